Source: an optimization exercise on an open RTL-to-GDS flow (aim: small area, a short achievable clock period and few clock cycles). Production flows keep margins and buffers that such runs may drop.
Function was checked by simulation only, so behaviour that the tests miss may differ from the original.
Runs are listed by start time; runs that overlapped did not see each other's results, and the first one shown may already differ from the original design.
The series may have gaps, and a smaller design here may also do less where the tests do not look.

--- flow/config.mk ---
export PLATFORM = sky130hd
export DESIGN_NAME = conv3x3_2D
export DESIGN_NICKNAME = conv3x3_2D
export VERILOG_FILES = /design/flow/design.v
export SDC_FILE = /design/flow/constraint.sdc
export NUM_CORES = 8
export LEC_CHECK = 0
export CAP_MARGIN = 20
export CORE_MARGIN = 2
export CORE_UTILIZATION = 40
export SLEW_MARGIN = 20
--- flow/constraint.sdc ---
create_clock -name core_clock -period 180.0 [get_ports {clk}]
set_input_delay 36.0000 -clock core_clock [delete_from_list [all_inputs] [get_ports {clk}]]
set_output_delay 36.0000 -clock core_clock [all_outputs]
set_load 0.01 [all_outputs]
--- flow/design.v ---
module addition_fp (Sum, InA, InB, valid_in, valid_out);
	input [31:0] InA, InB;
	input valid_in;
	output [31:0] Sum;
	output valid_out;
	reg [7:0] Exponent, Exponent_A, Exponent_B, Exponent_A_Out, Exponent_B_Out;
	reg  Sign_A, Sign_B, Sign, S, Temp;
	reg [23:0] Fraction_A,  Fraction_B, Fraction, Fraction_A_Out, Fraction_B_Out;
	reg [24:0] Result_Fraction, Fraction_Temp;
	reg [7:0] Ex_Difference;
always @ (*) begin
	begin
		Sign_A = InA[31];
		Sign_B = InB[31];
		Exponent_A = InA[30:23];
		Exponent_B = InB[30:23];
		Fraction_A = {1'b1, InA[22:0]};
		Fraction_B = {1'b1, InB[22:0]};
		Ex_Difference = 8'd0;
		if (Exponent_A == Exponent_B)
		begin
			Exponent_A_Out = Exponent_A + 8'd1;
			Exponent_B_Out = Exponent_B + 8'd1;
			Fraction_A_Out = Fraction_A;
			Fraction_B_Out = Fraction_B;
			S = 1'b1;
		end
		else if (Exponent_A > Exponent_B)
		begin
			Ex_Difference = Exponent_A - Exponent_B; 
			Exponent_A_Out = Exponent_A + 8'd1;
			Exponent_B_Out = Exponent_A + 8'd1;
			Fraction_A_Out = Fraction_A;
			Fraction_B_Out = Fraction_B >> Ex_Difference;
			S = 1'b1;
		end
		else
		begin
			Ex_Difference = Exponent_B - Exponent_A;
			Exponent_A_Out = Exponent_B + 8'd1;
			Exponent_B_Out = Exponent_B + 8'd1;
			Fraction_A_Out = Fraction_B;
			Fraction_B_Out = Fraction_A >> Ex_Difference;
			S = 1'b0;
		end
		if (Sign_A ^ Sign_B)
			Result_Fraction = Fraction_A_Out - Fraction_B_Out;
		else
			Result_Fraction = Fraction_A_Out + Fraction_B_Out;
		Temp = Sign_A ^ Sign_B;
		Sign = S ? (Sign_A ^ (Result_Fraction[24] & Temp)) : (Sign_B ^ (Result_Fraction[24] & Temp));
		Fraction_Temp = (Result_Fraction[24] & Temp) ? (~Result_Fraction + 25'd1) : Result_Fraction;
	end
end
	wire [23:0] Norm_Fraction [0:24];
	wire [7:0] Norm_Exponent [0:24];
	assign Norm_Fraction[0] = Fraction_Temp[24:1];
	assign Norm_Exponent[0] = Exponent_A_Out;
	genvar n;
	generate
		for (n = 0; n < 24; n = n + 1) begin: norm_stage
			assign Norm_Fraction[n+1] = Norm_Fraction[n][23] ? Norm_Fraction[n] : (Norm_Fraction[n] << 1'b1);
			assign Norm_Exponent[n+1] = Norm_Fraction[n][23] ? Norm_Exponent[n] : (Norm_Exponent[n] - 8'd1);
		end
	endgenerate
	always @ (*) begin
		Fraction = Norm_Fraction[24];
		Exponent = Norm_Exponent[24];
	end
	assign valid_out = valid_in;
	assign Sum = ((InA == 32'd0 && InB == 32'd0 || InA == 32'h80000000 && InB == 32'd0 ||InB == 32'h80000000 && InA == 32'd80000000 ||InB == 32'h80000000 && InA == 32'd0 ) ? 32'd0 :{Sign, Exponent, Fraction[22:0]});
endmodule
module multiple_fp (Out, InA, InB, valid_in, valid_out);
	input [31:0] InA, InB;
	input valid_in;
	output [31:0] Out;
	output valid_out;
	wire Sign;
	wire [7:0] Exponent_A, Exponent_B, Exponent, Exponent_Temp;
	wire [23:0] Fraction_A, Fraction_B;
	wire [47:0] Fraction_Temp;
	wire [22:0] Fraction;
	assign Sign = InA[31] ^ InB[31];
	assign Exponent_A = InA[30:23];
	assign Exponent_B = InB[30:23];
	assign Fraction_A = {1'b1, InA[22:0]};
	assign Fraction_B = {1'b1, InB[22:0]};
	assign Exponent_Temp = (Exponent_A - 8'd127) + (Exponent_B - 8'd127) + 8'd127;
	assign Fraction_Temp = Fraction_A * Fraction_B;
	Normalize N(Fraction, Exponent, Fraction_Temp, Exponent_Temp, valid_in, valid_out);
	assign Out = (InA == 32'd0 || InB == 32'd0) ? 32'd0 : {Sign, Exponent, Fraction};
endmodule
module Normalize(Fraction, Exponent, Fraction_Temp, Exponent_Temp, valid_in, valid_out);
	input valid_in;
	input [47:0] Fraction_Temp;
	input [7:0] Exponent_Temp;
	output reg [22:0] Fraction;
	output reg [7:0] Exponent;
	output valid_out;
	always @ (*)
	begin
		begin
			if (Fraction_Temp[47])
			begin
				Exponent = Exponent_Temp + 8'd1;
				Fraction = Fraction_Temp[46:24];
			end
			else
			begin
				Exponent = Exponent_Temp;
				Fraction = Fraction_Temp[45:23];
			end
		end
	end
	assign valid_out = valid_in;
endmodule
module fifo_padding_image 
	#(	parameter DATA_WIDTH = 32,
		parameter IMAGE_WIDTH = 4)
	(	clk,
		rst_n,
		i_valid,
		i_data,
		o_data,
		o_valid
	);
localparam IMAGE_OUT_WIDTH = IMAGE_WIDTH + 2;
input 								clk;
input 								rst_n;
input 								i_valid;
input 		[DATA_WIDTH-1:0]	i_data;
output reg 	[DATA_WIDTH-1:0] 	o_data;
output reg 							o_valid;
reg 		[DATA_WIDTH-1:0] 	ram_in 	[0:IMAGE_WIDTH*3-1];
integer col;
integer row;
integer i;
integer pixel_count;
integer mem_count;
always @(posedge clk or negedge rst_n) begin
	if (!rst_n) begin
		for (i=0; i<IMAGE_WIDTH*3; i=i+1) begin
			ram_in[i] = 'd0;
		end
		col = 0;
		row = 0;
		pixel_count = -1;
		mem_count = 0;
		o_data <= 'd0;
		o_valid <= 1'b0;
	end
	else begin
		if (i_valid) begin
			ram_in[mem_count] = i_data;
			mem_count = mem_count + 1;
		end
		if (mem_count == 1) begin
			if (pixel_count < 0) begin
				pixel_count = 0;
			end
		end
		if (pixel_count < IMAGE_OUT_WIDTH**2 && pixel_count >= 0) begin
			if (row < IMAGE_OUT_WIDTH+1) begin
				if (col < IMAGE_OUT_WIDTH) begin
					col = col + 1;
				end
				else begin
					col = 1;
					row = row + 1;
				end
			end
			if (col == 1 || col == IMAGE_OUT_WIDTH || row == 0 || row == IMAGE_OUT_WIDTH) begin	
				o_data <= 'd0;
			end
			else begin
				if (mem_count > 0) begin
					o_data <= ram_in[0];
					for (i=0; i<IMAGE_WIDTH*3-1; i=i+1) begin
						ram_in[i] = ram_in[i+1];
					end
					mem_count = mem_count - 1;
				end
			end
			pixel_count = pixel_count + 1;
			o_valid <= 1'b1;
		end
		else begin
			row = 0;
			col = 0;
			pixel_count = -1;
			o_valid <= 0;
		end
	end
end
endmodule
module lines_buffer_conv 
	#(	parameter DATA_WIDTH = 32,
		parameter IMAGE_WIDTH = 4)
	(	clk,
		rst_n,
		i_valid,
		i_data,
		o_data_0,
		o_data_1,
		o_data_2,
		o_data_3,
		o_data_4,
		o_data_5,
		o_data_6,
		o_data_7,
		o_data_8,
		o_valid
	);
input 							clk;
input 							rst_n;
input 							i_valid;
input 	[DATA_WIDTH-1:0] 	i_data;
output 	[DATA_WIDTH-1:0] 	o_data_0;
output 	[DATA_WIDTH-1:0] 	o_data_1;
output 	[DATA_WIDTH-1:0] 	o_data_2;
output 	[DATA_WIDTH-1:0] 	o_data_3;
output  	[DATA_WIDTH-1:0] 	o_data_4;
output  	[DATA_WIDTH-1:0] 	o_data_5;
output  	[DATA_WIDTH-1:0] 	o_data_6;
output  	[DATA_WIDTH-1:0] 	o_data_7;
output  	[DATA_WIDTH-1:0] 	o_data_8;
output reg						o_valid;
reg [DATA_WIDTH-1:0] register [0:2*IMAGE_WIDTH+2];
integer row;  
integer col;  
integer count;
always @(posedge clk or negedge rst_n) begin
	if (!rst_n) begin	
		for (count=0; count<2*IMAGE_WIDTH+3; count=count+1) begin
			register[count] = 32'd0;
		end
		row = 1;
		col = 0;
		o_valid <= 1'b0;
	end
	else begin
		if (i_valid) begin
			if (col < IMAGE_WIDTH) begin
				col = col + 1;
			end
			else begin
				if (row < IMAGE_WIDTH) begin
					row = row + 1;
					col = 1;
				end
				else begin
					row = 1;
					col = 1;
				end
			end
			for (count=2*IMAGE_WIDTH+2; count>0; count=count-1) begin
				register[count] = register[count-1];
			end
			register[0] = i_data;
			if (col >= 3 && row >=3) begin
				if (col <= IMAGE_WIDTH) begin
					o_valid <= 1;
				end
			end
			else begin
				o_valid <= 0;
			end
		end
		else o_valid <= 0;
	end
end
assign o_data_0 = register[IMAGE_WIDTH*2+2];
assign o_data_1 = register[IMAGE_WIDTH*2+1];
assign o_data_2 = register[IMAGE_WIDTH*2+0];
assign o_data_3 = register[IMAGE_WIDTH+2];
assign o_data_4 = register[IMAGE_WIDTH+1];
assign o_data_5 = register[IMAGE_WIDTH+0];
assign o_data_6 = register[2];
assign o_data_7 = register[1];
assign o_data_8 = register[0];
endmodule
module conv3x3_2D
	#(	parameter DATA_WIDTH = 32,
		parameter IMAGE_WIDTH = 5)
	(	clk,
		rst_n,
		i_valid,
		i_data,
		i_kernel,
		o_data,
		o_valid
	);
input 								clk;
input 								rst_n;
input 								i_valid;
input 	[DATA_WIDTH-1:0] 		i_data;
input 	[DATA_WIDTH*9-1:0] 	i_kernel;
output 	[DATA_WIDTH-1:0] 		o_data;
output 								o_valid;	
wire 		[DATA_WIDTH-1:0]		data_fifo_out;
wire 		[DATA_WIDTH-1:0] 		kernel 	[0:8];
wire 		[DATA_WIDTH-1:0] 		data 	[0:8];
wire 		[DATA_WIDTH-1:0] 		data_out_temp;
wire 		[DATA_WIDTH-1:0] 		mul [0:8];
wire 		[DATA_WIDTH-1:0] 		sum [0:6];
wire valid_fifo_out, load_data_done;
wire mul_done[0:8];
wire add1_done [0:3];
wire add2_done [0:1];
wire add3_done, add4_done;
wire add1_valid, add2_valid, add3_valid, add4_valid;
assign kernel[0] = i_kernel[DATA_WIDTH*1-1:DATA_WIDTH*0];
assign kernel[1] = i_kernel[DATA_WIDTH*2-1:DATA_WIDTH*1];
assign kernel[2] = i_kernel[DATA_WIDTH*3-1:DATA_WIDTH*2];
assign kernel[3] = i_kernel[DATA_WIDTH*4-1:DATA_WIDTH*3];
assign kernel[4] = i_kernel[DATA_WIDTH*5-1:DATA_WIDTH*4];
assign kernel[5] = i_kernel[DATA_WIDTH*6-1:DATA_WIDTH*5];
assign kernel[6] = i_kernel[DATA_WIDTH*7-1:DATA_WIDTH*6];
assign kernel[7] = i_kernel[DATA_WIDTH*8-1:DATA_WIDTH*7];
assign kernel[8] = i_kernel[DATA_WIDTH*9-1:DATA_WIDTH*8];
fifo_padding_image 
	#(	.DATA_WIDTH(DATA_WIDTH),
		.IMAGE_WIDTH(IMAGE_WIDTH))
	fifo_padding
	(	.clk(clk),
		.rst_n(rst_n),
		.i_valid(i_valid),
		.i_data(i_data),
		.o_data(data_fifo_out),
		.o_valid(valid_fifo_out)
	);
lines_buffer_conv 
		#(	.DATA_WIDTH(DATA_WIDTH),
			.IMAGE_WIDTH(IMAGE_WIDTH+2))
	LinesBuffer
		(	.clk(clk), 
			.rst_n(rst_n), 
			.i_valid(valid_fifo_out), 
			.i_data(data_fifo_out), 
			.o_data_0(data[0]),
			.o_data_1(data[1]),
			.o_data_2(data[2]),
			.o_data_3(data[3]),
			.o_data_4(data[4]),
			.o_data_5(data[5]),
			.o_data_6(data[6]),
			.o_data_7(data[7]),
			.o_data_8(data[8]),
			.o_valid(load_data_done)
		);
assign add1_valid = mul_done[0] & mul_done[1] & mul_done[2] & mul_done[3] & mul_done[4] & mul_done[5] & mul_done[6] & mul_done[7] & mul_done[8];
assign add2_valid = add1_done[0] & add1_done[1] & add1_done[2] & add1_done[3];
assign add3_valid = add2_done[0] & add2_done[1];
assign add4_valid = add3_done;
genvar i;
generate 
	for (i=0; i<9; i=i+1) begin: mul_generate
		multiple_fp muls (mul[i], kernel[i], data[i], load_data_done, mul_done[i]);
	end 
endgenerate
generate 
	for (i=0; i<4; i=i+1) begin: add1_generate
		addition_fp adds1 (sum[i], mul[7-i], mul[i], add1_valid, add1_done[i]);
	end
endgenerate
generate 
	for (i=0; i<2; i=i+1) begin: add2_generate
		addition_fp adds2 (sum[i+4], sum[3-i], sum[i], add2_valid, add2_done[i]);
	end
endgenerate
addition_fp adds3 (sum[6], sum[5], sum[4], add3_valid, add3_done);
addition_fp adds4 (data_out_temp, sum[6], mul[8], add4_valid, add4_done);
assign o_valid = add4_done;
assign o_data = data_out_temp;
endmodule 
--- flow/run.sh ---
#!/bin/bash
# synth_recipe.tcl (not shown) runs the flow's synth.tcl, then flattens the netlist and writes it again
# the make line also repeats each setting of config.mk as NAME=value (left out here)
make -C /OpenROAD-flow-scripts/flow DESIGN_CONFIG=/design/flow/config.mk WORK_HOME=/design/flow/orfs CLKGATE_MAP_FILE= SYNTH_SCRIPT=/design/flow/synth_recipe.tcl finish
==> results.cfg, run 1 <==
[outcome]
status = complete, no violations

[setup_path]
cp_slowest_cell = xor2_1
crit_path_start_kind = primary input
end_kind = primary output
critical_path.max_stage_delay_ns = 0.77
critPathMaxFanout = 50
critPathKind = in -> out
cp_data_required_time_ns = 144.00
crit_arrival_ns = 137.14
path_common_cell = ha_1

[floorplan]
num_rows = 346
core_area_um2 = 888000
die_w_um = 948
dieArea_um2 = 899000
initial_core_util_pct = 40.1
dieHeight_um = 948
io_pins = 356

[synthesis]
synth_top_family_by_area = adder cells
yosys_warnings = 7
synth-adder-area-share_pct = 32.1
synth_seq_area_share_pct = 8.78
synth_nets = 51200
syn_inst = 44400
synthXorXnorAreaFrac_pct = 5.62
avgSynthCellArea_um2 = 8.03
synth_flop_cell = dfrtp_1
synth_most_common_cell = inv_1
synth_edf_count = 0
yosys.area_share.simple_pct = 22.0
synth_mux_area_share_pct = 4.64
syn_area_um2 = 357000
synth_compound_area_share_pct = 17.2
yosysTopAreaCell = fa_1
ys_types = 229
netlist_top_cells_count = 5992 x inv_1, 5581 x nand2_1, 4362 x fa_1
synthArstFlopShare_pct = 100
yosysTopAreaCellShare_pct = 24.5
synth.area.top_cells = fa_1 24%, dfrtp_1 8.5%, ha_1 7.5%, inv_1 6.3%, nand2_1 5.9%
ys_ff_latch = 1250

[timing]
rsz0062_at_grt = no
slew_violations = 0
clock.fmax_ghz = 0.00578
final_hold_viol_count = 0
worstMarginPinSlew_ns = 1.29
period_share_pct = 96.2
min_period_ns = 173.14
finalSetupTns_ns = 0
whs_ns = 0.427
setup_violations = 0
clock-skew-final_ns = 0.157
maxSlewHeadroom_pct = 12.9

[global_routing]
grt_pass1_vias = 342000
grtUsageTotal_pct = 33.0
grt_max_degree = 157
grt-ovfl-total = 0
grt_pass1_wl_um = 2280000
antenna_found_initial = 158

[clock_network]
insertion_delay_ns = 1.06
hold_buffers = 0
cts.sinks = 1250
cts_made_buffers = 158
htree_levels = 4
postCtsSetupBuffers = 0
cts_root_buffer = clkbuf_16
ctsResizeCount = 0
cts_tree = yes
clock_path_buffers = 4
cts.clk_slew.worst_paths_ns = 0.06

[route]
routedWlPerCell_um = 27.5
vias = 338000
first_pass_iters = 12
drc = 0
viasPerCell = 6.08
drtIter0Drc = 35300
drt-total-wl_um = 1530000
antenna_left = 0

[place]
place_area_um2 = 372000
dp_hpwl_um = 1210000
port-buffer-count = 355
gp_routability_congestion = 1.02

[finish]
syn_to_final_growth_pct = 6.02
drive_above_1_share_pct = 8.30
post-route-cell-area_um2 = 378000
nets = 50400

[worst_hold_path]
hold_class = reg -> reg

[flow_run]
drv_cap = 0
## cell families (layout without fill, tap and decap cells)
| family | Yosys count | after routing |
|---|---|---|
| buffers and inverters | 8474 | 7749 |
| AOI/OAI and AO/OA | 8663 | 8663 |
| adders and majority gates | 6535 | 6535 |
| other | 0 | 129 |
| DFF | 1250 | 1250 |
| and+or+nand+nor | 15900 | 15900 |
| muxes | 1484 | 1484 |
| xor gates and xnor gates | 2128 | 2128 |
## path summary, 6_finish.rpt
path	to	from	cells after the start	slack, ns
min in group asynchronous	LinesBuffer.row[14]	rst_n	1	35.05
max in group asynchronous	LinesBuffer.register[15][3]	rst_n	6	141.09
hold / removal	fifo_padding.ram_in[3][19]	fifo_padding.ram_in[4][19]	2	0.43
setup / recovery	o_data[30]	i_kernel[72]	436	6.86
setup reg to reg	fifo_padding.mem_count[26]	fifo_padding.mem_count[0]	37	170.21
hold reg to reg	fifo_padding.ram_in[3][19]	fifo_padding.ram_in[4][19]	2	0.43
## routing by layer
layer	GRT usage, %	part of all wire, %	routed length [um]	vias to the layer above
li1	-	-	-	149000
met1	43.6	41	631000	171000
met2	52.6	45	684000	15600
met3	5.45	8.0	122000	3237
met4	16.2	6.0	91900	69
met5	0	0.031	471	-
## critical path, delay by kind of cell
kind	cells	cell delay, ns
adders and majority gates	83	26.56
buffers and inverters	36	5.66
AOI/OAI and AO/OA	111	24.09
xor gates and xnor gates	36	10.13
and+or+nand+nor	146	28.13
muxes	24	6.33
## state kept, by name (all words and copies together), names as in the netlist
signal	flops
LinesBuffer.register	544
fifo_padding.ram_in	480
LinesBuffer.col	32
LinesBuffer.row	32
fifo_padding.col	32
fifo_padding.mem_count	32
fifo_padding.o_data	32
fifo_padding.pixel_count	32
fifo_padding.row	32
LinesBuffer.o_valid	1
fifo_padding.o_valid	1
## through the flow
| step | std cells | util [%] | setup slack, ns |
|---|---|---|---|
| floorplan | 44400 | - | 21.95 |
| global placement | 55200 | 41.9 | 7.58 |
| detailed placement | 55200 | 41.9 | 7.51 |
| CTS | 55500 | 42.5 | 6.93 |
| global route | 55600 | 42.6 | 0.252 |
| finish | 55600 | 42.6 | 6.86 |
## placed cells by master (no fill, tap or decap), drive strengths merged, types with 161 or more instances in the layout
master,n
ha,2148
and3,395
or3,296
mux2i,686
nor2b,161
a222oi,358
xnor2,1369
nand4,497
o21a,244
buf,1072
mux2,752
clkdlybuf4s50,338
nand2b,226
o22ai,375
or2,190
a21o,301
inv,6016
nor3,969
nor2,3046
xor2,703
dfrtp,1217
o211ai,372
fa,4362
nand3,1092
o21bai,170
a21oi,1813
a211oi,433
o21ai,1783
nand2,5635
nor4,496
and2,2285
o31ai,273
a31oi,409
clkbuf,213
## layout make-up
| class | instances | area (um^2) |
|---|---|---|
| multi-input combinational | 34700 | 292000 |
| clock buffer | 213 | 4490 |
| tap | 11800 | 14800 |
| fill | 90200 | 510000 |
| clock inverter | 75 | 986 |
| inverter | 6051 | 22700 |
| timing repair buffer | 1410 | 11400 |
| antenna | 129 | 323 |
| sequential | 1250 | 31300 |
Testbench counts, summed over its fixed seeds: cycles 40,800.
Power of run 1 is not shown: default switching activity piles up to over one toggle a cycle in this logic, so the estimate is an artifact.
==> inputs of run 2 (changes only) <==
==> flow/design.v (replaced) <==
module addition_fp (Sum, InA, InB);
	input  [31:0] InA, InB;
	output [31:0] Sum;
	wire        sA = InA[31], sB = InB[31];
	wire [7:0]  eA = InA[30:23], eB = InB[30:23];
	wire [8:0]  dAB = {1'b0, eA} - {1'b0, eB};
	wire        agb = ~dAB[8];                       
	wire [7:0]  d   = agb ? dAB[7:0] : (8'd0 - dAB[7:0]);
	wire [23:0] high   = agb ? {1'b1, InA[22:0]} : {1'b1, InB[22:0]};
	wire [23:0] low = agb ? {1'b1, InB[22:0]} : {1'b1, InA[22:0]};
	wire [7:0]  E1 = (agb ? eA : eB) + 8'd1;
	wire [23:0] low_sh = (d > 8'd23) ? 24'd0 : (low >> d[4:0]);
	wire        sub = sA ^ sB;
	wire [24:0] R = sub ? ({1'b0, high} - {1'b0, low_sh}) : ({1'b0, high} + {1'b0, low_sh});
	wire        neg = R[24] & sub;
	wire        Sign = (agb ? sA : sB) ^ neg;
	wire [24:0] FT = neg ? (~R + 25'd1) : R;
	wire [23:0] F0 = FT[24:1];
	wire        z16 = ~|F0[23:8];
	wire [23:0] F1 = z16 ? {F0[7:0], 16'd0} : F0;
	wire        z8  = ~|F1[23:16];
	wire [23:0] F2 = z8 ? {F1[15:0], 8'd0} : F1;
	wire        z4  = ~|F2[23:20];
	wire [23:0] F3 = z4 ? {F2[19:0], 4'd0} : F2;
	wire        z2  = ~|F3[23:22];
	wire [23:0] F4 = z2 ? {F3[21:0], 2'd0} : F3;
	wire        z1  = ~F4[23];
	wire [23:0] F5 = z1 ? {F4[22:0], 1'b0} : F4;
	wire        fz  = ~|F0;
	wire [4:0]  n   = fz ? 5'd24 : {z16, z8, z4, z2, z1};
	wire [7:0]  E   = E1 - {3'd0, n};
	wire zero = (InA == 32'd0 && InB == 32'd0) || (InA == 32'h80000000 && InB == 32'd0) ||
	            (InB == 32'h80000000 && InA == 32'd80000000) || (InB == 32'h80000000 && InA == 32'd0);
	assign Sum = zero ? 32'd0 : {Sign, E, F5[22:0]};
endmodule
module multiple_fp (Out, InA, InB, pad);
	input  [31:0] InA, InB;
	input         pad;           
	output [31:0] Out;
	wire [24:0] p;               
	mul_mant mm (InA[22:0], InB[22:0], p);
	wire [7:0] e0 = InA[30:23] + InB[30:23] + 8'd129;
	wire [7:0] e1 = InA[30:23] + InB[30:23] + 8'd130;
	wire [7:0] Exponent = p[24] ? e1 : e0;
	wire [22:0] Fraction = p[24] ? p[23:1] : p[22:0];
	assign Out = (pad || InA == 32'd0 || InB == 32'd0) ? 32'd0 : {InA[31] ^ InB[31], Exponent, Fraction};
endmodule
module mul_mant (a, b, p);
	input  [22:0] a, b;
	output [24:0] p;
	wire s1, c2;
	ha_bit u_s1 ((a[0] & b[19]), (a[1] & b[18]), s1, c2);
	wire s3, c4;
	fa_bit u_s3 ((a[0] & b[20]), (a[1] & b[19]), (a[2] & b[18]), s3, c4);
	wire s5, c6;
	ha_bit u_s5 ((a[3] & b[17]), (a[4] & b[16]), s5, c6);
	wire s7, c8;
	fa_bit u_s7 ((a[0] & b[21]), (a[1] & b[20]), (a[2] & b[19]), s7, c8);
	wire s9, c10;
	fa_bit u_s9 ((a[3] & b[18]), (a[4] & b[17]), (a[5] & b[16]), s9, c10);
	wire s11, c12;
	ha_bit u_s11 ((a[6] & b[15]), (a[7] & b[14]), s11, c12);
	wire s13, c14;
	fa_bit u_s13 ((a[0] & b[22]), (a[1] & b[21]), (a[2] & b[20]), s13, c14);
	wire s15, c16;
	fa_bit u_s15 ((a[3] & b[19]), (a[4] & b[18]), (a[5] & b[17]), s15, c16);
	wire s17, c18;
	fa_bit u_s17 ((a[6] & b[16]), (a[7] & b[15]), (a[8] & b[14]), s17, c18);
	wire s19, c20;
	ha_bit u_s19 ((a[9] & b[13]), (a[10] & b[12]), s19, c20);
	wire s21, c22;
	fa_bit u_s21 (a[0], (a[1] & b[22]), (a[2] & b[21]), s21, c22);
	wire s23, c24;
	fa_bit u_s23 ((a[3] & b[20]), (a[4] & b[19]), (a[5] & b[18]), s23, c24);
	wire s25, c26;
	fa_bit u_s25 ((a[6] & b[17]), (a[7] & b[16]), (a[8] & b[15]), s25, c26);
	wire s27, c28;
	fa_bit u_s27 ((a[9] & b[14]), (a[10] & b[13]), (a[11] & b[12]), s27, c28);
	wire s29, c30;
	ha_bit u_s29 ((a[12] & b[11]), (a[13] & b[10]), s29, c30);
	wire s31, c32;
	fa_bit u_s31 (a[1], (a[2] & b[22]), (a[3] & b[21]), s31, c32);
	wire s33, c34;
	fa_bit u_s33 ((a[4] & b[20]), (a[5] & b[19]), (a[6] & b[18]), s33, c34);
	wire s35, c36;
	fa_bit u_s35 ((a[7] & b[17]), (a[8] & b[16]), (a[9] & b[15]), s35, c36);
	wire s37, c38;
	fa_bit u_s37 ((a[10] & b[14]), (a[11] & b[13]), (a[12] & b[12]), s37, c38);
	wire s39, c40;
	ha_bit u_s39 ((a[13] & b[11]), (a[14] & b[10]), s39, c40);
	wire s41, c42;
	fa_bit u_s41 (a[2], (a[3] & b[22]), (a[4] & b[21]), s41, c42);
	wire s43, c44;
	fa_bit u_s43 ((a[5] & b[20]), (a[6] & b[19]), (a[7] & b[18]), s43, c44);
	wire s45, c46;
	fa_bit u_s45 ((a[8] & b[17]), (a[9] & b[16]), (a[10] & b[15]), s45, c46);
	wire s47, c48;
	fa_bit u_s47 ((a[11] & b[14]), (a[12] & b[13]), (a[13] & b[12]), s47, c48);
	wire s49, c50;
	fa_bit u_s49 (a[3], (a[4] & b[22]), (a[5] & b[21]), s49, c50);
	wire s51, c52;
	fa_bit u_s51 ((a[6] & b[20]), (a[7] & b[19]), (a[8] & b[18]), s51, c52);
	wire s53, c54;
	fa_bit u_s53 ((a[9] & b[17]), (a[10] & b[16]), (a[11] & b[15]), s53, c54);
	wire s55, c56;
	fa_bit u_s55 (a[4], (a[5] & b[22]), (a[6] & b[21]), s55, c56);
	wire s57, c58;
	fa_bit u_s57 ((a[7] & b[20]), (a[8] & b[19]), (a[9] & b[18]), s57, c58);
	wire s59, c60;
	fa_bit u_s59 (a[5], (a[6] & b[22]), (a[7] & b[21]), s59, c60);
	wire s61, c62;
	ha_bit u_s61 ((a[0] & b[13]), (a[1] & b[12]), s61, c62);
	wire s63, c64;
	fa_bit u_s63 ((a[0] & b[14]), (a[1] & b[13]), (a[2] & b[12]), s63, c64);
	wire s65, c66;
	ha_bit u_s65 ((a[3] & b[11]), (a[4] & b[10]), s65, c66);
	wire s67, c68;
	fa_bit u_s67 ((a[0] & b[15]), (a[1] & b[14]), (a[2] & b[13]), s67, c68);
	wire s69, c70;
	fa_bit u_s69 ((a[3] & b[12]), (a[4] & b[11]), (a[5] & b[10]), s69, c70);
	wire s71, c72;
	ha_bit u_s71 ((a[6] & b[9]), (a[7] & b[8]), s71, c72);
	wire s73, c74;
	fa_bit u_s73 ((a[0] & b[16]), (a[1] & b[15]), (a[2] & b[14]), s73, c74);
	wire s75, c76;
	fa_bit u_s75 ((a[3] & b[13]), (a[4] & b[12]), (a[5] & b[11]), s75, c76);
	wire s77, c78;
	fa_bit u_s77 ((a[6] & b[10]), (a[7] & b[9]), (a[8] & b[8]), s77, c78);
	wire s79, c80;
	ha_bit u_s79 ((a[9] & b[7]), (a[10] & b[6]), s79, c80);
	wire s81, c82;
	fa_bit u_s81 ((a[0] & b[17]), (a[1] & b[16]), (a[2] & b[15]), s81, c82);
	wire s83, c84;
	fa_bit u_s83 ((a[3] & b[14]), (a[4] & b[13]), (a[5] & b[12]), s83, c84);
	wire s85, c86;
	fa_bit u_s85 ((a[6] & b[11]), (a[7] & b[10]), (a[8] & b[9]), s85, c86);
	wire s87, c88;
	fa_bit u_s87 ((a[9] & b[8]), (a[10] & b[7]), (a[11] & b[6]), s87, c88);
	wire s89, c90;
	ha_bit u_s89 ((a[12] & b[5]), (a[13] & b[4]), s89, c90);
	wire s91, c92;
	fa_bit u_s91 ((a[0] & b[18]), (a[1] & b[17]), (a[2] & b[16]), s91, c92);
	wire s93, c94;
	fa_bit u_s93 ((a[3] & b[15]), (a[4] & b[14]), (a[5] & b[13]), s93, c94);
	wire s95, c96;
	fa_bit u_s95 ((a[6] & b[12]), (a[7] & b[11]), (a[8] & b[10]), s95, c96);
	wire s97, c98;
	fa_bit u_s97 ((a[9] & b[9]), (a[10] & b[8]), (a[11] & b[7]), s97, c98);
	wire s99, c100;
	fa_bit u_s99 ((a[12] & b[6]), (a[13] & b[5]), (a[14] & b[4]), s99, c100);
	wire s101, c102;
	ha_bit u_s101 ((a[15] & b[3]), (a[16] & b[2]), s101, c102);
	wire s103, c104;
	fa_bit u_s103 (s1, (a[2] & b[17]), (a[3] & b[16]), s103, c104);
	wire s105, c106;
	fa_bit u_s105 ((a[4] & b[15]), (a[5] & b[14]), (a[6] & b[13]), s105, c106);
	wire s107, c108;
	fa_bit u_s107 ((a[7] & b[12]), (a[8] & b[11]), (a[9] & b[10]), s107, c108);
	wire s109, c110;
	fa_bit u_s109 ((a[10] & b[9]), (a[11] & b[8]), (a[12] & b[7]), s109, c110);
	wire s111, c112;
	fa_bit u_s111 ((a[13] & b[6]), (a[14] & b[5]), (a[15] & b[4]), s111, c112);
	wire s113, c114;
	fa_bit u_s113 ((a[16] & b[3]), (a[17] & b[2]), (a[18] & b[1]), s113, c114);
	wire s115, c116;
	fa_bit u_s115 (s3, s5, (a[5] & b[15]), s115, c116);
	wire s117, c118;
	fa_bit u_s117 ((a[6] & b[14]), (a[7] & b[13]), (a[8] & b[12]), s117, c118);
	wire s119, c120;
	fa_bit u_s119 ((a[9] & b[11]), (a[10] & b[10]), (a[11] & b[9]), s119, c120);
	wire s121, c122;
	fa_bit u_s121 ((a[12] & b[8]), (a[13] & b[7]), (a[14] & b[6]), s121, c122);
	wire s123, c124;
	fa_bit u_s123 ((a[15] & b[5]), (a[16] & b[4]), (a[17] & b[3]), s123, c124);
	wire s125, c126;
	fa_bit u_s125 ((a[18] & b[2]), (a[19] & b[1]), (a[20] & b[0]), s125, c126);
	wire s127, c128;
	fa_bit u_s127 (s7, s9, s11, s127, c128);
	wire s129, c130;
	fa_bit u_s129 ((a[8] & b[13]), (a[9] & b[12]), (a[10] & b[11]), s129, c130);
	wire s131, c132;
	fa_bit u_s131 ((a[11] & b[10]), (a[12] & b[9]), (a[13] & b[8]), s131, c132);
	wire s133, c134;
	fa_bit u_s133 ((a[14] & b[7]), (a[15] & b[6]), (a[16] & b[5]), s133, c134);
	wire s135, c136;
	fa_bit u_s135 ((a[17] & b[4]), (a[18] & b[3]), (a[19] & b[2]), s135, c136);
	wire s137, c138;
	fa_bit u_s137 ((a[20] & b[1]), (a[21] & b[0]), c4, s137, c138);
	wire s139, c140;
	fa_bit u_s139 (s13, s15, s17, s139, c140);
	wire s141, c142;
	fa_bit u_s141 (s19, (a[11] & b[11]), (a[12] & b[10]), s141, c142);
	wire s143, c144;
	fa_bit u_s143 ((a[13] & b[9]), (a[14] & b[8]), (a[15] & b[7]), s143, c144);
	wire s145, c146;
	fa_bit u_s145 ((a[16] & b[6]), (a[17] & b[5]), (a[18] & b[4]), s145, c146);
	wire s147, c148;
	fa_bit u_s147 ((a[19] & b[3]), (a[20] & b[2]), (a[21] & b[1]), s147, c148);
	wire s149, c150;
	fa_bit u_s149 ((a[22] & b[0]), c8, c10, s149, c150);
	wire s151, c152;
	fa_bit u_s151 (s21, s23, s25, s151, c152);
	wire s153, c154;
	fa_bit u_s153 (s27, s29, (a[14] & b[9]), s153, c154);
	wire s155, c156;
	fa_bit u_s155 ((a[15] & b[8]), (a[16] & b[7]), (a[17] & b[6]), s155, c156);
	wire s157, c158;
	fa_bit u_s157 ((a[18] & b[5]), (a[19] & b[4]), (a[20] & b[3]), s157, c158);
	wire s159, c160;
	fa_bit u_s159 ((a[21] & b[2]), (a[22] & b[1]), b[0], s159, c160);
	wire s161, c162;
	fa_bit u_s161 (c14, c16, c18, s161, c162);
	wire s163, c164;
	fa_bit u_s163 (s31, s33, s35, s163, c164);
	wire s165, c166;
	fa_bit u_s165 (s37, s39, (a[15] & b[9]), s165, c166);
	wire s167, c168;
	fa_bit u_s167 ((a[16] & b[8]), (a[17] & b[7]), (a[18] & b[6]), s167, c168);
	wire s169, c170;
	fa_bit u_s169 ((a[19] & b[5]), (a[20] & b[4]), (a[21] & b[3]), s169, c170);
	wire s171, c172;
	fa_bit u_s171 ((a[22] & b[2]), b[1], c22, s171, c172);
	wire s173, c174;
	fa_bit u_s173 (c24, c26, c28, s173, c174);
	wire s175, c176;
	fa_bit u_s175 (s41, s43, s45, s175, c176);
	wire s177, c178;
	fa_bit u_s177 (s47, (a[14] & b[11]), (a[15] & b[10]), s177, c178);
	wire s179, c180;
	fa_bit u_s179 ((a[16] & b[9]), (a[17] & b[8]), (a[18] & b[7]), s179, c180);
	wire s181, c182;
	fa_bit u_s181 ((a[19] & b[6]), (a[20] & b[5]), (a[21] & b[4]), s181, c182);
	wire s183, c184;
	fa_bit u_s183 ((a[22] & b[3]), b[2], c32, s183, c184);
	wire s185, c186;
	fa_bit u_s185 (c34, c36, c38, s185, c186);
	wire s187, c188;
	fa_bit u_s187 (s49, s51, s53, s187, c188);
	wire s189, c190;
	fa_bit u_s189 ((a[12] & b[14]), (a[13] & b[13]), (a[14] & b[12]), s189, c190);
	wire s191, c192;
	fa_bit u_s191 ((a[15] & b[11]), (a[16] & b[10]), (a[17] & b[9]), s191, c192);
	wire s193, c194;
	fa_bit u_s193 ((a[18] & b[8]), (a[19] & b[7]), (a[20] & b[6]), s193, c194);
	wire s195, c196;
	fa_bit u_s195 ((a[21] & b[5]), (a[22] & b[4]), b[3], s195, c196);
	wire s197, c198;
	fa_bit u_s197 (c42, c44, c46, s197, c198);
	wire s199, c200;
	fa_bit u_s199 (s55, s57, (a[10] & b[17]), s199, c200);
	wire s201, c202;
	fa_bit u_s201 ((a[11] & b[16]), (a[12] & b[15]), (a[13] & b[14]), s201, c202);
	wire s203, c204;
	fa_bit u_s203 ((a[14] & b[13]), (a[15] & b[12]), (a[16] & b[11]), s203, c204);
	wire s205, c206;
	fa_bit u_s205 ((a[17] & b[10]), (a[18] & b[9]), (a[19] & b[8]), s205, c206);
	wire s207, c208;
	fa_bit u_s207 ((a[20] & b[7]), (a[21] & b[6]), (a[22] & b[5]), s207, c208);
	wire s209, c210;
	fa_bit u_s209 (b[4], c50, c52, s209, c210);
	wire s211, c212;
	fa_bit u_s211 (s59, (a[8] & b[20]), (a[9] & b[19]), s211, c212);
	wire s213, c214;
	fa_bit u_s213 ((a[10] & b[18]), (a[11] & b[17]), (a[12] & b[16]), s213, c214);
	wire s215, c216;
	fa_bit u_s215 ((a[13] & b[15]), (a[14] & b[14]), (a[15] & b[13]), s215, c216);
	wire s217, c218;
	fa_bit u_s217 ((a[16] & b[12]), (a[17] & b[11]), (a[18] & b[10]), s217, c218);
	wire s219, c220;
	fa_bit u_s219 ((a[19] & b[9]), (a[20] & b[8]), (a[21] & b[7]), s219, c220);
	wire s221, c222;
	fa_bit u_s221 ((a[22] & b[6]), b[5], c56, s221, c222);
	wire s223, c224;
	fa_bit u_s223 (a[6], (a[7] & b[22]), (a[8] & b[21]), s223, c224);
	wire s225, c226;
	fa_bit u_s225 ((a[9] & b[20]), (a[10] & b[19]), (a[11] & b[18]), s225, c226);
	wire s227, c228;
	fa_bit u_s227 ((a[12] & b[17]), (a[13] & b[16]), (a[14] & b[15]), s227, c228);
	wire s229, c230;
	fa_bit u_s229 ((a[15] & b[14]), (a[16] & b[13]), (a[17] & b[12]), s229, c230);
	wire s231, c232;
	fa_bit u_s231 ((a[18] & b[11]), (a[19] & b[10]), (a[20] & b[9]), s231, c232);
	wire s233, c234;
	fa_bit u_s233 ((a[21] & b[8]), (a[22] & b[7]), b[6], s233, c234);
	wire s235, c236;
	fa_bit u_s235 (a[7], (a[8] & b[22]), (a[9] & b[21]), s235, c236);
	wire s237, c238;
	fa_bit u_s237 ((a[10] & b[20]), (a[11] & b[19]), (a[12] & b[18]), s237, c238);
	wire s239, c240;
	fa_bit u_s239 ((a[13] & b[17]), (a[14] & b[16]), (a[15] & b[15]), s239, c240);
	wire s241, c242;
	fa_bit u_s241 ((a[16] & b[14]), (a[17] & b[13]), (a[18] & b[12]), s241, c242);
	wire s243, c244;
	fa_bit u_s243 ((a[19] & b[11]), (a[20] & b[10]), (a[21] & b[9]), s243, c244);
	wire s245, c246;
	fa_bit u_s245 (a[8], (a[9] & b[22]), (a[10] & b[21]), s245, c246);
	wire s247, c248;
	fa_bit u_s247 ((a[11] & b[20]), (a[12] & b[19]), (a[13] & b[18]), s247, c248);
	wire s249, c250;
	fa_bit u_s249 ((a[14] & b[17]), (a[15] & b[16]), (a[16] & b[15]), s249, c250);
	wire s251, c252;
	fa_bit u_s251 ((a[17] & b[14]), (a[18] & b[13]), (a[19] & b[12]), s251, c252);
	wire s253, c254;
	fa_bit u_s253 (a[9], (a[10] & b[22]), (a[11] & b[21]), s253, c254);
	wire s255, c256;
	fa_bit u_s255 ((a[12] & b[20]), (a[13] & b[19]), (a[14] & b[18]), s255, c256);
	wire s257, c258;
	fa_bit u_s257 ((a[15] & b[17]), (a[16] & b[16]), (a[17] & b[15]), s257, c258);
	wire s259, c260;
	fa_bit u_s259 (a[10], (a[11] & b[22]), (a[12] & b[21]), s259, c260);
	wire s261, c262;
	fa_bit u_s261 ((a[13] & b[20]), (a[14] & b[19]), (a[15] & b[18]), s261, c262);
	wire s263, c264;
	fa_bit u_s263 (a[11], (a[12] & b[22]), (a[13] & b[21]), s263, c264);
	wire s265, c266;
	ha_bit u_s265 ((a[0] & b[9]), (a[1] & b[8]), s265, c266);
	wire s267, c268;
	fa_bit u_s267 ((a[0] & b[10]), (a[1] & b[9]), (a[2] & b[8]), s267, c268);
	wire s269, c270;
	ha_bit u_s269 ((a[3] & b[7]), (a[4] & b[6]), s269, c270);
	wire s271, c272;
	fa_bit u_s271 ((a[0] & b[11]), (a[1] & b[10]), (a[2] & b[9]), s271, c272);
	wire s273, c274;
	fa_bit u_s273 ((a[3] & b[8]), (a[4] & b[7]), (a[5] & b[6]), s273, c274);
	wire s275, c276;
	ha_bit u_s275 ((a[6] & b[5]), (a[7] & b[4]), s275, c276);
	wire s277, c278;
	fa_bit u_s277 ((a[0] & b[12]), (a[1] & b[11]), (a[2] & b[10]), s277, c278);
	wire s279, c280;
	fa_bit u_s279 ((a[3] & b[9]), (a[4] & b[8]), (a[5] & b[7]), s279, c280);
	wire s281, c282;
	fa_bit u_s281 ((a[6] & b[6]), (a[7] & b[5]), (a[8] & b[4]), s281, c282);
	wire s283, c284;
	ha_bit u_s283 ((a[9] & b[3]), (a[10] & b[2]), s283, c284);
	wire s285, c286;
	fa_bit u_s285 (s61, (a[2] & b[11]), (a[3] & b[10]), s285, c286);
	wire s287, c288;
	fa_bit u_s287 ((a[4] & b[9]), (a[5] & b[8]), (a[6] & b[7]), s287, c288);
	wire s289, c290;
	fa_bit u_s289 ((a[7] & b[6]), (a[8] & b[5]), (a[9] & b[4]), s289, c290);
	wire s291, c292;
	fa_bit u_s291 ((a[10] & b[3]), (a[11] & b[2]), (a[12] & b[1]), s291, c292);
	wire s293, c294;
	fa_bit u_s293 (s63, s65, (a[5] & b[9]), s293, c294);
	wire s295, c296;
	fa_bit u_s295 ((a[6] & b[8]), (a[7] & b[7]), (a[8] & b[6]), s295, c296);
	wire s297, c298;
	fa_bit u_s297 ((a[9] & b[5]), (a[10] & b[4]), (a[11] & b[3]), s297, c298);
	wire s299, c300;
	fa_bit u_s299 ((a[12] & b[2]), (a[13] & b[1]), (a[14] & b[0]), s299, c300);
	wire s301, c302;
	fa_bit u_s301 (s67, s69, s71, s301, c302);
	wire s303, c304;
	fa_bit u_s303 ((a[8] & b[7]), (a[9] & b[6]), (a[10] & b[5]), s303, c304);
	wire s305, c306;
	fa_bit u_s305 ((a[11] & b[4]), (a[12] & b[3]), (a[13] & b[2]), s305, c306);
	wire s307, c308;
	fa_bit u_s307 ((a[14] & b[1]), (a[15] & b[0]), c64, s307, c308);
	wire s309, c310;
	fa_bit u_s309 (s73, s75, s77, s309, c310);
	wire s311, c312;
	fa_bit u_s311 (s79, (a[11] & b[5]), (a[12] & b[4]), s311, c312);
	wire s313, c314;
	fa_bit u_s313 ((a[13] & b[3]), (a[14] & b[2]), (a[15] & b[1]), s313, c314);
	wire s315, c316;
	fa_bit u_s315 ((a[16] & b[0]), c68, c70, s315, c316);
	wire s317, c318;
	fa_bit u_s317 (s81, s83, s85, s317, c318);
	wire s319, c320;
	fa_bit u_s319 (s87, s89, (a[14] & b[3]), s319, c320);
	wire s321, c322;
	fa_bit u_s321 ((a[15] & b[2]), (a[16] & b[1]), (a[17] & b[0]), s321, c322);
	wire s323, c324;
	fa_bit u_s323 (c74, c76, c78, s323, c324);
	wire s325, c326;
	fa_bit u_s325 (s91, s93, s95, s325, c326);
	wire s327, c328;
	fa_bit u_s327 (s97, s99, s101, s327, c328);
	wire s329, c330;
	fa_bit u_s329 ((a[17] & b[1]), (a[18] & b[0]), c82, s329, c330);
	wire s331, c332;
	fa_bit u_s331 (c84, c86, c88, s331, c332);
	wire s333, c334;
	fa_bit u_s333 (s103, s105, s107, s333, c334);
	wire s335, c336;
	fa_bit u_s335 (s109, s111, s113, s335, c336);
	wire s337, c338;
	fa_bit u_s337 ((a[19] & b[0]), c92, c94, s337, c338);
	wire s339, c340;
	fa_bit u_s339 (c96, c98, c100, s339, c340);
	wire s341, c342;
	fa_bit u_s341 (s115, s117, s119, s341, c342);
	wire s343, c344;
	fa_bit u_s343 (s121, s123, s125, s343, c344);
	wire s345, c346;
	fa_bit u_s345 (c2, c104, c106, s345, c346);
	wire s347, c348;
	fa_bit u_s347 (c108, c110, c112, s347, c348);
	wire s349, c350;
	fa_bit u_s349 (s127, s129, s131, s349, c350);
	wire s351, c352;
	fa_bit u_s351 (s133, s135, s137, s351, c352);
	wire s353, c354;
	fa_bit u_s353 (c6, c116, c118, s353, c354);
	wire s355, c356;
	fa_bit u_s355 (c120, c122, c124, s355, c356);
	wire s357, c358;
	fa_bit u_s357 (s139, s141, s143, s357, c358);
	wire s359, c360;
	fa_bit u_s359 (s145, s147, s149, s359, c360);
	wire s361, c362;
	fa_bit u_s361 (c12, c128, c130, s361, c362);
	wire s363, c364;
	fa_bit u_s363 (c132, c134, c136, s363, c364);
	wire s365, c366;
	fa_bit u_s365 (s151, s153, s155, s365, c366);
	wire s367, c368;
	fa_bit u_s367 (s157, s159, s161, s367, c368);
	wire s369, c370;
	fa_bit u_s369 (c20, c140, c142, s369, c370);
	wire s371, c372;
	fa_bit u_s371 (c144, c146, c148, s371, c372);
	wire s373, c374;
	fa_bit u_s373 (s163, s165, s167, s373, c374);
	wire s375, c376;
	fa_bit u_s375 (s169, s171, s173, s375, c376);
	wire s377, c378;
	fa_bit u_s377 (c30, c152, c154, s377, c378);
	wire s379, c380;
	fa_bit u_s379 (c156, c158, c160, s379, c380);
	wire s381, c382;
	fa_bit u_s381 (s175, s177, s179, s381, c382);
	wire s383, c384;
	fa_bit u_s383 (s181, s183, s185, s383, c384);
	wire s385, c386;
	fa_bit u_s385 (c40, c164, c166, s385, c386);
	wire s387, c388;
	fa_bit u_s387 (c168, c170, c172, s387, c388);
	wire s389, c390;
	fa_bit u_s389 (s187, s189, s191, s389, c390);
	wire s391, c392;
	fa_bit u_s391 (s193, s195, s197, s391, c392);
	wire s393, c394;
	fa_bit u_s393 (c48, c176, c178, s393, c394);
	wire s395, c396;
	fa_bit u_s395 (c180, c182, c184, s395, c396);
	wire s397, c398;
	fa_bit u_s397 (s199, s201, s203, s397, c398);
	wire s399, c400;
	fa_bit u_s399 (s205, s207, s209, s399, c400);
	wire s401, c402;
	fa_bit u_s401 (c54, c188, c190, s401, c402);
	wire s403, c404;
	fa_bit u_s403 (c192, c194, c196, s403, c404);
	wire s405, c406;
	fa_bit u_s405 (s211, s213, s215, s405, c406);
	wire s407, c408;
	fa_bit u_s407 (s217, s219, s221, s407, c408);
	wire s409, c410;
	fa_bit u_s409 (c58, c200, c202, s409, c410);
	wire s411, c412;
	fa_bit u_s411 (c204, c206, c208, s411, c412);
	wire s413, c414;
	fa_bit u_s413 (s223, s225, s227, s413, c414);
	wire s415, c416;
	fa_bit u_s415 (s229, s231, s233, s415, c416);
	wire s417, c418;
	fa_bit u_s417 (c60, c212, c214, s417, c418);
	wire s419, c420;
	fa_bit u_s419 (c216, c218, c220, s419, c420);
	wire s421, c422;
	fa_bit u_s421 (s235, s237, s239, s421, c422);
	wire s423, c424;
	fa_bit u_s423 (s241, s243, (a[22] & b[8]), s423, c424);
	wire s425, c426;
	fa_bit u_s425 (b[7], c224, c226, s425, c426);
	wire s427, c428;
	fa_bit u_s427 (c228, c230, c232, s427, c428);
	wire s429, c430;
	fa_bit u_s429 (s245, s247, s249, s429, c430);
	wire s431, c432;
	fa_bit u_s431 (s251, (a[20] & b[11]), (a[21] & b[10]), s431, c432);
	wire s433, c434;
	fa_bit u_s433 ((a[22] & b[9]), b[8], c236, s433, c434);
	wire s435, c436;
	fa_bit u_s435 (c238, c240, c242, s435, c436);
	wire s437, c438;
	fa_bit u_s437 (s253, s255, s257, s437, c438);
	wire s439, c440;
	fa_bit u_s439 ((a[18] & b[14]), (a[19] & b[13]), (a[20] & b[12]), s439, c440);
	wire s441, c442;
	fa_bit u_s441 ((a[21] & b[11]), (a[22] & b[10]), b[9], s441, c442);
	wire s443, c444;
	fa_bit u_s443 (c246, c248, c250, s443, c444);
	wire s445, c446;
	fa_bit u_s445 (s259, s261, (a[16] & b[17]), s445, c446);
	wire s447, c448;
	fa_bit u_s447 ((a[17] & b[16]), (a[18] & b[15]), (a[19] & b[14]), s447, c448);
	wire s449, c450;
	fa_bit u_s449 ((a[20] & b[13]), (a[21] & b[12]), (a[22] & b[11]), s449, c450);
	wire s451, c452;
	fa_bit u_s451 (b[10], c254, c256, s451, c452);
	wire s453, c454;
	fa_bit u_s453 (s263, (a[14] & b[20]), (a[15] & b[19]), s453, c454);
	wire s455, c456;
	fa_bit u_s455 ((a[16] & b[18]), (a[17] & b[17]), (a[18] & b[16]), s455, c456);
	wire s457, c458;
	fa_bit u_s457 ((a[19] & b[15]), (a[20] & b[14]), (a[21] & b[13]), s457, c458);
	wire s459, c460;
	fa_bit u_s459 ((a[22] & b[12]), b[11], c260, s459, c460);
	wire s461, c462;
	fa_bit u_s461 (a[12], (a[13] & b[22]), (a[14] & b[21]), s461, c462);
	wire s463, c464;
	fa_bit u_s463 ((a[15] & b[20]), (a[16] & b[19]), (a[17] & b[18]), s463, c464);
	wire s465, c466;
	fa_bit u_s465 ((a[18] & b[17]), (a[19] & b[16]), (a[20] & b[15]), s465, c466);
	wire s467, c468;
	fa_bit u_s467 ((a[21] & b[14]), (a[22] & b[13]), b[12], s467, c468);
	wire s469, c470;
	fa_bit u_s469 (a[13], (a[14] & b[22]), (a[15] & b[21]), s469, c470);
	wire s471, c472;
	fa_bit u_s471 ((a[16] & b[20]), (a[17] & b[19]), (a[18] & b[18]), s471, c472);
	wire s473, c474;
	fa_bit u_s473 ((a[19] & b[17]), (a[20] & b[16]), (a[21] & b[15]), s473, c474);
	wire s475, c476;
	fa_bit u_s475 (a[14], (a[15] & b[22]), (a[16] & b[21]), s475, c476);
	wire s477, c478;
	fa_bit u_s477 ((a[17] & b[20]), (a[18] & b[19]), (a[19] & b[18]), s477, c478);
	wire s479, c480;
	fa_bit u_s479 (a[15], (a[16] & b[22]), (a[17] & b[21]), s479, c480);
	wire s481, c482;
	ha_bit u_s481 ((a[0] & b[6]), (a[1] & b[5]), s481, c482);
	wire s483, c484;
	fa_bit u_s483 ((a[0] & b[7]), (a[1] & b[6]), (a[2] & b[5]), s483, c484);
	wire s485, c486;
	ha_bit u_s485 ((a[3] & b[4]), (a[4] & b[3]), s485, c486);
	wire s487, c488;
	fa_bit u_s487 ((a[0] & b[8]), (a[1] & b[7]), (a[2] & b[6]), s487, c488);
	wire s489, c490;
	fa_bit u_s489 ((a[3] & b[5]), (a[4] & b[4]), (a[5] & b[3]), s489, c490);
	wire s491, c492;
	ha_bit u_s491 ((a[6] & b[2]), (a[7] & b[1]), s491, c492);
	wire s493, c494;
	fa_bit u_s493 (s265, (a[2] & b[7]), (a[3] & b[6]), s493, c494);
	wire s495, c496;
	fa_bit u_s495 ((a[4] & b[5]), (a[5] & b[4]), (a[6] & b[3]), s495, c496);
	wire s497, c498;
	fa_bit u_s497 ((a[7] & b[2]), (a[8] & b[1]), (a[9] & b[0]), s497, c498);
	wire s499, c500;
	fa_bit u_s499 (s267, s269, (a[5] & b[5]), s499, c500);
	wire s501, c502;
	fa_bit u_s501 ((a[6] & b[4]), (a[7] & b[3]), (a[8] & b[2]), s501, c502);
	wire s503, c504;
	fa_bit u_s503 ((a[9] & b[1]), (a[10] & b[0]), c266, s503, c504);
	wire s505, c506;
	fa_bit u_s505 (s271, s273, s275, s505, c506);
	wire s507, c508;
	fa_bit u_s507 ((a[8] & b[3]), (a[9] & b[2]), (a[10] & b[1]), s507, c508);
	wire s509, c510;
	fa_bit u_s509 ((a[11] & b[0]), c268, c270, s509, c510);
	wire s511, c512;
	fa_bit u_s511 (s277, s279, s281, s511, c512);
	wire s513, c514;
	fa_bit u_s513 (s283, (a[11] & b[1]), (a[12] & b[0]), s513, c514);
	wire s515, c516;
	fa_bit u_s515 (c272, c274, c276, s515, c516);
	wire s517, c518;
	fa_bit u_s517 (s285, s287, s289, s517, c518);
	wire s519, c520;
	fa_bit u_s519 (s291, (a[13] & b[0]), c278, s519, c520);
	wire s521, c522;
	fa_bit u_s521 (c280, c282, c284, s521, c522);
	wire s523, c524;
	fa_bit u_s523 (s293, s295, s297, s523, c524);
	wire s525, c526;
	fa_bit u_s525 (s299, c62, c286, s525, c526);
	wire s527, c528;
	fa_bit u_s527 (c288, c290, c292, s527, c528);
	wire s529, c530;
	fa_bit u_s529 (s301, s303, s305, s529, c530);
	wire s531, c532;
	fa_bit u_s531 (s307, c66, c294, s531, c532);
	wire s533, c534;
	fa_bit u_s533 (c296, c298, c300, s533, c534);
	wire s535, c536;
	fa_bit u_s535 (s309, s311, s313, s535, c536);
	wire s537, c538;
	fa_bit u_s537 (s315, c72, c302, s537, c538);
	wire s539, c540;
	fa_bit u_s539 (c304, c306, c308, s539, c540);
	wire s541, c542;
	fa_bit u_s541 (s317, s319, s321, s541, c542);
	wire s543, c544;
	fa_bit u_s543 (s323, c80, c310, s543, c544);
	wire s545, c546;
	fa_bit u_s545 (c312, c314, c316, s545, c546);
	wire s547, c548;
	fa_bit u_s547 (s325, s327, s329, s547, c548);
	wire s549, c550;
	fa_bit u_s549 (s331, c90, c318, s549, c550);
	wire s551, c552;
	fa_bit u_s551 (c320, c322, c324, s551, c552);
	wire s553, c554;
	fa_bit u_s553 (s333, s335, s337, s553, c554);
	wire s555, c556;
	fa_bit u_s555 (s339, c102, c326, s555, c556);
	wire s557, c558;
	fa_bit u_s557 (c328, c330, c332, s557, c558);
	wire s559, c560;
	fa_bit u_s559 (s341, s343, s345, s559, c560);
	wire s561, c562;
	fa_bit u_s561 (s347, c114, c334, s561, c562);
	wire s563, c564;
	fa_bit u_s563 (c336, c338, c340, s563, c564);
	wire s565, c566;
	fa_bit u_s565 (s349, s351, s353, s565, c566);
	wire s567, c568;
	fa_bit u_s567 (s355, c126, c342, s567, c568);
	wire s569, c570;
	fa_bit u_s569 (c344, c346, c348, s569, c570);
	wire s571, c572;
	fa_bit u_s571 (s357, s359, s361, s571, c572);
	wire s573, c574;
	fa_bit u_s573 (s363, c138, c350, s573, c574);
	wire s575, c576;
	fa_bit u_s575 (c352, c354, c356, s575, c576);
	wire s577, c578;
	fa_bit u_s577 (s365, s367, s369, s577, c578);
	wire s579, c580;
	fa_bit u_s579 (s371, c150, c358, s579, c580);
	wire s581, c582;
	fa_bit u_s581 (c360, c362, c364, s581, c582);
	wire s583, c584;
	fa_bit u_s583 (s373, s375, s377, s583, c584);
	wire s585, c586;
	fa_bit u_s585 (s379, c162, c366, s585, c586);
	wire s587, c588;
	fa_bit u_s587 (c368, c370, c372, s587, c588);
	wire s589, c590;
	fa_bit u_s589 (s381, s383, s385, s589, c590);
	wire s591, c592;
	fa_bit u_s591 (s387, c174, c374, s591, c592);
	wire s593, c594;
	fa_bit u_s593 (c376, c378, c380, s593, c594);
	wire s595, c596;
	fa_bit u_s595 (s389, s391, s393, s595, c596);
	wire s597, c598;
	fa_bit u_s597 (s395, c186, c382, s597, c598);
	wire s599, c600;
	fa_bit u_s599 (c384, c386, c388, s599, c600);
	wire s601, c602;
	fa_bit u_s601 (s397, s399, s401, s601, c602);
	wire s603, c604;
	fa_bit u_s603 (s403, c198, c390, s603, c604);
	wire s605, c606;
	fa_bit u_s605 (c392, c394, c396, s605, c606);
	wire s607, c608;
	fa_bit u_s607 (s405, s407, s409, s607, c608);
	wire s609, c610;
	fa_bit u_s609 (s411, c210, c398, s609, c610);
	wire s611, c612;
	fa_bit u_s611 (c400, c402, c404, s611, c612);
	wire s613, c614;
	fa_bit u_s613 (s413, s415, s417, s613, c614);
	wire s615, c616;
	fa_bit u_s615 (s419, c222, c406, s615, c616);
	wire s617, c618;
	fa_bit u_s617 (c408, c410, c412, s617, c618);
	wire s619, c620;
	fa_bit u_s619 (s421, s423, s425, s619, c620);
	wire s621, c622;
	fa_bit u_s621 (s427, c234, c414, s621, c622);
	wire s623, c624;
	fa_bit u_s623 (c416, c418, c420, s623, c624);
	wire s625, c626;
	fa_bit u_s625 (s429, s431, s433, s625, c626);
	wire s627, c628;
	fa_bit u_s627 (s435, c244, c422, s627, c628);
	wire s629, c630;
	fa_bit u_s629 (c424, c426, c428, s629, c630);
	wire s631, c632;
	fa_bit u_s631 (s437, s439, s441, s631, c632);
	wire s633, c634;
	fa_bit u_s633 (s443, c252, c430, s633, c634);
	wire s635, c636;
	fa_bit u_s635 (c432, c434, c436, s635, c636);
	wire s637, c638;
	fa_bit u_s637 (s445, s447, s449, s637, c638);
	wire s639, c640;
	fa_bit u_s639 (s451, c258, c438, s639, c640);
	wire s641, c642;
	fa_bit u_s641 (c440, c442, c444, s641, c642);
	wire s643, c644;
	fa_bit u_s643 (s453, s455, s457, s643, c644);
	wire s645, c646;
	fa_bit u_s645 (s459, c262, c446, s645, c646);
	wire s647, c648;
	fa_bit u_s647 (c448, c450, c452, s647, c648);
	wire s649, c650;
	fa_bit u_s649 (s461, s463, s465, s649, c650);
	wire s651, c652;
	fa_bit u_s651 (s467, c264, c454, s651, c652);
	wire s653, c654;
	fa_bit u_s653 (c456, c458, c460, s653, c654);
	wire s655, c656;
	fa_bit u_s655 (s469, s471, s473, s655, c656);
	wire s657, c658;
	fa_bit u_s657 ((a[22] & b[14]), b[13], c462, s657, c658);
	wire s659, c660;
	fa_bit u_s659 (c464, c466, c468, s659, c660);
	wire s661, c662;
	fa_bit u_s661 (s475, s477, (a[20] & b[17]), s661, c662);
	wire s663, c664;
	fa_bit u_s663 ((a[21] & b[16]), (a[22] & b[15]), b[14], s663, c664);
	wire s665, c666;
	fa_bit u_s665 (c470, c472, c474, s665, c666);
	wire s667, c668;
	fa_bit u_s667 (s479, (a[18] & b[20]), (a[19] & b[19]), s667, c668);
	wire s669, c670;
	fa_bit u_s669 ((a[20] & b[18]), (a[21] & b[17]), (a[22] & b[16]), s669, c670);
	wire s671, c672;
	fa_bit u_s671 (b[15], c476, c478, s671, c672);
	wire s673, c674;
	fa_bit u_s673 (a[16], (a[17] & b[22]), (a[18] & b[21]), s673, c674);
	wire s675, c676;
	fa_bit u_s675 ((a[19] & b[20]), (a[20] & b[19]), (a[21] & b[18]), s675, c676);
	wire s677, c678;
	fa_bit u_s677 ((a[22] & b[17]), b[16], c480, s677, c678);
	wire s679, c680;
	fa_bit u_s679 (a[17], (a[18] & b[22]), (a[19] & b[21]), s679, c680);
	wire s681, c682;
	fa_bit u_s681 ((a[20] & b[20]), (a[21] & b[19]), (a[22] & b[18]), s681, c682);
	wire s683, c684;
	fa_bit u_s683 (a[18], (a[19] & b[22]), (a[20] & b[21]), s683, c684);
	wire s685, c686;
	ha_bit u_s685 ((a[0] & b[4]), (a[1] & b[3]), s685, c686);
	wire s687, c688;
	fa_bit u_s687 ((a[0] & b[5]), (a[1] & b[4]), (a[2] & b[3]), s687, c688);
	wire s689, c690;
	ha_bit u_s689 ((a[3] & b[2]), (a[4] & b[1]), s689, c690);
	wire s691, c692;
	fa_bit u_s691 (s481, (a[2] & b[4]), (a[3] & b[3]), s691, c692);
	wire s693, c694;
	fa_bit u_s693 ((a[4] & b[2]), (a[5] & b[1]), (a[6] & b[0]), s693, c694);
	wire s695, c696;
	fa_bit u_s695 (s483, s485, (a[5] & b[2]), s695, c696);
	wire s697, c698;
	fa_bit u_s697 ((a[6] & b[1]), (a[7] & b[0]), c482, s697, c698);
	wire s699, c700;
	fa_bit u_s699 (s487, s489, s491, s699, c700);
	wire s701, c702;
	fa_bit u_s701 ((a[8] & b[0]), c484, c486, s701, c702);
	wire s703, c704;
	fa_bit u_s703 (s493, s495, s497, s703, c704);
	wire s705, c706;
	fa_bit u_s705 (c488, c490, c492, s705, c706);
	wire s707, c708;
	fa_bit u_s707 (s499, s501, s503, s707, c708);
	wire s709, c710;
	fa_bit u_s709 (c494, c496, c498, s709, c710);
	wire s711, c712;
	fa_bit u_s711 (s505, s507, s509, s711, c712);
	wire s713, c714;
	fa_bit u_s713 (c500, c502, c504, s713, c714);
	wire s715, c716;
	fa_bit u_s715 (s511, s513, s515, s715, c716);
	wire s717, c718;
	fa_bit u_s717 (c506, c508, c510, s717, c718);
	wire s719, c720;
	fa_bit u_s719 (s517, s519, s521, s719, c720);
	wire s721, c722;
	fa_bit u_s721 (c512, c514, c516, s721, c722);
	wire s723, c724;
	fa_bit u_s723 (s523, s525, s527, s723, c724);
	wire s725, c726;
	fa_bit u_s725 (c518, c520, c522, s725, c726);
	wire s727, c728;
	fa_bit u_s727 (s529, s531, s533, s727, c728);
	wire s729, c730;
	fa_bit u_s729 (c524, c526, c528, s729, c730);
	wire s731, c732;
	fa_bit u_s731 (s535, s537, s539, s731, c732);
	wire s733, c734;
	fa_bit u_s733 (c530, c532, c534, s733, c734);
	wire s735, c736;
	fa_bit u_s735 (s541, s543, s545, s735, c736);
	wire s737, c738;
	fa_bit u_s737 (c536, c538, c540, s737, c738);
	wire s739, c740;
	fa_bit u_s739 (s547, s549, s551, s739, c740);
	wire s741, c742;
	fa_bit u_s741 (c542, c544, c546, s741, c742);
	wire s743, c744;
	fa_bit u_s743 (s553, s555, s557, s743, c744);
	wire s745, c746;
	fa_bit u_s745 (c548, c550, c552, s745, c746);
	wire s747, c748;
	fa_bit u_s747 (s559, s561, s563, s747, c748);
	wire s749, c750;
	fa_bit u_s749 (c554, c556, c558, s749, c750);
	wire s751, c752;
	fa_bit u_s751 (s565, s567, s569, s751, c752);
	wire s753, c754;
	fa_bit u_s753 (c560, c562, c564, s753, c754);
	wire s755, c756;
	fa_bit u_s755 (s571, s573, s575, s755, c756);
	wire s757, c758;
	fa_bit u_s757 (c566, c568, c570, s757, c758);
	wire s759, c760;
	fa_bit u_s759 (s577, s579, s581, s759, c760);
	wire s761, c762;
	fa_bit u_s761 (c572, c574, c576, s761, c762);
	wire s763, c764;
	fa_bit u_s763 (s583, s585, s587, s763, c764);
	wire s765, c766;
	fa_bit u_s765 (c578, c580, c582, s765, c766);
	wire s767, c768;
	fa_bit u_s767 (s589, s591, s593, s767, c768);
	wire s769, c770;
	fa_bit u_s769 (c584, c586, c588, s769, c770);
	wire s771, c772;
	fa_bit u_s771 (s595, s597, s599, s771, c772);
	wire s773, c774;
	fa_bit u_s773 (c590, c592, c594, s773, c774);
	wire s775, c776;
	fa_bit u_s775 (s601, s603, s605, s775, c776);
	wire s777, c778;
	fa_bit u_s777 (c596, c598, c600, s777, c778);
	wire s779, c780;
	fa_bit u_s779 (s607, s609, s611, s779, c780);
	wire s781, c782;
	fa_bit u_s781 (c602, c604, c606, s781, c782);
	wire s783, c784;
	fa_bit u_s783 (s613, s615, s617, s783, c784);
	wire s785, c786;
	fa_bit u_s785 (c608, c610, c612, s785, c786);
	wire s787, c788;
	fa_bit u_s787 (s619, s621, s623, s787, c788);
	wire s789, c790;
	fa_bit u_s789 (c614, c616, c618, s789, c790);
	wire s791, c792;
	fa_bit u_s791 (s625, s627, s629, s791, c792);
	wire s793, c794;
	fa_bit u_s793 (c620, c622, c624, s793, c794);
	wire s795, c796;
	fa_bit u_s795 (s631, s633, s635, s795, c796);
	wire s797, c798;
	fa_bit u_s797 (c626, c628, c630, s797, c798);
	wire s799, c800;
	fa_bit u_s799 (s637, s639, s641, s799, c800);
	wire s801, c802;
	fa_bit u_s801 (c632, c634, c636, s801, c802);
	wire s803, c804;
	fa_bit u_s803 (s643, s645, s647, s803, c804);
	wire s805, c806;
	fa_bit u_s805 (c638, c640, c642, s805, c806);
	wire s807, c808;
	fa_bit u_s807 (s649, s651, s653, s807, c808);
	wire s809, c810;
	fa_bit u_s809 (c644, c646, c648, s809, c810);
	wire s811, c812;
	fa_bit u_s811 (s655, s657, s659, s811, c812);
	wire s813, c814;
	fa_bit u_s813 (c650, c652, c654, s813, c814);
	wire s815, c816;
	fa_bit u_s815 (s661, s663, s665, s815, c816);
	wire s817, c818;
	fa_bit u_s817 (c656, c658, c660, s817, c818);
	wire s819, c820;
	fa_bit u_s819 (s667, s669, s671, s819, c820);
	wire s821, c822;
	fa_bit u_s821 (c662, c664, c666, s821, c822);
	wire s823, c824;
	fa_bit u_s823 (s673, s675, s677, s823, c824);
	wire s825, c826;
	fa_bit u_s825 (c668, c670, c672, s825, c826);
	wire s827, c828;
	fa_bit u_s827 (s679, s681, b[17], s827, c828);
	wire s829, c830;
	fa_bit u_s829 (c674, c676, c678, s829, c830);
	wire s831, c832;
	fa_bit u_s831 (s683, (a[21] & b[20]), (a[22] & b[19]), s831, c832);
	wire s833, c834;
	fa_bit u_s833 (b[18], c680, c682, s833, c834);
	wire s835, c836;
	fa_bit u_s835 (a[19], (a[20] & b[22]), (a[21] & b[21]), s835, c836);
	wire s837, c838;
	fa_bit u_s837 ((a[22] & b[20]), b[19], c684, s837, c838);
	wire s839, c840;
	fa_bit u_s839 (a[20], (a[21] & b[22]), (a[22] & b[21]), s839, c840);
	wire s841, c842;
	ha_bit u_s841 ((a[0] & b[3]), (a[1] & b[2]), s841, c842);
	wire s843, c844;
	fa_bit u_s843 (s685, (a[2] & b[2]), (a[3] & b[1]), s843, c844);
	wire s845, c846;
	fa_bit u_s845 (s687, s689, (a[5] & b[0]), s845, c846);
	wire s847, c848;
	fa_bit u_s847 (s691, s693, c688, s847, c848);
	wire s849, c850;
	fa_bit u_s849 (s695, s697, c692, s849, c850);
	wire s851, c852;
	fa_bit u_s851 (s699, s701, c696, s851, c852);
	wire s853, c854;
	fa_bit u_s853 (s703, s705, c700, s853, c854);
	wire s855, c856;
	fa_bit u_s855 (s707, s709, c704, s855, c856);
	wire s857, c858;
	fa_bit u_s857 (s711, s713, c708, s857, c858);
	wire s859, c860;
	fa_bit u_s859 (s715, s717, c712, s859, c860);
	wire s861, c862;
	fa_bit u_s861 (s719, s721, c716, s861, c862);
	wire s863, c864;
	fa_bit u_s863 (s723, s725, c720, s863, c864);
	wire s865, c866;
	fa_bit u_s865 (s727, s729, c724, s865, c866);
	wire s867, c868;
	fa_bit u_s867 (s731, s733, c728, s867, c868);
	wire s869, c870;
	fa_bit u_s869 (s735, s737, c732, s869, c870);
	wire s871, c872;
	fa_bit u_s871 (s739, s741, c736, s871, c872);
	wire s873, c874;
	fa_bit u_s873 (s743, s745, c740, s873, c874);
	wire s875, c876;
	fa_bit u_s875 (s747, s749, c744, s875, c876);
	wire s877, c878;
	fa_bit u_s877 (s751, s753, c748, s877, c878);
	wire s879, c880;
	fa_bit u_s879 (s755, s757, c752, s879, c880);
	wire s881, c882;
	fa_bit u_s881 (s759, s761, c756, s881, c882);
	wire s883, c884;
	fa_bit u_s883 (s763, s765, c760, s883, c884);
	wire s885, c886;
	fa_bit u_s885 (s767, s769, c764, s885, c886);
	wire s887, c888;
	fa_bit u_s887 (s771, s773, c768, s887, c888);
	wire s889, c890;
	fa_bit u_s889 (s775, s777, c772, s889, c890);
	wire s891, c892;
	fa_bit u_s891 (s779, s781, c776, s891, c892);
	wire s893, c894;
	fa_bit u_s893 (s783, s785, c780, s893, c894);
	wire s895, c896;
	fa_bit u_s895 (s787, s789, c784, s895, c896);
	wire s897, c898;
	fa_bit u_s897 (s791, s793, c788, s897, c898);
	wire s899, c900;
	fa_bit u_s899 (s795, s797, c792, s899, c900);
	wire s901, c902;
	fa_bit u_s901 (s799, s801, c796, s901, c902);
	wire s903, c904;
	fa_bit u_s903 (s803, s805, c800, s903, c904);
	wire s905, c906;
	fa_bit u_s905 (s807, s809, c804, s905, c906);
	wire s907, c908;
	fa_bit u_s907 (s811, s813, c808, s907, c908);
	wire s909, c910;
	fa_bit u_s909 (s815, s817, c812, s909, c910);
	wire s911, c912;
	fa_bit u_s911 (s819, s821, c816, s911, c912);
	wire s913, c914;
	fa_bit u_s913 (s823, s825, c820, s913, c914);
	wire s915, c916;
	fa_bit u_s915 (s827, s829, c824, s915, c916);
	wire s917, c918;
	fa_bit u_s917 (s831, s833, c828, s917, c918);
	wire s919, c920;
	fa_bit u_s919 (s835, s837, c832, s919, c920);
	wire s921, c922;
	fa_bit u_s921 (s839, b[20], c836, s921, c922);
	wire s923, c924;
	fa_bit u_s923 (a[21], (a[22] & b[22]), b[21], s923, c924);
	wire s925, c926;
	ha_bit u_s925 ((a[0] & b[2]), (a[1] & b[1]), s925, c926);
	wire s927, c928;
	fa_bit u_s927 (s841, (a[2] & b[1]), (a[3] & b[0]), s927, c928);
	wire s929, c930;
	fa_bit u_s929 (s843, (a[4] & b[0]), c842, s929, c930);
	wire s931, c932;
	fa_bit u_s931 (s845, c686, c844, s931, c932);
	wire s933, c934;
	fa_bit u_s933 (s847, c690, c846, s933, c934);
	wire s935, c936;
	fa_bit u_s935 (s849, c694, c848, s935, c936);
	wire s937, c938;
	fa_bit u_s937 (s851, c698, c850, s937, c938);
	wire s939, c940;
	fa_bit u_s939 (s853, c702, c852, s939, c940);
	wire s941, c942;
	fa_bit u_s941 (s855, c706, c854, s941, c942);
	wire s943, c944;
	fa_bit u_s943 (s857, c710, c856, s943, c944);
	wire s945, c946;
	fa_bit u_s945 (s859, c714, c858, s945, c946);
	wire s947, c948;
	fa_bit u_s947 (s861, c718, c860, s947, c948);
	wire s949, c950;
	fa_bit u_s949 (s863, c722, c862, s949, c950);
	wire s951, c952;
	fa_bit u_s951 (s865, c726, c864, s951, c952);
	wire s953, c954;
	fa_bit u_s953 (s867, c730, c866, s953, c954);
	wire s955, c956;
	fa_bit u_s955 (s869, c734, c868, s955, c956);
	wire s957, c958;
	fa_bit u_s957 (s871, c738, c870, s957, c958);
	wire s959, c960;
	fa_bit u_s959 (s873, c742, c872, s959, c960);
	wire s961, c962;
	fa_bit u_s961 (s875, c746, c874, s961, c962);
	wire s963, c964;
	fa_bit u_s963 (s877, c750, c876, s963, c964);
	wire s965, c966;
	fa_bit u_s965 (s879, c754, c878, s965, c966);
	wire s967, c968;
	fa_bit u_s967 (s881, c758, c880, s967, c968);
	wire s969, c970;
	fa_bit u_s969 (s883, c762, c882, s969, c970);
	wire s971, c972;
	fa_bit u_s971 (s885, c766, c884, s971, c972);
	wire s973, c974;
	fa_bit u_s973 (s887, c770, c886, s973, c974);
	wire s975, c976;
	fa_bit u_s975 (s889, c774, c888, s975, c976);
	wire s977, c978;
	fa_bit u_s977 (s891, c778, c890, s977, c978);
	wire s979, c980;
	fa_bit u_s979 (s893, c782, c892, s979, c980);
	wire s981, c982;
	fa_bit u_s981 (s895, c786, c894, s981, c982);
	wire s983, c984;
	fa_bit u_s983 (s897, c790, c896, s983, c984);
	wire s985, c986;
	fa_bit u_s985 (s899, c794, c898, s985, c986);
	wire s987, c988;
	fa_bit u_s987 (s901, c798, c900, s987, c988);
	wire s989, c990;
	fa_bit u_s989 (s903, c802, c902, s989, c990);
	wire s991, c992;
	fa_bit u_s991 (s905, c806, c904, s991, c992);
	wire s993, c994;
	fa_bit u_s993 (s907, c810, c906, s993, c994);
	wire s995, c996;
	fa_bit u_s995 (s909, c814, c908, s995, c996);
	wire s997, c998;
	fa_bit u_s997 (s911, c818, c910, s997, c998);
	wire s999, c1000;
	fa_bit u_s999 (s913, c822, c912, s999, c1000);
	wire s1001, c1002;
	fa_bit u_s1001 (s915, c826, c914, s1001, c1002);
	wire s1003, c1004;
	fa_bit u_s1003 (s917, c830, c916, s1003, c1004);
	wire s1005, c1006;
	fa_bit u_s1005 (s919, c834, c918, s1005, c1006);
	wire s1007, c1008;
	fa_bit u_s1007 (s921, c838, c920, s1007, c1008);
	wire s1009, c1010;
	fa_bit u_s1009 (s923, c840, c922, s1009, c1010);
	wire s1011, c1012;
	fa_bit u_s1011 (a[22], b[22], c924, s1011, c1012);
	wire [47:0] ra = {1'b0, 1'b1, s1011, s1009, s1007, s1005, s1003, s1001, s999, s997, s995, s993, s991, s989, s987, s985, s983, s981, s979, s977, s975, s973, s971, s969, s967, s965, s963, s961, s959, s957, s955, s953, s951, s949, s947, s945, s943, s941, s939, s937, s935, s933, s931, s929, s927, s925, (a[0] & b[1]), (a[0] & b[0])};
	wire [47:0] rb = {1'b0, c1012, c1010, c1008, c1006, c1004, c1002, c1000, c998, c996, c994, c992, c990, c988, c986, c984, c982, c980, c978, c976, c974, c972, c970, c968, c966, c964, c962, c960, c958, c956, c954, c952, c950, c948, c946, c944, c942, c940, c938, c936, c934, c932, c930, c928, c926, (a[2] & b[0]), (a[1] & b[0]), 1'b0};
	wire [48:0] cy;
	wire [47:0] sum;
	assign cy[0] = 1'b0;
	genvar k;
	generate for (k = 0; k < 48; k = k + 1) begin: cpa
		assign sum[k] = ra[k] ^ rb[k] ^ cy[k];
		assign cy[k+1] = (ra[k] & rb[k]) | (ra[k] & cy[k]) | (rb[k] & cy[k]);
	end endgenerate
	assign p = sum[47:23];
endmodule
module fa_bit (x, y, z, s, c);
	input  x, y, z;
	output s, c;
	assign s = x ^ y ^ z;
	assign c = (x & y) | (x & z) | (y & z);
endmodule
module ha_bit (x, y, s, c);
	input  x, y;
	output s, c;
	assign s = x ^ y;
	assign c = x & y;
endmodule
module fifo_padding_image
	#(	parameter IMAGE_WIDTH = 5)
	(	input 				clk,
		input 				rst_n,
		input 				i_valid,
		output reg 			o_valid,
		output 		[3:0]	pad_s2,		 
		output 		[3:0]	pad_s1,		 
		output 		[3:0]	pad_s0		 
	);
localparam NPIX  = IMAGE_WIDTH * IMAGE_WIDTH;
localparam LAST  = NPIX + 7;				 
reg [5:0] cnt;								 
function [3:0] edges;
	input [5:0] c;
	input [5:0] off;
	integer k;
	begin
		edges = 4'd0;
		for (k = 0; k < NPIX; k = k + 1)
			if (c == k + off)
				edges = {(k % IMAGE_WIDTH) == IMAGE_WIDTH-1, (k % IMAGE_WIDTH) == 0,
				         (k / IMAGE_WIDTH) == IMAGE_WIDTH-1, (k / IMAGE_WIDTH) == 0};
	end
endfunction
assign pad_s2 = edges(cnt, 6'd5);
assign pad_s1 = edges(cnt, 6'd6);
assign pad_s0 = edges(cnt, 6'd7);
always @(posedge clk or negedge rst_n) begin
	if (!rst_n) begin
		cnt <= 6'd0;
		o_valid <= 1'b0;
	end
	else begin
		if (cnt == 6'd0)
			cnt <= i_valid ? 6'd1 : 6'd0;
		else if (cnt == LAST)
			cnt <= 6'd0;
		else
			cnt <= cnt + 6'd1;
		o_valid <= (cnt >= 6'd7) && (cnt < LAST);
	end
end
endmodule
module lines_buffer_conv
	#(	parameter DATA_WIDTH = 32,
		parameter DEPTH = 12)
	(	input 							clk,
		input 	[DATA_WIDTH-1:0] 		i_data,
		output 	[DATA_WIDTH*DEPTH-1:0] 	o_taps
	);
reg [DATA_WIDTH-1:0] register [0:DEPTH-1];
integer j;
always @(posedge clk) begin
	register[0] <= i_data;
	for (j = 1; j < DEPTH; j = j + 1)
		register[j] <= register[j-1];
end
genvar g;
generate
	for (g = 0; g < DEPTH; g = g + 1) begin: taps
		assign o_taps[DATA_WIDTH*g +: DATA_WIDTH] = register[g];
	end
endgenerate
endmodule
module conv3x3_2D
	#(	parameter DATA_WIDTH = 32,
		parameter IMAGE_WIDTH = 5)
	(	clk,
		rst_n,
		i_valid,
		i_data,
		i_kernel,
		o_data,
		o_valid
	);
input 								clk;
input 								rst_n;
input 								i_valid;
input 	[DATA_WIDTH-1:0] 		i_data;
input 	[DATA_WIDTH*9-1:0] 	i_kernel;
output 	[DATA_WIDTH-1:0] 		o_data;
output 								o_valid;
reg [DATA_WIDTH*9-1:0] kernel_r;
always @(posedge clk) kernel_r <= i_kernel;
wire [DATA_WIDTH-1:0] K [0:8];
genvar g;
generate
	for (g = 0; g < 9; g = g + 1) begin: kw
		assign K[g] = kernel_r[DATA_WIDTH*g +: DATA_WIDTH];
	end
endgenerate
localparam DEPTH = 2*IMAGE_WIDTH + 2;
wire [DATA_WIDTH*DEPTH-1:0] taps;
lines_buffer_conv #(.DATA_WIDTH(DATA_WIDTH), .DEPTH(DEPTH)) LinesBuffer (
	.clk(clk), .i_data(i_data), .o_taps(taps));
wire [DATA_WIDTH-1:0] P [0:DEPTH-1];
generate
	for (g = 0; g < DEPTH; g = g + 1) begin: px
		assign P[g] = taps[DATA_WIDTH*g +: DATA_WIDTH];
	end
endgenerate
wire [3:0] pad2, pad1, pad0;			 
fifo_padding_image #(.IMAGE_WIDTH(IMAGE_WIDTH)) fifo_padding (
	.clk(clk), .rst_n(rst_n), .i_valid(i_valid), .o_valid(o_valid),
	.pad_s2(pad2), .pad_s1(pad1), .pad_s0(pad0));
wire [DATA_WIDTH-1:0] m6, m1, m5, m2, s1, s2;
multiple_fp mul6 (m6, K[6], P[0], pad2[1] | pad2[2]);
multiple_fp mul1 (m1, K[1], P[9], pad2[0]);
multiple_fp mul5 (m5, K[5], P[3], pad2[3]);
multiple_fp mul2 (m2, K[2], P[8], pad2[0] | pad2[3]);
addition_fp add1 (s1, m6, m1);
addition_fp add2 (s2, m5, m2);
reg [DATA_WIDTH-1:0] s1_r, s2_r;
always @(posedge clk) begin
	s1_r <= s1;
	s2_r <= s2;
end
wire [DATA_WIDTH-1:0] m7, m0, m4, m3, s0, s3, s5;
multiple_fp mul7 (m7, K[7], P[0], pad1[1]);
multiple_fp mul0 (m0, K[0], P[11], pad1[0] | pad1[2]);
multiple_fp mul4 (m4, K[4], P[5], 1'b0);
multiple_fp mul3 (m3, K[3], P[6], pad1[2]);
addition_fp add0 (s0, m7, m0);
addition_fp add3 (s3, m4, m3);
addition_fp add5 (s5, s2_r, s1_r);
reg [DATA_WIDTH-1:0] s0_r, s3_r, s5_r;
always @(posedge clk) begin
	s0_r <= s0;
	s3_r <= s3;
	s5_r <= s5;
end
wire [DATA_WIDTH-1:0] m8, s4, s6, result;
multiple_fp mul8 (m8, K[8], P[0], pad0[1] | pad0[3]);
addition_fp add4 (s4, s3_r, s0_r);
addition_fp add6 (s6, s5_r, s4);
addition_fp add7 (result, s6, m8);
reg [DATA_WIDTH-1:0] result_r;
always @(posedge clk) result_r <= result;
assign o_data = result_r;
endmodule
--- a/flow/config.mk
+++ b/flow/config.mk
@@ -11 +11,2 @@
 export SLEW_MARGIN = 20
+export SYNTH_HIERARCHICAL = 1
==> run 2 against run 1 <==
Against the previous run:
- still clean
- wire length decreased by 46%
- non-clock buffer count decreased by 497
- core utilization increased by 0.23 points
- critical endpoint is now result_r[30]
==> results.cfg, run 2 <==
[floorplan]
initial_core_util_pct = 40.1
io_pins = 356
num_rows = 276
dieHeight_um = 757
die_w_um = 757
dieArea_um2 = 573000
core_area_um2 = 565000

[route]
drt-total-wl_um = 828000
routedWlPerCell_um = 27.0
antenna_left = 0
vias = 186000
drtIter0Drc = 18000
first_pass_iters = 9
drc = 0
viasPerCell = 6.08

[clock_network]
ctsResizeCount = 0
cts_tree = yes
postCtsSetupBuffers = 0
htree_levels = 3
insertion_delay_ns = 0.95
cts_root_buffer = clkbuf_16
cts.clk_slew.worst_paths_ns = 0.06
clock_path_buffers = 4
cts_made_buffers = 113
hold_buffers = 0
cts.sinks = 871

[setup_path]
crit_arrival_ns = 42.11
critPathMaxFanout = 43
cp_slowest_cell = a221oi_2
critical_path.max_stage_delay_ns = 0.82
critPathKind = reg -> reg
end_kind = flop
cp_data_required_time_ns = 180.77
crit_path_start_kind = flop
rr_worst_depth = 135

[global_routing]
grt_pass1_vias = 196000
antenna_found_initial = 45
grt-ovfl-total = 0
grtUsageTotal_pct = 28.7
grt_pass1_wl_um = 1260000
grt_max_degree = 62

[timing]
final_hold_viol_count = 0
clock-skew-final_ns = 0.0729
setup_violations = 0
worstMarginPinSlew_ns = 1.29
period_share_pct = 23.0
maxSlewHeadroom_pct = 12.6
slew_violations = 0
min_period_ns = 41.34
clock.fmax_ghz = 0.0242
finalSetupTns_ns = 0
rsz0062_at_grt = no
layout_setup_ws_ns = 138.66

[finish]
final_common_cell = and2_1
fillers = 55000
drive_above_1_share_pct = 7.35
final_cell_mix = 4830 x and2_1, 4587 x fa_1, 1487 x nand2_1
fin_util_pct = 42.8
syn_to_final_growth_pct = 6.62
largest_reg_flops = 384
nets = 28600

[flow_run]
drv_cap = 0

[place]
port-buffer-count = 355
dp_hpwl_um = 606000
gp_routability_congestion = 0.985
place_worst_setup_slack_ns = 139.43

[outcome]
status = complete, no violations

[synthesis]
avgSynthCellArea_um2 = 9.67
syn_inst = 23400
syn_area_um2 = 227000
yosys_warnings = 10
synth_nets = 29000

[worst_hold_path]
whs_path_depth = 0
hold_class = reg -> reg
## run 2: cell types whose count changed in the layout (fill, tap and decap cells not counted), moves of 1197 or more
| cell | change |
|---|---|
| nor2_1 | -1584 |
| dfrtp_1 | -1197 |
| inv_1 | -5663 |
| and2_1 | +2605 |
| nand2_1 | -4093 |
| ha_1 | -1486 |
## run 2: per-layer routing
metal | up-vias | GRT usage (%) | part of all wire [%]
met1 | 96300 | 39.4 | 42
li1 | 79200 | - | -
met5 | - | 0.295 | 0.040
met4 | 16 | 10.6 | 4.3
met2 | 9295 | 44.2 | 44
met3 | 1549 | 6.75 | 9.8
## run 2: final timing paths
kind / from / endpoint / slack [ns]
setup reg to reg: s3_r[23] / result_r[30] / 138.66
hold reg to reg: LinesBuffer.register[2][14] / LinesBuffer.register[3][14] / 0.26
max in group asynchronous: rst_n / fifo_padding.o_valid / 144.11
min in group asynchronous: rst_n / fifo_padding.cnt[3] / 35.45
setup / recovery: s3_r[23] / result_r[30] / 138.66
hold / removal: LinesBuffer.register[2][14] / LinesBuffer.register[3][14] / 0.26
## run 2: layout make-up
cell class	instances	area, um^2	area share, %
Antenna cell	60	150	0.0621
Clock buffer	135	3020	1.25
Multi-Input combinational cell	20700	202000	83.5
Inverter	347	1310	0.543
Clock inverter	71	817	0.338
Timing Repair Buffer	913	7750	3.20
Sequential cell	871	17600	7.26
Tap cell	7506	9390	3.88
## run 2: critical path: cells and delay by family (launching register included)
kind,cells,cell delay (ns)
AO/OA/AOI/OAI,62,19.33
XOR/XNOR,9,1.92
adder cells (fa/ha/maj),18,6.09
buffers and inverters,12,1.69
flip-flops,1,0.32
multiplexers,4,1.48
AND/OR/NAND/NOR,30,10.20
## run 2: stage by stage
step                instance area [um^2]  hold WS [ns]  std cells
detailed placement                238000         0.312      30400
global route                      242000         0.269      30600
finish                            242000         0.257      30700
global placement                  238000         0.310      30400
floorplan                         227000         0.310      23400
CTS                               242000         0.256      30600
Testbench counts for the RTL of run 2, summed over its fixed seeds: cycles 26,400.
Power of run 2 is left out for the same reason.
==> inputs of run 3 (changes only) <==
--- a/flow/config.mk
+++ b/flow/config.mk
@@ -9,3 +9,3 @@
 export CORE_MARGIN = 2
-export CORE_UTILIZATION = 40
+export CORE_UTILIZATION = 60
 export SLEW_MARGIN = 20
==> run 3 against run 2 <==
Against the previous run:
- die area is 33% lower
- critical path type unchanged
- register-to-register slack worse by 0.60 ns
- core utilization grew 21 points
- via count increased by 2.2%
- still clean on timing, DRC and antenna
- sequential cell count did not move
- maximum frequency down 1.4%
- final cell count is 8.2% lower
==> results.cfg, run 3 <==
[timing]
clock.fmax_ghz = 0.0238
setup_violations = 0
period_share_pct = 23.3
min_period_ns = 41.94
rsz0062_at_grt = no
final_hold_viol_count = 0
finalSetupTns_ns = 0
worstMarginPinSlew_ns = 1.26
maxSlewHeadroom_pct = 16.2
slew_violations = 0
clock-skew-final_ns = 0.126

[floorplan]
dieHeight_um = 619
core_area_um2 = 376000
dieArea_um2 = 383000
num_rows = 225
initial_core_util_pct = 60.3
io_pins = 356
die_w_um = 619

[global_routing]
grt_pass1_vias = 198000
grt_pass1_wl_um = 1240000
grt-ovfl-total = 0
grtUsageTotal_pct = 42.6
grt_max_degree = 77
antenna_found_initial = 40

[worst_hold_path]
hold_class = reg -> reg
holdCritStartpoint = LinesBuffer.register[2][19]
whs_path_depth = 0
whs_endpoint = LinesBuffer.register[3][19]

[setup_path]
crit_arrival_ns = 42.65
critPathMaxFanout = 43
end_kind = flop
cp_data_required_time_ns = 180.71
timing.rr.start = s0_r[23]
crit_path_start_kind = flop
ff2ff_setup_slack_ns = 138.06
critPathKind = reg -> reg
path_common_cell = ha_1
reg2reg_to = result_r[30]
critical_path.max_stage_delay_ns = 0.79
cp_slowest_cell = a221oi_2
rr_worst_depth = 134

[clock_network]
cts_made_buffers = 109
cts_root_buffer = clkbuf_16
cts.sinks = 871
cts_tree = yes
ctsResizeCount = 0
htree_levels = 3
hold_buffers = 0
insertion_delay_ns = 0.94
cts.clk_slew.worst_paths_ns = 0.06
postCtsSetupBuffers = 0
clock_path_buffers = 4

[place]
port-buffer-count = 355
dp_hpwl_um = 600000
gp_routability_congestion = 1.07

[finish]
syn_to_final_growth_pct = 5.26
final_common_cell = and2_1
final_cell_mix = 4830 x and2_1, 4587 x fa_1, 1487 x nand2_1
largest_reg_flops = 384
drive_above_1_share_pct = 7.41
nets = 28600

[outcome]
status = complete, no violations

[route]
drc = 0
first_pass_iters = 7
viasPerCell = 6.77
routedWlPerCell_um = 28.8
drt-total-wl_um = 812000
antenna_left = 0
vias = 191000
drtIter0Drc = 20700

[synthesis]
yosys_warnings = 10
syn_inst = 23400
avgSynthCellArea_um2 = 9.67
synth_nets = 29000
syn_area_um2 = 227000

[flow_run]
drv_cap = 0
[run 3: cell types whose count changed in the layout (fill, tap and decap cells not counted), moves of 4 or more]
| cell | previous run | this run |
|---|---|---|
| dfxtp_1 | 831 | 840 |
| buf_4 | 557 | 577 |
| inv_6 | 16 | 12 |
| buf_12 | 0 | 4 |
| dfxtp_4 | 16 | 6 |
| diode_2 | 60 | 38 |
| clkbuf_8 | 7 | 12 |
| clkinv_4 | 5 | 10 |
| clkbuf_16 | 115 | 109 |
[run 3: per-stage QoR]
step | instances | worst slack (ns) | hold slack (ns) | cell area [um^2] | util [%]
after floorplan | 23400 | 143.62 | 0.310 | 227000 | -
after global placement | 27900 | 139.05 | 0.310 | 235000 | 62.5
after detailed placement | 27900 | 138.92 | 0.312 | 235000 | 62.5
after CTS | 28100 | 138.74 | 0.309 | 239000 | 63.5
after global routing | 28100 | 135.03 | 0.323 | 239000 | 63.5
final | 28100 | 138.06 | 0.298 | 239000 | 63.5
[run 3: critical path, delay by kind of cell (launching register included)]
kind                       cells  cell delay (ns)
xor gates and xnor gates       6             0.90
muxes                          6             1.97
adders and majority gates     18             6.32
buffers and inverters          8             1.23
DFF                            1             0.37
and+or+nand+nor               26             9.01
AOI/OAI and AO/OA             70            21.83
[run 3: layout make-up]
class	count	area, um^2
diodes	38	95.1
multi-input cells	20700	202000
fillers	31200	137000
clock inverters	66	739
flip-flops and latches	871	17500
well taps	4994	6250
inverters	347	1310
repair buffers	939	8010
clock buffers	132	2930
[run 3: per-layer routing]
layer  GRT usage (%)  vias up  wire [um]
met5           0.114        -        226
met4            20.8       28      45900
met3            12.0     2484     100000
met2            63.7    12400     353000
met1            57.2    96400     312000
li1                -    79300          -
[run 3: worst max path at each step]
| stage | start | end | slack, ns | cells past startpoint |
|---|---|---|---|---|
| CTS | s0_r[23] | result_r[30] | 138.74 | 133 |
| global route | s0_r[23] | result_r[30] | 135.03 | 137 |
| finish | s0_r[23] | result_r[30] | 138.06 | 134 |
| floorplan | fifo_padding.o_valid | o_valid | 143.62 | 0 |
| global placement | s3_r[23] | result_r[30] | 139.05 | 134 |
| detailed placement | s3_r[23] | result_r[30] | 138.92 | 135 |
Power of run 3 is left out for the same reason.
==> inputs of run 4 (changes only) <==
==> flow/design.v (replaced) <==
module addition_fp (Sum, InA, InB);
	input  [31:0] InA, InB;
	output [31:0] Sum;
	wire        sA = InA[31], sB = InB[31];
	wire [7:0]  eA = InA[30:23], eB = InB[30:23];
	wire [8:0]  dAB = {1'b0, eA} - {1'b0, eB};
	wire [7:0]  dBA = eB - eA;
	wire        swe = dAB[8];                        
	wire        eq  = dAB[7:0] == 8'd0;
	wire        mgt = InB[22:0] > InA[22:0];
	wire [7:0]  d   = swe ? dBA : dAB[7:0];
	wire [23:0] hi0 = swe ? {1'b1, InB[22:0]} : {1'b1, InA[22:0]};
	wire [23:0] lo0 = swe ? {1'b1, InA[22:0]} : {1'b1, InB[22:0]};
	wire [7:0]  E1  = (swe ? eB : eA) + 8'd1;
	wire [23:0] lo_sh = (d > 8'd23) ? 24'd0 : (lo0 >> d[4:0]);
	wire        sw2 = eq & mgt;                      
	wire [23:0] high   = sw2 ? lo_sh : hi0;
	wire [23:0] low_sh = sw2 ? hi0 : lo_sh;
	wire        Sign = (swe | sw2) ? sB : sA;
	wire        sub = sA ^ sB;
	wire [25:0] Rx = {1'b0, high, 1'b1} + {1'b0, low_sh ^ {24{sub}}, sub};
	wire [23:0] F0 = {Rx[25] & ~sub, Rx[24:2]};      
	wire        z16 = ~|F0[23:8];
	wire [23:0] F1 = z16 ? {F0[7:0], 16'd0} : F0;
	wire        z8  = ~|F1[23:16];
	wire [23:0] F2 = z8 ? {F1[15:0], 8'd0} : F1;
	wire        z4  = ~|F2[23:20];
	wire [23:0] F3 = z4 ? {F2[19:0], 4'd0} : F2;
	wire        z2  = ~|F3[23:22];
	wire [23:0] F4 = z2 ? {F3[21:0], 2'd0} : F3;
	wire        z1  = ~F4[23];
	wire [23:0] F5 = z1 ? {F4[22:0], 1'b0} : F4;
	wire        fz  = ~|F0;
	wire [4:0]  n   = fz ? 5'd24 : {z16, z8, z4, z2, z1};
	wire [7:0]  E   = E1 - {3'd0, n};
	wire zero = (InA == 32'd0 && InB == 32'd0) || (InA == 32'h80000000 && InB == 32'd0) ||
	            (InB == 32'h80000000 && InA == 32'd80000000) || (InB == 32'h80000000 && InA == 32'd0);
	assign Sum = zero ? 32'd0 : {Sign, E, F5[22:0]};
endmodule
module addition_fp_s (Sum, InA, InB);
	input  [31:0] InA, InB;
	output [31:0] Sum;
	wire        sA = InA[31], sB = InB[31];
	wire [31:0] gt;
	assign gt[0] = 1'b0;
	genvar k;
	generate for (k = 0; k < 31; k = k + 1) begin: cmp
		assign gt[k+1] = (InB[k] & ~InA[k]) | (~(InB[k] ^ InA[k]) & gt[k]);
	end endgenerate
	wire        swap = gt[31];
	wire [7:0]  eH = swap ? InB[30:23] : InA[30:23];
	wire [7:0]  eL = swap ? InA[30:23] : InB[30:23];
	wire [8:0]  bw;
	wire [7:0]  d;
	assign bw[0] = 1'b0;
	generate for (k = 0; k < 8; k = k + 1) begin: dsub
		assign d[k] = eH[k] ^ eL[k] ^ bw[k];
		assign bw[k+1] = (~eH[k] & eL[k]) | (~(eH[k] ^ eL[k]) & bw[k]);
	end endgenerate
	wire [23:0] high = swap ? {1'b1, InB[22:0]} : {1'b1, InA[22:0]};
	wire [23:0] low  = swap ? {1'b1, InA[22:0]} : {1'b1, InB[22:0]};
	wire        Sign = swap ? sB : sA;
	wire [23:0] low_sh = (d[7:5] != 3'd0 || d[4:3] == 2'b11) ? 24'd0 : (low >> d[4:0]);
	wire        sub = sA ^ sB;
	wire [23:0] op = low_sh ^ {24{sub}};
	wire [24:0] cy;
	wire [23:0] R;
	assign cy[0] = sub;
	generate for (k = 0; k < 24; k = k + 1) begin: radd
		assign R[k] = high[k] ^ op[k] ^ cy[k];
		assign cy[k+1] = (high[k] & op[k]) | (high[k] & cy[k]) | (op[k] & cy[k]);
	end endgenerate
	wire [23:0] F0 = {cy[24] & ~sub, R[23:1]};       
	wire        z16 = ~|F0[23:8];
	wire [23:0] F1 = z16 ? {F0[7:0], 16'd0} : F0;
	wire        z8  = ~|F1[23:16];
	wire [23:0] F2 = z8 ? {F1[15:0], 8'd0} : F1;
	wire        z4  = ~|F2[23:20];
	wire [23:0] F3 = z4 ? {F2[19:0], 4'd0} : F2;
	wire        z2  = ~|F3[23:22];
	wire [23:0] F4 = z2 ? {F3[21:0], 2'd0} : F3;
	wire        z1  = ~F4[23];
	wire [23:0] F5 = z1 ? {F4[22:0], 1'b0} : F4;
	wire        fz  = ~|F0;
	wire [4:0]  n   = fz ? 5'd24 : {z16, z8, z4, z2, z1};
	wire [7:0]  nm1 = {3'd0, n} - 8'd1;
	wire [8:0]  eb;
	wire [7:0]  E;
	assign eb[0] = 1'b0;
	generate for (k = 0; k < 8; k = k + 1) begin: esub
		assign E[k] = eH[k] ^ nm1[k] ^ eb[k];
		assign eb[k+1] = (~eH[k] & nm1[k]) | (~(eH[k] ^ nm1[k]) & eb[k]);
	end endgenerate
	wire zero = (InA == 32'd0 && InB == 32'd0) || (InA == 32'h80000000 && InB == 32'd0) ||
	            (InB == 32'h80000000 && InA == 32'd80000000) || (InB == 32'h80000000 && InA == 32'd0);
	assign Sum = zero ? 32'd0 : {Sign, E, F5[22:0]};
endmodule
module multiple_fp (Out, InA, InB, pad);
	input  [31:0] InA, InB;
	input         pad;           
	output [31:0] Out;
	wire [24:0] p;               
	mul_mant mm (InB[22:0], InA[22:0], p);
	wire [7:0] e0 = InA[30:23] + InB[30:23] + 8'd129;
	wire [7:0] e1 = InA[30:23] + InB[30:23] + 8'd130;
	wire [7:0] Exponent = p[24] ? e1 : e0;
	wire [22:0] Fraction = p[24] ? p[23:1] : p[22:0];
	assign Out = (pad || InA == 32'd0 || InB == 32'd0) ? 32'd0 : {InA[31] ^ InB[31], Exponent, Fraction};
endmodule
module mul_mant (a, b, p);
	input  [22:0] a, b;
	output [24:0] p;
	wire [25:0] y = {2'b01, b, 1'b0};      
	wire [11:0] one, two, ng, nng;
	genvar j;
	generate for (j = 0; j < 12; j = j + 1) begin: enc
		assign one[j] = y[2*j+1] ^ y[2*j];
		assign two[j] = (y[2*j+2] & ~y[2*j+1] & ~y[2*j]) | (~y[2*j+2] & y[2*j+1] & y[2*j]);
		assign ng[j]  = y[2*j+2] & (one[j] | two[j]);    
		assign nng[j] = ~ng[j];
	end endgenerate
	wire pp0_0 = (one[0] & (a[0] ^ ng[0])) | (two[0] & ng[0]);
	wire pp0_1;
	booth_sel u_pp0_1 (a[1] ^ ng[0], a[0] ^ ng[0], one[0], two[0], pp0_1);
	wire pp0_2;
	booth_sel u_pp0_2 (a[2] ^ ng[0], a[1] ^ ng[0], one[0], two[0], pp0_2);
	wire pp0_3;
	booth_sel u_pp0_3 (a[3] ^ ng[0], a[2] ^ ng[0], one[0], two[0], pp0_3);
	wire pp0_4;
	booth_sel u_pp0_4 (a[4] ^ ng[0], a[3] ^ ng[0], one[0], two[0], pp0_4);
	wire pp0_5;
	booth_sel u_pp0_5 (a[5] ^ ng[0], a[4] ^ ng[0], one[0], two[0], pp0_5);
	wire pp0_6;
	booth_sel u_pp0_6 (a[6] ^ ng[0], a[5] ^ ng[0], one[0], two[0], pp0_6);
	wire pp0_7;
	booth_sel u_pp0_7 (a[7] ^ ng[0], a[6] ^ ng[0], one[0], two[0], pp0_7);
	wire pp0_8;
	booth_sel u_pp0_8 (a[8] ^ ng[0], a[7] ^ ng[0], one[0], two[0], pp0_8);
	wire pp0_9;
	booth_sel u_pp0_9 (a[9] ^ ng[0], a[8] ^ ng[0], one[0], two[0], pp0_9);
	wire pp0_10;
	booth_sel u_pp0_10 (a[10] ^ ng[0], a[9] ^ ng[0], one[0], two[0], pp0_10);
	wire pp0_11;
	booth_sel u_pp0_11 (a[11] ^ ng[0], a[10] ^ ng[0], one[0], two[0], pp0_11);
	wire pp0_12;
	booth_sel u_pp0_12 (a[12] ^ ng[0], a[11] ^ ng[0], one[0], two[0], pp0_12);
	wire pp0_13;
	booth_sel u_pp0_13 (a[13] ^ ng[0], a[12] ^ ng[0], one[0], two[0], pp0_13);
	wire pp0_14;
	booth_sel u_pp0_14 (a[14] ^ ng[0], a[13] ^ ng[0], one[0], two[0], pp0_14);
	wire pp0_15;
	booth_sel u_pp0_15 (a[15] ^ ng[0], a[14] ^ ng[0], one[0], two[0], pp0_15);
	wire pp0_16;
	booth_sel u_pp0_16 (a[16] ^ ng[0], a[15] ^ ng[0], one[0], two[0], pp0_16);
	wire pp0_17;
	booth_sel u_pp0_17 (a[17] ^ ng[0], a[16] ^ ng[0], one[0], two[0], pp0_17);
	wire pp0_18;
	booth_sel u_pp0_18 (a[18] ^ ng[0], a[17] ^ ng[0], one[0], two[0], pp0_18);
	wire pp0_19;
	booth_sel u_pp0_19 (a[19] ^ ng[0], a[18] ^ ng[0], one[0], two[0], pp0_19);
	wire pp0_20;
	booth_sel u_pp0_20 (a[20] ^ ng[0], a[19] ^ ng[0], one[0], two[0], pp0_20);
	wire pp0_21;
	booth_sel u_pp0_21 (a[21] ^ ng[0], a[20] ^ ng[0], one[0], two[0], pp0_21);
	wire pp0_22;
	booth_sel u_pp0_22 (a[22] ^ ng[0], a[21] ^ ng[0], one[0], two[0], pp0_22);
	wire pp0_23 = (one[0] & ~ng[0]) | (two[0] & (a[22] ^ ng[0]));
	wire pp0_24 = (one[0] & ng[0]) | (two[0] & ~ng[0]);
	wire pp1_0 = (one[1] & (a[0] ^ ng[1])) | (two[1] & ng[1]);
	wire pp1_1;
	booth_sel u_pp1_1 (a[1] ^ ng[1], a[0] ^ ng[1], one[1], two[1], pp1_1);
	wire pp1_2;
	booth_sel u_pp1_2 (a[2] ^ ng[1], a[1] ^ ng[1], one[1], two[1], pp1_2);
	wire pp1_3;
	booth_sel u_pp1_3 (a[3] ^ ng[1], a[2] ^ ng[1], one[1], two[1], pp1_3);
	wire pp1_4;
	booth_sel u_pp1_4 (a[4] ^ ng[1], a[3] ^ ng[1], one[1], two[1], pp1_4);
	wire pp1_5;
	booth_sel u_pp1_5 (a[5] ^ ng[1], a[4] ^ ng[1], one[1], two[1], pp1_5);
	wire pp1_6;
	booth_sel u_pp1_6 (a[6] ^ ng[1], a[5] ^ ng[1], one[1], two[1], pp1_6);
	wire pp1_7;
	booth_sel u_pp1_7 (a[7] ^ ng[1], a[6] ^ ng[1], one[1], two[1], pp1_7);
	wire pp1_8;
	booth_sel u_pp1_8 (a[8] ^ ng[1], a[7] ^ ng[1], one[1], two[1], pp1_8);
	wire pp1_9;
	booth_sel u_pp1_9 (a[9] ^ ng[1], a[8] ^ ng[1], one[1], two[1], pp1_9);
	wire pp1_10;
	booth_sel u_pp1_10 (a[10] ^ ng[1], a[9] ^ ng[1], one[1], two[1], pp1_10);
	wire pp1_11;
	booth_sel u_pp1_11 (a[11] ^ ng[1], a[10] ^ ng[1], one[1], two[1], pp1_11);
	wire pp1_12;
	booth_sel u_pp1_12 (a[12] ^ ng[1], a[11] ^ ng[1], one[1], two[1], pp1_12);
	wire pp1_13;
	booth_sel u_pp1_13 (a[13] ^ ng[1], a[12] ^ ng[1], one[1], two[1], pp1_13);
	wire pp1_14;
	booth_sel u_pp1_14 (a[14] ^ ng[1], a[13] ^ ng[1], one[1], two[1], pp1_14);
	wire pp1_15;
	booth_sel u_pp1_15 (a[15] ^ ng[1], a[14] ^ ng[1], one[1], two[1], pp1_15);
	wire pp1_16;
	booth_sel u_pp1_16 (a[16] ^ ng[1], a[15] ^ ng[1], one[1], two[1], pp1_16);
	wire pp1_17;
	booth_sel u_pp1_17 (a[17] ^ ng[1], a[16] ^ ng[1], one[1], two[1], pp1_17);
	wire pp1_18;
	booth_sel u_pp1_18 (a[18] ^ ng[1], a[17] ^ ng[1], one[1], two[1], pp1_18);
	wire pp1_19;
	booth_sel u_pp1_19 (a[19] ^ ng[1], a[18] ^ ng[1], one[1], two[1], pp1_19);
	wire pp1_20;
	booth_sel u_pp1_20 (a[20] ^ ng[1], a[19] ^ ng[1], one[1], two[1], pp1_20);
	wire pp1_21;
	booth_sel u_pp1_21 (a[21] ^ ng[1], a[20] ^ ng[1], one[1], two[1], pp1_21);
	wire pp1_22;
	booth_sel u_pp1_22 (a[22] ^ ng[1], a[21] ^ ng[1], one[1], two[1], pp1_22);
	wire pp1_23 = (one[1] & ~ng[1]) | (two[1] & (a[22] ^ ng[1]));
	wire pp1_24 = (one[1] & ng[1]) | (two[1] & ~ng[1]);
	wire pp2_0 = (one[2] & (a[0] ^ ng[2])) | (two[2] & ng[2]);
	wire pp2_1;
	booth_sel u_pp2_1 (a[1] ^ ng[2], a[0] ^ ng[2], one[2], two[2], pp2_1);
	wire pp2_2;
	booth_sel u_pp2_2 (a[2] ^ ng[2], a[1] ^ ng[2], one[2], two[2], pp2_2);
	wire pp2_3;
	booth_sel u_pp2_3 (a[3] ^ ng[2], a[2] ^ ng[2], one[2], two[2], pp2_3);
	wire pp2_4;
	booth_sel u_pp2_4 (a[4] ^ ng[2], a[3] ^ ng[2], one[2], two[2], pp2_4);
	wire pp2_5;
	booth_sel u_pp2_5 (a[5] ^ ng[2], a[4] ^ ng[2], one[2], two[2], pp2_5);
	wire pp2_6;
	booth_sel u_pp2_6 (a[6] ^ ng[2], a[5] ^ ng[2], one[2], two[2], pp2_6);
	wire pp2_7;
	booth_sel u_pp2_7 (a[7] ^ ng[2], a[6] ^ ng[2], one[2], two[2], pp2_7);
	wire pp2_8;
	booth_sel u_pp2_8 (a[8] ^ ng[2], a[7] ^ ng[2], one[2], two[2], pp2_8);
	wire pp2_9;
	booth_sel u_pp2_9 (a[9] ^ ng[2], a[8] ^ ng[2], one[2], two[2], pp2_9);
	wire pp2_10;
	booth_sel u_pp2_10 (a[10] ^ ng[2], a[9] ^ ng[2], one[2], two[2], pp2_10);
	wire pp2_11;
	booth_sel u_pp2_11 (a[11] ^ ng[2], a[10] ^ ng[2], one[2], two[2], pp2_11);
	wire pp2_12;
	booth_sel u_pp2_12 (a[12] ^ ng[2], a[11] ^ ng[2], one[2], two[2], pp2_12);
	wire pp2_13;
	booth_sel u_pp2_13 (a[13] ^ ng[2], a[12] ^ ng[2], one[2], two[2], pp2_13);
	wire pp2_14;
	booth_sel u_pp2_14 (a[14] ^ ng[2], a[13] ^ ng[2], one[2], two[2], pp2_14);
	wire pp2_15;
	booth_sel u_pp2_15 (a[15] ^ ng[2], a[14] ^ ng[2], one[2], two[2], pp2_15);
	wire pp2_16;
	booth_sel u_pp2_16 (a[16] ^ ng[2], a[15] ^ ng[2], one[2], two[2], pp2_16);
	wire pp2_17;
	booth_sel u_pp2_17 (a[17] ^ ng[2], a[16] ^ ng[2], one[2], two[2], pp2_17);
	wire pp2_18;
	booth_sel u_pp2_18 (a[18] ^ ng[2], a[17] ^ ng[2], one[2], two[2], pp2_18);
	wire pp2_19;
	booth_sel u_pp2_19 (a[19] ^ ng[2], a[18] ^ ng[2], one[2], two[2], pp2_19);
	wire pp2_20;
	booth_sel u_pp2_20 (a[20] ^ ng[2], a[19] ^ ng[2], one[2], two[2], pp2_20);
	wire pp2_21;
	booth_sel u_pp2_21 (a[21] ^ ng[2], a[20] ^ ng[2], one[2], two[2], pp2_21);
	wire pp2_22;
	booth_sel u_pp2_22 (a[22] ^ ng[2], a[21] ^ ng[2], one[2], two[2], pp2_22);
	wire pp2_23 = (one[2] & ~ng[2]) | (two[2] & (a[22] ^ ng[2]));
	wire pp2_24 = (one[2] & ng[2]) | (two[2] & ~ng[2]);
	wire pp3_0 = (one[3] & (a[0] ^ ng[3])) | (two[3] & ng[3]);
	wire pp3_1;
	booth_sel u_pp3_1 (a[1] ^ ng[3], a[0] ^ ng[3], one[3], two[3], pp3_1);
	wire pp3_2;
	booth_sel u_pp3_2 (a[2] ^ ng[3], a[1] ^ ng[3], one[3], two[3], pp3_2);
	wire pp3_3;
	booth_sel u_pp3_3 (a[3] ^ ng[3], a[2] ^ ng[3], one[3], two[3], pp3_3);
	wire pp3_4;
	booth_sel u_pp3_4 (a[4] ^ ng[3], a[3] ^ ng[3], one[3], two[3], pp3_4);
	wire pp3_5;
	booth_sel u_pp3_5 (a[5] ^ ng[3], a[4] ^ ng[3], one[3], two[3], pp3_5);
	wire pp3_6;
	booth_sel u_pp3_6 (a[6] ^ ng[3], a[5] ^ ng[3], one[3], two[3], pp3_6);
	wire pp3_7;
	booth_sel u_pp3_7 (a[7] ^ ng[3], a[6] ^ ng[3], one[3], two[3], pp3_7);
	wire pp3_8;
	booth_sel u_pp3_8 (a[8] ^ ng[3], a[7] ^ ng[3], one[3], two[3], pp3_8);
	wire pp3_9;
	booth_sel u_pp3_9 (a[9] ^ ng[3], a[8] ^ ng[3], one[3], two[3], pp3_9);
	wire pp3_10;
	booth_sel u_pp3_10 (a[10] ^ ng[3], a[9] ^ ng[3], one[3], two[3], pp3_10);
	wire pp3_11;
	booth_sel u_pp3_11 (a[11] ^ ng[3], a[10] ^ ng[3], one[3], two[3], pp3_11);
	wire pp3_12;
	booth_sel u_pp3_12 (a[12] ^ ng[3], a[11] ^ ng[3], one[3], two[3], pp3_12);
	wire pp3_13;
	booth_sel u_pp3_13 (a[13] ^ ng[3], a[12] ^ ng[3], one[3], two[3], pp3_13);
	wire pp3_14;
	booth_sel u_pp3_14 (a[14] ^ ng[3], a[13] ^ ng[3], one[3], two[3], pp3_14);
	wire pp3_15;
	booth_sel u_pp3_15 (a[15] ^ ng[3], a[14] ^ ng[3], one[3], two[3], pp3_15);
	wire pp3_16;
	booth_sel u_pp3_16 (a[16] ^ ng[3], a[15] ^ ng[3], one[3], two[3], pp3_16);
	wire pp3_17;
	booth_sel u_pp3_17 (a[17] ^ ng[3], a[16] ^ ng[3], one[3], two[3], pp3_17);
	wire pp3_18;
	booth_sel u_pp3_18 (a[18] ^ ng[3], a[17] ^ ng[3], one[3], two[3], pp3_18);
	wire pp3_19;
	booth_sel u_pp3_19 (a[19] ^ ng[3], a[18] ^ ng[3], one[3], two[3], pp3_19);
	wire pp3_20;
	booth_sel u_pp3_20 (a[20] ^ ng[3], a[19] ^ ng[3], one[3], two[3], pp3_20);
	wire pp3_21;
	booth_sel u_pp3_21 (a[21] ^ ng[3], a[20] ^ ng[3], one[3], two[3], pp3_21);
	wire pp3_22;
	booth_sel u_pp3_22 (a[22] ^ ng[3], a[21] ^ ng[3], one[3], two[3], pp3_22);
	wire pp3_23 = (one[3] & ~ng[3]) | (two[3] & (a[22] ^ ng[3]));
	wire pp3_24 = (one[3] & ng[3]) | (two[3] & ~ng[3]);
	wire pp4_0 = (one[4] & (a[0] ^ ng[4])) | (two[4] & ng[4]);
	wire pp4_1;
	booth_sel u_pp4_1 (a[1] ^ ng[4], a[0] ^ ng[4], one[4], two[4], pp4_1);
	wire pp4_2;
	booth_sel u_pp4_2 (a[2] ^ ng[4], a[1] ^ ng[4], one[4], two[4], pp4_2);
	wire pp4_3;
	booth_sel u_pp4_3 (a[3] ^ ng[4], a[2] ^ ng[4], one[4], two[4], pp4_3);
	wire pp4_4;
	booth_sel u_pp4_4 (a[4] ^ ng[4], a[3] ^ ng[4], one[4], two[4], pp4_4);
	wire pp4_5;
	booth_sel u_pp4_5 (a[5] ^ ng[4], a[4] ^ ng[4], one[4], two[4], pp4_5);
	wire pp4_6;
	booth_sel u_pp4_6 (a[6] ^ ng[4], a[5] ^ ng[4], one[4], two[4], pp4_6);
	wire pp4_7;
	booth_sel u_pp4_7 (a[7] ^ ng[4], a[6] ^ ng[4], one[4], two[4], pp4_7);
	wire pp4_8;
	booth_sel u_pp4_8 (a[8] ^ ng[4], a[7] ^ ng[4], one[4], two[4], pp4_8);
	wire pp4_9;
	booth_sel u_pp4_9 (a[9] ^ ng[4], a[8] ^ ng[4], one[4], two[4], pp4_9);
	wire pp4_10;
	booth_sel u_pp4_10 (a[10] ^ ng[4], a[9] ^ ng[4], one[4], two[4], pp4_10);
	wire pp4_11;
	booth_sel u_pp4_11 (a[11] ^ ng[4], a[10] ^ ng[4], one[4], two[4], pp4_11);
	wire pp4_12;
	booth_sel u_pp4_12 (a[12] ^ ng[4], a[11] ^ ng[4], one[4], two[4], pp4_12);
	wire pp4_13;
	booth_sel u_pp4_13 (a[13] ^ ng[4], a[12] ^ ng[4], one[4], two[4], pp4_13);
	wire pp4_14;
	booth_sel u_pp4_14 (a[14] ^ ng[4], a[13] ^ ng[4], one[4], two[4], pp4_14);
	wire pp4_15;
	booth_sel u_pp4_15 (a[15] ^ ng[4], a[14] ^ ng[4], one[4], two[4], pp4_15);
	wire pp4_16;
	booth_sel u_pp4_16 (a[16] ^ ng[4], a[15] ^ ng[4], one[4], two[4], pp4_16);
	wire pp4_17;
	booth_sel u_pp4_17 (a[17] ^ ng[4], a[16] ^ ng[4], one[4], two[4], pp4_17);
	wire pp4_18;
	booth_sel u_pp4_18 (a[18] ^ ng[4], a[17] ^ ng[4], one[4], two[4], pp4_18);
	wire pp4_19;
	booth_sel u_pp4_19 (a[19] ^ ng[4], a[18] ^ ng[4], one[4], two[4], pp4_19);
	wire pp4_20;
	booth_sel u_pp4_20 (a[20] ^ ng[4], a[19] ^ ng[4], one[4], two[4], pp4_20);
	wire pp4_21;
	booth_sel u_pp4_21 (a[21] ^ ng[4], a[20] ^ ng[4], one[4], two[4], pp4_21);
	wire pp4_22;
	booth_sel u_pp4_22 (a[22] ^ ng[4], a[21] ^ ng[4], one[4], two[4], pp4_22);
	wire pp4_23 = (one[4] & ~ng[4]) | (two[4] & (a[22] ^ ng[4]));
	wire pp4_24 = (one[4] & ng[4]) | (two[4] & ~ng[4]);
	wire pp5_0 = (one[5] & (a[0] ^ ng[5])) | (two[5] & ng[5]);
	wire pp5_1;
	booth_sel u_pp5_1 (a[1] ^ ng[5], a[0] ^ ng[5], one[5], two[5], pp5_1);
	wire pp5_2;
	booth_sel u_pp5_2 (a[2] ^ ng[5], a[1] ^ ng[5], one[5], two[5], pp5_2);
	wire pp5_3;
	booth_sel u_pp5_3 (a[3] ^ ng[5], a[2] ^ ng[5], one[5], two[5], pp5_3);
	wire pp5_4;
	booth_sel u_pp5_4 (a[4] ^ ng[5], a[3] ^ ng[5], one[5], two[5], pp5_4);
	wire pp5_5;
	booth_sel u_pp5_5 (a[5] ^ ng[5], a[4] ^ ng[5], one[5], two[5], pp5_5);
	wire pp5_6;
	booth_sel u_pp5_6 (a[6] ^ ng[5], a[5] ^ ng[5], one[5], two[5], pp5_6);
	wire pp5_7;
	booth_sel u_pp5_7 (a[7] ^ ng[5], a[6] ^ ng[5], one[5], two[5], pp5_7);
	wire pp5_8;
	booth_sel u_pp5_8 (a[8] ^ ng[5], a[7] ^ ng[5], one[5], two[5], pp5_8);
	wire pp5_9;
	booth_sel u_pp5_9 (a[9] ^ ng[5], a[8] ^ ng[5], one[5], two[5], pp5_9);
	wire pp5_10;
	booth_sel u_pp5_10 (a[10] ^ ng[5], a[9] ^ ng[5], one[5], two[5], pp5_10);
	wire pp5_11;
	booth_sel u_pp5_11 (a[11] ^ ng[5], a[10] ^ ng[5], one[5], two[5], pp5_11);
	wire pp5_12;
	booth_sel u_pp5_12 (a[12] ^ ng[5], a[11] ^ ng[5], one[5], two[5], pp5_12);
	wire pp5_13;
	booth_sel u_pp5_13 (a[13] ^ ng[5], a[12] ^ ng[5], one[5], two[5], pp5_13);
	wire pp5_14;
	booth_sel u_pp5_14 (a[14] ^ ng[5], a[13] ^ ng[5], one[5], two[5], pp5_14);
	wire pp5_15;
	booth_sel u_pp5_15 (a[15] ^ ng[5], a[14] ^ ng[5], one[5], two[5], pp5_15);
	wire pp5_16;
	booth_sel u_pp5_16 (a[16] ^ ng[5], a[15] ^ ng[5], one[5], two[5], pp5_16);
	wire pp5_17;
	booth_sel u_pp5_17 (a[17] ^ ng[5], a[16] ^ ng[5], one[5], two[5], pp5_17);
	wire pp5_18;
	booth_sel u_pp5_18 (a[18] ^ ng[5], a[17] ^ ng[5], one[5], two[5], pp5_18);
	wire pp5_19;
	booth_sel u_pp5_19 (a[19] ^ ng[5], a[18] ^ ng[5], one[5], two[5], pp5_19);
	wire pp5_20;
	booth_sel u_pp5_20 (a[20] ^ ng[5], a[19] ^ ng[5], one[5], two[5], pp5_20);
	wire pp5_21;
	booth_sel u_pp5_21 (a[21] ^ ng[5], a[20] ^ ng[5], one[5], two[5], pp5_21);
	wire pp5_22;
	booth_sel u_pp5_22 (a[22] ^ ng[5], a[21] ^ ng[5], one[5], two[5], pp5_22);
	wire pp5_23 = (one[5] & ~ng[5]) | (two[5] & (a[22] ^ ng[5]));
	wire pp5_24 = (one[5] & ng[5]) | (two[5] & ~ng[5]);
	wire pp6_0 = (one[6] & (a[0] ^ ng[6])) | (two[6] & ng[6]);
	wire pp6_1;
	booth_sel u_pp6_1 (a[1] ^ ng[6], a[0] ^ ng[6], one[6], two[6], pp6_1);
	wire pp6_2;
	booth_sel u_pp6_2 (a[2] ^ ng[6], a[1] ^ ng[6], one[6], two[6], pp6_2);
	wire pp6_3;
	booth_sel u_pp6_3 (a[3] ^ ng[6], a[2] ^ ng[6], one[6], two[6], pp6_3);
	wire pp6_4;
	booth_sel u_pp6_4 (a[4] ^ ng[6], a[3] ^ ng[6], one[6], two[6], pp6_4);
	wire pp6_5;
	booth_sel u_pp6_5 (a[5] ^ ng[6], a[4] ^ ng[6], one[6], two[6], pp6_5);
	wire pp6_6;
	booth_sel u_pp6_6 (a[6] ^ ng[6], a[5] ^ ng[6], one[6], two[6], pp6_6);
	wire pp6_7;
	booth_sel u_pp6_7 (a[7] ^ ng[6], a[6] ^ ng[6], one[6], two[6], pp6_7);
	wire pp6_8;
	booth_sel u_pp6_8 (a[8] ^ ng[6], a[7] ^ ng[6], one[6], two[6], pp6_8);
	wire pp6_9;
	booth_sel u_pp6_9 (a[9] ^ ng[6], a[8] ^ ng[6], one[6], two[6], pp6_9);
	wire pp6_10;
	booth_sel u_pp6_10 (a[10] ^ ng[6], a[9] ^ ng[6], one[6], two[6], pp6_10);
	wire pp6_11;
	booth_sel u_pp6_11 (a[11] ^ ng[6], a[10] ^ ng[6], one[6], two[6], pp6_11);
	wire pp6_12;
	booth_sel u_pp6_12 (a[12] ^ ng[6], a[11] ^ ng[6], one[6], two[6], pp6_12);
	wire pp6_13;
	booth_sel u_pp6_13 (a[13] ^ ng[6], a[12] ^ ng[6], one[6], two[6], pp6_13);
	wire pp6_14;
	booth_sel u_pp6_14 (a[14] ^ ng[6], a[13] ^ ng[6], one[6], two[6], pp6_14);
	wire pp6_15;
	booth_sel u_pp6_15 (a[15] ^ ng[6], a[14] ^ ng[6], one[6], two[6], pp6_15);
	wire pp6_16;
	booth_sel u_pp6_16 (a[16] ^ ng[6], a[15] ^ ng[6], one[6], two[6], pp6_16);
	wire pp6_17;
	booth_sel u_pp6_17 (a[17] ^ ng[6], a[16] ^ ng[6], one[6], two[6], pp6_17);
	wire pp6_18;
	booth_sel u_pp6_18 (a[18] ^ ng[6], a[17] ^ ng[6], one[6], two[6], pp6_18);
	wire pp6_19;
	booth_sel u_pp6_19 (a[19] ^ ng[6], a[18] ^ ng[6], one[6], two[6], pp6_19);
	wire pp6_20;
	booth_sel u_pp6_20 (a[20] ^ ng[6], a[19] ^ ng[6], one[6], two[6], pp6_20);
	wire pp6_21;
	booth_sel u_pp6_21 (a[21] ^ ng[6], a[20] ^ ng[6], one[6], two[6], pp6_21);
	wire pp6_22;
	booth_sel u_pp6_22 (a[22] ^ ng[6], a[21] ^ ng[6], one[6], two[6], pp6_22);
	wire pp6_23 = (one[6] & ~ng[6]) | (two[6] & (a[22] ^ ng[6]));
	wire pp6_24 = (one[6] & ng[6]) | (two[6] & ~ng[6]);
	wire pp7_0 = (one[7] & (a[0] ^ ng[7])) | (two[7] & ng[7]);
	wire pp7_1;
	booth_sel u_pp7_1 (a[1] ^ ng[7], a[0] ^ ng[7], one[7], two[7], pp7_1);
	wire pp7_2;
	booth_sel u_pp7_2 (a[2] ^ ng[7], a[1] ^ ng[7], one[7], two[7], pp7_2);
	wire pp7_3;
	booth_sel u_pp7_3 (a[3] ^ ng[7], a[2] ^ ng[7], one[7], two[7], pp7_3);
	wire pp7_4;
	booth_sel u_pp7_4 (a[4] ^ ng[7], a[3] ^ ng[7], one[7], two[7], pp7_4);
	wire pp7_5;
	booth_sel u_pp7_5 (a[5] ^ ng[7], a[4] ^ ng[7], one[7], two[7], pp7_5);
	wire pp7_6;
	booth_sel u_pp7_6 (a[6] ^ ng[7], a[5] ^ ng[7], one[7], two[7], pp7_6);
	wire pp7_7;
	booth_sel u_pp7_7 (a[7] ^ ng[7], a[6] ^ ng[7], one[7], two[7], pp7_7);
	wire pp7_8;
	booth_sel u_pp7_8 (a[8] ^ ng[7], a[7] ^ ng[7], one[7], two[7], pp7_8);
	wire pp7_9;
	booth_sel u_pp7_9 (a[9] ^ ng[7], a[8] ^ ng[7], one[7], two[7], pp7_9);
	wire pp7_10;
	booth_sel u_pp7_10 (a[10] ^ ng[7], a[9] ^ ng[7], one[7], two[7], pp7_10);
	wire pp7_11;
	booth_sel u_pp7_11 (a[11] ^ ng[7], a[10] ^ ng[7], one[7], two[7], pp7_11);
	wire pp7_12;
	booth_sel u_pp7_12 (a[12] ^ ng[7], a[11] ^ ng[7], one[7], two[7], pp7_12);
	wire pp7_13;
	booth_sel u_pp7_13 (a[13] ^ ng[7], a[12] ^ ng[7], one[7], two[7], pp7_13);
	wire pp7_14;
	booth_sel u_pp7_14 (a[14] ^ ng[7], a[13] ^ ng[7], one[7], two[7], pp7_14);
	wire pp7_15;
	booth_sel u_pp7_15 (a[15] ^ ng[7], a[14] ^ ng[7], one[7], two[7], pp7_15);
	wire pp7_16;
	booth_sel u_pp7_16 (a[16] ^ ng[7], a[15] ^ ng[7], one[7], two[7], pp7_16);
	wire pp7_17;
	booth_sel u_pp7_17 (a[17] ^ ng[7], a[16] ^ ng[7], one[7], two[7], pp7_17);
	wire pp7_18;
	booth_sel u_pp7_18 (a[18] ^ ng[7], a[17] ^ ng[7], one[7], two[7], pp7_18);
	wire pp7_19;
	booth_sel u_pp7_19 (a[19] ^ ng[7], a[18] ^ ng[7], one[7], two[7], pp7_19);
	wire pp7_20;
	booth_sel u_pp7_20 (a[20] ^ ng[7], a[19] ^ ng[7], one[7], two[7], pp7_20);
	wire pp7_21;
	booth_sel u_pp7_21 (a[21] ^ ng[7], a[20] ^ ng[7], one[7], two[7], pp7_21);
	wire pp7_22;
	booth_sel u_pp7_22 (a[22] ^ ng[7], a[21] ^ ng[7], one[7], two[7], pp7_22);
	wire pp7_23 = (one[7] & ~ng[7]) | (two[7] & (a[22] ^ ng[7]));
	wire pp7_24 = (one[7] & ng[7]) | (two[7] & ~ng[7]);
	wire pp8_0 = (one[8] & (a[0] ^ ng[8])) | (two[8] & ng[8]);
	wire pp8_1;
	booth_sel u_pp8_1 (a[1] ^ ng[8], a[0] ^ ng[8], one[8], two[8], pp8_1);
	wire pp8_2;
	booth_sel u_pp8_2 (a[2] ^ ng[8], a[1] ^ ng[8], one[8], two[8], pp8_2);
	wire pp8_3;
	booth_sel u_pp8_3 (a[3] ^ ng[8], a[2] ^ ng[8], one[8], two[8], pp8_3);
	wire pp8_4;
	booth_sel u_pp8_4 (a[4] ^ ng[8], a[3] ^ ng[8], one[8], two[8], pp8_4);
	wire pp8_5;
	booth_sel u_pp8_5 (a[5] ^ ng[8], a[4] ^ ng[8], one[8], two[8], pp8_5);
	wire pp8_6;
	booth_sel u_pp8_6 (a[6] ^ ng[8], a[5] ^ ng[8], one[8], two[8], pp8_6);
	wire pp8_7;
	booth_sel u_pp8_7 (a[7] ^ ng[8], a[6] ^ ng[8], one[8], two[8], pp8_7);
	wire pp8_8;
	booth_sel u_pp8_8 (a[8] ^ ng[8], a[7] ^ ng[8], one[8], two[8], pp8_8);
	wire pp8_9;
	booth_sel u_pp8_9 (a[9] ^ ng[8], a[8] ^ ng[8], one[8], two[8], pp8_9);
	wire pp8_10;
	booth_sel u_pp8_10 (a[10] ^ ng[8], a[9] ^ ng[8], one[8], two[8], pp8_10);
	wire pp8_11;
	booth_sel u_pp8_11 (a[11] ^ ng[8], a[10] ^ ng[8], one[8], two[8], pp8_11);
	wire pp8_12;
	booth_sel u_pp8_12 (a[12] ^ ng[8], a[11] ^ ng[8], one[8], two[8], pp8_12);
	wire pp8_13;
	booth_sel u_pp8_13 (a[13] ^ ng[8], a[12] ^ ng[8], one[8], two[8], pp8_13);
	wire pp8_14;
	booth_sel u_pp8_14 (a[14] ^ ng[8], a[13] ^ ng[8], one[8], two[8], pp8_14);
	wire pp8_15;
	booth_sel u_pp8_15 (a[15] ^ ng[8], a[14] ^ ng[8], one[8], two[8], pp8_15);
	wire pp8_16;
	booth_sel u_pp8_16 (a[16] ^ ng[8], a[15] ^ ng[8], one[8], two[8], pp8_16);
	wire pp8_17;
	booth_sel u_pp8_17 (a[17] ^ ng[8], a[16] ^ ng[8], one[8], two[8], pp8_17);
	wire pp8_18;
	booth_sel u_pp8_18 (a[18] ^ ng[8], a[17] ^ ng[8], one[8], two[8], pp8_18);
	wire pp8_19;
	booth_sel u_pp8_19 (a[19] ^ ng[8], a[18] ^ ng[8], one[8], two[8], pp8_19);
	wire pp8_20;
	booth_sel u_pp8_20 (a[20] ^ ng[8], a[19] ^ ng[8], one[8], two[8], pp8_20);
	wire pp8_21;
	booth_sel u_pp8_21 (a[21] ^ ng[8], a[20] ^ ng[8], one[8], two[8], pp8_21);
	wire pp8_22;
	booth_sel u_pp8_22 (a[22] ^ ng[8], a[21] ^ ng[8], one[8], two[8], pp8_22);
	wire pp8_23 = (one[8] & ~ng[8]) | (two[8] & (a[22] ^ ng[8]));
	wire pp8_24 = (one[8] & ng[8]) | (two[8] & ~ng[8]);
	wire pp9_0 = (one[9] & (a[0] ^ ng[9])) | (two[9] & ng[9]);
	wire pp9_1;
	booth_sel u_pp9_1 (a[1] ^ ng[9], a[0] ^ ng[9], one[9], two[9], pp9_1);
	wire pp9_2;
	booth_sel u_pp9_2 (a[2] ^ ng[9], a[1] ^ ng[9], one[9], two[9], pp9_2);
	wire pp9_3;
	booth_sel u_pp9_3 (a[3] ^ ng[9], a[2] ^ ng[9], one[9], two[9], pp9_3);
	wire pp9_4;
	booth_sel u_pp9_4 (a[4] ^ ng[9], a[3] ^ ng[9], one[9], two[9], pp9_4);
	wire pp9_5;
	booth_sel u_pp9_5 (a[5] ^ ng[9], a[4] ^ ng[9], one[9], two[9], pp9_5);
	wire pp9_6;
	booth_sel u_pp9_6 (a[6] ^ ng[9], a[5] ^ ng[9], one[9], two[9], pp9_6);
	wire pp9_7;
	booth_sel u_pp9_7 (a[7] ^ ng[9], a[6] ^ ng[9], one[9], two[9], pp9_7);
	wire pp9_8;
	booth_sel u_pp9_8 (a[8] ^ ng[9], a[7] ^ ng[9], one[9], two[9], pp9_8);
	wire pp9_9;
	booth_sel u_pp9_9 (a[9] ^ ng[9], a[8] ^ ng[9], one[9], two[9], pp9_9);
	wire pp9_10;
	booth_sel u_pp9_10 (a[10] ^ ng[9], a[9] ^ ng[9], one[9], two[9], pp9_10);
	wire pp9_11;
	booth_sel u_pp9_11 (a[11] ^ ng[9], a[10] ^ ng[9], one[9], two[9], pp9_11);
	wire pp9_12;
	booth_sel u_pp9_12 (a[12] ^ ng[9], a[11] ^ ng[9], one[9], two[9], pp9_12);
	wire pp9_13;
	booth_sel u_pp9_13 (a[13] ^ ng[9], a[12] ^ ng[9], one[9], two[9], pp9_13);
	wire pp9_14;
	booth_sel u_pp9_14 (a[14] ^ ng[9], a[13] ^ ng[9], one[9], two[9], pp9_14);
	wire pp9_15;
	booth_sel u_pp9_15 (a[15] ^ ng[9], a[14] ^ ng[9], one[9], two[9], pp9_15);
	wire pp9_16;
	booth_sel u_pp9_16 (a[16] ^ ng[9], a[15] ^ ng[9], one[9], two[9], pp9_16);
	wire pp9_17;
	booth_sel u_pp9_17 (a[17] ^ ng[9], a[16] ^ ng[9], one[9], two[9], pp9_17);
	wire pp9_18;
	booth_sel u_pp9_18 (a[18] ^ ng[9], a[17] ^ ng[9], one[9], two[9], pp9_18);
	wire pp9_19;
	booth_sel u_pp9_19 (a[19] ^ ng[9], a[18] ^ ng[9], one[9], two[9], pp9_19);
	wire pp9_20;
	booth_sel u_pp9_20 (a[20] ^ ng[9], a[19] ^ ng[9], one[9], two[9], pp9_20);
	wire pp9_21;
	booth_sel u_pp9_21 (a[21] ^ ng[9], a[20] ^ ng[9], one[9], two[9], pp9_21);
	wire pp9_22;
	booth_sel u_pp9_22 (a[22] ^ ng[9], a[21] ^ ng[9], one[9], two[9], pp9_22);
	wire pp9_23 = (one[9] & ~ng[9]) | (two[9] & (a[22] ^ ng[9]));
	wire pp9_24 = (one[9] & ng[9]) | (two[9] & ~ng[9]);
	wire pp10_0 = (one[10] & (a[0] ^ ng[10])) | (two[10] & ng[10]);
	wire pp10_1;
	booth_sel u_pp10_1 (a[1] ^ ng[10], a[0] ^ ng[10], one[10], two[10], pp10_1);
	wire pp10_2;
	booth_sel u_pp10_2 (a[2] ^ ng[10], a[1] ^ ng[10], one[10], two[10], pp10_2);
	wire pp10_3;
	booth_sel u_pp10_3 (a[3] ^ ng[10], a[2] ^ ng[10], one[10], two[10], pp10_3);
	wire pp10_4;
	booth_sel u_pp10_4 (a[4] ^ ng[10], a[3] ^ ng[10], one[10], two[10], pp10_4);
	wire pp10_5;
	booth_sel u_pp10_5 (a[5] ^ ng[10], a[4] ^ ng[10], one[10], two[10], pp10_5);
	wire pp10_6;
	booth_sel u_pp10_6 (a[6] ^ ng[10], a[5] ^ ng[10], one[10], two[10], pp10_6);
	wire pp10_7;
	booth_sel u_pp10_7 (a[7] ^ ng[10], a[6] ^ ng[10], one[10], two[10], pp10_7);
	wire pp10_8;
	booth_sel u_pp10_8 (a[8] ^ ng[10], a[7] ^ ng[10], one[10], two[10], pp10_8);
	wire pp10_9;
	booth_sel u_pp10_9 (a[9] ^ ng[10], a[8] ^ ng[10], one[10], two[10], pp10_9);
	wire pp10_10;
	booth_sel u_pp10_10 (a[10] ^ ng[10], a[9] ^ ng[10], one[10], two[10], pp10_10);
	wire pp10_11;
	booth_sel u_pp10_11 (a[11] ^ ng[10], a[10] ^ ng[10], one[10], two[10], pp10_11);
	wire pp10_12;
	booth_sel u_pp10_12 (a[12] ^ ng[10], a[11] ^ ng[10], one[10], two[10], pp10_12);
	wire pp10_13;
	booth_sel u_pp10_13 (a[13] ^ ng[10], a[12] ^ ng[10], one[10], two[10], pp10_13);
	wire pp10_14;
	booth_sel u_pp10_14 (a[14] ^ ng[10], a[13] ^ ng[10], one[10], two[10], pp10_14);
	wire pp10_15;
	booth_sel u_pp10_15 (a[15] ^ ng[10], a[14] ^ ng[10], one[10], two[10], pp10_15);
	wire pp10_16;
	booth_sel u_pp10_16 (a[16] ^ ng[10], a[15] ^ ng[10], one[10], two[10], pp10_16);
	wire pp10_17;
	booth_sel u_pp10_17 (a[17] ^ ng[10], a[16] ^ ng[10], one[10], two[10], pp10_17);
	wire pp10_18;
	booth_sel u_pp10_18 (a[18] ^ ng[10], a[17] ^ ng[10], one[10], two[10], pp10_18);
	wire pp10_19;
	booth_sel u_pp10_19 (a[19] ^ ng[10], a[18] ^ ng[10], one[10], two[10], pp10_19);
	wire pp10_20;
	booth_sel u_pp10_20 (a[20] ^ ng[10], a[19] ^ ng[10], one[10], two[10], pp10_20);
	wire pp10_21;
	booth_sel u_pp10_21 (a[21] ^ ng[10], a[20] ^ ng[10], one[10], two[10], pp10_21);
	wire pp10_22;
	booth_sel u_pp10_22 (a[22] ^ ng[10], a[21] ^ ng[10], one[10], two[10], pp10_22);
	wire pp10_23 = (one[10] & ~ng[10]) | (two[10] & (a[22] ^ ng[10]));
	wire pp10_24 = (one[10] & ng[10]) | (two[10] & ~ng[10]);
	wire pp11_0 = (one[11] & (a[0] ^ ng[11])) | (two[11] & ng[11]);
	wire pp11_1;
	booth_sel u_pp11_1 (a[1] ^ ng[11], a[0] ^ ng[11], one[11], two[11], pp11_1);
	wire pp11_2;
	booth_sel u_pp11_2 (a[2] ^ ng[11], a[1] ^ ng[11], one[11], two[11], pp11_2);
	wire pp11_3;
	booth_sel u_pp11_3 (a[3] ^ ng[11], a[2] ^ ng[11], one[11], two[11], pp11_3);
	wire pp11_4;
	booth_sel u_pp11_4 (a[4] ^ ng[11], a[3] ^ ng[11], one[11], two[11], pp11_4);
	wire pp11_5;
	booth_sel u_pp11_5 (a[5] ^ ng[11], a[4] ^ ng[11], one[11], two[11], pp11_5);
	wire pp11_6;
	booth_sel u_pp11_6 (a[6] ^ ng[11], a[5] ^ ng[11], one[11], two[11], pp11_6);
	wire pp11_7;
	booth_sel u_pp11_7 (a[7] ^ ng[11], a[6] ^ ng[11], one[11], two[11], pp11_7);
	wire pp11_8;
	booth_sel u_pp11_8 (a[8] ^ ng[11], a[7] ^ ng[11], one[11], two[11], pp11_8);
	wire pp11_9;
	booth_sel u_pp11_9 (a[9] ^ ng[11], a[8] ^ ng[11], one[11], two[11], pp11_9);
	wire pp11_10;
	booth_sel u_pp11_10 (a[10] ^ ng[11], a[9] ^ ng[11], one[11], two[11], pp11_10);
	wire pp11_11;
	booth_sel u_pp11_11 (a[11] ^ ng[11], a[10] ^ ng[11], one[11], two[11], pp11_11);
	wire pp11_12;
	booth_sel u_pp11_12 (a[12] ^ ng[11], a[11] ^ ng[11], one[11], two[11], pp11_12);
	wire pp11_13;
	booth_sel u_pp11_13 (a[13] ^ ng[11], a[12] ^ ng[11], one[11], two[11], pp11_13);
	wire pp11_14;
	booth_sel u_pp11_14 (a[14] ^ ng[11], a[13] ^ ng[11], one[11], two[11], pp11_14);
	wire pp11_15;
	booth_sel u_pp11_15 (a[15] ^ ng[11], a[14] ^ ng[11], one[11], two[11], pp11_15);
	wire pp11_16;
	booth_sel u_pp11_16 (a[16] ^ ng[11], a[15] ^ ng[11], one[11], two[11], pp11_16);
	wire pp11_17;
	booth_sel u_pp11_17 (a[17] ^ ng[11], a[16] ^ ng[11], one[11], two[11], pp11_17);
	wire pp11_18;
	booth_sel u_pp11_18 (a[18] ^ ng[11], a[17] ^ ng[11], one[11], two[11], pp11_18);
	wire pp11_19;
	booth_sel u_pp11_19 (a[19] ^ ng[11], a[18] ^ ng[11], one[11], two[11], pp11_19);
	wire pp11_20;
	booth_sel u_pp11_20 (a[20] ^ ng[11], a[19] ^ ng[11], one[11], two[11], pp11_20);
	wire pp11_21;
	booth_sel u_pp11_21 (a[21] ^ ng[11], a[20] ^ ng[11], one[11], two[11], pp11_21);
	wire pp11_22;
	booth_sel u_pp11_22 (a[22] ^ ng[11], a[21] ^ ng[11], one[11], two[11], pp11_22);
	wire pp11_23 = (one[11] & ~ng[11]) | (two[11] & (a[22] ^ ng[11]));
	wire pp11_24 = (one[11] & ng[11]) | (two[11] & ~ng[11]);
	wire n1 = ~nng[0];
	wire n2 = ~pp1_24;
	wire n3 = ~pp2_24;
	wire n4 = ~pp3_24;
	wire n5 = ~pp4_24;
	wire n6 = ~pp5_24;
	wire n7 = ~pp6_24;
	wire n8 = ~pp7_24;
	wire n9 = ~pp8_24;
	wire n10 = ~pp9_24;
	wire n11 = ~pp10_24;
	wire n12 = ~pp11_24;
	wire n13 = ~nng[11];
	wire s14, c15;
	ha_bit u_s14 (pp0_16, pp1_14, s14, c15);
	wire s16, c17;
	ha_bit u_s16 (pp0_17, pp1_15, s16, c17);
	wire s18, c19;
	fa_bit u_s18 (pp0_18, pp1_16, pp2_14, s18, c19);
	wire s20, c21;
	ha_bit u_s20 (pp3_12, pp4_10, s20, c21);
	wire s22, c23;
	fa_bit u_s22 (pp0_19, pp1_17, pp2_15, s22, c23);
	wire s24, c25;
	ha_bit u_s24 (pp3_13, pp4_11, s24, c25);
	wire s26, c27;
	fa_bit u_s26 (pp0_20, pp1_18, pp2_16, s26, c27);
	wire s28, c29;
	fa_bit u_s28 (pp3_14, pp4_12, pp5_10, s28, c29);
	wire s30, c31;
	ha_bit u_s30 (pp6_8, pp7_6, s30, c31);
	wire s32, c33;
	fa_bit u_s32 (pp0_21, pp1_19, pp2_17, s32, c33);
	wire s34, c35;
	fa_bit u_s34 (pp3_15, pp4_13, pp5_11, s34, c35);
	wire s36, c37;
	ha_bit u_s36 (pp6_9, pp7_7, s36, c37);
	wire s38, c39;
	fa_bit u_s38 (pp0_22, pp1_20, pp2_18, s38, c39);
	wire s40, c41;
	fa_bit u_s40 (pp3_16, pp4_14, pp5_12, s40, c41);
	wire s42, c43;
	fa_bit u_s42 (pp6_10, pp7_8, pp8_6, s42, c43);
	wire s44, c45;
	ha_bit u_s44 (pp9_4, pp10_2, s44, c45);
	wire s46, c47;
	fa_bit u_s46 (pp0_23, pp1_21, pp2_19, s46, c47);
	wire s48, c49;
	fa_bit u_s48 (pp3_17, pp4_15, pp5_13, s48, c49);
	wire s50, c51;
	fa_bit u_s50 (pp6_11, pp7_9, pp8_7, s50, c51);
	wire s52, c53;
	ha_bit u_s52 (pp9_5, pp10_3, s52, c53);
	wire s54, c55;
	fa_bit u_s54 (pp0_24, pp1_22, pp2_20, s54, c55);
	wire s56, c57;
	fa_bit u_s56 (pp3_18, pp4_16, pp5_14, s56, c57);
	wire s58, c59;
	fa_bit u_s58 (pp6_12, pp7_10, pp8_8, s58, c59);
	wire s60, c61;
	fa_bit u_s60 (pp9_6, pp10_4, pp11_2, s60, c61);
	wire s62, c63;
	fa_bit u_s62 (pp1_23, pp2_21, pp3_19, s62, c63);
	wire s64, c65;
	fa_bit u_s64 (pp4_17, pp5_15, pp6_13, s64, c65);
	wire s66, c67;
	fa_bit u_s66 (pp7_11, pp8_9, pp9_7, s66, c67);
	wire s68, c69;
	fa_bit u_s68 (pp10_5, pp11_3, a[1], s68, c69);
	wire s70, c71;
	fa_bit u_s70 (pp2_22, pp3_20, pp4_18, s70, c71);
	wire s72, c73;
	fa_bit u_s72 (pp5_16, pp6_14, pp7_12, s72, c73);
	wire s74, c75;
	fa_bit u_s74 (pp8_10, pp9_8, pp10_6, s74, c75);
	wire s76, c77;
	fa_bit u_s76 (pp11_4, a[2], nng[0], s76, c77);
	wire s78, c79;
	fa_bit u_s78 (nng[1], pp2_23, pp3_21, s78, c79);
	wire s80, c81;
	fa_bit u_s80 (pp4_19, pp5_17, pp6_15, s80, c81);
	wire s82, c83;
	fa_bit u_s82 (pp7_13, pp8_11, pp9_9, s82, c83);
	wire s84, c85;
	fa_bit u_s84 (pp10_7, pp11_5, a[3], s84, c85);
	wire s86, c87;
	fa_bit u_s86 (pp3_22, pp4_20, pp5_18, s86, c87);
	wire s88, c89;
	fa_bit u_s88 (pp6_16, pp7_14, pp8_12, s88, c89);
	wire s90, c91;
	fa_bit u_s90 (pp9_10, pp10_8, pp11_6, s90, c91);
	wire s92, c93;
	fa_bit u_s92 (nng[2], pp3_23, pp4_21, s92, c93);
	wire s94, c95;
	fa_bit u_s94 (pp5_19, pp6_17, pp7_15, s94, c95);
	wire s96, c97;
	fa_bit u_s96 (pp8_13, pp9_11, pp10_9, s96, c97);
	wire s98, c99;
	fa_bit u_s98 (pp4_22, pp5_20, pp6_18, s98, c99);
	wire s100, c101;
	fa_bit u_s100 (pp7_16, pp8_14, pp9_12, s100, c101);
	wire s102, c103;
	fa_bit u_s102 (nng[3], pp4_23, pp5_21, s102, c103);
	wire s104, c105;
	fa_bit u_s104 (pp6_19, pp7_17, pp8_15, s104, c105);
	wire s106, c107;
	fa_bit u_s106 (pp5_22, pp6_20, pp7_18, s106, c107);
	wire s108, c109;
	fa_bit u_s108 (nng[4], pp5_23, pp6_21, s108, c109);
	wire s110, c111;
	ha_bit u_s110 (pp0_10, pp1_8, s110, c111);
	wire s112, c113;
	ha_bit u_s112 (pp0_11, pp1_9, s112, c113);
	wire s114, c115;
	fa_bit u_s114 (pp0_12, pp1_10, pp2_8, s114, c115);
	wire s116, c117;
	ha_bit u_s116 (pp3_6, pp4_4, s116, c117);
	wire s118, c119;
	fa_bit u_s118 (pp0_13, pp1_11, pp2_9, s118, c119);
	wire s120, c121;
	ha_bit u_s120 (pp3_7, pp4_5, s120, c121);
	wire s122, c123;
	fa_bit u_s122 (pp0_14, pp1_12, pp2_10, s122, c123);
	wire s124, c125;
	fa_bit u_s124 (pp3_8, pp4_6, pp5_4, s124, c125);
	wire s126, c127;
	ha_bit u_s126 (pp6_2, pp7_0, s126, c127);
	wire s128, c129;
	fa_bit u_s128 (pp0_15, pp1_13, pp2_11, s128, c129);
	wire s130, c131;
	fa_bit u_s130 (pp3_9, pp4_7, pp5_5, s130, c131);
	wire s132, c133;
	ha_bit u_s132 (pp6_3, pp7_1, s132, c133);
	wire s134, c135;
	fa_bit u_s134 (s14, pp2_12, pp3_10, s134, c135);
	wire s136, c137;
	fa_bit u_s136 (pp4_8, pp5_6, pp6_4, s136, c137);
	wire s138, c139;
	fa_bit u_s138 (pp7_2, pp8_0, ng[8], s138, c139);
	wire s140, c141;
	fa_bit u_s140 (s16, pp2_13, pp3_11, s140, c141);
	wire s142, c143;
	fa_bit u_s142 (pp4_9, pp5_7, pp6_5, s142, c143);
	wire s144, c145;
	fa_bit u_s144 (pp7_3, pp8_1, c15, s144, c145);
	wire s146, c147;
	fa_bit u_s146 (s18, s20, pp5_8, s146, c147);
	wire s148, c149;
	fa_bit u_s148 (pp6_6, pp7_4, pp8_2, s148, c149);
	wire s150, c151;
	fa_bit u_s150 (pp9_0, ng[9], c17, s150, c151);
	wire s152, c153;
	fa_bit u_s152 (s22, s24, pp5_9, s152, c153);
	wire s154, c155;
	fa_bit u_s154 (pp6_7, pp7_5, pp8_3, s154, c155);
	wire s156, c157;
	fa_bit u_s156 (pp9_1, c19, c21, s156, c157);
	wire s158, c159;
	fa_bit u_s158 (s26, s28, s30, s158, c159);
	wire s160, c161;
	fa_bit u_s160 (pp8_4, pp9_2, pp10_0, s160, c161);
	wire s162, c163;
	fa_bit u_s162 (ng[10], c23, c25, s162, c163);
	wire s164, c165;
	fa_bit u_s164 (s32, s34, s36, s164, c165);
	wire s166, c167;
	fa_bit u_s166 (pp8_5, pp9_3, pp10_1, s166, c167);
	wire s168, c169;
	fa_bit u_s168 (c27, c29, c31, s168, c169);
	wire s170, c171;
	fa_bit u_s170 (s38, s40, s42, s170, c171);
	wire s172, c173;
	fa_bit u_s172 (s44, pp11_0, ng[11], s172, c173);
	wire s174, c175;
	fa_bit u_s174 (c33, c35, c37, s174, c175);
	wire s176, c177;
	fa_bit u_s176 (s46, s48, s50, s176, c177);
	wire s178, c179;
	fa_bit u_s178 (s52, pp11_1, c39, s178, c179);
	wire s180, c181;
	fa_bit u_s180 (c41, c43, c45, s180, c181);
	wire s182, c183;
	fa_bit u_s182 (s54, s56, s58, s182, c183);
	wire s184, c185;
	fa_bit u_s184 (s60, a[0], c47, s184, c185);
	wire s186, c187;
	fa_bit u_s186 (c49, c51, c53, s186, c187);
	wire s188, c189;
	fa_bit u_s188 (s62, s64, s66, s188, c189);
	wire s190, c191;
	fa_bit u_s190 (s68, n1, c55, s190, c191);
	wire s192, c193;
	fa_bit u_s192 (c57, c59, c61, s192, c193);
	wire s194, c195;
	fa_bit u_s194 (s70, s72, s74, s194, c195);
	wire s196, c197;
	fa_bit u_s196 (s76, n2, c63, s196, c197);
	wire s198, c199;
	fa_bit u_s198 (c65, c67, c69, s198, c199);
	wire s200, c201;
	fa_bit u_s200 (s78, s80, s82, s200, c201);
	wire s202, c203;
	fa_bit u_s202 (s84, pp1_24, c71, s202, c203);
	wire s204, c205;
	fa_bit u_s204 (c73, c75, c77, s204, c205);
	wire s206, c207;
	fa_bit u_s206 (s86, s88, s90, s206, c207);
	wire s208, c209;
	fa_bit u_s208 (a[4], n3, c79, s208, c209);
	wire s210, c211;
	fa_bit u_s210 (c81, c83, c85, s210, c211);
	wire s212, c213;
	fa_bit u_s212 (s92, s94, s96, s212, c213);
	wire s214, c215;
	fa_bit u_s214 (pp11_7, a[5], pp2_24, s214, c215);
	wire s216, c217;
	fa_bit u_s216 (c87, c89, c91, s216, c217);
	wire s218, c219;
	fa_bit u_s218 (s98, s100, pp10_10, s218, c219);
	wire s220, c221;
	fa_bit u_s220 (pp11_8, a[6], n4, s220, c221);
	wire s222, c223;
	fa_bit u_s222 (c93, c95, c97, s222, c223);
	wire s224, c225;
	fa_bit u_s224 (s102, s104, pp9_13, s224, c225);
	wire s226, c227;
	fa_bit u_s226 (pp10_11, pp11_9, a[7], s226, c227);
	wire s228, c229;
	fa_bit u_s228 (pp3_24, c99, c101, s228, c229);
	wire s230, c231;
	fa_bit u_s230 (s106, pp8_16, pp9_14, s230, c231);
	wire s232, c233;
	fa_bit u_s232 (pp10_12, pp11_10, a[8], s232, c233);
	wire s234, c235;
	fa_bit u_s234 (n5, c103, c105, s234, c235);
	wire s236, c237;
	fa_bit u_s236 (s108, pp7_19, pp8_17, s236, c237);
	wire s238, c239;
	fa_bit u_s238 (pp9_15, pp10_13, pp11_11, s238, c239);
	wire s240, c241;
	fa_bit u_s240 (a[9], pp4_24, c107, s240, c241);
	wire s242, c243;
	fa_bit u_s242 (pp6_22, pp7_20, pp8_18, s242, c243);
	wire s244, c245;
	fa_bit u_s244 (pp9_16, pp10_14, pp11_12, s244, c245);
	wire s246, c247;
	fa_bit u_s246 (a[10], n6, c109, s246, c247);
	wire s248, c249;
	fa_bit u_s248 (nng[5], pp6_23, pp7_21, s248, c249);
	wire s250, c251;
	fa_bit u_s250 (pp8_19, pp9_17, pp10_15, s250, c251);
	wire s252, c253;
	fa_bit u_s252 (pp11_13, a[11], pp5_24, s252, c253);
	wire s254, c255;
	fa_bit u_s254 (pp7_22, pp8_20, pp9_18, s254, c255);
	wire s256, c257;
	fa_bit u_s256 (pp10_16, pp11_14, a[12], s256, c257);
	wire s258, c259;
	fa_bit u_s258 (nng[6], pp7_23, pp8_21, s258, c259);
	wire s260, c261;
	fa_bit u_s260 (pp9_19, pp10_17, pp11_15, s260, c261);
	wire s262, c263;
	fa_bit u_s262 (pp8_22, pp9_20, pp10_18, s262, c263);
	wire s264, c265;
	fa_bit u_s264 (nng[7], pp8_23, pp9_21, s264, c265);
	wire s266, c267;
	ha_bit u_s266 (pp0_6, pp1_4, s266, c267);
	wire s268, c269;
	ha_bit u_s268 (pp0_7, pp1_5, s268, c269);
	wire s270, c271;
	fa_bit u_s270 (pp0_8, pp1_6, pp2_4, s270, c271);
	wire s272, c273;
	ha_bit u_s272 (pp3_2, pp4_0, s272, c273);
	wire s274, c275;
	fa_bit u_s274 (pp0_9, pp1_7, pp2_5, s274, c275);
	wire s276, c277;
	ha_bit u_s276 (pp3_3, pp4_1, s276, c277);
	wire s278, c279;
	fa_bit u_s278 (s110, pp2_6, pp3_4, s278, c279);
	wire s280, c281;
	fa_bit u_s280 (pp4_2, pp5_0, ng[5], s280, c281);
	wire s282, c283;
	fa_bit u_s282 (s112, pp2_7, pp3_5, s282, c283);
	wire s284, c285;
	fa_bit u_s284 (pp4_3, pp5_1, c111, s284, c285);
	wire s286, c287;
	fa_bit u_s286 (s114, s116, pp5_2, s286, c287);
	wire s288, c289;
	fa_bit u_s288 (pp6_0, ng[6], c113, s288, c289);
	wire s290, c291;
	fa_bit u_s290 (s118, s120, pp5_3, s290, c291);
	wire s292, c293;
	fa_bit u_s292 (pp6_1, c115, c117, s292, c293);
	wire s294, c295;
	fa_bit u_s294 (s122, s124, s126, s294, c295);
	wire s296, c297;
	fa_bit u_s296 (ng[7], c119, c121, s296, c297);
	wire s298, c299;
	fa_bit u_s298 (s128, s130, s132, s298, c299);
	wire s300, c301;
	fa_bit u_s300 (c123, c125, c127, s300, c301);
	wire s302, c303;
	fa_bit u_s302 (s134, s136, s138, s302, c303);
	wire s304, c305;
	fa_bit u_s304 (c129, c131, c133, s304, c305);
	wire s306, c307;
	fa_bit u_s306 (s140, s142, s144, s306, c307);
	wire s308, c309;
	fa_bit u_s308 (c135, c137, c139, s308, c309);
	wire s310, c311;
	fa_bit u_s310 (s146, s148, s150, s310, c311);
	wire s312, c313;
	fa_bit u_s312 (c141, c143, c145, s312, c313);
	wire s314, c315;
	fa_bit u_s314 (s152, s154, s156, s314, c315);
	wire s316, c317;
	fa_bit u_s316 (c147, c149, c151, s316, c317);
	wire s318, c319;
	fa_bit u_s318 (s158, s160, s162, s318, c319);
	wire s320, c321;
	fa_bit u_s320 (c153, c155, c157, s320, c321);
	wire s322, c323;
	fa_bit u_s322 (s164, s166, s168, s322, c323);
	wire s324, c325;
	fa_bit u_s324 (c159, c161, c163, s324, c325);
	wire s326, c327;
	fa_bit u_s326 (s170, s172, s174, s326, c327);
	wire s328, c329;
	fa_bit u_s328 (c165, c167, c169, s328, c329);
	wire s330, c331;
	fa_bit u_s330 (s176, s178, s180, s330, c331);
	wire s332, c333;
	fa_bit u_s332 (c171, c173, c175, s332, c333);
	wire s334, c335;
	fa_bit u_s334 (s182, s184, s186, s334, c335);
	wire s336, c337;
	fa_bit u_s336 (c177, c179, c181, s336, c337);
	wire s338, c339;
	fa_bit u_s338 (s188, s190, s192, s338, c339);
	wire s340, c341;
	fa_bit u_s340 (c183, c185, c187, s340, c341);
	wire s342, c343;
	fa_bit u_s342 (s194, s196, s198, s342, c343);
	wire s344, c345;
	fa_bit u_s344 (c189, c191, c193, s344, c345);
	wire s346, c347;
	fa_bit u_s346 (s200, s202, s204, s346, c347);
	wire s348, c349;
	fa_bit u_s348 (c195, c197, c199, s348, c349);
	wire s350, c351;
	fa_bit u_s350 (s206, s208, s210, s350, c351);
	wire s352, c353;
	fa_bit u_s352 (c201, c203, c205, s352, c353);
	wire s354, c355;
	fa_bit u_s354 (s212, s214, s216, s354, c355);
	wire s356, c357;
	fa_bit u_s356 (c207, c209, c211, s356, c357);
	wire s358, c359;
	fa_bit u_s358 (s218, s220, s222, s358, c359);
	wire s360, c361;
	fa_bit u_s360 (c213, c215, c217, s360, c361);
	wire s362, c363;
	fa_bit u_s362 (s224, s226, s228, s362, c363);
	wire s364, c365;
	fa_bit u_s364 (c219, c221, c223, s364, c365);
	wire s366, c367;
	fa_bit u_s366 (s230, s232, s234, s366, c367);
	wire s368, c369;
	fa_bit u_s368 (c225, c227, c229, s368, c369);
	wire s370, c371;
	fa_bit u_s370 (s236, s238, s240, s370, c371);
	wire s372, c373;
	fa_bit u_s372 (c231, c233, c235, s372, c373);
	wire s374, c375;
	fa_bit u_s374 (s242, s244, s246, s374, c375);
	wire s376, c377;
	fa_bit u_s376 (c237, c239, c241, s376, c377);
	wire s378, c379;
	fa_bit u_s378 (s248, s250, s252, s378, c379);
	wire s380, c381;
	fa_bit u_s380 (c243, c245, c247, s380, c381);
	wire s382, c383;
	fa_bit u_s382 (s254, s256, n7, s382, c383);
	wire s384, c385;
	fa_bit u_s384 (c249, c251, c253, s384, c385);
	wire s386, c387;
	fa_bit u_s386 (s258, s260, a[13], s386, c387);
	wire s388, c389;
	fa_bit u_s388 (pp6_24, c255, c257, s388, c389);
	wire s390, c391;
	fa_bit u_s390 (s262, pp11_16, a[14], s390, c391);
	wire s392, c393;
	fa_bit u_s392 (n8, c259, c261, s392, c393);
	wire s394, c395;
	fa_bit u_s394 (s264, pp10_19, pp11_17, s394, c395);
	wire s396, c397;
	fa_bit u_s396 (a[15], pp7_24, c263, s396, c397);
	wire s398, c399;
	fa_bit u_s398 (pp9_22, pp10_20, pp11_18, s398, c399);
	wire s400, c401;
	fa_bit u_s400 (a[16], n9, c265, s400, c401);
	wire s402, c403;
	fa_bit u_s402 (nng[8], pp9_23, pp10_21, s402, c403);
	wire s404, c405;
	fa_bit u_s404 (pp11_19, a[17], pp8_24, s404, c405);
	wire s406, c407;
	fa_bit u_s406 (pp10_22, pp11_20, a[18], s406, c407);
	wire s408, c409;
	fa_bit u_s408 (nng[9], pp10_23, pp11_21, s408, c409);
	wire s410, c411;
	ha_bit u_s410 (pp0_4, pp1_2, s410, c411);
	wire s412, c413;
	ha_bit u_s412 (pp0_5, pp1_3, s412, c413);
	wire s414, c415;
	fa_bit u_s414 (s266, pp2_2, pp3_0, s414, c415);
	wire s416, c417;
	fa_bit u_s416 (s268, pp2_3, pp3_1, s416, c417);
	wire s418, c419;
	fa_bit u_s418 (s270, s272, ng[4], s418, c419);
	wire s420, c421;
	fa_bit u_s420 (s274, s276, c271, s420, c421);
	wire s422, c423;
	fa_bit u_s422 (s278, s280, c275, s422, c423);
	wire s424, c425;
	fa_bit u_s424 (s282, s284, c279, s424, c425);
	wire s426, c427;
	fa_bit u_s426 (s286, s288, c283, s426, c427);
	wire s428, c429;
	fa_bit u_s428 (s290, s292, c287, s428, c429);
	wire s430, c431;
	fa_bit u_s430 (s294, s296, c291, s430, c431);
	wire s432, c433;
	fa_bit u_s432 (s298, s300, c295, s432, c433);
	wire s434, c435;
	fa_bit u_s434 (s302, s304, c299, s434, c435);
	wire s436, c437;
	fa_bit u_s436 (s306, s308, c303, s436, c437);
	wire s438, c439;
	fa_bit u_s438 (s310, s312, c307, s438, c439);
	wire s440, c441;
	fa_bit u_s440 (s314, s316, c311, s440, c441);
	wire s442, c443;
	fa_bit u_s442 (s318, s320, c315, s442, c443);
	wire s444, c445;
	fa_bit u_s444 (s322, s324, c319, s444, c445);
	wire s446, c447;
	fa_bit u_s446 (s326, s328, c323, s446, c447);
	wire s448, c449;
	fa_bit u_s448 (s330, s332, c327, s448, c449);
	wire s450, c451;
	fa_bit u_s450 (s334, s336, c331, s450, c451);
	wire s452, c453;
	fa_bit u_s452 (s338, s340, c335, s452, c453);
	wire s454, c455;
	fa_bit u_s454 (s342, s344, c339, s454, c455);
	wire s456, c457;
	fa_bit u_s456 (s346, s348, c343, s456, c457);
	wire s458, c459;
	fa_bit u_s458 (s350, s352, c347, s458, c459);
	wire s460, c461;
	fa_bit u_s460 (s354, s356, c351, s460, c461);
	wire s462, c463;
	fa_bit u_s462 (s358, s360, c355, s462, c463);
	wire s464, c465;
	fa_bit u_s464 (s362, s364, c359, s464, c465);
	wire s466, c467;
	fa_bit u_s466 (s366, s368, c363, s466, c467);
	wire s468, c469;
	fa_bit u_s468 (s370, s372, c367, s468, c469);
	wire s470, c471;
	fa_bit u_s470 (s374, s376, c371, s470, c471);
	wire s472, c473;
	fa_bit u_s472 (s378, s380, c375, s472, c473);
	wire s474, c475;
	fa_bit u_s474 (s382, s384, c379, s474, c475);
	wire s476, c477;
	fa_bit u_s476 (s386, s388, c383, s476, c477);
	wire s478, c479;
	fa_bit u_s478 (s390, s392, c387, s478, c479);
	wire s480, c481;
	fa_bit u_s480 (s394, s396, c391, s480, c481);
	wire s482, c483;
	fa_bit u_s482 (s398, s400, c395, s482, c483);
	wire s484, c485;
	fa_bit u_s484 (s402, s404, c399, s484, c485);
	wire s486, c487;
	fa_bit u_s486 (s406, n10, c403, s486, c487);
	wire s488, c489;
	fa_bit u_s488 (s408, a[19], pp9_24, s488, c489);
	wire s490, c491;
	fa_bit u_s490 (pp11_22, a[20], n11, s490, c491);
	wire s492, c493;
	fa_bit u_s492 (nng[10], pp11_23, a[21], s492, c493);
	wire s494, c495;
	ha_bit u_s494 (pp0_2, pp1_0, s494, c495);
	wire s496, c497;
	ha_bit u_s496 (pp0_3, pp1_1, s496, c497);
	wire s498, c499;
	fa_bit u_s498 (s410, pp2_0, ng[2], s498, c499);
	wire s500, c501;
	fa_bit u_s500 (s412, pp2_1, c411, s500, c501);
	wire s502, c503;
	fa_bit u_s502 (s414, ng[3], c413, s502, c503);
	wire s504, c505;
	fa_bit u_s504 (s416, c267, c415, s504, c505);
	wire s506, c507;
	fa_bit u_s506 (s418, c269, c417, s506, c507);
	wire s508, c509;
	fa_bit u_s508 (s420, c273, c419, s508, c509);
	wire s510, c511;
	fa_bit u_s510 (s422, c277, c421, s510, c511);
	wire s512, c513;
	fa_bit u_s512 (s424, c281, c423, s512, c513);
	wire s514, c515;
	fa_bit u_s514 (s426, c285, c425, s514, c515);
	wire s516, c517;
	fa_bit u_s516 (s428, c289, c427, s516, c517);
	wire s518, c519;
	fa_bit u_s518 (s430, c293, c429, s518, c519);
	wire s520, c521;
	fa_bit u_s520 (s432, c297, c431, s520, c521);
	wire s522, c523;
	fa_bit u_s522 (s434, c301, c433, s522, c523);
	wire s524, c525;
	fa_bit u_s524 (s436, c305, c435, s524, c525);
	wire s526, c527;
	fa_bit u_s526 (s438, c309, c437, s526, c527);
	wire s528, c529;
	fa_bit u_s528 (s440, c313, c439, s528, c529);
	wire s530, c531;
	fa_bit u_s530 (s442, c317, c441, s530, c531);
	wire s532, c533;
	fa_bit u_s532 (s444, c321, c443, s532, c533);
	wire s534, c535;
	fa_bit u_s534 (s446, c325, c445, s534, c535);
	wire s536, c537;
	fa_bit u_s536 (s448, c329, c447, s536, c537);
	wire s538, c539;
	fa_bit u_s538 (s450, c333, c449, s538, c539);
	wire s540, c541;
	fa_bit u_s540 (s452, c337, c451, s540, c541);
	wire s542, c543;
	fa_bit u_s542 (s454, c341, c453, s542, c543);
	wire s544, c545;
	fa_bit u_s544 (s456, c345, c455, s544, c545);
	wire s546, c547;
	fa_bit u_s546 (s458, c349, c457, s546, c547);
	wire s548, c549;
	fa_bit u_s548 (s460, c353, c459, s548, c549);
	wire s550, c551;
	fa_bit u_s550 (s462, c357, c461, s550, c551);
	wire s552, c553;
	fa_bit u_s552 (s464, c361, c463, s552, c553);
	wire s554, c555;
	fa_bit u_s554 (s466, c365, c465, s554, c555);
	wire s556, c557;
	fa_bit u_s556 (s468, c369, c467, s556, c557);
	wire s558, c559;
	fa_bit u_s558 (s470, c373, c469, s558, c559);
	wire s560, c561;
	fa_bit u_s560 (s472, c377, c471, s560, c561);
	wire s562, c563;
	fa_bit u_s562 (s474, c381, c473, s562, c563);
	wire s564, c565;
	fa_bit u_s564 (s476, c385, c475, s564, c565);
	wire s566, c567;
	fa_bit u_s566 (s478, c389, c477, s566, c567);
	wire s568, c569;
	fa_bit u_s568 (s480, c393, c479, s568, c569);
	wire s570, c571;
	fa_bit u_s570 (s482, c397, c481, s570, c571);
	wire s572, c573;
	fa_bit u_s572 (s484, c401, c483, s572, c573);
	wire s574, c575;
	fa_bit u_s574 (s486, c405, c485, s574, c575);
	wire s576, c577;
	fa_bit u_s576 (s488, c407, c487, s576, c577);
	wire s578, c579;
	fa_bit u_s578 (s490, c409, c489, s578, c579);
	wire s580, c581;
	fa_bit u_s580 (s492, pp10_24, c491, s580, c581);
	wire s582, c583;
	fa_bit u_s582 (a[22], n12, c493, s582, c583);
	wire s584, c585;
	ha_bit u_s584 (pp11_24, n13, s584, c585);
	wire [47:0] ra = {s584, s582, s580, s578, s576, s574, s572, s570, s568, s566, s564, s562, s560, s558, s556, s554, s552, s550, s548, s546, s544, s542, s540, s538, s536, s534, s532, s530, s528, s526, s524, s522, s520, s518, s516, s514, s512, s510, s508, s506, s504, s502, s500, s498, s496, s494, pp0_1, pp0_0};
	wire [47:0] rb = {c583, c581, c579, c577, c575, c573, c571, c569, c567, c565, c563, c561, c559, c557, c555, c553, c551, c549, c547, c545, c543, c541, c539, c537, c535, c533, c531, c529, c527, c525, c523, c521, c519, c517, c515, c513, c511, c509, c507, c505, c503, c501, c499, c497, c495, ng[1], 1'b0, ng[0]};
	wire [48:0] cy;
	wire [47:0] sum;
	assign cy[0] = 1'b0;
	genvar k;
	generate for (k = 0; k < 48; k = k + 1) begin: cpa
		assign sum[k] = ra[k] ^ rb[k] ^ cy[k];
		assign cy[k+1] = (ra[k] & rb[k]) | (ra[k] & cy[k]) | (rb[k] & cy[k]);
	end endgenerate
	assign p = sum[47:23];
endmodule
module booth_sel (x1, x0, one, two, pp);
	input  x1, x0, one, two;
	output pp;
	assign pp = (one & x1) | (two & x0);
endmodule
module fa_bit (x, y, z, s, c);
	input  x, y, z;
	output s, c;
	assign s = x ^ y ^ z;
	assign c = (x & y) | (x & z) | (y & z);
endmodule
module ha_bit (x, y, s, c);
	input  x, y;
	output s, c;
	assign s = x ^ y;
	assign c = x & y;
endmodule
module fifo_padding_image
	#(	parameter IMAGE_WIDTH = 5)
	(	input 				clk,
		input 				rst_n,
		input 				i_valid,
		output reg 			o_valid,
		output 		[3:0]	pad_4,
		output 		[3:0]	pad_5,
		output 		[3:0]	pad_6,
		output 		[3:0]	pad_7
	);
localparam NPIX  = IMAGE_WIDTH * IMAGE_WIDTH;
localparam LAST  = NPIX + 8;				 
reg [5:0] cnt;								 
function [3:0] edges;
	input [5:0] c;
	input [5:0] off;
	integer k;
	begin
		edges = 4'd0;
		for (k = 0; k < NPIX; k = k + 1)
			if (c == k + off)
				edges = {(k % IMAGE_WIDTH) == IMAGE_WIDTH-1, (k % IMAGE_WIDTH) == 0,
				         (k / IMAGE_WIDTH) == IMAGE_WIDTH-1, (k / IMAGE_WIDTH) == 0};
	end
endfunction
assign pad_4 = edges(cnt, 6'd4);
assign pad_5 = edges(cnt, 6'd5);
assign pad_6 = edges(cnt, 6'd6);
assign pad_7 = edges(cnt, 6'd7);
always @(posedge clk or negedge rst_n) begin
	if (!rst_n) begin
		cnt <= 6'd0;
		o_valid <= 1'b0;
	end
	else begin
		if (cnt == 6'd0)
			cnt <= i_valid ? 6'd1 : 6'd0;
		else if (cnt == LAST)
			cnt <= 6'd0;
		else
			cnt <= cnt + 6'd1;
		o_valid <= (cnt >= 6'd8) && (cnt < LAST);
	end
end
endmodule
module lines_buffer_conv
	#(	parameter DATA_WIDTH = 32,
		parameter DEPTH = 12)
	(	input 							clk,
		input 	[DATA_WIDTH-1:0] 		i_data,
		output 	[DATA_WIDTH*DEPTH-1:0] 	o_taps
	);
reg [DATA_WIDTH-1:0] register [0:DEPTH-1];
integer j;
always @(posedge clk) begin
	register[0] <= i_data;
	for (j = 1; j < DEPTH; j = j + 1)
		register[j] <= register[j-1];
end
genvar g;
generate
	for (g = 0; g < DEPTH; g = g + 1) begin: taps
		assign o_taps[DATA_WIDTH*g +: DATA_WIDTH] = register[g];
	end
endgenerate
endmodule
module conv3x3_2D
	#(	parameter DATA_WIDTH = 32,
		parameter IMAGE_WIDTH = 5)
	(	clk,
		rst_n,
		i_valid,
		i_data,
		i_kernel,
		o_data,
		o_valid
	);
input 								clk;
input 								rst_n;
input 								i_valid;
input 	[DATA_WIDTH-1:0] 		i_data;
input 	[DATA_WIDTH*9-1:0] 	i_kernel;
output 	[DATA_WIDTH-1:0] 		o_data;
output 								o_valid;
reg [DATA_WIDTH*9-1:0] kernel_r;
always @(posedge clk) kernel_r <= i_kernel;
wire [DATA_WIDTH-1:0] K [0:8];
genvar g;
generate
	for (g = 0; g < 9; g = g + 1) begin: kw
		assign K[g] = kernel_r[DATA_WIDTH*g +: DATA_WIDTH];
	end
endgenerate
localparam DEPTH = 2*IMAGE_WIDTH + 2;
wire [DATA_WIDTH*DEPTH-1:0] taps;
lines_buffer_conv #(.DATA_WIDTH(DATA_WIDTH), .DEPTH(DEPTH)) LinesBuffer (
	.clk(clk), .i_data(i_data), .o_taps(taps));
wire [DATA_WIDTH-1:0] P [0:DEPTH-1];
generate
	for (g = 0; g < DEPTH; g = g + 1) begin: px
		assign P[g] = taps[DATA_WIDTH*g +: DATA_WIDTH];
	end
endgenerate
wire [3:0] pad4, pad5, pad6, pad7;		 
fifo_padding_image #(.IMAGE_WIDTH(IMAGE_WIDTH)) fifo_padding (
	.clk(clk), .rst_n(rst_n), .i_valid(i_valid), .o_valid(o_valid),
	.pad_4(pad4), .pad_5(pad5), .pad_6(pad6), .pad_7(pad7));
wire [DATA_WIDTH-1:0] m5, m2;
multiple_fp mul5 (m5, K[5], P[2], pad4[3]);
multiple_fp mul2 (m2, K[2], P[7], pad4[0] | pad4[3]);
reg [DATA_WIDTH-1:0] m5_r, m2_r;
always @(posedge clk) begin
	m5_r <= m5;
	m2_r <= m2;
end
wire [DATA_WIDTH-1:0] m6, m1, m4, m3, s1, s2;
multiple_fp mul6 (m6, K[6], P[0], pad5[1] | pad5[2]);
multiple_fp mul1 (m1, K[1], P[9], pad5[0]);
multiple_fp mul4 (m4, K[4], P[4], 1'b0);
multiple_fp mul3 (m3, K[3], P[5], pad5[2]);
addition_fp   add1 (s1, m6, m1);
addition_fp_s add2 (s2, m5_r, m2_r);
reg [DATA_WIDTH-1:0] s1_r, s2_r, m4_r, m3_r;
always @(posedge clk) begin
	s1_r <= s1;
	s2_r <= s2;
	m4_r <= m4;
	m3_r <= m3;
end
wire [DATA_WIDTH-1:0] m7, m0, s0, s3, s5;
multiple_fp mul7 (m7, K[7], P[0], pad6[1]);
multiple_fp mul0 (m0, K[0], P[11], pad6[0] | pad6[2]);
addition_fp   add0 (s0, m7, m0);
addition_fp_s add3 (s3, m4_r, m3_r);
addition_fp_s add5 (s5, s2_r, s1_r);
reg [DATA_WIDTH-1:0] s0_r, s3_r, s5_r;
always @(posedge clk) begin
	s0_r <= s0;
	s3_r <= s3;
	s5_r <= s5;
end
wire [DATA_WIDTH-1:0] m8, s4, s6;
multiple_fp mul8 (m8, K[8], P[0], pad7[1] | pad7[3]);
addition_fp add4 (s4, s3_r, s0_r);
addition_fp add6 (s6, s5_r, s4);
reg [DATA_WIDTH-1:0] m8_r, s6_r;
always @(posedge clk) begin
	m8_r <= m8;
	s6_r <= s6;
end
wire [DATA_WIDTH-1:0] result;
addition_fp_s add7 (result, s6_r, m8_r);
reg [DATA_WIDTH-1:0] result_r;
always @(posedge clk) result_r <= result;
assign o_data = result_r;
endmodule
--- a/flow/config.mk
+++ b/flow/config.mk
@@ -9,3 +9,3 @@
 export CORE_MARGIN = 2
-export CORE_UTILIZATION = 60
+export CORE_UTILIZATION = 40
 export SLEW_MARGIN = 20
==> run 4 against run 3 <==
Against the previous run:
- largest cell class unchanged
- still clean
- wire length fell by 8.7%
- via count fell by 10%
- sequential cell count rose by 192
==> results.cfg, run 4 <==
[setup_path]
cp_data_required_time_ns = 144.00
crit_path_start_kind = flop
critPathKind = reg -> out
critPathBufInv = 1
cp_cell_sequence = clkdlybuf4s50_1
end_kind = primary output
cp_top_family = buffers and inverters
crit_arrival_ns = 1.76
critical_path.max_stage_delay_ns = 0.53
critPathMaxFanout = 1
timing.rr.start = kernel_r[197]
crit_start = fifo_padding.o_valid
cp_slowest_cell = clkdlybuf4s50_1

[worst_hold_path]
holdCritStartpoint = LinesBuffer.register[1][10]
hold_class = reg -> reg

[timing]
setup_violations = 0
period_share_pct = 21.0
clock-skew-final_ns = 0.115
rsz0062_at_grt = no
slew_violations = 0
worstMarginPinSlew_ns = 1.27
final_hold_viol_count = 0
clock.fmax_ghz = 0.0265
min_period_ns = 37.76
maxSlewHeadroom_pct = 13.3
finalSetupTns_ns = 0

[floorplan]
core_area_um2 = 494000
dieHeight_um = 709
die_w_um = 709
io_pins = 356
num_rows = 258
dieArea_um2 = 502000
initial_core_util_pct = 40.2

[finish]
multiInputGateArea_um2 = 169000
fillers = 48100
final_common_cell = fa_1
nets = 24500
final_cell_mix = 2716 x fa_1, 2463 x a22o_1, 2023 x xor2_1
ff_latch_area_um2 = 21400
drive_above_1_share_pct = 7.60
largest_reg_flops = 384
syn_to_final_growth_pct = 8.40

[route]
routedWlPerCell_um = 27.1
first_pass_iters = 9
viasPerCell = 6.24
drt-total-wl_um = 741000
antenna_left = 0
vias = 171000
drc = 0
drtIter0Drc = 17000

[clock_network]
cts_root_buffer = clkbuf_16
cts_made_buffers = 139
cts_tree = yes
hold_buffers = 0
cts.sinks = 1063
ctsResizeCount = 0
cts.clk_slew.worst_paths_ns = 0.06
clock_path_buffers = 4
htree_levels = 4
postCtsSetupBuffers = 0
insertion_delay_ns = 0.93

[global_routing]
antenna_found_initial = 21
grt-ovfl-total = 0
grtUsageTotal_pct = 28.8
grt_pass1_vias = 172000
grt_max_degree = 78
grt_pass1_wl_um = 1110000

[place]
gp_routability_congestion = 0.987
dp_hpwl_um = 579000
port-buffer-count = 355

[outcome]
status = complete, no violations

[synthesis]
syn_inst = 20800
synth_nets = 24600
avgSynthCellArea_um2 = 9.53
syn_area_um2 = 199000
yosys_warnings = 10

[flow_run]
drv_cap = 0
[run 4: area by class of cell]
class	instances	share of cell area [%]
multi-input combinational	17700	78.7
sequential	1063	9.95
timing repair buffer	1017	3.96
tap	6630	3.85
clock buffer	172	1.80
inverter	732	1.28
clock inverter	75	0.447
antenna	10	0.0116
[run 4: per-stage QoR]
step / hold WS, ns / worst slack [ns] / area, um^2 / utilization, % / std cells
after detailed placement: 0.312 / 143.15 / 210000 / 42.6 / 27100
after global placement: 0.310 / 143.16 / 210000 / 42.6 / 27100
final: 0.308 / 142.24 / 215000 / 43.6 / 27400
after global routing: 0.308 / 142.21 / 215000 / 43.6 / 27400
after floorplan: 0.310 / 143.62 / 199000 / - / 20800
after CTS: 0.312 / 142.18 / 215000 / 43.6 / 27400
[run 4: per-layer routing]
| layer | vias up | GRT usage (%) | part of all wire [%] |
|---|---|---|---|
| li1 | 75300 | - | - |
| met1 | 86000 | 39.1 | 42 |
| met2 | 8049 | 44.3 | 44 |
| met3 | 1588 | 5.84 | 8.9 |
| met4 | 14 | 12.6 | 5.1 |
| met5 | - | 0 | 0.013 |
[run 4: path summary, 6_finish.rpt]
kind,cells past startpoint,endpoint,slack [ns]
worst max-delay path,1,o_valid,142.24
worst min register to register,0,LinesBuffer.register[2][10],0.31
min in group asynchronous,1,fifo_padding.o_valid,35.37
worst max register to register,84,s1_r[30],150.86
max in group asynchronous,1,fifo_padding.cnt[2],144.37
worst min-delay path,0,LinesBuffer.register[2][10],0.31
Testbench counts for the RTL of run 4, summed over its fixed seeds: cycles 27,200.
Power of run 4 is left out for the same reason.
==> inputs of run 5 (changes only) <==
--- a/flow/design.v
+++ b/flow/design.v
@@ -103,2 +103,17 @@
 	mul_mant mm (InB[22:0], InA[22:0], p);
+	mul_pack pk (Out, InA, InB, pad, p);
+endmodule
+module multiple_fp_f (Out, InA, InB, pad);
+	input  [31:0] InA, InB;
+	input         pad;
+	output [31:0] Out;
+	wire [24:0] p;
+	mul_mant_f mm (InB[22:0], InA[22:0], p);
+	mul_pack pk (Out, InA, InB, pad, p);
+endmodule
+module mul_pack (Out, InA, InB, pad, p);
+	input  [31:0] InA, InB;
+	input         pad;
+	input  [24:0] p;
+	output [31:0] Out;
 	wire [7:0] e0 = InA[30:23] + InB[30:23] + 8'd129;
@@ -1282,2 +1297,1168 @@
 endmodule
+module mul_mant_f (a, b, p);
+	input  [22:0] a, b;
+	output [24:0] p;
+	wire [25:0] y = {2'b01, b, 1'b0};      
+	wire [11:0] one, two, ng, nng;
+	genvar j;
+	generate for (j = 0; j < 12; j = j + 1) begin: enc
+		assign one[j] = y[2*j+1] ^ y[2*j];
+		assign two[j] = (y[2*j+2] & ~y[2*j+1] & ~y[2*j]) | (~y[2*j+2] & y[2*j+1] & y[2*j]);
+		assign ng[j]  = y[2*j+2] & (one[j] | two[j]);    
+		assign nng[j] = ~ng[j];
+	end endgenerate
+	wire pp0_0 = (one[0] & (a[0] ^ ng[0])) | (two[0] & ng[0]);
+	wire pp0_1;
+	booth_sel u_pp0_1 (a[1] ^ ng[0], a[0] ^ ng[0], one[0], two[0], pp0_1);
+	wire pp0_2;
+	booth_sel u_pp0_2 (a[2] ^ ng[0], a[1] ^ ng[0], one[0], two[0], pp0_2);
+	wire pp0_3;
+	booth_sel u_pp0_3 (a[3] ^ ng[0], a[2] ^ ng[0], one[0], two[0], pp0_3);
+	wire pp0_4;
+	booth_sel u_pp0_4 (a[4] ^ ng[0], a[3] ^ ng[0], one[0], two[0], pp0_4);
+	wire pp0_5;
+	booth_sel u_pp0_5 (a[5] ^ ng[0], a[4] ^ ng[0], one[0], two[0], pp0_5);
+	wire pp0_6;
+	booth_sel u_pp0_6 (a[6] ^ ng[0], a[5] ^ ng[0], one[0], two[0], pp0_6);
+	wire pp0_7;
+	booth_sel u_pp0_7 (a[7] ^ ng[0], a[6] ^ ng[0], one[0], two[0], pp0_7);
+	wire pp0_8;
+	booth_sel u_pp0_8 (a[8] ^ ng[0], a[7] ^ ng[0], one[0], two[0], pp0_8);
+	wire pp0_9;
+	booth_sel u_pp0_9 (a[9] ^ ng[0], a[8] ^ ng[0], one[0], two[0], pp0_9);
+	wire pp0_10;
+	booth_sel u_pp0_10 (a[10] ^ ng[0], a[9] ^ ng[0], one[0], two[0], pp0_10);
+	wire pp0_11;
+	booth_sel u_pp0_11 (a[11] ^ ng[0], a[10] ^ ng[0], one[0], two[0], pp0_11);
+	wire pp0_12;
+	booth_sel u_pp0_12 (a[12] ^ ng[0], a[11] ^ ng[0], one[0], two[0], pp0_12);
+	wire pp0_13;
+	booth_sel u_pp0_13 (a[13] ^ ng[0], a[12] ^ ng[0], one[0], two[0], pp0_13);
+	wire pp0_14;
+	booth_sel u_pp0_14 (a[14] ^ ng[0], a[13] ^ ng[0], one[0], two[0], pp0_14);
+	wire pp0_15;
+	booth_sel u_pp0_15 (a[15] ^ ng[0], a[14] ^ ng[0], one[0], two[0], pp0_15);
+	wire pp0_16;
+	booth_sel u_pp0_16 (a[16] ^ ng[0], a[15] ^ ng[0], one[0], two[0], pp0_16);
+	wire pp0_17;
+	booth_sel u_pp0_17 (a[17] ^ ng[0], a[16] ^ ng[0], one[0], two[0], pp0_17);
+	wire pp0_18;
+	booth_sel u_pp0_18 (a[18] ^ ng[0], a[17] ^ ng[0], one[0], two[0], pp0_18);
+	wire pp0_19;
+	booth_sel u_pp0_19 (a[19] ^ ng[0], a[18] ^ ng[0], one[0], two[0], pp0_19);
+	wire pp0_20;
+	booth_sel u_pp0_20 (a[20] ^ ng[0], a[19] ^ ng[0], one[0], two[0], pp0_20);
+	wire pp0_21;
+	booth_sel u_pp0_21 (a[21] ^ ng[0], a[20] ^ ng[0], one[0], two[0], pp0_21);
+	wire pp0_22;
+	booth_sel u_pp0_22 (a[22] ^ ng[0], a[21] ^ ng[0], one[0], two[0], pp0_22);
+	wire pp0_23 = (one[0] & ~ng[0]) | (two[0] & (a[22] ^ ng[0]));
+	wire pp0_24 = (one[0] & ng[0]) | (two[0] & ~ng[0]);
+	wire pp1_0 = (one[1] & (a[0] ^ ng[1])) | (two[1] & ng[1]);
+	wire pp1_1;
+	booth_sel u_pp1_1 (a[1] ^ ng[1], a[0] ^ ng[1], one[1], two[1], pp1_1);
+	wire pp1_2;
+	booth_sel u_pp1_2 (a[2] ^ ng[1], a[1] ^ ng[1], one[1], two[1], pp1_2);
+	wire pp1_3;
+	booth_sel u_pp1_3 (a[3] ^ ng[1], a[2] ^ ng[1], one[1], two[1], pp1_3);
+	wire pp1_4;
+	booth_sel u_pp1_4 (a[4] ^ ng[1], a[3] ^ ng[1], one[1], two[1], pp1_4);
+	wire pp1_5;
+	booth_sel u_pp1_5 (a[5] ^ ng[1], a[4] ^ ng[1], one[1], two[1], pp1_5);
+	wire pp1_6;
+	booth_sel u_pp1_6 (a[6] ^ ng[1], a[5] ^ ng[1], one[1], two[1], pp1_6);
+	wire pp1_7;
+	booth_sel u_pp1_7 (a[7] ^ ng[1], a[6] ^ ng[1], one[1], two[1], pp1_7);
+	wire pp1_8;
+	booth_sel u_pp1_8 (a[8] ^ ng[1], a[7] ^ ng[1], one[1], two[1], pp1_8);
+	wire pp1_9;
+	booth_sel u_pp1_9 (a[9] ^ ng[1], a[8] ^ ng[1], one[1], two[1], pp1_9);
+	wire pp1_10;
+	booth_sel u_pp1_10 (a[10] ^ ng[1], a[9] ^ ng[1], one[1], two[1], pp1_10);
+	wire pp1_11;
+	booth_sel u_pp1_11 (a[11] ^ ng[1], a[10] ^ ng[1], one[1], two[1], pp1_11);
+	wire pp1_12;
+	booth_sel u_pp1_12 (a[12] ^ ng[1], a[11] ^ ng[1], one[1], two[1], pp1_12);
+	wire pp1_13;
+	booth_sel u_pp1_13 (a[13] ^ ng[1], a[12] ^ ng[1], one[1], two[1], pp1_13);
+	wire pp1_14;
+	booth_sel u_pp1_14 (a[14] ^ ng[1], a[13] ^ ng[1], one[1], two[1], pp1_14);
+	wire pp1_15;
+	booth_sel u_pp1_15 (a[15] ^ ng[1], a[14] ^ ng[1], one[1], two[1], pp1_15);
+	wire pp1_16;
+	booth_sel u_pp1_16 (a[16] ^ ng[1], a[15] ^ ng[1], one[1], two[1], pp1_16);
+	wire pp1_17;
+	booth_sel u_pp1_17 (a[17] ^ ng[1], a[16] ^ ng[1], one[1], two[1], pp1_17);
+	wire pp1_18;
+	booth_sel u_pp1_18 (a[18] ^ ng[1], a[17] ^ ng[1], one[1], two[1], pp1_18);
+	wire pp1_19;
+	booth_sel u_pp1_19 (a[19] ^ ng[1], a[18] ^ ng[1], one[1], two[1], pp1_19);
+	wire pp1_20;
+	booth_sel u_pp1_20 (a[20] ^ ng[1], a[19] ^ ng[1], one[1], two[1], pp1_20);
+	wire pp1_21;
+	booth_sel u_pp1_21 (a[21] ^ ng[1], a[20] ^ ng[1], one[1], two[1], pp1_21);
+	wire pp1_22;
+	booth_sel u_pp1_22 (a[22] ^ ng[1], a[21] ^ ng[1], one[1], two[1], pp1_22);
+	wire pp1_23 = (one[1] & ~ng[1]) | (two[1] & (a[22] ^ ng[1]));
+	wire pp1_24 = (one[1] & ng[1]) | (two[1] & ~ng[1]);
+	wire pp2_0 = (one[2] & (a[0] ^ ng[2])) | (two[2] & ng[2]);
+	wire pp2_1;
+	booth_sel u_pp2_1 (a[1] ^ ng[2], a[0] ^ ng[2], one[2], two[2], pp2_1);
+	wire pp2_2;
+	booth_sel u_pp2_2 (a[2] ^ ng[2], a[1] ^ ng[2], one[2], two[2], pp2_2);
+	wire pp2_3;
+	booth_sel u_pp2_3 (a[3] ^ ng[2], a[2] ^ ng[2], one[2], two[2], pp2_3);
+	wire pp2_4;
+	booth_sel u_pp2_4 (a[4] ^ ng[2], a[3] ^ ng[2], one[2], two[2], pp2_4);
+	wire pp2_5;
+	booth_sel u_pp2_5 (a[5] ^ ng[2], a[4] ^ ng[2], one[2], two[2], pp2_5);
+	wire pp2_6;
+	booth_sel u_pp2_6 (a[6] ^ ng[2], a[5] ^ ng[2], one[2], two[2], pp2_6);
+	wire pp2_7;
+	booth_sel u_pp2_7 (a[7] ^ ng[2], a[6] ^ ng[2], one[2], two[2], pp2_7);
+	wire pp2_8;
+	booth_sel u_pp2_8 (a[8] ^ ng[2], a[7] ^ ng[2], one[2], two[2], pp2_8);
+	wire pp2_9;
+	booth_sel u_pp2_9 (a[9] ^ ng[2], a[8] ^ ng[2], one[2], two[2], pp2_9);
+	wire pp2_10;
+	booth_sel u_pp2_10 (a[10] ^ ng[2], a[9] ^ ng[2], one[2], two[2], pp2_10);
+	wire pp2_11;
+	booth_sel u_pp2_11 (a[11] ^ ng[2], a[10] ^ ng[2], one[2], two[2], pp2_11);
+	wire pp2_12;
+	booth_sel u_pp2_12 (a[12] ^ ng[2], a[11] ^ ng[2], one[2], two[2], pp2_12);
+	wire pp2_13;
+	booth_sel u_pp2_13 (a[13] ^ ng[2], a[12] ^ ng[2], one[2], two[2], pp2_13);
+	wire pp2_14;
+	booth_sel u_pp2_14 (a[14] ^ ng[2], a[13] ^ ng[2], one[2], two[2], pp2_14);
+	wire pp2_15;
+	booth_sel u_pp2_15 (a[15] ^ ng[2], a[14] ^ ng[2], one[2], two[2], pp2_15);
+	wire pp2_16;
+	booth_sel u_pp2_16 (a[16] ^ ng[2], a[15] ^ ng[2], one[2], two[2], pp2_16);
+	wire pp2_17;
+	booth_sel u_pp2_17 (a[17] ^ ng[2], a[16] ^ ng[2], one[2], two[2], pp2_17);
+	wire pp2_18;
+	booth_sel u_pp2_18 (a[18] ^ ng[2], a[17] ^ ng[2], one[2], two[2], pp2_18);
+	wire pp2_19;
+	booth_sel u_pp2_19 (a[19] ^ ng[2], a[18] ^ ng[2], one[2], two[2], pp2_19);
+	wire pp2_20;
+	booth_sel u_pp2_20 (a[20] ^ ng[2], a[19] ^ ng[2], one[2], two[2], pp2_20);
+	wire pp2_21;
+	booth_sel u_pp2_21 (a[21] ^ ng[2], a[20] ^ ng[2], one[2], two[2], pp2_21);
+	wire pp2_22;
+	booth_sel u_pp2_22 (a[22] ^ ng[2], a[21] ^ ng[2], one[2], two[2], pp2_22);
+	wire pp2_23 = (one[2] & ~ng[2]) | (two[2] & (a[22] ^ ng[2]));
+	wire pp2_24 = (one[2] & ng[2]) | (two[2] & ~ng[2]);
+	wire pp3_0 = (one[3] & (a[0] ^ ng[3])) | (two[3] & ng[3]);
+	wire pp3_1;
+	booth_sel u_pp3_1 (a[1] ^ ng[3], a[0] ^ ng[3], one[3], two[3], pp3_1);
+	wire pp3_2;
+	booth_sel u_pp3_2 (a[2] ^ ng[3], a[1] ^ ng[3], one[3], two[3], pp3_2);
+	wire pp3_3;
+	booth_sel u_pp3_3 (a[3] ^ ng[3], a[2] ^ ng[3], one[3], two[3], pp3_3);
+	wire pp3_4;
+	booth_sel u_pp3_4 (a[4] ^ ng[3], a[3] ^ ng[3], one[3], two[3], pp3_4);
+	wire pp3_5;
+	booth_sel u_pp3_5 (a[5] ^ ng[3], a[4] ^ ng[3], one[3], two[3], pp3_5);
+	wire pp3_6;
+	booth_sel u_pp3_6 (a[6] ^ ng[3], a[5] ^ ng[3], one[3], two[3], pp3_6);
+	wire pp3_7;
+	booth_sel u_pp3_7 (a[7] ^ ng[3], a[6] ^ ng[3], one[3], two[3], pp3_7);
+	wire pp3_8;
+	booth_sel u_pp3_8 (a[8] ^ ng[3], a[7] ^ ng[3], one[3], two[3], pp3_8);
+	wire pp3_9;
+	booth_sel u_pp3_9 (a[9] ^ ng[3], a[8] ^ ng[3], one[3], two[3], pp3_9);
+	wire pp3_10;
+	booth_sel u_pp3_10 (a[10] ^ ng[3], a[9] ^ ng[3], one[3], two[3], pp3_10);
+	wire pp3_11;
+	booth_sel u_pp3_11 (a[11] ^ ng[3], a[10] ^ ng[3], one[3], two[3], pp3_11);
+	wire pp3_12;
+	booth_sel u_pp3_12 (a[12] ^ ng[3], a[11] ^ ng[3], one[3], two[3], pp3_12);
+	wire pp3_13;
+	booth_sel u_pp3_13 (a[13] ^ ng[3], a[12] ^ ng[3], one[3], two[3], pp3_13);
+	wire pp3_14;
+	booth_sel u_pp3_14 (a[14] ^ ng[3], a[13] ^ ng[3], one[3], two[3], pp3_14);
+	wire pp3_15;
+	booth_sel u_pp3_15 (a[15] ^ ng[3], a[14] ^ ng[3], one[3], two[3], pp3_15);
+	wire pp3_16;
+	booth_sel u_pp3_16 (a[16] ^ ng[3], a[15] ^ ng[3], one[3], two[3], pp3_16);
+	wire pp3_17;
+	booth_sel u_pp3_17 (a[17] ^ ng[3], a[16] ^ ng[3], one[3], two[3], pp3_17);
+	wire pp3_18;
+	booth_sel u_pp3_18 (a[18] ^ ng[3], a[17] ^ ng[3], one[3], two[3], pp3_18);
+	wire pp3_19;
+	booth_sel u_pp3_19 (a[19] ^ ng[3], a[18] ^ ng[3], one[3], two[3], pp3_19);
+	wire pp3_20;
+	booth_sel u_pp3_20 (a[20] ^ ng[3], a[19] ^ ng[3], one[3], two[3], pp3_20);
+	wire pp3_21;
+	booth_sel u_pp3_21 (a[21] ^ ng[3], a[20] ^ ng[3], one[3], two[3], pp3_21);
+	wire pp3_22;
+	booth_sel u_pp3_22 (a[22] ^ ng[3], a[21] ^ ng[3], one[3], two[3], pp3_22);
+	wire pp3_23 = (one[3] & ~ng[3]) | (two[3] & (a[22] ^ ng[3]));
+	wire pp3_24 = (one[3] & ng[3]) | (two[3] & ~ng[3]);
+	wire pp4_0 = (one[4] & (a[0] ^ ng[4])) | (two[4] & ng[4]);
+	wire pp4_1;
+	booth_sel u_pp4_1 (a[1] ^ ng[4], a[0] ^ ng[4], one[4], two[4], pp4_1);
+	wire pp4_2;
+	booth_sel u_pp4_2 (a[2] ^ ng[4], a[1] ^ ng[4], one[4], two[4], pp4_2);
+	wire pp4_3;
+	booth_sel u_pp4_3 (a[3] ^ ng[4], a[2] ^ ng[4], one[4], two[4], pp4_3);
+	wire pp4_4;
+	booth_sel u_pp4_4 (a[4] ^ ng[4], a[3] ^ ng[4], one[4], two[4], pp4_4);
+	wire pp4_5;
+	booth_sel u_pp4_5 (a[5] ^ ng[4], a[4] ^ ng[4], one[4], two[4], pp4_5);
+	wire pp4_6;
+	booth_sel u_pp4_6 (a[6] ^ ng[4], a[5] ^ ng[4], one[4], two[4], pp4_6);
+	wire pp4_7;
+	booth_sel u_pp4_7 (a[7] ^ ng[4], a[6] ^ ng[4], one[4], two[4], pp4_7);
+	wire pp4_8;
+	booth_sel u_pp4_8 (a[8] ^ ng[4], a[7] ^ ng[4], one[4], two[4], pp4_8);
+	wire pp4_9;
+	booth_sel u_pp4_9 (a[9] ^ ng[4], a[8] ^ ng[4], one[4], two[4], pp4_9);
+	wire pp4_10;
+	booth_sel u_pp4_10 (a[10] ^ ng[4], a[9] ^ ng[4], one[4], two[4], pp4_10);
+	wire pp4_11;
+	booth_sel u_pp4_11 (a[11] ^ ng[4], a[10] ^ ng[4], one[4], two[4], pp4_11);
+	wire pp4_12;
+	booth_sel u_pp4_12 (a[12] ^ ng[4], a[11] ^ ng[4], one[4], two[4], pp4_12);
+	wire pp4_13;
+	booth_sel u_pp4_13 (a[13] ^ ng[4], a[12] ^ ng[4], one[4], two[4], pp4_13);
+	wire pp4_14;
+	booth_sel u_pp4_14 (a[14] ^ ng[4], a[13] ^ ng[4], one[4], two[4], pp4_14);
+	wire pp4_15;
+	booth_sel u_pp4_15 (a[15] ^ ng[4], a[14] ^ ng[4], one[4], two[4], pp4_15);
+	wire pp4_16;
+	booth_sel u_pp4_16 (a[16] ^ ng[4], a[15] ^ ng[4], one[4], two[4], pp4_16);
+	wire pp4_17;
+	booth_sel u_pp4_17 (a[17] ^ ng[4], a[16] ^ ng[4], one[4], two[4], pp4_17);
+	wire pp4_18;
+	booth_sel u_pp4_18 (a[18] ^ ng[4], a[17] ^ ng[4], one[4], two[4], pp4_18);
+	wire pp4_19;
+	booth_sel u_pp4_19 (a[19] ^ ng[4], a[18] ^ ng[4], one[4], two[4], pp4_19);
+	wire pp4_20;
+	booth_sel u_pp4_20 (a[20] ^ ng[4], a[19] ^ ng[4], one[4], two[4], pp4_20);
+	wire pp4_21;
+	booth_sel u_pp4_21 (a[21] ^ ng[4], a[20] ^ ng[4], one[4], two[4], pp4_21);
+	wire pp4_22;
+	booth_sel u_pp4_22 (a[22] ^ ng[4], a[21] ^ ng[4], one[4], two[4], pp4_22);
+	wire pp4_23 = (one[4] & ~ng[4]) | (two[4] & (a[22] ^ ng[4]));
+	wire pp4_24 = (one[4] & ng[4]) | (two[4] & ~ng[4]);
+	wire pp5_0 = (one[5] & (a[0] ^ ng[5])) | (two[5] & ng[5]);
+	wire pp5_1;
+	booth_sel u_pp5_1 (a[1] ^ ng[5], a[0] ^ ng[5], one[5], two[5], pp5_1);
+	wire pp5_2;
+	booth_sel u_pp5_2 (a[2] ^ ng[5], a[1] ^ ng[5], one[5], two[5], pp5_2);
+	wire pp5_3;
+	booth_sel u_pp5_3 (a[3] ^ ng[5], a[2] ^ ng[5], one[5], two[5], pp5_3);
+	wire pp5_4;
+	booth_sel u_pp5_4 (a[4] ^ ng[5], a[3] ^ ng[5], one[5], two[5], pp5_4);
+	wire pp5_5;
+	booth_sel u_pp5_5 (a[5] ^ ng[5], a[4] ^ ng[5], one[5], two[5], pp5_5);
+	wire pp5_6;
+	booth_sel u_pp5_6 (a[6] ^ ng[5], a[5] ^ ng[5], one[5], two[5], pp5_6);
+	wire pp5_7;
+	booth_sel u_pp5_7 (a[7] ^ ng[5], a[6] ^ ng[5], one[5], two[5], pp5_7);
+	wire pp5_8;
+	booth_sel u_pp5_8 (a[8] ^ ng[5], a[7] ^ ng[5], one[5], two[5], pp5_8);
+	wire pp5_9;
+	booth_sel u_pp5_9 (a[9] ^ ng[5], a[8] ^ ng[5], one[5], two[5], pp5_9);
+	wire pp5_10;
+	booth_sel u_pp5_10 (a[10] ^ ng[5], a[9] ^ ng[5], one[5], two[5], pp5_10);
+	wire pp5_11;
+	booth_sel u_pp5_11 (a[11] ^ ng[5], a[10] ^ ng[5], one[5], two[5], pp5_11);
+	wire pp5_12;
+	booth_sel u_pp5_12 (a[12] ^ ng[5], a[11] ^ ng[5], one[5], two[5], pp5_12);
+	wire pp5_13;
+	booth_sel u_pp5_13 (a[13] ^ ng[5], a[12] ^ ng[5], one[5], two[5], pp5_13);
+	wire pp5_14;
+	booth_sel u_pp5_14 (a[14] ^ ng[5], a[13] ^ ng[5], one[5], two[5], pp5_14);
+	wire pp5_15;
+	booth_sel u_pp5_15 (a[15] ^ ng[5], a[14] ^ ng[5], one[5], two[5], pp5_15);
+	wire pp5_16;
+	booth_sel u_pp5_16 (a[16] ^ ng[5], a[15] ^ ng[5], one[5], two[5], pp5_16);
+	wire pp5_17;
+	booth_sel u_pp5_17 (a[17] ^ ng[5], a[16] ^ ng[5], one[5], two[5], pp5_17);
+	wire pp5_18;
+	booth_sel u_pp5_18 (a[18] ^ ng[5], a[17] ^ ng[5], one[5], two[5], pp5_18);
+	wire pp5_19;
+	booth_sel u_pp5_19 (a[19] ^ ng[5], a[18] ^ ng[5], one[5], two[5], pp5_19);
+	wire pp5_20;
+	booth_sel u_pp5_20 (a[20] ^ ng[5], a[19] ^ ng[5], one[5], two[5], pp5_20);
+	wire pp5_21;
+	booth_sel u_pp5_21 (a[21] ^ ng[5], a[20] ^ ng[5], one[5], two[5], pp5_21);
+	wire pp5_22;
+	booth_sel u_pp5_22 (a[22] ^ ng[5], a[21] ^ ng[5], one[5], two[5], pp5_22);
+	wire pp5_23 = (one[5] & ~ng[5]) | (two[5] & (a[22] ^ ng[5]));
+	wire pp5_24 = (one[5] & ng[5]) | (two[5] & ~ng[5]);
+	wire pp6_0 = (one[6] & (a[0] ^ ng[6])) | (two[6] & ng[6]);
+	wire pp6_1;
+	booth_sel u_pp6_1 (a[1] ^ ng[6], a[0] ^ ng[6], one[6], two[6], pp6_1);
+	wire pp6_2;
+	booth_sel u_pp6_2 (a[2] ^ ng[6], a[1] ^ ng[6], one[6], two[6], pp6_2);
+	wire pp6_3;
+	booth_sel u_pp6_3 (a[3] ^ ng[6], a[2] ^ ng[6], one[6], two[6], pp6_3);
+	wire pp6_4;
+	booth_sel u_pp6_4 (a[4] ^ ng[6], a[3] ^ ng[6], one[6], two[6], pp6_4);
+	wire pp6_5;
+	booth_sel u_pp6_5 (a[5] ^ ng[6], a[4] ^ ng[6], one[6], two[6], pp6_5);
+	wire pp6_6;
+	booth_sel u_pp6_6 (a[6] ^ ng[6], a[5] ^ ng[6], one[6], two[6], pp6_6);
+	wire pp6_7;
+	booth_sel u_pp6_7 (a[7] ^ ng[6], a[6] ^ ng[6], one[6], two[6], pp6_7);
+	wire pp6_8;
+	booth_sel u_pp6_8 (a[8] ^ ng[6], a[7] ^ ng[6], one[6], two[6], pp6_8);
+	wire pp6_9;
+	booth_sel u_pp6_9 (a[9] ^ ng[6], a[8] ^ ng[6], one[6], two[6], pp6_9);
+	wire pp6_10;
+	booth_sel u_pp6_10 (a[10] ^ ng[6], a[9] ^ ng[6], one[6], two[6], pp6_10);
+	wire pp6_11;
+	booth_sel u_pp6_11 (a[11] ^ ng[6], a[10] ^ ng[6], one[6], two[6], pp6_11);
+	wire pp6_12;
+	booth_sel u_pp6_12 (a[12] ^ ng[6], a[11] ^ ng[6], one[6], two[6], pp6_12);
+	wire pp6_13;
+	booth_sel u_pp6_13 (a[13] ^ ng[6], a[12] ^ ng[6], one[6], two[6], pp6_13);
+	wire pp6_14;
+	booth_sel u_pp6_14 (a[14] ^ ng[6], a[13] ^ ng[6], one[6], two[6], pp6_14);
+	wire pp6_15;
+	booth_sel u_pp6_15 (a[15] ^ ng[6], a[14] ^ ng[6], one[6], two[6], pp6_15);
+	wire pp6_16;
+	booth_sel u_pp6_16 (a[16] ^ ng[6], a[15] ^ ng[6], one[6], two[6], pp6_16);
+	wire pp6_17;
+	booth_sel u_pp6_17 (a[17] ^ ng[6], a[16] ^ ng[6], one[6], two[6], pp6_17);
+	wire pp6_18;
+	booth_sel u_pp6_18 (a[18] ^ ng[6], a[17] ^ ng[6], one[6], two[6], pp6_18);
+	wire pp6_19;
+	booth_sel u_pp6_19 (a[19] ^ ng[6], a[18] ^ ng[6], one[6], two[6], pp6_19);
+	wire pp6_20;
+	booth_sel u_pp6_20 (a[20] ^ ng[6], a[19] ^ ng[6], one[6], two[6], pp6_20);
+	wire pp6_21;
+	booth_sel u_pp6_21 (a[21] ^ ng[6], a[20] ^ ng[6], one[6], two[6], pp6_21);
+	wire pp6_22;
+	booth_sel u_pp6_22 (a[22] ^ ng[6], a[21] ^ ng[6], one[6], two[6], pp6_22);
+	wire pp6_23 = (one[6] & ~ng[6]) | (two[6] & (a[22] ^ ng[6]));
+	wire pp6_24 = (one[6] & ng[6]) | (two[6] & ~ng[6]);
+	wire pp7_0 = (one[7] & (a[0] ^ ng[7])) | (two[7] & ng[7]);
+	wire pp7_1;
+	booth_sel u_pp7_1 (a[1] ^ ng[7], a[0] ^ ng[7], one[7], two[7], pp7_1);
+	wire pp7_2;
+	booth_sel u_pp7_2 (a[2] ^ ng[7], a[1] ^ ng[7], one[7], two[7], pp7_2);
+	wire pp7_3;
+	booth_sel u_pp7_3 (a[3] ^ ng[7], a[2] ^ ng[7], one[7], two[7], pp7_3);
+	wire pp7_4;
+	booth_sel u_pp7_4 (a[4] ^ ng[7], a[3] ^ ng[7], one[7], two[7], pp7_4);
+	wire pp7_5;
+	booth_sel u_pp7_5 (a[5] ^ ng[7], a[4] ^ ng[7], one[7], two[7], pp7_5);
+	wire pp7_6;
+	booth_sel u_pp7_6 (a[6] ^ ng[7], a[5] ^ ng[7], one[7], two[7], pp7_6);
+	wire pp7_7;
+	booth_sel u_pp7_7 (a[7] ^ ng[7], a[6] ^ ng[7], one[7], two[7], pp7_7);
+	wire pp7_8;
+	booth_sel u_pp7_8 (a[8] ^ ng[7], a[7] ^ ng[7], one[7], two[7], pp7_8);
+	wire pp7_9;
+	booth_sel u_pp7_9 (a[9] ^ ng[7], a[8] ^ ng[7], one[7], two[7], pp7_9);
+	wire pp7_10;
+	booth_sel u_pp7_10 (a[10] ^ ng[7], a[9] ^ ng[7], one[7], two[7], pp7_10);
+	wire pp7_11;
+	booth_sel u_pp7_11 (a[11] ^ ng[7], a[10] ^ ng[7], one[7], two[7], pp7_11);
+	wire pp7_12;
+	booth_sel u_pp7_12 (a[12] ^ ng[7], a[11] ^ ng[7], one[7], two[7], pp7_12);
+	wire pp7_13;
+	booth_sel u_pp7_13 (a[13] ^ ng[7], a[12] ^ ng[7], one[7], two[7], pp7_13);
+	wire pp7_14;
+	booth_sel u_pp7_14 (a[14] ^ ng[7], a[13] ^ ng[7], one[7], two[7], pp7_14);
+	wire pp7_15;
+	booth_sel u_pp7_15 (a[15] ^ ng[7], a[14] ^ ng[7], one[7], two[7], pp7_15);
+	wire pp7_16;
+	booth_sel u_pp7_16 (a[16] ^ ng[7], a[15] ^ ng[7], one[7], two[7], pp7_16);
+	wire pp7_17;
+	booth_sel u_pp7_17 (a[17] ^ ng[7], a[16] ^ ng[7], one[7], two[7], pp7_17);
+	wire pp7_18;
+	booth_sel u_pp7_18 (a[18] ^ ng[7], a[17] ^ ng[7], one[7], two[7], pp7_18);
+	wire pp7_19;
+	booth_sel u_pp7_19 (a[19] ^ ng[7], a[18] ^ ng[7], one[7], two[7], pp7_19);
+	wire pp7_20;
+	booth_sel u_pp7_20 (a[20] ^ ng[7], a[19] ^ ng[7], one[7], two[7], pp7_20);
+	wire pp7_21;
+	booth_sel u_pp7_21 (a[21] ^ ng[7], a[20] ^ ng[7], one[7], two[7], pp7_21);
+	wire pp7_22;
+	booth_sel u_pp7_22 (a[22] ^ ng[7], a[21] ^ ng[7], one[7], two[7], pp7_22);
+	wire pp7_23 = (one[7] & ~ng[7]) | (two[7] & (a[22] ^ ng[7]));
+	wire pp7_24 = (one[7] & ng[7]) | (two[7] & ~ng[7]);
+	wire pp8_0 = (one[8] & (a[0] ^ ng[8])) | (two[8] & ng[8]);
+	wire pp8_1;
+	booth_sel u_pp8_1 (a[1] ^ ng[8], a[0] ^ ng[8], one[8], two[8], pp8_1);
+	wire pp8_2;
+	booth_sel u_pp8_2 (a[2] ^ ng[8], a[1] ^ ng[8], one[8], two[8], pp8_2);
+	wire pp8_3;
+	booth_sel u_pp8_3 (a[3] ^ ng[8], a[2] ^ ng[8], one[8], two[8], pp8_3);
+	wire pp8_4;
+	booth_sel u_pp8_4 (a[4] ^ ng[8], a[3] ^ ng[8], one[8], two[8], pp8_4);
+	wire pp8_5;
+	booth_sel u_pp8_5 (a[5] ^ ng[8], a[4] ^ ng[8], one[8], two[8], pp8_5);
+	wire pp8_6;
+	booth_sel u_pp8_6 (a[6] ^ ng[8], a[5] ^ ng[8], one[8], two[8], pp8_6);
+	wire pp8_7;
+	booth_sel u_pp8_7 (a[7] ^ ng[8], a[6] ^ ng[8], one[8], two[8], pp8_7);
+	wire pp8_8;
+	booth_sel u_pp8_8 (a[8] ^ ng[8], a[7] ^ ng[8], one[8], two[8], pp8_8);
+	wire pp8_9;
+	booth_sel u_pp8_9 (a[9] ^ ng[8], a[8] ^ ng[8], one[8], two[8], pp8_9);
+	wire pp8_10;
+	booth_sel u_pp8_10 (a[10] ^ ng[8], a[9] ^ ng[8], one[8], two[8], pp8_10);
+	wire pp8_11;
+	booth_sel u_pp8_11 (a[11] ^ ng[8], a[10] ^ ng[8], one[8], two[8], pp8_11);
+	wire pp8_12;
+	booth_sel u_pp8_12 (a[12] ^ ng[8], a[11] ^ ng[8], one[8], two[8], pp8_12);
+	wire pp8_13;
+	booth_sel u_pp8_13 (a[13] ^ ng[8], a[12] ^ ng[8], one[8], two[8], pp8_13);
+	wire pp8_14;
+	booth_sel u_pp8_14 (a[14] ^ ng[8], a[13] ^ ng[8], one[8], two[8], pp8_14);
+	wire pp8_15;
+	booth_sel u_pp8_15 (a[15] ^ ng[8], a[14] ^ ng[8], one[8], two[8], pp8_15);
+	wire pp8_16;
+	booth_sel u_pp8_16 (a[16] ^ ng[8], a[15] ^ ng[8], one[8], two[8], pp8_16);
+	wire pp8_17;
+	booth_sel u_pp8_17 (a[17] ^ ng[8], a[16] ^ ng[8], one[8], two[8], pp8_17);
+	wire pp8_18;
+	booth_sel u_pp8_18 (a[18] ^ ng[8], a[17] ^ ng[8], one[8], two[8], pp8_18);
+	wire pp8_19;
+	booth_sel u_pp8_19 (a[19] ^ ng[8], a[18] ^ ng[8], one[8], two[8], pp8_19);
+	wire pp8_20;
+	booth_sel u_pp8_20 (a[20] ^ ng[8], a[19] ^ ng[8], one[8], two[8], pp8_20);
+	wire pp8_21;
+	booth_sel u_pp8_21 (a[21] ^ ng[8], a[20] ^ ng[8], one[8], two[8], pp8_21);
+	wire pp8_22;
+	booth_sel u_pp8_22 (a[22] ^ ng[8], a[21] ^ ng[8], one[8], two[8], pp8_22);
+	wire pp8_23 = (one[8] & ~ng[8]) | (two[8] & (a[22] ^ ng[8]));
+	wire pp8_24 = (one[8] & ng[8]) | (two[8] & ~ng[8]);
+	wire pp9_0 = (one[9] & (a[0] ^ ng[9])) | (two[9] & ng[9]);
+	wire pp9_1;
+	booth_sel u_pp9_1 (a[1] ^ ng[9], a[0] ^ ng[9], one[9], two[9], pp9_1);
+	wire pp9_2;
+	booth_sel u_pp9_2 (a[2] ^ ng[9], a[1] ^ ng[9], one[9], two[9], pp9_2);
+	wire pp9_3;
+	booth_sel u_pp9_3 (a[3] ^ ng[9], a[2] ^ ng[9], one[9], two[9], pp9_3);
+	wire pp9_4;
+	booth_sel u_pp9_4 (a[4] ^ ng[9], a[3] ^ ng[9], one[9], two[9], pp9_4);
+	wire pp9_5;
+	booth_sel u_pp9_5 (a[5] ^ ng[9], a[4] ^ ng[9], one[9], two[9], pp9_5);
+	wire pp9_6;
+	booth_sel u_pp9_6 (a[6] ^ ng[9], a[5] ^ ng[9], one[9], two[9], pp9_6);
+	wire pp9_7;
+	booth_sel u_pp9_7 (a[7] ^ ng[9], a[6] ^ ng[9], one[9], two[9], pp9_7);
+	wire pp9_8;
+	booth_sel u_pp9_8 (a[8] ^ ng[9], a[7] ^ ng[9], one[9], two[9], pp9_8);
+	wire pp9_9;
+	booth_sel u_pp9_9 (a[9] ^ ng[9], a[8] ^ ng[9], one[9], two[9], pp9_9);
+	wire pp9_10;
+	booth_sel u_pp9_10 (a[10] ^ ng[9], a[9] ^ ng[9], one[9], two[9], pp9_10);
+	wire pp9_11;
+	booth_sel u_pp9_11 (a[11] ^ ng[9], a[10] ^ ng[9], one[9], two[9], pp9_11);
+	wire pp9_12;
+	booth_sel u_pp9_12 (a[12] ^ ng[9], a[11] ^ ng[9], one[9], two[9], pp9_12);
+	wire pp9_13;
+	booth_sel u_pp9_13 (a[13] ^ ng[9], a[12] ^ ng[9], one[9], two[9], pp9_13);
+	wire pp9_14;
+	booth_sel u_pp9_14 (a[14] ^ ng[9], a[13] ^ ng[9], one[9], two[9], pp9_14);
+	wire pp9_15;
+	booth_sel u_pp9_15 (a[15] ^ ng[9], a[14] ^ ng[9], one[9], two[9], pp9_15);
+	wire pp9_16;
+	booth_sel u_pp9_16 (a[16] ^ ng[9], a[15] ^ ng[9], one[9], two[9], pp9_16);
+	wire pp9_17;
+	booth_sel u_pp9_17 (a[17] ^ ng[9], a[16] ^ ng[9], one[9], two[9], pp9_17);
+	wire pp9_18;
+	booth_sel u_pp9_18 (a[18] ^ ng[9], a[17] ^ ng[9], one[9], two[9], pp9_18);
+	wire pp9_19;
+	booth_sel u_pp9_19 (a[19] ^ ng[9], a[18] ^ ng[9], one[9], two[9], pp9_19);
+	wire pp9_20;
+	booth_sel u_pp9_20 (a[20] ^ ng[9], a[19] ^ ng[9], one[9], two[9], pp9_20);
+	wire pp9_21;
+	booth_sel u_pp9_21 (a[21] ^ ng[9], a[20] ^ ng[9], one[9], two[9], pp9_21);
+	wire pp9_22;
+	booth_sel u_pp9_22 (a[22] ^ ng[9], a[21] ^ ng[9], one[9], two[9], pp9_22);
+	wire pp9_23 = (one[9] & ~ng[9]) | (two[9] & (a[22] ^ ng[9]));
+	wire pp9_24 = (one[9] & ng[9]) | (two[9] & ~ng[9]);
+	wire pp10_0 = (one[10] & (a[0] ^ ng[10])) | (two[10] & ng[10]);
+	wire pp10_1;
+	booth_sel u_pp10_1 (a[1] ^ ng[10], a[0] ^ ng[10], one[10], two[10], pp10_1);
+	wire pp10_2;
+	booth_sel u_pp10_2 (a[2] ^ ng[10], a[1] ^ ng[10], one[10], two[10], pp10_2);
+	wire pp10_3;
+	booth_sel u_pp10_3 (a[3] ^ ng[10], a[2] ^ ng[10], one[10], two[10], pp10_3);
+	wire pp10_4;
+	booth_sel u_pp10_4 (a[4] ^ ng[10], a[3] ^ ng[10], one[10], two[10], pp10_4);
+	wire pp10_5;
+	booth_sel u_pp10_5 (a[5] ^ ng[10], a[4] ^ ng[10], one[10], two[10], pp10_5);
+	wire pp10_6;
+	booth_sel u_pp10_6 (a[6] ^ ng[10], a[5] ^ ng[10], one[10], two[10], pp10_6);
+	wire pp10_7;
+	booth_sel u_pp10_7 (a[7] ^ ng[10], a[6] ^ ng[10], one[10], two[10], pp10_7);
+	wire pp10_8;
+	booth_sel u_pp10_8 (a[8] ^ ng[10], a[7] ^ ng[10], one[10], two[10], pp10_8);
+	wire pp10_9;
+	booth_sel u_pp10_9 (a[9] ^ ng[10], a[8] ^ ng[10], one[10], two[10], pp10_9);
+	wire pp10_10;
+	booth_sel u_pp10_10 (a[10] ^ ng[10], a[9] ^ ng[10], one[10], two[10], pp10_10);
+	wire pp10_11;
+	booth_sel u_pp10_11 (a[11] ^ ng[10], a[10] ^ ng[10], one[10], two[10], pp10_11);
+	wire pp10_12;
+	booth_sel u_pp10_12 (a[12] ^ ng[10], a[11] ^ ng[10], one[10], two[10], pp10_12);
+	wire pp10_13;
+	booth_sel u_pp10_13 (a[13] ^ ng[10], a[12] ^ ng[10], one[10], two[10], pp10_13);
+	wire pp10_14;
+	booth_sel u_pp10_14 (a[14] ^ ng[10], a[13] ^ ng[10], one[10], two[10], pp10_14);
+	wire pp10_15;
+	booth_sel u_pp10_15 (a[15] ^ ng[10], a[14] ^ ng[10], one[10], two[10], pp10_15);
+	wire pp10_16;
+	booth_sel u_pp10_16 (a[16] ^ ng[10], a[15] ^ ng[10], one[10], two[10], pp10_16);
+	wire pp10_17;
+	booth_sel u_pp10_17 (a[17] ^ ng[10], a[16] ^ ng[10], one[10], two[10], pp10_17);
+	wire pp10_18;
+	booth_sel u_pp10_18 (a[18] ^ ng[10], a[17] ^ ng[10], one[10], two[10], pp10_18);
+	wire pp10_19;
+	booth_sel u_pp10_19 (a[19] ^ ng[10], a[18] ^ ng[10], one[10], two[10], pp10_19);
+	wire pp10_20;
+	booth_sel u_pp10_20 (a[20] ^ ng[10], a[19] ^ ng[10], one[10], two[10], pp10_20);
+	wire pp10_21;
+	booth_sel u_pp10_21 (a[21] ^ ng[10], a[20] ^ ng[10], one[10], two[10], pp10_21);
+	wire pp10_22;
+	booth_sel u_pp10_22 (a[22] ^ ng[10], a[21] ^ ng[10], one[10], two[10], pp10_22);
+	wire pp10_23 = (one[10] & ~ng[10]) | (two[10] & (a[22] ^ ng[10]));
+	wire pp10_24 = (one[10] & ng[10]) | (two[10] & ~ng[10]);
+	wire pp11_0 = (one[11] & (a[0] ^ ng[11])) | (two[11] & ng[11]);
+	wire pp11_1;
+	booth_sel u_pp11_1 (a[1] ^ ng[11], a[0] ^ ng[11], one[11], two[11], pp11_1);
+	wire pp11_2;
+	booth_sel u_pp11_2 (a[2] ^ ng[11], a[1] ^ ng[11], one[11], two[11], pp11_2);
+	wire pp11_3;
+	booth_sel u_pp11_3 (a[3] ^ ng[11], a[2] ^ ng[11], one[11], two[11], pp11_3);
+	wire pp11_4;
+	booth_sel u_pp11_4 (a[4] ^ ng[11], a[3] ^ ng[11], one[11], two[11], pp11_4);
+	wire pp11_5;
+	booth_sel u_pp11_5 (a[5] ^ ng[11], a[4] ^ ng[11], one[11], two[11], pp11_5);
+	wire pp11_6;
+	booth_sel u_pp11_6 (a[6] ^ ng[11], a[5] ^ ng[11], one[11], two[11], pp11_6);
+	wire pp11_7;
+	booth_sel u_pp11_7 (a[7] ^ ng[11], a[6] ^ ng[11], one[11], two[11], pp11_7);
+	wire pp11_8;
+	booth_sel u_pp11_8 (a[8] ^ ng[11], a[7] ^ ng[11], one[11], two[11], pp11_8);
+	wire pp11_9;
+	booth_sel u_pp11_9 (a[9] ^ ng[11], a[8] ^ ng[11], one[11], two[11], pp11_9);
+	wire pp11_10;
+	booth_sel u_pp11_10 (a[10] ^ ng[11], a[9] ^ ng[11], one[11], two[11], pp11_10);
+	wire pp11_11;
+	booth_sel u_pp11_11 (a[11] ^ ng[11], a[10] ^ ng[11], one[11], two[11], pp11_11);
+	wire pp11_12;
+	booth_sel u_pp11_12 (a[12] ^ ng[11], a[11] ^ ng[11], one[11], two[11], pp11_12);
+	wire pp11_13;
+	booth_sel u_pp11_13 (a[13] ^ ng[11], a[12] ^ ng[11], one[11], two[11], pp11_13);
+	wire pp11_14;
+	booth_sel u_pp11_14 (a[14] ^ ng[11], a[13] ^ ng[11], one[11], two[11], pp11_14);
+	wire pp11_15;
+	booth_sel u_pp11_15 (a[15] ^ ng[11], a[14] ^ ng[11], one[11], two[11], pp11_15);
+	wire pp11_16;
+	booth_sel u_pp11_16 (a[16] ^ ng[11], a[15] ^ ng[11], one[11], two[11], pp11_16);
+	wire pp11_17;
+	booth_sel u_pp11_17 (a[17] ^ ng[11], a[16] ^ ng[11], one[11], two[11], pp11_17);
+	wire pp11_18;
+	booth_sel u_pp11_18 (a[18] ^ ng[11], a[17] ^ ng[11], one[11], two[11], pp11_18);
+	wire pp11_19;
+	booth_sel u_pp11_19 (a[19] ^ ng[11], a[18] ^ ng[11], one[11], two[11], pp11_19);
+	wire pp11_20;
+	booth_sel u_pp11_20 (a[20] ^ ng[11], a[19] ^ ng[11], one[11], two[11], pp11_20);
+	wire pp11_21;
+	booth_sel u_pp11_21 (a[21] ^ ng[11], a[20] ^ ng[11], one[11], two[11], pp11_21);
+	wire pp11_22;
+	booth_sel u_pp11_22 (a[22] ^ ng[11], a[21] ^ ng[11], one[11], two[11], pp11_22);
+	wire pp11_23 = (one[11] & ~ng[11]) | (two[11] & (a[22] ^ ng[11]));
+	wire pp11_24 = (one[11] & ng[11]) | (two[11] & ~ng[11]);
+	wire n1 = ~nng[0];
+	wire n2 = ~pp1_24;
+	wire n3 = ~pp2_24;
+	wire n4 = ~pp3_24;
+	wire n5 = ~pp4_24;
+	wire n6 = ~pp5_24;
+	wire n7 = ~pp6_24;
+	wire n8 = ~pp7_24;
+	wire n9 = ~pp8_24;
+	wire n10 = ~pp9_24;
+	wire n11 = ~pp10_24;
+	wire n12 = ~pp11_24;
+	wire n13 = ~nng[11];
+	wire s14, c15;
+	ha_bit u_s14 (pp0_16, pp1_14, s14, c15);
+	wire s16, c17;
+	ha_bit u_s16 (pp0_17, pp1_15, s16, c17);
+	wire s18, c19;
+	fa_bit u_s18 (pp0_18, pp1_16, pp2_14, s18, c19);
+	wire s20, c21;
+	ha_bit u_s20 (pp3_12, pp4_10, s20, c21);
+	wire s22, c23;
+	fa_bit u_s22 (pp0_19, pp1_17, pp2_15, s22, c23);
+	wire s24, c25;
+	ha_bit u_s24 (pp3_13, pp4_11, s24, c25);
+	wire s26, c27;
+	fa_bit u_s26 (pp0_20, pp1_18, pp2_16, s26, c27);
+	wire s28, c29;
+	fa_bit u_s28 (pp3_14, pp4_12, pp5_10, s28, c29);
+	wire s30, c31;
+	ha_bit u_s30 (pp6_8, pp7_6, s30, c31);
+	wire s32, c33;
+	fa_bit u_s32 (pp0_21, pp1_19, pp2_17, s32, c33);
+	wire s34, c35;
+	fa_bit u_s34 (pp3_15, pp4_13, pp5_11, s34, c35);
+	wire s36, c37;
+	ha_bit u_s36 (pp6_9, pp7_7, s36, c37);
+	wire s38, c39;
+	fa_bit u_s38 (pp0_22, pp1_20, pp2_18, s38, c39);
+	wire s40, c41;
+	fa_bit u_s40 (pp3_16, pp4_14, pp5_12, s40, c41);
+	wire s42, c43;
+	fa_bit u_s42 (pp6_10, pp7_8, pp8_6, s42, c43);
+	wire s44, c45;
+	ha_bit u_s44 (pp9_4, pp10_2, s44, c45);
+	wire s46, c47;
+	fa_bit u_s46 (pp0_23, pp1_21, pp2_19, s46, c47);
+	wire s48, c49;
+	fa_bit u_s48 (pp3_17, pp4_15, pp5_13, s48, c49);
+	wire s50, c51;
+	fa_bit u_s50 (pp6_11, pp7_9, pp8_7, s50, c51);
+	wire s52, c53;
+	ha_bit u_s52 (pp9_5, pp10_3, s52, c53);
+	wire s54, c55;
+	fa_bit u_s54 (pp0_24, pp1_22, pp2_20, s54, c55);
+	wire s56, c57;
+	fa_bit u_s56 (pp3_18, pp4_16, pp5_14, s56, c57);
+	wire s58, c59;
+	fa_bit u_s58 (pp6_12, pp7_10, pp8_8, s58, c59);
+	wire s60, c61;
+	fa_bit u_s60 (pp9_6, pp10_4, pp11_2, s60, c61);
+	wire s62, c63;
+	fa_bit u_s62 (pp1_23, pp2_21, pp3_19, s62, c63);
+	wire s64, c65;
+	fa_bit u_s64 (pp4_17, pp5_15, pp6_13, s64, c65);
+	wire s66, c67;
+	fa_bit u_s66 (pp7_11, pp8_9, pp9_7, s66, c67);
+	wire s68, c69;
+	fa_bit u_s68 (pp10_5, pp11_3, a[1], s68, c69);
+	wire s70, c71;
+	fa_bit u_s70 (pp2_22, pp3_20, pp4_18, s70, c71);
+	wire s72, c73;
+	fa_bit u_s72 (pp5_16, pp6_14, pp7_12, s72, c73);
+	wire s74, c75;
+	fa_bit u_s74 (pp8_10, pp9_8, pp10_6, s74, c75);
+	wire s76, c77;
+	fa_bit u_s76 (pp11_4, a[2], nng[0], s76, c77);
+	wire s78, c79;
+	fa_bit u_s78 (nng[1], pp2_23, pp3_21, s78, c79);
+	wire s80, c81;
+	fa_bit u_s80 (pp4_19, pp5_17, pp6_15, s80, c81);
+	wire s82, c83;
+	fa_bit u_s82 (pp7_13, pp8_11, pp9_9, s82, c83);
+	wire s84, c85;
+	fa_bit u_s84 (pp10_7, pp11_5, a[3], s84, c85);
+	wire s86, c87;
+	fa_bit u_s86 (pp3_22, pp4_20, pp5_18, s86, c87);
+	wire s88, c89;
+	fa_bit u_s88 (pp6_16, pp7_14, pp8_12, s88, c89);
+	wire s90, c91;
+	fa_bit u_s90 (pp9_10, pp10_8, pp11_6, s90, c91);
+	wire s92, c93;
+	fa_bit u_s92 (nng[2], pp3_23, pp4_21, s92, c93);
+	wire s94, c95;
+	fa_bit u_s94 (pp5_19, pp6_17, pp7_15, s94, c95);
+	wire s96, c97;
+	fa_bit u_s96 (pp8_13, pp9_11, pp10_9, s96, c97);
+	wire s98, c99;
+	fa_bit u_s98 (pp4_22, pp5_20, pp6_18, s98, c99);
+	wire s100, c101;
+	fa_bit u_s100 (pp7_16, pp8_14, pp9_12, s100, c101);
+	wire s102, c103;
+	fa_bit u_s102 (nng[3], pp4_23, pp5_21, s102, c103);
+	wire s104, c105;
+	fa_bit u_s104 (pp6_19, pp7_17, pp8_15, s104, c105);
+	wire s106, c107;
+	fa_bit u_s106 (pp5_22, pp6_20, pp7_18, s106, c107);
+	wire s108, c109;
+	fa_bit u_s108 (nng[4], pp5_23, pp6_21, s108, c109);
+	wire s110, c111;
+	ha_bit u_s110 (pp0_10, pp1_8, s110, c111);
+	wire s112, c113;
+	ha_bit u_s112 (pp0_11, pp1_9, s112, c113);
+	wire s114, c115;
+	fa_bit u_s114 (pp0_12, pp1_10, pp2_8, s114, c115);
+	wire s116, c117;
+	ha_bit u_s116 (pp3_6, pp4_4, s116, c117);
+	wire s118, c119;
+	fa_bit u_s118 (pp0_13, pp1_11, pp2_9, s118, c119);
+	wire s120, c121;
+	ha_bit u_s120 (pp3_7, pp4_5, s120, c121);
+	wire s122, c123;
+	fa_bit u_s122 (pp0_14, pp1_12, pp2_10, s122, c123);
+	wire s124, c125;
+	fa_bit u_s124 (pp3_8, pp4_6, pp5_4, s124, c125);
+	wire s126, c127;
+	ha_bit u_s126 (pp6_2, pp7_0, s126, c127);
+	wire s128, c129;
+	fa_bit u_s128 (pp0_15, pp1_13, pp2_11, s128, c129);
+	wire s130, c131;
+	fa_bit u_s130 (pp3_9, pp4_7, pp5_5, s130, c131);
+	wire s132, c133;
+	ha_bit u_s132 (pp6_3, pp7_1, s132, c133);
+	wire s134, c135;
+	fa_bit u_s134 (s14, pp2_12, pp3_10, s134, c135);
+	wire s136, c137;
+	fa_bit u_s136 (pp4_8, pp5_6, pp6_4, s136, c137);
+	wire s138, c139;
+	fa_bit u_s138 (pp7_2, pp8_0, ng[8], s138, c139);
+	wire s140, c141;
+	fa_bit u_s140 (s16, pp2_13, pp3_11, s140, c141);
+	wire s142, c143;
+	fa_bit u_s142 (pp4_9, pp5_7, pp6_5, s142, c143);
+	wire s144, c145;
+	fa_bit u_s144 (pp7_3, pp8_1, c15, s144, c145);
+	wire s146, c147;
+	fa_bit u_s146 (s18, s20, pp5_8, s146, c147);
+	wire s148, c149;
+	fa_bit u_s148 (pp6_6, pp7_4, pp8_2, s148, c149);
+	wire s150, c151;
+	fa_bit u_s150 (pp9_0, ng[9], c17, s150, c151);
+	wire s152, c153;
+	fa_bit u_s152 (s22, s24, pp5_9, s152, c153);
+	wire s154, c155;
+	fa_bit u_s154 (pp6_7, pp7_5, pp8_3, s154, c155);
+	wire s156, c157;
+	fa_bit u_s156 (pp9_1, c19, c21, s156, c157);
+	wire s158, c159;
+	fa_bit u_s158 (s26, s28, s30, s158, c159);
+	wire s160, c161;
+	fa_bit u_s160 (pp8_4, pp9_2, pp10_0, s160, c161);
+	wire s162, c163;
+	fa_bit u_s162 (ng[10], c23, c25, s162, c163);
+	wire s164, c165;
+	fa_bit u_s164 (s32, s34, s36, s164, c165);
+	wire s166, c167;
+	fa_bit u_s166 (pp8_5, pp9_3, pp10_1, s166, c167);
+	wire s168, c169;
+	fa_bit u_s168 (c27, c29, c31, s168, c169);
+	wire s170, c171;
+	fa_bit u_s170 (s38, s40, s42, s170, c171);
+	wire s172, c173;
+	fa_bit u_s172 (s44, pp11_0, ng[11], s172, c173);
+	wire s174, c175;
+	fa_bit u_s174 (c33, c35, c37, s174, c175);
+	wire s176, c177;
+	fa_bit u_s176 (s46, s48, s50, s176, c177);
+	wire s178, c179;
+	fa_bit u_s178 (s52, pp11_1, c39, s178, c179);
+	wire s180, c181;
+	fa_bit u_s180 (c41, c43, c45, s180, c181);
+	wire s182, c183;
+	fa_bit u_s182 (s54, s56, s58, s182, c183);
+	wire s184, c185;
+	fa_bit u_s184 (s60, a[0], c47, s184, c185);
+	wire s186, c187;
+	fa_bit u_s186 (c49, c51, c53, s186, c187);
+	wire s188, c189;
+	fa_bit u_s188 (s62, s64, s66, s188, c189);
+	wire s190, c191;
+	fa_bit u_s190 (s68, n1, c55, s190, c191);
+	wire s192, c193;
+	fa_bit u_s192 (c57, c59, c61, s192, c193);
+	wire s194, c195;
+	fa_bit u_s194 (s70, s72, s74, s194, c195);
+	wire s196, c197;
+	fa_bit u_s196 (s76, n2, c63, s196, c197);
+	wire s198, c199;
+	fa_bit u_s198 (c65, c67, c69, s198, c199);
+	wire s200, c201;
+	fa_bit u_s200 (s78, s80, s82, s200, c201);
+	wire s202, c203;
+	fa_bit u_s202 (s84, pp1_24, c71, s202, c203);
+	wire s204, c205;
+	fa_bit u_s204 (c73, c75, c77, s204, c205);
+	wire s206, c207;
+	fa_bit u_s206 (s86, s88, s90, s206, c207);
+	wire s208, c209;
+	fa_bit u_s208 (a[4], n3, c79, s208, c209);
+	wire s210, c211;
+	fa_bit u_s210 (c81, c83, c85, s210, c211);
+	wire s212, c213;
+	fa_bit u_s212 (s92, s94, s96, s212, c213);
+	wire s214, c215;
+	fa_bit u_s214 (pp11_7, a[5], pp2_24, s214, c215);
+	wire s216, c217;
+	fa_bit u_s216 (c87, c89, c91, s216, c217);
+	wire s218, c219;
+	fa_bit u_s218 (s98, s100, pp10_10, s218, c219);
+	wire s220, c221;
+	fa_bit u_s220 (pp11_8, a[6], n4, s220, c221);
+	wire s222, c223;
+	fa_bit u_s222 (c93, c95, c97, s222, c223);
+	wire s224, c225;
+	fa_bit u_s224 (s102, s104, pp9_13, s224, c225);
+	wire s226, c227;
+	fa_bit u_s226 (pp10_11, pp11_9, a[7], s226, c227);
+	wire s228, c229;
+	fa_bit u_s228 (pp3_24, c99, c101, s228, c229);
+	wire s230, c231;
+	fa_bit u_s230 (s106, pp8_16, pp9_14, s230, c231);
+	wire s232, c233;
+	fa_bit u_s232 (pp10_12, pp11_10, a[8], s232, c233);
+	wire s234, c235;
+	fa_bit u_s234 (n5, c103, c105, s234, c235);
+	wire s236, c237;
+	fa_bit u_s236 (s108, pp7_19, pp8_17, s236, c237);
+	wire s238, c239;
+	fa_bit u_s238 (pp9_15, pp10_13, pp11_11, s238, c239);
+	wire s240, c241;
+	fa_bit u_s240 (a[9], pp4_24, c107, s240, c241);
+	wire s242, c243;
+	fa_bit u_s242 (pp6_22, pp7_20, pp8_18, s242, c243);
+	wire s244, c245;
+	fa_bit u_s244 (pp9_16, pp10_14, pp11_12, s244, c245);
+	wire s246, c247;
+	fa_bit u_s246 (a[10], n6, c109, s246, c247);
+	wire s248, c249;
+	fa_bit u_s248 (nng[5], pp6_23, pp7_21, s248, c249);
+	wire s250, c251;
+	fa_bit u_s250 (pp8_19, pp9_17, pp10_15, s250, c251);
+	wire s252, c253;
+	fa_bit u_s252 (pp11_13, a[11], pp5_24, s252, c253);
+	wire s254, c255;
+	fa_bit u_s254 (pp7_22, pp8_20, pp9_18, s254, c255);
+	wire s256, c257;
+	fa_bit u_s256 (pp10_16, pp11_14, a[12], s256, c257);
+	wire s258, c259;
+	fa_bit u_s258 (nng[6], pp7_23, pp8_21, s258, c259);
+	wire s260, c261;
+	fa_bit u_s260 (pp9_19, pp10_17, pp11_15, s260, c261);
+	wire s262, c263;
+	fa_bit u_s262 (pp8_22, pp9_20, pp10_18, s262, c263);
+	wire s264, c265;
+	fa_bit u_s264 (nng[7], pp8_23, pp9_21, s264, c265);
+	wire s266, c267;
+	ha_bit u_s266 (pp0_6, pp1_4, s266, c267);
+	wire s268, c269;
+	ha_bit u_s268 (pp0_7, pp1_5, s268, c269);
+	wire s270, c271;
+	fa_bit u_s270 (pp0_8, pp1_6, pp2_4, s270, c271);
+	wire s272, c273;
+	ha_bit u_s272 (pp3_2, pp4_0, s272, c273);
+	wire s274, c275;
+	fa_bit u_s274 (pp0_9, pp1_7, pp2_5, s274, c275);
+	wire s276, c277;
+	ha_bit u_s276 (pp3_3, pp4_1, s276, c277);
+	wire s278, c279;
+	fa_bit u_s278 (s110, pp2_6, pp3_4, s278, c279);
+	wire s280, c281;
+	fa_bit u_s280 (pp4_2, pp5_0, ng[5], s280, c281);
+	wire s282, c283;
+	fa_bit u_s282 (s112, pp2_7, pp3_5, s282, c283);
+	wire s284, c285;
+	fa_bit u_s284 (pp4_3, pp5_1, c111, s284, c285);
+	wire s286, c287;
+	fa_bit u_s286 (s114, s116, pp5_2, s286, c287);
+	wire s288, c289;
+	fa_bit u_s288 (pp6_0, ng[6], c113, s288, c289);
+	wire s290, c291;
+	fa_bit u_s290 (s118, s120, pp5_3, s290, c291);
+	wire s292, c293;
+	fa_bit u_s292 (pp6_1, c115, c117, s292, c293);
+	wire s294, c295;
+	fa_bit u_s294 (s122, s124, s126, s294, c295);
+	wire s296, c297;
+	fa_bit u_s296 (ng[7], c119, c121, s296, c297);
+	wire s298, c299;
+	fa_bit u_s298 (s128, s130, s132, s298, c299);
+	wire s300, c301;
+	fa_bit u_s300 (c123, c125, c127, s300, c301);
+	wire s302, c303;
+	fa_bit u_s302 (s134, s136, s138, s302, c303);
+	wire s304, c305;
+	fa_bit u_s304 (c129, c131, c133, s304, c305);
+	wire s306, c307;
+	fa_bit u_s306 (s140, s142, s144, s306, c307);
+	wire s308, c309;
+	fa_bit u_s308 (c135, c137, c139, s308, c309);
+	wire s310, c311;
+	fa_bit u_s310 (s146, s148, s150, s310, c311);
+	wire s312, c313;
+	fa_bit u_s312 (c141, c143, c145, s312, c313);
+	wire s314, c315;
+	fa_bit u_s314 (s152, s154, s156, s314, c315);
+	wire s316, c317;
+	fa_bit u_s316 (c147, c149, c151, s316, c317);
+	wire s318, c319;
+	fa_bit u_s318 (s158, s160, s162, s318, c319);
+	wire s320, c321;
+	fa_bit u_s320 (c153, c155, c157, s320, c321);
+	wire s322, c323;
+	fa_bit u_s322 (s164, s166, s168, s322, c323);
+	wire s324, c325;
+	fa_bit u_s324 (c159, c161, c163, s324, c325);
+	wire s326, c327;
+	fa_bit u_s326 (s170, s172, s174, s326, c327);
+	wire s328, c329;
+	fa_bit u_s328 (c165, c167, c169, s328, c329);
+	wire s330, c331;
+	fa_bit u_s330 (s176, s178, s180, s330, c331);
+	wire s332, c333;
+	fa_bit u_s332 (c171, c173, c175, s332, c333);
+	wire s334, c335;
+	fa_bit u_s334 (s182, s184, s186, s334, c335);
+	wire s336, c337;
+	fa_bit u_s336 (c177, c179, c181, s336, c337);
+	wire s338, c339;
+	fa_bit u_s338 (s188, s190, s192, s338, c339);
+	wire s340, c341;
+	fa_bit u_s340 (c183, c185, c187, s340, c341);
+	wire s342, c343;
+	fa_bit u_s342 (s194, s196, s198, s342, c343);
+	wire s344, c345;
+	fa_bit u_s344 (c189, c191, c193, s344, c345);
+	wire s346, c347;
+	fa_bit u_s346 (s200, s202, s204, s346, c347);
+	wire s348, c349;
+	fa_bit u_s348 (c195, c197, c199, s348, c349);
+	wire s350, c351;
+	fa_bit u_s350 (s206, s208, s210, s350, c351);
+	wire s352, c353;
+	fa_bit u_s352 (c201, c203, c205, s352, c353);
+	wire s354, c355;
+	fa_bit u_s354 (s212, s214, s216, s354, c355);
+	wire s356, c357;
+	fa_bit u_s356 (c207, c209, c211, s356, c357);
+	wire s358, c359;
+	fa_bit u_s358 (s218, s220, s222, s358, c359);
+	wire s360, c361;
+	fa_bit u_s360 (c213, c215, c217, s360, c361);
+	wire s362, c363;
+	fa_bit u_s362 (s224, s226, s228, s362, c363);
+	wire s364, c365;
+	fa_bit u_s364 (c219, c221, c223, s364, c365);
+	wire s366, c367;
+	fa_bit u_s366 (s230, s232, s234, s366, c367);
+	wire s368, c369;
+	fa_bit u_s368 (c225, c227, c229, s368, c369);
+	wire s370, c371;
+	fa_bit u_s370 (s236, s238, s240, s370, c371);
+	wire s372, c373;
+	fa_bit u_s372 (c231, c233, c235, s372, c373);
+	wire s374, c375;
+	fa_bit u_s374 (s242, s244, s246, s374, c375);
+	wire s376, c377;
+	fa_bit u_s376 (c237, c239, c241, s376, c377);
+	wire s378, c379;
+	fa_bit u_s378 (s248, s250, s252, s378, c379);
+	wire s380, c381;
+	fa_bit u_s380 (c243, c245, c247, s380, c381);
+	wire s382, c383;
+	fa_bit u_s382 (s254, s256, n7, s382, c383);
+	wire s384, c385;
+	fa_bit u_s384 (c249, c251, c253, s384, c385);
+	wire s386, c387;
+	fa_bit u_s386 (s258, s260, a[13], s386, c387);
+	wire s388, c389;
+	fa_bit u_s388 (pp6_24, c255, c257, s388, c389);
+	wire s390, c391;
+	fa_bit u_s390 (s262, pp11_16, a[14], s390, c391);
+	wire s392, c393;
+	fa_bit u_s392 (n8, c259, c261, s392, c393);
+	wire s394, c395;
+	fa_bit u_s394 (s264, pp10_19, pp11_17, s394, c395);
+	wire s396, c397;
+	fa_bit u_s396 (a[15], pp7_24, c263, s396, c397);
+	wire s398, c399;
+	fa_bit u_s398 (pp9_22, pp10_20, pp11_18, s398, c399);
+	wire s400, c401;
+	fa_bit u_s400 (a[16], n9, c265, s400, c401);
+	wire s402, c403;
+	fa_bit u_s402 (nng[8], pp9_23, pp10_21, s402, c403);
+	wire s404, c405;
+	fa_bit u_s404 (pp11_19, a[17], pp8_24, s404, c405);
+	wire s406, c407;
+	fa_bit u_s406 (pp10_22, pp11_20, a[18], s406, c407);
+	wire s408, c409;
+	fa_bit u_s408 (nng[9], pp10_23, pp11_21, s408, c409);
+	wire s410, c411;
+	ha_bit u_s410 (pp0_4, pp1_2, s410, c411);
+	wire s412, c413;
+	ha_bit u_s412 (pp0_5, pp1_3, s412, c413);
+	wire s414, c415;
+	fa_bit u_s414 (s266, pp2_2, pp3_0, s414, c415);
+	wire s416, c417;
+	fa_bit u_s416 (s268, pp2_3, pp3_1, s416, c417);
+	wire s418, c419;
+	fa_bit u_s418 (s270, s272, ng[4], s418, c419);
+	wire s420, c421;
+	fa_bit u_s420 (s274, s276, c271, s420, c421);
+	wire s422, c423;
+	fa_bit u_s422 (s278, s280, c275, s422, c423);
+	wire s424, c425;
+	fa_bit u_s424 (s282, s284, c279, s424, c425);
+	wire s426, c427;
+	fa_bit u_s426 (s286, s288, c283, s426, c427);
+	wire s428, c429;
+	fa_bit u_s428 (s290, s292, c287, s428, c429);
+	wire s430, c431;
+	fa_bit u_s430 (s294, s296, c291, s430, c431);
+	wire s432, c433;
+	fa_bit u_s432 (s298, s300, c295, s432, c433);
+	wire s434, c435;
+	fa_bit u_s434 (s302, s304, c299, s434, c435);
+	wire s436, c437;
+	fa_bit u_s436 (s306, s308, c303, s436, c437);
+	wire s438, c439;
+	fa_bit u_s438 (s310, s312, c307, s438, c439);
+	wire s440, c441;
+	fa_bit u_s440 (s314, s316, c311, s440, c441);
+	wire s442, c443;
+	fa_bit u_s442 (s318, s320, c315, s442, c443);
+	wire s444, c445;
+	fa_bit u_s444 (s322, s324, c319, s444, c445);
+	wire s446, c447;
+	fa_bit u_s446 (s326, s328, c323, s446, c447);
+	wire s448, c449;
+	fa_bit u_s448 (s330, s332, c327, s448, c449);
+	wire s450, c451;
+	fa_bit u_s450 (s334, s336, c331, s450, c451);
+	wire s452, c453;
+	fa_bit u_s452 (s338, s340, c335, s452, c453);
+	wire s454, c455;
+	fa_bit u_s454 (s342, s344, c339, s454, c455);
+	wire s456, c457;
+	fa_bit u_s456 (s346, s348, c343, s456, c457);
+	wire s458, c459;
+	fa_bit u_s458 (s350, s352, c347, s458, c459);
+	wire s460, c461;
+	fa_bit u_s460 (s354, s356, c351, s460, c461);
+	wire s462, c463;
+	fa_bit u_s462 (s358, s360, c355, s462, c463);
+	wire s464, c465;
+	fa_bit u_s464 (s362, s364, c359, s464, c465);
+	wire s466, c467;
+	fa_bit u_s466 (s366, s368, c363, s466, c467);
+	wire s468, c469;
+	fa_bit u_s468 (s370, s372, c367, s468, c469);
+	wire s470, c471;
+	fa_bit u_s470 (s374, s376, c371, s470, c471);
+	wire s472, c473;
+	fa_bit u_s472 (s378, s380, c375, s472, c473);
+	wire s474, c475;
+	fa_bit u_s474 (s382, s384, c379, s474, c475);
+	wire s476, c477;
+	fa_bit u_s476 (s386, s388, c383, s476, c477);
+	wire s478, c479;
+	fa_bit u_s478 (s390, s392, c387, s478, c479);
+	wire s480, c481;
+	fa_bit u_s480 (s394, s396, c391, s480, c481);
+	wire s482, c483;
+	fa_bit u_s482 (s398, s400, c395, s482, c483);
+	wire s484, c485;
+	fa_bit u_s484 (s402, s404, c399, s484, c485);
+	wire s486, c487;
+	fa_bit u_s486 (s406, n10, c403, s486, c487);
+	wire s488, c489;
+	fa_bit u_s488 (s408, a[19], pp9_24, s488, c489);
+	wire s490, c491;
+	fa_bit u_s490 (pp11_22, a[20], n11, s490, c491);
+	wire s492, c493;
+	fa_bit u_s492 (nng[10], pp11_23, a[21], s492, c493);
+	wire s494, c495;
+	ha_bit u_s494 (pp0_2, pp1_0, s494, c495);
+	wire s496, c497;
+	ha_bit u_s496 (pp0_3, pp1_1, s496, c497);
+	wire s498, c499;
+	fa_bit u_s498 (s410, pp2_0, ng[2], s498, c499);
+	wire s500, c501;
+	fa_bit u_s500 (s412, pp2_1, c411, s500, c501);
+	wire s502, c503;
+	fa_bit u_s502 (s414, ng[3], c413, s502, c503);
+	wire s504, c505;
+	fa_bit u_s504 (s416, c267, c415, s504, c505);
+	wire s506, c507;
+	fa_bit u_s506 (s418, c269, c417, s506, c507);
+	wire s508, c509;
+	fa_bit u_s508 (s420, c273, c419, s508, c509);
+	wire s510, c511;
+	fa_bit u_s510 (s422, c277, c421, s510, c511);
+	wire s512, c513;
+	fa_bit u_s512 (s424, c281, c423, s512, c513);
+	wire s514, c515;
+	fa_bit u_s514 (s426, c285, c425, s514, c515);
+	wire s516, c517;
+	fa_bit u_s516 (s428, c289, c427, s516, c517);
+	wire s518, c519;
+	fa_bit u_s518 (s430, c293, c429, s518, c519);
+	wire s520, c521;
+	fa_bit u_s520 (s432, c297, c431, s520, c521);
+	wire s522, c523;
+	fa_bit u_s522 (s434, c301, c433, s522, c523);
+	wire s524, c525;
+	fa_bit u_s524 (s436, c305, c435, s524, c525);
+	wire s526, c527;
+	fa_bit u_s526 (s438, c309, c437, s526, c527);
+	wire s528, c529;
+	fa_bit u_s528 (s440, c313, c439, s528, c529);
+	wire s530, c531;
+	fa_bit u_s530 (s442, c317, c441, s530, c531);
+	wire s532, c533;
+	fa_bit u_s532 (s444, c321, c443, s532, c533);
+	wire s534, c535;
+	fa_bit u_s534 (s446, c325, c445, s534, c535);
+	wire s536, c537;
+	fa_bit u_s536 (s448, c329, c447, s536, c537);
+	wire s538, c539;
+	fa_bit u_s538 (s450, c333, c449, s538, c539);
+	wire s540, c541;
+	fa_bit u_s540 (s452, c337, c451, s540, c541);
+	wire s542, c543;
+	fa_bit u_s542 (s454, c341, c453, s542, c543);
+	wire s544, c545;
+	fa_bit u_s544 (s456, c345, c455, s544, c545);
+	wire s546, c547;
+	fa_bit u_s546 (s458, c349, c457, s546, c547);
+	wire s548, c549;
+	fa_bit u_s548 (s460, c353, c459, s548, c549);
+	wire s550, c551;
+	fa_bit u_s550 (s462, c357, c461, s550, c551);
+	wire s552, c553;
+	fa_bit u_s552 (s464, c361, c463, s552, c553);
+	wire s554, c555;
+	fa_bit u_s554 (s466, c365, c465, s554, c555);
+	wire s556, c557;
+	fa_bit u_s556 (s468, c369, c467, s556, c557);
+	wire s558, c559;
+	fa_bit u_s558 (s470, c373, c469, s558, c559);
+	wire s560, c561;
+	fa_bit u_s560 (s472, c377, c471, s560, c561);
+	wire s562, c563;
+	fa_bit u_s562 (s474, c381, c473, s562, c563);
+	wire s564, c565;
+	fa_bit u_s564 (s476, c385, c475, s564, c565);
+	wire s566, c567;
+	fa_bit u_s566 (s478, c389, c477, s566, c567);
+	wire s568, c569;
+	fa_bit u_s568 (s480, c393, c479, s568, c569);
+	wire s570, c571;
+	fa_bit u_s570 (s482, c397, c481, s570, c571);
+	wire s572, c573;
+	fa_bit u_s572 (s484, c401, c483, s572, c573);
+	wire s574, c575;
+	fa_bit u_s574 (s486, c405, c485, s574, c575);
+	wire s576, c577;
+	fa_bit u_s576 (s488, c407, c487, s576, c577);
+	wire s578, c579;
+	fa_bit u_s578 (s490, c409, c489, s578, c579);
+	wire s580, c581;
+	fa_bit u_s580 (s492, pp10_24, c491, s580, c581);
+	wire s582, c583;
+	fa_bit u_s582 (a[22], n12, c493, s582, c583);
+	wire s584, c585;
+	ha_bit u_s584 (pp11_24, n13, s584, c585);
+	wire [47:0] ra = {s584, s582, s580, s578, s576, s574, s572, s570, s568, s566, s564, s562, s560, s558, s556, s554, s552, s550, s548, s546, s544, s542, s540, s538, s536, s534, s532, s530, s528, s526, s524, s522, s520, s518, s516, s514, s512, s510, s508, s506, s504, s502, s500, s498, s496, s494, pp0_1, pp0_0};
+	wire [47:0] rb = {c583, c581, c579, c577, c575, c573, c571, c569, c567, c565, c563, c561, c559, c557, c555, c553, c551, c549, c547, c545, c543, c541, c539, c537, c535, c533, c531, c529, c527, c525, c523, c521, c519, c517, c515, c513, c511, c509, c507, c505, c503, c501, c499, c497, c495, ng[1], 1'b0, ng[0]};
+	wire [47:0] sum = ra + rb;
+	assign p = sum[47:23];
+endmodule
 module booth_sel (x1, x0, one, two, pp);
@@ -1311,3 +2492,3 @@
 localparam NPIX  = IMAGE_WIDTH * IMAGE_WIDTH;
-localparam LAST  = NPIX + 8;				 
+localparam LAST  = NPIX + 7;				 
 reg [5:0] cnt;								 
@@ -1341,3 +2522,3 @@
 			cnt <= cnt + 6'd1;
-		o_valid <= (cnt >= 6'd8) && (cnt < LAST);
+		o_valid <= (cnt >= 6'd7) && (cnt < LAST);
 	end
@@ -1393,3 +2574,3 @@
 endgenerate
-localparam DEPTH = 2*IMAGE_WIDTH + 2;
+localparam DEPTH = 2*IMAGE_WIDTH + 1;
 wire [DATA_WIDTH*DEPTH-1:0] taps;
@@ -1407,6 +2588,8 @@
 	.pad_4(pad4), .pad_5(pad5), .pad_6(pad6), .pad_7(pad7));
-wire [DATA_WIDTH-1:0] m5, m2;
+wire [DATA_WIDTH-1:0] m5, m2, m4, m3;
 multiple_fp mul5 (m5, K[5], P[2], pad4[3]);
 multiple_fp mul2 (m2, K[2], P[7], pad4[0] | pad4[3]);
-reg [DATA_WIDTH-1:0] m5_r, m2_r;
+multiple_fp mul4 (m4, K[4], P[3], 1'b0);
+multiple_fp mul3 (m3, K[3], P[4], pad4[2]);
+reg [DATA_WIDTH-1:0] m5_r, m2_r, m4_r, m3_r;
 always @(posedge clk) begin
@@ -1414,40 +2597,33 @@
 	m2_r <= m2;
+	m4_r <= m4;
+	m3_r <= m3;
 end
-wire [DATA_WIDTH-1:0] m6, m1, m4, m3, s1, s2;
+wire [DATA_WIDTH-1:0] m6, m1, m0, s1, s2, s3;
 multiple_fp mul6 (m6, K[6], P[0], pad5[1] | pad5[2]);
 multiple_fp mul1 (m1, K[1], P[9], pad5[0]);
-multiple_fp mul4 (m4, K[4], P[4], 1'b0);
-multiple_fp mul3 (m3, K[3], P[5], pad5[2]);
+multiple_fp mul0 (m0, K[0], P[10], pad5[0] | pad5[2]);
 addition_fp   add1 (s1, m6, m1);
 addition_fp_s add2 (s2, m5_r, m2_r);
-reg [DATA_WIDTH-1:0] s1_r, s2_r, m4_r, m3_r;
+addition_fp_s add3 (s3, m4_r, m3_r);
+reg [DATA_WIDTH-1:0] m0_r, s1_r, s2_r, s3_r;
 always @(posedge clk) begin
+	m0_r <= m0;
 	s1_r <= s1;
 	s2_r <= s2;
-	m4_r <= m4;
-	m3_r <= m3;
+	s3_r <= s3;
 end
-wire [DATA_WIDTH-1:0] m7, m0, s0, s3, s5;
-multiple_fp mul7 (m7, K[7], P[0], pad6[1]);
-multiple_fp mul0 (m0, K[0], P[11], pad6[0] | pad6[2]);
-addition_fp   add0 (s0, m7, m0);
-addition_fp_s add3 (s3, m4_r, m3_r);
+wire [DATA_WIDTH-1:0] m7, s0, s4, s5;
+multiple_fp_f mul7 (m7, K[7], P[0], pad6[1]);
+addition_fp   add0 (s0, m7, m0_r);
+addition_fp   add4 (s4, s3_r, s0);
 addition_fp_s add5 (s5, s2_r, s1_r);
-reg [DATA_WIDTH-1:0] s0_r, s3_r, s5_r;
+reg [DATA_WIDTH-1:0] s4_r, s5_r;
 always @(posedge clk) begin
-	s0_r <= s0;
-	s3_r <= s3;
+	s4_r <= s4;
 	s5_r <= s5;
 end
-wire [DATA_WIDTH-1:0] m8, s4, s6;
+wire [DATA_WIDTH-1:0] m8, s6, result;
 multiple_fp mul8 (m8, K[8], P[0], pad7[1] | pad7[3]);
-addition_fp add4 (s4, s3_r, s0_r);
-addition_fp add6 (s6, s5_r, s4);
-reg [DATA_WIDTH-1:0] m8_r, s6_r;
-always @(posedge clk) begin
-	m8_r <= m8;
-	s6_r <= s6;
-end
-wire [DATA_WIDTH-1:0] result;
-addition_fp_s add7 (result, s6_r, m8_r);
+addition_fp add6 (s6, s5_r, s4_r);
+addition_fp add7 (result, s6, m8);
 reg [DATA_WIDTH-1:0] result_r;
==> run 5 against run 4 <==
Against the previous run:
- register-to-register slack got worse by 2.6 ns
- final area increased by 1.3%
- hold slack got worse by 0.024 ns
- worst setup slack got worse by 0.13 ns
- count of clock-buffer cells in the layout decreased by 30
- global-route usage decreased by 0.40 points
- still clean
- core utilization decreased by 0.34 points
- sequential cell count decreased by 64
- die area increased by 1.9%
- highest routed layer unchanged
- sequential share of layout area decreased by 0.71 points
- final cell count increased by 2.4%
==> results.cfg, run 5 <==
[synthesis]
avgSynthCellArea_um2 = 9.43
syn_inst = 21500
yosys_warnings = 10
synth_nets = 25300
syn_area_um2 = 202000

[finish]
drive_above_1_share_pct = 7.59
nets = 25000
largest_reg_flops = 352
instances_no_fill = 28000
final_cell_mix = 2667 x fa_1, 2469 x a22o_1, 1740 x xor2_1
fin_util_pct = 43.2
syn_to_final_growth_pct = 7.79
final_common_cell = fa_1

[worst_hold_path]
hold_class = reg -> reg
holdCritStartpoint = LinesBuffer.register[1][2]
whs_path_depth = 0
whs_endpoint = LinesBuffer.register[2][2]

[place]
gp_routability_congestion = 1.00
dp_hpwl_um = 589000
port-buffer-count = 355
dpl.cell_count = 27800

[global_routing]
grt_pass1_vias = 174000
grt-ovfl-total = 0
grtUsageTotal_pct = 28.4
grt_max_degree = 94
grt_pass1_wl_um = 1120000
antenna_found_initial = 23

[clock_network]
postCtsSetupBuffers = 0
insertion_delay_ns = 1.01
hold_buffers = 0
cts.clk_slew.worst_paths_ns = 0.07
cts.sinks = 999
cts_made_buffers = 120
clock_path_buffers = 4
cts_root_buffer = clkbuf_16
cts_tree = yes
htree_levels = 3
ctsResizeCount = 0

[timing]
rsz0062_at_grt = no
worstMarginPinSlew_ns = 1.20
setup_violations = 0
final_hold_viol_count = 0
clock.fmax_ghz = 0.0264
slew_violations = 0
min_period_ns = 37.89
clock-skew-final_ns = 0.136
period_share_pct = 21.0
maxSlewHeadroom_pct = 19.8
finalSetupTns_ns = 0

[setup_path]
critical_path.max_stage_delay_ns = 0.54
reg2reg_to = s4_r[30]
cp_top_family = buffers and inverters
critPathBufInv = 1
cp_slowest_cell = clkdlybuf4s50_1
critPathKind = reg -> out
cp_cell_sequence = clkdlybuf4s50_1
cp_data_required_time_ns = 144.00
rr_worst_depth = 102
timing.rr.start = kernel_r[238]
crit_path_start_kind = flop
critPathMaxFanout = 1
ff2ff_setup_slack_ns = 148.28
end_kind = primary output
crit_arrival_ns = 1.89

[floorplan]
core_area_um2 = 505000
num_rows = 261
die_w_um = 715
dieHeight_um = 715
dieArea_um2 = 512000
initial_core_util_pct = 40.1
io_pins = 356

[route]
first_pass_iters = 6
routedWlPerCell_um = 26.7
viasPerCell = 6.24
drt-total-wl_um = 747000
drc = 0
drtIter0Drc = 17900
vias = 175000
antenna_left = 0

[outcome]
status = complete, no violations

[flow_run]
drv_cap = 0
-- run 5: per-layer routing --
layer	vias to the layer above	GRT usage, %	share of wire (%)
li1	77800	-	-
met1	87400	38.1	42
met2	8170	43.7	44
met3	1549	5.69	9.0
met4	20	13.9	5.6
met5	-	0	0.021
-- run 5: how the worst max path moves through the flow --
| stage | slack [ns] | depth (start not counted) | from | endpoint |
|---|---|---|---|---|
| 2_1_floorplan | 143.62 | 0 | fifo_padding.o_valid | o_valid |
| 4_1_cts | 142.07 | 1 | fifo_padding.o_valid | o_valid |
| 5_1_grt | 142.07 | 1 | fifo_padding.o_valid | o_valid |
| 6_report | 142.11 | 1 | fifo_padding.o_valid | o_valid |
| 3_5_place_dp | 143.14 | 1 | result_r[18] | o_data[18] |
| 3_3_place_gp | 143.15 | 1 | fifo_padding.o_valid | o_valid |
-- run 5: layout make-up --
type	count	area (um^2)
clock inverters	78	893
flip-flops and latches	999	20200
clock buffers	142	3210
repair buffers	1000	8430
diodes	20	50.0
multi-input cells	18400	174000
well taps	6706	8390
inverters	734	2760
fillers	49100	286000
-- run 5: through the flow --
| step | area (um^2) | hold slack, ns | worst slack [ns] |
|---|---|---|---|
| global placement | 214000 | 0.310 | 143.15 |
| detailed placement | 214000 | 0.312 | 143.14 |
| floorplan | 202000 | 0.310 | 143.62 |
| CTS | 218000 | 0.266 | 142.07 |
| global route | 218000 | 0.270 | 142.07 |
| finish | 218000 | 0.284 | 142.11 |
Testbench counts for the RTL of run 5, summed over its fixed seeds: cycles 26,400.
Power of run 5 is left out for the same reason.
==> inputs of run 6 (changes only) <==
--- a/flow/config.mk
+++ b/flow/config.mk
@@ -10,2 +10,4 @@
 export CORE_UTILIZATION = 40
+export CTS_CLUSTER_DIAMETER = 120
+export CTS_CLUSTER_SIZE = 30
 export SLEW_MARGIN = 20
==> run 6 against run 5 <==
Against the previous run:
- synthesized cell count unchanged
- critical path depth did not move
- area after synthesis stayed put
- non-clock buffer count unchanged
- maximum frequency up 0.30%
- worst setup slack improved by 0.11 ns
- count of clock-buffer cells in the layout decreased by 80
- final cell count is 0.41% lower
- core utilization decreased by 0.34 points
==> results.cfg, run 6 <==
[route]
vias = 175000
drtIter0Drc = 17700
viasPerCell = 6.25
routedWlPerCell_um = 26.7
antenna_left = 0
drt-total-wl_um = 745000
first_pass_iters = 9
drc = 0

[setup_path]
crit_arrival_ns = 1.78
cp_slowest_cell = clkdlybuf4s50_1
critPathMaxFanout = 1
cp_cell_sequence = clkdlybuf4s50_1
cp_top_family = buffers and inverters
critPathBufInv = 1
critPathKind = reg -> out
end_kind = primary output
critical_path.max_stage_delay_ns = 0.56
cp_data_required_time_ns = 144.00
crit_path_start_kind = flop

[place]
gp_routability_congestion = 1.00
place_area_um2 = 214000
port-buffer-count = 355
dp_hpwl_um = 589000

[clock_network]
cts.clk_slew.worst_paths_ns = 0.11
cts_root_buffer = clkbuf_16
clock_path_buffers = 3
hold_buffers = 0
cts_tree = yes
ctsResizeCount = 0
cts_made_buffers = 60
cts.sinks = 999
htree_levels = 2
insertion_delay_ns = 0.93
postCtsSetupBuffers = 0

[floorplan]
core_area_um2 = 505000
initial_core_util_pct = 40.1
dieHeight_um = 715
die_w_um = 715
num_rows = 261
dieArea_um2 = 512000
io_pins = 356

[synthesis]
synth_nets = 25300
avgSynthCellArea_um2 = 9.43
yosys_warnings = 10
syn_inst = 21500
syn_area_um2 = 202000

[timing]
finalSetupTns_ns = 0
rsz0062_at_grt = no
min_period_ns = 37.78
setup_violations = 0
worstMarginPinSlew_ns = 1.21
period_share_pct = 21.0
clock-skew-final_ns = 0.0865
maxSlewHeadroom_pct = 18.1
final_hold_viol_count = 0
slew_violations = 0
clock.fmax_ghz = 0.0265

[finish]
largest_reg_flops = 352
drive_above_1_share_pct = 7.13
syn_to_final_growth_pct = 6.96
post-route-cell-area_um2 = 216000
ff_latch_area_um2 = 20200
fillers = 49200
nets = 25000
final_cell_mix = 2667 x fa_1, 2469 x a22o_1, 1740 x xor2_1
multiInputGateArea_um2 = 174000
final_common_cell = fa_1

[global_routing]
grtUsageTotal_pct = 28.3
grt_pass1_wl_um = 1120000
grt_pass1_vias = 173000
grt-ovfl-total = 0
antenna_found_initial = 23
grt_max_degree = 94

[flow_run]
drv_cap = 0

[worst_hold_path]
hold_class = reg -> reg

[outcome]
status = complete, no violations
==> run 6: worst paths after layout <==
| check | to | depth (start not counted) | from | slack, ns |
|---|---|---|---|---|
| hold reg to reg | LinesBuffer.register[6][23] | 0 | LinesBuffer.register[5][23] | 0.31 |
| setup reg to reg | s4_r[30] | 101 | kernel_r[238] | 148.28 |
| setup / recovery | o_data[18] | 1 | result_r[18] | 142.22 |
| hold / removal | LinesBuffer.register[6][23] | 0 | LinesBuffer.register[5][23] | 0.31 |
| max in group asynchronous | fifo_padding.cnt[0] | 1 | rst_n | 144.07 |
| min in group asynchronous | fifo_padding.cnt[5] | 1 | rst_n | 35.52 |
==> run 6: routing by layer <==
| layer | GRT usage (%) | vias to the layer above | routed length (um) |
|---|---|---|---|
| met1 | 38.2 | 87300 | 312000 |
| met4 | 13.2 | 12 | 40200 |
| met3 | 5.48 | 1469 | 66700 |
| li1 | - | 77600 | - |
| met5 | 0 | - | 73 |
| met2 | 43.8 | 8269 | 326000 |
==> run 6: area by class of cell <==
class,count,share of cell area (%)
clock inverters,42,0.399
well taps,6706,3.88
flip-flops and latches,999,9.31
multi-input cells,18400,80.5
clock buffers,62,0.707
diodes,22,0.0254
repair buffers,1000,3.89
inverters,734,1.28
==> run 6: through the flow <==
stage               hold WS, ns  cells  setup slack [ns]  utilization (%)
floorplan                 0.310  21500            143.62                -
global placement          0.310  27800            143.15             42.4
detailed placement        0.312  27800            143.14             42.4
CTS                       0.293  27900            142.15             42.9
global route              0.292  27900            142.17             42.9
finish                    0.310  27900            142.22             42.9
Power of run 6 is left out for the same reason.
## Run 7: large edit since run 6, in outline
flow/design.v: 2632 -> 30693 lines; modules unchanged: 5
  addition_fp: edited, 39 -> 5789 lines, not shown
  addition_fp_s: edited, 58 -> 4848 lines, not shown
  addition_fp_c: new, 39 lines
  mul_pack: edited, 11 -> 959 lines, not shown
  mul_mant: edited, 1173 -> 8891 lines, not shown
  mul_mant_f: edited, 1166 -> 9775 lines, shown in part
  c_a2111o: new, 5 lines
  c_a211o: new, 5 lines
  c_a21o: new, 5 lines
  c_a221o: new, 5 lines
  c_a222oi: new, 5 lines
  c_a22o: new, 5 lines
  c_a311oi: new, 5 lines
  c_a31o: new, 5 lines
  c_a31oi: new, 5 lines
  c_a32o: new, 5 lines
  c_a32oi: new, 5 lines
  c_and2: new, 5 lines
  c_and3: new, 5 lines
  c_and3b: new, 5 lines
  c_and4: new, 5 lines
  c_fa: new, 6 lines
  c_ha: new, 6 lines
  c_inv: new, 5 lines
  c_mux2i: new, 5 lines
  c_nand2: new, 5 lines
  c_nand2b: new, 5 lines
  c_nand3: new, 5 lines
  c_nand3b: new, 5 lines
  c_nand4: new, 5 lines
  and 22 more new or edited modules, 22 of them shown
  removed: booth_sel
==> module addition_fp_c as of run 7 <==
module addition_fp_c (Sum, InA, InB);
	input  [31:0] InA, InB;
	output [31:0] Sum;
	wire        sA = InA[31], sB = InB[31];
	wire [7:0]  eA = InA[30:23], eB = InB[30:23];
	wire [8:0]  dAB = {1'b0, eA} - {1'b0, eB};
	wire [7:0]  dBA = eB - eA;
	wire        swe = dAB[8];                        
	wire        eq  = dAB[7:0] == 8'd0;
	wire        mgt = InB[22:0] > InA[22:0];
	wire [7:0]  d   = swe ? dBA : dAB[7:0];
	wire [23:0] hi0 = swe ? {1'b1, InB[22:0]} : {1'b1, InA[22:0]};
	wire [23:0] lo0 = swe ? {1'b1, InA[22:0]} : {1'b1, InB[22:0]};
	wire [7:0]  E1  = (swe ? eB : eA) + 8'd1;
	wire [23:0] lo_sh = (d > 8'd23) ? 24'd0 : (lo0 >> d[4:0]);
	wire        sw2 = eq & mgt;                      
	wire [23:0] high   = sw2 ? lo_sh : hi0;
	wire [23:0] low_sh = sw2 ? hi0 : lo_sh;
	wire        Sign = (swe | sw2) ? sB : sA;
	wire        sub = sA ^ sB;
	wire [25:0] Rx = {1'b0, high, 1'b1} + {1'b0, low_sh ^ {24{sub}}, sub};
	wire [23:0] F0 = {Rx[25] & ~sub, Rx[24:2]};      
	wire        z16 = ~|F0[23:8];
	wire [23:0] F1 = z16 ? {F0[7:0], 16'd0} : F0;
	wire        z8  = ~|F1[23:16];
	wire [23:0] F2 = z8 ? {F1[15:0], 8'd0} : F1;
	wire        z4  = ~|F2[23:20];
	wire [23:0] F3 = z4 ? {F2[19:0], 4'd0} : F2;
	wire        z2  = ~|F3[23:22];
	wire [23:0] F4 = z2 ? {F3[21:0], 2'd0} : F3;
	wire        z1  = ~F4[23];
	wire [23:0] F5 = z1 ? {F4[22:0], 1'b0} : F4;
	wire        fz  = ~|F0;
	wire [4:0]  n   = fz ? 5'd24 : {z16, z8, z4, z2, z1};
	wire [7:0]  E   = E1 - {3'd0, n};
	wire zero = (InA == 32'd0 && InB == 32'd0) || (InA == 32'h80000000 && InB == 32'd0) ||
	            (InB == 32'h80000000 && InA == 32'd80000000) || (InB == 32'h80000000 && InA == 32'd0);
	assign Sum = zero ? 32'd0 : {Sign, E, F5[22:0]};
endmodule
==> module mul_mant_f as of run 7, first 118 of 9775 lines <==
module mul_mant_f(a, b, p);
  input [22:0] a;
  wire [22:0] a;
  input [22:0] b;
  wire [22:0] b;
  output [24:0] p;
  wire [24:0] p;
  wire _0000_;
  wire _0001_;
  wire _0002_;
  wire _0003_;
  wire _0004_;
  wire _0005_;
  wire _0006_;
  wire _0007_;
  wire _0008_;
  wire _0009_;
  wire _0010_;
  wire _0011_;
  wire _0012_;
  wire _0013_;
  wire _0014_;
  wire _0015_;
  wire _0016_;
  wire _0017_;
  wire _0018_;
  wire _0019_;
  wire _0020_;
  wire _0021_;
  wire _0022_;
  wire _0023_;
  wire _0024_;
  wire _0025_;
  wire _0026_;
  wire _0027_;
  wire _0028_;
  wire _0029_;
  wire _0030_;
  wire _0031_;
  wire _0032_;
  wire _0033_;
  wire _0034_;
  wire _0035_;
  wire _0036_;
  wire _0037_;
  wire _0038_;
  wire _0039_;
  wire _0040_;
  wire _0041_;
  wire _0042_;
  wire _0043_;
  wire _0044_;
  wire _0045_;
  wire _0046_;
  wire _0047_;
  wire _0048_;
  wire _0049_;
  wire _0050_;
  wire _0051_;
  wire _0052_;
  wire _0053_;
  wire _0054_;
  wire _0055_;
  wire _0056_;
  wire _0057_;
  wire _0058_;
  wire _0059_;
  wire _0060_;
  wire _0061_;
  wire _0062_;
  wire _0063_;
  wire _0064_;
  wire _0065_;
  wire _0066_;
  wire _0067_;
  wire _0068_;
  wire _0069_;
  wire _0070_;
  wire _0071_;
  wire _0072_;
  wire _0073_;
  wire _0074_;
  wire _0075_;
  wire _0076_;
  wire _0077_;
  wire _0078_;
  wire _0079_;
  wire _0080_;
  wire _0081_;
  wire _0082_;
  wire _0083_;
  wire _0084_;
  wire _0085_;
  wire _0086_;
  wire _0087_;
  wire _0088_;
  wire _0089_;
  wire _0090_;
  wire _0091_;
  wire _0092_;
  wire _0093_;
  wire _0094_;
  wire _0095_;
  wire _0096_;
  wire _0097_;
  wire _0098_;
  wire _0099_;
  wire _0100_;
  wire _0101_;
  wire _0102_;
  wire _0103_;
  wire _0104_;
  wire _0105_;
  wire _0106_;
  wire _0107_;
  wire _0108_;
  wire _0109_;
  wire _0110_;
==> module c_a2111o as of run 7 <==
module c_a2111o (A1, A2, B1, C1, D1, X);
	input  A1, A2, B1, C1, D1;
	output X;
	assign X = (A1&A2) | (B1) | (C1) | (D1);
endmodule
==> module c_a211o as of run 7 <==
module c_a211o (A1, A2, B1, C1, X);
	input  A1, A2, B1, C1;
	output X;
	assign X = (A1&A2) | (B1) | (C1);
endmodule
==> module c_a21o as of run 7 <==
module c_a21o (A1, A2, B1, X);
	input  A1, A2, B1;
	output X;
	assign X = (A1&A2) | (B1);
endmodule
==> module c_a221o as of run 7 <==
module c_a221o (A1, A2, B1, B2, C1, X);
	input  A1, A2, B1, B2, C1;
	output X;
	assign X = (B1&B2) | (A1&A2) | (C1);
endmodule
==> module c_a222oi as of run 7 <==
module c_a222oi (A1, A2, B1, B2, C1, C2, Y);
	input  A1, A2, B1, B2, C1, C2;
	output Y;
	assign Y = (~A1&~B1&~C1) | (~A1&~B1&~C2) | (~A1&~B2&~C1) | (~A2&~B1&~C1) | (~A1&~B2&~C2) | (~A2&~B1&~C2) | (~A2&~B2&~C1) | (~A2&~B2&~C2);
endmodule
==> module c_a22o as of run 7 <==
module c_a22o (A1, A2, B1, B2, X);
	input  A1, A2, B1, B2;
	output X;
	assign X = (B1&B2) | (A1&A2);
endmodule
==> module c_a311oi as of run 7 <==
module c_a311oi (A1, A2, A3, B1, C1, Y);
	input  A1, A2, A3, B1, C1;
	output Y;
	assign Y = (~A1&~B1&~C1) | (~A2&~B1&~C1) | (~A3&~B1&~C1);
endmodule
==> module c_a31o as of run 7 <==
module c_a31o (A1, A2, A3, B1, X);
	input  A1, A2, A3, B1;
	output X;
	assign X = (A1&A2&A3) | (B1);
endmodule
==> module c_a31oi as of run 7 <==
module c_a31oi (A1, A2, A3, B1, Y);
	input  A1, A2, A3, B1;
	output Y;
	assign Y = (~A1&~B1) | (~A2&~B1) | (~A3&~B1);
endmodule
==> module c_a32o as of run 7 <==
module c_a32o (A1, A2, A3, B1, B2, X);
	input  A1, A2, A3, B1, B2;
	output X;
	assign X = (A1&A2&A3) | (B1&B2);
endmodule
==> module c_a32oi as of run 7 <==
module c_a32oi (A1, A2, A3, B1, B2, Y);
	input  A1, A2, A3, B1, B2;
	output Y;
	assign Y = (~A1&~B1) | (~A1&~B2) | (~A2&~B1) | (~A3&~B1) | (~A2&~B2) | (~A3&~B2);
endmodule
==> module c_and2 as of run 7 <==
module c_and2 (A, B, X);
	input  A, B;
	output X;
	assign X = (A&B);
endmodule
==> module c_and3 as of run 7 <==
module c_and3 (A, B, C, X);
	input  A, B, C;
	output X;
	assign X = (A&B&C);
endmodule
==> module c_and3b as of run 7 <==
module c_and3b (A_N, B, C, X);
	input  A_N, B, C;
	output X;
	assign X = (~A_N&B&C);
endmodule
==> module c_and4 as of run 7 <==
module c_and4 (A, B, C, D, X);
	input  A, B, C, D;
	output X;
	assign X = (A&B&C&D);
endmodule
==> module c_fa as of run 7 <==
module c_fa (A, B, CIN, COUT, SUM);
	input  A, B, CIN;
	output COUT, SUM;
	assign COUT = (A&B) | (A&CIN) | (B&CIN);
	assign SUM = (A&~B&~CIN) | (~A&B&~CIN) | (~A&~B&CIN) | (A&B&CIN);
endmodule
==> module c_ha as of run 7 <==
module c_ha (A, B, COUT, SUM);
	input  A, B;
	output COUT, SUM;
	assign COUT = (A&B);
	assign SUM = (A&~B) | (~A&B);
endmodule
==> module c_inv as of run 7 <==
module c_inv (A, Y);
	input  A;
	output Y;
	assign Y = (~A);
endmodule
==> module c_mux2i as of run 7 <==
module c_mux2i (A0, A1, S, Y);
	input  A0, A1, S;
	output Y;
	assign Y = (~A0&~S) | (~A1&S);
endmodule
==> module c_nand2 as of run 7 <==
module c_nand2 (A, B, Y);
	input  A, B;
	output Y;
	assign Y = (~A) | (~B);
endmodule
==> module c_nand2b as of run 7 <==
module c_nand2b (A_N, B, Y);
	input  A_N, B;
	output Y;
	assign Y = (A_N) | (~B);
endmodule
==> module c_nand3 as of run 7 <==
module c_nand3 (A, B, C, Y);
	input  A, B, C;
	output Y;
	assign Y = (~A) | (~B) | (~C);
endmodule
==> module c_nand3b as of run 7 <==
module c_nand3b (A_N, B, C, Y);
	input  A_N, B, C;
	output Y;
	assign Y = (A_N) | (~B) | (~C);
endmodule
==> module c_nand4 as of run 7 <==
module c_nand4 (A, B, C, D, Y);
	input  A, B, C, D;
	output Y;
	assign Y = (~A) | (~B) | (~C) | (~D);
endmodule
==> module c_nand4b as of run 7 <==
module c_nand4b (A_N, B, C, D, Y);
	input  A_N, B, C, D;
	output Y;
	assign Y = (A_N) | (~B) | (~C) | (~D);
endmodule
==> module c_nor2 as of run 7 <==
module c_nor2 (A, B, Y);
	input  A, B;
	output Y;
	assign Y = (~A&~B);
endmodule
==> module c_o2111a as of run 7 <==
module c_o2111a (A1, A2, B1, C1, D1, X);
	input  A1, A2, B1, C1, D1;
	output X;
	assign X = (A1&B1&C1&D1) | (A2&B1&C1&D1);
endmodule
==> module c_o211a as of run 7 <==
module c_o211a (A1, A2, B1, C1, X);
	input  A1, A2, B1, C1;
	output X;
	assign X = (A1&B1&C1) | (A2&B1&C1);
endmodule
==> module c_o21a as of run 7 <==
module c_o21a (A1, A2, B1, X);
	input  A1, A2, B1;
	output X;
	assign X = (A1&B1) | (A2&B1);
endmodule
==> module c_o21ai as of run 7 <==
module c_o21ai (A1, A2, B1, Y);
	input  A1, A2, B1;
	output Y;
	assign Y = (~A1&~A2) | (~B1);
endmodule
==> module c_o21bai as of run 7 <==
module c_o21bai (A1, A2, B1_N, Y);
	input  A1, A2, B1_N;
	output Y;
	assign Y = (~A1&~A2) | (B1_N);
endmodule
==> module c_o221a as of run 7 <==
module c_o221a (A1, A2, B1, B2, C1, X);
	input  A1, A2, B1, B2, C1;
	output X;
	assign X = (A1&B1&C1) | (A2&B1&C1) | (A1&B2&C1) | (A2&B2&C1);
endmodule
==> module c_o22a as of run 7 <==
module c_o22a (A1, A2, B1, B2, X);
	input  A1, A2, B1, B2;
	output X;
	assign X = (A1&B1) | (A2&B1) | (A1&B2) | (A2&B2);
endmodule
==> module c_o22ai as of run 7 <==
module c_o22ai (A1, A2, B1, B2, Y);
	input  A1, A2, B1, B2;
	output Y;
	assign Y = (~B1&~B2) | (~A1&~A2);
endmodule
==> module c_o311a as of run 7 <==
module c_o311a (A1, A2, A3, B1, C1, X);
	input  A1, A2, A3, B1, C1;
	output X;
	assign X = (A1&B1&C1) | (A2&B1&C1) | (A3&B1&C1);
endmodule
==> module c_o311ai as of run 7 <==
module c_o311ai (A1, A2, A3, B1, C1, Y);
	input  A1, A2, A3, B1, C1;
	output Y;
	assign Y = (~A1&~A2&~A3) | (~B1) | (~C1);
endmodule
==> module c_o31a as of run 7 <==
module c_o31a (A1, A2, A3, B1, X);
	input  A1, A2, A3, B1;
	output X;
	assign X = (A1&B1) | (A2&B1) | (A3&B1);
endmodule
==> module c_o32a as of run 7 <==
module c_o32a (A1, A2, A3, B1, B2, X);
	input  A1, A2, A3, B1, B2;
	output X;
	assign X = (A1&B1) | (A1&B2) | (A2&B1) | (A3&B1) | (A2&B2) | (A3&B2);
endmodule
==> module c_o41a as of run 7 <==
module c_o41a (A1, A2, A3, A4, B1, X);
	input  A1, A2, A3, A4, B1;
	output X;
	assign X = (A1&B1) | (A2&B1) | (A3&B1) | (A4&B1);
endmodule
==> module c_or2 as of run 7 <==
module c_or2 (A, B, X);
	input  A, B;
	output X;
	assign X = (A) | (B);
endmodule
==> module c_or3 as of run 7 <==
module c_or3 (A, B, C, X);
	input  A, B, C;
	output X;
	assign X = (A) | (B) | (C);
endmodule
==> module c_or4 as of run 7 <==
module c_or4 (A, B, C, D, X);
	input  A, B, C, D;
	output X;
	assign X = (A) | (B) | (C) | (D);
endmodule
==> module c_xnor2 as of run 7 <==
module c_xnor2 (A, B, Y);
	input  A, B;
	output Y;
	assign Y = (~A&~B) | (A&B);
endmodule
==> module c_xor2 as of run 7 <==
module c_xor2 (A, B, X);
	input  A, B;
	output X;
	assign X = (A&~B) | (~A&B);
endmodule
==> module fifo_padding_image, changes in run 7 <==
@@ -6,3 +6,2 @@
 		output reg 			o_valid,
-		output 		[3:0]	pad_4,
 		output 		[3:0]	pad_5,
@@ -26,3 +25,2 @@
 endfunction
-assign pad_4 = edges(cnt, 6'd4);
 assign pad_5 = edges(cnt, 6'd5);
==> module conv3x3_2D as of run 7 <==
module conv3x3_2D
	#(	parameter DATA_WIDTH = 32,
		parameter IMAGE_WIDTH = 5)
	(	clk,
		rst_n,
		i_valid,
		i_data,
		i_kernel,
		o_data,
		o_valid
	);
input 								clk;
input 								rst_n;
input 								i_valid;
input 	[DATA_WIDTH-1:0] 		i_data;
input 	[DATA_WIDTH*9-1:0] 	i_kernel;
output 	[DATA_WIDTH-1:0] 		o_data;
output 								o_valid;
reg [DATA_WIDTH*9-1:0] kernel_r;
always @(posedge clk) kernel_r <= i_kernel;
wire [DATA_WIDTH-1:0] K [0:8];
genvar g;
generate
	for (g = 0; g < 9; g = g + 1) begin: kw
		assign K[g] = kernel_r[DATA_WIDTH*g +: DATA_WIDTH];
	end
endgenerate
localparam DEPTH = 2*IMAGE_WIDTH + 1;
wire [DATA_WIDTH*DEPTH-1:0] taps;
lines_buffer_conv #(.DATA_WIDTH(DATA_WIDTH), .DEPTH(DEPTH)) LinesBuffer (
	.clk(clk), .i_data(i_data), .o_taps(taps));
wire [DATA_WIDTH-1:0] P [0:DEPTH-1];
generate
	for (g = 0; g < DEPTH; g = g + 1) begin: px
		assign P[g] = taps[DATA_WIDTH*g +: DATA_WIDTH];
	end
endgenerate
wire [3:0] pad5, pad6, pad7;			 
fifo_padding_image #(.IMAGE_WIDTH(IMAGE_WIDTH)) fifo_padding (
	.clk(clk), .rst_n(rst_n), .i_valid(i_valid), .o_valid(o_valid),
	.pad_5(pad5), .pad_6(pad6), .pad_7(pad7));
wire [DATA_WIDTH-1:0] m6, m1, m5, m2, m4, m3, m0, s1, s2, s3;
multiple_fp mul6 (m6, K[6], P[0], pad5[1] | pad5[2]);
multiple_fp mul1 (m1, K[1], P[9], pad5[0]);
multiple_fp mul5 (m5, K[5], P[3], pad5[3]);
multiple_fp mul2 (m2, K[2], P[8], pad5[0] | pad5[3]);
multiple_fp mul4 (m4, K[4], P[4], 1'b0);
multiple_fp mul3 (m3, K[3], P[5], pad5[2]);
multiple_fp mul0 (m0, K[0], P[10], pad5[0] | pad5[2]);
addition_fp add1 (s1, m6, m1);
addition_fp add2 (s2, m5, m2);
addition_fp add3 (s3, m4, m3);
reg [DATA_WIDTH-1:0] m0_r, s1_r, s2_r, s3_r;
always @(posedge clk) begin
	m0_r <= m0;
	s1_r <= s1;
	s2_r <= s2;
	s3_r <= s3;
end
wire [DATA_WIDTH-1:0] m7, s0, s4, s5;
multiple_fp_f mul7 (m7, K[7], P[0], pad6[1]);
addition_fp_c add0 (s0, m7, m0_r);
addition_fp_c add4 (s4, s3_r, s0);
addition_fp_s add5 (s5, s2_r, s1_r);
reg [DATA_WIDTH-1:0] s4_r, s5_r;
always @(posedge clk) begin
	s4_r <= s4;
	s5_r <= s5;
end
wire [DATA_WIDTH-1:0] m8, s6, result;
multiple_fp mul8 (m8, K[8], P[0], pad7[1] | pad7[3]);
addition_fp add6 (s6, s5_r, s4_r);
addition_fp add7 (result, s6, m8);
reg [DATA_WIDTH-1:0] result_r;
always @(posedge clk) result_r <= result;
assign o_data = result_r;
endmodule
removed: flow/run.sh
==> flow/flow/run.sh (new file) <==
#!/bin/bash
# The standard layout (standard.sh, standard synthesis included), except
# that the port buffers are buf_2 cells instead of the weak delay buffers
# buffer_ports picks by default.  make's full output goes to flow_make.log;
# ORFS's per-step logs are under orfs/logs.
set -euo pipefail
bash standard.sh "BUFFER_PORTS_ARGS=-buffer_cell sky130_fd_sc_hd__buf_2" finish > flow_make.log 2>&1
==> flow/standard.sh (new file) <==
#!/bin/bash
# synth_recipe.tcl (not shown) runs the flow's synth.tcl, then flattens the netlist and writes it again
# the make line also repeats each setting of config.mk as NAME=value (left out here)
make -C /OpenROAD-flow-scripts/flow DESIGN_CONFIG=/design/flow/config.mk WORK_HOME=/design/flow/orfs CLKGATE_MAP_FILE= SYNTH_SCRIPT=/design/flow/synth_recipe.tcl "${@:-finish}"
--- a/flow/config.mk
+++ b/flow/config.mk
@@ -10,4 +10,4 @@
 export CORE_UTILIZATION = 40
-export CTS_CLUSTER_DIAMETER = 120
-export CTS_CLUSTER_SIZE = 30
+export CTS_CLUSTER_DIAMETER = 100
+export CTS_CLUSTER_SIZE = 24
 export SLEW_MARGIN = 20
==> run 7 against run 6 <==
Against the previous run:
- still clean
- core utilization rose by 0.99 points
- non-clock buffer count down 41
- wire length increased by 6.1%
- sequential cell count down 128
- final area fell by 15%
- area after synthesis is 16% lower
- hold slack worse by 0.0034 ns
- via count grew 3.3%
- sequential share of layout area grew 0.17 points
- critical path depth did not move
- count of clock-buffer cells in the layout grew 15
- critical path type unchanged
==> results.cfg, run 7 <==
[setup_path]
critical_path.max_stage_delay_ns = 0.37
cp_data_required_time_ns = 144.00
timing.rr.start = kernel_r[257]
ff2ff_setup_slack_ns = 144.04
rr_worst_depth = 137
reg2reg_to = result_r[30]
end_kind = primary output
critPathBufInv = 1
cp_top_family = flip-flops
path_depth = 1
crit_arrival_ns = 1.39
critPathKind = reg -> out
cp_cell_sequence = buf_2
critPathMaxFanout = 1
crit_path_start_kind = flop
cp_slowest_cell = dfrtp_1

[timing]
final_hold_viol_count = 0
min_period_ns = 37.39
finalSetupTns_ns = 0
maxSlewHeadroom_pct = 17.0
clock-skew-final_ns = 0.0833
clock.fmax_ghz = 0.0267
layout_setup_ws_ns = 142.61
setup_violations = 0
worstMarginPinSlew_ns = 1.24
period_share_pct = 20.8
slew_violations = 0
rsz0062_at_grt = no

[global_routing]
antenna_found_initial = 51
grtUsageTotal_pct = 35.8
grt_pass1_vias = 176000
grt-ovfl-total = 0
grt_pass1_wl_um = 1160000
grt_max_degree = 72

[clock_network]
cts.sinks = 871
postCtsSetupBuffers = 0
cts_root_buffer = clkbuf_16
hold_buffers = 0
ctsResizeCount = 0
insertion_delay_ns = 0.87
cts.clk_slew.worst_paths_ns = 0.09
cts_tree = yes
cts_made_buffers = 71
htree_levels = 3
clock_path_buffers = 4

[worst_hold_path]
whs_path_depth = 0
whs_endpoint = LinesBuffer.register[8][22]
holdCritStartpoint = LinesBuffer.register[7][22]
hold_class = reg -> reg

[place]
place_worst_setup_slack_ns = 143.54
dpl.cell_count = 25700
gp_routability_congestion = 1.07
port-buffer-count = 355
dp_hpwl_um = 606000

[floorplan]
dieHeight_um = 654
num_rows = 238
dieArea_um2 = 428000
initial_core_util_pct = 40.2
io_pins = 356
die_w_um = 654
core_area_um2 = 420000

[route]
viasPerCell = 6.98
first_pass_iters = 14
drtIter0Drc = 24700
drt-total-wl_um = 791000
routedWlPerCell_um = 30.6
vias = 180000
drc = 0
antenna_left = 0

[finish]
largest_reg_flops = 352
syn_to_final_growth_pct = 9.10
final_cell_mix = 5521 x o22ai_1, 2607 x fa_1, 1467 x nand2_1
instances_no_fill = 25800
fillers = 42500
nets = 23900
drive_above_1_share_pct = 6.28
final_common_cell = o22ai_1

[flow_run]
drv_cap = 0

[synthesis]
synth_nets = 23100
syn_inst = 19300
yosys_warnings = 10
syn_area_um2 = 169000
avgSynthCellArea_um2 = 8.78

[outcome]
status = complete, no violations
-- run 7: how the worst max path moves through the flow --
stage                          from            to  slack (ns)
2_1_floorplan         kernel_r[193]      s1_r[30]      143.61
4_1_cts        fifo_padding.o_valid       o_valid      142.54
5_1_grt               kernel_r[257]  result_r[30]      141.62
3_3_place_gp   fifo_padding.o_valid       o_valid      143.53
6_report       fifo_padding.o_valid       o_valid      142.61
3_5_place_dp   fifo_padding.o_valid       o_valid      143.54
-- run 7: per-layer routing --
layer / track usage, % / wire [um] / vias to the layer above
met5: 0.374 / 510 / -
met4: 22.9 / 64200 / 50
met3: 11.5 / 99200 / 3348
met2: 52.5 / 327000 / 13400
met1: 45.2 / 300000 / 86700
li1: - / - / 77000
-- run 7: cell type report --
cell class	count	area, um^2	share of cell area (%)
Sequential cell	871	17500	9.49
Clock buffer	77	1840	0.998
Clock inverter	37	627	0.340
Timing Repair Buffer	959	6310	3.42
Inverter	1416	5320	2.88
Multi-Input combinational cell	16800	146000	79.0
Tap cell	5640	7060	3.82
Antenna cell	49	123	0.0665
-- run 7: through the flow --
| stage | instance area, um^2 | hold WS [ns] | utilization [%] |
|---|---|---|---|
| 2_1_floorplan | 169000 | 0.310 | - |
| 3_3_place_gp | 182000 | 0.310 | 43.2 |
| 3_5_place_dp | 182000 | 0.312 | 43.3 |
| 4_1_cts | 184000 | 0.294 | 43.8 |
| 5_1_grt | 184000 | 0.310 | 43.9 |
| 6_report | 184000 | 0.306 | 43.9 |
Testbench counts for the RTL of run 7, summed over its fixed seeds: cycles 26,400.
Power of run 7 is left out for the same reason.
==> run 8: too many edits to list; what changed since run 7 <==
flow/design.v: 30693 -> 37228 lines; modules unchanged: 49
  addition_fp: edited, 5789 -> 5590 lines, not shown
  addition_fp_s: edited, 4848 -> 4798 lines, not shown
  addition_fp_c: edited, 39 -> 6398 lines, not shown
  mul_mant: edited, 8891 -> 8881 lines, not shown
  mul_mant_f: edited, 9775 -> 10215 lines, shown in part
  c_and4b: new, 5 lines
  c_or3b: new, 5 lines
  removed: c_o2111a, c_o32a, c_o41a
==> module mul_mant_f, changes in run 8, first 112 of 11181 lines <==
@@ -827,2 +827,147 @@
   wire _0819_;
+  wire _0820_;
+  wire _0821_;
+  wire _0822_;
+  wire _0823_;
+  wire _0824_;
+  wire _0825_;
+  wire _0826_;
+  wire _0827_;
+  wire _0828_;
+  wire _0829_;
+  wire _0830_;
+  wire _0831_;
+  wire _0832_;
+  wire _0833_;
+  wire _0834_;
+  wire _0835_;
+  wire _0836_;
+  wire _0837_;
+  wire _0838_;
+  wire _0839_;
+  wire _0840_;
+  wire _0841_;
+  wire _0842_;
+  wire _0843_;
+  wire _0844_;
+  wire _0845_;
+  wire _0846_;
+  wire _0847_;
+  wire _0848_;
+  wire _0849_;
+  wire _0850_;
+  wire _0851_;
+  wire _0852_;
+  wire _0853_;
+  wire _0854_;
+  wire _0855_;
+  wire _0856_;
+  wire _0857_;
+  wire _0858_;
+  wire _0859_;
+  wire _0860_;
+  wire _0861_;
+  wire _0862_;
+  wire _0863_;
+  wire _0864_;
+  wire _0865_;
+  wire _0866_;
+  wire _0867_;
+  wire _0868_;
+  wire _0869_;
+  wire _0870_;
+  wire _0871_;
+  wire _0872_;
+  wire _0873_;
+  wire _0874_;
+  wire _0875_;
+  wire _0876_;
+  wire _0877_;
+  wire _0878_;
+  wire _0879_;
+  wire _0880_;
+  wire _0881_;
+  wire _0882_;
+  wire _0883_;
+  wire _0884_;
+  wire _0885_;
+  wire _0886_;
+  wire _0887_;
+  wire _0888_;
+  wire _0889_;
+  wire _0890_;
+  wire _0891_;
+  wire _0892_;
+  wire _0893_;
+  wire _0894_;
+  wire _0895_;
+  wire _0896_;
+  wire _0897_;
+  wire _0898_;
+  wire _0899_;
+  wire _0900_;
+  wire _0901_;
+  wire _0902_;
+  wire _0903_;
+  wire _0904_;
+  wire _0905_;
+  wire _0906_;
+  wire _0907_;
+  wire _0908_;
+  wire _0909_;
+  wire _0910_;
+  wire _0911_;
+  wire _0912_;
+  wire _0913_;
+  wire _0914_;
+  wire _0915_;
+  wire _0916_;
+  wire _0917_;
+  wire _0918_;
+  wire _0919_;
+  wire _0920_;
+  wire _0921_;
+  wire _0922_;
+  wire _0923_;
+  wire _0924_;
+  wire _0925_;
+  wire _0926_;
+  wire _0927_;
+  wire _0928_;
+  wire _0929_;
==> module c_and4b as of run 8 <==
module c_and4b (A_N, B, C, D, X);
	input  A_N, B, C, D;
	output X;
	assign X = (~A_N&B&C&D);
endmodule
==> module c_or3b as of run 8 <==
module c_or3b (A, B, C_N, X);
	input  A, B, C_N;
	output X;
	assign X = (A) | (B) | (~C_N);
endmodule
==> run 8 against run 7 <==
Against the previous run:
- sequential cell count stayed put
- final cell count is 1.9% lower
- still clean on timing, DRC and antenna
- final area is 1.6% lower
- die area is 2.1% lower
- synthesized cell count is 2.3% lower
- worst setup slack better by 0.050 ns
- critical path type unchanged
==> results.cfg, run 8 <==
[clock_network]
ctsResizeCount = 0
postCtsSetupBuffers = 0
cts_made_buffers = 70
cts.sinks = 871
cts_tree = yes
hold_buffers = 0
cts.clk_slew.worst_paths_ns = 0.09
insertion_delay_ns = 0.87
clock_path_buffers = 4
cts_root_buffer = clkbuf_16
htree_levels = 3

[worst_hold_path]
whs_path_depth = 0
hold_class = reg -> reg
holdCritStartpoint = LinesBuffer.register[6][5]

[floorplan]
core_area_um2 = 413000
num_rows = 236
dieHeight_um = 647
die_w_um = 647
initial_core_util_pct = 40.1
dieArea_um2 = 419000
io_pins = 356

[setup_path]
critPathKind = reg -> out
cp_cell_sequence = buf_2
path_depth = 1
timing.rr.start = kernel_r[257]
cp_data_required_time_ns = 144.00
cp_slowest_cell = dfrtp_1
critPathMaxFanout = 1
crit_arrival_ns = 1.34
rr_worst_depth = 157
cp_top_family = flip-flops
crit_path_start_kind = flop
critPathBufInv = 1
crit_start = fifo_padding.o_valid
end_kind = primary output
critical_path.max_stage_delay_ns = 0.37

[timing]
finalSetupTns_ns = 0
period_share_pct = 20.7
min_period_ns = 37.34
final_hold_viol_count = 0
rsz0062_at_grt = no
clock.fmax_ghz = 0.0268
setup_violations = 0
worstMarginPinSlew_ns = 1.17
clock-skew-final_ns = 0.0549
slew_violations = 0
maxSlewHeadroom_pct = 21.7

[global_routing]
grt_max_degree = 90
grt-ovfl-total = 0
grt_pass1_wl_um = 1060000
grtUsageTotal_pct = 32.9
antenna_found_initial = 36
grt_pass1_vias = 168000

[route]
drc = 0
first_pass_iters = 12
antenna_left = 0
drtIter0Drc = 23400
vias = 172000
drt-total-wl_um = 710000
viasPerCell = 6.79
routedWlPerCell_um = 28.0

[finish]
final_cell_mix = 5238 x o22ai_1, 2607 x fa_1, 1750 x nand2_1
final_common_cell = o22ai_1
syn_to_final_growth_pct = 9.65
largest_reg_flops = 352
nets = 23600
drive_above_1_share_pct = 5.91

[flow_run]
drv_cap = 0

[synthesis]
syn_area_um2 = 166000
syn_inst = 18800
yosys_warnings = 10
avgSynthCellArea_um2 = 8.80
synth_nets = 22600

[place]
gp_routability_congestion = 1.02
port-buffer-count = 355
dp_hpwl_um = 541000

[outcome]
status = complete, no violations
[run 8: routing by layer]
metal  routed length, um  track usage, %
met1              273000            41.7
met2              296000            48.4
met3               88600            10.8
met4               52800            20.0
met5                 283           0.162
[run 8: path summary, 6_finish.rpt]
| path | end | slack, ns |
|---|---|---|
| worst min register to register | LinesBuffer.register[7][5] | 0.31 |
| max in group asynchronous | fifo_padding.cnt[1] | 144.73 |
| worst min-delay path | LinesBuffer.register[7][5] | 0.31 |
| min in group asynchronous | fifo_padding.o_valid | 35.02 |
| worst max register to register | result_r[30] | 144.08 |
| worst max-delay path | o_valid | 142.66 |
[run 8: final cells by class]
| class | count | area [um^2] |
|---|---|---|
| fill | 41300 | 231000 |
| multi-input combinational | 16700 | 144000 |
| sequential | 871 | 17500 |
| tap | 5474 | 6850 |
| timing repair buffer | 923 | 6070 |
| inverter | 1257 | 4720 |
| clock buffer | 77 | 1810 |
| clock inverter | 38 | 643 |
| antenna | 41 | 103 |
[run 8: per-stage QoR]
stage,cells,area [um^2],hold slack [ns],util (%),setup slack (ns)
final,25400,182000,0.313,44.0,142.66
after CTS,25300,181000,0.316,44.0,142.61
after detailed placement,25200,179000,0.312,43.4,143.53
after global routing,25300,181000,0.312,44.0,141.53
after global placement,25200,179000,0.310,43.4,143.53
after floorplan,18800,166000,0.310,-,139.19
Testbench counts for the RTL of run 8, summed over its fixed seeds: cycles 26,400.
Power of run 8 is left out for the same reason.
## Run 9: large edit since run 8, in outline
flow/design.v: 37228 -> 38418 lines; modules unchanged: 53
  addition_fp: edited, 5590 -> 5983 lines, not shown
  mul_mant_f: edited, 10215 -> 11007 lines, shown in part
  c_o2111a: new, 5 lines
  c_o32a: new, 5 lines
  removed: c_or3b
==> module mul_mant_f, changes in run 9, first 103 of 11778 lines <==
@@ -972,2 +972,38 @@
   wire _0964_;
+  wire _0965_;
+  wire _0966_;
+  wire _0967_;
+  wire _0968_;
+  wire _0969_;
+  wire _0970_;
+  wire _0971_;
+  wire _0972_;
+  wire _0973_;
+  wire _0974_;
+  wire _0975_;
+  wire _0976_;
+  wire _0977_;
+  wire _0978_;
+  wire _0979_;
+  wire _0980_;
+  wire _0981_;
+  wire _0982_;
+  wire _0983_;
+  wire _0984_;
+  wire _0985_;
+  wire _0986_;
+  wire _0987_;
+  wire _0988_;
+  wire _0989_;
+  wire _0990_;
+  wire _0991_;
+  wire _0992_;
+  wire _0993_;
+  wire _0994_;
+  wire _0995_;
+  wire _0996_;
+  wire _0997_;
+  wire _0998_;
+  wire _0999_;
+  wire _1000_;
   wire c101;
@@ -1875,87 +1911,103 @@
   wire s98;
-  c_nand2 _0965_ (
+  c_inv _1001_ (
     .A(b[2]),
-    .B(b[1]),
-    .Y(_0550_)
+    .Y(_0573_)
   );
-  c_nand2 _0966_ (
-    .A(b[3]),
-    .B(_0550_),
-    .Y(_0551_)
+  assign _0574_ = b[1];
+  c_inv _1003_ (
+    .A(_0574_),
+    .Y(_0575_)
   );
-  assign \nng[1] = _0551_;
-  c_inv _0968_ (
-    .A(\nng[1] ),
-    .Y(_0044_)
-  );
-  assign _0552_ = b[1];
-  assign _0553_ = _0552_;
-  assign n1 = _0553_;
-  assign _0554_ = _0001_;
-  assign _0555_ = _0003_;
-  c_nand4 _0974_ (
+  assign _0576_ = _0575_;
+  c_o21ai _1005_ (
+    .A1(_0573_),
+    .A2(_0576_),
+    .B1(b[3]),
+    .Y(_0577_)
+  );
+  assign \nng[1] = _0577_;
+  c_inv _1007_ (
+    .A(_0577_),
+    .Y(_0578_)
+  );
+  assign _0044_ = _0578_;
+  assign _0579_ = _0574_;
+  assign n1 = _0579_;
+  assign _0580_ = _0001_;
+  assign _0581_ = _0003_;
+  c_and2 _1013_ (
     .A(_0009_),
     .B(_0007_),
-    .C(_0005_),
-    .D(_0555_),
-    .Y(_0556_)
+    .X(_0582_)
   );
-  c_nand4 _0975_ (
-    .A(_0015_),
-    .B(_0013_),
-    .C(_0011_),
-    .D(_0017_),
-    .Y(_0557_)
+  c_nand3 _1014_ (
+    .A(_0005_),
+    .B(_0581_),
+    .C(_0582_),
==> module c_o2111a as of run 9 <==
module c_o2111a (A1, A2, B1, C1, D1, X);
	input  A1, A2, B1, C1, D1;
	output X;
	assign X = (A1&B1&C1&D1) | (A2&B1&C1&D1);
endmodule
==> module c_o32a as of run 9 <==
module c_o32a (A1, A2, A3, B1, B2, X);
	input  A1, A2, A3, B1, B2;
	output X;
	assign X = (A1&B1) | (A1&B2) | (A2&B1) | (A3&B1) | (A2&B2) | (A3&B2);
endmodule
==> run 9 against run 8 <==
Against the previous run:
- maximum frequency barely moved
- clock skew rose by 0.027 ns
- critical path depth did not move
- register-to-register slack improved by 0.02 ns
- final area fell by 0.56%
- global-route usage rose by 2.1 points
- synthesized cell count rose by 0.56%
- non-clock buffer count rose by 41
- hold slack got worse by 0.00080 ns
- worst setup slack got worse by 0.035 ns
- sequential share of layout area rose by 0.053 points
- critical endpoint unchanged
- largest cell class unchanged
==> results.cfg, run 9 <==
[synthesis]
avgSynthCellArea_um2 = 8.70
syn_area_um2 = 165000
synth_nets = 22700
syn_inst = 18900
yosys_warnings = 10

[worst_hold_path]
holdCritStartpoint = LinesBuffer.register[2][6]
whs_endpoint = LinesBuffer.register[3][6]
hold_class = reg -> reg
whs_path_depth = 0

[clock_network]
insertion_delay_ns = 0.89
cts.sinks = 871
cts_made_buffers = 59
cts.clk_slew.worst_paths_ns = 0.08
hold_buffers = 0
ctsResizeCount = 0
cts_tree = yes
clock_path_buffers = 3
cts_root_buffer = clkbuf_16
postCtsSetupBuffers = 0
htree_levels = 2

[timing]
min_period_ns = 37.37
setup_violations = 0
clock.fmax_ghz = 0.0268
finalSetupTns_ns = 0
final_hold_viol_count = 0
maxSlewHeadroom_pct = 12.8
clock-skew-final_ns = 0.0819
rsz0062_at_grt = no
worstMarginPinSlew_ns = 1.31
period_share_pct = 20.8
whs_ns = 0.313
slew_violations = 0

[finish]
instances_no_fill = 25400
syn_to_final_growth_pct = 9.65
final_common_cell = o22ai_1
final_cell_mix = 6025 x o22ai_1, 2607 x fa_1, 1555 x inv_1
nets = 23700
drive_above_1_share_pct = 5.97
largest_reg_flops = 352

[floorplan]
core_area_um2 = 410000
die_w_um = 646
dieArea_um2 = 417000
io_pins = 356
dieHeight_um = 646
initial_core_util_pct = 40.2
num_rows = 235

[setup_path]
timing.rr.start = kernel_r[161]
critPathKind = reg -> out
cp_data_required_time_ns = 144.00
path_depth = 1
crit_path_start_kind = flop
cp_slowest_cell = dfrtp_1
reg2reg_to = s2_r[30]
ff2ff_setup_slack_ns = 144.10
critPathMaxFanout = 1
end_kind = primary output
crit_start = fifo_padding.o_valid
cp_top_family = flip-flops
rr_worst_depth = 151
crit_arrival_ns = 1.37
critPathBufInv = 1
cp_cell_sequence = buf_2
critical_path.max_stage_delay_ns = 0.36

[place]
gp_routability_congestion = 1.06
dp_hpwl_um = 574000
port-buffer-count = 355
dpl.cell_count = 25300

[global_routing]
grt_pass1_vias = 173000
grtUsageTotal_pct = 35.0
antenna_found_initial = 26
grt_max_degree = 90
grt_pass1_wl_um = 1120000
grt-ovfl-total = 0

[route]
routedWlPerCell_um = 29.8
first_pass_iters = 14
antenna_left = 0
drtIter0Drc = 26500
vias = 179000
drt-total-wl_um = 757000
viasPerCell = 7.05
drc = 0

[outcome]
status = complete, no violations

[flow_run]
drv_cap = 0
[run 9: cell types whose count changed in the layout (fill, tap and decap cells not counted), moves of 141 or more]
cell	before	now
o22ai_1	5238	6025
mux2i_1	661	221
nand2_1	1750	1403
inv_1	1256	1555
xor2_1	374	85
xnor2_1	374	99
o221a_1	7	148
[run 9: how the worst max path moves through the flow]
stage	endpoint
2_1_floorplan	s4_r[30]
3_3_place_gp	o_valid
3_5_place_dp	o_valid
4_1_cts	o_valid
5_1_grt	s2_r[30]
6_report	o_valid
[run 9: metrics by stage]
| stage | instance area [um^2] | setup slack [ns] | utilization (%) |
|---|---|---|---|
| 2_1_floorplan | 165000 | 138.30 | - |
| 3_3_place_gp | 178000 | 143.53 | 43.5 |
| 3_5_place_dp | 178000 | 143.53 | 43.5 |
| 4_1_cts | 180000 | 142.59 | 44.0 |
| 5_1_grt | 180000 | 141.51 | 44.1 |
| 6_report | 181000 | 142.63 | 44.1 |
[run 9: final cells by class]
cell class	instances	area, um^2
fill	41200	229000
multi-input combinational	16500	142000
sequential	871	17500
tap	5451	6820
timing repair buffer	964	6370
inverter	1556	5840
clock buffer	65	1520
clock inverter	34	622
antenna	15	37.5
[run 9: routing by layer]
| metal | vias to the layer above | routed length, um | global-route usage [%] |
|---|---|---|---|
| li1 | 77100 | - | - |
| met4 | 12 | 57100 | 20.9 |
| met2 | 13500 | 307000 | 50.2 |
| met1 | 86000 | 294000 | 45.6 |
| met5 | - | 127 | 0.208 |
| met3 | 2919 | 99300 | 11.6 |
Testbench counts for the RTL of run 9, summed over its fixed seeds: cycles 26,400.
Power of run 9 is left out for the same reason.
==> run 10: too many edits to list; what changed since run 9 <==
flow/design.v: 38418 -> 38527 lines; modules unchanged: 55
  addition_fp_c: edited, 6398 -> 6512 lines, shown in part
  removed: c_mux2i
==> module addition_fp_c, changes in run 10, first 109 of 9182 lines <==
@@ -1043,27 +1043,3 @@
   wire _1035_;
-  wire _1036_;
-  wire _1037_;
-  wire _1038_;
-  wire _1039_;
-  wire _1040_;
-  wire _1041_;
-  wire _1042_;
-  wire _1043_;
-  wire _1044_;
-  wire _1045_;
-  wire _1046_;
-  wire _1047_;
-  wire _1048_;
-  wire _1049_;
-  wire _1050_;
-  wire _1051_;
-  wire _1052_;
-  wire _1053_;
-  wire _1054_;
-  wire _1055_;
-  wire _1056_;
-  wire _1057_;
-  wire _1058_;
-  wire _1059_;
-  c_inv _1060_ (
+  c_inv _1036_ (
     .A(InA[17]),
@@ -1071,3 +1047,3 @@
   );
-  c_inv _1061_ (
+  c_inv _1037_ (
     .A(InA[18]),
@@ -1075,3 +1051,3 @@
   );
-  c_inv _1062_ (
+  c_inv _1038_ (
     .A(InA[19]),
@@ -1079,3 +1055,3 @@
   );
-  c_inv _1063_ (
+  c_inv _1039_ (
     .A(InA[20]),
@@ -1083,3 +1059,3 @@
   );
-  c_inv _1064_ (
+  c_inv _1040_ (
     .A(InA[21]),
@@ -1087,3 +1063,3 @@
   );
-  c_inv _1065_ (
+  c_inv _1041_ (
     .A(InA[22]),
@@ -1091,45 +1067,143 @@
   );
-  c_xnor2 _1066_ (
+  c_nand2 _1042_ (
     .A(InB[31]),
     .B(InA[31]),
-    .Y(_0475_)
+    .Y(_0451_)
+  );
+  c_o21ai _1043_ (
+    .A1(InB[31]),
+    .A2(InA[31]),
+    .B1(_0451_),
+    .Y(_0452_)
+  );
+  assign _0453_ = _0452_;
+  assign _0454_ = _0453_;
+  assign _0455_ = _0029_;
+  assign _0456_ = _0044_;
+  c_inv _1048_ (
+    .A(_0037_),
+    .Y(_0001_)
+  );
+  c_a21o _1049_ (
+    .A1(_0048_),
+    .A2(_0456_),
+    .B1(_0046_),
+    .X(_0457_)
+  );
+  c_a31oi _1050_ (
+    .A1(_0041_),
+    .A2(_0456_),
+    .A3(_0001_),
+    .B1(_0457_),
+    .Y(_0458_)
+  );
+  c_inv _1051_ (
+    .A(_0455_),
+    .Y(_0459_)
+  );
+  c_inv _1052_ (
+    .A(_0458_),
+    .Y(_0460_)
+  );
+  c_o22ai _1053_ (
+    .A1(_0455_),
+    .A2(_0458_),
+    .B1(_0459_),
+    .B2(_0460_),
+    .Y(_0461_)
+  );
+  c_inv _1054_ (
+    .A(_0038_),
+    .Y(_0462_)
+  );
==> run 10 against run 9 <==
Against the previous run:
- wire length fell by 1.2%
- core utilization down 0.050 points
- global-route usage down 0.30 points
- sequential share of layout area barely moved
- hold slack got worse by 0.0038 ns
- final cell count fell by 0.21%
- count of clock-buffer cells in the layout rose by 11
- clock skew up 0.024 ns
- via count grew 0.85%
- area after synthesis fell by 0.44%
- synthesized cell count shrank 0.17%
- critical path type unchanged
- largest cell class unchanged
==> results.cfg, run 10 <==
[outcome]
status = complete, no violations

[clock_network]
cts_root_buffer = clkbuf_16
postCtsSetupBuffers = 0
cts.sinks = 871
cts_tree = yes
cts.clk_slew.worst_paths_ns = 0.09
insertion_delay_ns = 0.91
htree_levels = 3
ctsResizeCount = 0
hold_buffers = 0
clock_path_buffers = 4
cts_made_buffers = 72

[setup_path]
critPathBufInv = 1
critPathKind = reg -> out
critical_path.max_stage_delay_ns = 0.37
crit_path_start_kind = flop
crit_arrival_ns = 1.36
cp_cell_sequence = buf_2
cp_top_family = flip-flops
cp_data_required_time_ns = 144.00
critPathMaxFanout = 1
end_kind = primary output
ff2ff_setup_slack_ns = 142.93
rr_worst_depth = 136
reg2reg_to = s4_r[30]
cp_slowest_cell = dfrtp_1
timing.rr.start = kernel_r[225]

[timing]
min_period_ns = 37.36
final_hold_viol_count = 0
period_share_pct = 20.8
slew_violations = 0
worstMarginPinSlew_ns = 1.23
rsz0062_at_grt = no
setup_violations = 0
clock.fmax_ghz = 0.0268
maxSlewHeadroom_pct = 18.0
clock-skew-final_ns = 0.105
finalSetupTns_ns = 0

[route]
first_pass_iters = 17
routedWlPerCell_um = 29.5
vias = 181000
antenna_left = 0
drc = 0
drt-total-wl_um = 748000
drtIter0Drc = 28700
viasPerCell = 7.13

[flow_run]
drv_cap = 0

[floorplan]
die_w_um = 644
core_area_um2 = 409000
initial_core_util_pct = 40.1
dieHeight_um = 644
num_rows = 235
io_pins = 356
dieArea_um2 = 415000

[finish]
syn_to_final_growth_pct = 9.77
nets = 23700
largest_reg_flops = 352
ff_latch_area_um2 = 17500
instances_no_fill = 25400
final_common_cell = o22ai_1
drive_above_1_share_pct = 5.86
multiInputGateArea_um2 = 141000
fillers = 41200
final_cell_mix = 6292 x o22ai_1, 2607 x fa_1, 1661 x inv_1

[synthesis]
syn_area_um2 = 164000
yosys_warnings = 10
avgSynthCellArea_um2 = 8.68
syn_inst = 18900
synth_nets = 22700

[place]
dp_hpwl_um = 560000
dpl.cell_count = 25200
port-buffer-count = 355
gp_routability_congestion = 1.03

[global_routing]
grt-ovfl-total = 0
grt_pass1_vias = 176000
antenna_found_initial = 25
grt_max_degree = 71
grtUsageTotal_pct = 34.7
grt_pass1_wl_um = 1110000

[worst_hold_path]
whs_path_depth = 0
hold_class = reg -> reg
holdCritStartpoint = LinesBuffer.register[7][29]
whs_endpoint = LinesBuffer.register[8][29]
## run 10: how the worst max path moves through the flow
| stage | cells past startpoint | startpoint | end |
|---|---|---|---|
| finish | 1 | fifo_padding.o_valid | o_valid |
| global route | 138 | kernel_r[225] | s4_r[30] |
| CTS | 1 | fifo_padding.o_valid | o_valid |
| detailed placement | 1 | fifo_padding.o_valid | o_valid |
| global placement | 1 | fifo_padding.o_valid | o_valid |
| floorplan | 125 | kernel_r[225] | s4_r[30] |
## run 10: layout make-up
class                   count  area share [%]
multi-input cells       16300            78.2
flip-flops and latches    871            9.73
well taps                5451            3.79
inverters                1664            3.47
repair buffers            915            3.35
clock buffers              76            1.05
clock inverters            44           0.413
diodes                     21          0.0292
## run 10: layer usage
metal  up-vias  part of all wire (%)  track usage [%]
li1      77400                     -                -
met1     86100                    37             43.3
met2     13800                    42             51.4
met3      3586                    13             10.5
met4        28                   8.5             23.7
met5         -                 0.063            0.439
## run 10: per-stage QoR
stage | instance area (um^2) | utilization [%] | setup slack [ns] | hold WS, ns
floorplan | 164000 | - | 135.45 | 0.310
global placement | 177000 | 43.4 | 143.53 | 0.310
detailed placement | 177000 | 43.4 | 143.53 | 0.312
CTS | 180000 | 44.0 | 142.60 | 0.307
global route | 180000 | 44.0 | 140.26 | 0.321
finish | 180000 | 44.0 | 142.64 | 0.309
Testbench counts for the RTL of run 10, summed over its fixed seeds: cycles 26,400.
Power of run 10 is left out for the same reason.

[what the ideal ports hide]
The results above use ideal ports. As a check the final layouts listed here were re-extracted and re-timed, cells and wires unchanged.
Step 1 sets driving cells, clkbuf_16 on the clock port and buf_2 on the other inputs (assumed; they add their load-dependent delay and slew).
Step 2 also shifts input and output timing later by t, the mid clock arrival at the registers, as if the neighbouring blocks saw the same clock.
a / b / c = no drivers / after step 1 / after step 2; a / b = the first two.
run | t (ns) | setup WS [ns] | worst register clock-pin slew, ns
run 1 | 1.081 | 6.862 / 6.785 / 6.785 | 0.09 / 0.09
run 2 | 1.029 | 138.661 / 138.661 / 138.661 | 0.09 / 0.09
run 3 | 1.002 | 138.057 / 138.057 / 138.057 | 0.08 / 0.08
run 4 | 0.992 | 142.238 / 142.117 / 143.109 | 0.08 / 0.08
run 5 | 1.040 | 142.110 / 142.018 / 143.058 | 0.08 / 0.08
run 6 | 1.004 | 142.222 / 142.107 / 143.111 | 0.12 / 0.12
run 7 | 0.954 | 142.613 / 142.497 / 143.451 | 0.10 / 0.10
run 8 | 0.967 | 142.663 / 142.545 / 143.511 | 0.09 / 0.09
run 9 | 0.954 | 142.628 / 142.527 / 143.481 | 0.10 / 0.10
run 10 | 0.972 | 142.641 / 142.522 / 142.934 | 0.09 / 0.09
After both steps every run listed still meets setup and hold. For run 1, which loses most, drivers alone change the setup slack by -0.077 ns; drivers and shift together by -0.077 ns.
